From an optimization exercise on the open Yosys and OpenROAD flow, aimed at small area, a short achievable clock period and few clock cycles per item; shortcuts taken in it are not production practice. Where RTL was checked, it was by simulation tests only, not by an equivalence proof against the original. Runs are listed by start time; runs that overlapped did not see each other's results, and the first one shown may already differ from the original design. The series may have gaps, and a smaller design here may also do less where the tests do not look. For runs 2 to 7, 10 to 17, 22, 23, 29, 32 and 33, only the layout was checked, not whether the RTL still works. In runs 11 to 33 the design's own scripts or RTL, not TritonCTS, make the clock network. The clock port is modelled as an ideal driver, which makes a skipped or thinned clock tree look cheaper than it is; a real chip needs a root buffer or a tree.

==> flow/design.v <==
`timescale 1ns / 1ps
module automaton(
    input               clk,             
    input               rst,             
    input [31:0]        rule,            
    output reg [5:0]    row,             
    output reg [5:0]    col,             
    output reg          world_we,        
    input               world_in,        
    output reg          world_out,       
    output reg          update_done);    
localparam START                               = 5'd0;
localparam SET_PREVIOUS_ROW_TO_CURRENT_ROW     = 5'd1;
localparam READ_ROW                            = 5'd2;
localparam INCREMENT_COLUMN_TO_READ_ENTIRE_ROW = 5'd3;
localparam READ_CELL                           = 5'd4;
localparam READ_NORTH                          = 5'd5;
localparam READ_SOUTH                          = 5'd6;
localparam READ_WEST                           = 5'd7;
localparam READ_EAST                           = 5'd8;
localparam WRITE_CELL                          = 5'd9;
localparam INCREMENT                           = 5'd10;
reg [63:0] previous_row, current_row, next_previous_row, next_current_row;
reg [5:0] index_row, index_column, next_index_row, next_index_column, indexRule;
reg [4:0] state, next_state;
reg N, S, E, W, C, next_N, next_S, next_E, next_W, next_C, next_update_done;
always@(posedge clk) begin
	if(rst) begin
		state <= START;
		index_row <= 0;
		index_column <= 0;
		update_done <= 0;
	end
	else begin
		state <= next_state;
		index_row <= next_index_row;
		index_column <= next_index_column;
		update_done <= next_update_done;
	end
	previous_row <= next_previous_row;
	current_row <= next_current_row;
	N <= next_N;
	S <= next_S;
	E <= next_E;
	W <= next_W;
	C <= next_C;
end
always@(*)begin
	world_we = 0;
	world_out = 0;
	row = index_row;
	col = index_column;
	indexRule = 0;
	next_state = state;
	next_index_row = index_row;
	next_index_column = index_column;
	next_update_done = 0;
	next_previous_row = previous_row;
	next_current_row = current_row;
	next_N = N;
	next_S = S;
	next_E = E;
	next_W = W;
	next_C = C;
	case (state)
		START:
				begin
					next_update_done = 0;
					next_index_row = 0;
					next_index_column = 0;
					next_state = SET_PREVIOUS_ROW_TO_CURRENT_ROW;
				end
		SET_PREVIOUS_ROW_TO_CURRENT_ROW:
				begin
					next_previous_row = current_row;	 
					next_state = READ_ROW;
				end
		READ_ROW:
				begin
					row = index_row;
					col = index_column;
					next_current_row[index_column] = world_in;
					next_state = INCREMENT_COLUMN_TO_READ_ENTIRE_ROW;
				end
		INCREMENT_COLUMN_TO_READ_ENTIRE_ROW:
				begin
					if(index_column == 63)begin
						next_index_column = 0;
						next_state = READ_CELL;
					end
					else begin
						next_index_column = index_column + 1;
						next_state = READ_ROW;
					end
				end
		READ_CELL:
				begin
					row = index_row;
					col = index_column;
					next_C = current_row[index_column];
					next_state = READ_NORTH;
				end
		READ_NORTH:
				begin
					if(index_row == 0)begin
						next_N = 0;
					end
					else begin
						next_N = previous_row[index_column];
					end
					next_state = READ_SOUTH;
				end
		READ_SOUTH:
				begin
					if(index_row == 63)begin
						next_S = 0;
					end
					else begin
						row = index_row + 1;
						col = index_column;
						next_S = world_in;
					end
					next_state = READ_WEST;
				end
		READ_WEST:
				begin
					if(index_column == 0)begin
						next_W = 0;
					end
					else begin
						next_W = current_row[index_column - 1];
					end
					next_state = READ_EAST;
				end
		READ_EAST:
				begin
					if(index_column == 63)begin
						next_E = 0;
					end
					else begin
						next_E = current_row[index_column + 1];
					end
					next_state = WRITE_CELL;
				end
		WRITE_CELL:
				begin
					world_we = 1;
					row = index_row;
					col = index_column;
					if((N == 1) && (W == 1) && (C == 1) && (E == 1) && (S == 1))begin
						indexRule = 31;
					end
					else if((N == 1) && (W == 1) && (C == 1) && (E == 1) && (S == 0))begin
						indexRule = 30;
					end
					else if((N == 1) && (W == 1) && (C == 1) && (E == 0) && (S == 1))begin
						indexRule = 29;
					end
					else if((N == 1) && (W == 1) && (C == 1) && (E == 0) && (S == 0))begin
						indexRule = 28;
					end
					else if((N == 1) && (W == 1) && (C == 0) && (E == 1) && (S == 1))begin
						indexRule = 27;
					end
					else if((N == 1) && (W == 1) && (C == 0) && (E == 1) && (S == 0))begin
						indexRule = 26;
					end
					else if((N == 1) && (W == 1) && (C == 0) && (E == 0) && (S == 1))begin
						indexRule = 25;
					end
					else if((N == 1) && (W == 1) && (C == 0) && (E == 0) && (S == 0))begin
						indexRule = 24;
					end
					else if((N == 1) && (W == 0) && (C == 1) && (E == 1) && (S == 1))begin
						indexRule = 23;
					end
					else if((N == 1) && (W == 0) && (C == 1) && (E == 1) && (S == 0))begin
						indexRule = 22;
					end
					else if((N == 1) && (W == 0) && (C == 1) && (E == 0) && (S == 1))begin
						indexRule = 21;
					end
					else if((N == 1) && (W == 0) && (C == 1) && (E == 0) && (S == 0))begin
						indexRule = 20;
					end
					else if((N == 1) && (W == 0) && (C == 0) && (E == 1) && (S == 1))begin
						indexRule = 19;
					end
					else if((N == 1) && (W == 0) && (C == 0) && (E == 1) && (S == 0))begin
						indexRule = 18;
					end
					else if((N == 1) && (W == 0) && (C == 0) && (E == 0) && (S == 1))begin
						indexRule = 17;
					end
					else if((N == 1) && (W == 0) && (C == 0) && (E == 0) && (S == 0))begin
						indexRule = 16;
					end
					else if((N == 0) && (W == 1) && (C == 1) && (E == 1) && (S == 1))begin
						indexRule = 15;
					end
					else if((N == 0) && (W == 1) && (C == 1) && (E == 1) && (S == 0))begin
						indexRule = 14;
					end
					else if((N == 0) && (W == 1) && (C == 1) && (E == 0) && (S == 1))begin
						indexRule = 13;
					end
					else if((N == 0) && (W == 1) && (C == 1) && (E == 0) && (S == 0))begin
						indexRule = 12;
					end
					else if((N == 0) && (W == 1) && (C == 0) && (E == 1) && (S == 1))begin
						indexRule = 11;
					end
					else if((N == 0) && (W == 1) && (C == 0) && (E == 1) && (S == 0))begin
						indexRule = 10;
					end
					else if((N == 0) && (W == 1) && (C == 0) && (E == 0) && (S == 1))begin
						indexRule = 9;
					end
					else if((N == 0) && (W == 1) && (C == 0) && (E == 0) && (S == 0))begin
						indexRule = 8;
					end
					else if((N == 0) && (W == 0) && (C == 1) && (E == 1) && (S == 1))begin
						indexRule = 7;
					end
					else if((N == 0) && (W == 0) && (C == 1) && (E == 1) && (S == 0))begin
						indexRule = 6;
					end
					else if((N == 0) && (W == 0) && (C == 1) && (E == 0) && (S == 1))begin
						indexRule = 5;
					end
					else if((N == 0) && (W == 0) && (C == 1) && (E == 0) && (S == 0))begin
						indexRule = 4;
					end
					else if((N == 0) && (W == 0) && (C == 0) && (E == 1) && (S == 1))begin
						indexRule = 3;
					end
					else if((N == 0) && (W == 0) && (C == 0) && (E == 1) && (S == 0))begin
						indexRule = 2;
					end
					else if((N == 0) && (W == 0) && (C == 0) && (E == 0) && (S == 1))begin
						indexRule = 1;
					end
					else if((N == 0) && (W == 0) && (C == 0) && (E == 0) && (S == 0))begin
						indexRule = 0;
					end
					world_out = rule[indexRule];
					next_state = INCREMENT;
				end
		INCREMENT:
				begin
					if(index_row == 63 && index_column == 63) begin
						next_update_done = 1;
						next_state = START;
					end
					else if(index_column == 63) begin
							next_index_column = 0;
							next_index_row = index_row + 1;
							next_state = SET_PREVIOUS_ROW_TO_CURRENT_ROW;
						end
						else begin
							next_index_column = index_column + 1;
							next_state = READ_CELL;
						end
				end
		default:
				begin
					next_state = START;
				end
		endcase
end
endmodule
==> flow/run.sh <==
#!/bin/bash
# synth_recipe.tcl (not shown) runs the flow's synth.tcl, then flattens the netlist and writes it again
# the make line also repeats each setting of config.mk as NAME=value (left out here)
make -C /OpenROAD-flow-scripts/flow DESIGN_CONFIG=/design/flow/config.mk WORK_HOME=/design/flow/orfs CLKGATE_MAP_FILE= SYNTH_SCRIPT=/design/flow/synth_recipe.tcl finish
==> flow/config.mk <==
export PLATFORM = sky130hd
export DESIGN_NAME = automaton
export DESIGN_NICKNAME = automaton
export VERILOG_FILES = /design/flow/design.v
export SDC_FILE = /design/flow/constraint.sdc
export NUM_CORES = 4
export LEC_CHECK = 0
export CAP_MARGIN = 20
export CORE_MARGIN = 2
export CORE_UTILIZATION = 40
export SLEW_MARGIN = 20
==> flow/constraint.sdc <==
create_clock -name core_clock -period 5.0 [get_ports {clk}]
set_input_delay 1.0000 -clock core_clock [delete_from_list [all_inputs] [get_ports {clk}]]
set_output_delay 1.0000 -clock core_clock [all_outputs]
set_load 0.01 [all_outputs]
==> flow_metrics.env, run 1 <==
export IMPL_dp_hpwl_um=15060
export IMPL_worstPathArrival_ns=3.07
export IMPL_fp_dieW_um=149.9
export IMPL_required_ns=4.00
export IMPL_max_slew_margin_rel_pct=40.60
export IMPL_io_pin_count=50
export IMPL_ctsResizeCount=0
export IMPL_path_delay_family="multiplexers"
export IMPL_hp_class="register to register"
export IMPL_synthTopCellsByCount="133 x edfxtp_1, 93 x o21ai_0, 69 x mux4_2, 65 x nand2_1, 60 x nor2_1"
export IMPL_ys_seq_area_share_pct=50.88
export IMPL_grt_start_max_net_pins=65
export IMPL_synth_largest_area_cell="edfxtp_1"
export IMPL_synth_most_common_cell="edfxtp_1"
export IMPL_cts_htree_levels=4
export IMPL_wl_um=22860
export IMPL_clk_latency_ns=0.42
export IMPL_finalCriticalPeriod_ns=4.066
export IMPL_fmax_ghz=0.2459
export IMPL_grt_pass1_wl_um=35090
export IMPL_track_usage_pct=20.89
export IMPL_slowest_stage="mux4_2"
export IMPL_cp_max_fo=1
export IMPL_drtIter0Drc=760
export IMPL_fin_crit_sh_pct=81.32
export IMPL_crit_buf_inv=2
export IMPL_rsz0062_at_grt="false"
export IMPL_dr_pass1_iters=5
export IMPL_synth_top_area_share_pct=46.89
export IMPL_n_fill_cell=1922
export IMPL_die_y_um=149.9
export IMPL_routabilityCongestion=0.8825
export IMPL_maxSlewViolCount=0
export IMPL_nets=752
export IMPL_cp_start_kind="input pin"
export IMPL_place_ws_ns=0.9522
export IMPL_postCtsSetupRepairBufs=0
export IMPL_cts_root_buf="clkbuf_16"
export IMPL_clock_path_buffers=2
export IMPL_grt_overflow=0
export IMPL_yosysWarnings=1
export IMPL_die_area_mm2=0.02248
export IMPL_drv_cap=0
export IMPL_drc_errors=0
export IMPL_async_flop_share_pct=0
export IMPL_tightest_slew_ns=0.8909
export IMPL_vias=6115
export IMPL_layout_drive_gt1_share_pct=18.95
export IMPL_viasPerCell=6.127
export IMPL_synthTopCellsByArea="edfxtp_1 47%, mux4_2 18%, o21ai_0 5.5%"
export IMPL_setup_tns_final_ns=0
export IMPL_max_stage_delay_ns=0.49
export IMPL_synth_nets=720
export IMPL_core_rowCount=53
export IMPL_antenna_found_initial=0
export IMPL_fin_util_pct=46.78
export IMPL_post_drt_wl_per_cell_um=22.91
export IMPL_multi_input_area_mm2=0.003915
export IMPL_portBuffers=49
export IMPL_core_mm2=0.02096
export IMPL_synth_edff_count=133
export IMPL_skew_ns=0.007300
export IMPL_cts_tree="yes"
export IMPL_num_antenna_cells=0
export IMPL_hold_buffers=0
export IMPL_grt_pass1_vias=5900
export IMPL_area_growth_pct=15.07
export IMPL_setup_ws_ns=0.9340
export IMPL_detail_route_antenna_nets=0
export IMPL_syn_cell_area_mm2=0.008518
export IMPL_synth_main_ff_cell="edfxtp_1"
export IMPL_numCtsBuffers=17
export IMPL_cp_end_kind="output pin"
export IMPL_crit_type="input pin to output pin"
export IMPL_setup_viol=0
export IMPL_seq_area_mm2=0.004339
export IMPL_ys_seq_elements=150
export IMPL_outcome="no timing/DRC/antenna violations"
export IMPL_start_util_pct=40.65
export IMPL_clk_pin_slew_ns=0.06
export IMPL_finalHoldViolCount=0
export IMPL_crit_chain="clkdlybuf4s50_1 -> mux4_2 -> mux4_2 -> mux2i_1 -> nor3_1 -> clkdlybuf4s50_1"
export IMPL_avgSynthCellArea_um2=12.56
export IMPL_clock_sinks=150
export IMPL_ys_types=52
export IMPL_synthCells=678
-- sequential cells by signal (all words and copies together) (netlist names) --
signal        cells
previous_row     64
N                 1
state             4
index_column      6
C                 1
current_row      64
S                 1
update_done       1
index_row         6
E                 1
W                 1
-- worst reg2reg max path, cell delays in order (launching register included) --
cell      delay (ns)
dfxtp_1         0.87
buf_4           0.44
nor2b_1         0.10
a211oi_1        0.25
a21oi_1         0.08
mux4_2          0.49
mux2i_1         0.30
a21oi_1         0.22
-- path summary, 6_finish.rpt --
kind	startpoint	endpoint	slack, ns	cells past startpoint
setup / recovery	rule[27]	world_out	0.93	6
hold / removal	current_row[0]	previous_row[0]	0.51	0
setup reg to reg	index_column[2]	C	1.92	7
hold reg to reg	current_row[0]	previous_row[0]	0.51	0
-- routing by layer --
metal	track usage, %	routed length (µm)
met5	0	0
met4	6.981	511
met3	5.671	2265
met2	32.76	10730
met1	28.23	9357
-- cell families (layout without fill, tap and decap cells) --
kind of cell    after synthesis  in the layout  synth area share (%)
fa+ha+maj                     7              7                 1.028
flops                       150            150                 50.88
mux                         102            102                 22.96
xor+xnor                     10             10                 1.028
buf+inv                      64            109                 3.422
compound gates              161            161                 10.94
simple gates                184            184                 9.739
-- per-stage QoR --
step / hold WS [ns] / instance area, µm² / cells
floorplan: 0.4588 / 8528 / 678
global placement: 0.4894 / 9239 / 966
detailed placement: 0.4995 / 9239 / 966
CTS: 0.5190 / 9802 / 998
global route: 0.5317 / 9802 / 998
finish: 0.5122 / 9802 / 998
-- area by class of cell --
type | count | area share [%]
Clock buffer | 18 | 4.378
Clock inverter | 14 | 1.366
Inverter | 16 | 0.6127
Multi-Input combinational cell | 464 | 39.94
Sequential cell | 150 | 44.27
Tap cell | 275 | 3.510
Timing Repair Buffer | 61 | 5.923
-- layout by cell type (no fill, tap or decap), drive strengths merged, types with 5 or more instances in the layout --
master,instances
a21oi,25
clkdlybuf4s50,49
xnor2,8
nor2b,5
nor2,60
mux2,18
nand2,65
nand4,9
o21ai,93
o22ai,7
dfxtp,17
mux2i,12
a22oi,7
mux4,72
edfxtp,133
inv,17
ha,7
clkbuf,18
buf,12
nand3,7
and3,6
nor3,7
and2,8
clkinv,9
nand2b,7
Testbench counts, summed over its fixed seeds: cycles 1,772,592, generations 48.
Power of run 1 is not shown: the default activity estimate is doubtful for this run.
==> run 2, diff against run 1 <==
==> flow/design.v (replaced) <==
`timescale 1ns / 1ps
module automaton(
    input               clk,
    input               rst,
    input [31:0]        rule,
    output reg [5:0]    row,
    output reg [5:0]    col,
    output reg          world_we,
    input               world_in,
    output reg          world_out,
    output reg          update_done);
localparam P = 9;                
localparam L = 2 * P + 1;        
reg [L-1:0]  sr;                 
reg [63:0]   tb;                 
reg [2:0] rb;
reg [5:0] rc;
reg [2:0] ri;
reg       rs;
reg [2:0] cb;
reg [5:0] cc;
reg [2:0] ci;
reg       cs;
reg rd;          
reg pend;        
reg wsel2;       
reg active;      
reg ud1;
wire c_col0   = (cc == 6'd0);
wire c_col63  = (cc == 6'd63);
wire c_top    = ~cs & (ci == 3'd0);
wire c_lastb  = (cb == 3'd7);
wire n_bit    = c_top ? (tb[0] & (cb != 3'd0)) : sr[P+1];
wire w_bit    = c_col0 ? 1'b0 : sr[2*P];
wire c_bit    = sr[P];
wire e_bit    = c_col63 ? 1'b0 : sr[0];
wire s_bit    = (~cs & (ci == 3'd7) & c_lastb) ? 1'b0 : sr[P-1];
wire new_bit  = rule[{n_bit, w_bit, c_bit, e_bit, s_bit}];
wire flag     = active & ~cs & (new_bit ^ c_bit);
wire next_w = rd ? pend : (wsel2 & pend);
wire c_last = c_lastb & c_col63 & cs;
always @(posedge clk) begin
    if (rd) begin
        sr <= {sr[L-2:0], world_in};
        if (cs)
            tb <= {sr[P+1], tb[63:1]};
    end
    if (rst) begin
        rb <= 3'd0; rc <= 6'd0; ri <= 3'd1; rs <= 1'b0;
        cb <= 3'd7; cc <= 6'd62; ci <= 3'd0; cs <= 1'b1;
        row <= 6'd0; col <= 6'd0;
        world_we <= 1'b0;
        world_out <= 1'b0;
        rd <= 1'b1;
        pend <= 1'b0;
        wsel2 <= 1'b0;
        active <= 1'b0;
        ud1 <= 1'b0;
        update_done <= 1'b0;
    end else begin
        if (rd) begin
            if (cs) begin
                cs <= 1'b0;
                cc <= cc + 1'b1;
                if (c_col63) cb <= cb + 1'b1;
            end else begin
                ci <= ci + 1'b1;
                if (ci == 3'd7) cs <= 1'b1;
            end
            pend <= flag;
            wsel2 <= 1'b1;
            if (c_last) active <= 1'b1;
        end else begin
            wsel2 <= 1'b0;
            if (!wsel2) pend <= 1'b0;
        end
        ud1 <= rd & c_last & active;
        update_done <= ud1;
        world_we <= next_w;
        rd <= ~next_w;
        world_out <= ~sr[P+1];
        if (next_w) begin
            row <= {cb, ci - 3'd1};
            col <= cc;
        end else begin
            row <= rs ? {rb + 3'd1, 3'd0} : {rb, ri};
            col <= rc;
            if (rs) begin
                rs <= 1'b0;
                rc <= rc + 1'b1;
                if (rc == 6'd63) rb <= rb + 1'b1;
            end else begin
                ri <= ri + 1'b1;
                if (ri == 3'd7) rs <= 1'b1;
            end
        end
    end
end
endmodule
==> flow/flow/run.sh (new file) <==
#!/bin/bash
# The standard layout (standard.sh), with two changes to how ORFS sizes cells:
# ports are buffered with buf_2 instead of the slow delay buffer buffer_ports
# picks by default, and the resizer may swap cells of different footprints.
set -euo pipefail
sed 's/CLKGATE_MAP_FILE= /CLKGATE_MAP_FILE= MATCH_CELL_FOOTPRINT=0 "BUFFER_PORTS_ARGS=-buffer_cell sky130_fd_sc_hd__buf_2" /' standard.sh > standard_own.sh
grep -q BUFFER_PORTS_ARGS standard_own.sh
bash standard_own.sh > standard.log 2>&1
==> flow/standard.sh (new file) <==
#!/bin/bash
# synth_recipe.tcl (not shown) runs the flow's synth.tcl, then flattens the netlist and writes it again
# the make line also repeats each setting of config.mk as NAME=value (left out here)
make -C /OpenROAD-flow-scripts/flow DESIGN_CONFIG=/design/flow/config.mk WORK_HOME=/design/flow/orfs CLKGATE_MAP_FILE= SYNTH_SCRIPT=/design/flow/synth_recipe.tcl "${@:-finish}"
--- a/flow/config.mk
+++ b/flow/config.mk
@@ -7,5 +7,10 @@
 export LEC_CHECK = 0
+export ABC_CLOCK_PERIOD_IN_PS = 1700
 export CAP_MARGIN = 20
 export CORE_MARGIN = 2
-export CORE_UTILIZATION = 40
+export CORE_UTILIZATION = 50
+export CTS_BUF_LIST = sky130_fd_sc_hd__clkbuf_4 sky130_fd_sc_hd__clkbuf_8
+export CTS_CLUSTER_DIAMETER = 100
+export CTS_CLUSTER_SIZE = 30
+export SETUP_SLACK_MARGIN = 3.2
 export SLEW_MARGIN = 20
removed: flow/run.sh
==> run 2 against run 1 <==
Effect of this change:
- wire length down 64%
- core utilization up 17 points
- still clean on timing, DRC and antenna
- cell area shrank 40%
- setup slack better by 1.7 ns
- synthesized cell count fell by 50%
- first-iteration DRC count fell by 83%
- fmax up 74%
- non-clock buffer count grew 6
- global-route usage decreased by 4.5 points
- sequential share of layout area rose by 14 points
==> flow_metrics.env, run 2 <==
export IMPL_nets=461
export IMPL_rsz0062_at_grt="true"
export IMPL_dr_pass1_iters=4
export IMPL_fp_dieW_um=101.5
export IMPL_crit_type="register to register"
export IMPL_cp_end_kind="register"
export IMPL_hp_class="register to register"
export IMPL_drc_errors=0
export IMPL_grt_pass1_vias=2654
export IMPL_synthCells=339
export IMPL_area_growth_pct=23.27
export IMPL_synthTopCellsByCount="83 x edfxtp_1, 46 x dfxtp_1, 37 x nand2_1, 29 x nor2_1, 16 x a21oi_1"
export IMPL_cts_htree_levels=4
export IMPL_cp_max_fo=5
export IMPL_setup_tns_final_ns=0
export IMPL_synth_main_ff_cell="edfxtp_1"
export IMPL_fin_crit_sh_pct=46.72
export IMPL_dp_hpwl_um=4695
export IMPL_ys_types=40
export IMPL_max_slew_margin_rel_pct=62.54
export IMPL_tightest_slew_ns=0.5607
export IMPL_grt_start_max_net_pins=36
export IMPL_track_usage_pct=16.41
export IMPL_core_mm2=0.009240
export IMPL_fmax_ghz=0.4281
export IMPL_wl_um=8137
export IMPL_cts_tree="yes"
export IMPL_ys_seq_area_share_pct=71.81
export IMPL_io_pin_count=50
export IMPL_start_util_pct=51.44
export IMPL_maxSlewViolCount=0
export IMPL_largestRegisters="tb (64), sr (19)"
export IMPL_grt_overflow=0
export IMPL_hold_buffers=0
export IMPL_numCtsBuffers=17
export IMPL_yosysWarnings=1
export IMPL_outcome="no timing/DRC/antenna violations"
export IMPL_clock_path_buffers=2
export IMPL_finalCriticalPeriod_ns=2.336
export IMPL_max_stage_delay_ns=0.52
export IMPL_synthTopCellsByArea="edfxtp_1 52%, dfxtp_1 19%, ha_1 3.4%"
export IMPL_core_rowCount=35
export IMPL_post_drt_wl_per_cell_um=14.66
export IMPL_grt_pass1_wl_um=12610
export IMPL_worstPathArrival_ns=2.64
export IMPL_async_flop_share_pct=0
export IMPL_final_common_cell="edfxtp_1"
export IMPL_regMostFlops="tb"
export IMPL_mostFrequentLayoutCells="83 x edfxtp_1, 44 x buf_2, 36 x nand2_1, 31 x dfxtp_1, 28 x nor2_1"
export IMPL_cpMostUsedCell="mux2i_1"
export IMPL_antenna_found_initial=0
export IMPL_largest_register_ffs=64
export IMPL_cp_start_kind="register"
export IMPL_num_antenna_cells=0
export IMPL_avgSynthCellArea_um2=14.02
export IMPL_finalHoldViolCount=0
export IMPL_portBuffers=49
export IMPL_die_y_um=101.5
export IMPL_vias=2762
export IMPL_routabilityCongestion=0.7889
export IMPL_skew_ns=0.02275
export IMPL_crit_chain="ha_1 -> ha_2 -> nand2_2 -> o21ai_4 -> buf_12 -> mux2i_1 -> mux2i_1 -> nor3_1 -> or4_1 -> a311o_1"
export IMPL_setup_ws_ns=2.664
export IMPL_clk_latency_ns=0.43
export IMPL_synth_nets=387
export IMPL_layout_drive_gt1_share_pct=31.46
export IMPL_syn_cell_area_mm2=0.004753
export IMPL_detail_route_antenna_nets=0
export IMPL_required_ns=5.31
export IMPL_drv_cap=0
export IMPL_place_ws_ns=2.092
export IMPL_ys_seq_elements=129
export IMPL_synth_largest_area_cell="edfxtp_1"
export IMPL_slowest_stage="or4_1"
export IMPL_viasPerCell=4.977
export IMPL_synth_top_area_share_pct=52.43
export IMPL_cts_root_buf="clkbuf_8"
export IMPL_clk_pin_slew_ns=0.08
export IMPL_clock_sinks=129
export IMPL_die_area_mm2=0.01030
export IMPL_synth_most_common_cell="edfxtp_1"
export IMPL_whs_ns=0.4069
export IMPL_drtIter0Drc=126
export IMPL_setup_viol=0
export IMPL_synth_edff_count=83
-- run 2: cell count changes in the layout (fill, tap and decap cells not counted), moves of 15 or more --
cell             before  now
o21ai_0              93    7
mux4_2               69    2
edfxtp_1            133   83
clkdlybuf4s50_1      49    0
buf_2                 0   44
nor2_1               60   28
nand2_1              65   36
clkbuf_8              0   17
dfxtp_1              15   31
clkbuf_16            17    2
-- run 2: critical path, delay by kind of cell (launching register included) --
| family | cells | cell delay (ns) |
|---|---|---|
| DFF | 1 | 0.35 |
| AOI/OAI and AO/OA | 2 | 0.47 |
| adders and majority gates | 2 | 0.34 |
| and+or+nand+nor | 3 | 0.67 |
| buffers and inverters | 1 | 0.15 |
| muxes | 2 | 0.25 |
-- run 2: worst paths after layout --
check | to | start | cells past startpoint | slack, ns
worst max-delay path | pend | cb[0] | 10 | 2.66
worst min-delay path | sr[5] | sr[4] | 0 | 0.41
worst max register to register | pend | cb[0] | 10 | 2.66
worst min register to register | sr[5] | sr[4] | 0 | 0.41
-- run 2: final cells by class --
cell class                 count  area [µm²]
sequential                   129        3437
fill                         729        3381
multi-input combinational    186        1286
timing repair buffer          67       484.2
clock buffer                  18       241.5
clock inverter                14       203.9
tap                          129       161.4
inverter                      12       45.04
-- run 2: per-stage QoR --
step / utilization (%) / instance area, µm² / cells
3_5_place_dp: 55.57 / 5135 / 508
5_1_grt: 63.41 / 5859 / 555
6_report: 63.41 / 5859 / 555
3_3_place_gp: 55.57 / 5135 / 508
2_1_floorplan: - / 4771 / 339
4_1_cts: 62.19 / 5747 / 548
-- run 2: layer usage --
metal	share of wire, %	global-route usage, %	vias up
li1	-	-	1361
met1	51	23.62	1340
met2	43	23.13	49
met3	4.0	5.107	12
met4	1.3	6.965	0
met5	0	0	-
-- run 2: cells by family after synthesis --
family | count (synthesis) | synth area share [%]
AOI/OAI and AO/OA | 38 | 5.186
xor gates and xnor gates | 17 | 3.132
adders and majority gates | 13 | 3.422
buffers and inverters | 24 | 2.001
DFF | 129 | 71.81
muxes | 20 | 5.001
and+or+nand+nor | 98 | 9.450
-- run 2: timing repair --
action / in CTS / in global routing
setup endpoints to repair: 26 / 23
buffers inserted: 7 / 6
resized for setup: 21 / 14
gates cloned: 1 / 1
pin swaps: 2 / 2
Power of run 2 is not shown: the default activity estimate is doubtful for this run.
==> run 3, diff against run 2 <==
==> flow/run.sh (new file) <==
#!/bin/bash
# synth_recipe.tcl (not shown) runs the flow's synth.tcl, then flattens the netlist and writes it again
# the make line also repeats each setting of config.mk as NAME=value (left out here)
make -C /OpenROAD-flow-scripts/flow DESIGN_CONFIG=/design/flow/config.mk WORK_HOME=/design/flow/orfs CLKGATE_MAP_FILE= SYNTH_SCRIPT=/design/flow/synth_recipe.tcl finish
removed: flow/flow/run.sh
removed: flow/standard.sh
==> run 3 against run 2 <==
Effect of this change:
- die area unchanged
- worst hold slack better by 0.0099 ns
- critical endpoint unchanged
- via count fell by 0.36%
- non-clock buffer count rose by 7
- count of clock-buffer cells in the layout increased by 9
==> flow_metrics.env, run 3 <==
export IMPL_syn_cell_area_mm2=0.004753
export IMPL_multi_input_area_mm2=0.001344
export IMPL_detail_route_antenna_nets=0
export IMPL_synth_largest_area_cell="edfxtp_1"
export IMPL_n_fill_cell=709
export IMPL_cts_tree="yes"
export IMPL_ys_types=40
export IMPL_dp_cells=509
export IMPL_fin_crit_sh_pct=46.91
export IMPL_die_area_mm2=0.01030
export IMPL_rr_startpoint="ci[0]"
export IMPL_grt_overflow=0
export IMPL_synth_most_common_cell="edfxtp_1"
export IMPL_clock_path_buffers=2
export IMPL_setup_tns_final_ns=0
export IMPL_rrSetupSlack_ns=2.65
export IMPL_synthTopCellsByCount="83 x edfxtp_1, 46 x dfxtp_1, 37 x nand2_1, 29 x nor2_1, 16 x a21oi_1"
export IMPL_synth_top_area_share_pct=52.43
export IMPL_nets=468
export IMPL_synth_edff_count=83
export IMPL_fmax_ghz=0.4264
export IMPL_drtIter0Drc=93
export IMPL_synth_main_ff_cell="edfxtp_1"
export IMPL_cp_start_kind="register"
export IMPL_worstReg2RegEnd="pend"
export IMPL_viasPerCell=4.897
export IMPL_ys_seq_area_share_pct=71.81
export IMPL_num_antenna_cells=0
export IMPL_cp_max_fo=4
export IMPL_clock_sinks=129
export IMPL_io_pin_count=50
export IMPL_dp_hpwl_um=4803
export IMPL_largestRegisters="tb (64), sr (19)"
export IMPL_maxSlewViolCount=0
export IMPL_whs_ns=0.4168
export IMPL_track_usage_pct=17.66
export IMPL_rsz0062_at_grt="true"
export IMPL_final_common_cell="edfxtp_1"
export IMPL_vias=2752
export IMPL_tightest_slew_ns=0.5572
export IMPL_hold_depth=0
export IMPL_synthCells=339
export IMPL_hold_end="sr[17]"
export IMPL_async_flop_share_pct=0
export IMPL_start_util_pct=51.44
export IMPL_post_drt_wl_per_cell_um=15.15
export IMPL_synthTopCellsByArea="edfxtp_1 52%, dfxtp_1 19%, ha_1 3.4%"
export IMPL_core_mm2=0.009240
export IMPL_cp_end_kind="register"
export IMPL_fp_dieW_um=101.5
export IMPL_cts_root_buf="clkbuf_8"
export IMPL_outcome="no timing/DRC/antenna violations"
export IMPL_core_rowCount=35
export IMPL_mostFrequentLayoutCells="83 x edfxtp_1, 36 x nand2_1, 29 x dfxtp_1, 28 x nor2_1, 25 x clkdlybuf4s50_1"
export IMPL_yosysWarnings=1
export IMPL_area_growth_pct=29.11
export IMPL_clk_latency_ns=0.41
export IMPL_numCtsBuffers=17
export IMPL_synth_nets=387
export IMPL_drc_errors=0
export IMPL_crit_type="register to register"
export IMPL_portBuffers=49
export IMPL_ys_seq_elements=129
export IMPL_layout_cells_non_filler=562
export IMPL_hp_class="register to register"
export IMPL_wl_um=8515
export IMPL_clk_pin_slew_ns=0.07
export IMPL_finalHoldViolCount=0
export IMPL_grt_pass1_vias=2734
export IMPL_largest_register_ffs=64
export IMPL_avgSynthCellArea_um2=14.02
export IMPL_fin_util_pct=66.42
export IMPL_regMostFlops="tb"
export IMPL_antenna_found_initial=0
export IMPL_ff2ff_path_depth=10
export IMPL_required_ns=5.29
export IMPL_max_slew_margin_rel_pct=62.78
export IMPL_worstPathArrival_ns=2.64
export IMPL_seq_area_mm2=0.003440
export IMPL_grt_pass1_wl_um=13500
export IMPL_routabilityCongestion=0.8095
export IMPL_skew_ns=0.009711
export IMPL_dr_pass1_iters=4
export IMPL_hold_buffers=0
export IMPL_die_y_um=101.5
export IMPL_setup_viol=0
export IMPL_layout_drive_gt1_share_pct=26.33
export IMPL_drv_cap=0
export IMPL_finalCriticalPeriod_ns=2.345
export IMPL_cts_htree_levels=4
export IMPL_hold_start="sr[16]"
export IMPL_grt_start_max_net_pins=36
## run 3: cell counts after synthesis
Identical to the previous run, type by type.
## run 3: logic make-up (layout without fill, tap and decap cells)
family,after synthesis,in the layout,synth area share (%)
flops,129,129,71.81
xor+xnor,17,17,3.132
fa+ha+maj,13,13,3.422
compound gates,38,38,5.186
simple gates,98,98,9.450
buf+inv,24,118,2.001
mux,20,20,5.001
## run 3: per-layer routing
layer | vias to the layer above | routed length [µm] | track usage, %
met4 | 0 | 108 | 7.277
met5 | - | 0 | 0
met3 | 7 | 329 | 5.797
met2 | 49 | 3691 | 25.15
li1 | 1375 | - | -
met1 | 1321 | 4386 | 25.10
## run 3: final cells by class
class                           count  share of cell area [%]
Timing Repair Buffer               74                   12.05
Clock inverter                      5                   1.305
Sequential cell                   129                   56.04
Clock buffer                       27                   5.341
Multi-Input combinational cell    186                   21.90
Inverter                           12                  0.7339
Tap cell                          129                   2.630
## run 3: timing repair
item                                    CTS  global route
gates cloned                              2             1
endpoints found under the setup margin   38            24
gates resized for setup                  98            24
buffers inserted                         12             6
pin swaps                                 7             7
## run 3: metrics by stage
stage / worst slack, ns / area (µm²)
global placement: 1.919 / 5388
global route: 2.568 / 6137
detailed placement: 1.848 / 5388
CTS: 2.551 / 5979
finish: 2.655 / 6137
floorplan: 2.596 / 4776
## run 3: worst max-delay path, stage by stage, from the launching register on
cell     delay [ns]
dfxtp_2        0.37
ha_4           0.15
ha_4           0.13
nand2_2        0.06
o21ai_4        0.22
buf_12         0.15
mux2i_1        0.09
mux2i_2        0.19
nor3_1         0.07
or4_1          0.51
a311o_1        0.29
## run 3: worst max-delay path by stage
| stage | end | from | slack (ns) |
|---|---|---|---|
| 6_report | pend | ci[0] | 2.65 |
| 5_1_grt | pend | cc[1] | 2.57 |
| 4_1_cts | pend | cc[1] | 2.55 |
| 3_5_place_dp | pend | rst | 1.85 |
| 3_3_place_gp | pend | rst | 1.92 |
| 2_1_floorplan | pend | rule[24] | 2.60 |
Power of run 3 is not shown: the default activity estimate is doubtful for this run.
==> run 4, diff against run 3 <==
--- a/flow/design.v
+++ b/flow/design.v
@@ -30,13 +30,15 @@
 wire c_col63  = (cc == 6'd63);
-wire c_top    = ~cs & (ci == 3'd0);
-wire c_lastb  = (cb == 3'd7);
-wire n_bit    = c_top ? (tb[0] & (cb != 3'd0)) : sr[P+1];
-wire w_bit    = c_col0 ? 1'b0 : sr[2*P];
-wire c_bit    = sr[P];
-wire e_bit    = c_col63 ? 1'b0 : sr[0];
-wire s_bit    = (~cs & (ci == 3'd7) & c_lastb) ? 1'b0 : sr[P-1];
-wire new_bit  = rule[{n_bit, w_bit, c_bit, e_bit, s_bit}];
-wire flag     = active & ~cs & (new_bit ^ c_bit);
+wire n_top    = cs;                                  
+wire n_band0  = c_col63 ? (cb == 3'd7) : (cb == 3'd0);
+wire n_nbit   = n_top ? (tb[1] & ~n_band0) : sr[P];
+wire n_wbit   = (cs ? c_col63 : c_col0) ? 1'b0 : sr[2*P-1];
+wire n_cbit   = sr[P-1];
+wire n_sbit   = (~cs & (ci == 3'd6) & (cb == 3'd7)) ? 1'b0 : sr[P-2];
+wire n_emask  = cs ? (cc == 6'd62) : c_col63;
+reg [1:0] rlk;       
+reg       emask;     
+wire new_bit  = (sr[0] & ~emask) ? rlk[1] : rlk[0];
+wire flag     = active & ~cs & (new_bit ^ sr[P]);
 wire next_w = rd ? pend : (wsel2 & pend);
-wire c_last = c_lastb & c_col63 & cs;
+wire c_last = (cb == 3'd7) & c_col63 & cs;
 always @(posedge clk) begin
@@ -46,2 +48,5 @@
             tb <= {sr[P+1], tb[63:1]};
+        rlk <= {rule[{n_nbit, n_wbit, n_cbit, 1'b1, n_sbit}],
+                rule[{n_nbit, n_wbit, n_cbit, 1'b0, n_sbit}]};
+        emask <= n_emask;
     end
==> flow/flow/run.sh (new file) <==
#!/bin/bash
# The standard layout (standard.sh) with three changes to how ORFS sizes cells
# and builds the clock tree:
#  - ports are buffered with buf_2 instead of the slow delay buffer that
#    buffer_ports picks by default;
#  - the resizer may swap cells of different footprints;
#  - clock tree synthesis adds no dummy loads.
set -euo pipefail
export BUFFER_PORTS_ARGS="-buffer_cell sky130_fd_sc_hd__buf_2"
export CTS_ARGS="-sink_clustering_enable -repair_clock_nets -sink_clustering_size 30 -sink_clustering_max_diameter 100 -buf_list {sky130_fd_sc_hd__clkbuf_4 sky130_fd_sc_hd__clkbuf_8} -dont_use_dummy_load"
sed 's/CLKGATE_MAP_FILE= /CLKGATE_MAP_FILE= MATCH_CELL_FOOTPRINT=0 /' standard.sh > standard_own.sh
grep -q MATCH_CELL_FOOTPRINT=0 standard_own.sh
bash standard_own.sh > standard.log 2>&1
==> flow/standard.sh (new file) <==
#!/bin/bash
# synth_recipe.tcl (not shown) runs the flow's synth.tcl, then flattens the netlist and writes it again
# the make line also repeats each setting of config.mk as NAME=value (left out here)
make -C /OpenROAD-flow-scripts/flow DESIGN_CONFIG=/design/flow/config.mk WORK_HOME=/design/flow/orfs CLKGATE_MAP_FILE= SYNTH_SCRIPT=/design/flow/synth_recipe.tcl "${@:-finish}"
--- a/flow/config.mk
+++ b/flow/config.mk
@@ -10,3 +10,3 @@
 export CORE_MARGIN = 2
-export CORE_UTILIZATION = 50
+export CORE_UTILIZATION = 60
 export CTS_BUF_LIST = sky130_fd_sc_hd__clkbuf_4 sky130_fd_sc_hd__clkbuf_8
@@ -14,3 +14,3 @@
 export CTS_CLUSTER_SIZE = 30
-export SETUP_SLACK_MARGIN = 3.2
+export SETUP_SLACK_MARGIN = 3.4
 export SLEW_MARGIN = 20
removed: flow/run.sh
==> run 4 against run 3 <==
Effect of this change:
- core utilization increased by 5.4 points
- largest cell class unchanged
- clock skew increased by 0.018 ns
- synthesized cell count is 5.3% lower
- cell count decreased by 13%
- still clean on timing, DRC and antenna
- critical path depth is 3 lower
==> flow_metrics.env, run 4 <==
export IMPL_largestRegisters="tb (63), sr (18)"
export IMPL_ys_seq_elements=130
export IMPL_cts_root_buf="clkbuf_8"
export IMPL_viasPerCell=5.371
export IMPL_fp_dieW_um=93.51
export IMPL_worstPathArrival_ns=2.16
export IMPL_rrSetupSlack_ns=2.99
export IMPL_dr_pass1_iters=4
export IMPL_setup_viol=0
export IMPL_async_flop_share_pct=0
export IMPL_drv_cap=0
export IMPL_die_area_mm2=0.008744
export IMPL_syn_cell_area_mm2=0.004807
export IMPL_finalCriticalPeriod_ns=2.013
export IMPL_skew_ns=0.02810
export IMPL_clock_path_buffers=2
export IMPL_max_stage_delay_ns=0.52
export IMPL_cp_start_kind="register"
export IMPL_synth_nets=370
export IMPL_clk_pin_slew_ns=0.06
export IMPL_synth_top_family_by_area="simple AND/OR/NAND/NOR gates"
export IMPL_synth_fa_ha_area_share_pct=3.644
export IMPL_cp_max_fo=8
export IMPL_cp_end_kind="register"
export IMPL_mostFrequentLayoutCells="84 x edfxtp_1, 44 x buf_2, 35 x dfxtp_1, 25 x nor2_1, 20 x nand2_1"
export IMPL_core_mm2=0.007727
export IMPL_fmax_ghz=0.4967
export IMPL_ys_seq_area_share_pct=71.63
export IMPL_max_slew_margin_rel_pct=67.42
export IMPL_synth_main_ff_cell="edfxtp_1"
export IMPL_synth_simple_area_share_pct=9.084
export IMPL_ys_types=38
export IMPL_drc_errors=0
export IMPL_io_pin_count=50
export IMPL_yosysWarnings=1
export IMPL_synthXorXnorAreaFrac_pct=3.097
export IMPL_wl_um=7853
export IMPL_die_y_um=93.51
export IMPL_synth_mux_area_share_pct=6.247
export IMPL_seq_area_mm2=0.003462
export IMPL_hold_buffers=0
export IMPL_crit_chain="ha_4 -> ha_4 -> nand4b_1 -> nand2_4 -> mux4_2 -> mux2i_1 -> mux2i_1"
export IMPL_n_fill_cell=535
export IMPL_grt_pass1_vias=2519
export IMPL_cts_htree_levels=4
export IMPL_multi_input_area_mm2=0.001340
export IMPL_crit_buf_inv=0
export IMPL_cts_tree="yes"
export IMPL_nets=437
export IMPL_outcome="no timing/DRC/antenna violations"
export IMPL_crit_type="register to register"
export IMPL_fin_crit_sh_pct=40.27
export IMPL_area_growth_pct=15.43
export IMPL_synthTopCellsByArea="edfxtp_1 52%, dfxtp_1 19%, mux4_2 3.7%"
export IMPL_vias=2621
export IMPL_dp_hpwl_um=4617
export IMPL_grt_overflow=0
export IMPL_finalHoldViolCount=0
export IMPL_ff2ff_path_depth=7
export IMPL_clk_latency_ns=0.42
export IMPL_required_ns=5.14
export IMPL_clock_sinks=130
export IMPL_slowest_stage="mux4_2"
export IMPL_synth_top_area_share_pct=52.47
export IMPL_detail_route_antenna_nets=0
export IMPL_avgSynthCellArea_um2=14.98
export IMPL_path_delay_family="multiplexers"
export IMPL_rsz0062_at_grt="true"
export IMPL_synth_compound_area_share_pct=4.425
export IMPL_num_antenna_cells=0
export IMPL_setup_tns_final_ns=0
export IMPL_core_rowCount=32
export IMPL_hp_class="register to register"
export IMPL_portBuffers=49
export IMPL_crit_cells=7
export IMPL_post_drt_wl_per_cell_um=16.09
export IMPL_track_usage_pct=18.90
export IMPL_synthTopCellsByCount="84 x edfxtp_1, 46 x dfxtp_1, 26 x nor2_1, 20 x nand2_1"
export IMPL_numCtsBuffers=17
export IMPL_drtIter0Drc=149
export IMPL_routabilityCongestion=0.7399
export IMPL_hold_depth=0
export IMPL_synthCells=321
export IMPL_regMostFlops="tb"
export IMPL_layout_drive_gt1_share_pct=28.24
export IMPL_antenna_found_initial=0
export IMPL_start_util_pct=62.21
export IMPL_largest_register_ffs=63
export IMPL_maxSlewViolCount=0
export IMPL_tightest_slew_ns=0.4876
export IMPL_grt_pass1_wl_um=12210
export IMPL_synth_edff_count=84
export IMPL_final_common_cell="edfxtp_1"
export IMPL_synth_most_common_cell="edfxtp_1"
export IMPL_synth_largest_area_cell="edfxtp_1"
export IMPL_grt_start_max_net_pins=46
==> run 4: cell count changes after synthesis, sizes merged, moves of 3 or more <==
| cell | before | now |
|---|---|---|
| mux4 | 2 | 8 |
| nand2b | 1 | 7 |
| o21ai | 8 | 4 |
| and3 | 2 | 5 |
| a211o | 1 | 4 |
| nor2 | 31 | 27 |
| nand2 | 37 | 21 |
| o211ai | 3 | 0 |
| mux2 | 4 | 0 |
==> run 4: area by class of cell <==
cell class | count | share of cell area (%)
tap | 102 | 2.300
clock buffer | 17 | 4.216
multi-input combinational | 171 | 24.15
sequential | 130 | 62.39
timing repair buffer | 58 | 6.268
inverter | 10 | 0.6764
==> run 4: metrics by stage <==
step	worst slack, ns	std cells	area (µm²)	utilization [%]	hold slack, ns
floorplan	3.102	321	4873	-	0.4003
global placement	2.677	461	5169	66.89	0.4021
detailed placement	2.616	461	5169	66.89	0.4045
CTS	2.933	485	5472	70.81	0.4101
global route	2.878	488	5549	71.81	0.4138
finish	2.987	488	5549	71.81	0.4078
==> run 4: routing by layer <==
layer	track usage (%)	share of wire (%)	vias to the layer above
li1	-	-	1286
met1	26.91	48	1282
met2	27.46	47	43
met3	6.366	3.3	10
met4	6.618	1.2	0
met5	0	0	-
==> run 4: what timing repair did <==
action                                  4_1_cts  5_1_grt
setup buffers                                 5        3
cloned                                        2        0
resized for setup                             6       17
pin swaps                                     4        3
endpoints found under the setup margin      100       60
==> run 4: cell families after synthesis <==
kind of cell             count (synthesis)
AO/OA/AOI/OAI                           31
XOR/XNOR                                17
adder cells (fa/ha/maj)                 14
buffers and inverters                   22
flip-flops                             130
multiplexers                            20
AND/OR/NAND/NOR                         87
==> run 4: final timing paths <==
check,end,from
min,tb[26],tb[27]
max reg2reg,rlk[0],cb[1]
min reg2reg,tb[26],tb[27]
max,rlk[0],cb[1]
==> run 4: worst register-to-register path, delay by kind of cell, from the launching register on <==
family,cells,cell delay [ns]
and+or+nand+nor,2,0.36
DFF,1,0.35
muxes,3,0.78
adders and majority gates,2,0.26
Power of run 4 is not shown: the default activity estimate is doubtful for this run.
==> run 5, diff against run 4 <==
--- a/flow/config.mk
+++ b/flow/config.mk
@@ -10,3 +10,3 @@
 export CORE_MARGIN = 2
-export CORE_UTILIZATION = 60
+export CORE_UTILIZATION = 50
 export CTS_BUF_LIST = sky130_fd_sc_hd__clkbuf_4 sky130_fd_sc_hd__clkbuf_8
@@ -14,3 +14,3 @@
 export CTS_CLUSTER_SIZE = 30
-export SETUP_SLACK_MARGIN = 3.4
+export SETUP_SLACK_MARGIN = 3.2
 export SLEW_MARGIN = 20
==> run 5 against run 4 <==
Effect of this change:
- still clean
- fmax rose by 2.6%
- worst hold slack got worse by 0.012 ns
- non-clock buffer count fell by 3
- sequential share of layout area rose by 0.34 points
- die area rose by 19%
- sequential cell count did not move
- cell area fell by 0.72%
- cell count rose by 4.7%
- via count fell by 1.6%
- critical path type unchanged
==> flow_metrics.env, run 5 <==
export IMPL_cp_max_fo=8
export IMPL_die_y_um=102.1
export IMPL_core_rowCount=35
export IMPL_rsz0062_at_grt="true"
export IMPL_seq_area_mm2=0.003456
export IMPL_met2_usage_pct=22.01
export IMPL_avgSynthCellArea_um2=14.98
export IMPL_crit_start="cb[1]"
export IMPL_clk_latency_ns=0.42
export IMPL_required_ns=5.15
export IMPL_regMostFlops="tb"
export IMPL_yosysWarnings=1
export IMPL_synthTopCellsByCount="84 x edfxtp_1, 46 x dfxtp_1, 26 x nor2_1, 20 x nand2_1"
export IMPL_cts_htree_levels=4
export IMPL_hp_class="register to register"
export IMPL_detail_route_antenna_nets=0
export IMPL_wl_um=7513
export IMPL_clock_sinks=130
export IMPL_synth_nets=370
export IMPL_synthCells=321
export IMPL_die_area_mm2=0.01041
export IMPL_n_fill_cell=761
export IMPL_layout_drive_gt1_share_pct=25.39
export IMPL_tightest_slew_ns=0.8114
export IMPL_maxSlewViolCount=0
export IMPL_synth_simple_area_share_pct=9.084
export IMPL_synth_compound_area_share_pct=4.425
export IMPL_finalHoldViolCount=0
export IMPL_io_pin_count=50
export IMPL_cp_start_kind="register"
export IMPL_setup_viol=0
export IMPL_worstReg2RegEnd="rlk[0]"
export IMPL_cts_root_buf="clkbuf_8"
export IMPL_grt_overflow=0
export IMPL_synth_top_family_by_area="simple AND/OR/NAND/NOR gates"
export IMPL_synth_main_ff_cell="edfxtp_1"
export IMPL_fmax_ghz=0.5096
export IMPL_num_antenna_cells=0
export IMPL_nets=433
export IMPL_final_common_cell="edfxtp_1"
export IMPL_use_met3_pct=7.182
export IMPL_crit_type="register to register"
export IMPL_synthXorXnorAreaFrac_pct=3.097
export IMPL_grt_pass1_vias=2510
export IMPL_fin_crit_sh_pct=39.25
export IMPL_grt_busiest_layer="met2"
export IMPL_synth_fa_ha_area_share_pct=3.644
export IMPL_max_slew_margin_rel_pct=45.90
export IMPL_largestRegisters="tb (63), sr (18)"
export IMPL_portBuffers=49
export IMPL_synth_largest_area_cell="edfxtp_1"
export IMPL_dr_pass1_iters=4
export IMPL_drtIter0Drc=97
export IMPL_mostFrequentLayoutCells="84 x edfxtp_1, 47 x buf_2, 40 x dfxtp_1, 26 x nor2_1, 20 x nand2_1"
export IMPL_cts_tree="yes"
export IMPL_ff2ff_path_depth=7
export IMPL_clk_pin_slew_ns=0.08
export IMPL_viasPerCell=5.049
export IMPL_setup_tns_final_ns=0
export IMPL_synthTopCellsByArea="edfxtp_1 52%, dfxtp_1 19%, mux4_2 3.7%"
export IMPL_numCtsBuffers=17
export IMPL_synth_most_common_cell="edfxtp_1"
export IMPL_syn_cell_area_mm2=0.004807
export IMPL_antenna_found_initial=0
export IMPL_clock_path_buffers=2
export IMPL_multi_input_area_mm2=0.001310
export IMPL_grt_start_max_net_pins=46
export IMPL_grt_pass1_wl_um=12110
export IMPL_ys_seq_elements=130
export IMPL_vias=2580
export IMPL_routabilityCongestion=0.7175
export IMPL_skew_ns=0.02557
export IMPL_drc_errors=0
export IMPL_area_growth_pct=14.60
export IMPL_worstPathArrival_ns=2.12
export IMPL_ys_types=38
export IMPL_drv_cap=0
export IMPL_synth_top_area_share_pct=52.47
export IMPL_ys_seq_area_share_pct=71.63
export IMPL_fp_dieW_um=102.1
export IMPL_grtUsageMet1_pct=22.01
export IMPL_rrSetupSlack_ns=3.04
export IMPL_outcome="no timing/DRC/antenna violations"
export IMPL_start_util_pct=51.78
export IMPL_largest_register_ffs=63
export IMPL_rr_startpoint="cb[1]"
export IMPL_synth_mux_area_share_pct=6.247
export IMPL_core_mm2=0.009284
export IMPL_finalCriticalPeriod_ns=1.962
export IMPL_cp_end_kind="register"
export IMPL_post_drt_wl_per_cell_um=14.70
export IMPL_hold_buffers=0
export IMPL_async_flop_share_pct=0
export IMPL_endpoint="rlk[0]"
export IMPL_synth_edff_count=84
export IMPL_dp_hpwl_um=4474
export IMPL_track_usage_pct=15.93
==> run 5: cell types whose count changed in the layout (fill, tap and decap cells not counted), sizes merged <==
cell and delta:
clkbuf -1, and2 -1, buf -2
==> run 5: metrics by stage <==
stage | area, µm² | utilization (%) | cells | worst slack, ns | hold slack, ns
2_1_floorplan | 4851 | - | 321 | 3.102 | 0.4003
3_3_place_gp | 5209 | 56.11 | 489 | 2.762 | 0.4041
3_5_place_dp | 5209 | 56.11 | 489 | 2.696 | 0.4045
4_1_cts | 5482 | 59.04 | 510 | 2.978 | 0.3986
5_1_grt | 5509 | 59.34 | 511 | 2.917 | 0.4014
6_report | 5509 | 59.34 | 511 | 3.038 | 0.3956
==> run 5: routing by layer <==
metal / wire, µm / up-vias
met5: 0 / -
met4: 95 / 0
met3: 365 / 12
met2: 3227 / 57
met1: 3824 / 1236
li1: - / 1275
==> run 5: area by class of cell <==
class / count / share of cell area [%]
timing repair buffer: 55 / 5.633
clock buffer: 17 / 4.247
inverter: 10 / 0.6814
sequential: 130 / 62.73
tap: 129 / 2.930
multi-input combinational: 170 / 23.78
==> run 5: worst max-delay path: stages (launching register included) <==
cell,delay [ns]
dfxtp_2,0.35
ha_4,0.14
ha_4,0.12
nand4b_1,0.15
nand2_4,0.19
mux4_2,0.52
mux2i_1,0.16
mux2i_1,0.08
==> run 5: how the worst min path moves through the flow <==
stage / startpoint / endpoint / slack [ns] / cells after the start
after floorplan: sr[11] / sr[12] / 0.40 / 0
after global placement: sr[11] / sr[12] / 0.40 / 0
after detailed placement: tb[19] / tb[18] / 0.40 / 0
after CTS: tb[63] / tb[62] / 0.40 / 0
after global routing: tb[63] / tb[62] / 0.40 / 0
final: tb[63] / tb[62] / 0.40 / 0
==> run 5: cells by family after synthesis <==
kind of cell / count (synthesis)
and+or+nand+nor: 87
DFF: 130
xor gates and xnor gates: 17
buffers and inverters: 22
AOI/OAI and AO/OA: 31
muxes: 20
adders and majority gates: 14
==> run 5: what timing repair did <==
action / in CTS / in global routing
setup endpoints to repair: 62 / 20
pin swaps: 2 / 2
gates cloned: 1 / 0
buffers inserted: 3 / 1
endpoints found under the hold margin: 0 / 0
resized for setup: 3 / 7
Power of run 5 is not shown: the default activity estimate is doubtful for this run.
==> run 6, diff against run 5 <==
--- a/flow/design.v
+++ b/flow/design.v
@@ -23,2 +23,3 @@
 reg       cs;
+reg col0, col62, col63, band0, band7;
 reg rd;          
@@ -28,11 +29,10 @@
 reg ud1;
-wire c_col0   = (cc == 6'd0);
-wire c_col63  = (cc == 6'd63);
+wire c_col63  = col63;
 wire n_top    = cs;                                  
-wire n_band0  = c_col63 ? (cb == 3'd7) : (cb == 3'd0);
+wire n_band0  = col63 ? band7 : band0;
 wire n_nbit   = n_top ? (tb[1] & ~n_band0) : sr[P];
-wire n_wbit   = (cs ? c_col63 : c_col0) ? 1'b0 : sr[2*P-1];
+wire n_wbit   = (cs ? col63 : col0) ? 1'b0 : sr[2*P-1];
 wire n_cbit   = sr[P-1];
-wire n_sbit   = (~cs & (ci == 3'd6) & (cb == 3'd7)) ? 1'b0 : sr[P-2];
-wire n_emask  = cs ? (cc == 6'd62) : c_col63;
+wire n_sbit   = (~cs & (ci == 3'd6) & band7) ? 1'b0 : sr[P-2];
+wire n_emask  = cs ? col62 : col63;
 reg [1:0] rlk;       
@@ -42,3 +42,3 @@
 wire next_w = rd ? pend : (wsel2 & pend);
-wire c_last = (cb == 3'd7) & c_col63 & cs;
+wire c_last = band7 & col63 & cs;
 always @(posedge clk) begin
@@ -55,2 +55,4 @@
         cb <= 3'd7; cc <= 6'd62; ci <= 3'd0; cs <= 1'b1;
+        col0 <= 1'b0; col62 <= 1'b1; col63 <= 1'b0;
+        band0 <= 1'b0; band7 <= 1'b1;
         row <= 6'd0; col <= 6'd0;
@@ -69,3 +71,10 @@
                 cc <= cc + 1'b1;
-                if (c_col63) cb <= cb + 1'b1;
+                col0 <= col63;
+                col63 <= col62;
+                col62 <= (cc == 6'd61);
+                if (col63) begin
+                    cb <= cb + 1'b1;
+                    band0 <= band7;
+                    band7 <= (cb == 3'd6);
+                end
             end else begin
==> run 6 against run 5 <==
Effect of this change:
- count of clock-buffer cells in the layout did not move
- critical path depth did not move
- non-clock buffer count unchanged
- wire length is 8.6% higher
- synthesized cell count is 8.7% higher
- setup slack gained 0.080 ns
- core utilization about the same
- highest routed layer unchanged
==> flow_metrics.env, run 6 <==
export IMPL_largest_register_ffs=63
export IMPL_crit_type="register to register"
export IMPL_cts_root_buf="clkbuf_8"
export IMPL_worstPathArrival_ns=2.03
export IMPL_fin_crit_sh_pct=37.64
export IMPL_ys_types=42
export IMPL_detail_route_antenna_nets=0
export IMPL_grt_overflow=0
export IMPL_async_flop_share_pct=0
export IMPL_drc_errors=0
export IMPL_setup_tns_final_ns=0
export IMPL_n_fill_cell=798
export IMPL_cts_tree="yes"
export IMPL_layout_cells_non_filler=543
export IMPL_cp_start_kind="register"
export IMPL_drv_cap=0
export IMPL_crit_start="ci[0]"
export IMPL_ys_seq_elements=135
export IMPL_finalCriticalPeriod_ns=1.882
export IMPL_regMostFlops="tb"
export IMPL_start_util_pct=51.09
export IMPL_synthTopCellsByArea="edfxtp_1 51%, dfxtp_1 21%, ha_1 3.0%"
export IMPL_synth_largest_area_cell="edfxtp_1"
export IMPL_area_growth_pct=16.21
export IMPL_nets=459
export IMPL_synth_top_area_share_pct=50.74
export IMPL_die_y_um=103.7
export IMPL_required_ns=5.14
export IMPL_synth_edff_count=84
export IMPL_antenna_found_initial=0
export IMPL_rsz0062_at_grt="true"
export IMPL_cts_htree_levels=4
export IMPL_skew_ns=0.03047
export IMPL_endpoint="rlk[1]"
export IMPL_syn_cell_area_mm2=0.004971
export IMPL_ys_seq_area_share_pct=71.28
export IMPL_synth_nets=396
export IMPL_grt_pass1_vias=2740
export IMPL_core_mm2=0.009729
export IMPL_core_rowCount=36
export IMPL_die_area_mm2=0.01076
export IMPL_fmax_ghz=0.5313
export IMPL_tightest_slew_ns=0.8503
export IMPL_hp_class="register to register"
export IMPL_synthTopCellsByCount="84 x edfxtp_1, 51 x dfxtp_1, 30 x nor2_1, 25 x nand2_1, 20 x a21oi_1"
export IMPL_clock_path_buffers=2
export IMPL_outcome="no timing/DRC/antenna violations"
export IMPL_rrSetupSlack_ns=3.12
export IMPL_hold_depth=0
export IMPL_synth_main_ff_cell="edfxtp_1"
export IMPL_final_common_cell="edfxtp_1"
export IMPL_numCtsBuffers=17
export IMPL_drtIter0Drc=111
export IMPL_routabilityCongestion=0.8030
export IMPL_worstReg2RegEnd="rlk[1]"
export IMPL_dp_hpwl_um=4774
export IMPL_grt_pass1_wl_um=13290
export IMPL_dp_cells=519
export IMPL_viasPerCell=5.265
export IMPL_synthCells=349
export IMPL_fp_dieW_um=103.7
export IMPL_avgSynthCellArea_um2=14.24
export IMPL_mostFrequentLayoutCells="84 x edfxtp_1, 43 x buf_2, 41 x dfxtp_1, 29 x nor2_1, 24 x nand2_1"
export IMPL_dr_pass1_iters=4
export IMPL_rr_startpoint="ci[0]"
export IMPL_portBuffers=49
export IMPL_clock_sinks=135
export IMPL_clk_latency_ns=0.42
export IMPL_post_drt_wl_per_cell_um=15.02
export IMPL_setup_viol=0
export IMPL_cp_max_fo=8
export IMPL_largestRegisters="tb (63), sr (18)"
export IMPL_layout_drive_gt1_share_pct=24.88
export IMPL_finalHoldViolCount=0
export IMPL_clk_pin_slew_ns=0.08
export IMPL_yosysWarnings=1
export IMPL_grt_start_max_net_pins=51
export IMPL_synth_most_common_cell="edfxtp_1"
export IMPL_track_usage_pct=16.01
export IMPL_ff2ff_path_depth=7
export IMPL_num_antenna_cells=0
export IMPL_cp_end_kind="register"
export IMPL_io_pin_count=50
export IMPL_maxSlewViolCount=0
export IMPL_max_slew_margin_rel_pct=43.31
export IMPL_vias=2859
export IMPL_wl_um=8156
## run 6: cell types whose count changed in the layout (fill, tap and decap cells not counted), moves of 4 or more
cell     delta
a21oi_1     +6
buf_2       -4
dfxtp_2     +5
mux2i_1     -4
mux4_2      -5
nand2_1     +4
nand3_1     +4
## run 6: how the worst min path moves through the flow
stage / from / endpoint / slack [ns]
after floorplan: sr[11] / sr[12] / 0.40
after global routing: tb[63] / tb[62] / 0.42
final: tb[59] / tb[58] / 0.41
after CTS: tb[59] / tb[58] / 0.41
after detailed placement: tb[30] / tb[29] / 0.40
after global placement: sr[12] / sr[13] / 0.40
## run 6: layer usage
| metal | track usage, % | routed length, µm | vias to the layer above |
|---|---|---|---|
| li1 | - | - | 1385 |
| met4 | 6.274 | 108 | 0 |
| met3 | 6.167 | 311 | 13 |
| met2 | 22.71 | 3617 | 49 |
| met5 | 0 | 0 | - |
| met1 | 22.34 | 4119 | 1412 |
## run 6: area by class of cell
class / count / area, µm² / share of cell area, %
Clock buffer: 17 / 234.0 / 4.050
Multi-Input combinational cell: 193 / 1418 / 24.54
Tap cell: 133 / 166.4 / 2.881
Inverter: 9 / 60.06 / 1.040
Sequential cell: 135 / 3558 / 61.60
Timing Repair inverter: 1 / 8.758 / 0.1516
Timing Repair Buffer: 55 / 331.6 / 5.740
## run 6: kinds of logic after synthesis
group | synth area share [%]
buf+inv | 1.611
mux | 4.480
compound gates | 5.814
xor+xnor | 3.171
flops | 71.28
fa+ha+maj | 3.020
simple gates | 10.62
## run 6: through the flow
step / hold WS, ns / utilization, % / area (µm²) / worst slack [ns]
floorplan: 0.4003 / - / 4992 / 3.044
global placement: 0.4010 / 55.07 / 5358 / 2.817
detailed placement: 0.4045 / 55.07 / 5358 / 2.699
CTS: 0.4080 / 58.38 / 5680 / 3.087
global route: 0.4154 / 59.38 / 5777 / 3.045
finish: 0.4072 / 59.38 / 5777 / 3.118
## run 6: timing repair
action                     CTS  global route
hold buffers                 0             0
setup endpoints to repair  105            26
buffers inserted             4             2
pin swaps                    1             2
hold endpoints to repair     0             0
gates resized for setup     14            17
gates cloned                 1             0
## run 6: critical path, cell delays in order (launching register included)
cell and delay (ns):
dfxtp_2 0.32, inv_2 0.07, ha_4 0.14, nand4b_4 0.15
nand2_8 0.14, mux4_2 0.53, o32ai_2 0.21, a21oi_1 0.06
Power of run 6 is not shown: the default activity estimate is doubtful for this run.
==> run 7, diff against run 6 <==
--- a/flow/design.v
+++ b/flow/design.v
@@ -15,6 +15,2 @@
 reg [63:0]   tb;                 
-reg [2:0] rb;
-reg [5:0] rc;
-reg [2:0] ri;
-reg       rs;
 reg [2:0] cb;
@@ -29,3 +25,2 @@
 reg ud1;
-wire c_col63  = col63;
 wire n_top    = cs;                                  
@@ -43,2 +38,9 @@
 wire c_last = band7 & col63 & cs;
+wire [3:0] rk   = cs ? 4'd8 : {1'b0, ci};
+wire [3:0] rt   = rk + 4'd1 + rd;
+wire       rw   = (rt >= 4'd9);
+wire [3:0] ridx = rw ? rt - 4'd9 : rt;
+wire [6:0] rcol = {1'b0, cc} + 7'd1 + rw;
+wire [2:0] rbnd = cb + rcol[6];
+wire [5:0] rrow = ridx[3] ? {rbnd + 3'd1, 3'd0} : {rbnd, ridx[2:0]};
 always @(posedge clk) begin
@@ -53,3 +55,2 @@
     if (rst) begin
-        rb <= 3'd0; rc <= 6'd0; ri <= 3'd1; rs <= 1'b0;
         cb <= 3'd7; cc <= 6'd62; ci <= 3'd0; cs <= 1'b1;
@@ -99,12 +100,4 @@
         end else begin
-            row <= rs ? {rb + 3'd1, 3'd0} : {rb, ri};
-            col <= rc;
-            if (rs) begin
-                rs <= 1'b0;
-                rc <= rc + 1'b1;
-                if (rc == 6'd63) rb <= rb + 1'b1;
-            end else begin
-                ri <= ri + 1'b1;
-                if (ri == 3'd7) rs <= 1'b1;
-            end
+            row <= rrow;
+            col <= rcol[5:0];
         end
==> run 7 against run 6 <==
Effect of this change:
- core utilization increased by 2.9 points
- sequential share of layout area decreased by 3.9 points
- non-clock buffer count increased by 8
- critical path depth increased by 12
- via count decreased by 5.0%
- register-to-register slack got worse by 1.2 ns
==> flow_metrics.env, run 7 <==
export IMPL_cp_end_kind="register"
export IMPL_synth_main_ff_cell="edfxtp_1"
export IMPL_fin_crit_sh_pct=62.55
export IMPL_outcome="no timing/DRC/antenna violations"
export IMPL_synth_nets=376
export IMPL_core_rowCount=35
export IMPL_multi_input_area_mm2=0.001548
export IMPL_grt_pass1_vias=2628
export IMPL_seq_area_mm2=0.003303
export IMPL_cts_htree_levels=4
export IMPL_yosysWarnings=1
export IMPL_ff2ff_path_depth=19
export IMPL_grt_pass1_wl_um=13080
export IMPL_hold_buffers=0
export IMPL_cp_max_fo=3
export IMPL_fp_dieW_um=101.2
export IMPL_nets=448
export IMPL_worstPathArrival_ns=3.43
export IMPL_required_ns=5.30
export IMPL_async_flop_share_pct=0
export IMPL_layout_drive_gt1_share_pct=34.77
export IMPL_wl_um=8287
export IMPL_drv_cap=0
export IMPL_m1WireLength_um=4056
export IMPL_clk_latency_ns=0.42
export IMPL_synthTopCellsByCount="84 x edfxtp_1, 38 x dfxtp_1, 27 x nor2_1, 17 x ha_1, 16 x a21oi_1"
export IMPL_maxSlewViolCount=0
export IMPL_viasPerCell=5.378
export IMPL_hp_class="register to register"
export IMPL_antenna_found_initial=0
export IMPL_die_area_mm2=0.01025
export IMPL_grt_start_max_net_pins=40
export IMPL_vias=2716
export IMPL_tightest_slew_ns=0.7239
export IMPL_drc_errors=0
export IMPL_num_antenna_cells=0
export IMPL_clk_pin_slew_ns=0.06
export IMPL_mostFrequentLayoutCells="84 x edfxtp_1, 42 x buf_2, 28 x dfxtp_1, 25 x nor2_1, 17 x clkbuf_8"
export IMPL_max_slew_margin_rel_pct=51.74
export IMPL_avgSynthCellArea_um2=14.59
export IMPL_largestRegisters="tb (63), sr (18)"
export IMPL_core_mm2=0.009196
export IMPL_cts_root_buf="clkbuf_8"
export IMPL_dr_pass1_iters=4
export IMPL_detail_route_antenna_nets=0
export IMPL_clock_path_buffers=2
export IMPL_place_ws_ns=1.447
export IMPL_cp_start_kind="register"
export IMPL_final_common_cell="edfxtp_1"
export IMPL_fin_util_pct=62.30
export IMPL_finalCriticalPeriod_ns=3.128
export IMPL_finalHoldViolCount=0
export IMPL_n_fill_cell=732
export IMPL_wl_met3_um=356
export IMPL_ys_seq_area_share_pct=69.47
export IMPL_regMostFlops="tb"
export IMPL_rsz0062_at_grt="true"
export IMPL_ys_seq_elements=122
export IMPL_area_growth_pct=21.23
export IMPL_cts_tree="yes"
export IMPL_syn_cell_area_mm2=0.004726
export IMPL_dp_hpwl_um=4896
export IMPL_setup_viol=0
export IMPL_clock_sinks=122
export IMPL_synth_most_common_cell="edfxtp_1"
export IMPL_grt_overflow=0
export IMPL_numCtsBuffers=17
export IMPL_fmax_ghz=0.3197
export IMPL_skew_ns=0.02664
export IMPL_synth_largest_area_cell="edfxtp_1"
export IMPL_synth_edff_count=84
export IMPL_largest_register_ffs=63
export IMPL_top_layer_used="met4"
export IMPL_io_pin_count=50
export IMPL_start_util_pct=51.39
export IMPL_crit_type="register to register"
export IMPL_routabilityCongestion=0.7068
export IMPL_synthTopCellsByArea="edfxtp_1 53%, dfxtp_1 16%, ha_1 4.5%"
export IMPL_synthCells=324
export IMPL_hold_depth=0
export IMPL_setup_ws_ns=1.872
export IMPL_die_y_um=101.2
export IMPL_synth_top_area_share_pct=53.38
export IMPL_portBuffers=49
export IMPL_track_usage_pct=17.12
export IMPL_ys_types=47
export IMPL_post_drt_wl_per_cell_um=16.41
export IMPL_met2WireLength_um=3806
export IMPL_drtIter0Drc=143
export IMPL_setup_tns_final_ns=0
run 7: logic make-up (layout without fill, tap and decap cells):
kind of cell	count (synthesis)	in the layout	share of synthesized area, %
adder cells (fa/ha/maj)	17	17	4.501
AO/OA/AOI/OAI	45	45	6.355
XOR/XNOR	15	15	2.939
flip-flops	122	122	69.47
multiplexers	14	14	4.580
AND/OR/NAND/NOR	85	85	9.876
buffers and inverters	26	96	2.277
run 7: through the flow:
step,instance area (µm²),cells,hold WS [ns]
6_report,5729,505,0.4100
5_1_grt,5729,505,0.4214
3_3_place_gp,5226,474,0.4019
4_1_cts,5608,502,0.4088
2_1_floorplan,4892,324,0.4003
3_5_place_dp,5226,474,0.4045
run 7: worst paths after layout:
check,to,slack (ns),startpoint
setup reg to reg,row[5],1.87,cs
setup / recovery,row[5],1.87,cs
hold / removal,sr[14],0.41,sr[13]
hold reg to reg,sr[14],0.41,sr[13]
run 7: worst max-delay path: stages, from the launching register on:
cell and delay [ns]:
dfxtp_4 0.34, nand2b_4 0.12, ha_4 0.13, inv_4 0.04
ha_4 0.27, inv_4 0.05, ha_4 0.15, nor2b_4 0.13
a21boi_4 0.14, inv_2 0.06, ha_4 0.16, inv_4 0.05
ha_4 0.12, and3_4 0.18, ha_4 0.12, ha_4 0.20
ha_4 0.14, nand4_1 0.08, mux2i_1 0.21, mux2_1 0.33
run 7: area by class of cell:
class                   instances  share of cell area [%]
well taps                     111                   2.424
repair inverters                1                  0.1529
clock buffers                  17                   4.084
multi-input cells             176                   27.01
repair buffers                 63                   7.229
flip-flops and latches        122                   57.65
inverters                      15                   1.441
run 7: what timing repair did:
item | in CTS | in global routing
setup endpoints to repair | 36 | 30
endpoints found under the hold margin | 0 | 0
setup buffers | 10 | 3
gates cloned | 1 | 0
pin swaps | 8 | 4
gates resized for setup | 20 | 25
run 7: layer usage:
metal	global-route usage, %	up-vias
li1	-	1330
met1	24.74	1317
met2	23.84	61
met3	6.418	8
met4	6.029	0
met5	0	-
Power of run 7 is not shown: the default activity estimate is doubtful for this run.
==> run 8, diff against run 7 <==
--- a/flow/design.v
+++ b/flow/design.v
@@ -15,2 +15,6 @@
 reg [63:0]   tb;                 
+reg [2:0] rb;
+reg [5:0] rc;
+reg [2:0] ri;
+reg       rs;
 reg [2:0] cb;
@@ -20,2 +24,3 @@
 reg col0, col62, col63, band0, band7;
+reg s6;          
 reg rd;          
@@ -25,2 +30,3 @@
 reg ud1;
+wire c_col63  = col63;
 wire n_top    = cs;                                  
@@ -30,3 +36,3 @@
 wire n_cbit   = sr[P-1];
-wire n_sbit   = (~cs & (ci == 3'd6) & band7) ? 1'b0 : sr[P-2];
+wire n_sbit   = s6 ? 1'b0 : sr[P-2];
 wire n_emask  = cs ? col62 : col63;
@@ -38,9 +44,2 @@
 wire c_last = band7 & col63 & cs;
-wire [3:0] rk   = cs ? 4'd8 : {1'b0, ci};
-wire [3:0] rt   = rk + 4'd1 + rd;
-wire       rw   = (rt >= 4'd9);
-wire [3:0] ridx = rw ? rt - 4'd9 : rt;
-wire [6:0] rcol = {1'b0, cc} + 7'd1 + rw;
-wire [2:0] rbnd = cb + rcol[6];
-wire [5:0] rrow = ridx[3] ? {rbnd + 3'd1, 3'd0} : {rbnd, ridx[2:0]};
 always @(posedge clk) begin
@@ -55,2 +54,3 @@
     if (rst) begin
+        rb <= 3'd0; rc <= 6'd0; ri <= 3'd1; rs <= 1'b0;
         cb <= 3'd7; cc <= 6'd62; ci <= 3'd0; cs <= 1'b1;
@@ -58,2 +58,3 @@
         band0 <= 1'b0; band7 <= 1'b1;
+        s6 <= 1'b0;
         row <= 6'd0; col <= 6'd0;
@@ -71,2 +72,3 @@
                 cs <= 1'b0;
+                s6 <= 1'b0;
                 cc <= cc + 1'b1;
@@ -82,2 +84,3 @@
                 ci <= ci + 1'b1;
+                s6 <= (ci == 3'd5) & band7;
                 if (ci == 3'd7) cs <= 1'b1;
@@ -100,4 +103,12 @@
         end else begin
-            row <= rrow;
-            col <= rcol[5:0];
+            row <= rs ? {rb + 3'd1, 3'd0} : {rb, ri};
+            col <= rc;
+            if (rs) begin
+                rs <= 1'b0;
+                rc <= rc + 1'b1;
+                if (rc == 6'd63) rb <= rb + 1'b1;
+            end else begin
+                ri <= ri + 1'b1;
+                if (ri == 3'd7) rs <= 1'b1;
+            end
         end
--- a/flow/config.mk
+++ b/flow/config.mk
@@ -14,3 +14,3 @@
 export CTS_CLUSTER_SIZE = 30
-export SETUP_SLACK_MARGIN = 3.2
+export SETUP_SLACK_MARGIN = 2.9
 export SLEW_MARGIN = 20
==> run 8 against run 7 <==
Effect of this change:
- still clean on timing, DRC and antenna
- cell count grew 4.0%
- worst hold slack lost 0.012 ns
- non-clock buffer count shrank 11
- register-to-register slack gained 1.2 ns
- global-route usage shrank 1.9 points
- core utilization shrank 4.7 points
- sequential share of layout area grew 6.3 points
- fmax grew 61%
- clock skew shrank 0.0011 ns
- setup slack gained 1.2 ns
- critical path type unchanged
- highest routed layer unchanged
==> flow_metrics.env, run 8 <==
export IMPL_regMostFlops="tb"
export IMPL_max_slew_margin_rel_pct=41.89
export IMPL_clk_latency_ns=0.42
export IMPL_grt_start_max_net_pins=52
export IMPL_ff2ff_path_depth=5
export IMPL_synthTopCellsByArea="edfxtp_1 51%, dfxtp_1 21%, mux2i_1 3.4%"
export IMPL_cp_end_kind="register"
export IMPL_hp_class="register to register"
export IMPL_die_area_mm2=0.01071
export IMPL_track_usage_pct=15.22
export IMPL_io_pin_count=50
export IMPL_outcome="no timing/DRC/antenna violations"
export IMPL_antenna_found_initial=0
export IMPL_yosysWarnings=1
export IMPL_vias=2628
export IMPL_syn_cell_area_mm2=0.004948
export IMPL_worstReg2RegEnd="rlk[0]"
export IMPL_m1WireLength_um=3948
export IMPL_finalHoldViolCount=0
export IMPL_cpMostUsedCell="mux2i_1"
export IMPL_final_common_cell="edfxtp_1"
export IMPL_maxSlewViolCount=0
export IMPL_mostFrequentLayoutCells="84 x edfxtp_1, 51 x dfxtp_1, 49 x buf_2, 29 x nor2_1, 23 x nand2_1"
export IMPL_wl_met3_um=289
export IMPL_avgSynthCellArea_um2=14.68
export IMPL_synthTopCellsByCount="84 x edfxtp_1, 52 x dfxtp_1, 29 x nor2_1, 23 x nand2_1, 18 x a21oi_1"
export IMPL_largestRegisters="tb (63), sr (18)"
export IMPL_dp_hpwl_um=4640
export IMPL_start_util_pct=51.10
export IMPL_clock_path_buffers=2
export IMPL_detail_route_antenna_nets=0
export IMPL_slowest_stage="dfxtp_1"
export IMPL_grt_pass1_vias=2370
export IMPL_top_layer_used="met4"
export IMPL_synth_edff_count=84
export IMPL_layout_drive_gt1_share_pct=20.66
export IMPL_post_drt_wl_per_cell_um=14.52
export IMPL_cts_htree_levels=4
export IMPL_seq_area_mm2=0.003567
export IMPL_clock_sinks=136
export IMPL_synth_most_common_cell="edfxtp_1"
export IMPL_synth_largest_area_cell="edfxtp_1"
export IMPL_drtIter0Drc=97
export IMPL_core_rowCount=36
export IMPL_grt_overflow=0
export IMPL_setup_viol=0
export IMPL_synth_nets=384
export IMPL_max_stage_delay_ns=0.53
export IMPL_endpoint="rlk[0]"
export IMPL_setup_tns_final_ns=0
export IMPL_rsz0062_at_grt="false"
export IMPL_crit_start="cs"
export IMPL_numCtsBuffers=17
export IMPL_portBuffers=49
export IMPL_dr_pass1_iters=4
export IMPL_synthCells=337
export IMPL_synth_main_ff_cell="edfxtp_1"
export IMPL_ys_seq_area_share_pct=72.01
export IMPL_die_y_um=103.5
export IMPL_async_flop_share_pct=0
export IMPL_ys_seq_elements=136
export IMPL_wl_um=7624
export IMPL_drc_errors=0
export IMPL_largest_register_ffs=63
export IMPL_cts_root_buf="clkbuf_8"
export IMPL_fin_crit_sh_pct=38.92
export IMPL_rrSetupSlack_ns=3.05
export IMPL_drv_cap=0
export IMPL_met2WireLength_um=3291
export IMPL_hold_buffers=0
export IMPL_num_antenna_cells=0
export IMPL_core_mm2=0.009684
export IMPL_cts_tree="yes"
export IMPL_multi_input_area_mm2=0.001299
export IMPL_fp_dieW_um=103.5
export IMPL_n_fill_cell=786
export IMPL_finalCriticalPeriod_ns=1.946
export IMPL_worstPathArrival_ns=2.11
export IMPL_cp_start_kind="register"
export IMPL_routabilityCongestion=0.7260
export IMPL_cp_max_fo=9
export IMPL_skew_ns=0.02553
export IMPL_fmax_ghz=0.5139
export IMPL_required_ns=5.16
export IMPL_crit_type="register to register"
export IMPL_viasPerCell=5.006
export IMPL_grt_pass1_wl_um=11750
export IMPL_area_growth_pct=12.77
export IMPL_nets=441
export IMPL_crit_chain="mux2i_1 -> nand2_2 -> mux4_1 -> mux2i_1 -> mux2i_1"
export IMPL_tightest_slew_ns=0.8716
export IMPL_ys_types=36
export IMPL_synth_top_area_share_pct=50.97
export IMPL_clk_pin_slew_ns=0.07
export IMPL_rr_startpoint="cs"
run 8: changes by cell type after synthesis, moves of 3 or more:
cell	change
o32ai_1	-3
clkbuf_1	+3
nand2_1	+12
inv_1	-8
mux4_2	+3
nand4_1	-3
dfxtp_1	+14
mux2i_1	+10
ha_1	-5
run 8: what timing repair did:
action	in CTS	in global routing
gates cloned	1	0
gates resized for setup	1	2
endpoints found under the setup margin	12	2
buffers inserted	0	1
run 8: per-layer routing:
metal  GRT usage (%)  vias to the layer above
met5               0                        -
met4           5.466                        0
met3           7.056                        8
met2           19.60                       38
met1           22.44                     1263
li1                -                     1319
run 8: stage by stage:
stage | utilization [%] | setup WS, ns | instance area (µm²) | hold slack, ns | instances
after floorplan | - | 2.575 | 4970 | 0.4003 | 337
after global placement | 54.96 | 2.709 | 5323 | 0.4023 | 506
after detailed placement | 54.96 | 2.628 | 5323 | 0.4045 | 506
after CTS | 57.47 | 2.969 | 5565 | 0.3967 | 524
after global routing | 57.62 | 2.923 | 5580 | 0.3960 | 525
final | 57.62 | 3.054 | 5580 | 0.3980 | 525
run 8: final cells by class:
class / instances / share of cell area, %
repair inverters: 1 / 0.08969
inverters: 7 / 0.5381
well taps: 133 / 2.982
flip-flops and latches: 136 / 63.92
multi-input cells: 179 / 23.27
clock buffers: 17 / 4.193
repair buffers: 52 / 5.000
run 8: kinds of logic (layout without fill, tap and decap cells):
| group | after synthesis | in the layout | synth area share [%] |
|---|---|---|---|
| DFF | 136 | 136 | 72.01 |
| and+or+nand+nor | 89 | 89 | 8.622 |
| AOI/OAI and AO/OA | 36 | 36 | 4.425 |
| muxes | 25 | 25 | 7.004 |
| buffers and inverters | 22 | 77 | 1.896 |
| xor gates and xnor gates | 17 | 17 | 3.009 |
| adders and majority gates | 12 | 12 | 3.034 |
run 8: critical path, delay by kind of cell (launching register included):
family	cells	cell delay (ns)
muxes	4	0.98
DFF	1	0.53
and+or+nand+nor	1	0.18
run 8: how the worst min path moves through the flow:
| stage | cells past startpoint | startpoint | end |
|---|---|---|---|
| after floorplan | 0 | sr[11] | sr[12] |
| after global placement | 0 | tb[22] | tb[21] |
| after detailed placement | 0 | tb[6] | tb[5] |
| after CTS | 0 | tb[24] | tb[23] |
| after global routing | 0 | tb[24] | tb[23] |
| final | 0 | tb[24] | tb[23] |
Testbench counts for the RTL of run 8, summed over its fixed seeds: cycles 308,561, generations 48.
Power of run 8 is not shown: the default activity estimate is doubtful for this run.
==> run 9, diff against run 8 <==
--- a/flow/config.mk
+++ b/flow/config.mk
@@ -14,3 +14,3 @@
 export CTS_CLUSTER_SIZE = 30
-export SETUP_SLACK_MARGIN = 2.9
+export SETUP_SLACK_MARGIN = 3.15
 export SLEW_MARGIN = 20
==> run 9 against run 8 <==
Effect of this change:
- still clean
- via count increased by 2.1%
- cell count decreased by 0.19%
- count of clock-buffer cells in the layout unchanged
- highest routed layer unchanged
==> flow_metrics.env, run 9 <==
export IMPL_crit_buf_inv=1
export IMPL_finalCriticalPeriod_ns=1.855
export IMPL_detail_route_antenna_nets=0
export IMPL_synth_most_common_cell="edfxtp_1"
export IMPL_viasPerCell=5.122
export IMPL_routabilityCongestion=0.7357
export IMPL_syn_cell_area_mm2=0.004948
export IMPL_yosysWarnings=1
export IMPL_tightest_slew_ns=0.8554
export IMPL_num_antenna_cells=0
export IMPL_cp_end_kind="output pin"
export IMPL_ys_seq_elements=136
export IMPL_wl_um=7582
export IMPL_grt_pass1_vias=2409
export IMPL_setup_viol=0
export IMPL_fin_crit_sh_pct=37.11
export IMPL_portBuffers=49
export IMPL_clk_pin_slew_ns=0.07
export IMPL_drc_errors=0
export IMPL_layout_drive_gt1_share_pct=23.27
export IMPL_cp_start_kind="register"
export IMPL_synth_nets=384
export IMPL_ff2ff_path_depth=5
export IMPL_ys_seq_area_share_pct=72.01
export IMPL_max_slew_margin_rel_pct=42.97
export IMPL_drtIter0Drc=137
export IMPL_setup_tns_final_ns=0
export IMPL_cts_htree_levels=4
export IMPL_synthTopCellsByArea="edfxtp_1 51%, dfxtp_1 21%, mux2i_1 3.4%"
export IMPL_avgSynthCellArea_um2=14.68
export IMPL_io_pin_count=50
export IMPL_area_growth_pct=13.50
export IMPL_synth_top_area_share_pct=50.97
export IMPL_worstPathArrival_ns=0.86
export IMPL_required_ns=4.00
export IMPL_final_common_cell="edfxtp_1"
export IMPL_grt_start_max_net_pins=65
export IMPL_synth_main_ff_cell="edfxtp_1"
export IMPL_synth_largest_area_cell="edfxtp_1"
export IMPL_numCtsBuffers=17
export IMPL_rsz0062_at_grt="true"
export IMPL_skew_ns=0.02390
export IMPL_hp_class="register to register"
export IMPL_track_usage_pct=14.98
export IMPL_maxSlewViolCount=0
export IMPL_cts_root_buf="clkbuf_8"
export IMPL_crit_type="register to output pin"
export IMPL_fp_dieW_um=103.5
export IMPL_grt_pass1_wl_um=11630
export IMPL_synth_edff_count=84
export IMPL_async_flop_share_pct=0
export IMPL_finalHoldViolCount=0
export IMPL_crit_cells=1
export IMPL_hold_depth=0
export IMPL_outcome="no timing/DRC/antenna violations"
export IMPL_fmax_ghz=0.5390
export IMPL_die_y_um=103.5
export IMPL_cp_max_fo=1
export IMPL_post_drt_wl_per_cell_um=14.47
export IMPL_drv_cap=0
export IMPL_synthTopCellsByCount="84 x edfxtp_1, 52 x dfxtp_1, 29 x nor2_1, 23 x nand2_1, 18 x a21oi_1"
export IMPL_core_rowCount=36
export IMPL_crit_chain="buf_6"
export IMPL_nets=440
export IMPL_die_area_mm2=0.01071
export IMPL_mostFrequentLayoutCells="84 x edfxtp_1, 44 x dfxtp_1, 43 x buf_2, 29 x nor2_1, 23 x nand2_1"
export IMPL_max_stage_delay_ns=0.32
export IMPL_clk_latency_ns=0.43
export IMPL_antenna_found_initial=0
export IMPL_largest_register_ffs=63
export IMPL_clock_sinks=136
export IMPL_cts_tree="yes"
export IMPL_hold_buffers=0
export IMPL_regMostFlops="tb"
export IMPL_grt_overflow=0
export IMPL_path_delay_family="flip-flops"
export IMPL_slowest_stage="dfxtp_2"
export IMPL_ys_types=36
export IMPL_synthCells=337
export IMPL_largestRegisters="tb (63), sr (18)"
export IMPL_dp_hpwl_um=4552
export IMPL_dr_pass1_iters=4
export IMPL_clock_path_buffers=2
export IMPL_core_mm2=0.009684
export IMPL_start_util_pct=51.10
export IMPL_vias=2684
run 9: changes by cell type in the layout (fill, tap and decap cells not counted), sizes merged:
cell and change:
clkinvlp -1
run 9: cell type report:
class / instances / area, µm²
sequential: 136 / 3578
tap: 133 / 166.4
timing repair buffer: 52 / 312.8
inverter: 7 / 30.03
multi-input combinational: 179 / 1295
clock buffer: 17 / 234.0
fill: 798 / 4068
run 9: worst paths after layout:
kind	from	to	slack, ns
worst max-delay path	world_we	world_we	3.14
worst min-delay path	sr[6]	sr[7]	0.41
worst max register to register	col63	rlk[0]	3.22
worst min register to register	sr[6]	sr[7]	0.41
run 9: repair_timing:
action / in CTS / in global routing
setup endpoints to repair: 83 / 17
gates resized for setup: 6 / 11
setup buffers: 0 / 1
run 9: routing by layer:
layer	share of wire [%]	global-route usage, %	vias to the layer above
li1	-	-	1314
met5	0	0	-
met1	50	21.18	1310
met2	45	20.55	48
met4	0.92	5.567	0
met3	4.3	6.452	12
run 9: per-stage QoR:
stage | instances | hold slack (ns) | instance area (µm²) | worst slack (ns) | util [%]
final | 524 | 0.4100 | 5617 | 3.145 | 58.00
after global routing | 524 | 0.4151 | 5617 | 3.090 | 58.00
after floorplan | 337 | 0.4003 | 4964 | 2.576 | -
after CTS | 523 | 0.4078 | 5565 | 3.115 | 57.47
after global placement | 506 | 0.4033 | 5315 | 2.941 | 54.88
after detailed placement | 506 | 0.4045 | 5315 | 2.940 | 54.88
run 9: kinds of logic (layout without fill, tap and decap cells):
kind of cell / count (synthesis) / in the layout / share of synthesized area [%]
flops: 136 / 136 / 72.01
simple gates: 89 / 89 / 8.622
compound gates: 36 / 36 / 4.425
buf+inv: 22 / 76 / 1.896
xor+xnor: 17 / 17 / 3.009
mux: 25 / 25 / 7.004
fa+ha+maj: 12 / 12 / 3.034
Power of run 9 is not shown: the default activity estimate is doubtful for this run.
==> run 10, diff against run 9 <==
--- a/flow/design.v
+++ b/flow/design.v
@@ -24,3 +24,5 @@
 reg col0, col62, col63, band0, band7;
-reg s6;          
+reg smask;       
+reg emask;       
+reg rst_q;       
 reg rd;          
@@ -30,13 +32,11 @@
 reg ud1;
-wire c_col63  = col63;
-wire n_top    = cs;                                  
 wire n_band0  = col63 ? band7 : band0;
-wire n_nbit   = n_top ? (tb[1] & ~n_band0) : sr[P];
+wire n_nbit   = cs ? (tb[1] & ~n_band0) : sr[P];
 wire n_wbit   = (cs ? col63 : col0) ? 1'b0 : sr[2*P-1];
 wire n_cbit   = sr[P-1];
-wire n_sbit   = s6 ? 1'b0 : sr[P-2];
 wire n_emask  = cs ? col62 : col63;
-reg [1:0] rlk;       
-reg       emask;     
-wire new_bit  = (sr[0] & ~emask) ? rlk[1] : rlk[0];
+reg [3:0] rlk;       
+wire e_bit    = sr[0] & ~emask;
+wire s_bit    = sr[P-1] & ~smask;
+wire new_bit  = rlk[{e_bit, s_bit}];
 wire flag     = active & ~cs & (new_bit ^ sr[P]);
@@ -45,2 +45,3 @@
 always @(posedge clk) begin
+    rst_q <= rst;
     if (rd) begin
@@ -49,15 +50,20 @@
             tb <= {sr[P+1], tb[63:1]};
-        rlk <= {rule[{n_nbit, n_wbit, n_cbit, 1'b1, n_sbit}],
-                rule[{n_nbit, n_wbit, n_cbit, 1'b0, n_sbit}]};
+        rlk <= rule[{n_nbit, n_wbit, n_cbit, 2'b00} +: 4];
         emask <= n_emask;
     end
-    if (rst) begin
-        rb <= 3'd0; rc <= 6'd0; ri <= 3'd1; rs <= 1'b0;
-        cb <= 3'd7; cc <= 6'd62; ci <= 3'd0; cs <= 1'b1;
+    world_out <= ~sr[P+1];
+    if (next_w) begin
+        row <= {cb, ci - 3'd1};
+        col <= cc;
+    end else begin
+        row <= rs ? {rb + 3'd1, 3'd0} : {rb, ri};
+        col <= rc;
+    end
+    if (rst_q) begin
+        rb <= 3'd0; rc <= 6'd0; ri <= 3'd0; rs <= 1'b0;
+        cb <= 3'd7; cc <= 6'd62; ci <= 3'd7; cs <= 1'b0;
         col0 <= 1'b0; col62 <= 1'b1; col63 <= 1'b0;
         band0 <= 1'b0; band7 <= 1'b1;
-        s6 <= 1'b0;
-        row <= 6'd0; col <= 6'd0;
+        smask <= 1'b0;
         world_we <= 1'b0;
-        world_out <= 1'b0;
         rd <= 1'b1;
@@ -72,3 +78,3 @@
                 cs <= 1'b0;
-                s6 <= 1'b0;
+                smask <= 1'b0;
                 cc <= cc + 1'b1;
@@ -84,3 +90,3 @@
                 ci <= ci + 1'b1;
-                s6 <= (ci == 3'd5) & band7;
+                smask <= (ci == 3'd6) & band7;
                 if (ci == 3'd7) cs <= 1'b1;
@@ -98,9 +104,3 @@
         rd <= ~next_w;
-        world_out <= ~sr[P+1];
-        if (next_w) begin
-            row <= {cb, ci - 3'd1};
-            col <= cc;
-        end else begin
-            row <= rs ? {rb + 3'd1, 3'd0} : {rb, ri};
-            col <= rc;
+        if (!next_w) begin
             if (rs) begin
==> run 10 against run 9 <==
Effect of this change:
- sequential cell count rose by 3
- via count fell by 2.4%
- critical endpoint is now col[1]
- cell area rose by 2.4%
- sequential share of layout area fell by 0.16 points
- setup slack improved by 0.0019 ns
- synthesized area rose by 2.0%
- still clean
==> flow_metrics.env, run 10 <==
export IMPL_ys_types=38
export IMPL_numCtsBuffers=17
export IMPL_clk_pin_slew_ns=0.08
export IMPL_crit_type="register to output pin"
export IMPL_outcome="no timing/DRC/antenna violations"
export IMPL_avgSynthCellArea_um2=15.40
export IMPL_clock_sinks=139
export IMPL_regMostFlops="tb"
export IMPL_setup_tns_final_ns=0
export IMPL_required_ns=4.00
export IMPL_yosysWarnings=1
export IMPL_viasPerCell=5.048
export IMPL_syn_cell_area_mm2=0.005050
export IMPL_dp_cells=499
export IMPL_drc_errors=0
export IMPL_layout_cells_non_filler=519
export IMPL_worstReg2RegEnd="rb[2]"
export IMPL_largestRegisters="tb (63), sr (18)"
export IMPL_setup_viol=0
export IMPL_cp_max_fo=1
export IMPL_track_usage_pct=14.68
export IMPL_vias=2620
export IMPL_maxSlewViolCount=0
export IMPL_final_common_cell="edfxtp_1"
export IMPL_finalHoldViolCount=0
export IMPL_area_growth_pct=13.85
export IMPL_fmax_ghz=0.5396
export IMPL_dp_hpwl_um=4456
export IMPL_rr_startpoint="rd"
export IMPL_mostFrequentLayoutCells="86 x edfxtp_1, 49 x dfxtp_1, 47 x buf_2, 23 x nor2_1, 17 x clkbuf_8"
export IMPL_fin_crit_sh_pct=37.07
export IMPL_layout_drive_gt1_share_pct=25.91
export IMPL_slowest_stage="dfxtp_1"
export IMPL_cp_end_kind="output pin"
export IMPL_drtIter0Drc=80
export IMPL_ff2ff_path_depth=5
export IMPL_synth_most_common_cell="edfxtp_1"
export IMPL_synthCells=328
export IMPL_hold_buffers=0
export IMPL_grt_start_max_net_pins=39
export IMPL_nets=435
export IMPL_rsz0062_at_grt="true"
export IMPL_die_area_mm2=0.01092
export IMPL_die_y_um=104.5
export IMPL_num_antenna_cells=0
export IMPL_skew_ns=0.02857
export IMPL_synthTopCellsByCount="86 x edfxtp_1, 53 x dfxtp_1, 23 x nor2_1, 15 x nand2_1, 12 x ha_1"
export IMPL_finalCriticalPeriod_ns=1.853
export IMPL_grt_pass1_vias=2511
export IMPL_rrSetupSlack_ns=3.25
export IMPL_worstPathArrival_ns=0.85
export IMPL_drv_cap=0
export IMPL_tightest_slew_ns=0.5658
export IMPL_portBuffers=49
export IMPL_core_rowCount=36
export IMPL_dr_pass1_iters=6
export IMPL_max_stage_delay_ns=0.30
export IMPL_largest_register_ffs=63
export IMPL_post_drt_wl_per_cell_um=14.53
export IMPL_start_util_pct=51.66
export IMPL_ys_seq_area_share_pct=72.15
export IMPL_wl_um=7542
export IMPL_grt_pass1_wl_um=12280
export IMPL_max_slew_margin_rel_pct=62.23
export IMPL_crit_chain="buf_2"
export IMPL_cts_root_buf="clkbuf_8"
export IMPL_routabilityCongestion=0.7102
export IMPL_clock_path_buffers=2
export IMPL_hp_class="register to register"
export IMPL_synth_largest_area_cell="edfxtp_1"
export IMPL_antenna_found_initial=0
export IMPL_synth_main_ff_cell="edfxtp_1"
export IMPL_hold_depth=0
export IMPL_cts_tree="yes"
export IMPL_synth_nets=375
export IMPL_synth_top_area_share_pct=51.14
export IMPL_synthTopCellsByArea="edfxtp_1 51%, dfxtp_1 21%, mux4_1 3.6%"
export IMPL_n_fill_cell=787
export IMPL_cts_htree_levels=4
export IMPL_fp_dieW_um=104.5
export IMPL_core_mm2=0.009774
export IMPL_io_pin_count=50
export IMPL_crit_buf_inv=1
export IMPL_hold_end="sr[2]"
export IMPL_clk_latency_ns=0.43
export IMPL_async_flop_share_pct=0
export IMPL_detail_route_antenna_nets=0
export IMPL_path_delay_family="flip-flops"
export IMPL_cp_start_kind="register"
export IMPL_synth_edff_count=86
export IMPL_ys_seq_elements=139
export IMPL_hold_start="sr[1]"
export IMPL_grt_overflow=0
## run 10: worst max path at each step
stage | start | end | slack, ns | cells past startpoint
3_3_place_gp | rd | cb[1] | 2.89 | 4
5_1_grt | row[1] | row[1] | 3.09 | 1
3_5_place_dp | rd | band7 | 2.82 | 4
6_report | col[1] | col[1] | 3.15 | 1
4_1_cts | col[2] | col[2] | 3.11 | 1
2_1_floorplan | rule[12] | rlk[0] | 3.04 | 2
## run 10: logic make-up (layout without fill, tap and decap cells)
logic type      after synthesis  after routing  synth area share [%]
flops                       139            139                 72.15
xor+xnor                     17             17                 2.948
mux                          25             25                 7.731
simple gates                 80             80                 8.176
fa+ha+maj                    12             12                 2.973
buf+inv                      23             81                 2.056
compound gates               32             32                 3.964
## run 10: repair_timing
action,in CTS,in global routing
gates cloned,1,0
endpoints found under the setup margin,92,22
buffers inserted,1,1
pin swaps,1,0
endpoints found under the hold margin,0,0
resized for setup,9,6
## run 10: cell type report
class / instances / area, µm² / share of cell area, %
inverter: 10 / 63.81 / 1.110
timing repair inverter: 1 / 8.758 / 0.1523
multi-input combinational: 166 / 1315 / 22.87
clock buffer: 17 / 234.0 / 4.070
sequential: 139 / 3654 / 63.55
tap: 133 / 166.4 / 2.894
timing repair buffer: 53 / 307.8 / 5.354
## run 10: metal layers
layer | vias up | global-route usage, % | wire (µm)
li1 | 1298 | - | -
met1 | 1256 | 21.55 | 3904
met2 | 60 | 19.98 | 3233
met3 | 6 | 5.827 | 363
met4 | 0 | 4.633 | 40
met5 | - | 0 | 0
## run 10: per-stage QoR
stage | setup WS [ns] | utilization (%) | hold WS, ns | area, µm²
after detailed placement | 2.822 | 55.38 | 0.4045 | 5413
final | 3.147 | 58.82 | 0.4056 | 5749
after CTS | 3.113 | 58.44 | 0.4076 | 5712
after floorplan | 3.040 | - | 0.4003 | 5049
after global placement | 2.885 | 55.38 | 0.4032 | 5413
after global routing | 3.093 | 58.82 | 0.4254 | 5749
Power of run 10 is not shown: the default activity estimate is doubtful for this run.
==> run 11, diff against run 10 <==
==> flow/flow/run.sh (replaced) <==
#!/bin/bash
# The standard layout (standard.sh) with these changes:
#  - ports are buffered with buf_2 instead of the slow delay buffer that
#    buffer_ports picks by default;
#  - the resizer may swap cells of different footprints;
#  - the clock tree is flat: flow/cts_flat.tcl replaces ORFS's cts step, with
#    the clock port driving four clock buffers that drive all the registers.
# Each step's output goes to its own log here.
set -euo pipefail
here=$(pwd)
export BUFFER_PORTS_ARGS="-buffer_cell sky130_fd_sc_hd__buf_2"
export FLAT_CLK_BUF=sky130_fd_sc_hd__clkbuf_16
sed 's/CLKGATE_MAP_FILE= /CLKGATE_MAP_FILE= MATCH_CELL_FOOTPRINT=0 /' standard.sh > standard_own.sh
grep -q MATCH_CELL_FOOTPRINT=0 standard_own.sh
bash standard_own.sh place > place.log 2>&1
bash standard_own.sh run RUN_SCRIPT="$here/flow/cts_flat.tcl" RUN_LOG_NAME_STEM=4_1_cts > cts.log 2>&1
bash standard_own.sh finish > finish.log 2>&1
==> flow/flow/cts_flat.tcl (new file) <==
# Clock tree step of the layout, in place of ORFS's cts.tcl: a flat tree of
# NBUF clock buffers, each driven by the clock port and driving the registers
# nearest to it (k-means on the register positions), so every register's clock
# passes through exactly one buffer. The rest is as in ORFS's cts.tcl: timing
# repair and detailed placement.
utl::set_metrics_stage "cts__{}"
source $::env(SCRIPTS_DIR)/load.tcl
erase_non_stage_variables cts
load_design 3_place.odb 3_place.sdc

set_dont_use $::env(DONT_USE_CELLS)

set nbuf 4
set bufcell $::env(FLAT_CLK_BUF)

set db [ord::get_db]
set block [ord::get_db_block]
set clk_net [[$block findBTerm clk] getNet]

set sinks {}
foreach it [$clk_net getITerms] {
  set inst [$it getInst]
  set bb [$inst getBBox]
  lappend sinks [list $it [expr {([$bb xMin] + [$bb xMax]) / 2.0}] [expr {([$bb yMin] + [$bb yMax]) / 2.0}]]
}
set n [llength $sinks]
puts "flat clock tree: $n sinks, $nbuf buffers of $bufcell"

# k-means, seeded with the sinks sorted by angle around their centroid
set sx 0.0; set sy 0.0
foreach s $sinks { set sx [expr {$sx + [lindex $s 1]}]; set sy [expr {$sy + [lindex $s 2]}] }
set mx [expr {$sx / $n}]; set my [expr {$sy / $n}]
set byang {}
foreach s $sinks {
  lappend byang [list [expr {atan2([lindex $s 2] - $my, [lindex $s 1] - $mx)}] [lindex $s 1] [lindex $s 2]]
}
set byang [lsort -real -index 0 $byang]
set cx {}; set cy {}
for {set k 0} {$k < $nbuf} {incr k} {
  set s [lindex $byang [expr {int(($k + 0.5) * $n / $nbuf)}]]
  lappend cx [lindex $s 1]; lappend cy [lindex $s 2]
}
for {set iter 0} {$iter < 30} {incr iter} {
  set assign {}
  set ax [lrepeat $nbuf 0.0]; set ay [lrepeat $nbuf 0.0]; set an [lrepeat $nbuf 0]
  foreach s $sinks {
    set best 0; set bd 1e30
    for {set k 0} {$k < $nbuf} {incr k} {
      set d [expr {abs([lindex $s 1] - [lindex $cx $k]) + abs([lindex $s 2] - [lindex $cy $k])}]
      if {$d < $bd} { set bd $d; set best $k }
    }
    lappend assign $best
    lset ax $best [expr {[lindex $ax $best] + [lindex $s 1]}]
    lset ay $best [expr {[lindex $ay $best] + [lindex $s 2]}]
    lset an $best [expr {[lindex $an $best] + 1}]
  }
  for {set k 0} {$k < $nbuf} {incr k} {
    if {[lindex $an $k] > 0} {
      lset cx $k [expr {[lindex $ax $k] / [lindex $an $k]}]
      lset cy $k [expr {[lindex $ay $k] / [lindex $an $k]}]
    }
  }
}
puts "flat clock tree: cluster sizes $an"

set master [$db findMaster $bufcell]
set w [$master getWidth]
set h [$master getHeight]
set bufs {}
set nets {}
for {set k 0} {$k < $nbuf} {incr k} {
  set inst [odb::dbInst_create $block $master "clkbuf_flat_$k"]
  set net [odb::dbNet_create $block "clknet_flat_$k"]
  $net setSigType CLOCK
  [$inst findITerm A] connect $clk_net
  [$inst findITerm X] connect $net
  $inst setLocation [expr {int([lindex $cx $k] - $w / 2)}] [expr {int([lindex $cy $k] - $h / 2)}]
  $inst setPlacementStatus PLACED
  lappend bufs $inst
  lappend nets $net
}
foreach s $sinks a $assign {
  set it [lindex $s 0]
  $it disconnect
  $it connect [lindex $nets $a]
}
global_connect

set_propagated_clock [all_clocks]

utl::push_metrics_stage "cts__{}__pre_repair_timing"
log_cmd estimate_parasitics -placement
utl::pop_metrics_stage

set_placement_padding -global \
  -left $::env(CELL_PAD_IN_SITES_DETAIL_PLACEMENT) \
  -right $::env(CELL_PAD_IN_SITES_DETAIL_PLACEMENT)
detailed_placement
log_cmd estimate_parasitics -placement

report_clock_skew
report_clock_min_period

repair_timing_helper
detailed_placement
check_placement -verbose

report_metrics 4 "cts final"
orfs_write_db $::env(RESULTS_DIR)/4_1_cts.odb
orfs_write_sdc $::env(RESULTS_DIR)/4_cts.sdc
==> run 11 against run 10 <==
Effect of this change:
- synthesized area unchanged
- cell area down 1.3%
- core utilization decreased by 0.78 points
- wire length decreased by 3.6%
- clock skew down 0.011 ns
- cell count shrank 2.3%
- synthesized cell count unchanged
- setup slack worse by 0.032 ns
- first-iteration DRC count down 15%
==> flow_metrics.env, run 11 <==
export IMPL_fmax_ghz=0.5305
export IMPL_worstPathArrival_ns=1.82
export IMPL_syn_cell_area_mm2=0.005050
export IMPL_dr_pass1_iters=4
export IMPL_drv_cap=0
export IMPL_ys_seq_area_share_pct=72.15
export IMPL_nets=423
export IMPL_hp_class="register to register"
export IMPL_cp_max_fo=1
export IMPL_crit_start="rule[28]"
export IMPL_detail_route_antenna_nets=0
export IMPL_drc_errors=0
export IMPL_clk_pin_slew_ns=0.12
export IMPL_cp_start_kind="input pin"
export IMPL_drtIter0Drc=68
export IMPL_outcome="no timing/DRC/antenna violations"
export IMPL_num_antenna_cells=0
export IMPL_max_slew_margin_rel_pct=63.23
export IMPL_dp_hpwl_um=4456
export IMPL_routabilityCongestion=0.7102
export IMPL_synth_main_ff_cell="edfxtp_1"
export IMPL_post_drt_wl_per_cell_um=14.34
export IMPL_synth_compound_area_share_pct=3.964
export IMPL_layout_drive_gt1_share_pct=22.99
export IMPL_synthTopCellsByCount="86 x edfxtp_1, 53 x dfxtp_1, 23 x nor2_1, 15 x nand2_1, 12 x ha_1"
export IMPL_synthCells=328
export IMPL_synth_simple_area_share_pct=8.176
export IMPL_start_util_pct=51.66
export IMPL_die_area_mm2=0.01092
export IMPL_core_mm2=0.009774
export IMPL_yosysWarnings=1
export IMPL_grt_pass1_vias=2479
export IMPL_synth_edff_count=86
export IMPL_antenna_found_initial=0
export IMPL_synth_fa_ha_area_share_pct=2.973
export IMPL_crit_type="input pin to register"
export IMPL_place_ws_ns=2.822
export IMPL_synth_mux_area_share_pct=7.730
export IMPL_synth_nets=375
export IMPL_setup_viol=0
export IMPL_portBuffers=49
export IMPL_rr_startpoint="cs"
export IMPL_avgSynthCellArea_um2=15.40
export IMPL_area_growth_pct=12.34
export IMPL_regMostFlops="tb"
export IMPL_io_pin_count=50
export IMPL_grt_overflow=0
export IMPL_tightest_slew_ns=0.5508
export IMPL_rsz0062_at_grt="true"
export IMPL_ys_types=38
export IMPL_synth_most_common_cell="edfxtp_1"
export IMPL_setup_tns_final_ns=0
export IMPL_cp_end_kind="register"
export IMPL_setup_ws_ns=3.115
export IMPL_async_flop_share_pct=0
export IMPL_clk_latency_ns=0.18
export IMPL_synthTopCellsByArea="edfxtp_1 51%, dfxtp_1 21%, mux4_1 3.6%"
export IMPL_whs_ns=0.4168
export IMPL_maxSlewViolCount=0
export IMPL_synth_top_area_share_pct=51.14
export IMPL_viasPerCell=5.061
export IMPL_synth_top_family_by_area="simple AND/OR/NAND/NOR gates"
export IMPL_vias=2566
export IMPL_largest_register_ffs=63
export IMPL_wl_um=7272
export IMPL_endpoint="rlk[0]"
export IMPL_core_rowCount=36
export IMPL_fin_crit_sh_pct=37.70
export IMPL_largestRegisters="tb (63), sr (18)"
export IMPL_hold_buffers=0
export IMPL_worstReg2RegEnd="rlk[0]"
export IMPL_rrSetupSlack_ns=3.25
export IMPL_synthXorXnorAreaFrac_pct=2.948
export IMPL_mostFrequentLayoutCells="86 x edfxtp_1, 51 x dfxtp_1, 38 x buf_2, 23 x nor2_1, 14 x nand2_1"
export IMPL_required_ns=4.94
export IMPL_ys_seq_elements=139
export IMPL_grt_start_max_net_pins=72
export IMPL_final_common_cell="edfxtp_1"
export IMPL_ff2ff_path_depth=4
export IMPL_grt_pass1_wl_um=11900
export IMPL_track_usage_pct=12.90
export IMPL_finalCriticalPeriod_ns=1.885
export IMPL_die_y_um=104.5
export IMPL_finalHoldViolCount=0
export IMPL_synth_largest_area_cell="edfxtp_1"
export IMPL_fp_dieW_um=104.5
export IMPL_skew_ns=0.01760
==> run 11: cell counts after synthesis <==
No cell type changed its count.
==> run 11: area by class of cell <==
| cell class | count | area, µm² |
|---|---|---|
| tap | 133 | 166.4 |
| fill | 801 | 4101 |
| buffer | 4 | 100.1 |
| timing repair inverter | 1 | 8.758 |
| inverter | 10 | 63.81 |
| multi-input combinational | 166 | 1315 |
| timing repair buffer | 54 | 367.9 |
| sequential | 139 | 3651 |
==> run 11: metal layers <==
metal	vias up	part of all wire [%]	GRT usage (%)
li1	1277	-	-
met1	1232	50	20.59
met2	55	45	20.17
met3	2	4.7	1.316
met4	0	0.19	0.7722
met5	-	0	0
==> run 11: worst min-delay path by stage <==
| stage | start | to | slack [ns] | cells past startpoint |
|---|---|---|---|---|
| 2_1_floorplan | sr[11] | sr[12] | 0.40 | 0 |
| 4_1_cts | sr[14] | sr[15] | 0.43 | 0 |
| 3_3_place_gp | rst_q | update_done | 0.40 | 1 |
| 6_report | sr[14] | sr[15] | 0.42 | 0 |
| 3_5_place_dp | sr[13] | sr[14] | 0.40 | 0 |
| 5_1_grt | tb[60] | tb[59] | 0.43 | 0 |
==> run 11: cells by family after synthesis <==
kind of cell,Yosys count
compound gates,32
xor+xnor,17
fa+ha+maj,12
buf+inv,23
flops,139
mux,25
simple gates,80
==> run 11: repair_timing <==
action	4_1_cts	5_1_grt
resized for setup	17	4
endpoints found under the setup margin	80	7
pin swaps	1	1
cloned	0	1
buffers inserted	2	1
==> run 11: worst max-delay path, cell delays in order <==
cell	delay [ns]
buf_2	0.10
mux4_2	0.46
mux2_4	0.26
==> run 11: per-stage QoR <==
stage	std cells	instance area, µm²	utilization [%]
3_3_place_gp	499	5413	55.38
6_report	507	5673	58.04
5_1_grt	507	5673	58.04
2_1_floorplan	328	5049	-
3_5_place_dp	499	5413	55.38
Power of run 11 is not shown: the default activity estimate is doubtful for this run.
==> run 12, diff against run 11 <==
--- a/flow/design.v
+++ b/flow/design.v
@@ -28,2 +28,3 @@
 reg rd;          
+reg nw;          
 reg pend;        
@@ -35,10 +36,10 @@
 wire n_wbit   = (cs ? col63 : col0) ? 1'b0 : sr[2*P-1];
-wire n_cbit   = sr[P-1];
 wire n_emask  = cs ? col62 : col63;
-reg [3:0] rlk;       
+reg [7:0] rlk;       
 wire e_bit    = sr[0] & ~emask;
 wire s_bit    = sr[P-1] & ~smask;
-wire new_bit  = rlk[{e_bit, s_bit}];
+wire new_bit  = rlk[{sr[P], e_bit, s_bit}];
 wire flag     = active & ~cs & (new_bit ^ sr[P]);
-wire next_w = rd ? pend : (wsel2 & pend);
+wire pend_n = rd ? flag : (wsel2 & pend);
+wire nw_n   = pend_n & (~nw | rd);
 wire c_last = band7 & col63 & cs;
@@ -50,3 +51,3 @@
             tb <= {sr[P+1], tb[63:1]};
-        rlk <= rule[{n_nbit, n_wbit, n_cbit, 2'b00} +: 4];
+        rlk <= rule[{n_nbit, n_wbit, 3'b000} +: 8];
         emask <= n_emask;
@@ -54,3 +55,3 @@
     world_out <= ~sr[P+1];
-    if (next_w) begin
+    if (nw) begin
         row <= {cb, ci - 3'd1};
@@ -69,2 +70,3 @@
         rd <= 1'b1;
+        nw <= 1'b0;
         pend <= 1'b0;
@@ -93,3 +95,2 @@
             end
-            pend <= flag;
             wsel2 <= 1'b1;
@@ -98,9 +99,10 @@
             wsel2 <= 1'b0;
-            if (!wsel2) pend <= 1'b0;
         end
+        pend <= pend_n;
+        nw <= nw_n;
         ud1 <= rd & c_last & active;
         update_done <= ud1;
-        world_we <= next_w;
-        rd <= ~next_w;
-        if (!next_w) begin
+        world_we <= nw;
+        rd <= ~nw;
+        if (!nw) begin
             if (rs) begin
--- a/flow/flow/run.sh
+++ b/flow/flow/run.sh
@@ -5,4 +5,5 @@
 #  - the resizer may swap cells of different footprints;
-#  - the clock tree is flat: flow/cts_flat.tcl replaces ORFS's cts step, with
-#    the clock port driving four clock buffers that drive all the registers.
+#  - flow/cts_flat.tcl replaces ORFS's cts step with a two-level clock tree
+#    built by hand: the clock port drives one buffer, which drives eight leaf
+#    buffers that drive the registers.
 # Each step's output goes to its own log here.
@@ -11,3 +12,4 @@
 export BUFFER_PORTS_ARGS="-buffer_cell sky130_fd_sc_hd__buf_2"
-export FLAT_CLK_BUF=sky130_fd_sc_hd__clkbuf_16
+export FLAT_CLK_N1=1 FLAT_CLK_BUF1=sky130_fd_sc_hd__clkbuf_16
+export FLAT_CLK_N2=8 FLAT_CLK_BUF2=sky130_fd_sc_hd__clkbuf_8
 sed 's/CLKGATE_MAP_FILE= /CLKGATE_MAP_FILE= MATCH_CELL_FOOTPRINT=0 /' standard.sh > standard_own.sh
==> flow/flow/cts_flat.tcl (replaced) <==
# Clock tree step of the layout, in place of ORFS's cts.tcl: a two-level tree
# built by hand. The clock port drives N1 buffers (FLAT_CLK_N1 of
# FLAT_CLK_BUF1); each drives some of N2 leaf buffers (FLAT_CLK_N2 of
# FLAT_CLK_BUF2), and each leaf drives the registers nearest to it, so every
# register's clock passes through exactly two buffers. Groups come from a
# balanced k-means on positions. The rest is as in ORFS's cts.tcl: timing
# repair and detailed placement.
utl::set_metrics_stage "cts__{}"
source $::env(SCRIPTS_DIR)/load.tcl
erase_non_stage_variables cts
load_design 3_place.odb 3_place.sdc

set_dont_use $::env(DONT_USE_CELLS)

set n1 $::env(FLAT_CLK_N1)
set n2 $::env(FLAT_CLK_N2)
set buf1 $::env(FLAT_CLK_BUF1)
set buf2 $::env(FLAT_CLK_BUF2)

set db [ord::get_db]
set block [ord::get_db_block]
set clk_net [[$block findBTerm clk] getNet]

# points: list of {x y}; returns {assignment centers}, at most ceil(n/k) each
proc balanced_kmeans { points k } {
  set n [llength $points]
  set sx 0.0; set sy 0.0
  foreach p $points { set sx [expr {$sx + [lindex $p 0]}]; set sy [expr {$sy + [lindex $p 1]}] }
  set mx [expr {$sx / $n}]; set my [expr {$sy / $n}]
  set byang {}
  foreach p $points {
    lappend byang [list [expr {atan2([lindex $p 1] - $my, [lindex $p 0] - $mx)}] {*}$p]
  }
  set byang [lsort -real -index 0 $byang]
  set cx {}; set cy {}
  for {set j 0} {$j < $k} {incr j} {
    set p [lindex $byang [expr {int(($j + 0.5) * $n / $k)}]]
    lappend cx [lindex $p 1]; lappend cy [lindex $p 2]
  }
  set cap [expr {($n + $k - 1) / $k}]
  for {set iter 0} {$iter < 20} {incr iter} {
    set pairs {}
    set i 0
    foreach p $points {
      for {set j 0} {$j < $k} {incr j} {
        lappend pairs [list [expr {abs([lindex $p 0] - [lindex $cx $j]) + abs([lindex $p 1] - [lindex $cy $j])}] $i $j]
      }
      incr i
    }
    set pairs [lsort -real -index 0 $pairs]
    set assign [lrepeat $n -1]
    set an [lrepeat $k 0]
    foreach q $pairs {
      lassign $q d i j
      if {[lindex $assign $i] >= 0 || [lindex $an $j] >= $cap} { continue }
      lset assign $i $j
      lset an $j [expr {[lindex $an $j] + 1}]
    }
    set ax [lrepeat $k 0.0]; set ay [lrepeat $k 0.0]
    foreach p $points a $assign {
      lset ax $a [expr {[lindex $ax $a] + [lindex $p 0]}]
      lset ay $a [expr {[lindex $ay $a] + [lindex $p 1]}]
    }
    for {set j 0} {$j < $k} {incr j} {
      if {[lindex $an $j] > 0} {
        lset cx $j [expr {[lindex $ax $j] / [lindex $an $j]}]
        lset cy $j [expr {[lindex $ay $j] / [lindex $an $j]}]
      }
    }
  }
  puts "clock tree: group sizes $an"
  return [list $assign $cx $cy]
}

proc add_buffer { name cell x y in_net } {
  set master [[ord::get_db] findMaster $cell]
  set block [ord::get_db_block]
  set inst [odb::dbInst_create $block $master $name]
  set net [odb::dbNet_create $block "${name}_net"]
  $net setSigType CLOCK
  [$inst findITerm A] connect $in_net
  [$inst findITerm X] connect $net
  $inst setLocation [expr {int($x - [$master getWidth] / 2)}] [expr {int($y - [$master getHeight] / 2)}]
  $inst setPlacementStatus PLACED
  return $net
}

set sinks {}
set pts {}
foreach it [$clk_net getITerms] {
  set bb [[$it getInst] getBBox]
  lappend sinks $it
  lappend pts [list [expr {([$bb xMin] + [$bb xMax]) / 2.0}] [expr {([$bb yMin] + [$bb yMax]) / 2.0}]]
}
puts "clock tree: [llength $sinks] sinks, $n1 x $buf1 over $n2 x $buf2"

lassign [balanced_kmeans $pts $n2] a2 x2 y2
set leafpts {}
for {set j 0} {$j < $n2} {incr j} { lappend leafpts [list [lindex $x2 $j] [lindex $y2 $j]] }
lassign [balanced_kmeans $leafpts $n1] a1 x1 y1

# the registers keep the clock net until their leaf's net exists
set nets1 {}
for {set j 0} {$j < $n1} {incr j} {
  lappend nets1 [add_buffer "clkbuf_top_$j" $buf1 [lindex $x1 $j] [lindex $y1 $j] $clk_net]
}
set nets2 {}
for {set j 0} {$j < $n2} {incr j} {
  lappend nets2 [add_buffer "clkbuf_leaf_$j" $buf2 [lindex $x2 $j] [lindex $y2 $j] [lindex $nets1 [lindex $a1 $j]]]
}
foreach it $sinks a $a2 {
  $it disconnect
  $it connect [lindex $nets2 $a]
}
global_connect

set_propagated_clock [all_clocks]

utl::push_metrics_stage "cts__{}__pre_repair_timing"
log_cmd estimate_parasitics -placement
utl::pop_metrics_stage

set_placement_padding -global \
  -left $::env(CELL_PAD_IN_SITES_DETAIL_PLACEMENT) \
  -right $::env(CELL_PAD_IN_SITES_DETAIL_PLACEMENT)
detailed_placement
log_cmd estimate_parasitics -placement

report_clock_skew
report_clock_min_period

repair_timing_helper
detailed_placement
check_placement -verbose

report_metrics 4 "cts final"
orfs_write_db $::env(RESULTS_DIR)/4_1_cts.odb
orfs_write_sdc $::env(RESULTS_DIR)/4_cts.sdc
--- a/flow/config.mk
+++ b/flow/config.mk
@@ -14,3 +14,3 @@
 export CTS_CLUSTER_SIZE = 30
-export SETUP_SLACK_MARGIN = 3.15
+export SETUP_SLACK_MARGIN = 3.35
 export SLEW_MARGIN = 20
==> run 12 against run 11 <==
Effect of this change:
- synthesized area is 1.2% higher
- worst hold slack better by 0.00065 ns
- die area is 1.1% higher
- critical path depth is 2 lower
- core utilization hardly changed
- sequential cell count is 5 higher
- wire length is 0.67% lower
- sequential share of layout area is 1.9 points higher
- cell area is 0.99% higher
- cell count is 1.2% higher
- critical path type is now register to output pin
==> flow_metrics.env, run 12 <==
export IMPL_detail_route_antenna_nets=0
export IMPL_grt_pass1_vias=2466
export IMPL_synthTopCellsByCount="90 x edfxtp_1, 54 x dfxtp_1, 32 x nand2_1, 17 x nor2_1"
export IMPL_hold_buffers=0
export IMPL_start_util_pct=51.79
export IMPL_cp_max_fo=1
export IMPL_layout_drive_gt1_share_pct=26.05
export IMPL_track_usage_pct=12.94
export IMPL_die_area_mm2=0.01104
export IMPL_skew_ns=0.01523
export IMPL_portBuffers=49
export IMPL_place_ws_ns=3.110
export IMPL_outcome="no timing/DRC/antenna violations"
export IMPL_max_stage_delay_ns=0.34
export IMPL_setup_ws_ns=3.208
export IMPL_wl_um=7223
export IMPL_crit_chain="buf_6"
export IMPL_grt_pass1_wl_um=11900
export IMPL_fin_crit_sh_pct=35.84
export IMPL_synthCells=324
export IMPL_cp_end_kind="output pin"
export IMPL_nets=429
export IMPL_n_fill_cell=816
export IMPL_antenna_found_initial=0
export IMPL_dp_hpwl_um=4348
export IMPL_clk_latency_ns=0.35
export IMPL_synth_most_common_cell="edfxtp_1"
export IMPL_drtIter0Drc=118
export IMPL_synth_edff_count=90
export IMPL_num_antenna_cells=0
export IMPL_required_ns=4.00
export IMPL_cp_start_kind="register"
export IMPL_clk_pin_slew_ns=0.11
export IMPL_area_growth_pct=12.15
export IMPL_finalHoldViolCount=0
export IMPL_die_y_um=105.1
export IMPL_crit_type="register to output pin"
export IMPL_fp_dieW_um=105.1
export IMPL_viasPerCell=5.021
export IMPL_synth_nets=371
export IMPL_dr_pass1_iters=4
export IMPL_synth_top_area_share_pct=52.90
export IMPL_core_mm2=0.009864
export IMPL_tightest_slew_ns=0.4579
export IMPL_avgSynthCellArea_um2=15.77
export IMPL_vias=2576
export IMPL_yosysWarnings=1
export IMPL_syn_cell_area_mm2=0.005109
export IMPL_setup_viol=0
export IMPL_synthTopCellsByArea="edfxtp_1 53%, dfxtp_1 21%, mux4_2 4.0%"
export IMPL_io_pin_count=50
export IMPL_crit_buf_inv=1
export IMPL_final_common_cell="edfxtp_1"
export IMPL_grt_overflow=0
export IMPL_hp_class="register to register"
export IMPL_routabilityCongestion=0.7415
export IMPL_post_drt_wl_per_cell_um=14.08
export IMPL_ys_types=42
export IMPL_async_flop_share_pct=0
export IMPL_slowest_stage="dfxtp_2"
export IMPL_core_rowCount=36
export IMPL_ys_seq_area_share_pct=74.06
export IMPL_setup_tns_final_ns=0
export IMPL_synth_largest_area_cell="edfxtp_1"
export IMPL_finalCriticalPeriod_ns=1.792
export IMPL_ys_seq_elements=144
export IMPL_grt_start_max_net_pins=71
export IMPL_largestRegisters="tb (63), sr (18), rlk (8)"
export IMPL_fmax_ghz=0.5581
export IMPL_worstPathArrival_ns=0.79
export IMPL_rsz0062_at_grt="true"
export IMPL_regMostFlops="tb"
export IMPL_mostFrequentLayoutCells="90 x edfxtp_1, 48 x dfxtp_1, 47 x buf_2, 32 x nand2_1, 17 x nor2_1"
export IMPL_drv_cap=0
export IMPL_maxSlewViolCount=0
export IMPL_synth_main_ff_cell="edfxtp_1"
export IMPL_max_slew_margin_rel_pct=69.44
export IMPL_largest_register_ffs=63
export IMPL_path_delay_family="flip-flops"
export IMPL_drc_errors=0
==> run 12: cell count changes in the layout (fill, tap and decap cells not counted), moves of 6 or more <==
cell	delta
nand2_1	+18
buf_6	-9
nor2_1	-6
buf_2	+9
a211o_1	-6
clkbuf_8	+8
==> run 12: final cells by class <==
type	instances	area, µm²	share of cell area [%]
timing repair buffer	55	304.0	5.307
multi-input combinational	160	1249	21.80
buffer	9	135.1	2.359
inverter	11	67.56	1.179
sequential	144	3796	66.26
timing repair inverter	1	11.26	0.1965
tap	133	166.4	2.905
==> run 12: worst paths after layout <==
check | from | end | slack (ns) | cells after the start
worst max-delay path | world_we | world_we | 3.21 | 1
worst min-delay path | sr[1] | sr[2] | 0.42 | 0
worst max register to register | emask | nw | 3.38 | 5
worst min register to register | sr[1] | sr[2] | 0.42 | 0
==> run 12: logic make-up (layout without fill, tap and decap cells) <==
kind of cell / after synthesis / after routing / share of synthesized area (%)
compound gates: 33 / 33 / 3.821
xor+xnor: 15 / 15 / 2.572
simple gates: 76 / 76 / 7.225
buf+inv: 20 / 76 / 2.229
flops: 144 / 144 / 74.06
mux: 24 / 24 / 7.152
fa+ha+maj: 12 / 12 / 2.939
==> run 12: what timing repair did <==
action	CTS	global route
endpoints found under the setup margin	33	28
setup buffers	2	3
pin swaps	0	0
resized for setup	8	7
cloned	0	1
==> run 12: through the flow <==
stage	hold WS [ns]	instances	utilization (%)	area, µm²
6_report	0.4174	513	58.08	5729
5_1_grt	0.4331	513	58.08	5729
3_5_place_dp	0.4045	498	55.47	5472
2_1_floorplan	0.4003	324	-	5125
3_3_place_gp	0.4028	498	55.47	5472
==> run 12: routing by layer <==
layer  share of wire (%)  GRT usage, %
met5                   0             0
met4                 1.7         1.905
met3                 5.2         2.121
met2                  41         18.88
met1                  52         20.85
Power of run 12 is not shown: the default activity estimate is doubtful for this run.
==> run 13, diff against run 12 <==
--- a/flow/flow/run.sh
+++ b/flow/flow/run.sh
@@ -12,4 +12,4 @@
 export BUFFER_PORTS_ARGS="-buffer_cell sky130_fd_sc_hd__buf_2"
-export FLAT_CLK_N1=1 FLAT_CLK_BUF1=sky130_fd_sc_hd__clkbuf_16
-export FLAT_CLK_N2=8 FLAT_CLK_BUF2=sky130_fd_sc_hd__clkbuf_8
+export FLAT_CLK_N1=2 FLAT_CLK_BUF1=sky130_fd_sc_hd__clkbuf_16
+export FLAT_CLK_N2=8 FLAT_CLK_BUF2=sky130_fd_sc_hd__clkbuf_16
 sed 's/CLKGATE_MAP_FILE= /CLKGATE_MAP_FILE= MATCH_CELL_FOOTPRINT=0 /' standard.sh > standard_own.sh
==> run 13 against run 12 <==
Effect of this change:
- fmax increased by 3.0%
- clock skew fell by 0.0040 ns
- wire length up 1.0%
- register-to-register slack is essentially flat
- cell count unchanged
- still clean on timing, DRC and antenna
- critical path depth is the same
- via count is 0.39% higher
- cell area increased by 1.6%
- critical endpoint unchanged
- die area unchanged
==> flow_metrics.env, run 13 <==
export IMPL_hold_end="sr[2]"
export IMPL_n_fill_cell=802
export IMPL_dp_hpwl_um=4348
export IMPL_synthCells=324
export IMPL_fin_crit_sh_pct=34.80
export IMPL_portBuffers=49
export IMPL_syn_cell_area_mm2=0.005109
export IMPL_final_common_cell="edfxtp_1"
export IMPL_drc_errors=0
export IMPL_yosysWarnings=1
export IMPL_regMostFlops="tb"
export IMPL_synthTopCellsByCount="90 x edfxtp_1, 54 x dfxtp_1, 32 x nand2_1, 17 x nor2_1"
export IMPL_synthTopCellsByArea="edfxtp_1 53%, dfxtp_1 21%, mux4_2 4.0%"
export IMPL_grt_pass1_vias=2514
export IMPL_setup_tns_final_ns=0
export IMPL_rrSetupSlack_ns=3.37
export IMPL_finalCriticalPeriod_ns=1.740
export IMPL_max_stage_delay_ns=0.33
export IMPL_synth_top_area_share_pct=52.90
export IMPL_seq_area_mm2=0.003796
export IMPL_ys_seq_area_share_pct=74.06
export IMPL_viasPerCell=5.041
export IMPL_worstReg2RegEnd="nw"
export IMPL_crit_chain="buf_6"
export IMPL_maxSlewViolCount=0
export IMPL_synth_largest_area_cell="edfxtp_1"
export IMPL_synth_edff_count=90
export IMPL_hold_depth=0
export IMPL_layout_drive_gt1_share_pct=26.05
export IMPL_fp_dieW_um=105.1
export IMPL_setup_viol=0
export IMPL_start_util_pct=51.79
export IMPL_slowest_stage="dfxtp_2"
export IMPL_rsz0062_at_grt="true"
export IMPL_drtIter0Drc=120
export IMPL_crit_buf_inv=1
export IMPL_area_growth_pct=13.94
export IMPL_cp_start_kind="register"
export IMPL_synth_most_common_cell="edfxtp_1"
export IMPL_outcome="no timing/DRC/antenna violations"
export IMPL_grt_pass1_wl_um=12240
export IMPL_hold_start="sr[1]"
export IMPL_vias=2586
export IMPL_post_drt_wl_per_cell_um=14.22
export IMPL_clk_latency_ns=0.30
export IMPL_cp_max_fo=1
export IMPL_num_antenna_cells=0
export IMPL_core_rowCount=36
export IMPL_ys_types=42
export IMPL_die_area_mm2=0.01104
export IMPL_clk_pin_slew_ns=0.08
export IMPL_crit_type="register to output pin"
export IMPL_rr_startpoint="emask"
export IMPL_track_usage_pct=13.36
export IMPL_skew_ns=0.01122
export IMPL_synth_main_ff_cell="edfxtp_1"
export IMPL_antenna_found_initial=0
export IMPL_required_ns=4.00
export IMPL_hold_buffers=0
export IMPL_grt_start_max_net_pins=36
export IMPL_dr_pass1_iters=4
export IMPL_finalHoldViolCount=0
export IMPL_largest_register_ffs=63
export IMPL_wl_um=7295
export IMPL_largestRegisters="tb (63), sr (18), rlk (8)"
export IMPL_path_delay_family="flip-flops"
export IMPL_avgSynthCellArea_um2=15.77
export IMPL_drv_cap=0
export IMPL_io_pin_count=50
export IMPL_synth_nets=371
export IMPL_fmax_ghz=0.5747
export IMPL_ys_seq_elements=144
export IMPL_die_y_um=105.1
export IMPL_multi_input_area_mm2=0.001249
export IMPL_detail_route_antenna_nets=0
export IMPL_mostFrequentLayoutCells="90 x edfxtp_1, 48 x dfxtp_1, 47 x buf_2, 32 x nand2_1, 17 x nor2_1"
export IMPL_cp_end_kind="output pin"
export IMPL_max_slew_margin_rel_pct=69.91
export IMPL_worstPathArrival_ns=0.74
export IMPL_nets=429
export IMPL_async_flop_share_pct=0
export IMPL_grt_overflow=0
export IMPL_ff2ff_path_depth=5
export IMPL_routabilityCongestion=0.7415
export IMPL_core_mm2=0.009864
export IMPL_tightest_slew_ns=0.4509
export IMPL_hp_class="register to register"
[run 13: cell counts after synthesis]
Identical to the previous run, type by type.
[run 13: per-layer routing]
layer	track usage (%)	vias up	wire length, µm
li1	-	1286	-
met1	21.37	1224	3771
met2	19.67	62	3003
met3	2.059	14	384
met4	2.190	0	135
met5	0	-	0
[run 13: final cells by class]
type                            instances  share of cell area [%]
Timing Repair inverter                  1                  0.1505
Timing Repair Buffer                   54                   5.095
Sequential cell                       144                   65.22
Tap cell                              133                   2.859
Inverter                               11                  0.9243
Buffer                                 10                   4.299
Multi-Input combinational cell        160                   21.45
[run 13: what timing repair did]
action,4_1_cts,5_1_grt
gates cloned,1,0
gates resized for setup,7,7
pin swaps,0,1
buffers inserted,2,2
setup endpoints to repair,33,26
[run 13: cells by family after synthesis]
family / count (synthesis) / share of synthesized area, %
XOR/XNOR: 15 / 2.572
buffers and inverters: 20 / 2.229
adder cells (fa/ha/maj): 12 / 2.939
AND/OR/NAND/NOR: 76 / 7.225
AO/OA/AOI/OAI: 33 / 3.821
multiplexers: 24 / 7.152
flip-flops: 144 / 74.06
[run 13: worst max path at each step]
stage                  start       end  slack (ns)  depth (start not counted)
finish              world_we  world_we        3.26                          1
global route          row[4]    row[4]        3.22                          1
CTS                 world_we  world_we        3.24                          1
detailed placement        rd     cc[5]        3.11                          5
global placement          rd     cc[5]        3.15                          5
floorplan           rule[16]    rlk[0]        3.30                          1
[run 13: metrics by stage]
| stage | hold WS [ns] | std cells | utilization (%) | setup slack, ns | instance area, µm² |
|---|---|---|---|---|---|
| floorplan | 0.4003 | 324 | - | 3.299 | 5125 |
| global placement | 0.4028 | 498 | 55.47 | 3.148 | 5472 |
| detailed placement | 0.4045 | 498 | 55.47 | 3.110 | 5472 |
| global route | 0.4261 | 513 | 59.01 | 3.223 | 5821 |
| finish | 0.4117 | 513 | 59.01 | 3.260 | 5821 |
Power of run 13 is not shown: the default activity estimate is doubtful for this run.
==> run 14, diff against run 13 <==
--- a/flow/design.v
+++ b/flow/design.v
@@ -15,6 +15,2 @@
 reg [63:0]   tb;                 
-reg [2:0] rb;
-reg [5:0] rc;
-reg [2:0] ri;
-reg       rs;
 reg [2:0] cb;
@@ -45,2 +41,8 @@
 wire c_last = band7 & col63 & cs;
+wire       rw     = cs | ((ci == 3'd7) & rd);
+wire       r_srow = ~cs & (rd ? (ci == 3'd6) : (ci == 3'd7));
+wire [2:0] r_idx  = rw ? {2'b00, cs & rd} : ci + 3'd1 + rd;
+wire [5:0] r_col  = cc + {rw, ~rw};
+wire [2:0] r_band = cb + (rw ? (col62 | col63) : col63);
+wire [5:0] r_row  = r_srow ? {r_band + 3'd1, 3'd0} : {r_band, r_idx};
 always @(posedge clk) begin
@@ -59,7 +61,6 @@
     end else begin
-        row <= rs ? {rb + 3'd1, 3'd0} : {rb, ri};
-        col <= rc;
+        row <= r_row;
+        col <= r_col;
     end
     if (rst_q) begin
-        rb <= 3'd0; rc <= 6'd0; ri <= 3'd0; rs <= 1'b0;
         cb <= 3'd7; cc <= 6'd62; ci <= 3'd7; cs <= 1'b0;
@@ -106,12 +107,2 @@
         rd <= ~nw;
-        if (!nw) begin
-            if (rs) begin
-                rs <= 1'b0;
-                rc <= rc + 1'b1;
-                if (rc == 6'd63) rb <= rb + 1'b1;
-            end else begin
-                ri <= ri + 1'b1;
-                if (ri == 3'd7) rs <= 1'b1;
-            end
-        end
     end
--- a/flow/flow/run.sh
+++ b/flow/flow/run.sh
@@ -12,4 +12,4 @@
 export BUFFER_PORTS_ARGS="-buffer_cell sky130_fd_sc_hd__buf_2"
-export FLAT_CLK_N1=2 FLAT_CLK_BUF1=sky130_fd_sc_hd__clkbuf_16
-export FLAT_CLK_N2=8 FLAT_CLK_BUF2=sky130_fd_sc_hd__clkbuf_16
+export FLAT_CLK_N1=4 FLAT_CLK_BUF1=sky130_fd_sc_hd__clkinv_16
+export FLAT_CLK_N2=8 FLAT_CLK_BUF2=sky130_fd_sc_hd__clkinv_16
 sed 's/CLKGATE_MAP_FILE= /CLKGATE_MAP_FILE= MATCH_CELL_FOOTPRINT=0 /' standard.sh > standard_own.sh
--- a/flow/flow/cts_flat.tcl
+++ b/flow/flow/cts_flat.tcl
@@ -1,6 +1,7 @@
-# Clock tree step of the layout, in place of ORFS's cts.tcl: a two-level tree
-# built by hand. The clock port drives N1 buffers (FLAT_CLK_N1 of
-# FLAT_CLK_BUF1); each drives some of N2 leaf buffers (FLAT_CLK_N2 of
-# FLAT_CLK_BUF2), and each leaf drives the registers nearest to it, so every
-# register's clock passes through exactly two buffers. Groups come from a
+# Clock tree step of the layout, in place of ORFS's cts.tcl: a clock tree of
+# one or two levels built by hand. The clock port drives N1 buffers or
+# inverters (FLAT_CLK_N1 of FLAT_CLK_BUF1); each drives some of N2 leaf buffers
+# or inverters (FLAT_CLK_N2 of FLAT_CLK_BUF2; none for a one-level tree), and
+# each leaf drives the registers nearest to it, so every register's clock
+# passes through the same number of cells. Groups come from a
 # balanced k-means on positions. The rest is as in ORFS's cts.tcl: timing
@@ -80,4 +81,6 @@
   $net setSigType CLOCK
-  [$inst findITerm A] connect $in_net
-  [$inst findITerm X] connect $net
+  foreach it [$inst getITerms] {
+    if {[$it isInputSignal]} { $it connect $in_net }
+    if {[$it isOutputSignal]} { $it connect $net }
+  }
   $inst setLocation [expr {int($x - [$master getWidth] / 2)}] [expr {int($y - [$master getHeight] / 2)}]
@@ -96,15 +99,22 @@
 
-lassign [balanced_kmeans $pts $n2] a2 x2 y2
-set leafpts {}
-for {set j 0} {$j < $n2} {incr j} { lappend leafpts [list [lindex $x2 $j] [lindex $y2 $j]] }
-lassign [balanced_kmeans $leafpts $n1] a1 x1 y1
-
-# the registers keep the clock net until their leaf's net exists
-set nets1 {}
-for {set j 0} {$j < $n1} {incr j} {
-  lappend nets1 [add_buffer "clkbuf_top_$j" $buf1 [lindex $x1 $j] [lindex $y1 $j] $clk_net]
-}
-set nets2 {}
-for {set j 0} {$j < $n2} {incr j} {
-  lappend nets2 [add_buffer "clkbuf_leaf_$j" $buf2 [lindex $x2 $j] [lindex $y2 $j] [lindex $nets1 [lindex $a1 $j]]]
+if {$n2 > 0} {
+  lassign [balanced_kmeans $pts $n2] a2 x2 y2
+  set leafpts {}
+  for {set j 0} {$j < $n2} {incr j} { lappend leafpts [list [lindex $x2 $j] [lindex $y2 $j]] }
+  lassign [balanced_kmeans $leafpts $n1] a1 x1 y1
+  set nets1 {}
+  for {set j 0} {$j < $n1} {incr j} {
+    lappend nets1 [add_buffer "clkbuf_top_$j" $buf1 [lindex $x1 $j] [lindex $y1 $j] $clk_net]
+  }
+  set nets2 {}
+  for {set j 0} {$j < $n2} {incr j} {
+    lappend nets2 [add_buffer "clkbuf_leaf_$j" $buf2 [lindex $x2 $j] [lindex $y2 $j] [lindex $nets1 [lindex $a1 $j]]]
+  }
+} else {
+  # one level: the port's buffers drive the registers
+  lassign [balanced_kmeans $pts $n1] a2 x2 y2
+  set nets2 {}
+  for {set j 0} {$j < $n1} {incr j} {
+    lappend nets2 [add_buffer "clkbuf_top_$j" $buf1 [lindex $x2 $j] [lindex $y2 $j] $clk_net]
+  }
 }
==> run 14 against run 13 <==
Effect of this change:
- worst hold slack lost 0.0037 ns
- cell count shrank 9.0%
- cell area shrank 0.15%
- synthesized cell count shrank 10%
- critical path type is now register to register
- critical endpoint is now row[5]
- largest cell class unchanged
==> flow_metrics.env, run 14 <==
export IMPL_core_mm2=0.009196
export IMPL_drv_cap=0
export IMPL_ys_types=43
export IMPL_skew_ns=0.01068
export IMPL_max_stage_delay_ns=0.33
export IMPL_synth_edff_count=90
export IMPL_ys_seq_area_share_pct=74.75
export IMPL_fmax_ghz=0.4677
export IMPL_worstReg2RegEnd="row[5]"
export IMPL_post_drt_wl_per_cell_um=15.82
export IMPL_synthTopCellsByArea="edfxtp_1 57%, dfxtp_1 17%, mux4_2 4.3%"
export IMPL_vias=2457
export IMPL_hold_buffers=0
export IMPL_antenna_found_initial=0
export IMPL_synth_top_area_share_pct=57.34
export IMPL_hold_start="tb[53]"
export IMPL_setup_viol=0
export IMPL_detail_route_antenna_nets=0
export IMPL_yosysWarnings=1
export IMPL_drtIter0Drc=107
export IMPL_regMostFlops="tb"
export IMPL_final_common_cell="edfxtp_1"
export IMPL_outcome="no timing/DRC/antenna violations"
export IMPL_tightest_slew_ns=0.5449
export IMPL_setup_tns_final_ns=0
export IMPL_grt_start_max_net_pins=48
export IMPL_place_ws_ns=2.426
export IMPL_finalCriticalPeriod_ns=2.138
export IMPL_wl_um=7386
export IMPL_worstPathArrival_ns=2.15
export IMPL_dr_pass1_iters=4
export IMPL_drc_errors=0
export IMPL_area_growth_pct=23.31
export IMPL_ff2ff_path_depth=11
export IMPL_core_rowCount=35
export IMPL_hold_depth=0
export IMPL_synth_nets=340
export IMPL_synth_largest_area_cell="edfxtp_1"
export IMPL_fp_dieW_um=101.1
export IMPL_cp_start_kind="register"
export IMPL_io_pin_count=50
export IMPL_viasPerCell=5.261
export IMPL_crit_chain="ha_4 -> ha_4 -> a21o_4 -> a21o_1 -> ha_4 -> ha_4 -> ha_4 -> o211ai_1 -> xor2_1 -> nor2_1 -> xor2_1"
export IMPL_start_util_pct=51.25
export IMPL_grt_pass1_wl_um=11940
export IMPL_cp_max_fo=3
export IMPL_synth_main_ff_cell="edfxtp_1"
export IMPL_dpl_cell_area_mm2=0.005127
export IMPL_finalHoldViolCount=0
export IMPL_synthTopCellsByCount="90 x edfxtp_1, 41 x dfxtp_1, 20 x nand2_1, 14 x ha_1"
export IMPL_fin_crit_sh_pct=42.76
export IMPL_required_ns=5.01
export IMPL_avgSynthCellArea_um2=16.20
export IMPL_layout_drive_gt1_share_pct=32.30
export IMPL_async_flop_share_pct=0
export IMPL_track_usage_pct=14.57
export IMPL_routabilityCongestion=0.8162
export IMPL_largestRegisters="tb (63), sr (18), rlk (8)"
export IMPL_rsz0062_at_grt="true"
export IMPL_clk_pin_slew_ns=0.04
export IMPL_path_delay_family="adder cells"
export IMPL_crit_buf_inv=0
export IMPL_mostFrequentLayoutCells="90 x edfxtp_1, 35 x dfxtp_1, 34 x buf_2, 20 x nand2_1, 17 x buf_6"
export IMPL_die_y_um=101.1
export IMPL_hp_class="register to register"
export IMPL_die_area_mm2=0.01022
export IMPL_slowest_stage="dfxtp_2"
export IMPL_synth_most_common_cell="edfxtp_1"
export IMPL_num_antenna_cells=0
export IMPL_cp_end_kind="register"
export IMPL_nets=407
export IMPL_ys_seq_elements=131
export IMPL_clk_latency_ns=0.13
export IMPL_layout_cells_non_filler=467
export IMPL_dp_cells=443
export IMPL_rr_startpoint="ci[0]"
export IMPL_grt_pass1_vias=2428
export IMPL_max_slew_margin_rel_pct=63.62
export IMPL_final_area_mm2=0.005812
export IMPL_hold_end="tb[52]"
export IMPL_largest_register_ffs=63
export IMPL_portBuffers=49
export IMPL_grt_overflow=0
export IMPL_rrSetupSlack_ns=2.86
export IMPL_synthCells=291
export IMPL_syn_cell_area_mm2=0.004713
export IMPL_setup_ws_ns=2.862
export IMPL_cpMostUsedCell="ha_4"
export IMPL_crit_type="register to register"
export IMPL_dp_hpwl_um=4516
export IMPL_maxSlewViolCount=0
-- run 14: cell families (layout without fill, tap and decap cells) --
kind of cell    count (synthesis)  in the layout  share of synthesized area (%)
compound gates                 34             34                          4.699
xor+xnor                       16             16                          2.973
fa+ha+maj                      14             14                          3.717
buf+inv                        23             88                          1.964
flops                         131            131                          74.75
mux                            17             17                          6.052
simple gates                   56             56                          5.841
-- run 14: repair_timing --
action                                  in CTS  in global routing
endpoints found under the setup margin      98                 66
pin swaps                                   12                  3
setup buffers                                8                  4
gates resized for setup                     38                 12
-- run 14: final cells by class --
type	count	area, µm²
inverter	26	425.4
tap	111	138.9
fill	700	3385
multi-input combinational	137	1242
timing repair buffer	62	464.2
sequential	131	3541
-- run 14: stage by stage --
stage	hold WS (ns)	util [%]
6_report	0.4080	63.20
5_1_grt	0.4175	63.20
3_5_place_dp	0.4045	55.76
3_3_place_gp	0.4019	55.76
2_1_floorplan	0.4003	-
-- run 14: per-layer routing --
| layer | up-vias | GRT usage (%) | share of wire [%] |
|---|---|---|---|
| met2 | 62 | 23.74 | 46 |
| met1 | 1192 | 21.31 | 48 |
| met4 | 0 | 2.911 | 1.8 |
| met3 | 10 | 1.872 | 3.8 |
| li1 | 1193 | - | - |
| met5 | - | 0 | 0 |
-- run 14: worst max-delay path by stage --
| stage | start | endpoint | slack [ns] | cells after the start |
|---|---|---|---|---|
| floorplan | ci[1] | row[5] | 2.87 | 11 |
| global placement | rd | tb[63] | 2.52 | 3 |
| detailed placement | rd | tb[40] | 2.43 | 3 |
| CTS | ci[1] | row[5] | 2.87 | 11 |
| global route | ci[0] | row[5] | 2.77 | 11 |
| finish | ci[0] | row[5] | 2.86 | 11 |
-- run 14: worst register-to-register path, cell delays in order, from the launching register on --
cell,delay [ns]
dfxtp_2,0.33
ha_4,0.16
ha_4,0.16
a21o_4,0.21
a21o_1,0.17
ha_4,0.16
ha_4,0.22
ha_4,0.14
o211ai_1,0.08
xor2_1,0.16
nor2_1,0.06
xor2_1,0.17
Power of run 14 is not shown: the default activity estimate is doubtful for this run.
==> run 15, diff against run 14 <==
--- a/flow/flow/run.sh
+++ b/flow/flow/run.sh
@@ -12,4 +12,4 @@
 export BUFFER_PORTS_ARGS="-buffer_cell sky130_fd_sc_hd__buf_2"
-export FLAT_CLK_N1=4 FLAT_CLK_BUF1=sky130_fd_sc_hd__clkinv_16
-export FLAT_CLK_N2=8 FLAT_CLK_BUF2=sky130_fd_sc_hd__clkinv_16
+export FLAT_CLK_N1=4 FLAT_CLK_BUF1=sky130_fd_sc_hd__clkbuf_16
+export FLAT_CLK_N2=0 FLAT_CLK_BUF2=sky130_fd_sc_hd__clkbuf_8
 sed 's/CLKGATE_MAP_FILE= /CLKGATE_MAP_FILE= MATCH_CELL_FOOTPRINT=0 /' standard.sh > standard_own.sh
--- a/flow/config.mk
+++ b/flow/config.mk
@@ -10,3 +10,3 @@
 export CORE_MARGIN = 2
-export CORE_UTILIZATION = 50
+export CORE_UTILIZATION = 65
 export CTS_BUF_LIST = sky130_fd_sc_hd__clkbuf_4 sky130_fd_sc_hd__clkbuf_8
==> run 15 against run 14 <==
Effect of this change:
- still clean
- register-to-register slack worse by 0.02 ns
- cell count is 2.6% lower
- wire length is 0.42% higher
- first-iteration DRC count is 11% higher
- largest cell class unchanged
- cell area is 4.6% lower
- highest routed layer unchanged
- fmax is 0.90% lower
- worst hold slack better by 0.022 ns
- core utilization is 14 points higher
- critical endpoint unchanged
- global-route usage is 3.0 points higher
- critical path depth stayed put
==> flow_metrics.env, run 15 <==
export IMPL_detail_route_antenna_nets=0
export IMPL_skew_ns=0.01032
export IMPL_fmax_ghz=0.4635
export IMPL_grt_overflow=0
export IMPL_grt_pass1_wl_um=10920
export IMPL_hp_class="register to register"
export IMPL_nets=407
export IMPL_synth_top_area_share_pct=57.34
export IMPL_outcome="no timing/DRC/antenna violations"
export IMPL_synthTopCellsByArea="edfxtp_1 57%, dfxtp_1 17%, mux4_2 4.3%"
export IMPL_grt_pass1_vias=2225
export IMPL_dr_pass1_iters=4
export IMPL_wl_um=7417
export IMPL_grt_start_max_net_pins=50
export IMPL_worstPathArrival_ns=2.27
export IMPL_track_usage_pct=17.60
export IMPL_drtIter0Drc=119
export IMPL_cp_start_kind="register"
export IMPL_tightest_slew_ns=0.5599
export IMPL_synth_largest_area_cell="edfxtp_1"
export IMPL_crit_type="register to register"
export IMPL_drv_cap=0
export IMPL_synth_nets=340
export IMPL_mostFrequentLayoutCells="90 x edfxtp_1, 44 x buf_2, 29 x dfxtp_1, 19 x nand2_1, 15 x buf_4"
export IMPL_multi_input_area_mm2=0.001210
export IMPL_ys_seq_area_share_pct=74.75
export IMPL_yosysWarnings=1
export IMPL_ys_types=43
export IMPL_area_growth_pct=17.63
export IMPL_cp_end_kind="register"
export IMPL_synth_main_ff_cell="edfxtp_1"
export IMPL_finalHoldViolCount=0
export IMPL_antenna_found_initial=0
export IMPL_viasPerCell=5.429
export IMPL_fp_dieW_um=89.16
export IMPL_synth_most_common_cell="edfxtp_1"
export IMPL_vias=2470
export IMPL_regMostFlops="tb"
export IMPL_cp_max_fo=2
export IMPL_async_flop_share_pct=0
export IMPL_setup_viol=0
export IMPL_drc_errors=0
export IMPL_clk_pin_slew_ns=0.11
export IMPL_hold_buffers=0
export IMPL_avgSynthCellArea_um2=16.20
export IMPL_seq_area_mm2=0.003551
export IMPL_final_common_cell="edfxtp_1"
export IMPL_post_drt_wl_per_cell_um=16.30
export IMPL_required_ns=5.11
export IMPL_setup_tns_final_ns=0
export IMPL_rsz0062_at_grt="true"
export IMPL_n_fill_cell=439
export IMPL_syn_cell_area_mm2=0.004713
export IMPL_maxSlewViolCount=0
export IMPL_routabilityCongestion=0.7931
export IMPL_dp_hpwl_um=4543
export IMPL_die_area_mm2=0.007949
export IMPL_fin_crit_sh_pct=43.15
export IMPL_synth_edff_count=90
export IMPL_die_y_um=89.16
export IMPL_finalCriticalPeriod_ns=2.157
export IMPL_num_antenna_cells=0
export IMPL_synthCells=291
export IMPL_core_mm2=0.007137
export IMPL_layout_drive_gt1_share_pct=33.43
export IMPL_clk_latency_ns=0.17
export IMPL_synthTopCellsByCount="90 x edfxtp_1, 41 x dfxtp_1, 20 x nand2_1, 14 x ha_1"
export IMPL_largestRegisters="tb (63), sr (18), rlk (8)"
export IMPL_max_slew_margin_rel_pct=62.62
export IMPL_core_rowCount=31
export IMPL_largest_register_ffs=63
export IMPL_io_pin_count=50
export IMPL_start_util_pct=66.04
export IMPL_ys_seq_elements=131
export IMPL_portBuffers=49
## run 15: changes by cell type in the layout (fill, tap and decap cells not counted), moves of 5 or more
cell       previous run  this run
buf_2                34        44
clkbuf_16             0         5
dfxtp_2               2         7
dfxtp_1              35        29
clkinv_16            12         0
buf_6                17         7
buf_4                 9        15
## run 15: layer usage
metal	GRT usage (%)	part of all wire (%)	routed length, µm	vias to the layer above
li1	-	-	-	1198
met1	26.65	47	3490	1201
met2	29.36	48	3594	65
met3	1.754	3.8	284	6
met4	1.493	0.63	47	0
met5	0	0	0	-
## run 15: critical path: stages (launching register included)
cell and delay, ns:
dfxtp_4 0.37, ha_4 0.16, ha_4 0.16, a21o_4 0.21, a21o_1 0.17, ha_4 0.16, ha_4 0.27, ha_4 0.11
o211ai_1 0.08, xor2_1 0.15, nor2_1 0.12, xor2_1 0.14
## run 15: worst paths after layout
check | to | start | slack [ns] | cells past startpoint
max reg2reg | row[5] | ci[1] | 2.84 | 11
min | tb[10] | tb[11] | 0.43 | 0
min reg2reg | tb[10] | tb[11] | 0.43 | 0
max | row[5] | ci[1] | 2.84 | 11
## run 15: timing repair
action | in CTS | in global routing
endpoints found under the setup margin | 98 | 79
pin swaps | 8 | 1
cloned | 0 | 1
resized for setup | 19 | 23
buffers inserted | 11 | 8
## run 15: cell families after synthesis
logic type / share of synthesized area [%]
flip-flops: 74.75
AO/OA/AOI/OAI: 4.699
adder cells (fa/ha/maj): 3.717
AND/OR/NAND/NOR: 5.841
multiplexers: 6.052
buffers and inverters: 1.964
XOR/XNOR: 2.973
## run 15: area by class of cell
cell class | count | share of cell area [%]
buffer | 4 | 1.805
inverter | 14 | 1.083
tap | 99 | 2.234
multi-input combinational | 137 | 21.82
sequential | 131 | 64.05
timing repair buffer | 70 | 9.005
## run 15: stage by stage
stage | hold slack (ns) | worst slack, ns | cells | utilization, % | cell area (µm²)
floorplan | 0.4003 | 2.874 | 291 | - | 4780
global placement | 0.4041 | 2.572 | 431 | 71.63 | 5112
detailed placement | 0.4045 | 2.490 | 431 | 71.63 | 5112
global route | 0.4367 | 2.759 | 455 | 77.68 | 5544
finish | 0.4300 | 2.843 | 455 | 77.68 | 5544
Power of run 15 is not shown: the default activity estimate is doubtful for this run.
==> run 16, diff against run 15 <==
--- a/flow/design.v
+++ b/flow/design.v
@@ -33,2 +33,7 @@
 wire n_emask  = cs ? col62 : col63;
+wire c_top    = ~cs & (ci == 3'd0);
+wire c_nbit   = c_top ? (tb[0] & ~band0) : sr[P+1];
+wire c_wbit   = col0 ? 1'b0 : sr[2*P];
+wire x_nbit   = rd ? n_nbit : c_nbit;
+wire x_wbit   = rd ? n_wbit : c_wbit;
 reg [7:0] rlk;       
@@ -41,8 +46,18 @@
 wire c_last = band7 & col63 & cs;
+wire [5:0] cc_p1  = {cc[5] ^ (&cc[4:0]), cc[4] ^ (&cc[3:0]), cc[3] ^ (&cc[2:0]),
+                     cc[2] ^ (&cc[1:0]), cc[1] ^ cc[0], ~cc[0]};
+wire [5:0] cc_p2  = {cc[5] ^ (&cc[4:1]), cc[4] ^ (&cc[3:1]), cc[3] ^ (&cc[2:1]),
+                     cc[2] ^ cc[1], ~cc[1], cc[0]};
+wire [2:0] cb_p1  = {cb[2] ^ (&cb[1:0]), cb[1] ^ cb[0], ~cb[0]};
+wire [2:0] cb_p2  = {cb[2] ^ cb[1], ~cb[1], cb[0]};
+wire [2:0] ci_p1  = {ci[2] ^ (&ci[1:0]), ci[1] ^ ci[0], ~ci[0]};
+wire [2:0] ci_p2  = {ci[2] ^ ci[1], ~ci[1], ci[0]};
 wire       rw     = cs | ((ci == 3'd7) & rd);
 wire       r_srow = ~cs & (rd ? (ci == 3'd6) : (ci == 3'd7));
-wire [2:0] r_idx  = rw ? {2'b00, cs & rd} : ci + 3'd1 + rd;
-wire [5:0] r_col  = cc + {rw, ~rw};
-wire [2:0] r_band = cb + (rw ? (col62 | col63) : col63);
-wire [5:0] r_row  = r_srow ? {r_band + 3'd1, 3'd0} : {r_band, r_idx};
+wire [2:0] r_idx  = rw ? {2'b00, cs & rd} : (rd ? ci_p2 : ci_p1);
+wire [5:0] r_col  = rw ? cc_p2 : cc_p1;
+wire       r_cy   = rw ? (col62 | col63) : col63;
+wire [2:0] r_band = r_cy ? cb_p1 : cb;
+wire [2:0] r_bnd1 = r_cy ? cb_p2 : cb_p1;
+wire [5:0] r_row  = r_srow ? {r_bnd1, 3'd0} : {r_band, r_idx};
 always @(posedge clk) begin
@@ -53,5 +68,5 @@
             tb <= {sr[P+1], tb[63:1]};
-        rlk <= rule[{n_nbit, n_wbit, 3'b000} +: 8];
         emask <= n_emask;
     end
+    rlk <= rule[{x_nbit, x_wbit, 3'b000} +: 8];
     world_out <= ~sr[P+1];
@@ -82,3 +97,3 @@
                 smask <= 1'b0;
-                cc <= cc + 1'b1;
+                cc <= cc_p1;
                 col0 <= col63;
@@ -87,3 +102,3 @@
                 if (col63) begin
-                    cb <= cb + 1'b1;
+                    cb <= cb_p1;
                     band0 <= band7;
@@ -92,3 +107,3 @@
             end else begin
-                ci <= ci + 1'b1;
+                ci <= ci_p1;
                 smask <= (ci == 3'd6) & band7;
--- a/flow/flow/run.sh
+++ b/flow/flow/run.sh
@@ -12,4 +12,4 @@
 export BUFFER_PORTS_ARGS="-buffer_cell sky130_fd_sc_hd__buf_2"
-export FLAT_CLK_N1=4 FLAT_CLK_BUF1=sky130_fd_sc_hd__clkbuf_16
-export FLAT_CLK_N2=0 FLAT_CLK_BUF2=sky130_fd_sc_hd__clkbuf_8
+export FLAT_CLK_N1=4 FLAT_CLK_BUF1=sky130_fd_sc_hd__clkinv_16
+export FLAT_CLK_N2=8 FLAT_CLK_BUF2=sky130_fd_sc_hd__clkinv_16
 sed 's/CLKGATE_MAP_FILE= /CLKGATE_MAP_FILE= MATCH_CELL_FOOTPRINT=0 /' standard.sh > standard_own.sh
==> run 16 against run 15 <==
Effect of this change:
- global-route usage is 7.3 points higher
- die area increased by 5.5%
- still clean on timing, DRC and antenna
- synthesized cell count rose by 16%
- synthesized area up 5.8%
- first-iteration DRC count increased by 140%
- core utilization up 5.9 points
- critical path type unchanged
- sequential share of layout area shrank 6.6 points
- worst hold slack worse by 0.019 ns
- setup slack better by 0.27 ns
==> flow_metrics.env, run 16 <==
export IMPL_outcome="no timing/DRC/antenna violations"
export IMPL_place_ws_ns=2.173
export IMPL_hold_buffers=0
export IMPL_layout_cells_non_filler=509
export IMPL_slowest_stage="dfxtp_4"
export IMPL_track_usage_pct=24.93
export IMPL_grt_start_max_net_pins=31
export IMPL_synth_edff_count=84
export IMPL_drtIter0Drc=284
export IMPL_max_stage_delay_ns=0.36
export IMPL_grt_pass1_vias=2997
export IMPL_grt_pass1_wl_um=16220
export IMPL_crit_chain="ha_4 -> ha_4 -> buf_4 -> a21oi_4 -> nor2_1 -> o21ai_0 -> o21ai_0"
export IMPL_synth_top_area_share_pct=50.59
export IMPL_synthTopCellsByArea="edfxtp_1 51%, dfxtp_1 20%, mux2i_1 6.0%"
export IMPL_crit_type="register to register"
export IMPL_post_drt_wl_per_cell_um=23.56
export IMPL_synth_mux_area_share_pct=7.604
export IMPL_vias=3140
export IMPL_hold_start="tb[57]"
export IMPL_core_rowCount=31
export IMPL_fin_util_pct=83.60
export IMPL_synth_nets=385
export IMPL_wl_um=11990
export IMPL_async_flop_share_pct=0
export IMPL_cp_max_fo=6
export IMPL_crit_buf_inv=1
export IMPL_ys_seq_area_share_pct=70.26
export IMPL_tightest_slew_ns=0.9503
export IMPL_max_slew_margin_rel_pct=36.56
export IMPL_hold_end="tb[56]"
export IMPL_synth_top_family_by_area="multiplexers"
export IMPL_synth_simple_area_share_pct=7.403
export IMPL_ys_seq_elements=133
export IMPL_path_delay_family="compound AO/OA/AOI/OAI gates"
export IMPL_ys_types=44
export IMPL_antenna_found_initial=0
export IMPL_skew_ns=0.007788
export IMPL_drv_cap=0
export IMPL_worstReg2RegEnd="col[4]"
export IMPL_setup_viol=0
export IMPL_portBuffers=49
export IMPL_die_y_um=91.59
export IMPL_core_mm2=0.007331
export IMPL_maxSlewViolCount=0
export IMPL_rr_startpoint="ci[0]"
export IMPL_num_antenna_cells=0
export IMPL_setup_ws_ns=3.111
export IMPL_ff2ff_path_depth=7
export IMPL_cp_start_kind="register"
export IMPL_regMostFlops="tb"
export IMPL_viasPerCell=6.169
export IMPL_n_fill_cell=318
export IMPL_hp_class="register to register"
export IMPL_grt_overflow=0
export IMPL_area_growth_pct=22.91
export IMPL_synthTopCellsByCount="84 x edfxtp_1, 49 x dfxtp_1, 30 x mux2i_1, 21 x nand2_1, 17 x nor2_1"
export IMPL_synthXorXnorAreaFrac_pct=1.581
export IMPL_required_ns=4.95
export IMPL_synth_fa_ha_area_share_pct=3.262
export IMPL_clk_latency_ns=0.13
export IMPL_synth_compound_area_share_pct=7.102
export IMPL_detail_route_antenna_nets=0
export IMPL_io_pin_count=50
export IMPL_start_util_pct=68.02
export IMPL_cp_end_kind="register"
export IMPL_clk_pin_slew_ns=0.05
export IMPL_nets=460
export IMPL_setup_tns_final_ns=0
export IMPL_largestRegisters="tb (64), sr (19), rlk (8)"
export IMPL_mostFrequentLayoutCells="84 x edfxtp_1, 49 x buf_2, 43 x dfxtp_1, 28 x mux2i_1, 20 x nand2_1"
export IMPL_synth_largest_area_cell="edfxtp_1"
export IMPL_die_area_mm2=0.008388
export IMPL_synth_most_common_cell="edfxtp_1"
export IMPL_yosysWarnings=1
export IMPL_syn_cell_area_mm2=0.004986
export IMPL_dp_hpwl_um=4805
export IMPL_synthCells=337
export IMPL_drc_errors=0
export IMPL_synth_main_ff_cell="edfxtp_1"
export IMPL_hold_depth=0
export IMPL_largest_register_ffs=64
export IMPL_dp_cells=472
export IMPL_dr_pass1_iters=5
export IMPL_fp_dieW_um=91.59
export IMPL_fin_crit_sh_pct=37.77
export IMPL_layout_drive_gt1_share_pct=31.22
export IMPL_avgSynthCellArea_um2=14.80
export IMPL_finalCriticalPeriod_ns=1.889
export IMPL_rsz0062_at_grt="true"
export IMPL_final_common_cell="edfxtp_1"
export IMPL_fmax_ghz=0.5295
export IMPL_finalHoldViolCount=0
export IMPL_rrSetupSlack_ns=3.11
export IMPL_worstPathArrival_ns=1.84
export IMPL_routabilityCongestion=0.7385
==> run 16: cell types whose count changed after synthesis, moves of 4 or more <==
cell | before | now
nor2b_1 | 1 | 6
a211o_1 | 0 | 8
edfxtp_1 | 90 | 84
dfxtp_1 | 41 | 49
nor2_1 | 10 | 17
mux2i_1 | 6 | 30
mux4_2 | 9 | 1
o211ai_1 | 4 | 0
xor2_1 | 10 | 3
nand2b_1 | 1 | 7
nand3_1 | 8 | 2
==> run 16: per-stage QoR <==
step	hold slack, ns	cell area (µm²)
6_report	0.4108	6128
5_1_grt	0.4138	6128
2_1_floorplan	0.4003	5012
3_5_place_dp	0.4052	5284
3_3_place_gp	0.4008	5284
==> run 16: what timing repair did <==
item	4_1_cts	5_1_grt
gates cloned	1	1
pin swaps	6	5
setup buffers	20	3
setup endpoints to repair	85	18
gates resized for setup	41	16
==> run 16: cells by family (layout without fill, tap and decap cells) <==
logic type,Yosys count,in the layout
AOI/OAI and AO/OA,48,48
DFF,133,133
xor gates and xnor gates,9,9
muxes,35,35
adders and majority gates,13,13
and+or+nand+nor,73,73
buffers and inverters,26,99
==> run 16: worst max path at each step <==
stage	slack, ns	end	start	cells past startpoint
final	3.11	col[4]	ci[0]	7
after detailed placement	2.17	rlk[3]	cs	7
after global routing	3.13	rlk[1]	ci[1]	8
after CTS	3.21	rlk[6]	ci[0]	8
after floorplan	3.25	rlk[4]	ci[1]	8
after global placement	2.30	rlk[4]	cs	7
==> run 16: layout make-up <==
type | count | area, µm² | share of cell area [%]
Timing Repair Buffer | 75 | 538.0 | 8.779
Inverter | 24 | 417.9 | 6.819
Sequential cell | 133 | 3518 | 57.41
Multi-Input combinational cell | 178 | 1530 | 24.97
Tap cell | 99 | 123.9 | 2.021
==> run 16: per-layer routing <==
metal	GRT usage, %	part of all wire, %
met5	0	0
met4	7.702	4.5
met3	2.822	8.8
met2	42.10	50
met1	34.26	36
Power of run 16 is not shown: the default activity estimate is doubtful for this run.
==> run 17, diff against run 16 <==
--- a/flow/flow/run.sh
+++ b/flow/flow/run.sh
@@ -12,4 +12,4 @@
 export BUFFER_PORTS_ARGS="-buffer_cell sky130_fd_sc_hd__buf_2"
-export FLAT_CLK_N1=4 FLAT_CLK_BUF1=sky130_fd_sc_hd__clkinv_16
-export FLAT_CLK_N2=8 FLAT_CLK_BUF2=sky130_fd_sc_hd__clkinv_16
+export FLAT_CLK_N1=4 FLAT_CLK_BUF1=sky130_fd_sc_hd__clkbuf_16
+export FLAT_CLK_N2=0 FLAT_CLK_BUF2=sky130_fd_sc_hd__clkbuf_8
 sed 's/CLKGATE_MAP_FILE= /CLKGATE_MAP_FILE= MATCH_CELL_FOOTPRINT=0 /' standard.sh > standard_own.sh
==> run 17 against run 16 <==
Effect of this change:
- wire length shrank 24%
- register-to-register slack improved by 0.06 ns
- cell count decreased by 0.98%
- global-route usage down 4.1 points
- worst hold slack improved by 0.013 ns
- sequential cell count is the same
- clock skew is 0.0065 ns higher
- via count decreased by 9.2%
- critical path depth stayed put
- fmax rose by 3.3%
==> flow_metrics.env, run 17 <==
export IMPL_dp_hpwl_um=4805
export IMPL_grt_overflow=0
export IMPL_slowest_stage="dfxtp_4"
export IMPL_multi_input_area_mm2=0.001504
export IMPL_fp_dieW_um=91.59
export IMPL_vias=2850
export IMPL_fmax_ghz=0.5468
export IMPL_dr_pass1_iters=5
export IMPL_ys_types=44
export IMPL_cp_end_kind="register"
export IMPL_nets=455
export IMPL_start_util_pct=68.02
export IMPL_synth_top_area_share_pct=50.59
export IMPL_synth_main_ff_cell="edfxtp_1"
export IMPL_die_area_mm2=0.008388
export IMPL_seq_area_mm2=0.003525
export IMPL_routabilityCongestion=0.7385
export IMPL_synth_edff_count=84
export IMPL_outcome="no timing/DRC/antenna violations"
export IMPL_final_common_cell="edfxtp_1"
export IMPL_use_met3_pct=1.245
export IMPL_core_rowCount=31
export IMPL_setup_tns_final_ns=0
export IMPL_portBuffers=49
export IMPL_rr_startpoint="ci[1]"
export IMPL_hold_start="tb[2]"
export IMPL_worstPathArrival_ns=1.87
export IMPL_io_pin_count=50
export IMPL_synth_nets=385
export IMPL_die_y_um=91.59
export IMPL_syn_cell_area_mm2=0.004986
export IMPL_ff2ff_path_depth=7
export IMPL_max_stage_delay_ns=0.39
export IMPL_area_growth_pct=17.69
export IMPL_clk_latency_ns=0.18
export IMPL_n_fill_cell=395
export IMPL_fin_crit_sh_pct=36.58
export IMPL_async_flop_share_pct=0
export IMPL_drtIter0Drc=180
export IMPL_ys_seq_area_share_pct=70.26
export IMPL_core_mm2=0.007331
export IMPL_mostFrequentLayoutCells="84 x edfxtp_1, 47 x buf_2, 40 x dfxtp_1, 28 x mux2i_1, 21 x buf_4"
export IMPL_regMostFlops="tb"
export IMPL_largest_register_ffs=64
export IMPL_viasPerCell=5.655
export IMPL_hold_depth=0
export IMPL_post_drt_wl_per_cell_um=18.07
export IMPL_maxSlewViolCount=0
export IMPL_synthTopCellsByCount="84 x edfxtp_1, 49 x dfxtp_1, 30 x mux2i_1, 21 x nand2_1, 17 x nor2_1"
export IMPL_cp_start_kind="register"
export IMPL_cp_max_fo=4
export IMPL_max_slew_margin_rel_pct=34.15
export IMPL_rrSetupSlack_ns=3.17
export IMPL_num_antenna_cells=0
export IMPL_largestRegisters="tb (64), sr (19), rlk (8)"
export IMPL_layout_drive_gt1_share_pct=30.86
export IMPL_met2_usage_pct=35.23
export IMPL_tightest_slew_ns=0.9865
export IMPL_drv_cap=0
export IMPL_rsz0062_at_grt="true"
export IMPL_skew_ns=0.01427
export IMPL_crit_type="register to register"
export IMPL_detail_route_antenna_nets=0
export IMPL_finalCriticalPeriod_ns=1.829
export IMPL_grt_pass1_wl_um=13900
export IMPL_finalHoldViolCount=0
export IMPL_hold_end="tb[1]"
export IMPL_synth_most_common_cell="edfxtp_1"
export IMPL_track_usage_pct=20.80
export IMPL_ys_seq_elements=133
export IMPL_grt_start_max_net_pins=35
export IMPL_synthCells=337
export IMPL_synth_largest_area_cell="edfxtp_1"
export IMPL_grtUsageMet1_pct=31.53
export IMPL_avgSynthCellArea_um2=14.80
export IMPL_crit_chain="ha_4 -> ha_4 -> a21o_4 -> a21o_1 -> or3_4 -> o221ai_2 -> a221oi_2"
export IMPL_drc_errors=0
export IMPL_cpMostUsedCell="ha_4"
export IMPL_required_ns=5.04
export IMPL_synthTopCellsByArea="edfxtp_1 51%, dfxtp_1 20%, mux2i_1 6.0%"
export IMPL_setup_viol=0
export IMPL_grt_pass1_vias=2737
export IMPL_wl_um=9107
export IMPL_worstReg2RegEnd="row[5]"
export IMPL_clk_pin_slew_ns=0.12
export IMPL_hp_class="register to register"
export IMPL_yosysWarnings=1
export IMPL_antenna_found_initial=0
export IMPL_grt_busiest_layer="met2"
==> run 17: cell counts after synthesis <==
Identical to the previous run, type by type.
==> run 17: worst max path at each step <==
stage	startpoint	endpoint	depth (start not counted)
3_3_place_gp	cs	rlk[4]	7
6_report	ci[1]	row[5]	7
5_1_grt	ci[0]	rlk[2]	8
4_1_cts	ci[0]	rlk[3]	8
2_1_floorplan	ci[1]	rlk[4]	8
3_5_place_dp	cs	rlk[3]	7
==> run 17: final cells by class <==
type / count / share of cell area (%)
Sequential cell: 133 / 60.06
Multi-Input combinational cell: 178 / 25.63
Timing Repair Buffer: 78 / 9.510
Tap cell: 99 / 2.111
Buffer: 4 / 1.706
Inverter: 12 / 0.9808
==> run 17: layer usage <==
metal,vias to the layer above,wire length [µm]
met2,100,4532
met5,-,0
li1,1362,-
met4,0,95
met3,9,462
met1,1379,4017
==> run 17: logic make-up after synthesis <==
| logic type | count (synthesis) | share of synthesized area [%] |
|---|---|---|
| flip-flops | 133 | 70.26 |
| AND/OR/NAND/NOR | 73 | 7.403 |
| AO/OA/AOI/OAI | 48 | 7.101 |
| multiplexers | 35 | 7.603 |
| buffers and inverters | 26 | 2.785 |
| adder cells (fa/ha/maj) | 13 | 3.262 |
| XOR/XNOR | 9 | 1.581 |
==> run 17: critical path, delay by kind of cell, from the launching register on <==
family                   cells  cell delay (ns)
adder cells (fa/ha/maj)      2             0.33
AND/OR/NAND/NOR              1             0.33
AO/OA/AOI/OAI                4             0.64
flip-flops                   1             0.39
==> run 17: through the flow <==
step                util [%]  setup slack [ns]  instances  area, µm²  hold WS, ns
finish                 80.05             3.171        504       5868       0.4234
global route           80.05             3.083        504       5868       0.4390
detailed placement     72.08             2.173        472       5284       0.4052
global placement       72.08             2.299        472       5284       0.4008
floorplan                  -             3.246        337       5012       0.4003
==> run 17: repair_timing <==
action                     in CTS  in global routing
setup endpoints to repair      82                 30
buffers inserted               16                 10
pin swaps                       4                  8
resized for setup              34                 23
cloned                          1                  1
hold buffers                    0                  0
hold endpoints to repair        0                  0
Power of run 17 is not shown: the default activity estimate is doubtful for this run.
==> run 18, diff against run 17 <==
--- a/flow/design.v
+++ b/flow/design.v
@@ -20,2 +20,3 @@
 reg col0, col62, col63, band0, band7;
+reg ci0, ci6, ci7;   
 reg smask;       
@@ -33,3 +34,3 @@
 wire n_emask  = cs ? col62 : col63;
-wire c_top    = ~cs & (ci == 3'd0);
+wire c_top    = ci0;
 wire c_nbit   = c_top ? (tb[0] & ~band0) : sr[P+1];
@@ -54,4 +55,4 @@
 wire [2:0] ci_p2  = {ci[2] ^ ci[1], ~ci[1], ci[0]};
-wire       rw     = cs | ((ci == 3'd7) & rd);
-wire       r_srow = ~cs & (rd ? (ci == 3'd6) : (ci == 3'd7));
+wire       rw     = cs | (ci7 & rd);
+wire       r_srow = rd ? ci6 : ci7;
 wire [2:0] r_idx  = rw ? {2'b00, cs & rd} : (rd ? ci_p2 : ci_p1);
@@ -84,2 +85,3 @@
         smask <= 1'b0;
+        ci0 <= 1'b0; ci6 <= 1'b0; ci7 <= 1'b1;
         world_we <= 1'b0;
@@ -96,2 +98,3 @@
                 cs <= 1'b0;
+                ci0 <= 1'b1;
                 smask <= 1'b0;
@@ -108,4 +111,7 @@
                 ci <= ci_p1;
-                smask <= (ci == 3'd6) & band7;
-                if (ci == 3'd7) cs <= 1'b1;
+                ci0 <= 1'b0;
+                ci6 <= (ci == 3'd5);
+                ci7 <= ci6;
+                smask <= ci6 & band7;
+                if (ci7) cs <= 1'b1;
             end
==> run 18 against run 17 <==
Effect of this change:
- cell area fell by 6.7%
- critical path depth fell by 6
- die area fell by 1.5%
- via count fell by 5.5%
- synthesized area fell by 1.5%
- clock skew rose by 0.0053 ns
- core utilization fell by 5.0 points
- register-to-register slack improved by 0.24 ns
- wire length fell by 14%
- largest cell class unchanged
==> flow_metrics.env, run 18 <==
export IMPL_core_mm2=0.007292
export IMPL_outcome="no timing/DRC/antenna violations"
export IMPL_rr_startpoint="cs"
export IMPL_drc_errors=0
export IMPL_worstReg2RegEnd="rlk[3]"
export IMPL_regMostFlops="tb"
export IMPL_crit_buf_inv=1
export IMPL_cp_max_fo=1
export IMPL_maxSlewViolCount=0
export IMPL_mostFrequentLayoutCells="84 x edfxtp_1, 47 x buf_2, 46 x dfxtp_1, 23 x nand2_1, 21 x a21oi_1"
export IMPL_antenna_found_initial=0
export IMPL_crit_cells=1
export IMPL_cp_start_kind="register"
export IMPL_finalCriticalPeriod_ns=1.635
export IMPL_num_antenna_cells=0
export IMPL_tightest_slew_ns=1.002
export IMPL_synth_most_common_cell="edfxtp_1"
export IMPL_clk_latency_ns=0.18
export IMPL_ys_seq_elements=136
export IMPL_grt_start_max_net_pins=75
export IMPL_synth_top_area_share_pct=51.38
export IMPL_clk_pin_slew_ns=0.13
export IMPL_path_delay_family="flip-flops"
export IMPL_hp_class="register to register"
export IMPL_viasPerCell=5.646
export IMPL_track_usage_pct=18.75
export IMPL_worstPathArrival_ns=0.63
export IMPL_ys_seq_area_share_pct=72.58
export IMPL_crit_type="register to output pin"
export IMPL_start_util_pct=67.33
export IMPL_post_drt_wl_per_cell_um=16.34
export IMPL_drv_cap=0
export IMPL_synth_nets=371
export IMPL_slowest_stage="dfxtp_2"
export IMPL_core_rowCount=31
export IMPL_yosysWarnings=1
export IMPL_portBuffers=49
export IMPL_layout_drive_gt1_share_pct=24.60
export IMPL_io_pin_count=50
export IMPL_avgSynthCellArea_um2=15.11
export IMPL_cp_end_kind="output pin"
export IMPL_ys_types=46
export IMPL_syn_cell_area_mm2=0.004910
export IMPL_grt_overflow=0
export IMPL_required_ns=4.00
export IMPL_die_y_um=90.91
export IMPL_vias=2693
export IMPL_drtIter0Drc=162
export IMPL_nets=426
export IMPL_endpoint="world_we"
export IMPL_synthTopCellsByArea="edfxtp_1 51%, dfxtp_1 21%, mux4_2 4.1%"
export IMPL_synth_edff_count=84
export IMPL_fin_util_pct=75.07
export IMPL_rsz0062_at_grt="true"
export IMPL_synth_main_ff_cell="edfxtp_1"
export IMPL_rrSetupSlack_ns=3.41
export IMPL_setup_tns_final_ns=0
export IMPL_setup_viol=0
export IMPL_grt_pass1_vias=2590
export IMPL_finalHoldViolCount=0
export IMPL_largestRegisters="tb (64), sr (19), rlk (8)"
export IMPL_crit_start="world_we"
export IMPL_grt_pass1_wl_um=12700
export IMPL_dp_cells=463
export IMPL_fp_dieW_um=90.91
export IMPL_synthCells=325
export IMPL_die_area_mm2=0.008265
export IMPL_hold_depth=0
export IMPL_synthTopCellsByCount="84 x edfxtp_1, 52 x dfxtp_1, 23 x nand2_1, 21 x a21oi_1, 14 x nor2_1"
export IMPL_skew_ns=0.01954
export IMPL_crit_chain="buf_6"
export IMPL_max_slew_margin_rel_pct=33.14
export IMPL_routabilityCongestion=0.7445
export IMPL_detail_route_antenna_nets=0
export IMPL_layout_cells_non_filler=477
export IMPL_wl_um=7795
export IMPL_final_common_cell="edfxtp_1"
export IMPL_async_flop_share_pct=0
export IMPL_fin_crit_sh_pct=32.70
export IMPL_synth_largest_area_cell="edfxtp_1"
export IMPL_fmax_ghz=0.6117
export IMPL_max_stage_delay_ns=0.34
export IMPL_largest_register_ffs=64
export IMPL_area_growth_pct=11.49
export IMPL_ff2ff_path_depth=4
export IMPL_dp_hpwl_um=4759
export IMPL_dr_pass1_iters=4
## run 18: stage by stage
stage / hold slack [ns] / cell area (µm²) / setup WS [ns]
global placement: 0.4021 / 5225 / 2.837
finish: 0.4294 / 5474 / 3.365
global route: 0.4388 / 5474 / 3.317
detailed placement: 0.4045 / 5225 / 2.753
floorplan: 0.4003 / 4923 / 3.437
## run 18: cells by family (layout without fill, tap and decap cells)
| kind of cell | Yosys count | in the layout | share of synthesized area [%] |
|---|---|---|---|
| DFF | 136 | 136 | 72.58 |
| and+or+nand+nor | 75 | 75 | 7.798 |
| AOI/OAI and AO/OA | 56 | 56 | 7.365 |
| buffers and inverters | 22 | 75 | 2.166 |
| muxes | 17 | 17 | 5.861 |
| adders and majority gates | 11 | 11 | 2.803 |
| xor gates and xnor gates | 8 | 8 | 1.427 |
## run 18: what timing repair did
action,in CTS,in global routing
gates resized for setup,10,8
setup buffers,6,4
pin swaps,1,2
setup endpoints to repair,86,25
cloned,0,0
hold buffers,0,0
## run 18: area by class of cell
cell class                      instances  area (µm²)
Sequential cell                       136        3576
Fill cell                             490        1818
Multi-Input combinational cell        167        1256
Timing Repair Buffer                   60       376.6
Tap cell                               99       123.9
Buffer                                  4       100.1
Inverter                               11       41.29
## run 18: worst min path at each step
stage,from,endpoint,slack [ns]
3_3_place_gp,tb[29],tb[28],0.40
2_1_floorplan,sr[11],sr[12],0.40
5_1_grt,tb[41],tb[40],0.44
4_1_cts,tb[22],tb[21],0.43
3_5_place_dp,sr[2],sr[3],0.40
6_report,tb[62],tb[61],0.43
## run 18: metal layers
| metal | global-route usage (%) | up-vias | routed length [µm] |
|---|---|---|---|
| met3 | 1.002 | 9 | 302 |
| met2 | 32.15 | 65 | 3697 |
| met4 | 2.525 | 0 | 125 |
| li1 | - | 1301 | - |
| met1 | 27.85 | 1318 | 3669 |
| met5 | 0 | - | 0 |
Testbench counts for the RTL of run 18, summed over its fixed seeds: cycles 308,609, generations 48.
Power of run 18 is not shown: the default activity estimate is doubtful for this run.
==> run 19, diff against run 18 <==
--- a/flow/flow/run.sh
+++ b/flow/flow/run.sh
@@ -12,4 +12,4 @@
 export BUFFER_PORTS_ARGS="-buffer_cell sky130_fd_sc_hd__buf_2"
-export FLAT_CLK_N1=4 FLAT_CLK_BUF1=sky130_fd_sc_hd__clkbuf_16
-export FLAT_CLK_N2=0 FLAT_CLK_BUF2=sky130_fd_sc_hd__clkbuf_8
+export FLAT_CLK_N1=4 FLAT_CLK_BUF1=sky130_fd_sc_hd__clkinv_4
+export FLAT_CLK_N2=8 FLAT_CLK_BUF2=sky130_fd_sc_hd__clkinv_8
 sed 's/CLKGATE_MAP_FILE= /CLKGATE_MAP_FILE= MATCH_CELL_FOOTPRINT=0 /' standard.sh > standard_own.sh
==> run 19 against run 18 <==
Effect of this change:
- still clean
- largest cell class unchanged
- critical path depth unchanged
- worst hold slack got worse by 0.018 ns
- die area unchanged
==> flow_metrics.env, run 19 <==
export IMPL_tightest_slew_ns=0.9508
export IMPL_mostFrequentLayoutCells="84 x edfxtp_1, 48 x dfxtp_1, 48 x buf_2, 23 x nand2_1, 21 x a21oi_1"
export IMPL_hold_start="tb[62]"
export IMPL_grt_overflow=0
export IMPL_use_met3_pct=2.003
export IMPL_rr_startpoint="rd"
export IMPL_largest_register_ffs=64
export IMPL_nets=436
export IMPL_grt_start_max_net_pins=75
export IMPL_dp_hpwl_um=4759
export IMPL_fin_crit_sh_pct=32.43
export IMPL_portBuffers=49
export IMPL_vias=2775
export IMPL_hold_depth=0
export IMPL_io_pin_count=50
export IMPL_synthCells=325
export IMPL_routabilityCongestion=0.7445
export IMPL_num_antenna_cells=0
export IMPL_maxSlewViolCount=0
export IMPL_viasPerCell=5.698
export IMPL_die_y_um=90.91
export IMPL_cp_end_kind="output pin"
export IMPL_path_delay_family="flip-flops"
export IMPL_required_ns=4.00
export IMPL_crit_buf_inv=1
export IMPL_rrSetupSlack_ns=3.42
export IMPL_core_rowCount=31
export IMPL_synth_largest_area_cell="edfxtp_1"
export IMPL_crit_chain="buf_2"
export IMPL_hp_class="register to register"
export IMPL_fp_dieW_um=90.91
export IMPL_outcome="no timing/DRC/antenna violations"
export IMPL_ys_seq_area_share_pct=72.58
export IMPL_synth_main_ff_cell="edfxtp_1"
export IMPL_fmax_ghz=0.6168
export IMPL_skew_ns=0.02755
export IMPL_worstPathArrival_ns=0.62
export IMPL_hold_buffers=0
export IMPL_setup_tns_final_ns=0
export IMPL_track_usage_pct=19.15
export IMPL_max_stage_delay_ns=0.31
export IMPL_setup_viol=0
export IMPL_ys_seq_elements=136
export IMPL_layout_cells_non_filler=487
export IMPL_hold_end="tb[61]"
export IMPL_rsz0062_at_grt="false"
export IMPL_drc_errors=0
export IMPL_drtIter0Drc=176
export IMPL_max_slew_margin_rel_pct=36.52
export IMPL_finalHoldViolCount=0
export IMPL_grtUsageMet1_pct=27.43
export IMPL_grt_pass1_wl_um=12880
export IMPL_crit_type="register to output pin"
export IMPL_async_flop_share_pct=0
export IMPL_synth_most_common_cell="edfxtp_1"
export IMPL_wl_um=8065
export IMPL_dr_pass1_iters=4
export IMPL_syn_cell_area_mm2=0.004910
export IMPL_layout_drive_gt1_share_pct=26.29
export IMPL_ff2ff_path_depth=5
export IMPL_yosysWarnings=1
export IMPL_regMostFlops="tb"
export IMPL_final_common_cell="edfxtp_1"
export IMPL_fin_util_pct=76.22
export IMPL_place_ws_ns=2.753
export IMPL_clk_pin_slew_ns=0.07
export IMPL_synth_edff_count=84
export IMPL_worstReg2RegEnd="rlk[3]"
export IMPL_area_growth_pct=13.20
export IMPL_clk_latency_ns=0.19
export IMPL_core_mm2=0.007292
export IMPL_synth_top_area_share_pct=51.38
export IMPL_cp_start_kind="register"
export IMPL_dp_cells=463
export IMPL_cp_max_fo=1
export IMPL_synthTopCellsByCount="84 x edfxtp_1, 52 x dfxtp_1, 23 x nand2_1, 21 x a21oi_1, 14 x nor2_1"
export IMPL_drv_cap=0
export IMPL_ys_types=46
export IMPL_synthTopCellsByArea="edfxtp_1 51%, dfxtp_1 21%, mux4_2 4.1%"
export IMPL_finalCriticalPeriod_ns=1.621
export IMPL_grt_busiest_layer="met2"
export IMPL_crit_start="world_we"
export IMPL_grt_pass1_vias=2698
export IMPL_setup_ws_ns=3.379
export IMPL_post_drt_wl_per_cell_um=16.56
export IMPL_die_area_mm2=0.008265
export IMPL_avgSynthCellArea_um2=15.11
export IMPL_largestRegisters="tb (64), sr (19), rlk (8)"
export IMPL_detail_route_antenna_nets=0
export IMPL_antenna_found_initial=0
export IMPL_met2_usage_pct=32.52
export IMPL_start_util_pct=67.33
export IMPL_slowest_stage="dfxtp_1"
export IMPL_synth_nets=371
run 19: cell counts after synthesis:
No cell type changed its count.
run 19: cell type report:
type	instances	area (µm²)
fillers	497	1734
inverters	23	206.4
multi-input cells	167	1272
flip-flops and latches	136	3573
well taps	99	123.9
repair buffers	62	381.6
run 19: kinds of logic (layout without fill, tap and decap cells):
group                      count (synthesis)  in the layout  synth area share (%)
xor gates and xnor gates                   8              8                 1.427
and+or+nand+nor                           75             75                 7.798
muxes                                     17             17                 5.861
buffers and inverters                     22             85                 2.166
AOI/OAI and AO/OA                         56             56                 7.365
DFF                                      136            136                 72.58
adders and majority gates                 11             11                 2.803
run 19: how the worst max path moves through the flow:
stage / to / depth (start not counted) / slack (ns)
2_1_floorplan: rlk[0] / 1 / 3.44
3_3_place_gp: cb[2] / 6 / 2.84
3_5_place_dp: cb[2] / 6 / 2.75
4_1_cts: row[4] / 5 / 3.36
5_1_grt: rlk[2] / 4 / 3.34
6_report: world_we / 1 / 3.38
run 19: worst reg2reg max path, cell delays in order (launching register included):
cell	delay [ns]
dfxtp_4	0.38
buf_6	0.15
nor2_2	0.11
a32o_2	0.16
buf_12	0.14
mux4_2	0.50
run 19: layer usage:
metal  share of wire, %  wire [µm]
met4                2.1        168
met5                  0          0
met2                 48       3908
met1                 45       3597
met3                4.8        390
run 19: timing repair:
item | in CTS | in global routing
endpoints found under the setup margin | 86 | 16
buffers inserted | 5 | 7
pin swaps | 1 | 3
hold endpoints to repair | 0 | 0
resized for setup | 10 | 8
run 19: metrics by stage:
| step | instance area, µm² | hold WS [ns] |
|---|---|---|
| after floorplan | 4923 | 0.4003 |
| after global placement | 5225 | 0.4021 |
| after detailed placement | 5225 | 0.4045 |
| after global routing | 5558 | 0.4199 |
| final | 5558 | 0.4115 |
Power of run 19 is not shown: the default activity estimate is doubtful for this run.
==> run 20, diff against run 19 <==
--- a/flow/flow/run.sh
+++ b/flow/flow/run.sh
@@ -12,3 +12,3 @@
 export BUFFER_PORTS_ARGS="-buffer_cell sky130_fd_sc_hd__buf_2"
-export FLAT_CLK_N1=4 FLAT_CLK_BUF1=sky130_fd_sc_hd__clkinv_4
+export FLAT_CLK_N1=4 FLAT_CLK_BUF1=sky130_fd_sc_hd__clkinv_8
 export FLAT_CLK_N2=8 FLAT_CLK_BUF2=sky130_fd_sc_hd__clkinv_8
==> run 20 against run 19 <==
Effect of this change:
- cell count decreased by 0.21%
- first-iteration DRC count did not move
- critical path depth is 4 higher
- clock skew decreased by 0.010 ns
- sequential share of layout area shrank 0.080 points
- via count decreased by 0.36%
- synthesized cell count stayed put
- cell area barely moved
- wire length grew 1.4%
==> flow_metrics.env, run 20 <==
export IMPL_setup_tns_final_ns=0
export IMPL_outcome="no timing/DRC/antenna violations"
export IMPL_cp_start_kind="register"
export IMPL_required_ns=4.99
export IMPL_ys_seq_area_share_pct=72.58
export IMPL_synth_nets=371
export IMPL_core_mm2=0.007292
export IMPL_grt_pass1_wl_um=13060
export IMPL_regMostFlops="tb"
export IMPL_antenna_found_initial=0
export IMPL_die_area_mm2=0.008265
export IMPL_routabilityCongestion=0.7445
export IMPL_wl_um=8180
export IMPL_crit_type="register to register"
export IMPL_grt_start_max_net_pins=75
export IMPL_cp_end_kind="register"
export IMPL_core_rowCount=31
export IMPL_worstPathArrival_ns=1.59
export IMPL_clk_pin_slew_ns=0.07
export IMPL_io_pin_count=50
export IMPL_rsz0062_at_grt="true"
export IMPL_tightest_slew_ns=0.9895
export IMPL_synth_most_common_cell="edfxtp_1"
export IMPL_portBuffers=49
export IMPL_grt_pass1_vias=2734
export IMPL_layout_drive_gt1_share_pct=25.84
export IMPL_cp_max_fo=9
export IMPL_vias=2765
export IMPL_yosysWarnings=1
export IMPL_synthTopCellsByArea="edfxtp_1 51%, dfxtp_1 21%, mux4_2 4.1%"
export IMPL_fmax_ghz=0.6244
export IMPL_detail_route_antenna_nets=0
export IMPL_drv_cap=0
export IMPL_avgSynthCellArea_um2=15.11
export IMPL_synth_largest_area_cell="edfxtp_1"
export IMPL_largestRegisters="tb (64), sr (19), rlk (8)"
export IMPL_synth_top_area_share_pct=51.38
export IMPL_start_util_pct=67.33
export IMPL_async_flop_share_pct=0
export IMPL_nets=435
export IMPL_skew_ns=0.01706
export IMPL_synth_edff_count=84
export IMPL_synth_main_ff_cell="edfxtp_1"
export IMPL_setup_viol=0
export IMPL_max_slew_margin_rel_pct=33.95
export IMPL_post_drt_wl_per_cell_um=16.83
export IMPL_viasPerCell=5.689
export IMPL_synthTopCellsByCount="84 x edfxtp_1, 52 x dfxtp_1, 23 x nand2_1, 21 x a21oi_1, 14 x nor2_1"
export IMPL_finalHoldViolCount=0
export IMPL_syn_cell_area_mm2=0.004910
export IMPL_n_fill_cell=495
export IMPL_maxSlewViolCount=0
export IMPL_fp_dieW_um=90.91
export IMPL_mostFrequentLayoutCells="84 x edfxtp_1, 49 x dfxtp_1, 49 x buf_2, 23 x nand2_1, 21 x a21oi_1"
export IMPL_synthCells=325
export IMPL_largest_register_ffs=64
export IMPL_drc_errors=0
export IMPL_fin_crit_sh_pct=32.03
export IMPL_ys_types=46
export IMPL_num_antenna_cells=0
export IMPL_die_y_um=90.91
export IMPL_ys_seq_elements=136
export IMPL_drtIter0Drc=176
export IMPL_final_common_cell="edfxtp_1"
export IMPL_clk_latency_ns=0.14
export IMPL_dr_pass1_iters=4
export IMPL_finalCriticalPeriod_ns=1.602
export IMPL_area_growth_pct=13.30
export IMPL_grt_overflow=0
export IMPL_hold_buffers=0
export IMPL_track_usage_pct=19.42
export IMPL_dp_hpwl_um=4759
export IMPL_hp_class="register to register"
==> run 20: cell types whose count changed in the layout (fill, tap and decap cells not counted), sizes merged <==
| cell | previous run | this run |
|---|---|---|
| buf | 62 | 61 |
==> run 20: metal layers <==
layer	share of wire, %	wire length (µm)	GRT usage [%]
met5	0	0	0
met2	50	4050	33.27
met3	4.8	395	2.087
met4	2.1	174	4.293
met1	44	3560	27.37
==> run 20: cell families after synthesis <==
| group | count (synthesis) | synth area share (%) |
|---|---|---|
| AOI/OAI and AO/OA | 56 | 7.365 |
| xor gates and xnor gates | 8 | 1.427 |
| adders and majority gates | 11 | 2.803 |
| buffers and inverters | 22 | 2.166 |
| DFF | 136 | 72.58 |
| muxes | 17 | 5.861 |
| and+or+nand+nor | 75 | 7.798 |
==> run 20: per-stage QoR <==
step / cell area, µm² / hold slack, ns / util (%) / cells / setup slack [ns]
3_5_place_dp: 5225 / 0.4045 / 71.65 / 463 / 2.753
6_report: 5563 / 0.4124 / 76.29 / 486 / 3.398
2_1_floorplan: 4923 / 0.4003 / - / 325 / 3.437
5_1_grt: 5563 / 0.4232 / 76.29 / 486 / 3.288
3_3_place_gp: 5225 / 0.4021 / 71.65 / 463 / 2.837
==> run 20: worst max-delay path: stages, from the launching register on <==
cell     delay, ns
dfxtp_1       0.48
a21o_2        0.32
a21o_1        0.24
a21oi_1       0.09
o31ai_1       0.23
o31ai_1       0.10
==> run 20: final timing paths <==
check | slack (ns) | from | cells past startpoint | to
worst min-delay path | 0.41 | tb[3] | 0 | tb[2]
worst min register to register | 0.41 | tb[3] | 0 | tb[2]
worst max-delay path | 3.40 | ci7 | 5 | row[4]
worst max register to register | 3.40 | ci7 | 5 | row[4]
==> run 20: layout make-up <==
class	instances	area (µm²)	share of cell area, %
sequential	136	3572	64.22
multi-input combinational	167	1266	22.76
tap	99	123.9	2.227
inverter	23	236.5	4.251
timing repair buffer	61	364.1	6.545
==> run 20: timing repair <==
| item | 4_1_cts | 5_1_grt |
|---|---|---|
| endpoints found under the setup margin | 86 | 15 |
| gates resized for setup | 10 | 4 |
| buffers inserted | 5 | 6 |
| endpoints found under the hold margin | 0 | 0 |
| pin swaps | 1 | 3 |
Power of run 20 is not shown: the default activity estimate is doubtful for this run.
==> run 21, diff against run 20 <==
--- a/flow/flow/run.sh
+++ b/flow/flow/run.sh
@@ -6,4 +6,5 @@
 #  - flow/cts_flat.tcl replaces ORFS's cts step with a two-level clock tree
-#    built by hand: the clock port drives one buffer, which drives eight leaf
-#    buffers that drive the registers.
+#    built by hand: the clock port drives four inverters, which drive eight
+#    leaf inverters that drive the registers (every register sees the same
+#    two inversions).
 # Each step's output goes to its own log here.
@@ -12,3 +13,3 @@
 export BUFFER_PORTS_ARGS="-buffer_cell sky130_fd_sc_hd__buf_2"
-export FLAT_CLK_N1=4 FLAT_CLK_BUF1=sky130_fd_sc_hd__clkinv_8
+export FLAT_CLK_N1=4 FLAT_CLK_BUF1=sky130_fd_sc_hd__clkinv_4
 export FLAT_CLK_N2=8 FLAT_CLK_BUF2=sky130_fd_sc_hd__clkinv_8
==> run 21 against run 20 <==
Effect of this change:
- clock skew up 0.010 ns
- synthesized cell count unchanged
- still clean on timing, DRC and antenna
- first-iteration DRC count unchanged
- critical path type is now register to output pin
- sequential share of layout area up 0.080 points
- largest cell class unchanged
- via count up 0.36%
- register-to-register slack better by 0.02 ns
- synthesized area unchanged
- global-route usage down 0.28 points
- fmax down 1.2%
==> flow_metrics.env, run 21 <==
export IMPL_outcome="no timing/DRC/antenna violations"
export IMPL_finalCriticalPeriod_ns=1.621
export IMPL_path_delay_family="flip-flops"
export IMPL_synth_main_ff_cell="edfxtp_1"
export IMPL_fmax_ghz=0.6168
export IMPL_max_stage_delay_ns=0.31
export IMPL_clk_latency_ns=0.19
export IMPL_dr_pass1_iters=4
export IMPL_synthTopCellsByCount="84 x edfxtp_1, 52 x dfxtp_1, 23 x nand2_1, 21 x a21oi_1, 14 x nor2_1"
export IMPL_num_antenna_cells=0
export IMPL_die_y_um=90.91
export IMPL_setup_tns_final_ns=0
export IMPL_cp_start_kind="register"
export IMPL_rr_startpoint="rd"
export IMPL_viasPerCell=5.698
export IMPL_largestRegisters="tb (64), sr (19), rlk (8)"
export IMPL_slowest_stage="dfxtp_1"
export IMPL_hp_class="register to register"
export IMPL_area_growth_pct=13.20
export IMPL_crit_start="world_we"
export IMPL_grt_pass1_vias=2698
export IMPL_grt_pass1_wl_um=12880
export IMPL_rsz0062_at_grt="false"
export IMPL_final_common_cell="edfxtp_1"
export IMPL_die_area_mm2=0.008265
export IMPL_io_pin_count=50
export IMPL_synthCells=325
export IMPL_synth_largest_area_cell="edfxtp_1"
export IMPL_yosysWarnings=1
export IMPL_drc_errors=0
export IMPL_finalHoldViolCount=0
export IMPL_nets=436
export IMPL_dp_hpwl_um=4759
export IMPL_worstReg2RegEnd="rlk[3]"
export IMPL_worstPathArrival_ns=0.62
export IMPL_skew_ns=0.02755
export IMPL_grt_start_max_net_pins=75
export IMPL_ys_seq_elements=136
export IMPL_crit_type="register to output pin"
export IMPL_drtIter0Drc=176
export IMPL_clk_pin_slew_ns=0.07
export IMPL_syn_cell_area_mm2=0.004910
export IMPL_synth_top_area_share_pct=51.38
export IMPL_core_rowCount=31
export IMPL_detail_route_antenna_nets=0
export IMPL_maxSlewViolCount=0
export IMPL_avgSynthCellArea_um2=15.11
export IMPL_max_slew_margin_rel_pct=36.52
export IMPL_core_mm2=0.007292
export IMPL_synth_edff_count=84
export IMPL_setup_viol=0
export IMPL_largest_register_ffs=64
export IMPL_crit_buf_inv=1
export IMPL_wl_um=8065
export IMPL_hold_buffers=0
export IMPL_mostFrequentLayoutCells="84 x edfxtp_1, 48 x dfxtp_1, 48 x buf_2, 23 x nand2_1, 21 x a21oi_1"
export IMPL_ys_seq_area_share_pct=72.58
export IMPL_required_ns=4.00
export IMPL_ys_types=46
export IMPL_crit_cells=1
export IMPL_drv_cap=0
export IMPL_post_drt_wl_per_cell_um=16.56
export IMPL_routabilityCongestion=0.7445
export IMPL_endpoint="world_we"
export IMPL_ff2ff_path_depth=5
export IMPL_portBuffers=49
export IMPL_antenna_found_initial=0
export IMPL_cp_max_fo=1
export IMPL_fin_crit_sh_pct=32.43
export IMPL_vias=2775
export IMPL_cp_end_kind="output pin"
export IMPL_start_util_pct=67.33
export IMPL_fp_dieW_um=90.91
export IMPL_synth_most_common_cell="edfxtp_1"
export IMPL_crit_chain="buf_2"
export IMPL_layout_drive_gt1_share_pct=26.29
export IMPL_synth_nets=371
export IMPL_async_flop_share_pct=0
export IMPL_track_usage_pct=19.15
export IMPL_synthTopCellsByArea="edfxtp_1 51%, dfxtp_1 21%, mux4_2 4.1%"
export IMPL_rrSetupSlack_ns=3.42
export IMPL_regMostFlops="tb"
export IMPL_tightest_slew_ns=0.9508
export IMPL_grt_overflow=0
## run 21: cell count changes in the layout (fill, tap and decap cells not counted)
cell and delta:
clkinv_4 +4, clkinv_8 -4, buf_6 +2, a21o_2 -1
a21o_4 +1, buf_2 -1, dfxtp_1 -1, dfxtp_2 +1
## run 21: how the worst min path moves through the flow
| stage | from | slack [ns] | cells past startpoint | to |
|---|---|---|---|---|
| 2_1_floorplan | sr[11] | 0.40 | 0 | sr[12] |
| 4_1_cts | tb[62] | 0.42 | 0 | tb[61] |
| 5_1_grt | tb[62] | 0.42 | 0 | tb[61] |
| 3_5_place_dp | sr[2] | 0.40 | 0 | sr[3] |
| 3_3_place_gp | tb[29] | 0.40 | 0 | tb[28] |
| 6_report | tb[62] | 0.41 | 0 | tb[61] |
## run 21: per-layer routing
layer | part of all wire [%] | global-route usage, % | vias to the layer above
li1 | - | - | 1322
met1 | 45 | 27.43 | 1345
met2 | 48 | 32.52 | 92
met3 | 4.8 | 2.003 | 16
met4 | 2.1 | 3.914 | 0
met5 | 0 | 0 | -
## run 21: cells by family (layout without fill, tap and decap cells)
kind of cell             count (synthesis)  count (layout)  share of synthesized area (%)
XOR/XNOR                                 8               8                          1.427
adder cells (fa/ha/maj)                 11              11                          2.803
multiplexers                            17              17                          5.861
flip-flops                             136             136                          72.58
AO/OA/AOI/OAI                           56              56                          7.365
buffers and inverters                   22              85                          2.166
AND/OR/NAND/NOR                         75              75                          7.798
## run 21: per-stage QoR
step / instances / util [%] / instance area [µm²] / hold WS [ns] / worst slack [ns]
floorplan: 325 / - / 4923 / 0.4003 / 3.437
global placement: 463 / 71.65 / 5225 / 0.4021 / 2.837
global route: 487 / 76.22 / 5558 / 0.4199 / 3.339
finish: 487 / 76.22 / 5558 / 0.4115 / 3.379
detailed placement: 463 / 71.65 / 5225 / 0.4045 / 2.753
## run 21: what timing repair did
| item | CTS | global route |
|---|---|---|
| gates resized for setup | 10 | 8 |
| endpoints found under the setup margin | 86 | 16 |
| setup buffers | 5 | 7 |
| pin swaps | 1 | 3 |
## run 21: cell type report
cell class                      count  area, µm²
Sequential cell                   136       3573
Multi-Input combinational cell    167       1272
Fill cell                         497       1734
Timing Repair Buffer               62      381.6
Inverter                           23      206.4
Tap cell                           99      123.9
Power of run 21 is not shown: the default activity estimate is doubtful for this run.
==> run 22, diff against run 21 <==
--- a/flow/design.v
+++ b/flow/design.v
@@ -42,4 +42,3 @@
 wire s_bit    = sr[P-1] & ~smask;
-wire new_bit  = rlk[{sr[P], e_bit, s_bit}];
-wire flag     = active & ~cs & (new_bit ^ sr[P]);
+wire flag     = active & ~cs & rlk[{sr[P], e_bit, s_bit}];
 wire pend_n = rd ? flag : (wsel2 & pend);
@@ -71,3 +70,3 @@
     end
-    rlk <= rule[{x_nbit, x_wbit, 3'b000} +: 8];
+    rlk <= rule[{x_nbit, x_wbit, 3'b000} +: 8] ^ 8'hf0;
     world_out <= ~sr[P+1];
==> run 22 against run 21 <==
Effect of this change:
- still clean
- wire length increased by 0.31%
- fmax hardly changed
- worst hold slack is essentially flat
- sequential cell count stayed put
- via count up 3.0%
- first-iteration DRC count stayed put
- global-route usage rose by 0.38 points
- core utilization is 0.57 points higher
- register-to-register slack got worse by 0.03 ns
- clock skew down 0.017 ns
- cell count grew 3.3%
- synthesized cell count increased by 5.8%
- critical path type unchanged
- critical endpoint is now col[2]
- largest cell class unchanged
==> flow_metrics.env, run 22 <==
export IMPL_max_slew_margin_rel_pct=65.93
export IMPL_grt_start_max_net_pins=78
export IMPL_antenna_found_initial=0
export IMPL_required_ns=4.00
export IMPL_drtIter0Drc=176
export IMPL_hold_buffers=0
export IMPL_synth_nets=390
export IMPL_synthTopCellsByArea="edfxtp_1 51%, dfxtp_1 21%, mux4_2 4.5%"
export IMPL_detail_route_antenna_nets=0
export IMPL_cp_start_kind="register"
export IMPL_mostFrequentLayoutCells="84 x edfxtp_1, 48 x buf_2, 44 x dfxtp_1, 27 x nand2_1, 26 x inv_1"
export IMPL_routabilityCongestion=0.7626
export IMPL_crit_start="col[2]"
export IMPL_worstPathArrival_ns=0.62
export IMPL_final_common_cell="edfxtp_1"
export IMPL_start_util_pct=67.91
export IMPL_synthCells=344
export IMPL_dr_pass1_iters=5
export IMPL_hold_start="tb[19]"
export IMPL_core_rowCount=31
export IMPL_slowest_stage="dfxtp_1"
export IMPL_outcome="no timing/DRC/antenna violations"
export IMPL_path_delay_family="flip-flops"
export IMPL_setup_viol=0
export IMPL_synthTopCellsByCount="84 x edfxtp_1, 52 x dfxtp_1, 28 x nand2_1, 26 x inv_1, 22 x a21oi_1"
export IMPL_max_stage_delay_ns=0.32
export IMPL_synth_most_common_cell="edfxtp_1"
export IMPL_skew_ns=0.01015
export IMPL_ys_types=43
export IMPL_avgSynthCellArea_um2=14.47
export IMPL_core_mm2=0.007331
export IMPL_rsz0062_at_grt="true"
export IMPL_area_growth_pct=13.07
export IMPL_regMostFlops="tb"
export IMPL_largest_register_ffs=64
export IMPL_post_drt_wl_per_cell_um=16.08
export IMPL_tightest_slew_ns=0.5103
export IMPL_drv_cap=0
export IMPL_layout_drive_gt1_share_pct=25.74
export IMPL_cp_end_kind="output pin"
export IMPL_hp_class="register to register"
export IMPL_n_fill_cell=428
export IMPL_grt_pass1_wl_um=13260
export IMPL_crit_type="register to output pin"
export IMPL_io_pin_count=50
export IMPL_ys_seq_area_share_pct=71.58
export IMPL_grt_pass1_vias=2726
export IMPL_setup_tns_final_ns=0
export IMPL_dp_hpwl_um=4936
export IMPL_track_usage_pct=19.53
export IMPL_synth_main_ff_cell="edfxtp_1"
export IMPL_maxSlewViolCount=0
export IMPL_rr_startpoint="cs"
export IMPL_finalHoldViolCount=0
export IMPL_crit_buf_inv=1
export IMPL_synth_top_area_share_pct=50.67
export IMPL_num_antenna_cells=0
export IMPL_whs_ns=0.4117
export IMPL_wl_um=8090
export IMPL_clk_latency_ns=0.18
export IMPL_nets=452
export IMPL_fmax_ghz=0.6169
export IMPL_portBuffers=49
export IMPL_grt_overflow=0
export IMPL_yosysWarnings=1
export IMPL_crit_chain="buf_2"
export IMPL_fp_dieW_um=91.52
export IMPL_syn_cell_area_mm2=0.004979
export IMPL_finalCriticalPeriod_ns=1.621
export IMPL_cp_max_fo=1
export IMPL_vias=2857
export IMPL_async_flop_share_pct=0
export IMPL_synth_largest_area_cell="edfxtp_1"
export IMPL_die_area_mm2=0.008375
export IMPL_viasPerCell=5.680
export IMPL_ys_seq_elements=136
export IMPL_rrSetupSlack_ns=3.39
export IMPL_largestRegisters="tb (64), sr (19), rlk (8)"
export IMPL_synth_edff_count=84
export IMPL_die_y_um=91.52
export IMPL_clk_pin_slew_ns=0.07
export IMPL_fin_crit_sh_pct=32.42
export IMPL_drc_errors=0
run 22: cell count changes after synthesis, sizes merged, moves of 4 or more:
cell,delta
a211o,-6
inv,+17
nand2,+4
nand2b,-6
o211ai,+5
o21ai,+5
run 22: layout make-up:
type | instances | area, µm² | share of cell area [%]
Sequential cell | 136 | 3581 | 63.61
Inverter | 40 | 270.3 | 4.801
Timing Repair Buffer | 59 | 362.8 | 6.446
Tap cell | 99 | 123.9 | 2.200
Multi-Input combinational cell | 169 | 1291 | 22.94
run 22: worst paths after layout:
check / endpoint / depth (start not counted)
worst max-delay path: col[2] / 1
worst min-delay path: tb[18] / 0
worst max register to register: rlk[6] / 4
worst min register to register: tb[18] / 0
run 22: kinds of logic (layout without fill, tap and decap cells):
family / count (synthesis) / after routing / synth area share [%]
AO/OA/AOI/OAI: 56 / 56 / 6.886
AND/OR/NAND/NOR: 74 / 74 / 7.414
buffers and inverters: 39 / 99 / 3.317
multiplexers: 21 / 21 / 6.811
XOR/XNOR: 7 / 7 / 1.231
flip-flops: 136 / 136 / 71.58
adder cells (fa/ha/maj): 11 / 11 / 2.764
run 22: timing repair:
| item | 4_1_cts | 5_1_grt |
|---|---|---|
| resized for setup | 12 | 12 |
| buffers inserted | 7 | 2 |
| setup endpoints to repair | 92 | 20 |
| pin swaps | 2 | 0 |
| cloned | 0 | 0 |
run 22: per-stage QoR:
| step | instances | setup slack (ns) | utilization [%] | instance area [µm²] |
|---|---|---|---|---|
| final | 503 | 3.379 | 76.79 | 5629 |
| after global routing | 503 | 3.308 | 76.79 | 5629 |
| after detailed placement | 482 | 2.517 | 72.28 | 5299 |
| after global placement | 482 | 2.629 | 72.28 | 5299 |
| after floorplan | 344 | 3.393 | - | 4989 |
run 22: layer usage:
| metal | wire (µm) | track usage [%] |
|---|---|---|
| met5 | 0 | 0 |
| met2 | 3874 | 32.17 |
| met4 | 146 | 4.293 |
| met3 | 465 | 2.656 |
| met1 | 3604 | 28.16 |
Power of run 22 is not shown: the default activity estimate is doubtful for this run.
==> run 23, diff against run 22 <==
--- a/flow/config.mk
+++ b/flow/config.mk
@@ -14,3 +14,3 @@
 export CTS_CLUSTER_SIZE = 30
-export SETUP_SLACK_MARGIN = 3.35
+export SETUP_SLACK_MARGIN = 3.5
 export SLEW_MARGIN = 20
==> run 23 against run 22 <==
Effect of this change:
- still clean on timing, DRC and antenna
- first-iteration DRC count is 35% higher
- synthesized cell count did not move
- synthesized area unchanged
- sequential share of layout area down 2.2 points
- global-route usage grew 1.4 points
- fmax shrank 0.36%
- critical path type unchanged
- highest routed layer unchanged
==> flow_metrics.env, run 23 <==
export IMPL_hold_end="tb[31]"
export IMPL_synth_edff_count=84
export IMPL_rsz0062_at_grt="true"
export IMPL_synth_mux_area_share_pct=6.811
export IMPL_skew_ns=0.01537
export IMPL_fmax_ghz=0.6147
export IMPL_core_rowCount=31
export IMPL_fin_crit_sh_pct=32.54
export IMPL_slowest_stage="dfxtp_2"
export IMPL_synth_top_area_share_pct=50.67
export IMPL_mostFrequentLayoutCells="84 x edfxtp_1, 39 x buf_2, 35 x dfxtp_1, 27 x nand2_1, 22 x inv_1"
export IMPL_ys_seq_elements=136
export IMPL_fp_dieW_um=91.52
export IMPL_synthXorXnorAreaFrac_pct=1.231
export IMPL_grt_overflow=0
export IMPL_setup_viol=0
export IMPL_maxSlewViolCount=0
export IMPL_antenna_found_initial=0
export IMPL_worstReg2RegEnd="rlk[5]"
export IMPL_portBuffers=49
export IMPL_largestRegisters="tb (64), sr (19), rlk (8)"
export IMPL_setup_tns_final_ns=0
export IMPL_nets=456
export IMPL_regMostFlops="tb"
export IMPL_die_area_mm2=0.008375
export IMPL_cp_max_fo=1
export IMPL_max_slew_margin_rel_pct=65.62
export IMPL_synthCells=344
export IMPL_synth_main_ff_cell="edfxtp_1"
export IMPL_max_stage_delay_ns=0.33
export IMPL_syn_cell_area_mm2=0.004979
export IMPL_rrSetupSlack_ns=3.41
export IMPL_cp_end_kind="output pin"
export IMPL_hold_depth=0
export IMPL_ys_seq_area_share_pct=71.58
export IMPL_tightest_slew_ns=0.5157
export IMPL_die_y_um=91.52
export IMPL_finalHoldViolCount=0
export IMPL_dp_hpwl_um=5086
export IMPL_dr_pass1_iters=7
export IMPL_synth_most_common_cell="edfxtp_1"
export IMPL_crit_chain="buf_6"
export IMPL_wl_met3_um=610
export IMPL_start_util_pct=67.91
export IMPL_finalCriticalPeriod_ns=1.627
export IMPL_synth_fa_ha_area_share_pct=2.765
export IMPL_grt_start_max_net_pins=71
export IMPL_crit_buf_inv=1
export IMPL_grt_pass1_vias=2844
export IMPL_hp_class="register to register"
export IMPL_routabilityCongestion=0.7506
export IMPL_clk_pin_slew_ns=0.08
export IMPL_crit_type="register to output pin"
export IMPL_largest_register_ffs=64
export IMPL_avgSynthCellArea_um2=14.47
export IMPL_rr_startpoint="rd"
export IMPL_path_delay_family="flip-flops"
export IMPL_met2WireLength_um=4528
export IMPL_yosysWarnings=1
export IMPL_crit_start="row[4]"
export IMPL_track_usage_pct=20.95
export IMPL_post_drt_wl_per_cell_um=18.23
export IMPL_synth_top_family_by_area="simple AND/OR/NAND/NOR gates"
export IMPL_drtIter0Drc=237
export IMPL_ff2ff_path_depth=5
export IMPL_m1WireLength_um=3960
export IMPL_synth_compound_area_share_pct=6.886
export IMPL_synth_simple_area_share_pct=7.414
export IMPL_drv_cap=0
export IMPL_outcome="no timing/DRC/antenna violations"
export IMPL_required_ns=4.00
export IMPL_viasPerCell=5.720
export IMPL_synthTopCellsByCount="84 x edfxtp_1, 52 x dfxtp_1, 28 x nand2_1, 26 x inv_1, 22 x a21oi_1"
export IMPL_synth_nets=390
export IMPL_wl_um=9242
export IMPL_hold_start="tb[32]"
export IMPL_synthTopCellsByArea="edfxtp_1 51%, dfxtp_1 21%, mux4_2 4.5%"
export IMPL_layout_drive_gt1_share_pct=31.62
export IMPL_area_growth_pct=17.64
export IMPL_cp_start_kind="register"
export IMPL_clk_latency_ns=0.18
export IMPL_top_layer_used="met4"
export IMPL_drc_errors=0
export IMPL_ys_types=43
export IMPL_synth_largest_area_cell="edfxtp_1"
export IMPL_num_antenna_cells=0
export IMPL_async_flop_share_pct=0
export IMPL_core_mm2=0.007331
export IMPL_final_common_cell="edfxtp_1"
export IMPL_worstPathArrival_ns=0.63
export IMPL_grt_pass1_wl_um=14020
export IMPL_hold_buffers=0
export IMPL_io_pin_count=50
export IMPL_seq_area_mm2=0.003595
export IMPL_detail_route_antenna_nets=0
export IMPL_multi_input_area_mm2=0.001365
export IMPL_vias=2900
export IMPL_n_fill_cell=392
-- run 23: cell type report --
type	instances	area share (%)
Tap cell	99	2.115
Sequential cell	136	61.38
Timing Repair Buffer	63	8.545
Multi-Input combinational cell	169	23.31
Inverter	40	4.657
-- run 23: metrics by stage --
step | setup WS (ns) | util, % | cell area [µm²] | cells | hold WS, ns
global route | 3.336 | 79.89 | 5857 | 507 | 0.4255
finish | 3.373 | 79.89 | 5857 | 507 | 0.4188
detailed placement | 2.788 | 72.42 | 5309 | 482 | 0.4045
global placement | 2.890 | 72.42 | 5309 | 482 | 0.4028
floorplan | 3.424 | - | 5005 | 344 | 0.4003
-- run 23: how the worst max path moves through the flow --
stage | end | slack, ns | cells past startpoint
2_1_floorplan | rlk[4] | 3.42 | 2
3_3_place_gp | cc[3] | 2.89 | 5
3_5_place_dp | col62 | 2.79 | 5
4_1_cts | row[4] | 3.36 | 1
5_1_grt | rlk[5] | 3.34 | 5
6_report | row[4] | 3.37 | 1
-- run 23: repair_timing --
item,CTS,global route
endpoints found under the setup margin,109,44
resized for setup,31,23
cloned,0,2
setup buffers,7,4
pin swaps,5,4
-- run 23: layer usage --
layer	GRT usage, %	vias up
li1	-	1383
met1	30.85	1396
met2	33.88	108
met3	3.320	13
met4	3.788	0
met5	0	-
-- run 23: logic make-up (layout without fill, tap and decap cells) --
| logic type | Yosys count | in the layout |
|---|---|---|
| DFF | 136 | 136 |
| and+or+nand+nor | 74 | 74 |
| AOI/OAI and AO/OA | 56 | 56 |
| buffers and inverters | 39 | 103 |
| muxes | 21 | 21 |
| adders and majority gates | 11 | 11 |
| xor gates and xnor gates | 7 | 7 |
Power of run 23 is not shown: the default activity estimate is doubtful for this run.
==> run 24, diff against run 23 <==
--- a/flow/design.v
+++ b/flow/design.v
@@ -42,3 +42,4 @@
 wire s_bit    = sr[P-1] & ~smask;
-wire flag     = active & ~cs & rlk[{sr[P], e_bit, s_bit}];
+wire new_bit  = rlk[{sr[P], e_bit, s_bit}];
+wire flag     = active & ~cs & (new_bit ^ sr[P]);
 wire pend_n = rd ? flag : (wsel2 & pend);
@@ -70,3 +71,3 @@
     end
-    rlk <= rule[{x_nbit, x_wbit, 3'b000} +: 8] ^ 8'hf0;
+    rlk <= rule[{x_nbit, x_wbit, 3'b000} +: 8];
     world_out <= ~sr[P+1];
--- a/flow/config.mk
+++ b/flow/config.mk
@@ -7,2 +7,3 @@
 export LEC_CHECK = 0
+export ABC_AREA = 1
 export ABC_CLOCK_PERIOD_IN_PS = 1700
@@ -14,3 +15,3 @@
 export CTS_CLUSTER_SIZE = 30
-export SETUP_SLACK_MARGIN = 3.5
+export SETUP_SLACK_MARGIN = 3.35
 export SLEW_MARGIN = 20
==> run 24 against run 23 <==
Effect of this change:
- first-iteration DRC count up 3.0%
- synthesized area increased by 2.9%
- clock skew grew 0.0059 ns
- cell area down 1.8%
- worst hold slack got worse by 0.0030 ns
- core utilization is 5.1 points lower
- still clean on timing, DRC and antenna
- critical path depth unchanged
- wire length decreased by 6.4%
- critical endpoint is now update_done
- global-route usage is 0.58 points lower
- highest routed layer unchanged
- register-to-register slack got worse by 0.02 ns
- via count rose by 7.2%
- die area rose by 2.8%
==> flow_metrics.env, run 24 <==
export IMPL_synth_largest_area_cell="edfxtp_1"
export IMPL_hold_end="update_done"
export IMPL_synth_main_ff_cell="edfxtp_1"
export IMPL_largest_register_ffs=64
export IMPL_drtIter0Drc=244
export IMPL_hold_start="ud1"
export IMPL_clk_pin_slew_ns=0.07
export IMPL_vias=3110
export IMPL_hold_buffers=0
export IMPL_hp_class="register to register"
export IMPL_mostFrequentLayoutCells="84 x nand2_1, 84 x edfxtp_1, 49 x dfxtp_1, 49 x buf_2, 47 x inv_1"
export IMPL_portBuffers=49
export IMPL_slowest_stage="dfxtp_1"
export IMPL_ff2ff_path_depth=7
export IMPL_cp_start_kind="register"
export IMPL_crit_buf_inv=1
export IMPL_rsz0062_at_grt="false"
export IMPL_detail_route_antenna_nets=0
export IMPL_core_rowCount=32
export IMPL_crit_chain="buf_2"
export IMPL_dp_hpwl_um=5249
export IMPL_maxSlewViolCount=0
export IMPL_rr_startpoint="rd"
export IMPL_grt_overflow=0
export IMPL_routabilityCongestion=0.7989
export IMPL_core_mm2=0.007687
export IMPL_synth_top_area_share_pct=49.22
export IMPL_outcome="no timing/DRC/antenna violations"
export IMPL_finalCriticalPeriod_ns=1.614
export IMPL_cp_max_fo=1
export IMPL_synth_nets=463
export IMPL_path_delay_family="flip-flops"
export IMPL_grt_pass1_wl_um=14150
export IMPL_worstPathArrival_ns=0.61
export IMPL_fin_crit_sh_pct=32.29
export IMPL_rrSetupSlack_ns=3.39
export IMPL_required_ns=4.00
export IMPL_synthTopCellsByCount="84 x edfxtp_1, 84 x nand2_1, 52 x dfxtp_1, 47 x inv_1, 27 x nand3_1"
export IMPL_start_util_pct=66.67
export IMPL_die_y_um=92.80
export IMPL_die_area_mm2=0.008611
export IMPL_max_slew_margin_rel_pct=66.04
export IMPL_drc_errors=0
export IMPL_yosysWarnings=1
export IMPL_ys_types=35
export IMPL_max_stage_delay_ns=0.32
export IMPL_setup_viol=0
export IMPL_grt_pass1_vias=2936
export IMPL_num_antenna_cells=0
export IMPL_synthTopCellsByArea="edfxtp_1 49%, dfxtp_1 20%, nand2_1 6.2%"
export IMPL_fp_dieW_um=92.80
export IMPL_drv_cap=0
export IMPL_ys_seq_area_share_pct=69.53
export IMPL_area_growth_pct=12.18
export IMPL_clk_latency_ns=0.18
export IMPL_nets=530
export IMPL_layout_drive_gt1_share_pct=22.61
export IMPL_antenna_found_initial=0
export IMPL_track_usage_pct=20.37
export IMPL_post_drt_wl_per_cell_um=14.81
export IMPL_cp_end_kind="output pin"
export IMPL_io_pin_count=50
export IMPL_dr_pass1_iters=4
export IMPL_avgSynthCellArea_um2=12.29
export IMPL_syn_cell_area_mm2=0.005125
export IMPL_skew_ns=0.02127
export IMPL_async_flop_share_pct=0
export IMPL_wl_um=8651
export IMPL_hold_depth=2
export IMPL_finalHoldViolCount=0
export IMPL_tightest_slew_ns=0.5076
export IMPL_synthCells=417
export IMPL_setup_tns_final_ns=0
export IMPL_synth_edff_count=84
export IMPL_fmax_ghz=0.6194
export IMPL_n_fill_cell=522
export IMPL_worstReg2RegEnd="rlk[6]"
export IMPL_crit_type="register to output pin"
export IMPL_ys_seq_elements=136
export IMPL_grt_start_max_net_pins=37
export IMPL_largestRegisters="tb (64), sr (19), rlk (8)"
export IMPL_viasPerCell=5.325
export IMPL_regMostFlops="tb"
-- run 24: logic make-up (layout without fill, tap and decap cells) --
family,after synthesis,after routing,share of synthesized area [%]
AOI/OAI and AO/OA,57,57,7.837
xor gates and xnor gates,10,10,1.709
adders and majority gates,11,11,2.686
buffers and inverters,58,122,5.029
DFF,136,136,69.53
muxes,1,1,0.2197
and+or+nand+nor,144,145,12.99
-- run 24: area by class of cell --
class	instances	area, µm²	share of cell area (%)
inverter	64	390.4	6.790
multi-input combinational	224	1329	23.11
sequential	136	3570	62.09
tap	102	127.6	2.220
timing repair buffer	57	321.6	5.593
timing repair inverter	1	11.26	0.1959
-- run 24: per-layer routing --
layer | wire length (µm) | share of wire, % | vias to the layer above | track usage (%)
li1 | - | - | 1552 | -
met1 | 4106 | 47 | 1469 | 30.76
met2 | 3997 | 46 | 83 | 33.09
met3 | 472 | 5.5 | 6 | 2.685
met4 | 75 | 0.87 | 0 | 2.451
met5 | 0 | 0 | - | 0
-- run 24: metrics by stage --
stage	area, µm²	util [%]	cells	hold slack, ns	setup WS (ns)
2_1_floorplan	5136	-	417	0.3883	3.371
3_3_place_gp	5451	70.91	562	0.3919	2.921
3_5_place_dp	5451	70.91	562	0.4045	2.827
5_1_grt	5749	74.79	584	0.4251	3.351
6_report	5749	74.79	584	0.4159	3.386
-- run 24: worst max path at each step --
stage	start	end	slack, ns	depth (start not counted)
after floorplan	rd	rlk[2]	3.37	9
after global placement	rd	rlk[2]	2.92	10
after detailed placement	rd	rlk[1]	2.83	10
after CTS	cs	rlk[3]	3.36	10
after global routing	rd	rlk[7]	3.35	7
final	update_done	update_done	3.39	1
-- run 24: repair_timing --
item | CTS | global route
resized for setup | 5 | 1
buffers inserted | 5 | 3
pin swaps | 3 | 0
gates cloned | 2 | 0
endpoints found under the setup margin | 21 | 15
Testbench counts for the RTL of run 24, summed over its fixed seeds: cycles 308,609, generations 48.
Power of run 24 is not shown: the default activity estimate is doubtful for this run.
==> run 25, diff against run 24 <==
--- a/flow/flow/run.sh
+++ b/flow/flow/run.sh
@@ -12,3 +12,3 @@
 here=$(pwd)
-export BUFFER_PORTS_ARGS="-buffer_cell sky130_fd_sc_hd__buf_2"
+export BUFFER_PORTS_ARGS="-buffer_cell sky130_fd_sc_hd__buf_1"
 export FLAT_CLK_N1=4 FLAT_CLK_BUF1=sky130_fd_sc_hd__clkinv_4
--- a/flow/config.mk
+++ b/flow/config.mk
@@ -7,3 +7,2 @@
 export LEC_CHECK = 0
-export ABC_AREA = 1
 export ABC_CLOCK_PERIOD_IN_PS = 1700
@@ -11,3 +10,3 @@
 export CORE_MARGIN = 2
-export CORE_UTILIZATION = 65
+export CORE_UTILIZATION = 75
 export CTS_BUF_LIST = sky130_fd_sc_hd__clkbuf_4 sky130_fd_sc_hd__clkbuf_8
==> run 25 against run 24 <==
Effect of this change:
- still clean on timing, DRC and antenna
- via count shrank 7.7%
- synthesized cell count shrank 22%
- clock skew grew 0.023 ns
- global-route usage grew 5.9 points
- register-to-register slack lost 0.14 ns
- wire length grew 9.8%
- synthesized area shrank 4.2%
- cell area shrank 3.7%
- critical path type is now register to register
- largest cell class unchanged
- highest routed layer unchanged
==> flow_metrics.env, run 25 <==
export IMPL_outcome="no timing/DRC/antenna violations"
export IMPL_synth_fa_ha_area_share_pct=2.803
export IMPL_post_drt_wl_per_cell_um=20.43
export IMPL_drtIter0Drc=275
export IMPL_layout_drive_gt1_share_pct=18.04
export IMPL_crit_buf_inv=2
export IMPL_mostFrequentLayoutCells="84 x edfxtp_1, 46 x dfxtp_1, 37 x buf_1, 22 x nand2_1, 20 x a21oi_1"
export IMPL_synth_compound_area_share_pct=7.365
export IMPL_synthXorXnorAreaFrac_pct=1.427
export IMPL_final_common_cell="edfxtp_1"
export IMPL_synth_largest_area_cell="edfxtp_1"
export IMPL_max_stage_delay_ns=0.37
export IMPL_setup_tns_final_ns=0
export IMPL_maxSlewViolCount=0
export IMPL_dpl_cell_area_mm2=0.005136
export IMPL_num_antenna_cells=0
export IMPL_hold_buffers=0
export IMPL_io_pin_count=50
export IMPL_hold_start="tb[48]"
export IMPL_ys_seq_area_share_pct=72.58
export IMPL_avgSynthCellArea_um2=15.11
export IMPL_grt_pass1_wl_um=14600
export IMPL_tightest_slew_ns=1.011
export IMPL_largest_register_ffs=64
export IMPL_cpMostUsedCell="buf_4"
export IMPL_max_slew_margin_rel_pct=32.51
export IMPL_syn_cell_area_mm2=0.004910
export IMPL_die_area_mm2=0.007210
export IMPL_start_util_pct=77.32
export IMPL_crit_chain="buf_4 -> buf_4 -> mux2i_4 -> nand2_1 -> nor3_1 -> a211oi_1 -> a31oi_1"
export IMPL_synth_most_common_cell="edfxtp_1"
export IMPL_dr_pass1_iters=4
export IMPL_rsz0062_at_grt="true"
export IMPL_synthTopCellsByArea="edfxtp_1 51%, dfxtp_1 21%, mux4_2 4.1%"
export IMPL_routabilityCongestion=0.7953
export IMPL_worstPathArrival_ns=1.89
export IMPL_skew_ns=0.04387
export IMPL_multi_input_area_mm2=0.001306
export IMPL_regMostFlops="tb"
export IMPL_clk_pin_slew_ns=0.09
export IMPL_finalHoldViolCount=0
export IMPL_detail_route_antenna_nets=0
export IMPL_rr_startpoint="rd"
export IMPL_fin_crit_sh_pct=35.11
export IMPL_area_growth_pct=12.77
export IMPL_drc_errors=0
export IMPL_yosysWarnings=1
export IMPL_synth_top_family_by_area="simple AND/OR/NAND/NOR gates"
export IMPL_wl_um=9501
export IMPL_cp_max_fo=8
export IMPL_die_y_um=84.91
export IMPL_fmax_ghz=0.5697
export IMPL_crit_type="register to register"
export IMPL_grt_start_max_net_pins=44
export IMPL_core_rowCount=29
export IMPL_synthTopCellsByCount="84 x edfxtp_1, 52 x dfxtp_1, 23 x nand2_1, 21 x a21oi_1, 14 x nor2_1"
export IMPL_final_area_mm2=0.005537
export IMPL_cp_start_kind="register"
export IMPL_seq_area_mm2=0.003576
export IMPL_grt_pass1_vias=2886
export IMPL_ys_types=46
export IMPL_n_fill_cell=284
export IMPL_core_mm2=0.006350
export IMPL_slowest_stage="dfxtp_4"
export IMPL_path_delay_family="simple AND/OR/NAND/NOR gates"
export IMPL_viasPerCell=6.176
export IMPL_synth_simple_area_share_pct=7.798
export IMPL_required_ns=5.14
export IMPL_largestRegisters="tb (64), sr (19), rlk (8)"
export IMPL_drv_cap=0
export IMPL_setup_viol=0
export IMPL_fp_dieW_um=84.91
export IMPL_finalCriticalPeriod_ns=1.755
export IMPL_synth_top_area_share_pct=51.38
export IMPL_portBuffers=49
export IMPL_synthCells=325
export IMPL_ys_seq_elements=136
export IMPL_synth_mux_area_share_pct=5.861
export IMPL_synth_edff_count=84
export IMPL_synth_main_ff_cell="edfxtp_1"
export IMPL_clk_latency_ns=0.21
export IMPL_fin_util_pct=87.19
export IMPL_async_flop_share_pct=0
export IMPL_grt_overflow=0
export IMPL_dp_hpwl_um=5223
export IMPL_nets=436
export IMPL_vias=2872
export IMPL_antenna_found_initial=0
export IMPL_crit_start="rd"
export IMPL_cp_end_kind="register"
export IMPL_track_usage_pct=26.25
export IMPL_synth_nets=371
export IMPL_hp_class="register to register"
-- run 25: cell types whose count changed after synthesis, moves of 5 or more --
| cell | previous run | this run |
|---|---|---|
| a211o_1 | 0 | 6 |
| a21oi_1 | 12 | 21 |
| inv_1 | 47 | 9 |
| mux2i_1 | 0 | 6 |
| mux4_2 | 0 | 9 |
| nand2_1 | 84 | 23 |
| nand2_2 | 14 | 1 |
| nand2b_1 | 0 | 7 |
| nand3_1 | 27 | 6 |
| nor3_1 | 0 | 5 |
| o211ai_1 | 7 | 0 |
| o211ai_2 | 8 | 1 |
| o21ai_0 | 15 | 9 |
-- run 25: per-stage QoR --
step / hold WS, ns / setup WS [ns] / instances
after detailed placement: 0.4045 / 2.267 / 441
after global placement: 0.4005 / 2.362 / 441
after floorplan: 0.4003 / 3.437 / 325
final: 0.3950 / 3.245 / 465
after global routing: 0.4046 / 3.143 / 465
-- run 25: final timing paths --
| kind | to | slack (ns) | depth (start not counted) |
|---|---|---|---|
| worst max-delay path | row[2] | 3.24 | 7 |
| worst min-delay path | tb[47] | 0.40 | 0 |
| worst max register to register | row[2] | 3.24 | 7 |
| worst min register to register | tb[47] | 0.40 | 0 |
-- run 25: what timing repair did --
item,in CTS,in global routing
gates resized for setup,34,15
setup buffers,9,2
gates cloned,1,0
setup endpoints to repair,101,27
pin swaps,2,1
-- run 25: cell families (layout without fill, tap and decap cells) --
kind of cell,count (synthesis),in the layout
multiplexers,17,17
XOR/XNOR,8,8
flip-flops,136,136
buffers and inverters,22,85
AO/OA/AOI/OAI,56,56
AND/OR/NAND/NOR,75,75
adder cells (fa/ha/maj),11,11
-- run 25: layout make-up --
class                           instances  share of cell area (%)
Inverter                               23                   3.955
Multi-Input combinational cell        167                   23.59
Tap cell                               77                   1.740
Timing Repair Buffer                   61                   5.966
Sequential cell                       136                   64.59
Timing Repair inverter                  1                  0.1582
-- run 25: layer usage --
metal  wire length (µm)  GRT usage (%)  up-vias
met5                  0              0        -
met4                202          4.906        0
met3                558          2.626       17
met2               5044          49.18      131
met1               3695          33.85     1392
li1                   -              -     1332
Power of run 25 is not shown: the default activity estimate is doubtful for this run.
==> run 26, diff against run 25 <==
--- a/flow/flow/run.sh
+++ b/flow/flow/run.sh
@@ -12,5 +12,5 @@
 here=$(pwd)
-export BUFFER_PORTS_ARGS="-buffer_cell sky130_fd_sc_hd__buf_1"
-export FLAT_CLK_N1=4 FLAT_CLK_BUF1=sky130_fd_sc_hd__clkinv_4
-export FLAT_CLK_N2=8 FLAT_CLK_BUF2=sky130_fd_sc_hd__clkinv_8
+export BUFFER_PORTS_ARGS="-buffer_cell sky130_fd_sc_hd__buf_2"
+export FLAT_CLK_N1=4 FLAT_CLK_BUF1=sky130_fd_sc_hd__clkinv_8
+export FLAT_CLK_N2=8 FLAT_CLK_BUF2=sky130_fd_sc_hd__clkinv_16
 sed 's/CLKGATE_MAP_FILE= /CLKGATE_MAP_FILE= MATCH_CELL_FOOTPRINT=0 /' standard.sh > standard_own.sh
--- a/flow/config.mk
+++ b/flow/config.mk
@@ -10,3 +10,3 @@
 export CORE_MARGIN = 2
-export CORE_UTILIZATION = 75
+export CORE_UTILIZATION = 65
 export CTS_BUF_LIST = sky130_fd_sc_hd__clkbuf_4 sky130_fd_sc_hd__clkbuf_8
==> run 26 against run 25 <==
Effect of this change:
- still clean on timing, DRC and antenna
- fmax up 7.4%
- die area increased by 15%
- first-iteration DRC count fell by 28%
- setup slack better by 0.12 ns
- cell area grew 2.7%
- critical path depth down 3
- critical path type unchanged
- critical endpoint is now rlk[4]
- largest cell class unchanged
==> flow_metrics.env, run 26 <==
export IMPL_fp_dieW_um=90.91
export IMPL_async_flop_share_pct=0
export IMPL_synth_nets=371
export IMPL_hp_class="register to register"
export IMPL_seq_area_mm2=0.003572
export IMPL_required_ns=5.04
export IMPL_crit_start="cs"
export IMPL_die_area_mm2=0.008265
export IMPL_synth_most_common_cell="edfxtp_1"
export IMPL_clk_pin_slew_ns=0.05
export IMPL_ys_seq_area_share_pct=72.58
export IMPL_worstPathArrival_ns=1.67
export IMPL_crit_type="register to register"
export IMPL_synth_top_area_share_pct=51.38
export IMPL_ys_seq_elements=136
export IMPL_rsz0062_at_grt="true"
export IMPL_track_usage_pct=20.46
export IMPL_max_slew_margin_rel_pct=32.12
export IMPL_syn_cell_area_mm2=0.004910
export IMPL_largestRegisters="tb (64), sr (19), rlk (8)"
export IMPL_tightest_slew_ns=1.017
export IMPL_setup_tns_final_ns=0
export IMPL_grt_pass1_wl_um=13630
export IMPL_drv_cap=0
export IMPL_endpoint="rlk[4]"
export IMPL_num_antenna_cells=0
export IMPL_regMostFlops="tb"
export IMPL_ys_types=46
export IMPL_rr_startpoint="cs"
export IMPL_worstReg2RegEnd="rlk[4]"
export IMPL_wl_um=8402
export IMPL_portBuffers=49
export IMPL_avgSynthCellArea_um2=15.11
export IMPL_start_util_pct=67.33
export IMPL_outcome="no timing/DRC/antenna violations"
export IMPL_fmax_ghz=0.6120
export IMPL_dr_pass1_iters=4
export IMPL_core_mm2=0.007292
export IMPL_layout_drive_gt1_share_pct=25.71
export IMPL_antenna_found_initial=0
export IMPL_synth_main_ff_cell="edfxtp_1"
export IMPL_area_growth_pct=15.80
export IMPL_finalCriticalPeriod_ns=1.634
export IMPL_ff2ff_path_depth=4
export IMPL_grt_start_max_net_pins=75
export IMPL_synthTopCellsByCount="84 x edfxtp_1, 52 x dfxtp_1, 23 x nand2_1, 21 x a21oi_1, 14 x nor2_1"
export IMPL_detail_route_antenna_nets=0
export IMPL_maxSlewViolCount=0
export IMPL_viasPerCell=5.721
export IMPL_vias=2769
export IMPL_grt_overflow=0
export IMPL_mostFrequentLayoutCells="84 x edfxtp_1, 49 x dfxtp_1, 49 x buf_2, 23 x nand2_1, 21 x a21oi_1"
export IMPL_routabilityCongestion=0.7445
export IMPL_fin_util_pct=77.97
export IMPL_n_fill_cell=461
export IMPL_post_drt_wl_per_cell_um=17.36
export IMPL_synthCells=325
export IMPL_nets=433
export IMPL_synth_largest_area_cell="edfxtp_1"
export IMPL_drtIter0Drc=198
export IMPL_fin_crit_sh_pct=32.68
export IMPL_rrSetupSlack_ns=3.37
export IMPL_synth_edff_count=84
export IMPL_synthTopCellsByArea="edfxtp_1 51%, dfxtp_1 21%, mux4_2 4.1%"
export IMPL_largest_register_ffs=64
export IMPL_cp_max_fo=8
export IMPL_die_y_um=90.91
export IMPL_skew_ns=0.01569
export IMPL_dp_hpwl_um=4759
export IMPL_clk_latency_ns=0.16
export IMPL_grt_pass1_vias=2750
export IMPL_core_rowCount=31
export IMPL_yosysWarnings=1
export IMPL_hold_buffers=0
export IMPL_final_common_cell="edfxtp_1"
export IMPL_cp_start_kind="register"
export IMPL_io_pin_count=50
export IMPL_cp_end_kind="register"
export IMPL_multi_input_area_mm2=0.001282
export IMPL_finalHoldViolCount=0
export IMPL_setup_viol=0
export IMPL_drc_errors=0
[run 26: cell types whose count changed in the layout (fill, tap and decap cells not counted), moves of 2 or more]
| cell | before | now |
|---|---|---|
| buf_2 | 6 | 49 |
| buf_1 | 37 | 0 |
| clkinv_16 | 0 | 8 |
| clkinv_8 | 9 | 4 |
| clkbuf_2 | 4 | 0 |
| clkinv_4 | 4 | 0 |
| buf_4 | 9 | 6 |
| dfxtp_1 | 46 | 49 |
| dfxtp_2 | 4 | 1 |
| mux2i_2 | 0 | 2 |
[run 26: metal layers]
metal,global-route usage [%],vias up,wire (µm)
li1,-,1311,-
met1,28.52,1356,3652
met2,35.45,84,4138
met3,2.087,18,378
met4,4.672,0,233
met5,0,-,0
[run 26: worst min path at each step]
| stage | startpoint | to | slack [ns] | cells past startpoint |
|---|---|---|---|---|
| after floorplan | sr[11] | sr[12] | 0.40 | 0 |
| after global placement | tb[29] | tb[28] | 0.40 | 0 |
| after detailed placement | sr[2] | sr[3] | 0.40 | 0 |
| after CTS | tb[21] | tb[20] | 0.42 | 0 |
| after global routing | tb[41] | tb[40] | 0.42 | 0 |
| final | tb[2] | tb[1] | 0.42 | 0 |
[run 26: metrics by stage]
step	instances	cell area (µm²)	setup slack (ns)	hold WS (ns)
2_1_floorplan	325	4923	3.437	0.4003
3_3_place_gp	463	5225	2.837	0.4021
3_5_place_dp	463	5225	2.753	0.4045
5_1_grt	484	5685	3.306	0.4200
6_report	484	5685	3.366	0.4165
[run 26: cell type report]
type,instances,area share (%)
multi-input combinational,167,22.56
tap,99,2.179
sequential,136,62.83
inverter,23,6.096
timing repair buffer,59,6.338
[run 26: what timing repair did]
action                                 4_1_cts  5_1_grt
resized for setup                           12        7
buffers inserted                             6        3
pin swaps                                    1        2
endpoints found under the hold margin        0        0
setup endpoints to repair                   86       14
[run 26: kinds of logic (layout without fill, tap and decap cells)]
| logic type | Yosys count | in the layout | share of synthesized area, % |
|---|---|---|---|
| flops | 136 | 136 | 72.58 |
| simple gates | 75 | 75 | 7.798 |
| compound gates | 56 | 56 | 7.365 |
| buf+inv | 22 | 82 | 2.166 |
| mux | 17 | 17 | 5.861 |
| fa+ha+maj | 11 | 11 | 2.803 |
| xor+xnor | 8 | 8 | 1.427 |
[run 26: worst max-delay path, cell delays in order, from the launching register on]
cell     delay [ns]
dfxtp_4        0.39
mux2i_2        0.24
a32o_2         0.23
buf_12         0.14
mux4_2         0.50
Power of run 26 is not shown: the default activity estimate is doubtful for this run.
==> run 27, diff against run 26 <==
--- a/flow/flow/run.sh
+++ b/flow/flow/run.sh
@@ -13,4 +13,4 @@
 export BUFFER_PORTS_ARGS="-buffer_cell sky130_fd_sc_hd__buf_2"
-export FLAT_CLK_N1=4 FLAT_CLK_BUF1=sky130_fd_sc_hd__clkinv_8
-export FLAT_CLK_N2=8 FLAT_CLK_BUF2=sky130_fd_sc_hd__clkinv_16
+export FLAT_CLK_N1=4 FLAT_CLK_BUF1=sky130_fd_sc_hd__clkinv_4
+export FLAT_CLK_N2=8 FLAT_CLK_BUF2=sky130_fd_sc_hd__clkinv_8
 sed 's/CLKGATE_MAP_FILE= /CLKGATE_MAP_FILE= MATCH_CELL_FOOTPRINT=0 /' standard.sh > standard_own.sh
--- a/flow/config.mk
+++ b/flow/config.mk
@@ -14,3 +14,3 @@
 export CTS_CLUSTER_SIZE = 30
-export SETUP_SLACK_MARGIN = 3.35
+export SETUP_SLACK_MARGIN = 3.25
 export SLEW_MARGIN = 20
==> run 27 against run 26 <==
Effect of this change:
- first-iteration DRC count down 19%
- largest cell class unchanged
- cell count down 0.62%
- highest routed layer unchanged
- fmax down 2.2%
- sequential share of layout area up 2.3 points
- still clean
- core utilization down 2.8 points
==> flow_metrics.env, run 27 <==
export IMPL_grt_overflow=0
export IMPL_ys_seq_elements=136
export IMPL_hp_class="register to register"
export IMPL_synthTopCellsByCount="84 x edfxtp_1, 52 x dfxtp_1, 23 x nand2_1, 21 x a21oi_1, 14 x nor2_1"
export IMPL_dp_hpwl_um=4913
export IMPL_max_slew_margin_rel_pct=38.96
export IMPL_portBuffers=49
export IMPL_clk_latency_ns=0.17
export IMPL_cpMostUsedCell="o22ai_1"
export IMPL_required_ns=5.03
export IMPL_rsz0062_at_grt="false"
export IMPL_finalCriticalPeriod_ns=1.672
export IMPL_synth_largest_area_cell="edfxtp_1"
export IMPL_wl_um=7621
export IMPL_hold_depth=0
export IMPL_ys_seq_area_share_pct=72.58
export IMPL_start_util_pct=67.33
export IMPL_worstReg2RegEnd="pend"
export IMPL_die_y_um=90.91
export IMPL_viasPerCell=5.611
export IMPL_area_growth_pct=11.67
export IMPL_path_delay_family="multiplexers"
export IMPL_synth_most_common_cell="edfxtp_1"
export IMPL_grt_pass1_wl_um=12850
export IMPL_die_area_mm2=0.008265
export IMPL_num_antenna_cells=0
export IMPL_cp_max_fo=3
export IMPL_largestRegisters="tb (64), sr (19), rlk (8)"
export IMPL_synthTopCellsByArea="edfxtp_1 51%, dfxtp_1 21%, mux4_2 4.1%"
export IMPL_syn_cell_area_mm2=0.004910
export IMPL_post_drt_wl_per_cell_um=15.84
export IMPL_detail_route_antenna_nets=0
export IMPL_slowest_stage="mux4_2"
export IMPL_setup_tns_final_ns=0
export IMPL_rrSetupSlack_ns=3.33
export IMPL_grt_pass1_vias=2661
export IMPL_ys_types=46
export IMPL_crit_chain="nor2b_4 -> mux4_2 -> o22ai_1 -> o22ai_1 -> nor2b_1"
export IMPL_setup_viol=0
export IMPL_place_ws_ns=2.520
export IMPL_mostFrequentLayoutCells="84 x edfxtp_1, 50 x dfxtp_1, 49 x buf_2, 23 x nand2_1, 21 x a21oi_1"
export IMPL_hold_start="sr[12]"
export IMPL_cp_start_kind="register"
export IMPL_skew_ns=0.01390
export IMPL_clk_pin_slew_ns=0.07
export IMPL_fmax_ghz=0.5982
export IMPL_avgSynthCellArea_um2=15.11
export IMPL_maxSlewViolCount=0
export IMPL_synth_nets=371
export IMPL_fp_dieW_um=90.91
export IMPL_outcome="no timing/DRC/antenna violations"
export IMPL_regMostFlops="tb"
export IMPL_crit_type="register to register"
export IMPL_vias=2699
export IMPL_core_mm2=0.007292
export IMPL_finalHoldViolCount=0
export IMPL_synth_main_ff_cell="edfxtp_1"
export IMPL_synthCells=325
export IMPL_drc_errors=0
export IMPL_tightest_slew_ns=0.9143
export IMPL_dr_pass1_iters=4
export IMPL_grt_start_max_net_pins=67
export IMPL_drtIter0Drc=161
export IMPL_cp_end_kind="register"
export IMPL_ff2ff_path_depth=5
export IMPL_nets=430
export IMPL_largest_register_ffs=64
export IMPL_synth_edff_count=84
export IMPL_max_stage_delay_ns=0.51
export IMPL_fin_util_pct=75.19
export IMPL_io_pin_count=50
export IMPL_worstPathArrival_ns=1.70
export IMPL_antenna_found_initial=0
export IMPL_drv_cap=0
export IMPL_track_usage_pct=19.04
export IMPL_yosysWarnings=1
export IMPL_final_common_cell="edfxtp_1"
export IMPL_core_rowCount=31
export IMPL_hold_end="sr[13]"
export IMPL_layout_drive_gt1_share_pct=23.82
export IMPL_fin_crit_sh_pct=33.43
export IMPL_crit_buf_inv=0
export IMPL_rr_startpoint="emask"
export IMPL_setup_ws_ns=3.328
export IMPL_async_flop_share_pct=0
export IMPL_crit_start="emask"
export IMPL_routabilityCongestion=0.7541
export IMPL_synth_top_area_share_pct=51.38
-- run 27: per-stage QoR --
step | std cells | instance area (µm²) | hold slack (ns)
floorplan | 325 | 4917 | 0.4003
global placement | 463 | 5223 | 0.4027
detailed placement | 463 | 5223 | 0.4054
global route | 481 | 5483 | 0.4233
finish | 481 | 5483 | 0.4205
-- run 27: routing by layer --
layer	routed length [µm]	GRT usage [%]	vias to the layer above
met5	0	0	-
met4	80	3.157	0
li1	-	-	1314
met3	336	1.669	6
met1	3697	29.49	1315
met2	3507	30.60	64
-- run 27: cell families after synthesis --
| group | after synthesis | synth area share (%) |
|---|---|---|
| and+or+nand+nor | 75 | 7.798 |
| adders and majority gates | 11 | 2.803 |
| DFF | 136 | 72.58 |
| muxes | 17 | 5.861 |
| xor gates and xnor gates | 8 | 1.427 |
| buffers and inverters | 22 | 2.166 |
| AOI/OAI and AO/OA | 56 | 7.365 |
-- run 27: worst max path at each step --
stage / to / cells after the start / slack, ns
detailed placement: cc[0] / 5 / 2.52
finish: pend / 5 / 3.33
floorplan: cc[3] / 5 / 3.30
global route: pend / 5 / 3.25
CTS: pend / 5 / 3.28
global placement: cc[0] / 5 / 2.63
-- run 27: area by class of cell --
type | instances | area (µm²)
timing repair buffer | 56 | 321.6
tap | 99 | 123.9
fill | 482 | 1809
sequential | 136 | 3571
multi-input combinational | 167 | 1257
inverter | 23 | 209.0
-- run 27: what timing repair did --
item | 4_1_cts | 5_1_grt
cloned | 0 | 0
resized for setup | 7 | 4
buffers inserted | 5 | 1
pin swaps | 1 | 1
hold buffers | 0 | 0
endpoints found under the setup margin | 94 | 74
-- run 27: worst register-to-register path: cells and delay by family, from the launching register on --
kind             cells  cell delay (ns)
AO/OA/AOI/OAI        2             0.30
AND/OR/NAND/NOR      2             0.31
flip-flops           1             0.43
multiplexers         1             0.51
Power of run 27 is not shown: the default activity estimate is doubtful for this run.
==> run 28, diff against run 27 <==
--- a/flow/config.mk
+++ b/flow/config.mk
@@ -14,3 +14,3 @@
 export CTS_CLUSTER_SIZE = 30
-export SETUP_SLACK_MARGIN = 3.25
+export SETUP_SLACK_MARGIN = 3.4
 export SLEW_MARGIN = 20
==> run 28 against run 27 <==
Effect of this change:
- cell count increased by 0.83%
- wire length rose by 4.7%
- cell area grew 1.5%
- synthesized area stayed put
- sequential share of layout area down 0.87 points
- core utilization increased by 1.1 points
- critical path depth shrank 4
- sequential cell count is the same
- highest routed layer unchanged
- synthesized cell count did not move
- via count rose by 1.9%
==> flow_metrics.env, run 28 <==
export IMPL_outcome="no timing/DRC/antenna violations"
export IMPL_synth_main_ff_cell="edfxtp_1"
export IMPL_synth_nets=371
export IMPL_synth_top_area_share_pct=51.38
export IMPL_hold_buffers=0
export IMPL_wl_um=7977
export IMPL_finalCriticalPeriod_ns=1.616
export IMPL_setup_tns_final_ns=0
export IMPL_largest_register_ffs=64
export IMPL_crit_cells=1
export IMPL_fin_crit_sh_pct=32.33
export IMPL_die_area_mm2=0.008265
export IMPL_synth_compound_area_share_pct=7.365
export IMPL_async_flop_share_pct=0
export IMPL_synth_mux_area_share_pct=5.861
export IMPL_routabilityCongestion=0.7445
export IMPL_tightest_slew_ns=0.9549
export IMPL_fp_dieW_um=90.91
export IMPL_n_fill_cell=495
export IMPL_die_y_um=90.91
export IMPL_core_rowCount=31
export IMPL_final_common_cell="edfxtp_1"
export IMPL_synth_simple_area_share_pct=7.798
export IMPL_max_stage_delay_ns=0.32
export IMPL_maxSlewViolCount=0
export IMPL_crit_buf_inv=1
export IMPL_grt_pass1_vias=2715
export IMPL_mostFrequentLayoutCells="84 x edfxtp_1, 46 x buf_2, 45 x dfxtp_1, 23 x nand2_1, 21 x a21oi_1"
export IMPL_worstPathArrival_ns=0.62
export IMPL_max_slew_margin_rel_pct=36.25
export IMPL_drv_cap=0
export IMPL_vias=2750
export IMPL_endpoint="world_we"
export IMPL_path_delay_family="flip-flops"
export IMPL_cp_start_kind="register"
export IMPL_viasPerCell=5.670
export IMPL_core_mm2=0.007292
export IMPL_grt_start_max_net_pins=75
export IMPL_finalHoldViolCount=0
export IMPL_dr_pass1_iters=5
export IMPL_synth_fa_ha_area_share_pct=2.803
export IMPL_rr_startpoint="rd"
export IMPL_clk_pin_slew_ns=0.07
export IMPL_num_antenna_cells=0
export IMPL_io_pin_count=50
export IMPL_required_ns=4.00
export IMPL_track_usage_pct=19.29
export IMPL_portBuffers=49
export IMPL_layout_drive_gt1_share_pct=26.68
export IMPL_rrSetupSlack_ns=3.42
export IMPL_hp_class="register to register"
export IMPL_post_drt_wl_per_cell_um=16.45
export IMPL_clk_latency_ns=0.19
export IMPL_cp_end_kind="output pin"
export IMPL_rsz0062_at_grt="true"
export IMPL_drc_errors=0
export IMPL_grt_pass1_wl_um=12970
export IMPL_nets=434
export IMPL_synth_top_family_by_area="simple AND/OR/NAND/NOR gates"
export IMPL_synth_edff_count=84
export IMPL_crit_start="world_we"
export IMPL_ff2ff_path_depth=6
export IMPL_regMostFlops="tb"
export IMPL_synthCells=325
export IMPL_synth_largest_area_cell="edfxtp_1"
export IMPL_fmax_ghz=0.6186
export IMPL_area_growth_pct=13.38
export IMPL_start_util_pct=67.33
export IMPL_synthTopCellsByCount="84 x edfxtp_1, 52 x dfxtp_1, 23 x nand2_1, 21 x a21oi_1, 14 x nor2_1"
export IMPL_synthXorXnorAreaFrac_pct=1.427
export IMPL_ys_types=46
export IMPL_avgSynthCellArea_um2=15.11
export IMPL_grt_overflow=0
export IMPL_crit_chain="buf_6"
export IMPL_skew_ns=0.02823
export IMPL_worstReg2RegEnd="rlk[3]"
export IMPL_ys_seq_area_share_pct=72.58
export IMPL_cp_max_fo=1
export IMPL_dp_hpwl_um=4759
export IMPL_ys_seq_elements=136
export IMPL_synthTopCellsByArea="edfxtp_1 51%, dfxtp_1 21%, mux4_2 4.1%"
export IMPL_largestRegisters="tb (64), sr (19), rlk (8)"
export IMPL_antenna_found_initial=0
export IMPL_syn_cell_area_mm2=0.004910
export IMPL_drtIter0Drc=168
export IMPL_setup_viol=0
export IMPL_crit_type="register to output pin"
export IMPL_synth_most_common_cell="edfxtp_1"
export IMPL_detail_route_antenna_nets=0
export IMPL_yosysWarnings=1
export IMPL_slowest_stage="dfxtp_2"
-- run 28: cell count changes in the layout (fill, tap and decap cells not counted), moves of 3 or more --
cell	change
buf_4	+3
dfxtp_1	-5
buf_2	-3
buf_6	+4
dfxtp_2	+5
-- run 28: kinds of logic after synthesis --
logic type | count (synthesis)
DFF | 136
and+or+nand+nor | 75
buffers and inverters | 22
adders and majority gates | 11
muxes | 17
xor gates and xnor gates | 8
AOI/OAI and AO/OA | 56
-- run 28: layer usage --
metal	GRT usage, %	vias up	share of wire (%)
met4	3.914	0	2.1
li1	-	1320	-
met5	0	-	0
met3	2.003	14	5.0
met1	27.55	1332	44
met2	32.90	84	49
-- run 28: final cells by class --
class | instances | area [µm²] | share of cell area, %
Inverter | 23 | 206.4 | 3.709
Multi-Input combinational cell | 167 | 1272 | 22.86
Sequential cell | 136 | 3577 | 64.26
Tap cell | 99 | 123.9 | 2.225
Timing Repair Buffer | 60 | 386.6 | 6.945
-- run 28: timing repair --
action                     in CTS  in global routing
setup buffers                   8                  2
hold endpoints to repair        0                  0
pin swaps                       1                  4
setup endpoints to repair     100                 29
gates resized for setup        14                 10
gates cloned                    0                  0
-- run 28: worst min path at each step --
stage,startpoint,to,slack (ns),cells past startpoint
after floorplan,sr[11],sr[12],0.40,0
after global placement,tb[29],tb[28],0.40,0
after detailed placement,sr[2],sr[3],0.40,0
after CTS,tb[62],tb[61],0.42,0
after global routing,tb[62],tb[61],0.42,0
final,tb[62],tb[61],0.41,0
-- run 28: metrics by stage --
stage / setup WS, ns / area (µm²) / hold slack (ns) / util, % / instances
after global routing: 3.343 / 5567 / 0.4199 / 76.34 / 485
final: 3.384 / 5567 / 0.4105 / 76.34 / 485
after global placement: 2.837 / 5225 / 0.4021 / 71.65 / 463
after floorplan: 3.437 / 4923 / 0.4003 / - / 325
after detailed placement: 2.753 / 5225 / 0.4045 / 71.65 / 463
Power of run 28 is not shown: the default activity estimate is doubtful for this run.
==> run 29, diff against run 28 <==
--- a/flow/design.v
+++ b/flow/design.v
@@ -21,4 +21,2 @@
 reg ci0, ci6, ci7;   
-reg smask;       
-reg emask;       
 reg rst_q;       
@@ -33,3 +31,2 @@
 wire n_wbit   = (cs ? col63 : col0) ? 1'b0 : sr[2*P-1];
-wire n_emask  = cs ? col62 : col63;
 wire c_top    = ci0;
@@ -40,4 +37,4 @@
 reg [7:0] rlk;       
-wire e_bit    = sr[0] & ~emask;
-wire s_bit    = sr[P-1] & ~smask;
+wire e_bit    = sr[0] & ~col63;              
+wire s_bit    = sr[P-1] & ~(ci7 & band7);    
 wire new_bit  = rlk[{sr[P], e_bit, s_bit}];
@@ -69,3 +66,2 @@
             tb <= {sr[P+1], tb[63:1]};
-        emask <= n_emask;
     end
@@ -84,3 +80,2 @@
         band0 <= 1'b0; band7 <= 1'b1;
-        smask <= 1'b0;
         ci0 <= 1'b0; ci6 <= 1'b0; ci7 <= 1'b1;
@@ -99,3 +94,2 @@
                 ci0 <= 1'b1;
-                smask <= 1'b0;
                 cc <= cc_p1;
@@ -114,3 +108,2 @@
                 ci7 <= ci6;
-                smask <= ci6 & band7;
                 if (ci7) cs <= 1'b1;
--- a/flow/config.mk
+++ b/flow/config.mk
@@ -14,3 +14,3 @@
 export CTS_CLUSTER_SIZE = 30
-export SETUP_SLACK_MARGIN = 3.4
+export SETUP_SLACK_MARGIN = 3.35
 export SLEW_MARGIN = 20
==> run 29 against run 28 <==
Effect of this change:
- register-to-register slack worse by 0.03 ns
- global-route usage down 0.94 points
- sequential share of layout area down 0.61 points
- setup slack better by 0.00054 ns
- core utilization down 0.88 points
- die area up 1.0%
- worst hold slack worse by 0.016 ns
- sequential cell count down 2
- critical path depth unchanged
- first-iteration DRC count down 20%
- synthesized cell count up 4.6%
- clock skew down 0.0052 ns
- largest cell class unchanged
==> flow_metrics.env, run 29 <==
export IMPL_synth_compound_area_share_pct=6.835
export IMPL_die_area_mm2=0.008348
export IMPL_crit_buf_inv=1
export IMPL_drtIter0Drc=134
export IMPL_track_usage_pct=18.35
export IMPL_synth_most_common_cell="edfxtp_1"
export IMPL_endpoint="update_done"
export IMPL_grt_pass1_vias=2604
export IMPL_rr_startpoint="col63"
export IMPL_vias=2789
export IMPL_maxSlewViolCount=0
export IMPL_num_antenna_cells=0
export IMPL_drv_cap=0
export IMPL_worstPathArrival_ns=0.62
export IMPL_finalCriticalPeriod_ns=1.616
export IMPL_crit_start="update_done"
export IMPL_dr_pass1_iters=4
export IMPL_synth_largest_area_cell="edfxtp_1"
export IMPL_cp_max_fo=1
export IMPL_slowest_stage="dfxtp_1"
export IMPL_routabilityCongestion=0.7811
export IMPL_grt_start_max_net_pins=40
export IMPL_setup_tns_final_ns=0
export IMPL_synthXorXnorAreaFrac_pct=1.236
export IMPL_ff2ff_path_depth=4
export IMPL_die_y_um=91.37
export IMPL_rrSetupSlack_ns=3.39
export IMPL_clk_pin_slew_ns=0.07
export IMPL_post_drt_wl_per_cell_um=16.04
export IMPL_required_ns=4.00
export IMPL_fin_crit_sh_pct=32.32
export IMPL_synth_simple_area_share_pct=7.415
export IMPL_grt_pass1_wl_um=12440
export IMPL_clk_latency_ns=0.18
export IMPL_synthCells=340
export IMPL_finalHoldViolCount=0
export IMPL_skew_ns=0.02298
export IMPL_io_pin_count=50
export IMPL_cp_end_kind="output pin"
export IMPL_crit_chain="buf_2"
export IMPL_yosysWarnings=1
export IMPL_ys_seq_elements=134
export IMPL_synth_nets=386
export IMPL_setup_viol=0
export IMPL_synth_top_area_share_pct=50.24
export IMPL_viasPerCell=5.634
export IMPL_crit_type="register to output pin"
export IMPL_worstReg2RegEnd="nw"
export IMPL_layout_drive_gt1_share_pct=22.73
export IMPL_wl_um=7942
export IMPL_detail_route_antenna_nets=0
export IMPL_fmax_ghz=0.6188
export IMPL_hold_buffers=0
export IMPL_rsz0062_at_grt="true"
export IMPL_nets=444
export IMPL_area_growth_pct=11.50
export IMPL_crit_cells=1
export IMPL_synth_mux_area_share_pct=8.020
export IMPL_portBuffers=49
export IMPL_cp_start_kind="register"
export IMPL_drc_errors=0
export IMPL_mostFrequentLayoutCells="83 x edfxtp_1, 49 x buf_2, 47 x dfxtp_1, 33 x mux2i_1, 27 x nand2_1"
export IMPL_core_mm2=0.007331
export IMPL_core_rowCount=31
export IMPL_antenna_found_initial=0
export IMPL_tightest_slew_ns=0.5486
export IMPL_max_stage_delay_ns=0.32
export IMPL_synth_top_family_by_area="multiplexers"
export IMPL_synthTopCellsByArea="edfxtp_1 50%, dfxtp_1 21%, mux2i_1 6.7%"
export IMPL_dp_hpwl_um=4908
export IMPL_fp_dieW_um=91.37
export IMPL_avgSynthCellArea_um2=14.59
export IMPL_grt_overflow=0
export IMPL_synthTopCellsByCount="83 x edfxtp_1, 51 x dfxtp_1, 33 x mux2i_1, 27 x nand2_1, 18 x a21oi_1"
export IMPL_regMostFlops="tb"
export IMPL_outcome="no timing/DRC/antenna violations"
export IMPL_path_delay_family="flip-flops"
export IMPL_ys_types=48
export IMPL_synth_main_ff_cell="edfxtp_1"
export IMPL_synth_edff_count=83
export IMPL_async_flop_share_pct=0
export IMPL_hp_class="register to register"
export IMPL_largestRegisters="tb (64), sr (19), rlk (8)"
export IMPL_max_slew_margin_rel_pct=63.39
export IMPL_final_common_cell="edfxtp_1"
export IMPL_ys_seq_area_share_pct=70.82
export IMPL_largest_register_ffs=64
export IMPL_start_util_pct=67.67
export IMPL_n_fill_cell=464
export IMPL_syn_cell_area_mm2=0.004961
export IMPL_synth_fa_ha_area_share_pct=2.774
## run 29: cell count changes after synthesis, moves of 4 or more
| cell | change |
|---|---|
| mux2i_1 | +27 |
| mux4_2 | -7 |
| a211o_1 | -6 |
| nand2b_1 | -6 |
| o21ai_0 | +6 |
| nand2_1 | +4 |
| nand3_1 | +4 |
| o211ai_1 | +4 |
## run 29: kinds of logic after synthesis
group                    after synthesis
XOR/XNOR                               7
adder cells (fa/ha/maj)               11
buffers and inverters                 24
flip-flops                           134
AO/OA/AOI/OAI                         52
multiplexers                          37
AND/OR/NAND/NOR                       75
## run 29: layer usage
layer | vias up | global-route usage, % | part of all wire [%] | wire length [µm]
met5 | - | 0 | 0 | 0
met4 | 0 | 3.914 | 2.2 | 171
met3 | 17 | 1.494 | 4.4 | 353
met2 | 76 | 30.19 | 47 | 3736
met1 | 1338 | 27.23 | 46 | 3680
li1 | 1358 | - | - | -
## run 29: worst min-delay path by stage
stage,start,to,slack [ns],depth (start not counted)
finish,tb[31],tb[30],0.39,0
global route,tb[31],tb[30],0.41,0
CTS,tb[31],tb[30],0.40,0
detailed placement,tb[24],tb[23],0.40,0
global placement,tb[45],tb[44],0.40,0
floorplan,sr[11],sr[12],0.40,0
## run 29: what timing repair did
action / 4_1_cts / 5_1_grt
pin swaps: 0 / 1
hold endpoints to repair: 0 / 0
setup endpoints to repair: 91 / 50
gates cloned: 0 / 1
resized for setup: 14 / 3
buffers inserted: 1 / 4
## run 29: cell type report
type	instances	area (µm²)	area share (%)
Inverter	24	222.7	4.026
Multi-Input combinational cell	182	1336	24.16
Sequential cell	134	3521	63.65
Tap cell	99	123.9	2.239
Timing Repair Buffer	55	319.1	5.768
Timing Repair inverter	1	8.758	0.1583
## run 29: stage by stage
step	hold slack, ns	setup WS, ns	utilization [%]	cells	area (µm²)
floorplan	0.4003	3.433	-	340	4980
detailed placement	0.4045	2.626	71.51	477	5243
finish	0.3946	3.384	75.46	495	5532
global placement	0.4010	2.697	71.51	477	5243
global route	0.4067	3.321	75.46	495	5532
## run 29: worst reg2reg max path: stages (launching register included)
cell	delay (ns)
dfxtp_2	0.42
nor2b_4	0.17
mux4_2	0.51
and2_4	0.18
o32ai_2	0.25
Power of run 29 is not shown: the default activity estimate is doubtful for this run.
==> run 30, diff against run 29 <==
--- a/flow/design.v
+++ b/flow/design.v
@@ -21,2 +21,4 @@
 reg ci0, ci6, ci7;   
+reg smask;       
+reg emask;       
 reg rst_q;       
@@ -31,2 +33,3 @@
 wire n_wbit   = (cs ? col63 : col0) ? 1'b0 : sr[2*P-1];
+wire n_emask  = cs ? col62 : col63;
 wire c_top    = ci0;
@@ -37,4 +40,4 @@
 reg [7:0] rlk;       
-wire e_bit    = sr[0] & ~col63;              
-wire s_bit    = sr[P-1] & ~(ci7 & band7);    
+wire e_bit    = sr[0] & ~emask;
+wire s_bit    = sr[P-1] & ~smask;
 wire new_bit  = rlk[{sr[P], e_bit, s_bit}];
@@ -66,2 +69,3 @@
             tb <= {sr[P+1], tb[63:1]};
+        emask <= n_emask;
     end
@@ -80,2 +84,3 @@
         band0 <= 1'b0; band7 <= 1'b1;
+        smask <= 1'b0;
         ci0 <= 1'b0; ci6 <= 1'b0; ci7 <= 1'b1;
@@ -94,2 +99,3 @@
                 ci0 <= 1'b1;
+                smask <= 1'b0;
                 cc <= cc_p1;
@@ -108,2 +114,3 @@
                 ci7 <= ci6;
+                smask <= ci6 & band7;
                 if (ci7) cs <= 1'b1;
--- a/flow/config.mk
+++ b/flow/config.mk
@@ -10,3 +10,3 @@
 export CORE_MARGIN = 2
-export CORE_UTILIZATION = 65
+export CORE_UTILIZATION = 75
 export CTS_BUF_LIST = sky130_fd_sc_hd__clkbuf_4 sky130_fd_sc_hd__clkbuf_8
==> run 30 against run 29 <==
Effect of this change:
- still clean
- critical path depth up 4
- worst hold slack gained 0.010 ns
- setup slack worse by 0.14 ns
- sequential cell count is 2 higher
- sequential share of layout area up 0.91 points
- via count increased by 0.97%
- register-to-register slack lost 0.14 ns
- critical endpoint is now pend
==> flow_metrics.env, run 30 <==
export IMPL_cp_max_fo=2
export IMPL_synth_largest_area_cell="edfxtp_1"
export IMPL_area_growth_pct=12.69
export IMPL_worstPathArrival_ns=1.79
export IMPL_regMostFlops="tb"
export IMPL_tightest_slew_ns=1.017
export IMPL_synth_top_area_share_pct=51.38
export IMPL_skew_ns=0.01408
export IMPL_clk_pin_slew_ns=0.07
export IMPL_die_area_mm2=0.007210
export IMPL_crit_type="register to register"
export IMPL_setup_viol=0
export IMPL_cp_end_kind="register"
export IMPL_die_y_um=84.91
export IMPL_synth_main_ff_cell="edfxtp_1"
export IMPL_outcome="no timing/DRC/antenna violations"
export IMPL_synth_most_common_cell="edfxtp_1"
export IMPL_core_rowCount=29
export IMPL_yosysWarnings=1
export IMPL_synthCells=325
export IMPL_drtIter0Drc=212
export IMPL_max_slew_margin_rel_pct=32.08
export IMPL_viasPerCell=6.108
export IMPL_drc_errors=0
export IMPL_track_usage_pct=23.43
export IMPL_grt_start_max_net_pins=39
export IMPL_seq_area_mm2=0.003572
export IMPL_syn_cell_area_mm2=0.004910
export IMPL_synthTopCellsByArea="edfxtp_1 51%, dfxtp_1 21%, mux4_2 4.1%"
export IMPL_finalHoldViolCount=0
export IMPL_avgSynthCellArea_um2=15.11
export IMPL_required_ns=5.03
export IMPL_detail_route_antenna_nets=0
export IMPL_ys_seq_area_share_pct=72.58
export IMPL_nets=432
export IMPL_ys_types=46
export IMPL_io_pin_count=50
export IMPL_num_antenna_cells=0
export IMPL_final_common_cell="edfxtp_1"
export IMPL_fin_crit_sh_pct=35.04
export IMPL_fp_dieW_um=84.91
export IMPL_multi_input_area_mm2=0.001299
export IMPL_dr_pass1_iters=4
export IMPL_hp_class="register to register"
export IMPL_grt_overflow=0
export IMPL_post_drt_wl_per_cell_um=18.48
export IMPL_largestRegisters="tb (64), sr (19), rlk (8)"
export IMPL_core_mm2=0.006350
export IMPL_synth_edff_count=84
export IMPL_portBuffers=49
export IMPL_finalCriticalPeriod_ns=1.752
export IMPL_fmax_ghz=0.5708
export IMPL_drv_cap=0
export IMPL_vias=2816
export IMPL_start_util_pct=77.32
export IMPL_largest_register_ffs=64
export IMPL_ys_seq_elements=136
export IMPL_antenna_found_initial=0
export IMPL_synthTopCellsByCount="84 x edfxtp_1, 52 x dfxtp_1, 23 x nand2_1, 21 x a21oi_1, 14 x nor2_1"
export IMPL_grt_pass1_vias=2781
export IMPL_setup_tns_final_ns=0
export IMPL_cp_start_kind="register"
export IMPL_hold_buffers=0
export IMPL_synth_nets=371
export IMPL_dp_hpwl_um=4760
export IMPL_routabilityCongestion=0.7880
export IMPL_grt_pass1_wl_um=13450
export IMPL_layout_drive_gt1_share_pct=26.04
export IMPL_maxSlewViolCount=0
export IMPL_mostFrequentLayoutCells="84 x edfxtp_1, 49 x dfxtp_1, 49 x buf_2, 22 x nand2_1, 21 x a21oi_1"
export IMPL_async_flop_share_pct=0
export IMPL_rsz0062_at_grt="true"
export IMPL_n_fill_cell=277
export IMPL_clk_latency_ns=0.18
export IMPL_wl_um=8520
## run 30: logic make-up after synthesis
group	Yosys count	synth area share, %
buffers and inverters	22	2.166
adder cells (fa/ha/maj)	11	2.803
AND/OR/NAND/NOR	75	7.798
multiplexers	17	5.861
AO/OA/AOI/OAI	56	7.365
flip-flops	136	72.58
XOR/XNOR	8	1.427
## run 30: per-layer routing
metal	wire length, µm	track usage [%]	vias to the layer above	share of wire [%]
met4	216	6.494	0	2.5
met1	3593	32.45	1366	42
li1	-	-	1317	-
met2	4143	39.66	113	49
met3	567	3.502	20	6.7
met5	0	0	-	0
## run 30: final timing paths
kind | start | end | slack, ns | cells after the start
setup reg to reg | emask | pend | 3.25 | 5
hold reg to reg | tb[61] | tb[60] | 0.40 | 0
hold / removal | tb[61] | tb[60] | 0.40 | 0
setup / recovery | emask | pend | 3.25 | 5
## run 30: layout make-up
cell class,instances,area share [%]
inverters,23,3.957
multi-input cells,167,23.47
flip-flops and latches,136,64.56
well taps,77,1.741
repair buffers,57,6.106
repair inverters,1,0.1583
## run 30: critical path, stage by stage (launching register included)
cell and delay [ns]:
edfxtp_1 0.43, nor2b_4 0.17, mux4_2 0.53, o22ai_2 0.18
o22ai_2 0.12, nor2b_2 0.18
## run 30: stage by stage
stage	cell area (µm²)	utilization, %	setup WS [ns]	cells	hold slack [ns]
global placement	5197	81.85	2.346	441	0.4022
detailed placement	5197	81.85	2.235	441	0.4045
global route	5533	87.13	3.206	461	0.4141
finish	5533	87.13	3.248	461	0.4046
floorplan	4923	-	3.437	325	0.4003
## run 30: timing repair
action / in CTS / in global routing
gates cloned: 1 / 0
pin swaps: 1 / 3
setup buffers: 7 / 0
setup endpoints to repair: 94 / 9
gates resized for setup: 16 / 10
Testbench counts for the RTL of run 30, summed over its fixed seeds: cycles 308,609, generations 48.
Power of run 30 is not shown: the default activity estimate is doubtful for this run.
==> run 31, diff against run 30 <==
--- a/flow/config.mk
+++ b/flow/config.mk
@@ -10,3 +10,3 @@
 export CORE_MARGIN = 2
-export CORE_UTILIZATION = 75
+export CORE_UTILIZATION = 55
 export CTS_BUF_LIST = sky130_fd_sc_hd__clkbuf_4 sky130_fd_sc_hd__clkbuf_8
==> run 31 against run 30 <==
Effect of this change:
- still clean
- sequential share of layout area fell by 0.17 points
- sequential cell count unchanged
- core utilization decreased by 23 points
- critical endpoint unchanged
- largest cell class unchanged
==> flow_metrics.env, run 31 <==
export IMPL_crit_type="register to register"
export IMPL_fin_util_pct=63.94
export IMPL_core_mm2=0.008678
export IMPL_outcome="no timing/DRC/antenna violations"
export IMPL_cpMostUsedCell="o22ai_2"
export IMPL_vias=2669
export IMPL_ys_types=46
export IMPL_synth_main_ff_cell="edfxtp_1"
export IMPL_avgSynthCellArea_um2=15.11
export IMPL_skew_ns=0.01420
export IMPL_crit_chain="nor2b_4 -> mux4_2 -> o22ai_2 -> o22ai_2 -> nor2b_1"
export IMPL_synth_fa_ha_area_share_pct=2.803
export IMPL_synthTopCellsByCount="84 x edfxtp_1, 52 x dfxtp_1, 23 x nand2_1, 21 x a21oi_1, 14 x nor2_1"
export IMPL_finalCriticalPeriod_ns=1.625
export IMPL_fp_dieW_um=98.48
export IMPL_grt_start_max_net_pins=74
export IMPL_grt_pass1_wl_um=13370
export IMPL_synth_compound_area_share_pct=7.365
export IMPL_fmax_ghz=0.6154
export IMPL_synth_nets=371
export IMPL_synth_largest_area_cell="edfxtp_1"
export IMPL_nets=432
export IMPL_setup_viol=0
export IMPL_max_stage_delay_ns=0.51
export IMPL_synthCells=325
export IMPL_cp_end_kind="register"
export IMPL_rsz0062_at_grt="true"
export IMPL_synth_top_family_by_area="simple AND/OR/NAND/NOR gates"
export IMPL_wl_um=7824
export IMPL_maxSlewViolCount=0
export IMPL_die_y_um=98.48
export IMPL_layout_drive_gt1_share_pct=25.78
export IMPL_crit_cells=5
export IMPL_drc_errors=0
export IMPL_viasPerCell=5.425
export IMPL_cp_max_fo=2
export IMPL_finalHoldViolCount=0
export IMPL_ys_seq_elements=136
export IMPL_synthXorXnorAreaFrac_pct=1.427
export IMPL_dp_hpwl_um=4574
export IMPL_synth_edff_count=84
export IMPL_regMostFlops="tb"
export IMPL_ff2ff_path_depth=5
export IMPL_whs_ns=0.4145
export IMPL_area_growth_pct=13.02
export IMPL_post_drt_wl_per_cell_um=15.90
export IMPL_num_antenna_cells=0
export IMPL_final_area_mm2=0.005549
export IMPL_hold_buffers=0
export IMPL_synth_mux_area_share_pct=5.861
export IMPL_grt_overflow=0
export IMPL_yosysWarnings=1
export IMPL_tightest_slew_ns=0.9966
export IMPL_drv_cap=0
export IMPL_synth_top_area_share_pct=51.38
export IMPL_crit_buf_inv=0
export IMPL_final_common_cell="edfxtp_1"
export IMPL_core_rowCount=34
export IMPL_grt_pass1_vias=2678
export IMPL_required_ns=5.04
export IMPL_syn_cell_area_mm2=0.004910
export IMPL_hold_depth=0
export IMPL_async_flop_share_pct=0
export IMPL_largestRegisters="tb (64), sr (19), rlk (8)"
export IMPL_mostFrequentLayoutCells="84 x edfxtp_1, 49 x buf_2, 48 x dfxtp_1, 23 x nand2_1, 21 x a21oi_1"
export IMPL_dr_pass1_iters=4
export IMPL_clk_pin_slew_ns=0.07
export IMPL_synth_simple_area_share_pct=7.798
export IMPL_worstPathArrival_ns=1.66
export IMPL_drtIter0Drc=167
export IMPL_dpl_cell_area_mm2=0.005236
export IMPL_path_delay_family="multiplexers"
export IMPL_synth_most_common_cell="edfxtp_1"
export IMPL_antenna_found_initial=0
export IMPL_clk_latency_ns=0.18
export IMPL_track_usage_pct=16.65
export IMPL_start_util_pct=56.57
export IMPL_max_slew_margin_rel_pct=33.47
export IMPL_largest_register_ffs=64
export IMPL_slowest_stage="mux4_2"
export IMPL_routabilityCongestion=0.7582
export IMPL_fin_crit_sh_pct=32.50
export IMPL_ys_seq_area_share_pct=72.58
export IMPL_synthTopCellsByArea="edfxtp_1 51%, dfxtp_1 21%, mux4_2 4.1%"
export IMPL_hp_class="register to register"
export IMPL_io_pin_count=50
export IMPL_setup_tns_final_ns=0
export IMPL_cp_start_kind="register"
export IMPL_detail_route_antenna_nets=0
export IMPL_portBuffers=49
export IMPL_die_area_mm2=0.009698
## run 31: worst paths after layout
path              startpoint  endpoint  slack (ns)
hold reg to reg        sr[2]     sr[3]        0.41
hold / removal         sr[2]     sr[3]        0.41
setup reg to reg       emask      pend        3.37
setup / recovery       emask      pend        3.37
## run 31: per-layer routing
| metal | share of wire, % | routed length (µm) | up-vias | global-route usage, % |
|---|---|---|---|---|
| li1 | - | - | 1319 | - |
| met1 | 48 | 3749 | 1265 | 25.82 |
| met2 | 45 | 3541 | 71 | 25.90 |
| met3 | 5.0 | 393 | 14 | 2.340 |
| met4 | 1.8 | 140 | 0 | 2.950 |
| met5 | 0 | 0 | - | 0 |
## run 31: cells by family after synthesis
group / Yosys count
AO/OA/AOI/OAI: 56
XOR/XNOR: 8
adder cells (fa/ha/maj): 11
buffers and inverters: 22
flip-flops: 136
multiplexers: 17
AND/OR/NAND/NOR: 75
## run 31: worst register-to-register path, stage by stage, from the launching register on
cell      delay, ns
edfxtp_1       0.41
nor2b_4        0.15
mux4_2         0.51
o22ai_2        0.17
o22ai_2        0.11
nor2b_1        0.14
## run 31: timing repair
item / in CTS / in global routing
setup buffers: 6 / 2
gates cloned: 0 / 0
gates resized for setup: 11 / 7
endpoints found under the setup margin: 87 / 14
pin swaps: 0 / 1
## run 31: final cells by class
type                            instances  area (µm²)
Inverter                               23       206.4
Tap cell                              108       135.1
Fill cell                             681        3129
Multi-Input combinational cell        167        1281
Sequential cell                       136        3573
Timing Repair Buffer                   58       352.8
## run 31: metrics by stage
stage,std cells,worst slack (ns)
5_1_grt,492,3.275
3_5_place_dp,472,2.710
6_report,492,3.375
3_3_place_gp,472,2.806
2_1_floorplan,325,3.437
Power of run 31 is not shown: the default activity estimate is doubtful for this run.
==> run 32, diff against run 31 <==
--- a/flow/design.v
+++ b/flow/design.v
@@ -21,4 +21,2 @@
 reg ci0, ci6, ci7;   
-reg smask;       
-reg emask;       
 reg rst_q;       
@@ -33,3 +31,2 @@
 wire n_wbit   = (cs ? col63 : col0) ? 1'b0 : sr[2*P-1];
-wire n_emask  = cs ? col62 : col63;
 wire c_top    = ci0;
@@ -40,4 +37,4 @@
 reg [7:0] rlk;       
-wire e_bit    = sr[0] & ~emask;
-wire s_bit    = sr[P-1] & ~smask;
+wire e_bit    = sr[0] & ~col63;              
+wire s_bit    = sr[P-1] & ~(ci7 & band7);    
 wire new_bit  = rlk[{sr[P], e_bit, s_bit}];
@@ -69,3 +66,2 @@
             tb <= {sr[P+1], tb[63:1]};
-        emask <= n_emask;
     end
@@ -84,3 +80,2 @@
         band0 <= 1'b0; band7 <= 1'b1;
-        smask <= 1'b0;
         ci0 <= 1'b0; ci6 <= 1'b0; ci7 <= 1'b1;
@@ -99,3 +94,2 @@
                 ci0 <= 1'b1;
-                smask <= 1'b0;
                 cc <= cc_p1;
@@ -114,3 +108,2 @@
                 ci7 <= ci6;
-                smask <= ci6 & band7;
                 if (ci7) cs <= 1'b1;
--- a/flow/config.mk
+++ b/flow/config.mk
@@ -7,6 +7,6 @@
 export LEC_CHECK = 0
-export ABC_CLOCK_PERIOD_IN_PS = 1700
+export ABC_CLOCK_PERIOD_IN_PS = 2500
 export CAP_MARGIN = 20
 export CORE_MARGIN = 2
-export CORE_UTILIZATION = 55
+export CORE_UTILIZATION = 65
 export CTS_BUF_LIST = sky130_fd_sc_hd__clkbuf_4 sky130_fd_sc_hd__clkbuf_8
==> run 32 against run 31 <==
Effect of this change:
- synthesized area rose by 1.0%
- cell area decreased by 0.32%
- register-to-register slack improved by 0.02 ns
- critical path depth fell by 4
- wire length increased by 1.5%
==> flow_metrics.env, run 32 <==
export IMPL_outcome="no timing/DRC/antenna violations"
export IMPL_regMostFlops="tb"
export IMPL_ff2ff_path_depth=4
export IMPL_die_y_um=91.37
export IMPL_maxSlewViolCount=0
export IMPL_vias=2789
export IMPL_grt_pass1_vias=2604
export IMPL_finalHoldViolCount=0
export IMPL_yosysWarnings=1
export IMPL_wl_um=7942
export IMPL_fp_dieW_um=91.37
export IMPL_cp_start_kind="register"
export IMPL_rrSetupSlack_ns=3.39
export IMPL_endpoint="update_done"
export IMPL_num_antenna_cells=0
export IMPL_async_flop_share_pct=0
export IMPL_synth_largest_area_cell="edfxtp_1"
export IMPL_synth_most_common_cell="edfxtp_1"
export IMPL_clk_latency_ns=0.18
export IMPL_synth_edff_count=83
export IMPL_mostFrequentLayoutCells="83 x edfxtp_1, 49 x buf_2, 47 x dfxtp_1, 33 x mux2i_1, 27 x nand2_1"
export IMPL_crit_cells=1
export IMPL_drtIter0Drc=134
export IMPL_worstReg2RegEnd="nw"
export IMPL_nets=444
export IMPL_drc_errors=0
export IMPL_n_fill_cell=464
export IMPL_worstPathArrival_ns=0.62
export IMPL_clk_pin_slew_ns=0.07
export IMPL_dr_pass1_iters=4
export IMPL_ys_seq_area_share_pct=70.82
export IMPL_crit_chain="buf_2"
export IMPL_fmax_ghz=0.6188
export IMPL_rsz0062_at_grt="true"
export IMPL_dp_hpwl_um=4908
export IMPL_setup_tns_final_ns=0
export IMPL_setup_viol=0
export IMPL_ys_seq_elements=134
export IMPL_synthTopCellsByArea="edfxtp_1 50%, dfxtp_1 21%, mux2i_1 6.7%"
export IMPL_ys_types=48
export IMPL_track_usage_pct=18.35
export IMPL_synth_top_area_share_pct=50.24
export IMPL_viasPerCell=5.634
export IMPL_final_common_cell="edfxtp_1"
export IMPL_crit_start="update_done"
export IMPL_layout_drive_gt1_share_pct=22.73
export IMPL_area_growth_pct=11.50
export IMPL_routabilityCongestion=0.7811
export IMPL_path_delay_family="flip-flops"
export IMPL_tightest_slew_ns=0.5486
export IMPL_synth_main_ff_cell="edfxtp_1"
export IMPL_largestRegisters="tb (64), sr (19), rlk (8)"
export IMPL_detail_route_antenna_nets=0
export IMPL_max_stage_delay_ns=0.32
export IMPL_hp_class="register to register"
export IMPL_io_pin_count=50
export IMPL_grt_start_max_net_pins=40
export IMPL_largest_register_ffs=64
export IMPL_rr_startpoint="col63"
export IMPL_grt_pass1_wl_um=12440
export IMPL_syn_cell_area_mm2=0.004961
export IMPL_drv_cap=0
export IMPL_cp_end_kind="output pin"
export IMPL_post_drt_wl_per_cell_um=16.04
export IMPL_antenna_found_initial=0
export IMPL_fin_crit_sh_pct=32.32
export IMPL_slowest_stage="dfxtp_1"
export IMPL_core_mm2=0.007331
export IMPL_skew_ns=0.02298
export IMPL_grt_overflow=0
export IMPL_start_util_pct=67.67
export IMPL_required_ns=4.00
export IMPL_die_area_mm2=0.008348
export IMPL_core_rowCount=31
export IMPL_avgSynthCellArea_um2=14.59
export IMPL_finalCriticalPeriod_ns=1.616
export IMPL_cp_max_fo=1
export IMPL_max_slew_margin_rel_pct=63.39
export IMPL_synth_nets=386
export IMPL_crit_type="register to output pin"
export IMPL_portBuffers=49
export IMPL_synthCells=340
export IMPL_crit_buf_inv=1
export IMPL_synthTopCellsByCount="83 x edfxtp_1, 51 x dfxtp_1, 33 x mux2i_1, 27 x nand2_1, 18 x a21oi_1"
==> run 32: cell families after synthesis <==
logic type      after synthesis  synth area share [%]
buf+inv                      24                 2.900
flops                       134                 70.82
fa+ha+maj                    11                 2.774
compound gates               52                 6.835
xor+xnor                      7                 1.236
simple gates                 75                 7.415
mux                          37                 8.020
==> run 32: timing repair <==
action | in CTS | in global routing
pin swaps | 0 | 1
resized for setup | 14 | 3
setup buffers | 1 | 4
hold buffers | 0 | 0
gates cloned | 0 | 1
endpoints found under the hold margin | 0 | 0
endpoints found under the setup margin | 91 | 50
==> run 32: metrics by stage <==
stage	cell area [µm²]	setup WS (ns)	hold slack (ns)	util [%]	instances
2_1_floorplan	4980	3.433	0.4003	-	340
3_3_place_gp	5243	2.697	0.4010	71.51	477
5_1_grt	5532	3.321	0.4067	75.46	495
3_5_place_dp	5243	2.626	0.4045	71.51	477
6_report	5532	3.384	0.3946	75.46	495
==> run 32: how the worst min path moves through the flow <==
stage	startpoint	cells past startpoint	end
floorplan	sr[11]	0	sr[12]
global placement	tb[45]	0	tb[44]
detailed placement	tb[24]	0	tb[23]
CTS	tb[31]	0	tb[30]
global route	tb[31]	0	tb[30]
finish	tb[31]	0	tb[30]
==> run 32: final cells by class <==
class	instances	area [µm²]	share of cell area, %
Inverter	24	222.7	4.026
Multi-Input combinational cell	182	1336	24.16
Sequential cell	134	3521	63.65
Tap cell	99	123.9	2.239
Timing Repair Buffer	55	319.1	5.768
Timing Repair inverter	1	8.758	0.1583
==> run 32: worst register-to-register path: cells and delay by family (launching register included) <==
kind,cells,cell delay [ns]
AOI/OAI and AO/OA,1,0.25
DFF,1,0.42
muxes,1,0.51
and+or+nand+nor,2,0.35
==> run 32: routing by layer <==
layer | up-vias | part of all wire [%] | routed length [µm] | global-route usage, %
met5 | - | 0 | 0 | 0
met4 | 0 | 2.2 | 171 | 3.914
met3 | 17 | 4.4 | 353 | 1.494
met2 | 76 | 47 | 3736 | 30.19
met1 | 1338 | 46 | 3680 | 27.23
li1 | 1358 | - | - | -
Power of run 32 is not shown: the default activity estimate is doubtful for this run.
==> run 33, diff against run 32 <==
--- a/flow/config.mk
+++ b/flow/config.mk
@@ -7,3 +7,3 @@
 export LEC_CHECK = 0
-export ABC_CLOCK_PERIOD_IN_PS = 2500
+export ABC_CLOCK_PERIOD_IN_PS = 1200
 export CAP_MARGIN = 20
==> run 33 against run 32 <==
Effect of this change:
- setup slack unchanged
- wire length unchanged
- register-to-register slack hardly changed
- core utilization stayed put
- global-route usage did not move
- cell count did not move
- largest cell class unchanged
- die area unchanged
==> flow_metrics.env, run 33 <==
export IMPL_path_delay_family="flip-flops"
export IMPL_setup_tns_final_ns=0
export IMPL_ys_types=48
export IMPL_dp_cells=477
export IMPL_synth_nets=386
export IMPL_n_fill_cell=464
export IMPL_slowest_stage="dfxtp_1"
export IMPL_required_ns=4.00
export IMPL_ys_seq_elements=134
export IMPL_hp_class="register to register"
export IMPL_core_mm2=0.007331
export IMPL_die_y_um=91.37
export IMPL_async_flop_share_pct=0
export IMPL_clk_latency_ns=0.18
export IMPL_drtIter0Drc=134
export IMPL_dr_pass1_iters=4
export IMPL_synthCells=340
export IMPL_finalCriticalPeriod_ns=1.616
export IMPL_regMostFlops="tb"
export IMPL_final_common_cell="edfxtp_1"
export IMPL_drc_errors=0
export IMPL_rsz0062_at_grt="true"
export IMPL_grt_overflow=0
export IMPL_crit_buf_inv=1
export IMPL_max_stage_delay_ns=0.32
export IMPL_grt_pass1_wl_um=12440
export IMPL_setup_viol=0
export IMPL_cp_max_fo=1
export IMPL_avgSynthCellArea_um2=14.59
export IMPL_tightest_slew_ns=0.5486
export IMPL_synth_largest_area_cell="edfxtp_1"
export IMPL_nets=444
export IMPL_start_util_pct=67.67
export IMPL_crit_type="register to output pin"
export IMPL_hold_start="tb[31]"
export IMPL_largest_register_ffs=64
export IMPL_outcome="no timing/DRC/antenna violations"
export IMPL_cp_start_kind="register"
export IMPL_rr_startpoint="col63"
export IMPL_grt_start_max_net_pins=40
export IMPL_ys_seq_area_share_pct=70.82
export IMPL_finalHoldViolCount=0
export IMPL_layout_cells_non_filler=495
export IMPL_grt_pass1_vias=2604
export IMPL_maxSlewViolCount=0
export IMPL_core_rowCount=31
export IMPL_fin_util_pct=75.46
export IMPL_cp_end_kind="output pin"
export IMPL_io_pin_count=50
export IMPL_synthTopCellsByArea="edfxtp_1 50%, dfxtp_1 21%, mux2i_1 6.7%"
export IMPL_routabilityCongestion=0.7811
export IMPL_largestRegisters="tb (64), sr (19), rlk (8)"
export IMPL_fin_crit_sh_pct=32.32
export IMPL_track_usage_pct=18.35
export IMPL_synthTopCellsByCount="83 x edfxtp_1, 51 x dfxtp_1, 33 x mux2i_1, 27 x nand2_1, 18 x a21oi_1"
export IMPL_antenna_found_initial=0
export IMPL_clk_pin_slew_ns=0.07
export IMPL_yosysWarnings=1
export IMPL_fmax_ghz=0.6188
export IMPL_vias=2789
export IMPL_wl_um=7942
export IMPL_fp_dieW_um=91.37
export IMPL_synth_most_common_cell="edfxtp_1"
export IMPL_area_growth_pct=11.50
export IMPL_drv_cap=0
export IMPL_detail_route_antenna_nets=0
export IMPL_dp_hpwl_um=4908
export IMPL_crit_start="update_done"
export IMPL_synth_main_ff_cell="edfxtp_1"
export IMPL_synth_edff_count=83
export IMPL_post_drt_wl_per_cell_um=16.04
export IMPL_syn_cell_area_mm2=0.004961
export IMPL_skew_ns=0.02298
export IMPL_viasPerCell=5.634
export IMPL_num_antenna_cells=0
export IMPL_crit_chain="buf_2"
export IMPL_worstPathArrival_ns=0.62
export IMPL_layout_drive_gt1_share_pct=22.73
export IMPL_portBuffers=49
export IMPL_die_area_mm2=0.008348
export IMPL_synth_top_area_share_pct=50.24
export IMPL_mostFrequentLayoutCells="83 x edfxtp_1, 49 x buf_2, 47 x dfxtp_1, 33 x mux2i_1, 27 x nand2_1"
export IMPL_max_slew_margin_rel_pct=63.39
[run 33: cell counts after synthesis]
Identical to the previous run, type by type.
[run 33: layout make-up]
cell class                 count  area (µm²)  share of cell area, %
timing repair buffer          55       319.1                  5.768
tap                           99       123.9                  2.239
timing repair inverter         1       8.758                 0.1583
multi-input combinational    182        1336                  24.16
inverter                      24       222.7                  4.026
sequential                   134        3521                  63.65
[run 33: final timing paths]
| path | end | cells after the start | slack, ns |
|---|---|---|---|
| max | update_done | 1 | 3.38 |
| min | tb[30] | 0 | 0.39 |
| max reg2reg | nw | 4 | 3.39 |
| min reg2reg | tb[30] | 0 | 0.39 |
[run 33: logic make-up (layout without fill, tap and decap cells)]
logic type | count (synthesis) | after routing | share of synthesized area, %
fa+ha+maj | 11 | 11 | 2.774
flops | 134 | 134 | 70.82
simple gates | 75 | 75 | 7.415
buf+inv | 24 | 80 | 2.900
xor+xnor | 7 | 7 | 1.236
mux | 37 | 37 | 8.020
compound gates | 52 | 52 | 6.835
[run 33: timing repair]
| action | CTS | global route |
|---|---|---|
| setup buffers | 1 | 4 |
| pin swaps | 0 | 1 |
| gates resized for setup | 14 | 3 |
| gates cloned | 0 | 1 |
| setup endpoints to repair | 91 | 50 |
| hold buffers | 0 | 0 |
[run 33: metal layers]
| metal | global-route usage (%) | vias to the layer above | wire, µm |
|---|---|---|---|
| li1 | - | 1358 | - |
| met1 | 27.23 | 1338 | 3680 |
| met2 | 30.19 | 76 | 3736 |
| met3 | 1.494 | 17 | 353 |
| met4 | 3.914 | 0 | 171 |
| met5 | 0 | - | 0 |
[run 33: through the flow]
step	instance area, µm²	hold slack (ns)	setup WS [ns]
after floorplan	4980	0.4003	3.433
after global placement	5243	0.4010	2.697
after detailed placement	5243	0.4045	2.626
after global routing	5532	0.4067	3.321
final	5532	0.3946	3.384
Power of run 33 is not shown: the default activity estimate is doubtful for this run.

==> re-timing with driven ports <==
Ports are ideal in the flow. The routed layouts listed here were re-timed in OpenROAD.
Step 1 assumes that a clkbuf_16 drives the clock port and a buf_2 every other input.
Step 2 adds t to the input delays and takes it off the output delays; t is the mean of the earliest and latest rising clock arrival at the registers after step 1. Input paths then give back, and output paths get back, about the clock's delay inside the block.
a / b / c = ideal / step 1 / step 2; a / b = the first two.
run	shift t [ns]	setup slack, ns	cell pins on the clock port's net
run 1	0.465	0.934 / 0.911 / 0.911	1
run 2	0.445	2.664 / 2.664 / 2.281	1
run 3	0.444	2.655 / 2.655 / 2.221	1
run 4	0.436	2.987 / 2.987 / 2.901	1
run 5	0.447	3.038 / 3.038 / 2.931	1
run 6	0.441	3.118 / 3.109 / 2.863	1
run 7	0.444	1.872 / 1.872 / 1.872	1
run 8	0.445	3.054 / 3.054 / 2.919	1
run 9	0.447	3.145 / 3.116 / 2.932	1
run 10	0.439	3.147 / 3.121 / 2.900	1
run 11	0.249	3.115 / 3.171 / 2.922	4
run 12	0.371	3.208 / 3.174 / 3.171	1
run 13	0.347	3.260 / 3.209 / 3.167	2
run 14	0.326	2.862 / 2.861 / 2.861	4
run 15	0.244	2.843 / 2.843 / 2.843	4
run 16	0.335	3.111 / 3.109 / 3.109	4
run 17	0.247	3.171 / 3.171 / 3.171	4
run 18	0.258	3.365 / 3.281 / 3.318	4
run 19	0.266	3.379 / 3.286 / 3.307	4
run 20	0.264	3.398 / 3.286 / 3.310	4
run 21	0.266	3.379 / 3.286 / 3.307	4
run 22	0.259	3.379 / 3.290 / 3.303	4
run 23	0.263	3.373 / 3.283 / 3.289	4
run 24	0.254	3.386 / 3.298 / 3.393	4
run 25	0.265	3.245 / 3.245 / 3.245	4
run 26	0.296	3.366 / 3.267 / 3.300	4
run 27	0.258	3.328 / 3.302 / 3.310	4
run 28	0.266	3.384 / 3.290 / 3.308	4
run 29	0.257	3.384 / 3.297 / 3.385	4
run 30	0.265	3.248 / 3.248 / 3.248	4
run 31	0.270	3.375 / 3.289 / 3.303	4
run 32	0.257	3.384 / 3.297 / 3.385	4
run 33	0.257	3.384 / 3.297 / 3.385	4
After both steps every run listed still meets setup and hold. The setup slack of run 3, which loses most, moves by 0.000 ns with the drivers and by -0.434 ns with both steps.
